Source: an optimization exercise on an open RTL-to-GDS flow (aim: small area). Production flows keep margins and buffers that such runs may drop. At most, simulation tests tie the RTL to the original design; equivalence was not proved. Order is by start time. A run may have started before the one above it ended, and the first run may already hold edits. Not every run is shown, and edits may drop behaviour that the tests do not exercise. Function not checked in runs 7 and 12: the RTL went through the layout flow alone. No activity file was given, so power comes from the tool's default toggle rates.

`flow/design.v`:
```
parameter PWM_FULL_SPEED_PERCENT_ON = 80;
parameter PWM_HARD_SPEED_PERCENT_ON = 80;
parameter PWM_VEER_SPEED_PERCENT_ON = 42;
parameter PWM_NINETY_SPEED_PERCENT_ON = 50;
parameter PWM_NINETY_FAST_SPEED_PERCENT_ON = 80;
parameter PWM_FREQUENCY  = 80;
parameter PWM_COUNT_FREQ = 50_000/(PWM_FREQUENCY);
parameter PWM_COUNT_FULL_SPEED_ON   = PWM_COUNT_FREQ*PWM_FULL_SPEED_PERCENT_ON/100;
parameter PWM_COUNT_VEER_SPEED_ON   = PWM_COUNT_FREQ*PWM_VEER_SPEED_PERCENT_ON/100;
parameter PWM_COUNT_HARD_SPEED_ON   = PWM_COUNT_FREQ*PWM_HARD_SPEED_PERCENT_ON/100;
parameter PWM_COUNT_NINETY_SPEED_ON   = PWM_COUNT_FREQ*PWM_NINETY_SPEED_PERCENT_ON/100;
parameter PWM_COUNT_NINETY_FAST_SPEED_ON   = PWM_COUNT_FREQ*PWM_NINETY_FAST_SPEED_PERCENT_ON/100;
parameter DRIVE = 2'b00;
parameter COLLISION = 2'b10;
parameter JUNCTION = 2'b11;
parameter DC_PROCEED = 2'b00;
parameter DC_TURN_LEFT = 2'b01;
parameter DC_TURN_RIGHT = 2'b10;
parameter DC_STOP = 2'b11;
parameter DC_FULL = 2'b00;
parameter DC_VEER = 2'b01;
parameter DC_HARD = 2'b10;
parameter TD_FORWARD = 3'b000;
parameter TD_LEFT = 3'b001;
parameter TD_RIGHT = 3'b010;
parameter TD_REVERSE = 3'b011;
parameter TD_STOP = 3'b100;
parameter TD_HOLD = 3'b101;
parameter J_DETECT = 2'b00;
parameter J_MANEUVER = 2'b01;
parameter J_COMPLETE = 2'b10;
parameter HB_RIGHT = 4'b1010;
parameter HB_LEFT = 4'b0101;
parameter HB_STRAIGHT = 4'b0110;
parameter HB_STOP = 4'b0000;
parameter FORWARDS = 1'b1;
parameter REVERSE = 1'b0;
parameter P_IDLE = 0;
parameter P_LOAD_MESSAGE = 1;
parameter P_DC_DIR = 2;
parameter P_DIR_STATE = 3;
parameter P_DRIVE_STATE = 4;
parameter P_JUNCTION_STATE = 5;
parameter P_TONE_DIR = 6;
parameter P_CLEAR_TERM = 7;
parameter CLEAR_SCREEN_COUNT = 30;
parameter C_HOLD_DOWN_SIGNAL = 7_500;
parameter C_HOLD_DOWN_NO_SIGNAL = 7_000;
parameter C_NO_COL_PAUSE = 25_000;
parameter C_FORWARDS = 1;
parameter C_BACKWARDS = 0;
parameter C_NO_COL_DETECT = 0;
parameter C_VALIDATE_SIGNAL = 1;
parameter C_COLLISION_STATE = 2;
parameter C_DRIVE = 1;
parameter C_STOP = 0; 
parameter INTERSECT_TIMER = 20_000;  
parameter NORMAL = 3'b000;
parameter DEBOUNCE = 3'b001;
parameter CHANGE_DIR = 3'b010;
parameter CHK_INTERSECT = 3'b011;
parameter CHK_SKINNY = 3'b100;
parameter SKINNY_MAX = 25_000;
parameter SKINNY_LEFT = SKINNY_MAX/4;
parameter SKINNY_RIGHT = SKINNY_MAX/2+SKINNY_LEFT;
parameter SKINNY_ORIGIN = SKINNY_MAX;
parameter VEER_RIGHT = 4'b10_01;
parameter HARD_RIGHT = 4'b10_10;
parameter NINETY_RIGHT = 4'b10_11;
parameter VEER_LEFT = 4'b01_01;
parameter HARD_LEFT = 4'b01_10;
parameter NINETY_LEFT = 4'b01_11;
parameter PROCEED = 4'b00_00;
parameter STOP = 4'b11_11;
`timescale 1ns / 1ps
module UART_Buffer(
	input rst,
	input clk,
	input rd_tick,
	input [7:0] din,
	input wr_en,
	input rd_en,
	output reg [7:0] dout,
	output full,
	output empty,
	output [9:0] rd_data_count,
	output [9:0] wr_data_count
	);
	reg [7:0] mem [0:127];
	reg [6:0] wrPtr;
	reg [6:0] rdPtr;
	reg [7:0] count;
	wire doWrite = wr_en && !full;
	wire doRead = rd_en && rd_tick && !empty;
	assign full = (count == 8'd128);
	assign empty = (count == 8'd0);
	assign rd_data_count = {2'b00, count};
	assign wr_data_count = {2'b00, count};
	always @(posedge clk) begin
		if(doWrite)begin
			mem[wrPtr] <= din;
		end
	end
	always @(posedge clk) begin
		if(rst)begin
			wrPtr <= 0;
			rdPtr <= 0;
			count <= 0;
			dout <= 0;
		end
		else begin
			if(doWrite)begin
				wrPtr <= wrPtr + 1;
			end
			if(doRead)begin
				rdPtr <= rdPtr + 1;
				dout <= mem[rdPtr];
			end
			count <= count + {7'd0, doWrite} - {7'd0, doRead};
		end
	end
endmodule
`timescale 1ns / 1ps
module TxUART(
			input clk,
			input rst,
			output txTick,
			output reg readEn,
			input [7:0]dout,
			input full,
			input empty,
			input [7:0]rdDataCount,
			output txData
			);
	parameter BAUD_RATE = 9600;
	parameter TX_CLK_COUNT = (50_000/2)/BAUD_RATE;
	parameter IDLE = 0;
	parameter PREPARE_PACKET = 1;
	parameter SENDING = 2;
	parameter BITS_TO_SEND = 9;
	reg regTxData;
	reg txClk;
	reg [1:0] txClkCounter;
	reg [2:0] txState;
	reg [3:0] bitsSent;
	reg [9:0] txDataBuffer;
	wire [9:0] shiftInput;
	wire [9:0] shiftOutput;
	assign txData = regTxData;
	assign shiftInput = txDataBuffer;
	assign txTick = (txClkCounter == TX_CLK_COUNT) && !txClk;
	always@(posedge clk)begin
		if(rst)begin
			txClkCounter <= 0;
			txClk <= 0;
		end
		else if(txClkCounter == TX_CLK_COUNT)begin
			txClkCounter <= 0;
			txClk <= ~txClk;
		end
		else begin
			txClkCounter <= txClkCounter + 1;
		end
	end
	always@(posedge clk)begin
		if(rst)begin
			readEn <= 0;
			txState <= IDLE;
			txDataBuffer <= 0;
			regTxData <= 1;
			bitsSent <= 0;
		end
		else if(txTick)begin
			case(txState)
				IDLE: begin
					if(readEn)begin
						txState <= PREPARE_PACKET;
						readEn <= 0;
					end
					else if(rdDataCount)begin
						readEn <= 1;
					end	
				end
				PREPARE_PACKET: begin
					readEn <= 0;
					txDataBuffer[9] <= 1;
					txDataBuffer[8:1] <= dout;
					txDataBuffer[0] <= 0;
					txState <= SENDING;
				end
				SENDING: begin
					regTxData <= txDataBuffer[0];
					txDataBuffer <= txDataBuffer >> 1;
					bitsSent <= bitsSent >> 1; 
					bitsSent <= bitsSent + 1;
					if(bitsSent == BITS_TO_SEND)begin
						bitsSent <= 0;
						if(rdDataCount == 0)begin
							txState <= IDLE;
						end
						else begin
							readEn <= 1;
							txState <= IDLE;
						end
					end
					else begin
						bitsSent <= bitsSent + 1;
					end
				end			
			endcase
		end
	end
endmodule
`timescale 1ns / 1ps
module UART(
	input rst,
	input clk,
	input pushBtn1,
	input [3:0] dirControl,
	input direction,
	input [1:0] driveState,
	output txData,
	input hbEnA,
	input hbEnB,
	input [1:0] junctionState,
	input [2:0] toneDir,
	input [14:0] rightCount,
	input [2:0] dirState
   );
parameter PWM_FULL_SPEED_PERCENT_ON = 80;
parameter PWM_HARD_SPEED_PERCENT_ON = 80;
parameter PWM_VEER_SPEED_PERCENT_ON = 42;
parameter PWM_NINETY_SPEED_PERCENT_ON = 50;
parameter PWM_NINETY_FAST_SPEED_PERCENT_ON = 80;
parameter PWM_FREQUENCY  = 80;
parameter PWM_COUNT_FREQ = 50_000/(PWM_FREQUENCY);
parameter PWM_COUNT_FULL_SPEED_ON   = PWM_COUNT_FREQ*PWM_FULL_SPEED_PERCENT_ON/100;
parameter PWM_COUNT_VEER_SPEED_ON   = PWM_COUNT_FREQ*PWM_VEER_SPEED_PERCENT_ON/100;
parameter PWM_COUNT_HARD_SPEED_ON   = PWM_COUNT_FREQ*PWM_HARD_SPEED_PERCENT_ON/100;
parameter PWM_COUNT_NINETY_SPEED_ON   = PWM_COUNT_FREQ*PWM_NINETY_SPEED_PERCENT_ON/100;
parameter PWM_COUNT_NINETY_FAST_SPEED_ON   = PWM_COUNT_FREQ*PWM_NINETY_FAST_SPEED_PERCENT_ON/100;
parameter DRIVE = 2'b00;
parameter COLLISION = 2'b10;
parameter JUNCTION = 2'b11;
parameter DC_PROCEED = 2'b00;
parameter DC_TURN_LEFT = 2'b01;
parameter DC_TURN_RIGHT = 2'b10;
parameter DC_STOP = 2'b11;
parameter DC_FULL = 2'b00;
parameter DC_VEER = 2'b01;
parameter DC_HARD = 2'b10;
parameter TD_FORWARD = 3'b000;
parameter TD_LEFT = 3'b001;
parameter TD_RIGHT = 3'b010;
parameter TD_REVERSE = 3'b011;
parameter TD_STOP = 3'b100;
parameter TD_HOLD = 3'b101;
parameter J_DETECT = 2'b00;
parameter J_MANEUVER = 2'b01;
parameter J_COMPLETE = 2'b10;
parameter HB_RIGHT = 4'b1010;
parameter HB_LEFT = 4'b0101;
parameter HB_STRAIGHT = 4'b0110;
parameter HB_STOP = 4'b0000;
parameter FORWARDS = 1'b1;
parameter REVERSE = 1'b0;
parameter P_IDLE = 0;
parameter P_LOAD_MESSAGE = 1;
parameter P_DC_DIR = 2;
parameter P_DIR_STATE = 3;
parameter P_DRIVE_STATE = 4;
parameter P_JUNCTION_STATE = 5;
parameter P_TONE_DIR = 6;
parameter P_CLEAR_TERM = 7;
parameter CLEAR_SCREEN_COUNT = 30;
parameter C_HOLD_DOWN_SIGNAL = 7_500;
parameter C_HOLD_DOWN_NO_SIGNAL = 7_000;
parameter C_NO_COL_PAUSE = 25_000;
parameter C_FORWARDS = 1;
parameter C_BACKWARDS = 0;
parameter C_NO_COL_DETECT = 0;
parameter C_VALIDATE_SIGNAL = 1;
parameter C_COLLISION_STATE = 2;
parameter C_DRIVE = 1;
parameter C_STOP = 0; 
parameter INTERSECT_TIMER = 20_000;  
parameter NORMAL = 3'b000;
parameter DEBOUNCE = 3'b001;
parameter CHANGE_DIR = 3'b010;
parameter CHK_INTERSECT = 3'b011;
parameter CHK_SKINNY = 3'b100;
parameter SKINNY_MAX = 25_000;
parameter SKINNY_LEFT = SKINNY_MAX/4;
parameter SKINNY_RIGHT = SKINNY_MAX/2+SKINNY_LEFT;
parameter SKINNY_ORIGIN = SKINNY_MAX;
parameter VEER_RIGHT = 4'b10_01;
parameter HARD_RIGHT = 4'b10_10;
parameter NINETY_RIGHT = 4'b10_11;
parameter VEER_LEFT = 4'b01_01;
parameter HARD_LEFT = 4'b01_10;
parameter NINETY_LEFT = 4'b01_11;
parameter PROCEED = 4'b00_00;
parameter STOP = 4'b11_11;
	wire rdTick;
	wire readEn;
	wire full;
	wire empty;
	wire [7:0] dout;
	wire [9:0] wrDataCount;
	wire [9:0] rdDataCount;
	reg writeEn;
	reg [4:0] loadCounter;
	reg [4:0] messageSize;
	reg [2:0] systemPoll;
	reg [2:0] lastSystemPolled;
	reg [6:0] initHoldDown;
	reg [7:0] message [26:0];
	reg [7:0] din;
	reg [4:0] clearScreenCounter;
	UART_Buffer myUART_Buffer (
		.rst				(rst),     
		.clk				(clk),     
		.rd_tick			(rdTick),  
		.din				(din),     
		.wr_en			(writeEn), 
		.rd_en			(readEn),  
		.dout				(dout),    
		.full				(full),    
		.empty			(empty),   
		.rd_data_count	(rdDataCount),  
		.wr_data_count	(wrDataCount)   
	);
	TxUART myTxUART(
		.clk (clk),
		.rst (rst),
		.txTick (rdTick),
		.readEn (readEn),
		.dout (dout),
		.full (full),
		.empty (empty),
		.rdDataCount (rdDataCount),
		.txData (txData)
	);
	always @(posedge clk)begin
		if(rst)begin
			initHoldDown <= 0;
			loadCounter <= 0;
			writeEn <= 0;
			din <= 0;
			messageSize <= 0;
			systemPoll <= P_IDLE;
			lastSystemPolled <= P_IDLE;
			clearScreenCounter <= 0;
		end
		else begin
			if(initHoldDown < 110)begin
				initHoldDown <= initHoldDown + 1;
			end
			else begin
				case(systemPoll)
					P_IDLE: begin
						if(wrDataCount == 0)begin
							systemPoll <= P_DC_DIR;
						end
					end
					P_LOAD_MESSAGE: begin
						if(loadCounter <= messageSize)begin
							writeEn <= 1;
							din <= message[loadCounter];
							loadCounter <= loadCounter + 1;
						end
						else if(lastSystemPolled < P_CLEAR_TERM)begin
							writeEn <= 0;
							systemPoll <= lastSystemPolled + 1;
						end
						else begin
							writeEn <= 0;
							systemPoll <= P_IDLE;
						end
					end
					P_DC_DIR: begin
						loadCounter <= 0;
						systemPoll <= P_LOAD_MESSAGE;
						lastSystemPolled <= P_DC_DIR;	
						messageSize <= 13;
						message[0] <= "D";
						message[1] <= "i";
						message[2] <= "r";
						message[3] <= ":";
						message[4] <= " ";
						if(dirControl[3:2] == DC_PROCEED) begin
							message[5] <= "P";
							message[6] <= "r";
							message[7] <= "o";
							message[8] <= "c";
							message[9] <= "e";
							message[10] <= "e";
							message[11] <= "d";
							message[12] <= 13;
							message[13] <= 10;
						end
						else if(dirControl[3:2] == DC_TURN_LEFT) begin
							message[5] <= "L";
							message[6] <= "e";
							message[7] <= "f";
							message[8] <= "t";
							message[9] <= " ";
							message[10] <= " ";
							message[11] <= " ";
							message[12] <= 13;
							message[13] <= 10;
						end
						else if(dirControl[3:2] == DC_TURN_RIGHT) begin
							message[5] <= "R";
							message[6] <= "i";
							message[7] <= "g";
							message[8] <= "h";
							message[9] <= "t";
							message[10] <= " ";
							message[11] <= " ";
							message[12] <= 13;
							message[13] <= 10;
						end
						else if(dirControl[3:2] == DC_STOP) begin
							message[5] <= "S";
							message[6] <= "t";
							message[7] <= "o";
							message[8] <= "p";
							message[9] <= " ";
							message[10] <= " ";
							message[11] <= " ";
							message[12] <= 13;
							message[13] <= 10;
						end
					end
					P_DIR_STATE: begin
						loadCounter <= 0;
						systemPoll <= P_LOAD_MESSAGE;
						lastSystemPolled <= P_DIR_STATE;	
						messageSize <= 20;
						message[0] <= "D";
						message[1] <= "i";
						message[2] <= "r";
						message[3] <= " ";
						message[4] <= "S";
						message[5] <= "t";
						message[6] <= "a";
						message[7] <= "t";
						message[8] <= "e";
						message[9] <= ":";
						message[10] <= " ";
						if(dirState == 3'b000)begin
							message[11] <= "N";
							message[12] <= "o";
							message[13] <= "r";
							message[14] <= "m";
							message[15] <= "a";
							message[16] <= "l";
							message[17] <= " ";
							message[18] <= " ";
							message[19] <= 13;
							message[20] <= 10;
						end
						else if(dirState == 3'b001)begin
							message[11] <= "D";
							message[12] <= "e";
							message[13] <= "b";
							message[14] <= "o";
							message[15] <= "u";
							message[16] <= "n";
							message[17] <= "c";
							message[18] <= "e";
							message[19] <= 13;
							message[20] <= 10;
						end
						else if(dirState == 3'b010)begin
							message[11] <= "C";
							message[12] <= "h";
							message[13] <= "a";
							message[14] <= "n";
							message[15] <= "g";
							message[16] <= "e";
							message[17] <= " ";
							message[18] <= "D";
							message[19] <= 13;
							message[20] <= 10;
						end
						else if(dirState == 3'b011)begin
							message[11] <= "C";
							message[12] <= "h";
							message[13] <= "k";
							message[14] <= " ";
							message[15] <= "I";
							message[16] <= "n";
							message[17] <= "t";
							message[18] <= " ";
							message[19] <= 13;
							message[20] <= 10;
						end
						else if(dirState == 3'b100)begin
							message[11] <= "S";
							message[12] <= "h";
							message[13] <= "i";
							message[14] <= "m";
							message[15] <= "m";
							message[16] <= "y";
							message[17] <= " ";
							message[18] <= " ";
							message[19] <= 13;
							message[20] <= 10;
						end
					end
					P_DRIVE_STATE: begin
						loadCounter <= 0;
						systemPoll <= P_LOAD_MESSAGE;
						lastSystemPolled <= P_DRIVE_STATE;	
						messageSize <= 23;
						message[0] <= "D";
						message[1] <= "r";
						message[2] <= "i";
						message[3] <= "v";
						message[4] <= "e";
						message[5] <= " ";
						message[6] <= "S";
						message[7] <= "t";
						message[8] <= "a";
						message[9] <= "t";
						message[10] <= "e";
						message[11] <= ":";
						message[12] <= " ";
						if(driveState == DRIVE)begin
							message[13] <= "D";
							message[14] <= "r";
							message[15] <= "i";
							message[16] <= "v";
							message[17] <= "e";
							message[18] <= " ";
							message[19] <= " ";
							message[20] <= " ";
							message[21] <= " ";
							message[22] <= 13;
							message[23] <= 10;
						end
						else if(driveState == COLLISION)begin
							message[13] <= "C";
							message[14] <= "o";
							message[15] <= "l";
							message[16] <= "l";
							message[17] <= "i";
							message[18] <= "s";
							message[19] <= "i";
							message[20] <= "o";
							message[21] <= "n";
							message[22] <= 13;
							message[23] <= 10;
						end
						else if(driveState == JUNCTION)begin
							message[13] <= "J";
							message[14] <= "u";
							message[15] <= "n";
							message[16] <= "c";
							message[17] <= "t";
							message[18] <= "i";
							message[19] <= "o";
							message[20] <= "n";
							message[21] <= " ";
							message[22] <= 13;
							message[23] <= 10;
						end
					end
					P_JUNCTION_STATE: begin
						loadCounter <= 0;
						systemPoll <= P_LOAD_MESSAGE;
						lastSystemPolled <= P_JUNCTION_STATE;	
						messageSize <= 26;
						message[0] <= "J";
						message[1] <= "u";
						message[2] <= "n";
						message[3] <= "c";
						message[4] <= "t";
						message[5] <= "i";
						message[6] <= "o";
						message[7] <= "n";
						message[8] <= " ";
						message[9] <= "S";
						message[10] <= "t";
						message[11] <= "a";
						message[12] <= "t";
						message[13] <= "e";
						message[14] <= ":";
						message[15] <= " ";
						if(junctionState == J_DETECT)begin
							message[16] <= "D";
							message[17] <= "e";
							message[18] <= "t";
							message[19] <= "e";
							message[20] <= "c";
							message[21] <= "t";
							message[22] <= " ";
							message[23] <= " ";
							message[24] <= " ";
							message[25] <= 13;
							message[26] <= 10;
						end
						else if(junctionState == J_MANEUVER)begin
							message[16] <= "M";
							message[17] <= "a";
							message[18] <= "n";
							message[19] <= "e";
							message[20] <= "u";
							message[21] <= "v";
							message[22] <= "e";
							message[23] <= "r";
							message[24] <= " ";
							message[25] <= 13;
							message[26] <= 10;
						end
						else if(junctionState == J_COMPLETE)begin
							message[16] <= "C";
							message[17] <= "o";
							message[18] <= "m";
							message[19] <= "p";
							message[20] <= "l";
							message[21] <= "e";
							message[22] <= "t";
							message[23] <= "e";
							message[24] <= " ";
							message[25] <= 13;
							message[26] <= 10;
						end
					end
					P_TONE_DIR: begin
						loadCounter <= 0;
						systemPoll <= P_LOAD_MESSAGE;
						lastSystemPolled <= P_TONE_DIR;	
						messageSize <= 19;
						message[0] <= "T";
						message[1] <= "o";
						message[2] <= "n";
						message[3] <= "e";
						message[4] <= " ";
						message[5] <= "D";
						message[6] <= "i";
						message[7] <= "r";
						message[8] <= ":";
						message[9] <= " ";
						if(toneDir == TD_FORWARD)begin
							message[10] <= "F";
							message[11] <= "o";
							message[12] <= "r";
							message[13] <= "w";
							message[14] <= "a";
							message[15] <= "r";
							message[16] <= "d";
							message[17] <= " ";
							message[18] <= 13;
							message[19] <= 10;
						end
						else if(toneDir == TD_LEFT)begin
							message[10] <= "L";
							message[11] <= "e";
							message[12] <= "f";
							message[13] <= "t";
							message[14] <= " ";
							message[15] <= " ";
							message[16] <= " ";
							message[17] <= " ";
							message[18] <= 13;
							message[19] <= 10;
						end
						else if(toneDir == TD_RIGHT)begin
							message[10] <= "R";
							message[11] <= "i";
							message[12] <= "g";
							message[13] <= "h";
							message[14] <= " ";
							message[15] <= " ";
							message[16] <= " ";
							message[17] <= " ";
							message[18] <= 13;
							message[19] <= 10;
						end
						else if(toneDir == TD_REVERSE)begin
							message[10] <= "R";
							message[11] <= "e";
							message[12] <= "v";
							message[13] <= "e";
							message[14] <= "r";
							message[15] <= "s";
							message[16] <= "e";
							message[17] <= " ";
							message[18] <= 13;
							message[19] <= 10;
						end
						else if(toneDir == TD_STOP)begin
							message[10] <= "S";
							message[11] <= "t";
							message[12] <= "o";
							message[13] <= "p";
							message[14] <= " ";
							message[15] <= " ";
							message[16] <= " ";
							message[17] <= " ";
							message[18] <= 13;
							message[19] <= 10;
						end
						else if(toneDir == TD_HOLD)begin
							message[10] <= "H";
							message[11] <= "o";
							message[12] <= "l";
							message[13] <= "d";
							message[14] <= " ";
							message[15] <= " ";
							message[16] <= " ";
							message[17] <= " ";
							message[18] <= 13;
							message[19] <= 10;
						end
					end
					P_CLEAR_TERM: begin
						loadCounter <= 0;
						systemPoll <= P_LOAD_MESSAGE;
						lastSystemPolled <= P_CLEAR_TERM;	
						if(clearScreenCounter == CLEAR_SCREEN_COUNT) begin
							clearScreenCounter <= 0;
							messageSize <= 11;
							message[0] <= 27;
							message[1] <= 91;
							message[2] <= 72;
							message[3] <= 27;
							message[4] <= 91;
							message[5] <= 63;
							message[6] <= 50;
							message[7] <= 53;
							message[8] <= 108;
							message[9] <= 27;
							message[10] <= 91;
							message[11] <= "J";
						end
						else begin
							clearScreenCounter <= clearScreenCounter + 1;
							messageSize <= 8;
							message[0] <= 27;
							message[1] <= 91;
							message[2] <= 72;
							message[3] <= 27;
							message[4] <= 91;
							message[5] <= 63;
							message[6] <= 50;
							message[7] <= 53;
							message[8] <= 108;
						end
					end
				endcase
			end
		end
	end
endmodule
`timescale 1ns / 1ps
module PulseWidthModulation(
		input clk,
		input rst,
		output fullSpeedPwm,
		output veerSpeedPwm,
		output hardSpeedPwm,
		output ninetySpeedPwm,
		output ninetyFastSpeedPwm
    );
parameter PWM_FULL_SPEED_PERCENT_ON = 80;
parameter PWM_HARD_SPEED_PERCENT_ON = 80;
parameter PWM_VEER_SPEED_PERCENT_ON = 42;
parameter PWM_NINETY_SPEED_PERCENT_ON = 50;
parameter PWM_NINETY_FAST_SPEED_PERCENT_ON = 80;
parameter PWM_FREQUENCY  = 80;
parameter PWM_COUNT_FREQ = 50_000/(PWM_FREQUENCY);
parameter PWM_COUNT_FULL_SPEED_ON   = PWM_COUNT_FREQ*PWM_FULL_SPEED_PERCENT_ON/100;
parameter PWM_COUNT_VEER_SPEED_ON   = PWM_COUNT_FREQ*PWM_VEER_SPEED_PERCENT_ON/100;
parameter PWM_COUNT_HARD_SPEED_ON   = PWM_COUNT_FREQ*PWM_HARD_SPEED_PERCENT_ON/100;
parameter PWM_COUNT_NINETY_SPEED_ON   = PWM_COUNT_FREQ*PWM_NINETY_SPEED_PERCENT_ON/100;
parameter PWM_COUNT_NINETY_FAST_SPEED_ON   = PWM_COUNT_FREQ*PWM_NINETY_FAST_SPEED_PERCENT_ON/100;
parameter DRIVE = 2'b00;
parameter COLLISION = 2'b10;
parameter JUNCTION = 2'b11;
parameter DC_PROCEED = 2'b00;
parameter DC_TURN_LEFT = 2'b01;
parameter DC_TURN_RIGHT = 2'b10;
parameter DC_STOP = 2'b11;
parameter DC_FULL = 2'b00;
parameter DC_VEER = 2'b01;
parameter DC_HARD = 2'b10;
parameter TD_FORWARD = 3'b000;
parameter TD_LEFT = 3'b001;
parameter TD_RIGHT = 3'b010;
parameter TD_REVERSE = 3'b011;
parameter TD_STOP = 3'b100;
parameter TD_HOLD = 3'b101;
parameter J_DETECT = 2'b00;
parameter J_MANEUVER = 2'b01;
parameter J_COMPLETE = 2'b10;
parameter HB_RIGHT = 4'b1010;
parameter HB_LEFT = 4'b0101;
parameter HB_STRAIGHT = 4'b0110;
parameter HB_STOP = 4'b0000;
parameter FORWARDS = 1'b1;
parameter REVERSE = 1'b0;
parameter P_IDLE = 0;
parameter P_LOAD_MESSAGE = 1;
parameter P_DC_DIR = 2;
parameter P_DIR_STATE = 3;
parameter P_DRIVE_STATE = 4;
parameter P_JUNCTION_STATE = 5;
parameter P_TONE_DIR = 6;
parameter P_CLEAR_TERM = 7;
parameter CLEAR_SCREEN_COUNT = 30;
parameter C_HOLD_DOWN_SIGNAL = 7_500;
parameter C_HOLD_DOWN_NO_SIGNAL = 7_000;
parameter C_NO_COL_PAUSE = 25_000;
parameter C_FORWARDS = 1;
parameter C_BACKWARDS = 0;
parameter C_NO_COL_DETECT = 0;
parameter C_VALIDATE_SIGNAL = 1;
parameter C_COLLISION_STATE = 2;
parameter C_DRIVE = 1;
parameter C_STOP = 0; 
parameter INTERSECT_TIMER = 20_000;  
parameter NORMAL = 3'b000;
parameter DEBOUNCE = 3'b001;
parameter CHANGE_DIR = 3'b010;
parameter CHK_INTERSECT = 3'b011;
parameter CHK_SKINNY = 3'b100;
parameter SKINNY_MAX = 25_000;
parameter SKINNY_LEFT = SKINNY_MAX/4;
parameter SKINNY_RIGHT = SKINNY_MAX/2+SKINNY_LEFT;
parameter SKINNY_ORIGIN = SKINNY_MAX;
parameter VEER_RIGHT = 4'b10_01;
parameter HARD_RIGHT = 4'b10_10;
parameter NINETY_RIGHT = 4'b10_11;
parameter VEER_LEFT = 4'b01_01;
parameter HARD_LEFT = 4'b01_10;
parameter NINETY_LEFT = 4'b01_11;
parameter PROCEED = 4'b00_00;
parameter STOP = 4'b11_11;
	reg regFullSpeedPwm;
	reg regVeerSpeedPwm;
	reg regHardSpeedPwm;
	reg regNinetySpeedPwm;
	reg regNinetyFastSpeedPwm;
	reg [9:0] pwmFullSpeedCount;
	reg [9:0] pwmHardSpeedCount;
	reg [9:0] pwmVeerSpeedCount;
	reg [9:0] pwmNinetySpeedCount;
	reg [9:0] pwmNinetyFastSpeedCount;
	assign fullSpeedPwm = regFullSpeedPwm;
	assign veerSpeedPwm = regVeerSpeedPwm;
	assign hardSpeedPwm = regHardSpeedPwm;
	assign ninetySpeedPwm = regNinetySpeedPwm;
	assign ninetyFastSpeedPwm = regNinetyFastSpeedPwm;
	always @(posedge clk) begin
	if(rst)begin
		regFullSpeedPwm <= 0;
		pwmFullSpeedCount <= 0;
		regVeerSpeedPwm <= 0;
		pwmVeerSpeedCount <= 0;
		regHardSpeedPwm <= 0;
		pwmHardSpeedCount <= 0;
		regNinetySpeedPwm <= 0;
		pwmNinetySpeedCount <= 0;
		regNinetyFastSpeedPwm <= 0;
		pwmNinetyFastSpeedCount <= 0;
	end
	else begin
		pwmFullSpeedCount <= pwmFullSpeedCount +1;
		if(pwmFullSpeedCount == PWM_COUNT_FULL_SPEED_ON) begin
			regFullSpeedPwm <= 0;
		end
		else if(pwmFullSpeedCount == PWM_COUNT_FREQ) begin
			regFullSpeedPwm <= 1;
			pwmFullSpeedCount <= 0;
		end
		pwmVeerSpeedCount <= pwmVeerSpeedCount +1;
		if(pwmVeerSpeedCount == PWM_COUNT_VEER_SPEED_ON) begin
			regVeerSpeedPwm <= 0;
		end
		else if(pwmVeerSpeedCount == PWM_COUNT_FREQ) begin
			regVeerSpeedPwm <= 1;
			pwmVeerSpeedCount <= 0;
		end
		pwmNinetySpeedCount <= pwmNinetySpeedCount +1;
		if(pwmNinetySpeedCount == PWM_COUNT_NINETY_SPEED_ON) begin
			regNinetySpeedPwm <= 0;
		end
		else if(pwmNinetySpeedCount == PWM_COUNT_FREQ) begin
			regNinetySpeedPwm <= 1;
			pwmNinetySpeedCount <= 0;
		end
		pwmNinetyFastSpeedCount <= pwmNinetyFastSpeedCount +1;
		if(pwmNinetyFastSpeedCount == PWM_COUNT_NINETY_FAST_SPEED_ON) begin
			regNinetyFastSpeedPwm <= 0;
		end
		else if(pwmNinetyFastSpeedCount == PWM_COUNT_FREQ) begin
			regNinetyFastSpeedPwm <= 1;
			pwmNinetyFastSpeedCount <= 0;
		end
		pwmHardSpeedCount <= pwmHardSpeedCount +1;
		if(pwmHardSpeedCount == PWM_COUNT_HARD_SPEED_ON) begin
			regHardSpeedPwm <= 0;
		end
		else if(pwmHardSpeedCount == PWM_COUNT_FREQ) begin
			regHardSpeedPwm <= 1;
			pwmHardSpeedCount <= 0;
		end
	end
	end
endmodule
`timescale 1ns / 1ps
module ToneDetection(
	 input clk,
	 input rst,
	 input enableToneDetection,
	 input pushBtn1,
	 input pushBtn2,
	 input pushBtn3,
	 input pushBtn4,
	 input rawBandPass1k,
	 input rawBandPass1_5k,
	 input rawBandPass2k,
	 input rawBandPass2_5k,
	 input rawBandPass3k,
	 output reg [2:0] toneDir,
	 output reg [14:0] rightCount
    );
parameter PWM_FULL_SPEED_PERCENT_ON = 80;
parameter PWM_HARD_SPEED_PERCENT_ON = 80;
parameter PWM_VEER_SPEED_PERCENT_ON = 42;
parameter PWM_NINETY_SPEED_PERCENT_ON = 50;
parameter PWM_NINETY_FAST_SPEED_PERCENT_ON = 80;
parameter PWM_FREQUENCY  = 80;
parameter PWM_COUNT_FREQ = 50_000/(PWM_FREQUENCY);
parameter PWM_COUNT_FULL_SPEED_ON   = PWM_COUNT_FREQ*PWM_FULL_SPEED_PERCENT_ON/100;
parameter PWM_COUNT_VEER_SPEED_ON   = PWM_COUNT_FREQ*PWM_VEER_SPEED_PERCENT_ON/100;
parameter PWM_COUNT_HARD_SPEED_ON   = PWM_COUNT_FREQ*PWM_HARD_SPEED_PERCENT_ON/100;
parameter PWM_COUNT_NINETY_SPEED_ON   = PWM_COUNT_FREQ*PWM_NINETY_SPEED_PERCENT_ON/100;
parameter PWM_COUNT_NINETY_FAST_SPEED_ON   = PWM_COUNT_FREQ*PWM_NINETY_FAST_SPEED_PERCENT_ON/100;
parameter DRIVE = 2'b00;
parameter COLLISION = 2'b10;
parameter JUNCTION = 2'b11;
parameter DC_PROCEED = 2'b00;
parameter DC_TURN_LEFT = 2'b01;
parameter DC_TURN_RIGHT = 2'b10;
parameter DC_STOP = 2'b11;
parameter DC_FULL = 2'b00;
parameter DC_VEER = 2'b01;
parameter DC_HARD = 2'b10;
parameter TD_FORWARD = 3'b000;
parameter TD_LEFT = 3'b001;
parameter TD_RIGHT = 3'b010;
parameter TD_REVERSE = 3'b011;
parameter TD_STOP = 3'b100;
parameter TD_HOLD = 3'b101;
parameter J_DETECT = 2'b00;
parameter J_MANEUVER = 2'b01;
parameter J_COMPLETE = 2'b10;
parameter HB_RIGHT = 4'b1010;
parameter HB_LEFT = 4'b0101;
parameter HB_STRAIGHT = 4'b0110;
parameter HB_STOP = 4'b0000;
parameter FORWARDS = 1'b1;
parameter REVERSE = 1'b0;
parameter P_IDLE = 0;
parameter P_LOAD_MESSAGE = 1;
parameter P_DC_DIR = 2;
parameter P_DIR_STATE = 3;
parameter P_DRIVE_STATE = 4;
parameter P_JUNCTION_STATE = 5;
parameter P_TONE_DIR = 6;
parameter P_CLEAR_TERM = 7;
parameter CLEAR_SCREEN_COUNT = 30;
parameter C_HOLD_DOWN_SIGNAL = 7_500;
parameter C_HOLD_DOWN_NO_SIGNAL = 7_000;
parameter C_NO_COL_PAUSE = 25_000;
parameter C_FORWARDS = 1;
parameter C_BACKWARDS = 0;
parameter C_NO_COL_DETECT = 0;
parameter C_VALIDATE_SIGNAL = 1;
parameter C_COLLISION_STATE = 2;
parameter C_DRIVE = 1;
parameter C_STOP = 0; 
parameter INTERSECT_TIMER = 20_000;  
parameter NORMAL = 3'b000;
parameter DEBOUNCE = 3'b001;
parameter CHANGE_DIR = 3'b010;
parameter CHK_INTERSECT = 3'b011;
parameter CHK_SKINNY = 3'b100;
parameter SKINNY_MAX = 25_000;
parameter SKINNY_LEFT = SKINNY_MAX/4;
parameter SKINNY_RIGHT = SKINNY_MAX/2+SKINNY_LEFT;
parameter SKINNY_ORIGIN = SKINNY_MAX;
parameter VEER_RIGHT = 4'b10_01;
parameter HARD_RIGHT = 4'b10_10;
parameter NINETY_RIGHT = 4'b10_11;
parameter VEER_LEFT = 4'b01_01;
parameter HARD_LEFT = 4'b01_10;
parameter NINETY_LEFT = 4'b01_11;
parameter PROCEED = 4'b00_00;
parameter STOP = 4'b11_11;
	reg [14:0] stopCount;
	reg [14:0] forwardCount;
	reg [14:0] leftCount;
	reg [14:0] reverseCount;
	reg [14:0] straightCount;
	reg bandPass1k;
	reg bandPass1_5k;
	reg bandPass2k;
	reg bandPass2_5k;
	reg bandPass3k;
	reg bufferBandPass1k;
	reg bufferBandPass1_5k;
	reg bufferBandPass2k;
	reg bufferBandPass2_5k;
	reg bufferBandPass3k;
	always@(posedge clk)begin
	if(rst)begin
		bufferBandPass1k <= 0;
		bufferBandPass1_5k <= 0;
		bufferBandPass2k <= 0;
		bufferBandPass2_5k <= 0;
		bufferBandPass3k <= 0;
		bandPass1k <= 0;
		bandPass1_5k <= 0;
		bandPass2k <= 0;
		bandPass2_5k <= 0;
		bandPass3k <= 0;
		toneDir <= TD_HOLD;
		stopCount <= 0;
		forwardCount <= 0;
		leftCount <= 0;
		rightCount <= 0;
		reverseCount <= 0;
		straightCount <= 0;
	end
	else begin
		bufferBandPass1k <= rawBandPass1k;
		bufferBandPass1_5k <= rawBandPass1_5k;
		bufferBandPass2k <= rawBandPass2k;
		bufferBandPass2_5k <= rawBandPass2_5k;
		bufferBandPass3k <= rawBandPass3k;
		bandPass1k <= bufferBandPass1k;
		bandPass1_5k <= bufferBandPass1_5k;
		bandPass2k <= bufferBandPass2k;
		bandPass2_5k <= bufferBandPass2_5k;
		bandPass3k <= bufferBandPass3k;
		if(enableToneDetection)begin
			if(bandPass1k)begin
				stopCount <= stopCount + 1;
				if(stopCount == 25_000)begin
					toneDir <= TD_STOP;
					stopCount <= 0;
					forwardCount <= 0;
					leftCount <= 0;
					rightCount <= 0;
					reverseCount <= 0;
					straightCount <= 0;
				end
			end
			else if(pushBtn1 || bandPass1_5k)begin
				straightCount <= straightCount + 1;
				if(straightCount == 25_000)begin
					toneDir <= TD_FORWARD;
					stopCount <= 0;
					forwardCount <= 0;
					leftCount <= 0;
					rightCount <= 0;
					reverseCount <= 0;
					straightCount <= 0;
				end
			end
			else if(pushBtn2 || bandPass2k)begin
				leftCount <= leftCount + 1;
				if(leftCount == 25_000)begin
					toneDir <= TD_LEFT;
					stopCount <= 0;
					forwardCount <= 0;
					leftCount <= 0;
					rightCount <= 0;
					reverseCount <= 0;
					straightCount <= 0;
				end
			end
			else if(pushBtn3 || bandPass2_5k)begin
				rightCount <= rightCount + 1;
				if(rightCount == 25_000)begin
					toneDir <= TD_RIGHT;
					stopCount <= 0;
					forwardCount <= 0;
					leftCount <= 0;
					rightCount <= 0;
					reverseCount <= 0;
					straightCount <= 0;
				end
			end
			else if(pushBtn4 || bandPass3k)begin
				reverseCount <= reverseCount + 1;
				if(reverseCount == 25_000)begin
					toneDir <= TD_REVERSE;
					stopCount <= 0;
					forwardCount <= 0;
					leftCount <= 0;
					rightCount <= 0;
					reverseCount <= 0;
					straightCount <= 0;
				end
			end
		end
		else begin
			toneDir <= TD_HOLD;
			stopCount <= 0;
			forwardCount <= 0;
			leftCount <= 0;
			rightCount <= 0;
			reverseCount <= 0;
			straightCount <= 0;
		end
	end
	end
endmodule
`timescale 1ns / 1ps
module CollisionDetection(
	input clk,
	input rst,
	input direction, 
	input colDetFrontRaw, 
	input colDetRearRaw,
	output led1, led2, led3,
	output reg colDetect);
parameter PWM_FULL_SPEED_PERCENT_ON = 80;
parameter PWM_HARD_SPEED_PERCENT_ON = 80;
parameter PWM_VEER_SPEED_PERCENT_ON = 42;
parameter PWM_NINETY_SPEED_PERCENT_ON = 50;
parameter PWM_NINETY_FAST_SPEED_PERCENT_ON = 80;
parameter PWM_FREQUENCY  = 80;
parameter PWM_COUNT_FREQ = 50_000/(PWM_FREQUENCY);
parameter PWM_COUNT_FULL_SPEED_ON   = PWM_COUNT_FREQ*PWM_FULL_SPEED_PERCENT_ON/100;
parameter PWM_COUNT_VEER_SPEED_ON   = PWM_COUNT_FREQ*PWM_VEER_SPEED_PERCENT_ON/100;
parameter PWM_COUNT_HARD_SPEED_ON   = PWM_COUNT_FREQ*PWM_HARD_SPEED_PERCENT_ON/100;
parameter PWM_COUNT_NINETY_SPEED_ON   = PWM_COUNT_FREQ*PWM_NINETY_SPEED_PERCENT_ON/100;
parameter PWM_COUNT_NINETY_FAST_SPEED_ON   = PWM_COUNT_FREQ*PWM_NINETY_FAST_SPEED_PERCENT_ON/100;
parameter DRIVE = 2'b00;
parameter COLLISION = 2'b10;
parameter JUNCTION = 2'b11;
parameter DC_PROCEED = 2'b00;
parameter DC_TURN_LEFT = 2'b01;
parameter DC_TURN_RIGHT = 2'b10;
parameter DC_STOP = 2'b11;
parameter DC_FULL = 2'b00;
parameter DC_VEER = 2'b01;
parameter DC_HARD = 2'b10;
parameter TD_FORWARD = 3'b000;
parameter TD_LEFT = 3'b001;
parameter TD_RIGHT = 3'b010;
parameter TD_REVERSE = 3'b011;
parameter TD_STOP = 3'b100;
parameter TD_HOLD = 3'b101;
parameter J_DETECT = 2'b00;
parameter J_MANEUVER = 2'b01;
parameter J_COMPLETE = 2'b10;
parameter HB_RIGHT = 4'b1010;
parameter HB_LEFT = 4'b0101;
parameter HB_STRAIGHT = 4'b0110;
parameter HB_STOP = 4'b0000;
parameter FORWARDS = 1'b1;
parameter REVERSE = 1'b0;
parameter P_IDLE = 0;
parameter P_LOAD_MESSAGE = 1;
parameter P_DC_DIR = 2;
parameter P_DIR_STATE = 3;
parameter P_DRIVE_STATE = 4;
parameter P_JUNCTION_STATE = 5;
parameter P_TONE_DIR = 6;
parameter P_CLEAR_TERM = 7;
parameter CLEAR_SCREEN_COUNT = 30;
parameter C_HOLD_DOWN_SIGNAL = 7_500;
parameter C_HOLD_DOWN_NO_SIGNAL = 7_000;
parameter C_NO_COL_PAUSE = 25_000;
parameter C_FORWARDS = 1;
parameter C_BACKWARDS = 0;
parameter C_NO_COL_DETECT = 0;
parameter C_VALIDATE_SIGNAL = 1;
parameter C_COLLISION_STATE = 2;
parameter C_DRIVE = 1;
parameter C_STOP = 0; 
parameter INTERSECT_TIMER = 20_000;  
parameter NORMAL = 3'b000;
parameter DEBOUNCE = 3'b001;
parameter CHANGE_DIR = 3'b010;
parameter CHK_INTERSECT = 3'b011;
parameter CHK_SKINNY = 3'b100;
parameter SKINNY_MAX = 25_000;
parameter SKINNY_LEFT = SKINNY_MAX/4;
parameter SKINNY_RIGHT = SKINNY_MAX/2+SKINNY_LEFT;
parameter SKINNY_ORIGIN = SKINNY_MAX;
parameter VEER_RIGHT = 4'b10_01;
parameter HARD_RIGHT = 4'b10_10;
parameter NINETY_RIGHT = 4'b10_11;
parameter VEER_LEFT = 4'b01_01;
parameter HARD_LEFT = 4'b01_10;
parameter NINETY_LEFT = 4'b01_11;
parameter PROCEED = 4'b00_00;
parameter STOP = 4'b11_11;
	reg regLed1;
	reg regLed2;
	reg regLed3;
	reg [1:0] state;
	reg [12:0] countNoSignal;
	reg [12:0] countSignal;
	reg sens; 
	reg colDetFrontBuffer;
	reg colDetRearBuffer;
	reg colDetFront;
	reg colDetRear;
	assign led1 = regLed1; 
	assign led2 = regLed2; 
	assign led3 = regLed3; 
	always @(posedge clk) begin
	if(rst)begin
		colDetect <= 0;
		regLed1 <= 0;
		regLed2 <= 0;
		regLed3 <= 0;
		state <= 2'b00;
		countNoSignal <= 0;
		countSignal <= 0;
		sens <= 0;
		colDetFrontBuffer <= 0;
		colDetRearBuffer <= 0;
		colDetFront <= 0;
		colDetRear <= 0;
	end
	else begin
		colDetFrontBuffer <= colDetFrontRaw;
		colDetRearBuffer <= colDetRearRaw;
		colDetFront <= colDetFrontBuffer;
		colDetRear <= colDetRearBuffer;
		if (direction == C_FORWARDS) begin 
			sens <= colDetFront;
		end
		else if (direction == C_BACKWARDS) begin
			sens <= colDetRear;
		end 
		case (state) 			
			C_NO_COL_DETECT: begin
				colDetect <= C_DRIVE;
				regLed1 <= 1;
				regLed2 <= 0;
				regLed3 <= 0;
				if(!sens) begin
					state <= C_VALIDATE_SIGNAL;
				end	
			end 
			C_VALIDATE_SIGNAL: begin
				regLed1 <= 0;
				regLed2 <= 1;
				regLed3 <= 0;
				if (!sens) begin
					countSignal <= countSignal + 1; 
					if (countSignal == C_HOLD_DOWN_SIGNAL) begin 
						state <= C_COLLISION_STATE; 
						countNoSignal <= 0;
						countSignal <= 0;
					end
				end
				else begin
					countNoSignal <= countNoSignal + 1; 
					if (countNoSignal == C_HOLD_DOWN_NO_SIGNAL) begin 
						state <= C_NO_COL_DETECT; 
						countNoSignal <= 0;
						countSignal <= 0;
					end
				end
			end
			C_COLLISION_STATE: begin
				colDetect <= C_STOP;
				regLed1 <= 0;
				regLed2 <= 0;
				regLed3 <= 1;
				if (sens) begin
					state <= C_VALIDATE_SIGNAL;
				end
			end
		endcase
	end
	end
endmodule
`timescale 1ns / 1ps
module DirectionControl(
		input clk,
		input rst,
		input RFS, 
		input RRS, 
		input RMS, 
		input LMS,
		input LFS, 
		input LRS,
		input direction,
		output reg [3:0]DIR,
		output reg [2:0]state,
		output reg [1:0]leadSens
   );
parameter PWM_FULL_SPEED_PERCENT_ON = 80;
parameter PWM_HARD_SPEED_PERCENT_ON = 80;
parameter PWM_VEER_SPEED_PERCENT_ON = 42;
parameter PWM_NINETY_SPEED_PERCENT_ON = 50;
parameter PWM_NINETY_FAST_SPEED_PERCENT_ON = 80;
parameter PWM_FREQUENCY  = 80;
parameter PWM_COUNT_FREQ = 50_000/(PWM_FREQUENCY);
parameter PWM_COUNT_FULL_SPEED_ON   = PWM_COUNT_FREQ*PWM_FULL_SPEED_PERCENT_ON/100;
parameter PWM_COUNT_VEER_SPEED_ON   = PWM_COUNT_FREQ*PWM_VEER_SPEED_PERCENT_ON/100;
parameter PWM_COUNT_HARD_SPEED_ON   = PWM_COUNT_FREQ*PWM_HARD_SPEED_PERCENT_ON/100;
parameter PWM_COUNT_NINETY_SPEED_ON   = PWM_COUNT_FREQ*PWM_NINETY_SPEED_PERCENT_ON/100;
parameter PWM_COUNT_NINETY_FAST_SPEED_ON   = PWM_COUNT_FREQ*PWM_NINETY_FAST_SPEED_PERCENT_ON/100;
parameter DRIVE = 2'b00;
parameter COLLISION = 2'b10;
parameter JUNCTION = 2'b11;
parameter DC_PROCEED = 2'b00;
parameter DC_TURN_LEFT = 2'b01;
parameter DC_TURN_RIGHT = 2'b10;
parameter DC_STOP = 2'b11;
parameter DC_FULL = 2'b00;
parameter DC_VEER = 2'b01;
parameter DC_HARD = 2'b10;
parameter TD_FORWARD = 3'b000;
parameter TD_LEFT = 3'b001;
parameter TD_RIGHT = 3'b010;
parameter TD_REVERSE = 3'b011;
parameter TD_STOP = 3'b100;
parameter TD_HOLD = 3'b101;
parameter J_DETECT = 2'b00;
parameter J_MANEUVER = 2'b01;
parameter J_COMPLETE = 2'b10;
parameter HB_RIGHT = 4'b1010;
parameter HB_LEFT = 4'b0101;
parameter HB_STRAIGHT = 4'b0110;
parameter HB_STOP = 4'b0000;
parameter FORWARDS = 1'b1;
parameter REVERSE = 1'b0;
parameter P_IDLE = 0;
parameter P_LOAD_MESSAGE = 1;
parameter P_DC_DIR = 2;
parameter P_DIR_STATE = 3;
parameter P_DRIVE_STATE = 4;
parameter P_JUNCTION_STATE = 5;
parameter P_TONE_DIR = 6;
parameter P_CLEAR_TERM = 7;
parameter CLEAR_SCREEN_COUNT = 30;
parameter C_HOLD_DOWN_SIGNAL = 7_500;
parameter C_HOLD_DOWN_NO_SIGNAL = 7_000;
parameter C_NO_COL_PAUSE = 25_000;
parameter C_FORWARDS = 1;
parameter C_BACKWARDS = 0;
parameter C_NO_COL_DETECT = 0;
parameter C_VALIDATE_SIGNAL = 1;
parameter C_COLLISION_STATE = 2;
parameter C_DRIVE = 1;
parameter C_STOP = 0; 
parameter INTERSECT_TIMER = 20_000;  
parameter NORMAL = 3'b000;
parameter DEBOUNCE = 3'b001;
parameter CHANGE_DIR = 3'b010;
parameter CHK_INTERSECT = 3'b011;
parameter CHK_SKINNY = 3'b100;
parameter SKINNY_MAX = 25_000;
parameter SKINNY_LEFT = SKINNY_MAX/4;
parameter SKINNY_RIGHT = SKINNY_MAX/2+SKINNY_LEFT;
parameter SKINNY_ORIGIN = SKINNY_MAX;
parameter VEER_RIGHT = 4'b10_01;
parameter HARD_RIGHT = 4'b10_10;
parameter NINETY_RIGHT = 4'b10_11;
parameter VEER_LEFT = 4'b01_01;
parameter HARD_LEFT = 4'b01_10;
parameter NINETY_LEFT = 4'b01_11;
parameter PROCEED = 4'b00_00;
parameter STOP = 4'b11_11;
	reg [14:0] intersectCount;
	reg [14:0] skinnyCounter;
   reg [5:0] unstableIn;  
	reg [5:0] stableSignal;  
	reg [5:0] bufferedSignal;  
	reg [5:0] prevSignal;  
	always@(posedge clk)begin
	if(rst)begin
		DIR <= STOP;
		state <= NORMAL;
		leadSens <= 0;
		intersectCount <= 0;
		skinnyCounter <= 0;
		unstableIn <= 0;
		stableSignal <= 0;
		bufferedSignal <= 0;
		prevSignal <= 0;
	end
	else begin
		prevSignal <= stableSignal;
		stableSignal <= bufferedSignal;
		bufferedSignal <= unstableIn;
		unstableIn[0] <= ~LRS;
		unstableIn[1] <= ~RRS;
		unstableIn[2] <= ~LMS; 
		unstableIn[3] <= ~RMS;
		unstableIn[4] <= ~LFS;
		unstableIn[5] <= ~RFS;
		if (direction == FORWARDS) begin  
			leadSens <= stableSignal[5:4];  
		end
		else if (direction == REVERSE) begin  
			leadSens <= stableSignal[1:0];  
		end
		case(state)
			NORMAL: begin
				if (direction == FORWARDS) begin  
					if (prevSignal[5:2] != stableSignal[5:2]) begin
						state <= CHANGE_DIR;
					end
				end
				else if (direction == REVERSE) begin  
					if (prevSignal[3:0] != stableSignal[3:0]) begin
						state <= CHANGE_DIR;
					end
				end
			end
			CHANGE_DIR: begin
				case (leadSens)
					2'b11: begin
							DIR <= PROCEED;
							state <= NORMAL;
					end
					2'b10: begin
							DIR <= HARD_RIGHT;
							state <= NORMAL;
					end
					2'b01: begin
							DIR <= HARD_LEFT;
							state <= NORMAL;
					end
					2'b00: begin
								intersectCount <= 0;  
								state <= CHK_SKINNY;
					end										
				endcase	
			end
			CHK_SKINNY: begin
				skinnyCounter <= skinnyCounter + 1;
				if(skinnyCounter < SKINNY_LEFT)begin
					DIR <= HARD_LEFT;
					if(leadSens)begin
						state <= CHANGE_DIR;
						skinnyCounter <= 0;
					end
				end
				else if(skinnyCounter < SKINNY_RIGHT)begin
					DIR <= HARD_RIGHT;
					if(leadSens)begin
						state <= CHANGE_DIR;
						skinnyCounter <= 0;
					end
				end
				else if(skinnyCounter < SKINNY_ORIGIN)begin
					DIR <= HARD_LEFT;
					if(leadSens)begin
						state <= CHANGE_DIR;
						skinnyCounter <= 0;
					end
				end
				else begin
					state <= CHK_INTERSECT;
					skinnyCounter <= 0;
				end
			end	
			CHK_INTERSECT: begin
				if (leadSens != 2'b00) begin
					state <= CHANGE_DIR;
					intersectCount <= 0;
				end
				else if (intersectCount == INTERSECT_TIMER) begin
					DIR <= STOP;
					state <= NORMAL;
					intersectCount <= 0;
				end
				else if (stableSignal[3:2] == 2'b01 && DIR != NINETY_RIGHT) begin
					DIR <= NINETY_LEFT;
				end
				else if (stableSignal[3:2] == 2'b10 && DIR != NINETY_LEFT) begin
					DIR <= NINETY_RIGHT;
				end
				else if (DIR != NINETY_RIGHT && DIR != NINETY_LEFT)begin
						intersectCount <= intersectCount + 1;
						DIR <= PROCEED;
				end
			end
		endcase
	end
	end
endmodule
`timescale 1ns / 1ps
module Drive(
	input clk,
	input rst,
	input colDetect,
	input [3:0] dirControl,
	input veerSpeedPwm,
	input fullSpeedPwm,
	input hardSpeedPwm,
	input ninetySpeedPwm,
	input ninetyFastSpeedPwm,
	input [2:0] toneDir,
	output hbIn1,
	output hbIn2,
	output hbIn3,
	output hbIn4,
	output reg enableToneDetection,
	output reg hbEnA,
	output reg hbEnB,
	output reg [1:0] driveState,
	output reg direction,
	output [1:0] junctionStateWire,
	input [1:0] leadSense
	);
parameter PWM_FULL_SPEED_PERCENT_ON = 80;
parameter PWM_HARD_SPEED_PERCENT_ON = 80;
parameter PWM_VEER_SPEED_PERCENT_ON = 42;
parameter PWM_NINETY_SPEED_PERCENT_ON = 50;
parameter PWM_NINETY_FAST_SPEED_PERCENT_ON = 80;
parameter PWM_FREQUENCY  = 80;
parameter PWM_COUNT_FREQ = 50_000/(PWM_FREQUENCY);
parameter PWM_COUNT_FULL_SPEED_ON   = PWM_COUNT_FREQ*PWM_FULL_SPEED_PERCENT_ON/100;
parameter PWM_COUNT_VEER_SPEED_ON   = PWM_COUNT_FREQ*PWM_VEER_SPEED_PERCENT_ON/100;
parameter PWM_COUNT_HARD_SPEED_ON   = PWM_COUNT_FREQ*PWM_HARD_SPEED_PERCENT_ON/100;
parameter PWM_COUNT_NINETY_SPEED_ON   = PWM_COUNT_FREQ*PWM_NINETY_SPEED_PERCENT_ON/100;
parameter PWM_COUNT_NINETY_FAST_SPEED_ON   = PWM_COUNT_FREQ*PWM_NINETY_FAST_SPEED_PERCENT_ON/100;
parameter DRIVE = 2'b00;
parameter COLLISION = 2'b10;
parameter JUNCTION = 2'b11;
parameter DC_PROCEED = 2'b00;
parameter DC_TURN_LEFT = 2'b01;
parameter DC_TURN_RIGHT = 2'b10;
parameter DC_STOP = 2'b11;
parameter DC_FULL = 2'b00;
parameter DC_VEER = 2'b01;
parameter DC_HARD = 2'b10;
parameter TD_FORWARD = 3'b000;
parameter TD_LEFT = 3'b001;
parameter TD_RIGHT = 3'b010;
parameter TD_REVERSE = 3'b011;
parameter TD_STOP = 3'b100;
parameter TD_HOLD = 3'b101;
parameter J_DETECT = 2'b00;
parameter J_MANEUVER = 2'b01;
parameter J_COMPLETE = 2'b10;
parameter HB_RIGHT = 4'b1010;
parameter HB_LEFT = 4'b0101;
parameter HB_STRAIGHT = 4'b0110;
parameter HB_STOP = 4'b0000;
parameter FORWARDS = 1'b1;
parameter REVERSE = 1'b0;
parameter P_IDLE = 0;
parameter P_LOAD_MESSAGE = 1;
parameter P_DC_DIR = 2;
parameter P_DIR_STATE = 3;
parameter P_DRIVE_STATE = 4;
parameter P_JUNCTION_STATE = 5;
parameter P_TONE_DIR = 6;
parameter P_CLEAR_TERM = 7;
parameter CLEAR_SCREEN_COUNT = 30;
parameter C_HOLD_DOWN_SIGNAL = 7_500;
parameter C_HOLD_DOWN_NO_SIGNAL = 7_000;
parameter C_NO_COL_PAUSE = 25_000;
parameter C_FORWARDS = 1;
parameter C_BACKWARDS = 0;
parameter C_NO_COL_DETECT = 0;
parameter C_VALIDATE_SIGNAL = 1;
parameter C_COLLISION_STATE = 2;
parameter C_DRIVE = 1;
parameter C_STOP = 0; 
parameter INTERSECT_TIMER = 20_000;  
parameter NORMAL = 3'b000;
parameter DEBOUNCE = 3'b001;
parameter CHANGE_DIR = 3'b010;
parameter CHK_INTERSECT = 3'b011;
parameter CHK_SKINNY = 3'b100;
parameter SKINNY_MAX = 25_000;
parameter SKINNY_LEFT = SKINNY_MAX/4;
parameter SKINNY_RIGHT = SKINNY_MAX/2+SKINNY_LEFT;
parameter SKINNY_ORIGIN = SKINNY_MAX;
parameter VEER_RIGHT = 4'b10_01;
parameter HARD_RIGHT = 4'b10_10;
parameter NINETY_RIGHT = 4'b10_11;
parameter VEER_LEFT = 4'b01_01;
parameter HARD_LEFT = 4'b01_10;
parameter NINETY_LEFT = 4'b01_11;
parameter PROCEED = 4'b00_00;
parameter STOP = 4'b11_11;
	reg [3:0] regHbRight;
	reg [3:0] regHbLeft;
	reg [3:0] regHbStraight;
	reg [3:0] regHbDrive;
	reg [1:0] junctionState;
	reg [2:0] junctionManeuver;
	reg [16:0] junctionTimer;
	reg [15:0] straightTimer;
	reg [14:0] colPauseCount;
	assign hbIn1 = regHbDrive[0];
	assign hbIn2 = regHbDrive[1];
	assign hbIn3 = regHbDrive[2];
	assign hbIn4 = regHbDrive[3];
	assign junctionStateWire = junctionState;
	always @(posedge clk) begin
	if(rst)begin
		enableToneDetection <= 0;
		hbEnA <= 0;
		hbEnB <= 0;
		driveState <= DRIVE;
		direction <= FORWARDS;
		regHbRight <= 0;
		regHbLeft <= 0;
		regHbStraight <= 0;
		regHbDrive <= 0;
		junctionState <= J_COMPLETE;
		junctionManeuver <= TD_HOLD;
		junctionTimer <= 0;
		straightTimer <= 0;
		colPauseCount <= 0;
	end
	else begin
		if (direction == FORWARDS) begin
			regHbRight <= HB_RIGHT;
			regHbLeft <= HB_LEFT;
			regHbStraight <= HB_STRAIGHT;
		end
		else if (direction == REVERSE) begin
			regHbRight <= ~HB_RIGHT;
			regHbLeft <= ~HB_LEFT;
			regHbStraight <= ~HB_STRAIGHT;
		end
		case(driveState)
			DRIVE: begin
				if(!colDetect) begin
					driveState <= COLLISION;
				end
				else if(dirControl[3:2] == DC_TURN_LEFT)begin
					if(dirControl[1:0] == DC_VEER)begin
						hbEnA <= veerSpeedPwm;
						hbEnB <= fullSpeedPwm;
						regHbDrive <= regHbStraight;
					end
					else if(dirControl[1:0] == DC_HARD) begin
						hbEnA <= veerSpeedPwm;
						hbEnB <= hardSpeedPwm;
						regHbDrive <= regHbLeft;
					end
					else if(dirControl[1:0] == DC_STOP) begin
						if (direction == FORWARDS) begin
							hbEnA <= ninetySpeedPwm;
							hbEnB <= ninetySpeedPwm;
							regHbDrive <= regHbLeft;
						end
						else if (direction == REVERSE) begin 
							hbEnA <= ninetyFastSpeedPwm;
							hbEnB <= ninetySpeedPwm;
							regHbDrive <= regHbLeft;
						end
					end
				end
				else if(dirControl[3:2] == DC_TURN_RIGHT) begin
					if(dirControl[1:0] == DC_VEER) begin
						hbEnA <= fullSpeedPwm;
						hbEnB <= veerSpeedPwm;
						regHbDrive <= regHbStraight;
					end
				   else if(dirControl[1:0] == DC_HARD) begin
						hbEnA <= hardSpeedPwm;
						hbEnB <= veerSpeedPwm;
						regHbDrive <= regHbRight;
					end 
					else if(dirControl[1:0] == DC_STOP) begin
					if (direction == FORWARDS) begin
							hbEnA <= ninetySpeedPwm;
							hbEnB <= ninetySpeedPwm;
							regHbDrive <= regHbRight;
						end
						else if (direction == REVERSE) begin 
							hbEnA <= ninetySpeedPwm;
							hbEnB <= ninetyFastSpeedPwm;
							regHbDrive <= regHbRight;
						end
					end 
				end
				else if(dirControl[3:2] == DC_PROCEED) begin
					if(dirControl[1:0] == 2'b00) begin
						hbEnA <= fullSpeedPwm;
						hbEnB <= fullSpeedPwm;
						regHbDrive <= regHbStraight;
					end
				end	
				else if(dirControl[3:2] == DC_STOP) begin
					hbEnA <= 0;
					hbEnB <= 0;
					regHbDrive <= HB_STOP;
					driveState <= JUNCTION;
				end
			end
			COLLISION: begin
				if (colDetect) begin
					colPauseCount <= colPauseCount + 1;
					if (colPauseCount == C_NO_COL_PAUSE) begin
						driveState <= DRIVE;
						colPauseCount <= 0;
					end
				end
					hbEnA <= fullSpeedPwm;
					hbEnB <= fullSpeedPwm;
					regHbDrive <= HB_STOP;
			end
			JUNCTION: begin
				case(junctionState)
					J_DETECT: begin
						enableToneDetection <= 1;
						if(toneDir == TD_FORWARD)begin
							junctionState <= J_MANEUVER;
							junctionManeuver <= TD_FORWARD;
							direction <= FORWARDS;
						end
						else if(toneDir == TD_LEFT)begin
							junctionState <= J_MANEUVER;
							junctionManeuver <= TD_LEFT;
							junctionTimer <= 0;
						end
						else if(toneDir == TD_RIGHT)begin
							junctionState <= J_MANEUVER;
							junctionManeuver <= TD_RIGHT;
						end
						else if(toneDir == TD_REVERSE)begin
							junctionState <= J_MANEUVER;
							junctionManeuver <= TD_REVERSE;
							direction <= REVERSE;
						end
						else if(toneDir == TD_STOP)begin
							junctionState <= J_MANEUVER;
							junctionManeuver <= TD_STOP;
						end
						else if(toneDir == TD_HOLD)begin
						end
					end
					J_MANEUVER: begin
						enableToneDetection <= 0;
						if(junctionManeuver == TD_FORWARD)begin
							junctionTimer <= junctionTimer +1;
							if(junctionTimer < 50_000)begin
								hbEnA <= fullSpeedPwm;
								hbEnB <= fullSpeedPwm;
								regHbDrive <= regHbStraight;
								if(leadSense)begin
									driveState <= DRIVE;
									junctionState <= J_COMPLETE;
									junctionTimer <= 0;
								end
							end
							else begin
								junctionTimer <= 0;
								junctionState <= J_COMPLETE;
								driveState <= DRIVE;
							end
						end
						else if(junctionManeuver == TD_LEFT)begin
							junctionTimer <= junctionTimer +1;
							if(junctionTimer < 75_000)begin
								hbEnA <= ninetySpeedPwm;
								hbEnB <= ninetySpeedPwm;
								regHbDrive <= regHbLeft;
							end
							else if(straightTimer < 50_000)begin
								straightTimer <= straightTimer + 1;
								hbEnA <= fullSpeedPwm;
								hbEnB <= fullSpeedPwm;
								regHbDrive <= regHbStraight;
								if(leadSense)begin
									driveState <= DRIVE;
									junctionState <= J_COMPLETE;
									junctionTimer <= 0;
									straightTimer <= 0;
								end
							end
							else begin
								junctionTimer <= 0;
								straightTimer <= 0;
								junctionState <= J_COMPLETE;
								driveState <= DRIVE;
							end
						end
						else if(junctionManeuver == TD_RIGHT)begin
							junctionTimer <= junctionTimer +1;
							if(junctionTimer < 75_000)begin
								hbEnA <= ninetySpeedPwm;
								hbEnB <= ninetySpeedPwm;
								regHbDrive <= regHbRight;
							end
							else if(straightTimer < 50_000)begin
								straightTimer <= straightTimer + 1;
								hbEnA <= fullSpeedPwm;
								hbEnB <= fullSpeedPwm;
								regHbDrive <= regHbStraight;
								if(leadSense)begin
									driveState <= DRIVE;
									junctionState <= J_COMPLETE;
									junctionTimer <= 0;
									straightTimer <= 0;
								end
							end
							else begin
								junctionTimer <= 0;
								straightTimer <= 0;
								junctionState <= J_COMPLETE;
								driveState <= DRIVE;
							end
						end
						else if(junctionManeuver == TD_REVERSE)begin
							junctionTimer <= junctionTimer +1;
							if(junctionTimer < 50_000)begin
								hbEnA <= fullSpeedPwm;
								hbEnB <= fullSpeedPwm;
								regHbDrive <= regHbStraight;
								if(leadSense)begin
									driveState <= DRIVE;
									junctionState <= J_COMPLETE;
									junctionTimer <= 0;
									straightTimer <= 0;
								end
							end
							else begin
								junctionTimer <= 0;
								junctionState <= J_COMPLETE;
								driveState <= DRIVE;
							end
						end
						else if(junctionManeuver == TD_STOP)begin
							junctionTimer <= junctionTimer +1;
							if(junctionTimer < 25_000)begin
								hbEnA <= fullSpeedPwm;
								hbEnB <= fullSpeedPwm;
								regHbDrive <= HB_STOP;
							end
							else begin
								junctionTimer <= 0;
								junctionState <= J_COMPLETE;
								driveState <= DRIVE;
							end			
						end
						else begin
							junctionTimer <= 0;
							junctionState <= J_COMPLETE;
							junctionManeuver <= 5;
						end
					end
					J_COMPLETE: begin
						junctionState <= J_DETECT;
					end
				endcase
			end
		endcase
	end
	end
endmodule
`timescale 1ns / 1ps
module TopModule(
	input clk,
	input rst,
	output hbEnA, 
	output hbEnB, 
	output hbIn1, 
	output hbIn2, 
	output hbIn3,
	output hbIn4,
	input RFS, 
	input RRS,
	input RMS,
	input LFS, 
	input LRS,
	input LMS,
	output sevenSeg0, 
	output sevenSeg1, 
	output sevenSeg2, 
	output sevenSeg3,
	input pushBtn1,
	input pushBtn2,
	input pushBtn3,
	input pushBtn4,
	input bandPass1k,
	input bandPass1_5k,
	input bandPass2k,
	input bandPass2_5k,
	input bandPass3k,
	input colDetF,
	input colDetR, 
	output led1,
	output led2,
	output led3,
	output txData
	);
	wire colDetect;
	wire [3:0] dirControl;
	wire fullSpeedPwm;
	wire veerSpeedPwm;
	wire hardSpeedPwm;
	wire ninetySpeedPwm;
	wire ninetyFastSpeedPwm;
	wire [2:0] toneDir;
	wire [1:0] driveState;
	wire direction;
	wire enableToneDetection;
	wire [1:0] junctionState;
	wire [14:0] rightCount;
	wire [2:0] dirState;
	wire [1:0] leadSense;
	assign sevenSeg0 = 1;
	assign sevenSeg1 = 1;
	assign sevenSeg2 = 1;
	assign sevenSeg3 = 1;
	DirectionControl myDirectionControl(
		.clk (clk),
		.rst (rst),
		.RFS (RFS),
		.RRS (RRS),
		.RMS (RMS),
		.LFS (LFS),
		.LRS (LRS),
		.LMS (LMS),
		.direction (direction),
		.DIR (dirControl),
		.state (dirState),
		.leadSens (leadSense)
	);
	CollisionDetection myCollisionDetection(
		.clk (clk),
		.rst (rst),
		.direction (direction),
		.colDetFrontRaw (colDetF),
		.colDetRearRaw (colDetR),
		.led1 (led1),
		.led2 (led2),
		.led3 (led3),
		.colDetect (colDetect)
	);
	ToneDetection myToneDetection (
		.clk (clk),
		.rst (rst),
		.enableToneDetection (enableToneDetection),
		.pushBtn1 (pushBtn1),
		.pushBtn2 (pushBtn2),
		.pushBtn3 (pushBtn3),
		.pushBtn4 (pushBtn4),
		.rawBandPass1k (bandPass1k),
		.rawBandPass1_5k (bandPass1_5k),
		.rawBandPass2k (bandPass2k),
		.rawBandPass2_5k (bandPass2_5k),
		.rawBandPass3k (bandPass3k),
		.toneDir (toneDir),
		.rightCount (rightCount)
	);
	UART myUART(
		.clk (clk),
		.rst (rst),
		.pushBtn1 (pushBtn1),
		.dirControl (dirControl),
		.direction (direction),
		.driveState (driveState),
		.txData (txData),
		.hbEnA (hbEnA),
		.hbEnB (hbEnB),
		.junctionState (junctionState),
		.toneDir (toneDir),
		.rightCount (rightCount),
		.dirState (dirState)
	);
	PulseWidthModulation myPulseWidthModulation(
		.clk (clk),
		.rst (rst),
		.fullSpeedPwm (fullSpeedPwm),
		.veerSpeedPwm (veerSpeedPwm),
		.hardSpeedPwm (hardSpeedPwm),
		.ninetySpeedPwm (ninetySpeedPwm),
		.ninetyFastSpeedPwm (ninetyFastSpeedPwm)
	);
	Drive myDrive(
		.clk (clk),
		.rst (rst),
		.colDetect (colDetect),
		.dirControl (dirControl),
		.veerSpeedPwm (veerSpeedPwm),
		.fullSpeedPwm (fullSpeedPwm),
		.hardSpeedPwm (hardSpeedPwm),
		.ninetySpeedPwm (ninetySpeedPwm),
		.ninetyFastSpeedPwm (ninetyFastSpeedPwm),
		.toneDir (toneDir),
		.hbIn1 (hbIn1),
		.hbIn2 (hbIn2),
		.hbIn3 (hbIn3),
		.hbIn4 (hbIn4),
		.hbEnA (hbEnA),
		.hbEnB (hbEnB),
		.driveState (driveState),
		.direction (direction),
		.enableToneDetection (enableToneDetection),
		.junctionStateWire (junctionState),
		.leadSense (leadSense)
	);
endmodule
```
`flow/run.sh`:
```
#!/bin/bash
# synth_recipe.tcl (not shown) runs the flow's synth.tcl, then flattens the netlist and writes it again
# the make line also repeats each setting of config.mk as NAME=value (left out here)
make -C /OpenROAD-flow-scripts/flow DESIGN_CONFIG=/design/flow/config.mk WORK_HOME=/design/flow/orfs CLKGATE_MAP_FILE= SYNTH_SCRIPT=/design/flow/synth_recipe.tcl finish
```
`flow/config.mk`:
```
export PLATFORM = sky130hd
export DESIGN_NAME = TopModule
export DESIGN_NICKNAME = TopModule
export VERILOG_FILES = /design/flow/design.v
export SDC_FILE = /design/flow/constraint.sdc
export NUM_CORES = 4
export LEC_CHECK = 0
export CAP_MARGIN = 20
export CORE_MARGIN = 2
export CORE_UTILIZATION = 40
export SLEW_MARGIN = 20
```
`flow/constraint.sdc`:
```
create_clock -name core_clock -period 10.0 [get_ports {clk}]
set_input_delay 2.0000 -clock core_clock [delete_from_list [all_inputs] [get_ports {clk}]]
set_output_delay 2.0000 -clock core_clock [all_outputs]
set_load 0.01 [all_outputs]
```
==> results of run 1 <==
-- cell families (layout without fill, tap and decap cells) --
| family | count (synthesis) | count (layout) | share of synthesized area [%] |
|---|---|---|---|
| compound gates | 689 | 689 | 7.33 |
| xor+xnor | 187 | 187 | 2.70 |
| fa+ha+maj | 94 | 94 | 1.95 |
| buf+inv | 356 | 496 | 2.41 |
| flops | 1440 | 1440 | 64.7 |
| mux | 335 | 335 | 9.73 |
| other cells | 1 | 4 | 0.00617 |
| simple gates | 1445 | 1445 | 11.2 |
-- registers in the layout (all words and copies together) (netlist names), 13 cells and up --
signal and flops:
myCollisionDetection.countSignal 13, myToneDetection.leftCount 15, myToneDetection.straightCount 15, myToneDetection.rightCount 15, myUART.myUART_Buffer.mem 896, myToneDetection.stopCount 15
myDrive.straightTimer 16, myToneDetection.reverseCount 15, myUART.message 150, myDrive.junctionTimer 17, myDrive.colPauseCount 15, myDirectionControl.skinnyCounter 15
myDirectionControl.intersectCount 15, myCollisionDetection.countNoSignal 13
-- final timing paths --
| path | depth (start not counted) | start | endpoint |
|---|---|---|---|
| setup / recovery | 10 | myUART.systemPoll[2] | myUART.message[18][4] |
| hold / removal | 1 | myUART.myTxUART.txClkCounter[0] | myUART.myTxUART.txClkCounter[0] |
| setup reg to reg | 10 | myUART.systemPoll[2] | myUART.message[18][4] |
| hold reg to reg | 1 | myUART.myTxUART.txClkCounter[0] | myUART.myTxUART.txClkCounter[0] |
-- per-layer routing --
| layer | wire length, um | GRT usage [%] | up-vias |
|---|---|---|---|
| li1 | - | - | 17100 |
| met1 | 68000 | 28.0 | 18900 |
| met2 | 69000 | 29.4 | 1357 |
| met3 | 11700 | 4.07 | 245 |
| met4 | 4080 | 5.94 | 4 |
| met5 | 36 | 0 | - |
-- critical path, cell delays in order, from the launching register on --
cell	delay (ps)
dfxtp_1	430
buf_4	290
nand2b_1	400
or2_2	400
clkinv_1	550
nand2_1	430
nor2_1	110
nor3_1	390
and3_1	700
o21a_1	210
buf_4	390
-- power by group through the flow --
stage	logic [mW]	registers, mW	clock network, mW
floorplan	0.328	6.52	0
finish	0.464	6.41	5.71
detailed placement	0.461	6.53	0
CTS	0.464	6.40	5.80
global placement	0.455	6.53	0
global route	0.516	6.41	6.04
-- area by class of cell --
type	instances	area [sq um]	area share (%)
clock inverter	81	985	1.44
inverter	134	503	0.737
multi-input combinational	2754	20000	29.4
tap	2030	2540	3.72
clock buffer	198	4120	6.03
timing repair buffer	83	742	1.09
sequential	1440	39300	57.6
-- layout by cell type (no fill, tap or decap), types with 57 or more instances in the layout --
| master | n |
|---|---|
| nor2_1 | 569 |
| nand4_1 | 66 |
| inv_1 | 124 |
| mux4_2 | 202 |
| a21oi_1 | 179 |
| xor2_1 | 112 |
| dfxtp_1 | 383 |
| mux2i_1 | 109 |
| ha_1 | 93 |
| nand2_1 | 301 |
| edfxtp_1 | 1046 |
| clkbuf_16 | 154 |
| nand3_1 | 136 |
| nor3_1 | 57 |
| nor2b_1 | 71 |
| o21ai_0 | 162 |
| xnor2_1 | 75 |
==> impl_metrics.json, run 1 <==
{
  "final_cells": 6720,
  "root_buffer": "clkbuf_16",
  "p_total_mw": 12.6,
  "start_util_pct": 40.1,
  "synthesis.area_sq_um": 60800,
  "synth_edf_count": 1046,
  "ys_seq_area_share_pct": 64.7,
  "synth.largest_area_cell": "edfxtp_1",
  "p_leak_nw": 22.0,
  "worst_slew_margin_rel_pct": 29.0,
  "drtPass1Iterations": 6,
  "pwr-share-comb_pct": 3.7,
  "fill_cells": 13500,
  "drc": 0,
  "antenna_found_initial": 4,
  "postLayoutCellArea_sq_um": 68300,
  "synth_top_area_share_pct": 51.7,
  "rsz0062_at_grt": "no",
  "hold_slack_ps": 421,
  "p_int_mw": 9.81,
  "cts_resized": 0,
  "drive_gt1_share_pct": 12.0,
  "drt_iter0_markers": 4087,
  "grt_max_degree": 157,
  "place_hpwl_um": 97200,
  "max_freq_ghz": 0.215,
  "setup_viol": 0,
  "placement.setup.worst_slack_ps": 4920,
  "power_switching_mw": 2.77,
  "period_share_pct": 46.6,
  "grt_pass1_vias": 36300,
  "num_antenna_cells": 0,
  "async_flop_share_pct": 0,
  "ys_types": 91,
  "drt-total-wl_um": 153000,
  "ys_ff_latch": 1440,
  "cts.clk_slew.worst_paths_ps": 60,
  "crit_fanout": 27,
  "timing.final.ws_setup_ps": 5340,
  "synth_common_cells": "edfxtp_1, nor2_1, dfxtp_1, nand2_1, mux4_2",
  "reg2reg_setup_slack_ps": 5340,
  "hp-class": "reg -> reg",
  "period_minus_slack_ps": 4660,
  "antenna_left": 0,
  "rows": 143,
  "placed_cells": 6441,
  "synthToLayoutAreaGrowth_pct": 12.4,
  "worst_pin_slew_ps": 1060,
  "hold_buffers": 0,
  "finalSetupTns_ps": 0,
  "finalWeightedCongestion": 0.964,
  "ir_drop_uv": 141,
  "cts_setup_buffers": 0,
  "grt_use_total_pct": 19.4,
  "port_buffers": 28,
  "fp.dieH_um": 394,
  "synthFlopType": "edfxtp_1",
  "top_level_ports": 33,
  "finalHoldViolations": 0,
  "wl_per_cell_um": 22.7,
  "vias": 37600,
  "grt_pass1_wl_um": 231000,
  "cts_tree": "built",
  "drv_slew": 0,
  "cts_made_buffers": 151,
  "worstPathArrival_ps": 5100,
  "h-tree-depth": 4,
  "start_kind": "register",
  "syn_avg_cell_area_sq_um": 13.4,
  "power_density_nw_per_um2": 184,
  "insertion_delay_ps": 810,
  "path_class": "reg -> reg",
  "fin_util_pct": 45.1,
  "layout.nets": 4677,
  "yosysMostFrequentCell": "edfxtp_1",
  "clk_path_buf_depth": 3,
  "coreArea_sq_um": 151000,
  "status": "finished clean",
  "pwr-share-clk_pct": 45.4,
  "seqPwrFrac_pct": 50.9,
  "place_area_sq_um": 63200,
  "critPathRequiredTime_ps": 10440,
  "die_area_sq_um": 155000,
  "sw_frac_of_total_pct": 22.0,
  "cts.sink_count": 1440,
  "synthCells": 4547,
  "fp.dieW_um": 394,
  "viasPerCell": 5.60,
  "yosys_warnings": 10,
  "end_kind": "register",
  "synthTopCellsByArea": "edfxtp_1, dfxtp_1, mux4_2",
  "maxCapViolCount": 0,
  "skew_ps": 63.3,
  "overflow": 0
}
==> run 2, diff against run 1 <==
==> flow/design.v (replaced) <==
parameter PWM_FULL_SPEED_PERCENT_ON = 80;
parameter PWM_HARD_SPEED_PERCENT_ON = 80;
parameter PWM_VEER_SPEED_PERCENT_ON = 42;
parameter PWM_NINETY_SPEED_PERCENT_ON = 50;
parameter PWM_NINETY_FAST_SPEED_PERCENT_ON = 80;
parameter PWM_FREQUENCY  = 80;
parameter PWM_COUNT_FREQ = 50_000/(PWM_FREQUENCY);
parameter PWM_COUNT_FULL_SPEED_ON   = PWM_COUNT_FREQ*PWM_FULL_SPEED_PERCENT_ON/100;
parameter PWM_COUNT_VEER_SPEED_ON   = PWM_COUNT_FREQ*PWM_VEER_SPEED_PERCENT_ON/100;
parameter PWM_COUNT_HARD_SPEED_ON   = PWM_COUNT_FREQ*PWM_HARD_SPEED_PERCENT_ON/100;
parameter PWM_COUNT_NINETY_SPEED_ON   = PWM_COUNT_FREQ*PWM_NINETY_SPEED_PERCENT_ON/100;
parameter PWM_COUNT_NINETY_FAST_SPEED_ON   = PWM_COUNT_FREQ*PWM_NINETY_FAST_SPEED_PERCENT_ON/100;
parameter DRIVE = 2'b00;
parameter COLLISION = 2'b10;
parameter JUNCTION = 2'b11;
parameter DC_PROCEED = 2'b00;
parameter DC_TURN_LEFT = 2'b01;
parameter DC_TURN_RIGHT = 2'b10;
parameter DC_STOP = 2'b11;
parameter DC_FULL = 2'b00;
parameter DC_VEER = 2'b01;
parameter DC_HARD = 2'b10;
parameter TD_FORWARD = 3'b000;
parameter TD_LEFT = 3'b001;
parameter TD_RIGHT = 3'b010;
parameter TD_REVERSE = 3'b011;
parameter TD_STOP = 3'b100;
parameter TD_HOLD = 3'b101;
parameter J_DETECT = 2'b00;
parameter J_MANEUVER = 2'b01;
parameter J_COMPLETE = 2'b10;
parameter HB_RIGHT = 4'b1010;
parameter HB_LEFT = 4'b0101;
parameter HB_STRAIGHT = 4'b0110;
parameter HB_STOP = 4'b0000;
parameter FORWARDS = 1'b1;
parameter REVERSE = 1'b0;
parameter P_IDLE = 0;
parameter P_LOAD_MESSAGE = 1;
parameter P_DC_DIR = 2;
parameter P_DIR_STATE = 3;
parameter P_DRIVE_STATE = 4;
parameter P_JUNCTION_STATE = 5;
parameter P_TONE_DIR = 6;
parameter P_CLEAR_TERM = 7;
parameter CLEAR_SCREEN_COUNT = 30;
parameter C_HOLD_DOWN_SIGNAL = 7_500;
parameter C_HOLD_DOWN_NO_SIGNAL = 7_000;
parameter C_NO_COL_PAUSE = 25_000;
parameter C_FORWARDS = 1;
parameter C_BACKWARDS = 0;
parameter C_NO_COL_DETECT = 0;
parameter C_VALIDATE_SIGNAL = 1;
parameter C_COLLISION_STATE = 2;
parameter C_DRIVE = 1;
parameter C_STOP = 0; 
parameter INTERSECT_TIMER = 20_000;  
parameter NORMAL = 3'b000;
parameter DEBOUNCE = 3'b001;
parameter CHANGE_DIR = 3'b010;
parameter CHK_INTERSECT = 3'b011;
parameter CHK_SKINNY = 3'b100;
parameter SKINNY_MAX = 25_000;
parameter SKINNY_LEFT = SKINNY_MAX/4;
parameter SKINNY_RIGHT = SKINNY_MAX/2+SKINNY_LEFT;
parameter SKINNY_ORIGIN = SKINNY_MAX;
parameter VEER_RIGHT = 4'b10_01;
parameter HARD_RIGHT = 4'b10_10;
parameter NINETY_RIGHT = 4'b10_11;
parameter VEER_LEFT = 4'b01_01;
parameter HARD_LEFT = 4'b01_10;
parameter NINETY_LEFT = 4'b01_11;
parameter PROCEED = 4'b00_00;
parameter STOP = 4'b11_11;
`timescale 1ns / 1ps
module UART_Buffer(
	input [6:0] idx,
	input [1:0] dirSel,
	input [1:0] dsSel,
	input [1:0] drvSel,
	input [1:0] jsSel,
	input [2:0] toneSel,
	output reg [7:0] dout
	);
	always @* begin
		case(idx)
			7'd0: dout = 8'h44;
			7'd1: dout = 8'h69;
			7'd2: dout = 8'h72;
			7'd3: dout = 8'h3a;
			7'd4: dout = 8'h20;
			7'd5: case(dirSel)
				2'd0: dout = 8'h50;
				2'd1: dout = 8'h4c;
				2'd2: dout = 8'h52;
				default: dout = 8'h53;
			endcase
			7'd6: case(dirSel)
				2'd0: dout = 8'h72;
				2'd1: dout = 8'h65;
				2'd2: dout = 8'h69;
				default: dout = 8'h74;
			endcase
			7'd7: case(dirSel)
				2'd0: dout = 8'h6f;
				2'd1: dout = 8'h66;
				2'd2: dout = 8'h67;
				default: dout = 8'h6f;
			endcase
			7'd8: case(dirSel)
				2'd0: dout = 8'h63;
				2'd1: dout = 8'h74;
				2'd2: dout = 8'h68;
				default: dout = 8'h70;
			endcase
			7'd9: case(dirSel)
				2'd0: dout = 8'h65;
				2'd1: dout = 8'h20;
				2'd2: dout = 8'h74;
				default: dout = 8'h20;
			endcase
			7'd10: case(dirSel)
				2'd0: dout = 8'h65;
				2'd1: dout = 8'h20;
				2'd2: dout = 8'h20;
				default: dout = 8'h20;
			endcase
			7'd11: case(dirSel)
				2'd0: dout = 8'h64;
				2'd1: dout = 8'h20;
				2'd2: dout = 8'h20;
				default: dout = 8'h20;
			endcase
			7'd12: dout = 8'h0d;
			7'd13: dout = 8'h0a;
			7'd14: dout = 8'h44;
			7'd15: dout = 8'h69;
			7'd16: dout = 8'h72;
			7'd17: dout = 8'h20;
			7'd18: dout = 8'h53;
			7'd19: dout = 8'h74;
			7'd20: dout = 8'h61;
			7'd21: dout = 8'h74;
			7'd22: dout = 8'h65;
			7'd23: dout = 8'h3a;
			7'd24: dout = 8'h20;
			7'd25: case(dsSel)
				2'd0: dout = 8'h4e;
				2'd1: dout = 8'h43;
				2'd2: dout = 8'h53;
				default: dout = 8'h43;
			endcase
			7'd26: case(dsSel)
				2'd0: dout = 8'h6f;
				2'd1: dout = 8'h68;
				2'd2: dout = 8'h68;
				default: dout = 8'h68;
			endcase
			7'd27: case(dsSel)
				2'd0: dout = 8'h72;
				2'd1: dout = 8'h61;
				2'd2: dout = 8'h69;
				default: dout = 8'h6b;
			endcase
			7'd28: case(dsSel)
				2'd0: dout = 8'h6d;
				2'd1: dout = 8'h6e;
				2'd2: dout = 8'h6d;
				default: dout = 8'h20;
			endcase
			7'd29: case(dsSel)
				2'd0: dout = 8'h61;
				2'd1: dout = 8'h67;
				2'd2: dout = 8'h6d;
				default: dout = 8'h49;
			endcase
			7'd30: case(dsSel)
				2'd0: dout = 8'h6c;
				2'd1: dout = 8'h65;
				2'd2: dout = 8'h79;
				default: dout = 8'h6e;
			endcase
			7'd31: case(dsSel)
				2'd0: dout = 8'h20;
				2'd1: dout = 8'h20;
				2'd2: dout = 8'h20;
				default: dout = 8'h74;
			endcase
			7'd32: case(dsSel)
				2'd0: dout = 8'h20;
				2'd1: dout = 8'h44;
				2'd2: dout = 8'h20;
				default: dout = 8'h20;
			endcase
			7'd33: dout = 8'h0d;
			7'd34: dout = 8'h0a;
			7'd35: dout = 8'h44;
			7'd36: dout = 8'h72;
			7'd37: dout = 8'h69;
			7'd38: dout = 8'h76;
			7'd39: dout = 8'h65;
			7'd40: dout = 8'h20;
			7'd41: dout = 8'h53;
			7'd42: dout = 8'h74;
			7'd43: dout = 8'h61;
			7'd44: dout = 8'h74;
			7'd45: dout = 8'h65;
			7'd46: dout = 8'h3a;
			7'd47: dout = 8'h20;
			7'd48: case(drvSel)
				2'd0: dout = 8'h44;
				2'd1: dout = 8'h44;
				2'd2: dout = 8'h43;
				default: dout = 8'h4a;
			endcase
			7'd49: case(drvSel)
				2'd0: dout = 8'h72;
				2'd1: dout = 8'h72;
				2'd2: dout = 8'h6f;
				default: dout = 8'h75;
			endcase
			7'd50: case(drvSel)
				2'd0: dout = 8'h69;
				2'd1: dout = 8'h69;
				2'd2: dout = 8'h6c;
				default: dout = 8'h6e;
			endcase
			7'd51: case(drvSel)
				2'd0: dout = 8'h76;
				2'd1: dout = 8'h76;
				2'd2: dout = 8'h6c;
				default: dout = 8'h63;
			endcase
			7'd52: case(drvSel)
				2'd0: dout = 8'h65;
				2'd1: dout = 8'h65;
				2'd2: dout = 8'h69;
				default: dout = 8'h74;
			endcase
			7'd53: case(drvSel)
				2'd0: dout = 8'h20;
				2'd1: dout = 8'h20;
				2'd2: dout = 8'h73;
				default: dout = 8'h69;
			endcase
			7'd54: case(drvSel)
				2'd0: dout = 8'h20;
				2'd1: dout = 8'h20;
				2'd2: dout = 8'h69;
				default: dout = 8'h6f;
			endcase
			7'd55: case(drvSel)
				2'd0: dout = 8'h20;
				2'd1: dout = 8'h20;
				2'd2: dout = 8'h6f;
				default: dout = 8'h6e;
			endcase
			7'd56: case(drvSel)
				2'd0: dout = 8'h20;
				2'd1: dout = 8'h20;
				2'd2: dout = 8'h6e;
				default: dout = 8'h20;
			endcase
			7'd57: dout = 8'h0d;
			7'd58: dout = 8'h0a;
			7'd59: dout = 8'h4a;
			7'd60: dout = 8'h75;
			7'd61: dout = 8'h6e;
			7'd62: dout = 8'h63;
			7'd63: dout = 8'h74;
			7'd64: dout = 8'h69;
			7'd65: dout = 8'h6f;
			7'd66: dout = 8'h6e;
			7'd67: dout = 8'h20;
			7'd68: dout = 8'h53;
			7'd69: dout = 8'h74;
			7'd70: dout = 8'h61;
			7'd71: dout = 8'h74;
			7'd72: dout = 8'h65;
			7'd73: dout = 8'h3a;
			7'd74: dout = 8'h20;
			7'd75: case(jsSel)
				2'd0: dout = 8'h44;
				2'd1: dout = 8'h4d;
				2'd2: dout = 8'h43;
				default: dout = 8'h43;
			endcase
			7'd76: case(jsSel)
				2'd0: dout = 8'h65;
				2'd1: dout = 8'h61;
				2'd2: dout = 8'h6f;
				default: dout = 8'h6f;
			endcase
			7'd77: case(jsSel)
				2'd0: dout = 8'h74;
				2'd1: dout = 8'h6e;
				2'd2: dout = 8'h6d;
				default: dout = 8'h6d;
			endcase
			7'd78: case(jsSel)
				2'd0: dout = 8'h65;
				2'd1: dout = 8'h65;
				2'd2: dout = 8'h70;
				default: dout = 8'h70;
			endcase
			7'd79: case(jsSel)
				2'd0: dout = 8'h63;
				2'd1: dout = 8'h75;
				2'd2: dout = 8'h6c;
				default: dout = 8'h6c;
			endcase
			7'd80: case(jsSel)
				2'd0: dout = 8'h74;
				2'd1: dout = 8'h76;
				2'd2: dout = 8'h65;
				default: dout = 8'h65;
			endcase
			7'd81: case(jsSel)
				2'd0: dout = 8'h20;
				2'd1: dout = 8'h65;
				2'd2: dout = 8'h74;
				default: dout = 8'h74;
			endcase
			7'd82: case(jsSel)
				2'd0: dout = 8'h20;
				2'd1: dout = 8'h72;
				2'd2: dout = 8'h65;
				default: dout = 8'h65;
			endcase
			7'd83: dout = 8'h20;
			7'd84: dout = 8'h0d;
			7'd85: dout = 8'h0a;
			7'd86: dout = 8'h54;
			7'd87: dout = 8'h6f;
			7'd88: dout = 8'h6e;
			7'd89: dout = 8'h65;
			7'd90: dout = 8'h20;
			7'd91: dout = 8'h44;
			7'd92: dout = 8'h69;
			7'd93: dout = 8'h72;
			7'd94: dout = 8'h3a;
			7'd95: dout = 8'h20;
			7'd96: case(toneSel)
				3'd0: dout = 8'h46;
				3'd1: dout = 8'h4c;
				3'd2: dout = 8'h52;
				3'd3: dout = 8'h52;
				3'd4: dout = 8'h53;
				3'd5: dout = 8'h48;
				3'd6: dout = 8'h48;
				default: dout = 8'h48;
			endcase
			7'd97: case(toneSel)
				3'd0: dout = 8'h6f;
				3'd1: dout = 8'h65;
				3'd2: dout = 8'h69;
				3'd3: dout = 8'h65;
				3'd4: dout = 8'h74;
				3'd5: dout = 8'h6f;
				3'd6: dout = 8'h6f;
				default: dout = 8'h6f;
			endcase
			7'd98: case(toneSel)
				3'd0: dout = 8'h72;
				3'd1: dout = 8'h66;
				3'd2: dout = 8'h67;
				3'd3: dout = 8'h76;
				3'd4: dout = 8'h6f;
				3'd5: dout = 8'h6c;
				3'd6: dout = 8'h6c;
				default: dout = 8'h6c;
			endcase
			7'd99: case(toneSel)
				3'd0: dout = 8'h77;
				3'd1: dout = 8'h74;
				3'd2: dout = 8'h68;
				3'd3: dout = 8'h65;
				3'd4: dout = 8'h70;
				3'd5: dout = 8'h64;
				3'd6: dout = 8'h64;
				default: dout = 8'h64;
			endcase
			7'd100: case(toneSel)
				3'd0: dout = 8'h61;
				3'd1: dout = 8'h20;
				3'd2: dout = 8'h20;
				3'd3: dout = 8'h72;
				3'd4: dout = 8'h20;
				3'd5: dout = 8'h20;
				3'd6: dout = 8'h20;
				default: dout = 8'h20;
			endcase
			7'd101: case(toneSel)
				3'd0: dout = 8'h72;
				3'd1: dout = 8'h20;
				3'd2: dout = 8'h20;
				3'd3: dout = 8'h73;
				3'd4: dout = 8'h20;
				3'd5: dout = 8'h20;
				3'd6: dout = 8'h20;
				default: dout = 8'h20;
			endcase
			7'd102: case(toneSel)
				3'd0: dout = 8'h64;
				3'd1: dout = 8'h20;
				3'd2: dout = 8'h20;
				3'd3: dout = 8'h65;
				3'd4: dout = 8'h20;
				3'd5: dout = 8'h20;
				3'd6: dout = 8'h20;
				default: dout = 8'h20;
			endcase
			7'd103: dout = 8'h20;
			7'd104: dout = 8'h0d;
			7'd105: dout = 8'h0a;
			7'd106: dout = 8'h1b;
			7'd107: dout = 8'h5b;
			7'd108: dout = 8'h48;
			7'd109: dout = 8'h1b;
			7'd110: dout = 8'h5b;
			7'd111: dout = 8'h3f;
			7'd112: dout = 8'h32;
			7'd113: dout = 8'h35;
			7'd114: dout = 8'h6c;
			7'd115: dout = 8'h1b;
			7'd116: dout = 8'h5b;
			7'd117: dout = 8'h4a;
			default: dout = 8'h4a;
		endcase
	end
endmodule
`timescale 1ns / 1ps
module TxUART(
			input clk,
			input rst,
			input notEmpty,
			input longClear,
			input [7:0] dout,
			output reg [6:0] readIdx,
			output lastRead,
			output reg txData
			);
	reg [2:0] tickCount;
	reg [3:0] phase;
	wire txTick = (tickCount == 3'd2);
	wire [6:0] lastIdx = longClear ? 7'd117 : 7'd114;
	wire [6:0] nextIdx = (readIdx == lastIdx) ? 7'd0 : readIdx + 7'd1;
	wire doRead = txTick && (phase == 4'd1);
	assign lastRead = doRead && (nextIdx == lastIdx);
	wire [9:0] frame = {1'b1, dout, 1'b0};
	wire [3:0] bitNum = phase - 4'd3;
	always@(posedge clk)begin
		if(rst)begin
			tickCount <= 0;
			phase <= 0;
			readIdx <= 7'd114;
			txData <= 1;
		end
		else begin
			tickCount <= (tickCount == 3'd5) ? 3'd0 : tickCount + 3'd1;
			if(txTick)begin
				case(phase)
					4'd0: if(notEmpty) phase <= 4'd1;
					4'd1: begin
						phase <= 4'd2;
						readIdx <= nextIdx;
					end
					4'd2: phase <= 4'd3;
					4'd12: begin
						txData <= frame[9];
						phase <= notEmpty ? 4'd1 : 4'd0;
					end
					default: begin
						txData <= frame[bitNum];
						phase <= phase + 4'd1;
					end
				endcase
			end
		end
	end
endmodule
`timescale 1ns / 1ps
module UART(
	input rst,
	input clk,
	input initDone,
	input [3:0] dirControl,
	input [1:0] driveState,
	output txData,
	input [1:0] junctionState,
	input [2:0] toneDir,
	input [1:0] dirState
   );
parameter PWM_FULL_SPEED_PERCENT_ON = 80;
parameter PWM_HARD_SPEED_PERCENT_ON = 80;
parameter PWM_VEER_SPEED_PERCENT_ON = 42;
parameter PWM_NINETY_SPEED_PERCENT_ON = 50;
parameter PWM_NINETY_FAST_SPEED_PERCENT_ON = 80;
parameter PWM_FREQUENCY  = 80;
parameter PWM_COUNT_FREQ = 50_000/(PWM_FREQUENCY);
parameter PWM_COUNT_FULL_SPEED_ON   = PWM_COUNT_FREQ*PWM_FULL_SPEED_PERCENT_ON/100;
parameter PWM_COUNT_VEER_SPEED_ON   = PWM_COUNT_FREQ*PWM_VEER_SPEED_PERCENT_ON/100;
parameter PWM_COUNT_HARD_SPEED_ON   = PWM_COUNT_FREQ*PWM_HARD_SPEED_PERCENT_ON/100;
parameter PWM_COUNT_NINETY_SPEED_ON   = PWM_COUNT_FREQ*PWM_NINETY_SPEED_PERCENT_ON/100;
parameter PWM_COUNT_NINETY_FAST_SPEED_ON   = PWM_COUNT_FREQ*PWM_NINETY_FAST_SPEED_PERCENT_ON/100;
parameter DRIVE = 2'b00;
parameter COLLISION = 2'b10;
parameter JUNCTION = 2'b11;
parameter DC_PROCEED = 2'b00;
parameter DC_TURN_LEFT = 2'b01;
parameter DC_TURN_RIGHT = 2'b10;
parameter DC_STOP = 2'b11;
parameter DC_FULL = 2'b00;
parameter DC_VEER = 2'b01;
parameter DC_HARD = 2'b10;
parameter TD_FORWARD = 3'b000;
parameter TD_LEFT = 3'b001;
parameter TD_RIGHT = 3'b010;
parameter TD_REVERSE = 3'b011;
parameter TD_STOP = 3'b100;
parameter TD_HOLD = 3'b101;
parameter J_DETECT = 2'b00;
parameter J_MANEUVER = 2'b01;
parameter J_COMPLETE = 2'b10;
parameter HB_RIGHT = 4'b1010;
parameter HB_LEFT = 4'b0101;
parameter HB_STRAIGHT = 4'b0110;
parameter HB_STOP = 4'b0000;
parameter FORWARDS = 1'b1;
parameter REVERSE = 1'b0;
parameter P_IDLE = 0;
parameter P_LOAD_MESSAGE = 1;
parameter P_DC_DIR = 2;
parameter P_DIR_STATE = 3;
parameter P_DRIVE_STATE = 4;
parameter P_JUNCTION_STATE = 5;
parameter P_TONE_DIR = 6;
parameter P_CLEAR_TERM = 7;
parameter CLEAR_SCREEN_COUNT = 30;
parameter C_HOLD_DOWN_SIGNAL = 7_500;
parameter C_HOLD_DOWN_NO_SIGNAL = 7_000;
parameter C_NO_COL_PAUSE = 25_000;
parameter C_FORWARDS = 1;
parameter C_BACKWARDS = 0;
parameter C_NO_COL_DETECT = 0;
parameter C_VALIDATE_SIGNAL = 1;
parameter C_COLLISION_STATE = 2;
parameter C_DRIVE = 1;
parameter C_STOP = 0; 
parameter INTERSECT_TIMER = 20_000;  
parameter NORMAL = 3'b000;
parameter DEBOUNCE = 3'b001;
parameter CHANGE_DIR = 3'b010;
parameter CHK_INTERSECT = 3'b011;
parameter CHK_SKINNY = 3'b100;
parameter SKINNY_MAX = 25_000;
parameter SKINNY_LEFT = SKINNY_MAX/4;
parameter SKINNY_RIGHT = SKINNY_MAX/2+SKINNY_LEFT;
parameter SKINNY_ORIGIN = SKINNY_MAX;
parameter VEER_RIGHT = 4'b10_01;
parameter HARD_RIGHT = 4'b10_10;
parameter NINETY_RIGHT = 4'b10_11;
parameter VEER_LEFT = 4'b01_01;
parameter HARD_LEFT = 4'b01_10;
parameter NINETY_LEFT = 4'b01_11;
parameter PROCEED = 4'b00_00;
parameter STOP = 4'b11_11;
	reg [6:0] prepCount;
	reg [4:0] clearScreenCounter;
	reg longClear;
	reg notEmpty;
	reg [1:0] capDir;
	reg [1:0] capDirState;
	reg [1:0] capDriveState;
	reg [1:0] capJunctionState;
	reg [2:0] capToneDir;
	wire [6:0] readIdx;
	wire [7:0] dout;
	wire lastRead;
	UART_Buffer myUART_Buffer (
		.idx		(readIdx),
		.dirSel		(capDir),
		.dsSel		(capDirState),
		.drvSel		(capDriveState),
		.jsSel		(capJunctionState),
		.toneSel	(capToneDir),
		.dout		(dout)
	);
	TxUART myTxUART(
		.clk (clk),
		.rst (rst),
		.notEmpty (notEmpty),
		.longClear (longClear),
		.dout (dout),
		.readIdx (readIdx),
		.lastRead (lastRead),
		.txData (txData)
	);
	always @(posedge clk)begin
		if(rst)begin
			prepCount <= 0;
			clearScreenCounter <= 0;
			longClear <= 0;
			notEmpty <= 0;
			capDir <= 0;
			capDirState <= 0;
			capDriveState <= 0;
			capJunctionState <= 0;
			capToneDir <= 0;
		end
		else begin
			if(prepCount == 0)begin
				if(initDone && !notEmpty)
					prepCount <= 1;
			end
			else if(prepCount == 117)
				prepCount <= 0;
			else
				prepCount <= prepCount + 1;
			if(prepCount == 3)
				notEmpty <= 1;
			else if(lastRead)
				notEmpty <= 0;
			if(prepCount == 1) capDir <= dirControl[3:2];
			if(prepCount == 17) capDirState <= dirState;
			if(prepCount == 40) capDriveState <= driveState;
			if(prepCount == 66) capJunctionState <= junctionState;
			if(prepCount == 95) capToneDir <= toneDir;
			if(prepCount == 117)begin
				if(clearScreenCounter == CLEAR_SCREEN_COUNT)begin
					clearScreenCounter <= 0;
					longClear <= 1;
				end
				else begin
					clearScreenCounter <= clearScreenCounter + 1;
					longClear <= 0;
				end
			end
		end
	end
endmodule
`timescale 1ns / 1ps
module PulseWidthModulation(
		input clk,
		input rst,
		output reg fullSpeedPwm,
		output reg veerSpeedPwm,
		output reg ninetySpeedPwm,
		output initDone
    );
parameter PWM_FULL_SPEED_PERCENT_ON = 80;
parameter PWM_HARD_SPEED_PERCENT_ON = 80;
parameter PWM_VEER_SPEED_PERCENT_ON = 42;
parameter PWM_NINETY_SPEED_PERCENT_ON = 50;
parameter PWM_NINETY_FAST_SPEED_PERCENT_ON = 80;
parameter PWM_FREQUENCY  = 80;
parameter PWM_COUNT_FREQ = 50_000/(PWM_FREQUENCY);
parameter PWM_COUNT_FULL_SPEED_ON   = PWM_COUNT_FREQ*PWM_FULL_SPEED_PERCENT_ON/100;
parameter PWM_COUNT_VEER_SPEED_ON   = PWM_COUNT_FREQ*PWM_VEER_SPEED_PERCENT_ON/100;
parameter PWM_COUNT_HARD_SPEED_ON   = PWM_COUNT_FREQ*PWM_HARD_SPEED_PERCENT_ON/100;
parameter PWM_COUNT_NINETY_SPEED_ON   = PWM_COUNT_FREQ*PWM_NINETY_SPEED_PERCENT_ON/100;
parameter PWM_COUNT_NINETY_FAST_SPEED_ON   = PWM_COUNT_FREQ*PWM_NINETY_FAST_SPEED_PERCENT_ON/100;
parameter DRIVE = 2'b00;
parameter COLLISION = 2'b10;
parameter JUNCTION = 2'b11;
parameter DC_PROCEED = 2'b00;
parameter DC_TURN_LEFT = 2'b01;
parameter DC_TURN_RIGHT = 2'b10;
parameter DC_STOP = 2'b11;
parameter DC_FULL = 2'b00;
parameter DC_VEER = 2'b01;
parameter DC_HARD = 2'b10;
parameter TD_FORWARD = 3'b000;
parameter TD_LEFT = 3'b001;
parameter TD_RIGHT = 3'b010;
parameter TD_REVERSE = 3'b011;
parameter TD_STOP = 3'b100;
parameter TD_HOLD = 3'b101;
parameter J_DETECT = 2'b00;
parameter J_MANEUVER = 2'b01;
parameter J_COMPLETE = 2'b10;
parameter HB_RIGHT = 4'b1010;
parameter HB_LEFT = 4'b0101;
parameter HB_STRAIGHT = 4'b0110;
parameter HB_STOP = 4'b0000;
parameter FORWARDS = 1'b1;
parameter REVERSE = 1'b0;
parameter P_IDLE = 0;
parameter P_LOAD_MESSAGE = 1;
parameter P_DC_DIR = 2;
parameter P_DIR_STATE = 3;
parameter P_DRIVE_STATE = 4;
parameter P_JUNCTION_STATE = 5;
parameter P_TONE_DIR = 6;
parameter P_CLEAR_TERM = 7;
parameter CLEAR_SCREEN_COUNT = 30;
parameter C_HOLD_DOWN_SIGNAL = 7_500;
parameter C_HOLD_DOWN_NO_SIGNAL = 7_000;
parameter C_NO_COL_PAUSE = 25_000;
parameter C_FORWARDS = 1;
parameter C_BACKWARDS = 0;
parameter C_NO_COL_DETECT = 0;
parameter C_VALIDATE_SIGNAL = 1;
parameter C_COLLISION_STATE = 2;
parameter C_DRIVE = 1;
parameter C_STOP = 0; 
parameter INTERSECT_TIMER = 20_000;  
parameter NORMAL = 3'b000;
parameter DEBOUNCE = 3'b001;
parameter CHANGE_DIR = 3'b010;
parameter CHK_INTERSECT = 3'b011;
parameter CHK_SKINNY = 3'b100;
parameter SKINNY_MAX = 25_000;
parameter SKINNY_LEFT = SKINNY_MAX/4;
parameter SKINNY_RIGHT = SKINNY_MAX/2+SKINNY_LEFT;
parameter SKINNY_ORIGIN = SKINNY_MAX;
parameter VEER_RIGHT = 4'b10_01;
parameter HARD_RIGHT = 4'b10_10;
parameter NINETY_RIGHT = 4'b10_11;
parameter VEER_LEFT = 4'b01_01;
parameter HARD_LEFT = 4'b01_10;
parameter NINETY_LEFT = 4'b01_11;
parameter PROCEED = 4'b00_00;
parameter STOP = 4'b11_11;
	reg [9:0] pwmCount;
	assign initDone = fullSpeedPwm || (pwmCount >= 10'd110);
	always @(posedge clk) begin
		if(rst)begin
			pwmCount <= 0;
			fullSpeedPwm <= 0;
			veerSpeedPwm <= 0;
			ninetySpeedPwm <= 0;
		end
		else begin
			if(pwmCount == PWM_COUNT_FREQ)begin
				pwmCount <= 0;
				fullSpeedPwm <= 1;
				veerSpeedPwm <= 1;
				ninetySpeedPwm <= 1;
			end
			else begin
				pwmCount <= pwmCount + 1;
				if(pwmCount == PWM_COUNT_FULL_SPEED_ON) fullSpeedPwm <= 0;
				if(pwmCount == PWM_COUNT_VEER_SPEED_ON) veerSpeedPwm <= 0;
				if(pwmCount == PWM_COUNT_NINETY_SPEED_ON) ninetySpeedPwm <= 0;
			end
		end
	end
endmodule
`timescale 1ns / 1ps
module ToneDetection(
	 input clk,
	 input rst,
	 input enableToneDetection,
	 input pushBtn1,
	 input pushBtn2,
	 input pushBtn3,
	 input pushBtn4,
	 input rawBandPass1k,
	 input rawBandPass1_5k,
	 input rawBandPass2k,
	 input rawBandPass2_5k,
	 input rawBandPass3k,
	 output reg [2:0] toneDir
    );
parameter PWM_FULL_SPEED_PERCENT_ON = 80;
parameter PWM_HARD_SPEED_PERCENT_ON = 80;
parameter PWM_VEER_SPEED_PERCENT_ON = 42;
parameter PWM_NINETY_SPEED_PERCENT_ON = 50;
parameter PWM_NINETY_FAST_SPEED_PERCENT_ON = 80;
parameter PWM_FREQUENCY  = 80;
parameter PWM_COUNT_FREQ = 50_000/(PWM_FREQUENCY);
parameter PWM_COUNT_FULL_SPEED_ON   = PWM_COUNT_FREQ*PWM_FULL_SPEED_PERCENT_ON/100;
parameter PWM_COUNT_VEER_SPEED_ON   = PWM_COUNT_FREQ*PWM_VEER_SPEED_PERCENT_ON/100;
parameter PWM_COUNT_HARD_SPEED_ON   = PWM_COUNT_FREQ*PWM_HARD_SPEED_PERCENT_ON/100;
parameter PWM_COUNT_NINETY_SPEED_ON   = PWM_COUNT_FREQ*PWM_NINETY_SPEED_PERCENT_ON/100;
parameter PWM_COUNT_NINETY_FAST_SPEED_ON   = PWM_COUNT_FREQ*PWM_NINETY_FAST_SPEED_PERCENT_ON/100;
parameter DRIVE = 2'b00;
parameter COLLISION = 2'b10;
parameter JUNCTION = 2'b11;
parameter DC_PROCEED = 2'b00;
parameter DC_TURN_LEFT = 2'b01;
parameter DC_TURN_RIGHT = 2'b10;
parameter DC_STOP = 2'b11;
parameter DC_FULL = 2'b00;
parameter DC_VEER = 2'b01;
parameter DC_HARD = 2'b10;
parameter TD_FORWARD = 3'b000;
parameter TD_LEFT = 3'b001;
parameter TD_RIGHT = 3'b010;
parameter TD_REVERSE = 3'b011;
parameter TD_STOP = 3'b100;
parameter TD_HOLD = 3'b101;
parameter J_DETECT = 2'b00;
parameter J_MANEUVER = 2'b01;
parameter J_COMPLETE = 2'b10;
parameter HB_RIGHT = 4'b1010;
parameter HB_LEFT = 4'b0101;
parameter HB_STRAIGHT = 4'b0110;
parameter HB_STOP = 4'b0000;
parameter FORWARDS = 1'b1;
parameter REVERSE = 1'b0;
parameter P_IDLE = 0;
parameter P_LOAD_MESSAGE = 1;
parameter P_DC_DIR = 2;
parameter P_DIR_STATE = 3;
parameter P_DRIVE_STATE = 4;
parameter P_JUNCTION_STATE = 5;
parameter P_TONE_DIR = 6;
parameter P_CLEAR_TERM = 7;
parameter CLEAR_SCREEN_COUNT = 30;
parameter C_HOLD_DOWN_SIGNAL = 7_500;
parameter C_HOLD_DOWN_NO_SIGNAL = 7_000;
parameter C_NO_COL_PAUSE = 25_000;
parameter C_FORWARDS = 1;
parameter C_BACKWARDS = 0;
parameter C_NO_COL_DETECT = 0;
parameter C_VALIDATE_SIGNAL = 1;
parameter C_COLLISION_STATE = 2;
parameter C_DRIVE = 1;
parameter C_STOP = 0; 
parameter INTERSECT_TIMER = 20_000;  
parameter NORMAL = 3'b000;
parameter DEBOUNCE = 3'b001;
parameter CHANGE_DIR = 3'b010;
parameter CHK_INTERSECT = 3'b011;
parameter CHK_SKINNY = 3'b100;
parameter SKINNY_MAX = 25_000;
parameter SKINNY_LEFT = SKINNY_MAX/4;
parameter SKINNY_RIGHT = SKINNY_MAX/2+SKINNY_LEFT;
parameter SKINNY_ORIGIN = SKINNY_MAX;
parameter VEER_RIGHT = 4'b10_01;
parameter HARD_RIGHT = 4'b10_10;
parameter NINETY_RIGHT = 4'b10_11;
parameter VEER_LEFT = 4'b01_01;
parameter HARD_LEFT = 4'b01_10;
parameter NINETY_LEFT = 4'b01_11;
parameter PROCEED = 4'b00_00;
parameter STOP = 4'b11_11;
	reg [14:0] stopCount;
	reg [14:0] leftCount;
	reg [14:0] rightCount;
	reg [14:0] reverseCount;
	reg [14:0] straightCount;
	reg [4:0] bufferBandPass;
	reg [4:0] bandPass;
	wire hit = bandPass[0] ? (stopCount == 25_000) :
	           (pushBtn1 || bandPass[1]) ? (straightCount == 25_000) :
	           (pushBtn2 || bandPass[2]) ? (leftCount == 25_000) :
	           (pushBtn3 || bandPass[3]) ? (rightCount == 25_000) :
	           (pushBtn4 || bandPass[4]) ? (reverseCount == 25_000) : 1'b0;
	always@(posedge clk)begin
	if(rst)begin
		bufferBandPass <= 0;
		bandPass <= 0;
		toneDir <= TD_HOLD;
		stopCount <= 0;
		leftCount <= 0;
		rightCount <= 0;
		reverseCount <= 0;
		straightCount <= 0;
	end
	else begin
		bufferBandPass <= {rawBandPass3k, rawBandPass2_5k, rawBandPass2k, rawBandPass1_5k, rawBandPass1k};
		bandPass <= bufferBandPass;
		if(!enableToneDetection || hit)begin
			stopCount <= 0;
			leftCount <= 0;
			rightCount <= 0;
			reverseCount <= 0;
			straightCount <= 0;
		end
		else if(bandPass[0])
			stopCount <= stopCount + 1;
		else if(pushBtn1 || bandPass[1])
			straightCount <= straightCount + 1;
		else if(pushBtn2 || bandPass[2])
			leftCount <= leftCount + 1;
		else if(pushBtn3 || bandPass[3])
			rightCount <= rightCount + 1;
		else if(pushBtn4 || bandPass[4])
			reverseCount <= reverseCount + 1;
		if(!enableToneDetection)
			toneDir <= TD_HOLD;
		else if(hit)begin
			if(bandPass[0]) toneDir <= TD_STOP;
			else if(pushBtn1 || bandPass[1]) toneDir <= TD_FORWARD;
			else if(pushBtn2 || bandPass[2]) toneDir <= TD_LEFT;
			else if(pushBtn3 || bandPass[3]) toneDir <= TD_RIGHT;
			else toneDir <= TD_REVERSE;
		end
	end
	end
endmodule
`timescale 1ns / 1ps
module CollisionDetection(
	input clk,
	input rst,
	input direction, 
	input colDetFrontRaw, 
	input colDetRearRaw,
	output led1, led2, led3,
	output reg colDetect);
parameter PWM_FULL_SPEED_PERCENT_ON = 80;
parameter PWM_HARD_SPEED_PERCENT_ON = 80;
parameter PWM_VEER_SPEED_PERCENT_ON = 42;
parameter PWM_NINETY_SPEED_PERCENT_ON = 50;
parameter PWM_NINETY_FAST_SPEED_PERCENT_ON = 80;
parameter PWM_FREQUENCY  = 80;
parameter PWM_COUNT_FREQ = 50_000/(PWM_FREQUENCY);
parameter PWM_COUNT_FULL_SPEED_ON   = PWM_COUNT_FREQ*PWM_FULL_SPEED_PERCENT_ON/100;
parameter PWM_COUNT_VEER_SPEED_ON   = PWM_COUNT_FREQ*PWM_VEER_SPEED_PERCENT_ON/100;
parameter PWM_COUNT_HARD_SPEED_ON   = PWM_COUNT_FREQ*PWM_HARD_SPEED_PERCENT_ON/100;
parameter PWM_COUNT_NINETY_SPEED_ON   = PWM_COUNT_FREQ*PWM_NINETY_SPEED_PERCENT_ON/100;
parameter PWM_COUNT_NINETY_FAST_SPEED_ON   = PWM_COUNT_FREQ*PWM_NINETY_FAST_SPEED_PERCENT_ON/100;
parameter DRIVE = 2'b00;
parameter COLLISION = 2'b10;
parameter JUNCTION = 2'b11;
parameter DC_PROCEED = 2'b00;
parameter DC_TURN_LEFT = 2'b01;
parameter DC_TURN_RIGHT = 2'b10;
parameter DC_STOP = 2'b11;
parameter DC_FULL = 2'b00;
parameter DC_VEER = 2'b01;
parameter DC_HARD = 2'b10;
parameter TD_FORWARD = 3'b000;
parameter TD_LEFT = 3'b001;
parameter TD_RIGHT = 3'b010;
parameter TD_REVERSE = 3'b011;
parameter TD_STOP = 3'b100;
parameter TD_HOLD = 3'b101;
parameter J_DETECT = 2'b00;
parameter J_MANEUVER = 2'b01;
parameter J_COMPLETE = 2'b10;
parameter HB_RIGHT = 4'b1010;
parameter HB_LEFT = 4'b0101;
parameter HB_STRAIGHT = 4'b0110;
parameter HB_STOP = 4'b0000;
parameter FORWARDS = 1'b1;
parameter REVERSE = 1'b0;
parameter P_IDLE = 0;
parameter P_LOAD_MESSAGE = 1;
parameter P_DC_DIR = 2;
parameter P_DIR_STATE = 3;
parameter P_DRIVE_STATE = 4;
parameter P_JUNCTION_STATE = 5;
parameter P_TONE_DIR = 6;
parameter P_CLEAR_TERM = 7;
parameter CLEAR_SCREEN_COUNT = 30;
parameter C_HOLD_DOWN_SIGNAL = 7_500;
parameter C_HOLD_DOWN_NO_SIGNAL = 7_000;
parameter C_NO_COL_PAUSE = 25_000;
parameter C_FORWARDS = 1;
parameter C_BACKWARDS = 0;
parameter C_NO_COL_DETECT = 0;
parameter C_VALIDATE_SIGNAL = 1;
parameter C_COLLISION_STATE = 2;
parameter C_DRIVE = 1;
parameter C_STOP = 0; 
parameter INTERSECT_TIMER = 20_000;  
parameter NORMAL = 3'b000;
parameter DEBOUNCE = 3'b001;
parameter CHANGE_DIR = 3'b010;
parameter CHK_INTERSECT = 3'b011;
parameter CHK_SKINNY = 3'b100;
parameter SKINNY_MAX = 25_000;
parameter SKINNY_LEFT = SKINNY_MAX/4;
parameter SKINNY_RIGHT = SKINNY_MAX/2+SKINNY_LEFT;
parameter SKINNY_ORIGIN = SKINNY_MAX;
parameter VEER_RIGHT = 4'b10_01;
parameter HARD_RIGHT = 4'b10_10;
parameter NINETY_RIGHT = 4'b10_11;
parameter VEER_LEFT = 4'b01_01;
parameter HARD_LEFT = 4'b01_10;
parameter NINETY_LEFT = 4'b01_11;
parameter PROCEED = 4'b00_00;
parameter STOP = 4'b11_11;
	reg regLed1;
	reg regLed2;
	reg regLed3;
	reg [1:0] state;
	reg [12:0] countNoSignal;
	reg [12:0] countSignal;
	reg sens; 
	reg colDetFrontBuffer;
	reg colDetRearBuffer;
	reg colDetFront;
	reg colDetRear;
	assign led1 = regLed1; 
	assign led2 = regLed2; 
	assign led3 = regLed3; 
	always @(posedge clk) begin
	if(rst)begin
		colDetect <= 0;
		regLed1 <= 0;
		regLed2 <= 0;
		regLed3 <= 0;
		state <= 2'b00;
		countNoSignal <= 0;
		countSignal <= 0;
		sens <= 0;
		colDetFrontBuffer <= 0;
		colDetRearBuffer <= 0;
		colDetFront <= 0;
		colDetRear <= 0;
	end
	else begin
		colDetFrontBuffer <= colDetFrontRaw;
		colDetRearBuffer <= colDetRearRaw;
		colDetFront <= colDetFrontBuffer;
		colDetRear <= colDetRearBuffer;
		if (direction == C_FORWARDS) begin 
			sens <= colDetFront;
		end
		else if (direction == C_BACKWARDS) begin
			sens <= colDetRear;
		end 
		case (state) 			
			C_NO_COL_DETECT: begin
				colDetect <= C_DRIVE;
				regLed1 <= 1;
				regLed2 <= 0;
				regLed3 <= 0;
				if(!sens) begin
					state <= C_VALIDATE_SIGNAL;
				end	
			end 
			C_VALIDATE_SIGNAL: begin
				regLed1 <= 0;
				regLed2 <= 1;
				regLed3 <= 0;
				if (!sens) begin
					countSignal <= countSignal + 1; 
					if (countSignal == C_HOLD_DOWN_SIGNAL) begin 
						state <= C_COLLISION_STATE; 
						countNoSignal <= 0;
						countSignal <= 0;
					end
				end
				else begin
					countNoSignal <= countNoSignal + 1; 
					if (countNoSignal == C_HOLD_DOWN_NO_SIGNAL) begin 
						state <= C_NO_COL_DETECT; 
						countNoSignal <= 0;
						countSignal <= 0;
					end
				end
			end
			C_COLLISION_STATE: begin
				colDetect <= C_STOP;
				regLed1 <= 0;
				regLed2 <= 0;
				regLed3 <= 1;
				if (sens) begin
					state <= C_VALIDATE_SIGNAL;
				end
			end
		endcase
	end
	end
endmodule
`timescale 1ns / 1ps
module DirectionControl(
		input clk,
		input rst,
		input RFS,
		input RRS,
		input RMS,
		input LMS,
		input LFS,
		input LRS,
		input direction,
		output reg [3:0]DIR,
		output reg [1:0]state,
		output reg [1:0]leadSens
   );
parameter PWM_FULL_SPEED_PERCENT_ON = 80;
parameter PWM_HARD_SPEED_PERCENT_ON = 80;
parameter PWM_VEER_SPEED_PERCENT_ON = 42;
parameter PWM_NINETY_SPEED_PERCENT_ON = 50;
parameter PWM_NINETY_FAST_SPEED_PERCENT_ON = 80;
parameter PWM_FREQUENCY  = 80;
parameter PWM_COUNT_FREQ = 50_000/(PWM_FREQUENCY);
parameter PWM_COUNT_FULL_SPEED_ON   = PWM_COUNT_FREQ*PWM_FULL_SPEED_PERCENT_ON/100;
parameter PWM_COUNT_VEER_SPEED_ON   = PWM_COUNT_FREQ*PWM_VEER_SPEED_PERCENT_ON/100;
parameter PWM_COUNT_HARD_SPEED_ON   = PWM_COUNT_FREQ*PWM_HARD_SPEED_PERCENT_ON/100;
parameter PWM_COUNT_NINETY_SPEED_ON   = PWM_COUNT_FREQ*PWM_NINETY_SPEED_PERCENT_ON/100;
parameter PWM_COUNT_NINETY_FAST_SPEED_ON   = PWM_COUNT_FREQ*PWM_NINETY_FAST_SPEED_PERCENT_ON/100;
parameter DRIVE = 2'b00;
parameter COLLISION = 2'b10;
parameter JUNCTION = 2'b11;
parameter DC_PROCEED = 2'b00;
parameter DC_TURN_LEFT = 2'b01;
parameter DC_TURN_RIGHT = 2'b10;
parameter DC_STOP = 2'b11;
parameter DC_FULL = 2'b00;
parameter DC_VEER = 2'b01;
parameter DC_HARD = 2'b10;
parameter TD_FORWARD = 3'b000;
parameter TD_LEFT = 3'b001;
parameter TD_RIGHT = 3'b010;
parameter TD_REVERSE = 3'b011;
parameter TD_STOP = 3'b100;
parameter TD_HOLD = 3'b101;
parameter J_DETECT = 2'b00;
parameter J_MANEUVER = 2'b01;
parameter J_COMPLETE = 2'b10;
parameter HB_RIGHT = 4'b1010;
parameter HB_LEFT = 4'b0101;
parameter HB_STRAIGHT = 4'b0110;
parameter HB_STOP = 4'b0000;
parameter FORWARDS = 1'b1;
parameter REVERSE = 1'b0;
parameter P_IDLE = 0;
parameter P_LOAD_MESSAGE = 1;
parameter P_DC_DIR = 2;
parameter P_DIR_STATE = 3;
parameter P_DRIVE_STATE = 4;
parameter P_JUNCTION_STATE = 5;
parameter P_TONE_DIR = 6;
parameter P_CLEAR_TERM = 7;
parameter CLEAR_SCREEN_COUNT = 30;
parameter C_HOLD_DOWN_SIGNAL = 7_500;
parameter C_HOLD_DOWN_NO_SIGNAL = 7_000;
parameter C_NO_COL_PAUSE = 25_000;
parameter C_FORWARDS = 1;
parameter C_BACKWARDS = 0;
parameter C_NO_COL_DETECT = 0;
parameter C_VALIDATE_SIGNAL = 1;
parameter C_COLLISION_STATE = 2;
parameter C_DRIVE = 1;
parameter C_STOP = 0; 
parameter INTERSECT_TIMER = 20_000;  
parameter NORMAL = 3'b000;
parameter DEBOUNCE = 3'b001;
parameter CHANGE_DIR = 3'b010;
parameter CHK_INTERSECT = 3'b011;
parameter CHK_SKINNY = 3'b100;
parameter SKINNY_MAX = 25_000;
parameter SKINNY_LEFT = SKINNY_MAX/4;
parameter SKINNY_RIGHT = SKINNY_MAX/2+SKINNY_LEFT;
parameter SKINNY_ORIGIN = SKINNY_MAX;
parameter VEER_RIGHT = 4'b10_01;
parameter HARD_RIGHT = 4'b10_10;
parameter NINETY_RIGHT = 4'b10_11;
parameter VEER_LEFT = 4'b01_01;
parameter HARD_LEFT = 4'b01_10;
parameter NINETY_LEFT = 4'b01_11;
parameter PROCEED = 4'b00_00;
parameter STOP = 4'b11_11;
	localparam S_NORMAL = 2'd0;
	localparam S_CHANGE_DIR = 2'd1;
	localparam S_CHK_SKINNY = 2'd2;
	localparam S_CHK_INTERSECT = 2'd3;
	reg [14:0] count;
	reg [5:0] unstableIn;
	reg [5:0] stableSignal;
	reg [5:0] bufferedSignal;
	reg [5:0] prevSignal;
	always@(posedge clk)begin
	if(rst)begin
		DIR <= STOP;
		state <= S_NORMAL;
		leadSens <= 0;
		count <= 0;
		unstableIn <= 0;
		stableSignal <= 0;
		bufferedSignal <= 0;
		prevSignal <= 0;
	end
	else begin
		prevSignal <= stableSignal;
		stableSignal <= bufferedSignal;
		bufferedSignal <= unstableIn;
		unstableIn <= ~{RFS, LFS, RMS, LMS, RRS, LRS};
		if (direction == FORWARDS)
			leadSens <= stableSignal[5:4];
		else
			leadSens <= stableSignal[1:0];
		case(state)
			S_NORMAL: begin
				if (direction == FORWARDS) begin
					if (prevSignal[5:2] != stableSignal[5:2])
						state <= S_CHANGE_DIR;
				end
				else begin
					if (prevSignal[3:0] != stableSignal[3:0])
						state <= S_CHANGE_DIR;
				end
			end
			S_CHANGE_DIR: begin
				case (leadSens)
					2'b11: begin DIR <= PROCEED; state <= S_NORMAL; end
					2'b10: begin DIR <= HARD_RIGHT; state <= S_NORMAL; end
					2'b01: begin DIR <= HARD_LEFT; state <= S_NORMAL; end
					2'b00: state <= S_CHK_SKINNY;
				endcase
			end
			S_CHK_SKINNY: begin
				count <= count + 1;
				if(count < SKINNY_ORIGIN)begin
					if(count < SKINNY_LEFT || count >= SKINNY_RIGHT)
						DIR <= HARD_LEFT;
					else
						DIR <= HARD_RIGHT;
					if(leadSens)begin
						state <= S_CHANGE_DIR;
						count <= 0;
					end
				end
				else begin
					state <= S_CHK_INTERSECT;
					count <= 0;
				end
			end
			S_CHK_INTERSECT: begin
				if (leadSens != 2'b00) begin
					state <= S_CHANGE_DIR;
					count <= 0;
				end
				else if (count == INTERSECT_TIMER) begin
					DIR <= STOP;
					state <= S_NORMAL;
					count <= 0;
				end
				else if (stableSignal[3:2] == 2'b01 && DIR != NINETY_RIGHT) begin
					DIR <= NINETY_LEFT;
				end
				else if (stableSignal[3:2] == 2'b10 && DIR != NINETY_LEFT) begin
					DIR <= NINETY_RIGHT;
				end
				else if (DIR != NINETY_RIGHT && DIR != NINETY_LEFT)begin
					count <= count + 1;
					DIR <= PROCEED;
				end
			end
		endcase
	end
	end
endmodule
`timescale 1ns / 1ps
module Drive(
	input clk,
	input rst,
	input colDetect,
	input [3:0] dirControl,
	input veerSpeedPwm,
	input fullSpeedPwm,
	input ninetySpeedPwm,
	input [2:0] toneDir,
	output hbIn1,
	output hbIn2,
	output hbIn3,
	output hbIn4,
	output reg enableToneDetection,
	output reg hbEnA,
	output reg hbEnB,
	output reg [1:0] driveState,
	output reg direction,
	output reg [1:0] junctionState,
	input [1:0] leadSense
	);
parameter PWM_FULL_SPEED_PERCENT_ON = 80;
parameter PWM_HARD_SPEED_PERCENT_ON = 80;
parameter PWM_VEER_SPEED_PERCENT_ON = 42;
parameter PWM_NINETY_SPEED_PERCENT_ON = 50;
parameter PWM_NINETY_FAST_SPEED_PERCENT_ON = 80;
parameter PWM_FREQUENCY  = 80;
parameter PWM_COUNT_FREQ = 50_000/(PWM_FREQUENCY);
parameter PWM_COUNT_FULL_SPEED_ON   = PWM_COUNT_FREQ*PWM_FULL_SPEED_PERCENT_ON/100;
parameter PWM_COUNT_VEER_SPEED_ON   = PWM_COUNT_FREQ*PWM_VEER_SPEED_PERCENT_ON/100;
parameter PWM_COUNT_HARD_SPEED_ON   = PWM_COUNT_FREQ*PWM_HARD_SPEED_PERCENT_ON/100;
parameter PWM_COUNT_NINETY_SPEED_ON   = PWM_COUNT_FREQ*PWM_NINETY_SPEED_PERCENT_ON/100;
parameter PWM_COUNT_NINETY_FAST_SPEED_ON   = PWM_COUNT_FREQ*PWM_NINETY_FAST_SPEED_PERCENT_ON/100;
parameter DRIVE = 2'b00;
parameter COLLISION = 2'b10;
parameter JUNCTION = 2'b11;
parameter DC_PROCEED = 2'b00;
parameter DC_TURN_LEFT = 2'b01;
parameter DC_TURN_RIGHT = 2'b10;
parameter DC_STOP = 2'b11;
parameter DC_FULL = 2'b00;
parameter DC_VEER = 2'b01;
parameter DC_HARD = 2'b10;
parameter TD_FORWARD = 3'b000;
parameter TD_LEFT = 3'b001;
parameter TD_RIGHT = 3'b010;
parameter TD_REVERSE = 3'b011;
parameter TD_STOP = 3'b100;
parameter TD_HOLD = 3'b101;
parameter J_DETECT = 2'b00;
parameter J_MANEUVER = 2'b01;
parameter J_COMPLETE = 2'b10;
parameter HB_RIGHT = 4'b1010;
parameter HB_LEFT = 4'b0101;
parameter HB_STRAIGHT = 4'b0110;
parameter HB_STOP = 4'b0000;
parameter FORWARDS = 1'b1;
parameter REVERSE = 1'b0;
parameter P_IDLE = 0;
parameter P_LOAD_MESSAGE = 1;
parameter P_DC_DIR = 2;
parameter P_DIR_STATE = 3;
parameter P_DRIVE_STATE = 4;
parameter P_JUNCTION_STATE = 5;
parameter P_TONE_DIR = 6;
parameter P_CLEAR_TERM = 7;
parameter CLEAR_SCREEN_COUNT = 30;
parameter C_HOLD_DOWN_SIGNAL = 7_500;
parameter C_HOLD_DOWN_NO_SIGNAL = 7_000;
parameter C_NO_COL_PAUSE = 25_000;
parameter C_FORWARDS = 1;
parameter C_BACKWARDS = 0;
parameter C_NO_COL_DETECT = 0;
parameter C_VALIDATE_SIGNAL = 1;
parameter C_COLLISION_STATE = 2;
parameter C_DRIVE = 1;
parameter C_STOP = 0; 
parameter INTERSECT_TIMER = 20_000;  
parameter NORMAL = 3'b000;
parameter DEBOUNCE = 3'b001;
parameter CHANGE_DIR = 3'b010;
parameter CHK_INTERSECT = 3'b011;
parameter CHK_SKINNY = 3'b100;
parameter SKINNY_MAX = 25_000;
parameter SKINNY_LEFT = SKINNY_MAX/4;
parameter SKINNY_RIGHT = SKINNY_MAX/2+SKINNY_LEFT;
parameter SKINNY_ORIGIN = SKINNY_MAX;
parameter VEER_RIGHT = 4'b10_01;
parameter HARD_RIGHT = 4'b10_10;
parameter NINETY_RIGHT = 4'b10_11;
parameter VEER_LEFT = 4'b01_01;
parameter HARD_LEFT = 4'b01_10;
parameter NINETY_LEFT = 4'b01_11;
parameter PROCEED = 4'b00_00;
parameter STOP = 4'b11_11;
	reg dirPrev;
	reg [3:0] regHbDrive;
	reg [2:0] junctionManeuver;
	reg [16:0] timer;
	wire [3:0] regHbRight = dirPrev ? HB_RIGHT : ~HB_RIGHT;
	wire [3:0] regHbLeft = dirPrev ? HB_LEFT : ~HB_LEFT;
	wire [3:0] regHbStraight = dirPrev ? HB_STRAIGHT : ~HB_STRAIGHT;
	assign hbIn1 = regHbDrive[0];
	assign hbIn2 = regHbDrive[1];
	assign hbIn3 = regHbDrive[2];
	assign hbIn4 = regHbDrive[3];
	always @(posedge clk) begin
	if(rst)begin
		enableToneDetection <= 0;
		hbEnA <= 0;
		hbEnB <= 0;
		driveState <= DRIVE;
		direction <= FORWARDS;
		dirPrev <= FORWARDS;
		regHbDrive <= 0;
		junctionState <= J_COMPLETE;
		junctionManeuver <= TD_HOLD;
		timer <= 0;
	end
	else begin
		dirPrev <= direction;
		case(driveState)
			DRIVE: begin
				if(!colDetect) begin
					driveState <= COLLISION;
				end
				else if(dirControl[3:2] == DC_TURN_LEFT)begin
					if(dirControl[1:0] == DC_VEER)begin
						hbEnA <= veerSpeedPwm;
						hbEnB <= fullSpeedPwm;
						regHbDrive <= regHbStraight;
					end
					else if(dirControl[1:0] == DC_HARD) begin
						hbEnA <= veerSpeedPwm;
						hbEnB <= fullSpeedPwm;
						regHbDrive <= regHbLeft;
					end
					else if(dirControl[1:0] == DC_STOP) begin
						hbEnA <= (direction == FORWARDS) ? ninetySpeedPwm : fullSpeedPwm;
						hbEnB <= ninetySpeedPwm;
						regHbDrive <= regHbLeft;
					end
				end
				else if(dirControl[3:2] == DC_TURN_RIGHT) begin
					if(dirControl[1:0] == DC_VEER) begin
						hbEnA <= fullSpeedPwm;
						hbEnB <= veerSpeedPwm;
						regHbDrive <= regHbStraight;
					end
					else if(dirControl[1:0] == DC_HARD) begin
						hbEnA <= fullSpeedPwm;
						hbEnB <= veerSpeedPwm;
						regHbDrive <= regHbRight;
					end
					else if(dirControl[1:0] == DC_STOP) begin
						hbEnA <= ninetySpeedPwm;
						hbEnB <= (direction == FORWARDS) ? ninetySpeedPwm : fullSpeedPwm;
						regHbDrive <= regHbRight;
					end
				end
				else if(dirControl[3:2] == DC_PROCEED) begin
					if(dirControl[1:0] == 2'b00) begin
						hbEnA <= fullSpeedPwm;
						hbEnB <= fullSpeedPwm;
						regHbDrive <= regHbStraight;
					end
				end
				else begin
					hbEnA <= 0;
					hbEnB <= 0;
					regHbDrive <= HB_STOP;
					driveState <= JUNCTION;
				end
			end
			COLLISION: begin
				if (colDetect) begin
					timer <= timer + 1;
					if (timer == C_NO_COL_PAUSE) begin
						driveState <= DRIVE;
						timer <= 0;
					end
				end
				hbEnA <= fullSpeedPwm;
				hbEnB <= fullSpeedPwm;
				regHbDrive <= HB_STOP;
			end
			JUNCTION: begin
				case(junctionState)
					J_DETECT: begin
						enableToneDetection <= 1;
						if(toneDir <= TD_STOP)begin
							junctionState <= J_MANEUVER;
							junctionManeuver <= toneDir;
						end
						if(toneDir == TD_FORWARD)
							direction <= FORWARDS;
						else if(toneDir == TD_REVERSE)
							direction <= REVERSE;
					end
					J_MANEUVER: begin
						enableToneDetection <= 0;
						timer <= timer + 1;
						if(junctionManeuver == TD_FORWARD || junctionManeuver == TD_REVERSE)begin
							if(timer < 50_000)begin
								hbEnA <= fullSpeedPwm;
								hbEnB <= fullSpeedPwm;
								regHbDrive <= regHbStraight;
								if(leadSense)begin
									driveState <= DRIVE;
									junctionState <= J_COMPLETE;
									timer <= 0;
								end
							end
							else begin
								timer <= 0;
								junctionState <= J_COMPLETE;
								driveState <= DRIVE;
							end
						end
						else if(junctionManeuver == TD_LEFT || junctionManeuver == TD_RIGHT)begin
							if(timer < 75_000)begin
								hbEnA <= ninetySpeedPwm;
								hbEnB <= ninetySpeedPwm;
								regHbDrive <= (junctionManeuver == TD_LEFT) ? regHbLeft : regHbRight;
							end
							else if(timer < 125_000)begin
								hbEnA <= fullSpeedPwm;
								hbEnB <= fullSpeedPwm;
								regHbDrive <= regHbStraight;
								if(leadSense)begin
									driveState <= DRIVE;
									junctionState <= J_COMPLETE;
									timer <= 0;
								end
							end
							else begin
								timer <= 0;
								junctionState <= J_COMPLETE;
								driveState <= DRIVE;
							end
						end
						else if(junctionManeuver == TD_STOP)begin
							if(timer < 25_000)begin
								hbEnA <= fullSpeedPwm;
								hbEnB <= fullSpeedPwm;
								regHbDrive <= HB_STOP;
							end
							else begin
								timer <= 0;
								junctionState <= J_COMPLETE;
								driveState <= DRIVE;
							end
						end
						else begin
							timer <= 0;
							junctionState <= J_COMPLETE;
							junctionManeuver <= 5;
						end
					end
					J_COMPLETE: begin
						junctionState <= J_DETECT;
					end
				endcase
			end
		endcase
	end
	end
endmodule
`timescale 1ns / 1ps
module TopModule(
	input clk,
	input rst,
	output hbEnA, 
	output hbEnB, 
	output hbIn1, 
	output hbIn2, 
	output hbIn3,
	output hbIn4,
	input RFS, 
	input RRS,
	input RMS,
	input LFS, 
	input LRS,
	input LMS,
	output sevenSeg0, 
	output sevenSeg1, 
	output sevenSeg2, 
	output sevenSeg3,
	input pushBtn1,
	input pushBtn2,
	input pushBtn3,
	input pushBtn4,
	input bandPass1k,
	input bandPass1_5k,
	input bandPass2k,
	input bandPass2_5k,
	input bandPass3k,
	input colDetF,
	input colDetR, 
	output led1,
	output led2,
	output led3,
	output txData
	);
	wire colDetect;
	wire [3:0] dirControl;
	wire fullSpeedPwm;
	wire veerSpeedPwm;
	wire ninetySpeedPwm;
	wire initDone;
	wire [2:0] toneDir;
	wire [1:0] driveState;
	wire direction;
	wire enableToneDetection;
	wire [1:0] junctionState;
	wire [1:0] dirState;
	wire [1:0] leadSense;
	assign sevenSeg0 = 1;
	assign sevenSeg1 = 1;
	assign sevenSeg2 = 1;
	assign sevenSeg3 = 1;
	DirectionControl myDirectionControl(
		.clk (clk),
		.rst (rst),
		.RFS (RFS),
		.RRS (RRS),
		.RMS (RMS),
		.LFS (LFS),
		.LRS (LRS),
		.LMS (LMS),
		.direction (direction),
		.DIR (dirControl),
		.state (dirState),
		.leadSens (leadSense)
	);
	CollisionDetection myCollisionDetection(
		.clk (clk),
		.rst (rst),
		.direction (direction),
		.colDetFrontRaw (colDetF),
		.colDetRearRaw (colDetR),
		.led1 (led1),
		.led2 (led2),
		.led3 (led3),
		.colDetect (colDetect)
	);
	ToneDetection myToneDetection (
		.clk (clk),
		.rst (rst),
		.enableToneDetection (enableToneDetection),
		.pushBtn1 (pushBtn1),
		.pushBtn2 (pushBtn2),
		.pushBtn3 (pushBtn3),
		.pushBtn4 (pushBtn4),
		.rawBandPass1k (bandPass1k),
		.rawBandPass1_5k (bandPass1_5k),
		.rawBandPass2k (bandPass2k),
		.rawBandPass2_5k (bandPass2_5k),
		.rawBandPass3k (bandPass3k),
		.toneDir (toneDir)
	);
	UART myUART(
		.clk (clk),
		.rst (rst),
		.initDone (initDone),
		.dirControl (dirControl),
		.driveState (driveState),
		.txData (txData),
		.junctionState (junctionState),
		.toneDir (toneDir),
		.dirState (dirState)
	);
	PulseWidthModulation myPulseWidthModulation(
		.clk (clk),
		.rst (rst),
		.fullSpeedPwm (fullSpeedPwm),
		.veerSpeedPwm (veerSpeedPwm),
		.ninetySpeedPwm (ninetySpeedPwm),
		.initDone (initDone)
	);
	Drive myDrive(
		.clk (clk),
		.rst (rst),
		.colDetect (colDetect),
		.dirControl (dirControl),
		.veerSpeedPwm (veerSpeedPwm),
		.fullSpeedPwm (fullSpeedPwm),
		.ninetySpeedPwm (ninetySpeedPwm),
		.toneDir (toneDir),
		.hbIn1 (hbIn1),
		.hbIn2 (hbIn2),
		.hbIn3 (hbIn3),
		.hbIn4 (hbIn4),
		.hbEnA (hbEnA),
		.hbEnB (hbEnB),
		.driveState (driveState),
		.direction (direction),
		.enableToneDetection (enableToneDetection),
		.junctionState (junctionState),
		.leadSense (leadSense)
	);
endmodule
==> run 2 against run 1 <==
  * Clock skew is 39 ps lower
  * Clock-buffer cell count decreased by 163
  * Synthesized cell count fell by 57%
  * Worst hold slack better by 7.0 ps
  * Die area shrank 74%
  * Global-route usage increased by 0.64 points
  * Flip-flop and latch count is 1182 lower
  * First-iteration DRC count is 69% lower
  * Final area down 75%
  * Setup slack better by 270 ps
  * Utilization is 0.31 points lower
  * Non-clock buffer count shrank 41
==> impl_metrics.json, run 2 <==
{
  "cts.clk_slew.worst_paths_ps": 70,
  "finalWeightedCongestion": 0.986,
  "ys_ff_latch": 258,
  "grt_pass1_vias": 13000,
  "fin_util_pct": 44.8,
  "power_density_nw_per_um2": 143,
  "h-tree-depth": 1,
  "final_common_cell": "nor2_1",
  "path_class": "in -> reg",
  "async_flop_share_pct": 0,
  "grt_use_total_pct": 20.0,
  "insertion_delay_ps": 540,
  "cts_tree": "built",
  "setup_viol": 0,
  "synth.largest_area_cell": "dfxtp_1",
  "viasPerCell": 5.70,
  "worstPathArrival_ps": 4770,
  "vias": 14000,
  "root_buffer": "clkbuf_16",
  "synth_common_cells": "nor2_1, dfxtp_1, nand2_1, xor2_1, a21oi_1",
  "worst_slew_margin_rel_pct": 33.9,
  "grt_pass1_wl_um": 68000,
  "top_level_ports": 33,
  "drive_gt1_share_pct": 5.16,
  "ys_seq_area_share_pct": 33.5,
  "cts.sink_count": 258,
  "yosys_warnings": 8,
  "drt_iter0_markers": 1249,
  "finalSetupTns_ps": 0,
  "die_area_sq_um": 40100,
  "critPathBufInv": 2,
  "reg2reg_setup_slack_ps": 5760,
  "num_antenna_cells": 0,
  "cts_resized": 0,
  "synth_edf_count": 0,
  "placed_cells": 2399,
  "drtPass1Iterations": 7,
  "cts_made_buffers": 27,
  "synthFlopType": "dfxtp_1",
  "overflow": 0,
  "end_kind": "register",
  "cts_setup_buffers": 0,
  "rows": 71,
  "grt_max_degree": 81,
  "final_cell_mix": "nor2_1, dfxtp_1, nand2_1",
  "hold_buffers": 0,
  "drc": 0,
  "place_hpwl_um": 29000,
  "maxCapViolCount": 0,
  "synth_top_area_share_pct": 33.5,
  "worst_pin_slew_ps": 983,
  "hold_slack_ps": 428,
  "start_util_pct": 40.8,
  "synthToLayoutAreaGrowth_pct": 9.80,
  "hp-class": "reg -> reg",
  "ir_drop_uv": 159,
  "port_buffers": 28,
  "worst_path_largest_cell_delay_ps": 520,
  "critPathSlowestCell": "buf_4",
  "skew_ps": 24.1,
  "ys_types": 86,
  "coreArea_sq_um": 37800,
  "largest_register_ffs": 17,
  "p_total_mw": 2.43,
  "start_kind": "input port",
  "status": "finished clean",
  "finalHoldViolations": 0,
  "final_cells": 2448,
  "layout.nets": 2007,
  "syn_avg_cell_area_sq_um": 7.87,
  "cp_top_family": "simple AND/OR/NAND/NOR gates",
  "critPathRequiredTime_ps": 10380,
  "max_freq_ghz": 0.228,
  "clk_path_buf_depth": 3,
  "synthTopCellsByArea": "dfxtp_1, nor2_1, ha_1",
  "p_leak_nw": 5.85,
  "antenna_found_initial": 0,
  "synthCells": 1957,
  "period_share_pct": 43.9,
  "path_cells": "clkdlybuf4s50_1, or3_1, nor2_1, a211oi_1, and3_1, nand2_2, buf_4, nor2_1",
  "fp.dieW_um": 200,
  "synthesis.area_sq_um": 15400,
  "yosysMostFrequentCell": "nor2_1",
  "fp.dieH_um": 200,
  "drv_slew": 0,
  "antenna_left": 0,
  "top_register": "myDrive.timer",
  "crit_fanout": 45,
  "drt-total-wl_um": 41500,
  "period_minus_slack_ps": 4390,
  "cpMostUsedCell": "nor2_1",
  "wl_per_cell_um": 17.0,
  "rsz0062_at_grt": "no"
}
-- run 2: worst register-to-register path, stage by stage, from the launching register on --
cell and delay (ps):
dfxtp_1 550, inv_1 120, ha_1 210, buf_4 230, nand3b_1 380, a21oi_1 80, a211oi_1 670, o2111ai_1 290
nor4_1 840, a311oi_1 250, a221oi_2 300, o221ai_1 140
-- run 2: kinds of logic (layout without fill, tap and decap cells) --
logic type / count (synthesis) / in the layout / synth area share (%)
adder cells (fa/ha/maj): 71 / 71 / 5.77
flip-flops: 258 / 258 / 33.5
buffers and inverters: 184 / 161 / 5.00
XOR/XNOR: 142 / 142 / 8.07
AO/OA/AOI/OAI: 329 / 329 / 14.2
AND/OR/NAND/NOR: 936 / 936 / 31.0
other: 1 / 4 / 0.0243
multiplexers: 36 / 36 / 2.39
-- run 2: path summary, 6_finish.rpt --
path / from / to / cells past startpoint
max: pushBtn1 / myToneDetection.stopCount[5] / 8
min: myDirectionControl.bufferedSignal[4] / myDirectionControl.stableSignal[4] / 1
max reg2reg: myUART.myTxUART.readIdx[0] / myUART.myTxUART.txData / 11
min reg2reg: myDirectionControl.bufferedSignal[4] / myDirectionControl.stableSignal[4] / 1
-- run 2: area by class of cell --
type | instances | area [sq um]
multi-input cells | 1518 | 9480
well taps | 511 | 639
clock buffers | 35 | 766
fillers | 3800 | 20800
flip-flops and latches | 258 | 5170
repair buffers | 42 | 383
inverters | 70 | 263
clock inverters | 14 | 213
-- run 2: metal layers --
layer,up-vias,routed length (um),GRT usage [%]
met5,-,0,0
met3,107,2790,2.95
met2,499,18200,32.0
met1,6511,18900,27.4
met4,0,1560,7.54
li1,6847,-,-
-- run 2: report_power, final --
group	switching (mW)	internal [mW]	total, mW	leakage (nW)
clock	0.426	0.671	1.10	0.482
combinational	0.129	0.0950	0.224	3.27
sequential	0.0473	1.06	1.11	2.09
total	0.603	1.82	2.43	5.85
-- run 2: per-stage QoR --
step,instance area (sq um),setup WS [ps]
floorplan,15400,6170
global placement,15900,5130
detailed placement,15900,5060
CTS,16900,5590
global route,16900,5360
finish,16900,5610
==> run 3, diff against run 2 <==
--- a/flow/config.mk
+++ b/flow/config.mk
@@ -8,4 +8,7 @@
 export CAP_MARGIN = 20
 export CORE_MARGIN = 2
 export CORE_UTILIZATION = 40
+export CTS_BUF_LIST = sky130_fd_sc_hd__clkbuf_8
+export CTS_CLUSTER_DIAMETER = 60
+export CTS_CLUSTER_SIZE = 20
 export SLEW_MARGIN = 20
==> run 3 against run 2 <==
  * Setup slack improved by 40 ps
  * First-iteration DRC count increased by 8.6%
  * Clock power decreased by about 40%
  * Sequential share of layout area increased by 0.91 points
  * Non-clock buffer count unchanged
  * Die area unchanged
  * Global-route usage decreased by 0.084 points
  * Critical endpoint is now myToneDetection.straightCount[13]
  * Largest cell class unchanged
  * Highest routed layer unchanged
==> impl_metrics.json, run 3 <==
{
  "period_share_pct": 43.5,
  "worst_slew_margin_rel_pct": 34.8,
  "cts.clk_slew.worst_paths_ps": 110,
  "syn_avg_cell_area_sq_um": 7.87,
  "ys_seq_area_share_pct": 33.5,
  "wl_per_cell_um": 16.9,
  "cpMostUsedCell": "nor2_1",
  "synthFlopType": "dfxtp_1",
  "hold_buffers": 0,
  "start_util_pct": 40.8,
  "h-tree-depth": 1,
  "cts_setup_buffers": 0,
  "power_density_nw_per_um2": 121,
  "place_area_sq_um": 15900,
  "num_antenna_cells": 0,
  "status": "finished clean",
  "cp_top_family": "simple AND/OR/NAND/NOR gates",
  "crit_fanout": 45,
  "synth_edf_count": 0,
  "drive_gt1_share_pct": 4.61,
  "fin_util_pct": 43.5,
  "skew_ps": 44.3,
  "finalHoldViolations": 0,
  "drtPass1Iterations": 6,
  "postLayoutCellArea_sq_um": 16400,
  "coreArea_sq_um": 37800,
  "max_freq_ghz": 0.230,
  "finalWeightedCongestion": 0.986,
  "synth_top_area_share_pct": 33.5,
  "clk_path_buf_depth": 3,
  "port_buffers": 28,
  "finalSetupTns_ps": 0,
  "critPathRequiredTime_ps": 10420,
  "path_cells": "clkdlybuf4s50_1, or3_1, nor2_1, a211oi_1, and3_1, nand2_2, buf_4, nor2_1",
  "drc": 0,
  "rows": 71,
  "top_register": "myDrive.timer",
  "fp.dieH_um": 200,
  "yosysMostFrequentCell": "nor2_1",
  "antenna_found_initial": 0,
  "synthTopCellsByArea": "dfxtp_1, nor2_1, ha_1",
  "largest_register_ffs": 17,
  "place_hpwl_um": 29000,
  "synthesis.area_sq_um": 15400,
  "viasPerCell": 5.69,
  "fp.dieW_um": 200,
  "synthToLayoutAreaGrowth_pct": 6.61,
  "p_leak_nw": 5.63,
  "end_kind": "register",
  "die_area_sq_um": 40100,
  "async_flop_share_pct": 0,
  "grt_use_total_pct": 20.0,
  "critPathSlowestCell": "buf_4",
  "hp-class": "reg -> reg",
  "final_common_cell": "nor2_1",
  "ir_drop_uv": 131,
  "synth_common_cells": "nor2_1, dfxtp_1, nand2_1, xor2_1, a21oi_1",
  "placement.setup.worst_slack_ps": 5060,
  "synthCells": 1957,
  "grt_pass1_wl_um": 67700,
  "yosys_warnings": 8,
  "top_level_ports": 33,
  "ys_types": 86,
  "critPathBufInv": 2,
  "drt-total-wl_um": 41300,
  "antenna_left": 0,
  "drv_slew": 0,
  "period_minus_slack_ps": 4350,
  "overflow": 0,
  "layout.nets": 2003,
  "drt_iter0_markers": 1356,
  "rsz0062_at_grt": "no",
  "worst_pin_slew_ps": 970,
  "ys_ff_latch": 258,
  "grt_max_degree": 81,
  "cts_resized": 0,
  "worstPathArrival_ps": 4770,
  "start_kind": "input port",
  "maxCapViolCount": 0,
  "final_cell_mix": "nor2_1, dfxtp_1, nand2_1",
  "fill_cells": 3840,
  "setup_viol": 0,
  "placed_cells": 2399,
  "timing.final.ws_setup_ps": 5650,
  "insertion_delay_ps": 580,
  "cts_tree": "built",
  "cts_made_buffers": 23,
  "final_cells": 2440,
  "synth.largest_area_cell": "dfxtp_1",
  "cts.sink_count": 258,
  "root_buffer": "clkbuf_8",
  "grt_pass1_vias": 12900,
  "vias": 13900,
  "worst_path_largest_cell_delay_ps": 520,
  "path_class": "in -> reg"
}
==> run 3: changes by cell type in the layout (fill, tap and decap cells not counted), sizes merged <==
cell | previous run | this run
clkbuf | 35 | 26
inv | 73 | 81
bufinv | 5 | 1
clkinv | 5 | 1
clkinvlp | 1 | 2
==> run 3: final cells by class <==
class	count	area, sq um	area share (%)
Multi-Input combinational cell	1518	9480	57.7
Clock inverter	15	130	0.792
Inverter	70	263	1.60
Sequential cell	258	5170	31.5
Tap cell	511	639	3.89
Timing Repair Buffer	42	383	2.33
Clock buffer	26	358	2.18
==> run 3: worst paths after layout <==
kind | start | to | slack (ps) | depth (start not counted)
hold reg to reg | myDirectionControl.unstableIn[0] | myDirectionControl.bufferedSignal[0] | 450 | 1
hold / removal | myDirectionControl.unstableIn[0] | myDirectionControl.bufferedSignal[0] | 450 | 1
setup reg to reg | myUART.myTxUART.readIdx[0] | myUART.myTxUART.txData | 5740 | 11
setup / recovery | pushBtn1 | myToneDetection.straightCount[13] | 5650 | 8
==> run 3: per-stage QoR <==
step | total power [mW] | hold slack, ps
final | 1.99 | 448
after CTS | 2.01 | 448
after global routing | 2.09 | 463
after global placement | 1.35 | 417
after detailed placement | 1.35 | 420
after floorplan | 1.28 | 414
==> run 3: cells by family (layout without fill, tap and decap cells) <==
kind of cell	after synthesis	in the layout	share of synthesized area (%)
flops	258	258	33.5
xor+xnor	142	142	8.07
simple gates	936	936	31.0
fa+ha+maj	71	71	5.77
buf+inv	184	153	5.00
other cells	1	4	0.0243
compound gates	329	329	14.2
mux	36	36	2.39
==> run 3: routing by layer <==
metal,track usage [%],share of wire (%),vias to the layer above,wire length (um)
li1,-,-,6831,-
met1,27.4,46,6447,18800
met2,31.7,44,491,18000
met3,3.03,7.1,106,2930
met4,7.28,3.6,0,1480
met5,0,0,-,0
==> run 3: power breakdown <==
part	switching, mW	internal (mW)
Sequential	0.0472	1.06
Clock	0.378	0.278
Combinational	0.129	0.0950
Total	0.554	1.43
==> run 4, diff against run 3 <==
--- a/flow/config.mk
+++ b/flow/config.mk
@@ -8,7 +8,7 @@
 export CAP_MARGIN = 20
 export CORE_MARGIN = 2
 export CORE_UTILIZATION = 40
-export CTS_BUF_LIST = sky130_fd_sc_hd__clkbuf_8
-export CTS_CLUSTER_DIAMETER = 60
-export CTS_CLUSTER_SIZE = 20
+export CTS_BUF_LIST = sky130_fd_sc_hd__clkbuf_16
+export CTS_CLUSTER_DIAMETER = 80
+export CTS_CLUSTER_SIZE = 30
 export SLEW_MARGIN = 20
==> run 4 against run 3 <==
  * Total power grew 0.43%
  * Utilization shrank 0.056 points
  * Global-route usage shrank 0.091 points
  * Setup slack lost 35 ps
  * Register-to-register slack gained 20 ps
  * Sequential power is essentially flat
  * Routed wire length shrank 0.54%
  * Final area shrank 0.13%
  * Clock skew shrank 26 ps
  * Flip-flop and latch count is the same
==> impl_metrics.json, run 4 <==
{
  "status": "finished clean",
  "setup_viol": 0,
  "worstReg2RegEnd": "myUART.myTxUART.txData",
  "finalSetupTns_ps": 0,
  "viasPerCell": 5.68,
  "wl_per_cell_um": 17.0,
  "grt_use_total_pct": 19.9,
  "cts_resized": 0,
  "drv_slew": 0,
  "root_buffer": "clkbuf_16",
  "drt_iter0_markers": 1158,
  "antenna_found_initial": 0,
  "hold_depth": 1,
  "synthToLayoutAreaGrowth_pct": 6.47,
  "ys_ff_latch": 258,
  "period_minus_slack_ps": 4380,
  "synthTopCellsByArea": "dfxtp_1, nor2_1, ha_1",
  "place_area_sq_um": 15900,
  "critPathRequiredTime_ps": 10370,
  "maxCapViolCount": 0,
  "worst_pin_slew_ps": 977,
  "drt-total-wl_um": 41000,
  "placement.setup.worst_slack_ps": 5060,
  "end_kind": "register",
  "fin_util_pct": 43.4,
  "start_kind": "input port",
  "yosys_warnings": 8,
  "final_common_cell": "nor2_1",
  "path_class": "in -> reg",
  "synthFlopType": "dfxtp_1",
  "grt_max_degree": 81,
  "cts_tree": "built",
  "skew_ps": 18.2,
  "drc": 0,
  "timing.final.ws_setup_ps": 5620,
  "port_buffers": 28,
  "p_leak_nw": 5.59,
  "top_level_ports": 33,
  "hold_end": "myDirectionControl.stableSignal[4]",
  "clk_path_buf_depth": 3,
  "drive_gt1_share_pct": 3.93,
  "grt_pass1_wl_um": 67300,
  "synth_top_area_share_pct": 33.5,
  "rsz0062_at_grt": "no",
  "synth.largest_area_cell": "dfxtp_1",
  "ir_drop_uv": 112,
  "ys_types": 86,
  "cts.clk_slew.worst_paths_ps": 110,
  "fp.dieH_um": 200,
  "cts.sink_count": 258,
  "top_register": "myDrive.timer",
  "worst_slew_margin_rel_pct": 34.3,
  "max_freq_ghz": 0.228,
  "largest_register_ffs": 17,
  "fp.dieW_um": 200,
  "h-tree-depth": 1,
  "die_area_sq_um": 40100,
  "crit_fanout": 45,
  "drtPass1Iterations": 6,
  "reg2reg_depth": 11,
  "finalWeightedCongestion": 0.986,
  "finalHoldViolations": 0,
  "synth_edf_count": 0,
  "num_antenna_cells": 0,
  "period_share_pct": 43.8,
  "hp-class": "reg -> reg",
  "r2r_start": "myUART.myTxUART.readIdx[0]",
  "p_total_mw": 1.99,
  "start_util_pct": 40.8,
  "rows": 71,
  "synthCells": 1957,
  "hold_buffers": 0,
  "vias": 13700,
  "yosysMostFrequentCell": "nor2_1",
  "cts_setup_buffers": 0,
  "postLayoutCellArea_sq_um": 16400,
  "antenna_left": 0,
  "cts_made_buffers": 14,
  "async_flop_share_pct": 0,
  "worstPathArrival_ps": 4750,
  "final_cell_mix": "nor2_1, dfxtp_1, nand2_1",
  "synthesis.area_sq_um": 15400,
  "syn_avg_cell_area_sq_um": 7.87,
  "fill_cells": 3848,
  "grt_pass1_vias": 12800,
  "insertion_delay_ps": 500,
  "reg2reg_setup_slack_ps": 5760,
  "overflow": 0,
  "layout.nets": 1994,
  "synth_common_cells": "nor2_1, dfxtp_1, nand2_1, xor2_1, a21oi_1",
  "hp-start": "myDirectionControl.bufferedSignal[4]",
  "ys_seq_area_share_pct": 33.5,
  "place_hpwl_um": 29000,
  "power_density_nw_per_um2": 122,
  "coreArea_sq_um": 37800
}
run 4: cell count changes in the layout (fill, tap and decap cells not counted):
cell,delta
inv_6,-3
inv_1,-5
clkinv_4,-1
inv_16,+2
clkbuf_8,-26
clkbuf_16,+15
clkinv_8,+1
inv_8,-1
bufinv_16,-1
run 4: worst max-delay path: stages:
cell             delay [ps]
clkdlybuf4s50_1         410
or3_1                   380
nor2_1                  420
a211oi_1                170
and3_1                  280
nand2_2                 460
buf_4                   510
nor2_1                  110
run 4: through the flow:
| stage | std cells | hold WS, ps |
|---|---|---|
| after floorplan | 1960 | 414 |
| after global placement | 2399 | 417 |
| after CTS | 2421 | 442 |
| after global routing | 2421 | 459 |
| after detailed placement | 2399 | 420 |
| final | 2421 | 440 |
run 4: area by class of cell:
| type | instances | area (sq um) | share of cell area (%) |
|---|---|---|---|
| clock buffers | 15 | 375 | 2.29 |
| clock inverters | 7 | 91.3 | 0.557 |
| inverters | 70 | 263 | 1.60 |
| multi-input cells | 1518 | 9480 | 57.8 |
| flip-flops and latches | 258 | 5170 | 31.5 |
| well taps | 511 | 639 | 3.90 |
| repair buffers | 42 | 383 | 2.33 |
run 4: kinds of logic (layout without fill, tap and decap cells):
| group | count (synthesis) | after routing | share of synthesized area (%) |
|---|---|---|---|
| and+or+nand+nor | 936 | 936 | 31.0 |
| xor gates and xnor gates | 142 | 142 | 8.07 |
| AOI/OAI and AO/OA | 329 | 329 | 14.2 |
| buffers and inverters | 184 | 134 | 5.00 |
| other | 1 | 4 | 0.0243 |
| muxes | 36 | 36 | 2.39 |
| adders and majority gates | 71 | 71 | 5.77 |
| DFF | 258 | 258 | 33.5 |
run 4: power by group:
group	internal, mW	switching [mW]	leakage, nW
clock	0.293	0.372	0.222
sequential	1.06	0.0470	2.09
combinational	0.0949	0.129	3.27
run 4: layer usage:
metal  routed length (um)  global-route usage, %
met1                19000                   27.3
met2                18000                   31.8
met3                 2720                   2.93
met4                 1380                   6.98
met5                    0                      0
run 4: worst max-delay path by stage:
| stage | start | to | cells after the start |
|---|---|---|---|
| global route | pushBtn1 | myToneDetection.stopCount[2] | 8 |
| global placement | pushBtn1 | myToneDetection.straightCount[13] | 8 |
| CTS | pushBtn1 | myToneDetection.straightCount[13] | 8 |
| floorplan | pushBtn1 | myToneDetection.leftCount[10] | 8 |
| detailed placement | pushBtn1 | myToneDetection.straightCount[13] | 8 |
| finish | pushBtn1 | myToneDetection.straightCount[13] | 8 |
==> run 5, diff against run 4 <==
--- a/flow/design.v
+++ b/flow/design.v
@@ -483,7 +483,6 @@
 module UART(
 	input rst,
 	input clk,
-	input initDone,
 	input [3:0] dirControl,
 	input [1:0] driveState,
 	output txData,
@@ -565,7 +564,17 @@
 parameter NINETY_LEFT = 4'b01_11;
 parameter PROCEED = 4'b00_00;
 parameter STOP = 4'b11_11;
-	reg [6:0] prepCount;
+	localparam [7:0] W_IDLE = 8'h21;    
+	localparam [7:0] W_DIR = 8'h42;     
+	localparam [7:0] W_FIRST = 8'h0a;   
+	localparam [7:0] W_STATE = 8'hbc;   
+	localparam [7:0] W_DRIVE = 8'hce;   
+	localparam [7:0] W_JUNC = 8'h58;    
+	localparam [7:0] W_TONE = 8'h66;    
+	localparam [7:0] W_CLEAR = 8'h8a;   
+	reg [7:0] prepCount;
+	wire [7:0] prepNext = {prepCount[6:0], ~(prepCount[7] ^ prepCount[5] ^ prepCount[4] ^ prepCount[3])};
+	localparam [4:0] CLEAR_COUNT_END = 5'h10;
 	reg [4:0] clearScreenCounter;
 	reg longClear;
 	reg notEmpty;
@@ -609,30 +618,30 @@
 			capToneDir <= 0;
 		end
 		else begin
-			if(prepCount == 0)begin
-				if(initDone && !notEmpty)
-					prepCount <= 1;
+			if(prepCount == W_IDLE)begin
+				if(!notEmpty)
+					prepCount <= prepNext;
 			end
-			else if(prepCount == 117)
-				prepCount <= 0;
+			else if(prepCount == W_CLEAR)
+				prepCount <= W_IDLE;
 			else
-				prepCount <= prepCount + 1;
-			if(prepCount == 3)
+				prepCount <= prepNext;
+			if(prepCount == W_FIRST)
 				notEmpty <= 1;
 			else if(lastRead)
 				notEmpty <= 0;
-			if(prepCount == 1) capDir <= dirControl[3:2];
-			if(prepCount == 17) capDirState <= dirState;
-			if(prepCount == 40) capDriveState <= driveState;
-			if(prepCount == 66) capJunctionState <= junctionState;
-			if(prepCount == 95) capToneDir <= toneDir;
-			if(prepCount == 117)begin
-				if(clearScreenCounter == CLEAR_SCREEN_COUNT)begin
+			if(prepCount == W_DIR) capDir <= dirControl[3:2];
+			if(prepCount == W_STATE) capDirState <= dirState;
+			if(prepCount == W_DRIVE) capDriveState <= driveState;
+			if(prepCount == W_JUNC) capJunctionState <= junctionState;
+			if(prepCount == W_TONE) capToneDir <= toneDir;
+			if(prepCount == W_CLEAR)begin
+				if(clearScreenCounter == CLEAR_COUNT_END)begin
 					clearScreenCounter <= 0;
 					longClear <= 1;
 				end
 				else begin
-					clearScreenCounter <= clearScreenCounter + 1;
+					clearScreenCounter <= {clearScreenCounter[3:0], ~(clearScreenCounter[4] ^ clearScreenCounter[2])};
 					longClear <= 0;
 				end
 			end
@@ -645,85 +654,13 @@
 		input rst,
 		output reg fullSpeedPwm,
 		output reg veerSpeedPwm,
-		output reg ninetySpeedPwm,
-		output initDone
+		output reg ninetySpeedPwm
     );
-parameter PWM_FULL_SPEED_PERCENT_ON = 80;
-parameter PWM_HARD_SPEED_PERCENT_ON = 80;
-parameter PWM_VEER_SPEED_PERCENT_ON = 42;
-parameter PWM_NINETY_SPEED_PERCENT_ON = 50;
-parameter PWM_NINETY_FAST_SPEED_PERCENT_ON = 80;
-parameter PWM_FREQUENCY  = 80;
-parameter PWM_COUNT_FREQ = 50_000/(PWM_FREQUENCY);
-parameter PWM_COUNT_FULL_SPEED_ON   = PWM_COUNT_FREQ*PWM_FULL_SPEED_PERCENT_ON/100;
-parameter PWM_COUNT_VEER_SPEED_ON   = PWM_COUNT_FREQ*PWM_VEER_SPEED_PERCENT_ON/100;
-parameter PWM_COUNT_HARD_SPEED_ON   = PWM_COUNT_FREQ*PWM_HARD_SPEED_PERCENT_ON/100;
-parameter PWM_COUNT_NINETY_SPEED_ON   = PWM_COUNT_FREQ*PWM_NINETY_SPEED_PERCENT_ON/100;
-parameter PWM_COUNT_NINETY_FAST_SPEED_ON   = PWM_COUNT_FREQ*PWM_NINETY_FAST_SPEED_PERCENT_ON/100;
-parameter DRIVE = 2'b00;
-parameter COLLISION = 2'b10;
-parameter JUNCTION = 2'b11;
-parameter DC_PROCEED = 2'b00;
-parameter DC_TURN_LEFT = 2'b01;
-parameter DC_TURN_RIGHT = 2'b10;
-parameter DC_STOP = 2'b11;
-parameter DC_FULL = 2'b00;
-parameter DC_VEER = 2'b01;
-parameter DC_HARD = 2'b10;
-parameter TD_FORWARD = 3'b000;
-parameter TD_LEFT = 3'b001;
-parameter TD_RIGHT = 3'b010;
-parameter TD_REVERSE = 3'b011;
-parameter TD_STOP = 3'b100;
-parameter TD_HOLD = 3'b101;
-parameter J_DETECT = 2'b00;
-parameter J_MANEUVER = 2'b01;
-parameter J_COMPLETE = 2'b10;
-parameter HB_RIGHT = 4'b1010;
-parameter HB_LEFT = 4'b0101;
-parameter HB_STRAIGHT = 4'b0110;
-parameter HB_STOP = 4'b0000;
-parameter FORWARDS = 1'b1;
-parameter REVERSE = 1'b0;
-parameter P_IDLE = 0;
-parameter P_LOAD_MESSAGE = 1;
-parameter P_DC_DIR = 2;
-parameter P_DIR_STATE = 3;
-parameter P_DRIVE_STATE = 4;
-parameter P_JUNCTION_STATE = 5;
-parameter P_TONE_DIR = 6;
-parameter P_CLEAR_TERM = 7;
-parameter CLEAR_SCREEN_COUNT = 30;
-parameter C_HOLD_DOWN_SIGNAL = 7_500;
-parameter C_HOLD_DOWN_NO_SIGNAL = 7_000;
-parameter C_NO_COL_PAUSE = 25_000;
-parameter C_FORWARDS = 1;
-parameter C_BACKWARDS = 0;
-parameter C_NO_COL_DETECT = 0;
-parameter C_VALIDATE_SIGNAL = 1;
-parameter C_COLLISION_STATE = 2;
-parameter C_DRIVE = 1;
-parameter C_STOP = 0; 
-parameter INTERSECT_TIMER = 20_000;  
-parameter NORMAL = 3'b000;
-parameter DEBOUNCE = 3'b001;
-parameter CHANGE_DIR = 3'b010;
-parameter CHK_INTERSECT = 3'b011;
-parameter CHK_SKINNY = 3'b100;
-parameter SKINNY_MAX = 25_000;
-parameter SKINNY_LEFT = SKINNY_MAX/4;
-parameter SKINNY_RIGHT = SKINNY_MAX/2+SKINNY_LEFT;
-parameter SKINNY_ORIGIN = SKINNY_MAX;
-parameter VEER_RIGHT = 4'b10_01;
-parameter HARD_RIGHT = 4'b10_10;
-parameter NINETY_RIGHT = 4'b10_11;
-parameter VEER_LEFT = 4'b01_01;
-parameter HARD_LEFT = 4'b01_10;
-parameter NINETY_LEFT = 4'b01_11;
-parameter PROCEED = 4'b00_00;
-parameter STOP = 4'b11_11;
+	localparam [9:0] CNT_VEER_ON = 10'h10d;     
+	localparam [9:0] CNT_NINETY_ON = 10'h30e;   
+	localparam [9:0] CNT_FULL_ON = 10'h15b;     
+	localparam [9:0] CNT_PERIOD = 10'h27b;      
 	reg [9:0] pwmCount;
-	assign initDone = fullSpeedPwm || (pwmCount >= 10'd110);
 	always @(posedge clk) begin
 		if(rst)begin
 			pwmCount <= 0;
@@ -732,17 +669,17 @@
 			ninetySpeedPwm <= 0;
 		end
 		else begin
-			if(pwmCount == PWM_COUNT_FREQ)begin
+			if(pwmCount == CNT_PERIOD)begin
 				pwmCount <= 0;
 				fullSpeedPwm <= 1;
 				veerSpeedPwm <= 1;
 				ninetySpeedPwm <= 1;
 			end
 			else begin
-				pwmCount <= pwmCount + 1;
-				if(pwmCount == PWM_COUNT_FULL_SPEED_ON) fullSpeedPwm <= 0;
-				if(pwmCount == PWM_COUNT_VEER_SPEED_ON) veerSpeedPwm <= 0;
-				if(pwmCount == PWM_COUNT_NINETY_SPEED_ON) ninetySpeedPwm <= 0;
+				pwmCount <= {pwmCount[8:0], ~(pwmCount[9] ^ pwmCount[6])};
+				if(pwmCount == CNT_FULL_ON) fullSpeedPwm <= 0;
+				if(pwmCount == CNT_VEER_ON) veerSpeedPwm <= 0;
+				if(pwmCount == CNT_NINETY_ON) ninetySpeedPwm <= 0;
 			end
 		end
 	end
@@ -837,6 +774,11 @@
 parameter NINETY_LEFT = 4'b01_11;
 parameter PROCEED = 4'b00_00;
 parameter STOP = 4'b11_11;
+	localparam [14:0] TONE_HELD = 15'h6f73;  
+	function [14:0] step;
+		input [14:0] q;
+		step = {q[13:0], ~(q[14] ^ q[13])};
+	endfunction
 	reg [14:0] stopCount;
 	reg [14:0] leftCount;
 	reg [14:0] rightCount;
@@ -844,11 +786,16 @@
 	reg [14:0] straightCount;
 	reg [4:0] bufferBandPass;
 	reg [4:0] bandPass;
-	wire hit = bandPass[0] ? (stopCount == 25_000) :
-	           (pushBtn1 || bandPass[1]) ? (straightCount == 25_000) :
-	           (pushBtn2 || bandPass[2]) ? (leftCount == 25_000) :
-	           (pushBtn3 || bandPass[3]) ? (rightCount == 25_000) :
-	           (pushBtn4 || bandPass[4]) ? (reverseCount == 25_000) : 1'b0;
+	wire isStop = bandPass[0];
+	wire isStraight = !isStop && (pushBtn1 || bandPass[1]);
+	wire isLeft = !isStop && !isStraight && (pushBtn2 || bandPass[2]);
+	wire isRight = !isStop && !isStraight && !isLeft && (pushBtn3 || bandPass[3]);
+	wire isReverse = !isStop && !isStraight && !isLeft && !isRight && (pushBtn4 || bandPass[4]);
+	wire hit = (isStop && stopCount == TONE_HELD) ||
+	           (isStraight && straightCount == TONE_HELD) ||
+	           (isLeft && leftCount == TONE_HELD) ||
+	           (isRight && rightCount == TONE_HELD) ||
+	           (isReverse && reverseCount == TONE_HELD);
 	always@(posedge clk)begin
 	if(rst)begin
 		bufferBandPass <= 0;
@@ -870,23 +817,20 @@
 			reverseCount <= 0;
 			straightCount <= 0;
 		end
-		else if(bandPass[0])
-			stopCount <= stopCount + 1;
-		else if(pushBtn1 || bandPass[1])
-			straightCount <= straightCount + 1;
-		else if(pushBtn2 || bandPass[2])
-			leftCount <= leftCount + 1;
-		else if(pushBtn3 || bandPass[3])
-			rightCount <= rightCount + 1;
-		else if(pushBtn4 || bandPass[4])
-			reverseCount <= reverseCount + 1;
+		else begin
+			if(isStop) stopCount <= step(stopCount);
+			if(isStraight) straightCount <= step(straightCount);
+			if(isLeft) leftCount <= step(leftCount);
+			if(isRight) rightCount <= step(rightCount);
+			if(isReverse) reverseCount <= step(reverseCount);
+		end
 		if(!enableToneDetection)
 			toneDir <= TD_HOLD;
 		else if(hit)begin
-			if(bandPass[0]) toneDir <= TD_STOP;
-			else if(pushBtn1 || bandPass[1]) toneDir <= TD_FORWARD;
-			else if(pushBtn2 || bandPass[2]) toneDir <= TD_LEFT;
-			else if(pushBtn3 || bandPass[3]) toneDir <= TD_RIGHT;
+			if(isStop) toneDir <= TD_STOP;
+			else if(isStraight) toneDir <= TD_FORWARD;
+			else if(isLeft) toneDir <= TD_LEFT;
+			else if(isRight) toneDir <= TD_RIGHT;
 			else toneDir <= TD_REVERSE;
 		end
 	end
@@ -896,10 +840,12 @@
 module CollisionDetection(
 	input clk,
 	input rst,
-	input direction, 
-	input colDetFrontRaw, 
+	input direction,
+	input colDetFrontRaw,
 	input colDetRearRaw,
-	output led1, led2, led3,
+	output reg led1,
+	output reg led2,
+	output reg led3,
 	output reg colDetect);
 parameter PWM_FULL_SPEED_PERCENT_ON = 80;
 parameter PWM_HARD_SPEED_PERCENT_ON = 80;
@@ -975,27 +921,27 @@
 parameter NINETY_LEFT = 4'b01_11;
 parameter PROCEED = 4'b00_00;
 parameter STOP = 4'b11_11;
-	reg regLed1;
-	reg regLed2;
-	reg regLed3;
+	localparam [12:0] HOLD_SIGNAL = 13'h1c53;     
+	localparam [12:0] HOLD_NO_SIGNAL = 13'h02b6;  
+	function [12:0] step;
+		input [12:0] q;
+		step = {q[11:0], ~(q[12] ^ q[3] ^ q[2] ^ q[0])};
+	endfunction
 	reg [1:0] state;
 	reg [12:0] countNoSignal;
 	reg [12:0] countSignal;
-	reg sens; 
+	reg sens;
 	reg colDetFrontBuffer;
 	reg colDetRearBuffer;
 	reg colDetFront;
 	reg colDetRear;
-	assign led1 = regLed1; 
-	assign led2 = regLed2; 
-	assign led3 = regLed3; 
 	always @(posedge clk) begin
 	if(rst)begin
 		colDetect <= 0;
-		regLed1 <= 0;
-		regLed2 <= 0;
-		regLed3 <= 0;
-		state <= 2'b00;
+		led1 <= 0;
+		led2 <= 0;
+		led3 <= 0;
+		state <= C_NO_COL_DETECT;
 		countNoSignal <= 0;
 		countSignal <= 0;
 		sens <= 0;
@@ -1009,38 +955,33 @@
 		colDetRearBuffer <= colDetRearRaw;
 		colDetFront <= colDetFrontBuffer;
 		colDetRear <= colDetRearBuffer;
-		if (direction == C_FORWARDS) begin 
-			sens <= colDetFront;
-		end
-		else if (direction == C_BACKWARDS) begin
-			sens <= colDetRear;
-		end 
-		case (state) 			
+		sens <= (direction == C_FORWARDS) ? colDetFront : colDetRear;
+		case (state)
 			C_NO_COL_DETECT: begin
 				colDetect <= C_DRIVE;
-				regLed1 <= 1;
-				regLed2 <= 0;
-				regLed3 <= 0;
+				led1 <= 1;
+				led2 <= 0;
+				led3 <= 0;
 				if(!sens) begin
 					state <= C_VALIDATE_SIGNAL;
-				end	
-			end 
+				end
+			end
 			C_VALIDATE_SIGNAL: begin
-				regLed1 <= 0;
-				regLed2 <= 1;
-				regLed3 <= 0;
+				led1 <= 0;
+				led2 <= 1;
+				led3 <= 0;
 				if (!sens) begin
-					countSignal <= countSignal + 1; 
-					if (countSignal == C_HOLD_DOWN_SIGNAL) begin 
-						state <= C_COLLISION_STATE; 
+					countSignal <= step(countSignal);
+					if (countSignal == HOLD_SIGNAL) begin
+						state <= C_COLLISION_STATE;
 						countNoSignal <= 0;
 						countSignal <= 0;
 					end
 				end
 				else begin
-					countNoSignal <= countNoSignal + 1; 
-					if (countNoSignal == C_HOLD_DOWN_NO_SIGNAL) begin 
-						state <= C_NO_COL_DETECT; 
+					countNoSignal <= step(countNoSignal);
+					if (countNoSignal == HOLD_NO_SIGNAL) begin
+						state <= C_NO_COL_DETECT;
 						countNoSignal <= 0;
 						countSignal <= 0;
 					end
@@ -1048,9 +989,9 @@
 			end
 			C_COLLISION_STATE: begin
 				colDetect <= C_STOP;
-				regLed1 <= 0;
-				regLed2 <= 0;
-				regLed3 <= 1;
+				led1 <= 0;
+				led2 <= 0;
+				led3 <= 1;
 				if (sens) begin
 					state <= C_VALIDATE_SIGNAL;
 				end
@@ -1152,24 +1093,37 @@
 	localparam S_CHANGE_DIR = 2'd1;
 	localparam S_CHK_SKINNY = 2'd2;
 	localparam S_CHK_INTERSECT = 2'd3;
+	localparam P_LEFT1 = 2'd0;
+	localparam P_RIGHT = 2'd1;
+	localparam P_LEFT2 = 2'd2;
+	localparam [14:0] C_6249 = 15'h0c5b;
+	localparam [14:0] C_6250 = 15'h18b7;
+	localparam [14:0] C_12499 = 15'h63de;
+	localparam [14:0] C_20000 = 15'h45e6;
 	reg [14:0] count;
+	reg [1:0] skinnyPhase;
+	wire [14:0] countNext = {count[13:0], ~(count[14] ^ count[13])};
 	reg [5:0] unstableIn;
 	reg [5:0] stableSignal;
 	reg [5:0] bufferedSignal;
-	reg [5:0] prevSignal;
+	reg changeF;
+	reg changeR;
 	always@(posedge clk)begin
 	if(rst)begin
 		DIR <= STOP;
 		state <= S_NORMAL;
 		leadSens <= 0;
 		count <= 0;
+		skinnyPhase <= P_LEFT1;
 		unstableIn <= 0;
 		stableSignal <= 0;
 		bufferedSignal <= 0;
-		prevSignal <= 0;
+		changeF <= 0;
+		changeR <= 0;
 	end
 	else begin
-		prevSignal <= stableSignal;
+		changeF <= (stableSignal[5:2] != bufferedSignal[5:2]);
+		changeR <= (stableSignal[3:0] != bufferedSignal[3:0]);
 		stableSignal <= bufferedSignal;
 		bufferedSignal <= unstableIn;
 		unstableIn <= ~{RFS, LFS, RMS, LMS, RRS, LRS};
@@ -1179,14 +1133,8 @@
 			leadSens <= stableSignal[1:0];
 		case(state)
 			S_NORMAL: begin
-				if (direction == FORWARDS) begin
-					if (prevSignal[5:2] != stableSignal[5:2])
-						state <= S_CHANGE_DIR;
-				end
-				else begin
-					if (prevSignal[3:0] != stableSignal[3:0])
-						state <= S_CHANGE_DIR;
-				end
+				if ((direction == FORWARDS) ? changeF : changeR)
+					state <= S_CHANGE_DIR;
 			end
 			S_CHANGE_DIR: begin
 				case (leadSens)
@@ -1197,20 +1145,27 @@
 				endcase
 			end
 			S_CHK_SKINNY: begin
-				count <= count + 1;
-				if(count < SKINNY_ORIGIN)begin
-					if(count < SKINNY_LEFT || count >= SKINNY_RIGHT)
-						DIR <= HARD_LEFT;
-					else
-						DIR <= HARD_RIGHT;
+				count <= countNext;
+				if(skinnyPhase == P_LEFT2 && count == C_6250)begin
+					state <= S_CHK_INTERSECT;
+					count <= 0;
+					skinnyPhase <= P_LEFT1;
+				end
+				else begin
+					DIR <= (skinnyPhase == P_RIGHT) ? HARD_RIGHT : HARD_LEFT;
 					if(leadSens)begin
 						state <= S_CHANGE_DIR;
 						count <= 0;
+						skinnyPhase <= P_LEFT1;
+					end
+					else if(skinnyPhase == P_LEFT1 && count == C_6249)begin
+						skinnyPhase <= P_RIGHT;
+						count <= 0;
+					end
+					else if(skinnyPhase == P_RIGHT && count == C_12499)begin
+						skinnyPhase <= P_LEFT2;
+						count <= 0;
 					end
-				end
-				else begin
-					state <= S_CHK_INTERSECT;
-					count <= 0;
 				end
 			end
 			S_CHK_INTERSECT: begin
@@ -1218,7 +1173,7 @@
 					state <= S_CHANGE_DIR;
 					count <= 0;
 				end
-				else if (count == INTERSECT_TIMER) begin
+				else if (count == C_20000) begin
 					DIR <= STOP;
 					state <= S_NORMAL;
 					count <= 0;
@@ -1230,7 +1185,7 @@
 					DIR <= NINETY_RIGHT;
 				end
 				else if (DIR != NINETY_RIGHT && DIR != NINETY_LEFT)begin
-					count <= count + 1;
+					count <= countNext;
 					DIR <= PROCEED;
 				end
 			end
@@ -1338,6 +1293,12 @@
 	reg [3:0] regHbDrive;
 	reg [2:0] junctionManeuver;
 	reg [16:0] timer;
+	reg straightPhase;
+	localparam [16:0] T_25000 = 17'h13f18;
+	localparam [16:0] T_50000 = 17'h0bbc3;
+	localparam [16:0] T_74999 = 17'h1f5cd;
+	localparam [16:0] T_125000 = 17'h11d08;
+	wire [16:0] timerNext = {timer[15:0], ~(timer[16] ^ timer[13])};
 	wire [3:0] regHbRight = dirPrev ? HB_RIGHT : ~HB_RIGHT;
 	wire [3:0] regHbLeft = dirPrev ? HB_LEFT : ~HB_LEFT;
 	wire [3:0] regHbStraight = dirPrev ? HB_STRAIGHT : ~HB_STRAIGHT;
@@ -1357,6 +1318,7 @@
 		junctionState <= J_COMPLETE;
 		junctionManeuver <= TD_HOLD;
 		timer <= 0;
+		straightPhase <= 0;
 	end
 	else begin
 		dirPrev <= direction;
@@ -1415,8 +1377,8 @@
 			end
 			COLLISION: begin
 				if (colDetect) begin
-					timer <= timer + 1;
-					if (timer == C_NO_COL_PAUSE) begin
+					timer <= timerNext;
+					if (timer == T_25000) begin
 						driveState <= DRIVE;
 						timer <= 0;
 					end
@@ -1440,9 +1402,9 @@
 					end
 					J_MANEUVER: begin
 						enableToneDetection <= 0;
-						timer <= timer + 1;
+						timer <= timerNext;
 						if(junctionManeuver == TD_FORWARD || junctionManeuver == TD_REVERSE)begin
-							if(timer < 50_000)begin
+							if(timer != T_50000)begin
 								hbEnA <= fullSpeedPwm;
 								hbEnB <= fullSpeedPwm;
 								regHbDrive <= regHbStraight;
@@ -1450,21 +1412,25 @@
 									driveState <= DRIVE;
 									junctionState <= J_COMPLETE;
 									timer <= 0;
+									straightPhase <= 0;
 								end
 							end
 							else begin
 								timer <= 0;
+								straightPhase <= 0;
 								junctionState <= J_COMPLETE;
 								driveState <= DRIVE;
 							end
 						end
 						else if(junctionManeuver == TD_LEFT || junctionManeuver == TD_RIGHT)begin
-							if(timer < 75_000)begin
+							if(!straightPhase)begin
 								hbEnA <= ninetySpeedPwm;
 								hbEnB <= ninetySpeedPwm;
 								regHbDrive <= (junctionManeuver == TD_LEFT) ? regHbLeft : regHbRight;
+								if(timer == T_74999)
+									straightPhase <= 1;
 							end
-							else if(timer < 125_000)begin
+							else if(timer != T_125000)begin
 								hbEnA <= fullSpeedPwm;
 								hbEnB <= fullSpeedPwm;
 								regHbDrive <= regHbStraight;
@@ -1472,22 +1438,25 @@
 									driveState <= DRIVE;
 									junctionState <= J_COMPLETE;
 									timer <= 0;
+									straightPhase <= 0;
 								end
 							end
 							else begin
 								timer <= 0;
+								straightPhase <= 0;
 								junctionState <= J_COMPLETE;
 								driveState <= DRIVE;
 							end
 						end
 						else if(junctionManeuver == TD_STOP)begin
-							if(timer < 25_000)begin
+							if(timer != T_25000)begin
 								hbEnA <= fullSpeedPwm;
 								hbEnB <= fullSpeedPwm;
 								regHbDrive <= HB_STOP;
 							end
 							else begin
 								timer <= 0;
+								straightPhase <= 0;
 								junctionState <= J_COMPLETE;
 								driveState <= DRIVE;
 							end
@@ -1548,7 +1517,6 @@
 	wire fullSpeedPwm;
 	wire veerSpeedPwm;
 	wire ninetySpeedPwm;
-	wire initDone;
 	wire [2:0] toneDir;
 	wire [1:0] driveState;
 	wire direction;
@@ -1603,7 +1571,6 @@
 	UART myUART(
 		.clk (clk),
 		.rst (rst),
-		.initDone (initDone),
 		.dirControl (dirControl),
 		.driveState (driveState),
 		.txData (txData),
@@ -1616,8 +1583,7 @@
 		.rst (rst),
 		.fullSpeedPwm (fullSpeedPwm),
 		.veerSpeedPwm (veerSpeedPwm),
-		.ninetySpeedPwm (ninetySpeedPwm),
-		.initDone (initDone)
+		.ninetySpeedPwm (ninetySpeedPwm)
 	);
 	Drive myDrive(
 		.clk (clk),
==> run 5 against run 4 <==
  * Final cell count shrank 11%
  * Via count shrank 7.9%
  * Largest power group unchanged
  * Fmax shrank 12%
  * Non-clock buffer count grew 1
  * Routed wire length shrank 8.0%
  * Clock power shrank 2%
  * Utilization shrank 0.35 points
  * Synthesized cell count shrank 10%
  * Final area shrank 9.0%
  * Critical path depth grew 2
==> impl_metrics.json, run 5 <==
{
  "cts.sink_count": 258,
  "yosys_warnings": 8,
  "drt-total-wl_um": 37800,
  "synth_top_family_by_area": "simple AND/OR/NAND/NOR gates",
  "crit_fanout": 38,
  "worstReg2RegEnd": "myUART.myTxUART.txData",
  "fp.dieW_um": 192,
  "p_int_mw": 1.40,
  "placement.setup.worst_slack_ps": 4490,
  "synthesis.area_sq_um": 14100,
  "drtPass1Iterations": 6,
  "grt_max_degree": 85,
  "grt_pass1_wl_um": 61600,
  "power_density_nw_per_um2": 125,
  "root_buffer": "clkbuf_16",
  "ys_types": 96,
  "synthCells": 1762,
  "critPathBufInv": 2,
  "dr_wl_met2_um": 16400,
  "worst_slew_margin_rel_pct": 30.1,
  "timing.final.ws_setup_ps": 5040,
  "hold_depth": 1,
  "port_buffers": 28,
  "finalSetupTns_ps": 0,
  "cp_top_family": "simple AND/OR/NAND/NOR gates",
  "status": "finished clean",
  "hold_slack_ps": 443,
  "hp-class": "reg -> reg",
  "vias": 12700,
  "p_leak_nw": 5.08,
  "viasPerCell": 5.85,
  "layout.nets": 1764,
  "skew_ps": 18.6,
  "wl_per_cell_um": 17.5,
  "synth_edf_count": 0,
  "reg2reg_depth": 12,
  "top_register": "myDrive.timer",
  "drc": 0,
  "top_level_ports": 33,
  "ys_seq_area_share_pct": 36.7,
  "synthTopCellsByArea": "dfxtp_1, nand2_1, nor2_1",
  "synth.largest_area_cell": "dfxtp_1",
  "grt_use_total_pct": 20.3,
  "h-tree-depth": 1,
  "hold_buffers": 0,
  "synth_common_cells": "dfxtp_1, nand2_1, nor2_1, a21oi_1, clkbuf_1",
  "hp-start": "myCollisionDetection.colDetRearBuffer",
  "die_area_sq_um": 36700,
  "synthFlopType": "dfxtp_1",
  "syn_avg_cell_area_sq_um": 7.99,
  "fill_cells": 3506,
  "coreArea_sq_um": 34600,
  "place_area_sq_um": 14400,
  "cts_resized": 0,
  "worst_pin_slew_ps": 1050,
  "seqPwrFrac_pct": 57.6,
  "synthToLayoutAreaGrowth_pct": 5.94,
  "rows": 68,
  "async_flop_share_pct": 0,
  "final_cell_mix": "dfxtp_1, nand2_1, nor2_1",
  "cts.clk_slew.worst_paths_ps": 100,
  "hold_end": "myCollisionDetection.colDetRear",
  "clk_path_buf_depth": 3,
  "synth_xor_xnor_area_share_pct": 1.87,
  "path_class": "in -> reg",
  "overflow": 0,
  "wl_met3_um": 2590,
  "drt_iter0_markers": 1285,
  "end_kind": "register",
  "largest_register_ffs": 17,
  "synth_top_area_share_pct": 36.7,
  "synth-compound-area-share_pct": 17.6,
  "worstPathArrival_ps": 5340,
  "start_util_pct": 40.7,
  "max_freq_ghz": 0.201,
  "power_switching_uw": 467,
  "rsz0062_at_grt": "no",
  "place_hpwl_um": 26300,
  "num_antenna_cells": 0,
  "grt_pass1_vias": 11500,
  "pwr-share-clk_pct": 34.9,
  "ir_drop_uv": 137,
  "yosysMostFrequentCell": "dfxtp_1",
  "antenna_left": 0,
  "finalWeightedCongestion": 0.996,
  "antenna_found_initial": 0,
  "drv_slew": 0,
  "synth_mux_area_share_pct": 4.73,
  "start_kind": "input port",
  "period_minus_slack_ps": 4960,
  "reg2reg_setup_slack_ps": 6180,
  "worst_path_largest_cell_delay_ps": 530,
  "period_share_pct": 49.6,
  "fp.dieH_um": 192,
  "ys_ff_latch": 258,
  "maxCapViolCount": 0,
  "top_layer_used": "met4",
  "r2r_start": "myUART.myTxUART.readIdx[0]",
  "synthAdderAreaFrac_pct": 3.82,
  "final_common_cell": "dfxtp_1",
  "path_cells": "clkdlybuf4s50_1, or3_1, nor3_2, o211ai_2, nor4_1, a31oi_1, and3_1, nand2_2, buf_4, nor2_1",
  "worst-path-stages": 10,
  "postLayoutCellArea_sq_um": 14900,
  "insertion_delay_ps": 500,
  "drt-met1-wl_um": 17200,
  "cts_setup_buffers": 0,
  "critPathRequiredTime_ps": 10370,
  "drive_gt1_share_pct": 4.92,
  "cts_tree": "built",
  "synthSimpleGateAreaFrac_pct": 29.9,
  "cts_made_buffers": 14,
  "finalHoldViolations": 0,
  "setup_viol": 0,
  "pwr-share-comb_pct": 7.4,
  "critPathSlowestCell": "nand2_2",
  "sw_frac_of_total_pct": 25.1
}
==> run 5: cell type report <==
type	count	area, sq um	area share, %
multi-input combinational	1346	8180	54.8
sequential	258	5170	34.6
tap	455	569	3.82
timing repair buffer	43	390	2.62
clock buffer	15	375	2.52
inverter	39	146	0.981
clock inverter	7	93.8	0.629
==> run 5: worst max-delay path by stage <==
| stage | endpoint | slack, ps | from |
|---|---|---|---|
| after global placement | myToneDetection.reverseCount[9] | 4540 | pushBtn1 |
| final | myToneDetection.reverseCount[9] | 5040 | pushBtn1 |
| after global routing | myToneDetection.reverseCount[9] | 4700 | pushBtn1 |
| after detailed placement | myToneDetection.reverseCount[13] | 4490 | pushBtn1 |
| after floorplan | myToneDetection.stopCount[10] | 6100 | pushBtn1 |
| after CTS | myToneDetection.reverseCount[7] | 5020 | pushBtn1 |
==> run 5: metal layers <==
layer	GRT usage, %	vias up
met1	28.7	5890
met2	31.2	496
li1	-	6150
met4	8.52	0
met5	0	-
met3	2.56	122
==> run 5: power by group through the flow <==
stage	combinational [mW]	sequential [mW]	clock, mW
2_1_floorplan	0.114	1.08	0
3_3_place_gp	0.137	1.10	0
3_5_place_dp	0.138	1.10	0
4_1_cts	0.139	1.07	0.678
5_1_grt	0.157	1.08	0.717
6_report	0.139	1.07	0.651
==> run 5: kinds of logic (layout without fill, tap and decap cells) <==
family                   Yosys count  count (layout)
buffers and inverters            161             104
adder cells (fa/ha/maj)           43              43
other                              1               4
AND/OR/NAND/NOR                  816             816
AO/OA/AOI/OAI                    388             388
XOR/XNOR                          30              30
flip-flops                       258             258
multiplexers                      65              65
==> run 5: metrics by stage <==
stage / instances / power [mW] / utilization (%)
3_3_place_gp: 2140 / 1.23 / 41.7
5_1_grt: 2163 / 1.95 / 43.1
4_1_cts: 2162 / 1.89 / 43.0
3_5_place_dp: 2140 / 1.24 / 41.7
6_report: 2163 / 1.86 / 43.1
2_1_floorplan: 1765 / 1.20 / -
==> run 6, diff against run 5 <==
==> flow/flow/run.sh (new file) <==
#!/bin/bash
# Layout flow: the standard flow, except that after the standard synthesis
# the combinational logic is re-mapped for area (flow/reopt.tcl). Registers
# keep their cells and names from the standard synthesis.
set -euo pipefail
R=orfs/results/${FLOW_PLATFORM}/TopModule/base
bash standard.sh synth > standard_synth.log 2>&1
cp "$R/1_2_yosys.v" std_synth.v
yosys -c flow/reopt.tcl > reopt.log 2>&1
cp reopt.v "$R/1_2_yosys.v"
bash standard.sh finish > standard_layout.log 2>&1
==> flow/flow/reopt.tcl (new file) <==
# Re-map the standard synthesis netlist's combinational logic for area.
# Reads std_synth.v, writes reopt.v. Flip-flops stay as they are (same
# instances, cells and names); every other cell is flattened to its function
# and mapped again by ABC with an area-oriented script.
yosys -import
set lib $::env(FLOW_HOME)/platforms/sky130hd/lib/sky130_fd_sc_hd__tt_025C_1v80.lib
set dont_use {}
foreach c {probe_p_8 probec_p_8 lpflow_bleeder_1
  lpflow_clkbufkapwr_1 lpflow_clkbufkapwr_16 lpflow_clkbufkapwr_2 lpflow_clkbufkapwr_4 lpflow_clkbufkapwr_8
  lpflow_clkinvkapwr_1 lpflow_clkinvkapwr_16 lpflow_clkinvkapwr_2 lpflow_clkinvkapwr_4 lpflow_clkinvkapwr_8
  lpflow_decapkapwr_12 lpflow_decapkapwr_3 lpflow_decapkapwr_4 lpflow_decapkapwr_6 lpflow_decapkapwr_8
  lpflow_inputiso0n_1 lpflow_inputiso0p_1 lpflow_inputiso1n_1 lpflow_inputiso1p_1 lpflow_inputisolatch_1
  lpflow_isobufsrc_1 lpflow_isobufsrc_16 lpflow_isobufsrc_2 lpflow_isobufsrc_4 lpflow_isobufsrc_8
  lpflow_isobufsrckapwr_16 lpflow_lsbuf_lh_hl_isowell_tap_1 lpflow_lsbuf_lh_hl_isowell_tap_2
  lpflow_lsbuf_lh_hl_isowell_tap_4 lpflow_lsbuf_lh_isowell_4 lpflow_lsbuf_lh_isowell_tap_1
  lpflow_lsbuf_lh_isowell_tap_2 lpflow_lsbuf_lh_isowell_tap_4} {
  lappend dont_use -dont_use sky130_fd_sc_hd__$c
}

read_liberty -ignore_miss_func $lib
# keep sequential cells as they are
blackbox sky130_fd_sc_hd__df* sky130_fd_sc_hd__edf* sky130_fd_sc_hd__sdf* sky130_fd_sc_hd__sedf* sky130_fd_sc_hd__dl*
read_verilog std_synth.v
hierarchy -check -top $::env(FLOW_TOP)
flatten
opt_clean
tee -o std_stat.txt stat -liberty $lib
techmap
opt -fast
abc -liberty $lib {*}$dont_use -script "+strash;&get,-n;&st;&deepsyn,-J,30,-T,300;&dch,-f;&nf,-p,-R,1000;&put"
opt_clean -purge
hilomap -singleton -hicell sky130_fd_sc_hd__conb_1 HI -locell sky130_fd_sc_hd__conb_1 LO
insbuf -buf sky130_fd_sc_hd__buf_4 A X
splitnets
opt_clean -purge
tee -o reopt_stat.txt stat -liberty $lib
write_verilog -noattr -nohex -nodec reopt.v

# the written netlist must be complete: every cell a library cell, no undriven net
design -reset
read_liberty -lib $lib
read_verilog reopt.v
hierarchy -check -top $::env(FLOW_TOP)
check -assert -mapped
==> flow/standard.sh (new file) <==
#!/bin/bash
# synth_recipe.tcl (not shown) runs the flow's synth.tcl, then flattens the netlist and writes it again
# the make line also repeats each setting of config.mk as NAME=value (left out here)
make -C /OpenROAD-flow-scripts/flow DESIGN_CONFIG=/design/flow/config.mk WORK_HOME=/design/flow/orfs CLKGATE_MAP_FILE= SYNTH_SCRIPT=/design/flow/synth_recipe.tcl "${@:-finish}"
removed: flow/run.sh
==> run 6 against run 5 <==
  * Fmax rose by 11%
  * Flip-flop and latch count did not move
  * Final cell count fell by 22%
  * Worst hold slack improved by 0.93 ps
  * Largest cell class unchanged
  * Clock power fell by 11%
  * First-iteration DRC count fell by 26%
  * Global-route usage rose by 0.17 points
  * Non-clock buffer count rose by 2
  * Sequential share of layout area rose by 6.8 points
  * Area after synthesis fell by 21%
  * Die area fell by 20%
==> impl_metrics.json, run 6 <==
{
  "clk_path_buf_depth": 3,
  "drive_gt1_share_pct": 2.93,
  "syn_avg_cell_area_sq_um": 9.05,
  "root_buffer": "clkbuf_16",
  "path_class": "in -> reg",
  "start_kind": "input port",
  "wl_per_cell_um": 18.1,
  "insertion_delay_ps": 490,
  "start_util_pct": 40.4,
  "placed_cells": 1659,
  "finalSetupTns_ps": 0,
  "ir_drop_uv": 124,
  "cts_resized": 0,
  "final_cell_mix": "dfxtp_1, a22o_1, nor2_1",
  "power_density_nw_per_um2": 146,
  "synthesis.area_sq_um": 11200,
  "finalWeightedCongestion": 1.01,
  "largest_register_ffs": 17,
  "layout.nets": 1315,
  "antenna_left": 0,
  "worst_pin_slew_ps": 1010,
  "grt_max_degree": 61,
  "viasPerCell": 5.90,
  "top_level_ports": 33,
  "cts.clk_slew.worst_paths_ps": 100,
  "crit_fanout": 15,
  "yosys_warnings": 8,
  "drv_slew": 0,
  "period_share_pct": 44.8,
  "skew_ps": 26.6,
  "synthToLayoutAreaGrowth_pct": 11.3,
  "final_common_cell": "dfxtp_1",
  "fp.dieW_um": 171,
  "grt_use_total_pct": 20.5,
  "cts.sink_count": 258,
  "port_buffers": 28,
  "final_cells": 1677,
  "grt_pass1_wl_um": 49100,
  "cts_setup_buffers": 0,
  "die_area_sq_um": 29300,
  "antenna_found_initial": 1,
  "maxCapViolCount": 0,
  "cts_tree": "built",
  "worst_slew_margin_rel_pct": 32.5,
  "rsz0062_at_grt": "no",
  "rows": 61,
  "drc": 0,
  "r2r_start": "myUART.myTxUART.readIdx[2]",
  "drt-total-wl_um": 30300,
  "end_kind": "register",
  "finalHoldViolations": 0,
  "place_area_sq_um": 12100,
  "worstSetupStartpoint": "pushBtn1",
  "hp-start": "myToneDetection.bufferBandPass[4]",
  "drtPass1Iterations": 6,
  "grt_pass1_vias": 9163,
  "overflow": 0,
  "seqPwrFrac_pct": 60.3,
  "pwr-share-comb_pct": 7.9,
  "postLayoutCellArea_sq_um": 12500,
  "drt_iter0_markers": 951,
  "sw_frac_of_total_pct": 24.7,
  "num_antenna_cells": 0,
  "power_switching_uw": 450,
  "pwr-share-clk_pct": 31.8,
  "vias": 9902,
  "top_register": "myDrive.timer",
  "hp-class": "reg -> reg",
  "hold_buffers": 0,
  "timing.final.ws_setup_ps": 5520,
  "coreArea_sq_um": 27700,
  "p_leak_nw": 4.41,
  "worstPathArrival_ps": 4850,
  "placement.setup.worst_slack_ps": 5010,
  "max_freq_ghz": 0.223,
  "synthCells": 1237,
  "fp.dieH_um": 171,
  "period_minus_slack_ps": 4480,
  "h-tree-depth": 1,
  "setup_viol": 0,
  "cts_made_buffers": 13,
  "critPathRequiredTime_ps": 10370,
  "place_hpwl_um": 21700,
  "p_int_mw": 1.37,
  "status": "finished clean"
}
## run 6: metal layers
metal | up-vias | global-route usage [%] | share of wire, %
met4 | 2 | 8.55 | 4.4
met2 | 406 | 32.3 | 44
met5 | - | 0 | 0.043
met1 | 4598 | 28.3 | 45
li1 | 4794 | - | -
met3 | 102 | 2.67 | 6.4
## run 6: per-stage QoR
step	hold slack (ps)	power (mW)	util, %
after floorplan	414	1.20	-
after global placement	416	1.27	43.6
after detailed placement	420	1.27	43.6
after CTS	446	1.85	45.0
after global routing	465	1.91	45.0
final	444	1.82	45.0
## run 6: cell type report
type | count | area (sq um)
Clock buffer | 13 | 325
Clock inverter | 5 | 63.8
Fill cell | 2736 | 15200
Inverter | 19 | 71.3
Multi-Input combinational cell | 959 | 5950
Sequential cell | 258 | 5160
Tap cell | 378 | 473
Timing Repair Buffer | 45 | 405
## run 6: power groups by stage
stage / logic [mW] / registers (mW) / clock network, mW
floorplan: 0.0908 / 1.11 / 0
global placement: 0.144 / 1.12 / 0
detailed placement: 0.145 / 1.12 / 0
CTS: 0.145 / 1.10 / 0.606
global route: 0.163 / 1.11 / 0.642
finish: 0.144 / 1.10 / 0.581
## run 6: path summary, 6_finish.rpt
| path | end | slack [ps] | cells after the start |
|---|---|---|---|
| worst min-delay path | myToneDetection.bandPass[4] | 440 | 1 |
| worst max-delay path | myToneDetection.reverseCount[5] | 5520 | 11 |
| worst max register to register | myUART.myTxUART.txData | 5620 | 15 |
| worst min register to register | myToneDetection.bandPass[4] | 440 | 1 |
## run 6: worst max-delay path, cell delays in order
cell and delay (ps):
clkdlybuf4s50_1 420, or3_1 400, nand2b_1 200, nor3_1 140
o21ai_0 170, nor4_1 290, a31oi_1 80, and2_0 260
nand2_1 300, nor2_1 280, a22o_1 300
==> run 7, diff against run 6 <==
--- a/flow/design.v
+++ b/flow/design.v
@@ -86,261 +86,261 @@
 		case(idx)
 			7'd0: dout = 8'h44;
 			7'd1: dout = 8'h69;
-			7'd2: dout = 8'h72;
-			7'd3: dout = 8'h3a;
-			7'd4: dout = 8'h20;
-			7'd5: case(dirSel)
+			7'd3: dout = 8'h72;
+			7'd7: dout = 8'h3a;
+			7'd15: dout = 8'h20;
+			7'd31: case(dirSel)
 				2'd0: dout = 8'h50;
 				2'd1: dout = 8'h4c;
 				2'd2: dout = 8'h52;
 				default: dout = 8'h53;
 			endcase
-			7'd6: case(dirSel)
+			7'd63: case(dirSel)
 				2'd0: dout = 8'h72;
 				2'd1: dout = 8'h65;
 				2'd2: dout = 8'h69;
 				default: dout = 8'h74;
 			endcase
-			7'd7: case(dirSel)
+			7'd126: case(dirSel)
 				2'd0: dout = 8'h6f;
 				2'd1: dout = 8'h66;
 				2'd2: dout = 8'h67;
 				default: dout = 8'h6f;
 			endcase
-			7'd8: case(dirSel)
+			7'd125: case(dirSel)
 				2'd0: dout = 8'h63;
 				2'd1: dout = 8'h74;
 				2'd2: dout = 8'h68;
 				default: dout = 8'h70;
 			endcase
-			7'd9: case(dirSel)
+			7'd123: case(dirSel)
 				2'd0: dout = 8'h65;
 				2'd1: dout = 8'h20;
 				2'd2: dout = 8'h74;
 				default: dout = 8'h20;
 			endcase
-			7'd10: case(dirSel)
+			7'd119: case(dirSel)
 				2'd0: dout = 8'h65;
 				2'd1: dout = 8'h20;
 				2'd2: dout = 8'h20;
 				default: dout = 8'h20;
 			endcase
-			7'd11: case(dirSel)
+			7'd111: case(dirSel)
 				2'd0: dout = 8'h64;
 				2'd1: dout = 8'h20;
 				2'd2: dout = 8'h20;
 				default: dout = 8'h20;
 			endcase
-			7'd12: dout = 8'h0d;
-			7'd13: dout = 8'h0a;
-			7'd14: dout = 8'h44;
-			7'd15: dout = 8'h69;
-			7'd16: dout = 8'h72;
-			7'd17: dout = 8'h20;
-			7'd18: dout = 8'h53;
-			7'd19: dout = 8'h74;
-			7'd20: dout = 8'h61;
-			7'd21: dout = 8'h74;
-			7'd22: dout = 8'h65;
-			7'd23: dout = 8'h3a;
-			7'd24: dout = 8'h20;
-			7'd25: case(dsSel)
+			7'd95: dout = 8'h0d;
+			7'd62: dout = 8'h0a;
+			7'd124: dout = 8'h44;
+			7'd121: dout = 8'h69;
+			7'd115: dout = 8'h72;
+			7'd103: dout = 8'h20;
+			7'd79: dout = 8'h53;
+			7'd30: dout = 8'h74;
+			7'd61: dout = 8'h61;
+			7'd122: dout = 8'h74;
+			7'd117: dout = 8'h65;
+			7'd107: dout = 8'h3a;
+			7'd87: dout = 8'h20;
+			7'd46: case(dsSel)
 				2'd0: dout = 8'h4e;
 				2'd1: dout = 8'h43;
 				2'd2: dout = 8'h53;
 				default: dout = 8'h43;
 			endcase
-			7'd26: case(dsSel)
+			7'd92: case(dsSel)
 				2'd0: dout = 8'h6f;
 				2'd1: dout = 8'h68;
 				2'd2: dout = 8'h68;
 				default: dout = 8'h68;
 			endcase
-			7'd27: case(dsSel)
+			7'd56: case(dsSel)
 				2'd0: dout = 8'h72;
 				2'd1: dout = 8'h61;
 				2'd2: dout = 8'h69;
 				default: dout = 8'h6b;
 			endcase
-			7'd28: case(dsSel)
+			7'd112: case(dsSel)
 				2'd0: dout = 8'h6d;
 				2'd1: dout = 8'h6e;
 				2'd2: dout = 8'h6d;
 				default: dout = 8'h20;
 			endcase
-			7'd29: case(dsSel)
+			7'd97: case(dsSel)
 				2'd0: dout = 8'h61;
 				2'd1: dout = 8'h67;
 				2'd2: dout = 8'h6d;
 				default: dout = 8'h49;
 			endcase
-			7'd30: case(dsSel)
+			7'd67: case(dsSel)
 				2'd0: dout = 8'h6c;
 				2'd1: dout = 8'h65;
 				2'd2: dout = 8'h79;
 				default: dout = 8'h6e;
 			endcase
-			7'd31: case(dsSel)
+			7'd6: case(dsSel)
 				2'd0: dout = 8'h20;
 				2'd1: dout = 8'h20;
 				2'd2: dout = 8'h20;
 				default: dout = 8'h74;
 			endcase
-			7'd32: case(dsSel)
+			7'd13: case(dsSel)
 				2'd0: dout = 8'h20;
 				2'd1: dout = 8'h44;
 				2'd2: dout = 8'h20;
 				default: dout = 8'h20;
 			endcase
-			7'd33: dout = 8'h0d;
-			7'd34: dout = 8'h0a;
-			7'd35: dout = 8'h44;
-			7'd36: dout = 8'h72;
-			7'd37: dout = 8'h69;
-			7'd38: dout = 8'h76;
-			7'd39: dout = 8'h65;
-			7'd40: dout = 8'h20;
-			7'd41: dout = 8'h53;
-			7'd42: dout = 8'h74;
-			7'd43: dout = 8'h61;
-			7'd44: dout = 8'h74;
-			7'd45: dout = 8'h65;
-			7'd46: dout = 8'h3a;
-			7'd47: dout = 8'h20;
-			7'd48: case(drvSel)
+			7'd27: dout = 8'h0d;
+			7'd55: dout = 8'h0a;
+			7'd110: dout = 8'h44;
+			7'd93: dout = 8'h72;
+			7'd58: dout = 8'h69;
+			7'd116: dout = 8'h76;
+			7'd105: dout = 8'h65;
+			7'd83: dout = 8'h20;
+			7'd38: dout = 8'h53;
+			7'd76: dout = 8'h74;
+			7'd24: dout = 8'h61;
+			7'd49: dout = 8'h74;
+			7'd98: dout = 8'h65;
+			7'd69: dout = 8'h3a;
+			7'd10: dout = 8'h20;
+			7'd21: case(drvSel)
 				2'd0: dout = 8'h44;
 				2'd1: dout = 8'h44;
 				2'd2: dout = 8'h43;
 				default: dout = 8'h4a;
 			endcase
-			7'd49: case(drvSel)
+			7'd43: case(drvSel)
 				2'd0: dout = 8'h72;
 				2'd1: dout = 8'h72;
 				2'd2: dout = 8'h6f;
 				default: dout = 8'h75;
 			endcase
-			7'd50: case(drvSel)
+			7'd86: case(drvSel)
 				2'd0: dout = 8'h69;
 				2'd1: dout = 8'h69;
 				2'd2: dout = 8'h6c;
 				default: dout = 8'h6e;
 			endcase
-			7'd51: case(drvSel)
+			7'd44: case(drvSel)
 				2'd0: dout = 8'h76;
 				2'd1: dout = 8'h76;
 				2'd2: dout = 8'h6c;
 				default: dout = 8'h63;
 			endcase
-			7'd52: case(drvSel)
+			7'd88: case(drvSel)
 				2'd0: dout = 8'h65;
 				2'd1: dout = 8'h65;
 				2'd2: dout = 8'h69;
 				default: dout = 8'h74;
 			endcase
-			7'd53: case(drvSel)
+			7'd48: case(drvSel)
 				2'd0: dout = 8'h20;
 				2'd1: dout = 8'h20;
 				2'd2: dout = 8'h73;
 				default: dout = 8'h69;
 			endcase
-			7'd54: case(drvSel)
+			7'd96: case(drvSel)
 				2'd0: dout = 8'h20;
 				2'd1: dout = 8'h20;
 				2'd2: dout = 8'h69;
 				default: dout = 8'h6f;
 			endcase
-			7'd55: case(drvSel)
+			7'd65: case(drvSel)
 				2'd0: dout = 8'h20;
 				2'd1: dout = 8'h20;
 				2'd2: dout = 8'h6f;
 				default: dout = 8'h6e;
 			endcase
-			7'd56: case(drvSel)
+			7'd2: case(drvSel)
 				2'd0: dout = 8'h20;
 				2'd1: dout = 8'h20;
 				2'd2: dout = 8'h6e;
 				default: dout = 8'h20;
 			endcase
-			7'd57: dout = 8'h0d;
-			7'd58: dout = 8'h0a;
-			7'd59: dout = 8'h4a;
-			7'd60: dout = 8'h75;
-			7'd61: dout = 8'h6e;
-			7'd62: dout = 8'h63;
-			7'd63: dout = 8'h74;
-			7'd64: dout = 8'h69;
-			7'd65: dout = 8'h6f;
-			7'd66: dout = 8'h6e;
-			7'd67: dout = 8'h20;
-			7'd68: dout = 8'h53;
-			7'd69: dout = 8'h74;
-			7'd70: dout = 8'h61;
-			7'd71: dout = 8'h74;
-			7'd72: dout = 8'h65;
-			7'd73: dout = 8'h3a;
-			7'd74: dout = 8'h20;
-			7'd75: case(jsSel)
+			7'd5: dout = 8'h0d;
+			7'd11: dout = 8'h0a;
+			7'd23: dout = 8'h4a;
+			7'd47: dout = 8'h75;
+			7'd94: dout = 8'h6e;
+			7'd60: dout = 8'h63;
+			7'd120: dout = 8'h74;
+			7'd113: dout = 8'h69;
+			7'd99: dout = 8'h6f;
+			7'd71: dout = 8'h6e;
+			7'd14: dout = 8'h20;
+			7'd29: dout = 8'h53;
+			7'd59: dout = 8'h74;
+			7'd118: dout = 8'h61;
+			7'd109: dout = 8'h74;
+			7'd91: dout = 8'h65;
+			7'd54: dout = 8'h3a;
+			7'd108: dout = 8'h20;
+			7'd89: case(jsSel)
 				2'd0: dout = 8'h44;
 				2'd1: dout = 8'h4d;
 				2'd2: dout = 8'h43;
 				default: dout = 8'h43;
 			endcase
-			7'd76: case(jsSel)
+			7'd50: case(jsSel)
 				2'd0: dout = 8'h65;
 				2'd1: dout = 8'h61;
 				2'd2: dout = 8'h6f;
 				default: dout = 8'h6f;
 			endcase
-			7'd77: case(jsSel)
+			7'd100: case(jsSel)
 				2'd0: dout = 8'h74;
 				2'd1: dout = 8'h6e;
 				2'd2: dout = 8'h6d;
 				default: dout = 8'h6d;
 			endcase
-			7'd78: case(jsSel)
+			7'd73: case(jsSel)
 				2'd0: dout = 8'h65;
 				2'd1: dout = 8'h65;
 				2'd2: dout = 8'h70;
 				default: dout = 8'h70;
 			endcase
-			7'd79: case(jsSel)
+			7'd18: case(jsSel)
 				2'd0: dout = 8'h63;
 				2'd1: dout = 8'h75;
 				2'd2: dout = 8'h6c;
 				default: dout = 8'h6c;
 			endcase
-			7'd80: case(jsSel)
+			7'd37: case(jsSel)
 				2'd0: dout = 8'h74;
 				2'd1: dout = 8'h76;
 				2'd2: dout = 8'h65;
 				default: dout = 8'h65;
 			endcase
-			7'd81: case(jsSel)
+			7'd74: case(jsSel)
 				2'd0: dout = 8'h20;
 				2'd1: dout = 8'h65;
 				2'd2: dout = 8'h74;
 				default: dout = 8'h74;
 			endcase
-			7'd82: case(jsSel)
+			7'd20: case(jsSel)
 				2'd0: dout = 8'h20;
 				2'd1: dout = 8'h72;
 				2'd2: dout = 8'h65;
 				default: dout = 8'h65;
 			endcase
-			7'd83: dout = 8'h20;
-			7'd84: dout = 8'h0d;
-			7'd85: dout = 8'h0a;
-			7'd86: dout = 8'h54;
-			7'd87: dout = 8'h6f;
-			7'd88: dout = 8'h6e;
-			7'd89: dout = 8'h65;
-			7'd90: dout = 8'h20;
-			7'd91: dout = 8'h44;
-			7'd92: dout = 8'h69;
-			7'd93: dout = 8'h72;
-			7'd94: dout = 8'h3a;
-			7'd95: dout = 8'h20;
-			7'd96: case(toneSel)
+			7'd41: dout = 8'h20;
+			7'd82: dout = 8'h0d;
+			7'd36: dout = 8'h0a;
+			7'd72: dout = 8'h54;
+			7'd16: dout = 8'h6f;
+			7'd33: dout = 8'h6e;
+			7'd66: dout = 8'h65;
+			7'd4: dout = 8'h20;
+			7'd9: dout = 8'h44;
+			7'd19: dout = 8'h69;
+			7'd39: dout = 8'h72;
+			7'd78: dout = 8'h3a;
+			7'd28: dout = 8'h20;
+			7'd57: case(toneSel)
 				3'd0: dout = 8'h46;
 				3'd1: dout = 8'h4c;
 				3'd2: dout = 8'h52;
@@ -350,7 +350,7 @@
 				3'd6: dout = 8'h48;
 				default: dout = 8'h48;
 			endcase
-			7'd97: case(toneSel)
+			7'd114: case(toneSel)
 				3'd0: dout = 8'h6f;
 				3'd1: dout = 8'h65;
 				3'd2: dout = 8'h69;
@@ -360,7 +360,7 @@
 				3'd6: dout = 8'h6f;
 				default: dout = 8'h6f;
 			endcase
-			7'd98: case(toneSel)
+			7'd101: case(toneSel)
 				3'd0: dout = 8'h72;
 				3'd1: dout = 8'h66;
 				3'd2: dout = 8'h67;
@@ -370,7 +370,7 @@
 				3'd6: dout = 8'h6c;
 				default: dout = 8'h6c;
 			endcase
-			7'd99: case(toneSel)
+			7'd75: case(toneSel)
 				3'd0: dout = 8'h77;
 				3'd1: dout = 8'h74;
 				3'd2: dout = 8'h68;
@@ -380,7 +380,7 @@
 				3'd6: dout = 8'h64;
 				default: dout = 8'h64;
 			endcase
-			7'd100: case(toneSel)
+			7'd22: case(toneSel)
 				3'd0: dout = 8'h61;
 				3'd1: dout = 8'h20;
 				3'd2: dout = 8'h20;
@@ -390,7 +390,7 @@
 				3'd6: dout = 8'h20;
 				default: dout = 8'h20;
 			endcase
-			7'd101: case(toneSel)
+			7'd45: case(toneSel)
 				3'd0: dout = 8'h72;
 				3'd1: dout = 8'h20;
 				3'd2: dout = 8'h20;
@@ -400,7 +400,7 @@
 				3'd6: dout = 8'h20;
 				default: dout = 8'h20;
 			endcase
-			7'd102: case(toneSel)
+			7'd90: case(toneSel)
 				3'd0: dout = 8'h64;
 				3'd1: dout = 8'h20;
 				3'd2: dout = 8'h20;
@@ -410,21 +410,21 @@
 				3'd6: dout = 8'h20;
 				default: dout = 8'h20;
 			endcase
-			7'd103: dout = 8'h20;
+			7'd52: dout = 8'h20;
 			7'd104: dout = 8'h0d;
-			7'd105: dout = 8'h0a;
-			7'd106: dout = 8'h1b;
-			7'd107: dout = 8'h5b;
-			7'd108: dout = 8'h48;
-			7'd109: dout = 8'h1b;
-			7'd110: dout = 8'h5b;
-			7'd111: dout = 8'h3f;
-			7'd112: dout = 8'h32;
-			7'd113: dout = 8'h35;
-			7'd114: dout = 8'h6c;
-			7'd115: dout = 8'h1b;
-			7'd116: dout = 8'h5b;
-			7'd117: dout = 8'h4a;
+			7'd81: dout = 8'h0a;
+			7'd34: dout = 8'h1b;
+			7'd68: dout = 8'h5b;
+			7'd8: dout = 8'h48;
+			7'd17: dout = 8'h1b;
+			7'd35: dout = 8'h5b;
+			7'd70: dout = 8'h3f;
+			7'd12: dout = 8'h32;
+			7'd25: dout = 8'h35;
+			7'd51: dout = 8'h6c;
+			7'd102: dout = 8'h1b;
+			7'd77: dout = 8'h5b;
+			7'd26: dout = 8'h4a;
 			default: dout = 8'h4a;
 		endcase
 	end
@@ -443,8 +443,10 @@
 	reg [2:0] tickCount;
 	reg [3:0] phase;
 	wire txTick = (tickCount == 3'd2);
-	wire [6:0] lastIdx = longClear ? 7'd117 : 7'd114;
-	wire [6:0] nextIdx = (readIdx == lastIdx) ? 7'd0 : readIdx + 7'd1;
+	localparam [6:0] IDX_114 = 7'h33;
+	localparam [6:0] IDX_117 = 7'h1a;
+	wire [6:0] lastIdx = longClear ? IDX_117 : IDX_114;
+	wire [6:0] nextIdx = (readIdx == lastIdx) ? 7'd0 : {readIdx[5:0], ~(readIdx[6] ^ readIdx[5])};
 	wire doRead = txTick && (phase == 4'd1);
 	assign lastRead = doRead && (nextIdx == lastIdx);
 	wire [9:0] frame = {1'b1, dout, 1'b0};
@@ -453,7 +455,7 @@
 		if(rst)begin
 			tickCount <= 0;
 			phase <= 0;
-			readIdx <= 7'd114;
+			readIdx <= IDX_114;
 			txData <= 1;
 		end
 		else begin
==> flow/flow/run.sh (replaced) <==
#!/bin/bash
# Layout flow: the standard flow, except that
# - after the standard synthesis the combinational logic is re-mapped for area
#   (flow/reopt.tcl); registers keep their cells and names;
# - ports are buffered with the smallest buffer (BUFFER_PORTS_ARGS);
# - clock tree synthesis runs without dummy loads (CTS_ARGS).
set -euo pipefail
R=orfs/results/${FLOW_PLATFORM}/TopModule/base
bash standard.sh synth > standard_synth.log 2>&1
cp "$R/1_2_yosys.v" std_synth.v
yosys -c flow/reopt.tcl > reopt.log 2>&1
cp reopt.v "$R/1_2_yosys.v"
bash standard.sh \
  "BUFFER_PORTS_ARGS=-buffer_cell sky130_fd_sc_hd__buf_1" \
  "CTS_ARGS=-sink_clustering_enable -repair_clock_nets -dont_use_dummy_load -buf_list sky130_fd_sc_hd__clkbuf_16 -sink_clustering_size 30 -sink_clustering_max_diameter 80" \
  finish > standard_layout.log 2>&1
==> run 7 against run 6 <==
  * Still clean on timing, DRC and antenna
  * Utilization is 0.82 points lower
  * Fmax down 4.3%
  * First-iteration DRC count rose by 7.7%
  * Die area increased by 0.26%
  * Final area down 1.8%
  * Clock power shrank 3.4%
  * Largest cell class unchanged
==> impl_metrics.json, run 7 <==
{
  "use_met3_pct": 3.73,
  "critPathRequiredTime_ps": 10350,
  "start_util_pct": 40.5,
  "top_level_ports": 33,
  "yosys_warnings": 8,
  "h-tree-depth": 1,
  "seqPwrFrac_pct": 61.1,
  "insertion_delay_ps": 500,
  "path_class": "reg -> reg",
  "power_density_nw_per_um2": 146,
  "worstPathArrival_ps": 5030,
  "finalSetupTns_ps": 0,
  "wl_per_cell_um": 19.2,
  "antenna_found_initial": 0,
  "finalWeightedCongestion": 1.02,
  "end_kind": "register",
  "fin_util_pct": 44.1,
  "die_area_sq_um": 29400,
  "place_hpwl_um": 23300,
  "critPathSlowestCell": "dfxtp_1",
  "synthCells": 1244,
  "postLayoutCellArea_sq_um": 12200,
  "grt_max_degree": 61,
  "rsz0062_at_grt": "no",
  "pwr-share-comb_pct": 7.4,
  "reg2reg_setup_slack_ps": 5320,
  "fp.dieH_um": 172,
  "port_buffers": 28,
  "maxCapViolCount": 0,
  "hp-class": "reg -> reg",
  "hold_buffers": 0,
  "busiest_layer": "met2",
  "p_leak_nw": 4.31,
  "syn_avg_cell_area_sq_um": 9.02,
  "drc": 0,
  "worst_slew_margin_rel_pct": 23.8,
  "num_antenna_cells": 0,
  "critPathBufInv": 0,
  "drive_gt1_share_pct": 2.08,
  "ir_drop_uv": 131,
  "drv_slew": 0,
  "cts_tree": "built",
  "coreArea_sq_um": 27700,
  "period_minus_slack_ps": 4680,
  "finalHoldViolations": 0,
  "rows": 61,
  "drt_iter0_markers": 1024,
  "final_cell_mix": "dfxtp_1, a22o_1, nor2_1",
  "grt_use_total_pct": 21.7,
  "hold_end": "myToneDetection.toneDir[0]",
  "reg2reg_depth": 15,
  "place_area_sq_um": 11900,
  "hp-start": "myDrive.enableToneDetection",
  "cts_setup_buffers": 0,
  "clk_path_buf_depth": 3,
  "pwr-share-clk_pct": 31.5,
  "vias": 10100,
  "cp_top_family": "simple AND/OR/NAND/NOR gates",
  "worstReg2RegEnd": "myUART.myTxUART.txData",
  "sw_frac_of_total_pct": 23.8,
  "skew_ps": 56.4,
  "worst_pin_slew_ps": 1130,
  "setup_viol": 0,
  "cts.sink_count": 258,
  "top_register": "myDrive.timer",
  "r2r_start": "myUART.myTxUART.readIdx[0]",
  "worst_path_largest_cell_delay_ps": 840,
  "met2_usage_pct": 32.9,
  "viasPerCell": 6.06,
  "status": "finished clean",
  "period_share_pct": 46.8,
  "p_int_mw": 1.36,
  "cts_made_buffers": 14,
  "antenna_left": 0,
  "hold_depth": 1,
  "layout.nets": 1318,
  "start_kind": "register",
  "cts_resized": 0,
  "cts.clk_slew.worst_paths_ps": 110,
  "grt_use_met1_pct": 29.8,
  "drt-total-wl_um": 32200,
  "grt_pass1_wl_um": 51200,
  "largest_register_ffs": 17,
  "crit_fanout": 23,
  "final_common_cell": "dfxtp_1",
  "drtPass1Iterations": 8,
  "fp.dieW_um": 172,
  "grt_pass1_vias": 9410,
  "power_switching_uw": 424,
  "fill_cells": 2743,
  "root_buffer": "clkbuf_16",
  "synthesis.area_sq_um": 11200,
  "overflow": 0,
  "max_freq_ghz": 0.214,
  "synthToLayoutAreaGrowth_pct": 8.94,
  "path_cells": "nand2b_1, nor2_1, nand2_1, nor2_1, a2111oi_0, nand3_1, or3_1, nor4_1, o211a_1, nor3_1, and4b_1, o32ai_1, o21ai_0, o211ai_1, nand3_1"
}
-- run 7: how the worst max path moves through the flow --
stage / startpoint / end / cells past startpoint
after floorplan: pushBtn1 / myToneDetection.leftCount[10] / 7
after CTS: myUART.myTxUART.readIdx[0] / myUART.myTxUART.txData / 15
after global placement: pushBtn1 / myToneDetection.reverseCount[4] / 8
after global routing: myUART.myTxUART.readIdx[0] / myUART.myTxUART.txData / 15
final: myUART.myTxUART.readIdx[0] / myUART.myTxUART.txData / 15
after detailed placement: pushBtn1 / myToneDetection.reverseCount[5] / 8
-- run 7: area by class of cell --
cell class	instances	area, sq um	share of cell area [%]
clock buffer	14	350	2.86
inverter	21	78.8	0.645
multi-input combinational	964	5960	48.8
sequential	258	5160	42.2
tap	378	473	3.87
timing repair buffer	40	199	1.63
-- run 7: power groups by stage --
stage                     combinational, mW  clock [mW]  sequential, mW
final                                 0.132       0.561            1.09
after floorplan                      0.0944           0            1.10
after global placement                0.131           0            1.11
after global routing                  0.149       0.622            1.09
after detailed placement              0.131           0            1.11
after CTS                             0.132       0.586            1.09
-- run 7: stage by stage --
step           instances  total power [mW]  worst slack, ps  hold slack [ps]
2_1_floorplan       1247              1.20             5760              398
3_3_place_gp        1661              1.24             5390              418
3_5_place_dp        1661              1.24             5330              423
4_1_cts             1675              1.81             5500              447
5_1_grt             1675              1.86             4910              460
6_report            1675              1.78             5320              439
-- run 7: per-layer routing --
metal  wire length [um]  up-vias
li1                   -     4861
met1              14500     4789
met3               2120      108
met5                  0        -
met4               1620        0
met2              14000      390
-- run 7: worst reg2reg max path, cell delays in order (launching register included) --
cell,delay (ps)
dfxtp_1,840
nand2b_1,310
nor2_1,130
nand2_1,290
nor2_1,130
a2111oi_0,580
nand3_1,190
or3_1,450
nor4_1,520
o211a_1,270
nor3_1,70
and4b_1,240
o32ai_1,250
o21ai_0,120
o211ai_1,100
nand3_1,80
==> run 8, diff against run 7 <==
--- a/flow/design.v
+++ b/flow/design.v
@@ -613,11 +613,6 @@
 			clearScreenCounter <= 0;
 			longClear <= 0;
 			notEmpty <= 0;
-			capDir <= 0;
-			capDirState <= 0;
-			capDriveState <= 0;
-			capJunctionState <= 0;
-			capToneDir <= 0;
 		end
 		else begin
 			if(prepCount == W_IDLE)begin
@@ -632,11 +627,6 @@
 				notEmpty <= 1;
 			else if(lastRead)
 				notEmpty <= 0;
-			if(prepCount == W_DIR) capDir <= dirControl[3:2];
-			if(prepCount == W_STATE) capDirState <= dirState;
-			if(prepCount == W_DRIVE) capDriveState <= driveState;
-			if(prepCount == W_JUNC) capJunctionState <= junctionState;
-			if(prepCount == W_TONE) capToneDir <= toneDir;
 			if(prepCount == W_CLEAR)begin
 				if(clearScreenCounter == CLEAR_COUNT_END)begin
 					clearScreenCounter <= 0;
@@ -649,6 +639,13 @@
 			end
 		end
 	end
+	always @(posedge clk)begin
+		if(prepCount == W_DIR) capDir <= dirControl[3:2];
+		if(prepCount == W_STATE) capDirState <= dirState;
+		if(prepCount == W_DRIVE) capDriveState <= driveState;
+		if(prepCount == W_JUNC) capJunctionState <= junctionState;
+		if(prepCount == W_TONE) capToneDir <= toneDir;
+	end
 endmodule
 `timescale 1ns / 1ps
 module PulseWidthModulation(
@@ -799,17 +796,6 @@
 	           (isRight && rightCount == TONE_HELD) ||
 	           (isReverse && reverseCount == TONE_HELD);
 	always@(posedge clk)begin
-	if(rst)begin
-		bufferBandPass <= 0;
-		bandPass <= 0;
-		toneDir <= TD_HOLD;
-		stopCount <= 0;
-		leftCount <= 0;
-		rightCount <= 0;
-		reverseCount <= 0;
-		straightCount <= 0;
-	end
-	else begin
 		bufferBandPass <= {rawBandPass3k, rawBandPass2_5k, rawBandPass2k, rawBandPass1_5k, rawBandPass1k};
 		bandPass <= bufferBandPass;
 		if(!enableToneDetection || hit)begin
@@ -836,7 +822,6 @@
 			else toneDir <= TD_REVERSE;
 		end
 	end
-	end
 endmodule
 `timescale 1ns / 1ps
 module CollisionDetection(
@@ -1292,7 +1277,9 @@
 parameter PROCEED = 4'b00_00;
 parameter STOP = 4'b11_11;
 	reg dirPrev;
-	reg [3:0] regHbDrive;
+	reg hbA;       
+	reg hbB;       
+	reg hbStop;    
 	reg [2:0] junctionManeuver;
 	reg [16:0] timer;
 	reg straightPhase;
@@ -1304,10 +1291,20 @@
 	wire [3:0] regHbRight = dirPrev ? HB_RIGHT : ~HB_RIGHT;
 	wire [3:0] regHbLeft = dirPrev ? HB_LEFT : ~HB_LEFT;
 	wire [3:0] regHbStraight = dirPrev ? HB_STRAIGHT : ~HB_STRAIGHT;
-	assign hbIn1 = regHbDrive[0];
-	assign hbIn2 = regHbDrive[1];
-	assign hbIn3 = regHbDrive[2];
-	assign hbIn4 = regHbDrive[3];
+	assign hbIn1 = hbA;
+	assign hbIn2 = !hbA && !hbStop;
+	assign hbIn3 = hbB;
+	assign hbIn4 = !hbB && !hbStop;
+	task setHb;
+		input [3:0] pattern;
+		begin
+			hbA <= pattern[0];
+			hbB <= pattern[2];
+			hbStop <= (pattern == HB_STOP);
+		end
+	endtask
+	always @(posedge clk)
+		dirPrev <= direction;
 	always @(posedge clk) begin
 	if(rst)begin
 		enableToneDetection <= 0;
@@ -1315,15 +1312,15 @@
 		hbEnB <= 0;
 		driveState <= DRIVE;
 		direction <= FORWARDS;
-		dirPrev <= FORWARDS;
-		regHbDrive <= 0;
+		hbA <= 0;
+		hbB <= 0;
+		hbStop <= 1;
 		junctionState <= J_COMPLETE;
 		junctionManeuver <= TD_HOLD;
 		timer <= 0;
 		straightPhase <= 0;
 	end
 	else begin
-		dirPrev <= direction;
 		case(driveState)
 			DRIVE: begin
 				if(!colDetect) begin
@@ -1333,47 +1330,47 @@
 					if(dirControl[1:0] == DC_VEER)begin
 						hbEnA <= veerSpeedPwm;
 						hbEnB <= fullSpeedPwm;
-						regHbDrive <= regHbStraight;
+						setHb(regHbStraight);
 					end
 					else if(dirControl[1:0] == DC_HARD) begin
 						hbEnA <= veerSpeedPwm;
 						hbEnB <= fullSpeedPwm;
-						regHbDrive <= regHbLeft;
+						setHb(regHbLeft);
 					end
 					else if(dirControl[1:0] == DC_STOP) begin
 						hbEnA <= (direction == FORWARDS) ? ninetySpeedPwm : fullSpeedPwm;
 						hbEnB <= ninetySpeedPwm;
-						regHbDrive <= regHbLeft;
+						setHb(regHbLeft);
 					end
 				end
 				else if(dirControl[3:2] == DC_TURN_RIGHT) begin
 					if(dirControl[1:0] == DC_VEER) begin
 						hbEnA <= fullSpeedPwm;
 						hbEnB <= veerSpeedPwm;
-						regHbDrive <= regHbStraight;
+						setHb(regHbStraight);
 					end
 					else if(dirControl[1:0] == DC_HARD) begin
 						hbEnA <= fullSpeedPwm;
 						hbEnB <= veerSpeedPwm;
-						regHbDrive <= regHbRight;
+						setHb(regHbRight);
 					end
 					else if(dirControl[1:0] == DC_STOP) begin
 						hbEnA <= ninetySpeedPwm;
 						hbEnB <= (direction == FORWARDS) ? ninetySpeedPwm : fullSpeedPwm;
-						regHbDrive <= regHbRight;
+						setHb(regHbRight);
 					end
 				end
 				else if(dirControl[3:2] == DC_PROCEED) begin
 					if(dirControl[1:0] == 2'b00) begin
 						hbEnA <= fullSpeedPwm;
 						hbEnB <= fullSpeedPwm;
-						regHbDrive <= regHbStraight;
+						setHb(regHbStraight);
 					end
 				end
 				else begin
 					hbEnA <= 0;
 					hbEnB <= 0;
-					regHbDrive <= HB_STOP;
+					setHb(HB_STOP);
 					driveState <= JUNCTION;
 				end
 			end
@@ -1387,7 +1384,7 @@
 				end
 				hbEnA <= fullSpeedPwm;
 				hbEnB <= fullSpeedPwm;
-				regHbDrive <= HB_STOP;
+				setHb(HB_STOP);
 			end
 			JUNCTION: begin
 				case(junctionState)
@@ -1409,7 +1406,7 @@
 							if(timer != T_50000)begin
 								hbEnA <= fullSpeedPwm;
 								hbEnB <= fullSpeedPwm;
-								regHbDrive <= regHbStraight;
+								setHb(regHbStraight);
 								if(leadSense)begin
 									driveState <= DRIVE;
 									junctionState <= J_COMPLETE;
@@ -1428,14 +1425,14 @@
 							if(!straightPhase)begin
 								hbEnA <= ninetySpeedPwm;
 								hbEnB <= ninetySpeedPwm;
-								regHbDrive <= (junctionManeuver == TD_LEFT) ? regHbLeft : regHbRight;
+								setHb((junctionManeuver == TD_LEFT) ? regHbLeft : regHbRight);
 								if(timer == T_74999)
 									straightPhase <= 1;
 							end
 							else if(timer != T_125000)begin
 								hbEnA <= fullSpeedPwm;
 								hbEnB <= fullSpeedPwm;
-								regHbDrive <= regHbStraight;
+								setHb(regHbStraight);
 								if(leadSense)begin
 									driveState <= DRIVE;
 									junctionState <= J_COMPLETE;
@@ -1454,7 +1451,7 @@
 							if(timer != T_25000)begin
 								hbEnA <= fullSpeedPwm;
 								hbEnB <= fullSpeedPwm;
-								regHbDrive <= HB_STOP;
+								setHb(HB_STOP);
 							end
 							else begin
 								timer <= 0;
--- a/flow/flow/reopt.tcl
+++ b/flow/flow/reopt.tcl
@@ -27,7 +27,7 @@
 tee -o std_stat.txt stat -liberty $lib
 techmap
 opt -fast
-abc -liberty $lib {*}$dont_use -script "+strash;&get,-n;&st;&deepsyn,-J,30,-T,300;&dch,-f;&nf,-p,-R,1000;&put"
+abc -liberty $lib {*}$dont_use -script "+strash;&get,-n;&st;&deepsyn,-J,30,-T,300;&put;dch,-f;amap;mfs2;&get,-n;&dch,-f;&nf,-p,-R,1000;&put"
 opt_clean -purge
 hilomap -singleton -hicell sky130_fd_sc_hd__conb_1 HI -locell sky130_fd_sc_hd__conb_1 LO
 insbuf -buf sky130_fd_sc_hd__buf_4 A X
==> run 8 against run 7 <==
  * Still clean
  * Non-clock buffer count down 2
  * Area after synthesis fell by 1.5%
  * Clock skew is 6.0 ps lower
  * Clock-buffer cell count decreased by 1
  * Synthesized cell count fell by 2.7%
  * Sequential power hardly changed
  * Setup slack better by 290 ps
  * First-iteration DRC count fell by 7.2%
  * Clock power is 3.9% lower
  * Register-to-register slack gained 490 ps
  * Critical endpoint is now myToneDetection.rightCount[11]
==> impl_metrics.json, run 8 <==
{
  "power_density_nw_per_um2": 140,
  "synthesis.area_sq_um": 11100,
  "rsz0062_at_grt": "no",
  "p_int_mw": 1.31,
  "hp-start": "myToneDetection.bufferBandPass[0]",
  "hp-class": "reg -> reg",
  "wl_per_cell_um": 19.3,
  "cts_resized": 0,
  "final_cell_mix": "dfxtp_1, a22o_1, nor2_1",
  "overflow": 0,
  "vias": 9907,
  "place_hpwl_um": 21900,
  "start_kind": "input port",
  "drtPass1Iterations": 5,
  "cts_setup_buffers": 0,
  "syn_avg_cell_area_sq_um": 9.14,
  "multi_input_area_sq_um": 5750,
  "ir_drop_uv": 123,
  "drt_iter0_markers": 950,
  "num_antenna_cells": 0,
  "grt_max_degree": 57,
  "power_switching_uw": 369,
  "insertion_delay_ps": 490,
  "drv_slew": 0,
  "root_buffer": "clkbuf_16",
  "hold_end": "myToneDetection.bandPass[0]",
  "drive_gt1_share_pct": 2.14,
  "worst_pin_slew_ps": 942,
  "worst_slew_margin_rel_pct": 37.0,
  "largest_register_ffs": 17,
  "p_leak_nw": 4.15,
  "layout.nets": 1281,
  "antenna_found_initial": 0,
  "pwr-share-clk_pct": 32.1,
  "seqPwrFrac_pct": 63.7,
  "period_share_pct": 43.9,
  "worstReg2RegEnd": "myUART.myTxUART.txData",
  "fp.dieH_um": 170,
  "synthToLayoutAreaGrowth_pct": 8.50,
  "coreArea_sq_um": 27000,
  "period_minus_slack_ps": 4390,
  "fp.dieW_um": 170,
  "pwr-share-comb_pct": 4.2,
  "cts.sink_count": 257,
  "cts_tree": "built",
  "sw_frac_of_total_pct": 22.0,
  "start_util_pct": 40.9,
  "fill_cells": 2694,
  "synthCells": 1210,
  "status": "finished clean",
  "drt-total-wl_um": 30900,
  "finalSetupTns_ps": 0,
  "final_common_cell": "dfxtp_1",
  "die_area_sq_um": 29000,
  "cts.clk_slew.worst_paths_ps": 110,
  "worstPathArrival_ps": 4840,
  "yosys_warnings": 8,
  "skew_ps": 50.4,
  "p_total_mw": 1.68,
  "grt_use_total_pct": 21.2,
  "grt_pass1_wl_um": 49700,
  "end_kind": "register",
  "top_register": "myDrive.timer",
  "cts_made_buffers": 13,
  "crit_fanout": 15,
  "hold_depth": 0,
  "viasPerCell": 6.19,
  "max_freq_ghz": 0.228,
  "h-tree-depth": 1,
  "setup_viol": 0,
  "reg2reg_setup_slack_ps": 5810,
  "hold_buffers": 0,
  "rows": 60,
  "path_class": "in -> reg",
  "reg2reg_depth": 12,
  "finalWeightedCongestion": 0.981,
  "seq_area_sq_um": 5260,
  "finalHoldViolations": 0,
  "clk_path_buf_depth": 3,
  "port_buffers": 28,
  "r2r_start": "myUART.myTxUART.readIdx[2]",
  "top_level_ports": 33,
  "maxCapViolCount": 0,
  "grt_pass1_vias": 9157,
  "antenna_left": 0,
  "drc": 0,
  "critPathRequiredTime_ps": 10440
}
-- run 8: changes by cell type in the layout (fill, tap and decap cells not counted), moves of 10 or more --
cell and change:
nand3_1 +14, dfxtp_1 -12, o21ai_0 +12, edfxtp_1 +11, nor2b_1 -11, nor4_1 -11, a31oi_1 -10
-- run 8: critical path, cell delays in order --
cell and delay (ps):
buf_1 80, nor3_1 310, nand2_1 110, nor3_1 170
or2_0 220, or4_1 140, o41ai_1 90, nor2_1 400
nand2_1 290, nor2_1 780, a22o_1 240
-- run 8: layer usage --
| metal | track usage (%) | up-vias | routed length (um) |
|---|---|---|---|
| met5 | 0 | - | 0 |
| met4 | 9.92 | 0 | 1490 |
| met3 | 2.70 | 116 | 2080 |
| met2 | 33.5 | 426 | 13600 |
| met1 | 28.9 | 4654 | 13700 |
| li1 | - | 4711 | - |
-- run 8: through the flow --
stage	std cells	cell area [sq um]	setup slack [ps]	hold WS, ps	utilization [%]
floorplan	1213	11100	5590	310	-
global placement	1588	11700	5240	311	43.2
global route	1601	12000	5180	347	44.4
CTS	1601	12000	5600	341	44.4
finish	1601	12000	5610	339	44.4
detailed placement	1588	11700	5080	316	43.2
-- run 8: how the worst max path moves through the flow --
stage               slack [ps]  cells after the start                                end      from
floorplan                 5590                     10   myToneDetection.straightCount[0]  pushBtn1
global route              5180                     11     myToneDetection.rightCount[10]  pushBtn1
CTS                       5600                     11      myToneDetection.rightCount[7]  pushBtn1
finish                    5610                     11     myToneDetection.rightCount[11]  pushBtn1
global placement          5240                     11    myToneDetection.reverseCount[9]  pushBtn1
detailed placement        5080                     11  myToneDetection.straightCount[12]  pushBtn1
-- run 8: final cells by class --
class / instances / area share, %
multi-input cells: 935 / 47.9
flip-flops and latches: 257 / 43.8
well taps: 341 / 3.56
clock buffers: 13 / 2.71
repair buffers: 38 / 1.51
inverters: 17 / 0.532
-- run 8: power groups by stage --
stage | clock network [mW] | registers [mW] | logic, mW
2_1_floorplan | 0 | 1.09 | 0.0484
3_3_place_gp | 0 | 1.09 | 0.0698
3_5_place_dp | 0 | 1.09 | 0.0706
4_1_cts | 0.559 | 1.07 | 0.0709
5_1_grt | 0.596 | 1.07 | 0.0799
6_report | 0.539 | 1.07 | 0.0709
==> run 9, diff against run 8 <==
--- a/flow/flow/run.sh
+++ b/flow/flow/run.sh
@@ -12,5 +12,5 @@
 cp reopt.v "$R/1_2_yosys.v"
 bash standard.sh \
   "BUFFER_PORTS_ARGS=-buffer_cell sky130_fd_sc_hd__buf_1" \
-  "CTS_ARGS=-sink_clustering_enable -repair_clock_nets -dont_use_dummy_load -buf_list sky130_fd_sc_hd__clkbuf_16 -sink_clustering_size 30 -sink_clustering_max_diameter 80" \
+  "CTS_ARGS=-sink_clustering_enable -repair_clock_nets -dont_use_dummy_load -buf_list {sky130_fd_sc_hd__clkbuf_8 sky130_fd_sc_hd__clkbuf_16} -sink_clustering_size 30 -sink_clustering_max_diameter 80" \
   finish > standard_layout.log 2>&1
==> run 9 against run 8 <==
  * Still clean on timing, DRC and antenna
  * Routed wire length unchanged
  * Critical path depth unchanged
  * Global-route usage unchanged
  * Clock power about the same
  * Sequential share of layout area unchanged
  * Final cell count unchanged
  * Flip-flop and latch count unchanged
  * Clock skew unchanged
==> impl_metrics.json, run 9 <==
{
  "rsz0062_at_grt": "no",
  "vias": 9907,
  "antenna_left": 0,
  "ir_drop_uv": 123,
  "grt_max_degree": 57,
  "setup_viol": 0,
  "grt_use_total_pct": 21.2,
  "end_kind": "register",
  "synthCells": 1210,
  "finalWeightedCongestion": 0.981,
  "antenna_found_initial": 0,
  "reg2reg_depth": 12,
  "multi_input_area_sq_um": 5750,
  "p_leak_nw": 4.15,
  "crit_fanout": 15,
  "period_share_pct": 43.9,
  "fill_cells": 2694,
  "start_util_pct": 40.9,
  "final_cells": 1601,
  "h-tree-depth": 1,
  "drc": 0,
  "maxCapViolCount": 0,
  "cts_tree": "built",
  "hp-class": "reg -> reg",
  "top_register": "myDrive.timer",
  "cts.clk_slew.worst_paths_ps": 110,
  "synthToLayoutAreaGrowth_pct": 8.50,
  "coreArea_sq_um": 27000,
  "drive_gt1_share_pct": 2.14,
  "timing.final.ws_setup_ps": 5610,
  "p_total_mw": 1.68,
  "num_antenna_cells": 0,
  "critPathRequiredTime_ps": 10440,
  "yosys_warnings": 8,
  "drt_iter0_markers": 950,
  "syn_avg_cell_area_sq_um": 9.14,
  "drt-total-wl_um": 30900,
  "largest_register_ffs": 17,
  "layout.nets": 1281,
  "place_hpwl_um": 21900,
  "hold_buffers": 0,
  "fp.dieW_um": 170,
  "grt_pass1_wl_um": 49700,
  "path_class": "in -> reg",
  "worst_slew_margin_rel_pct": 37.0,
  "fp.dieH_um": 170,
  "synthesis.area_sq_um": 11100,
  "wl_per_cell_um": 19.3,
  "die_area_sq_um": 29000,
  "power_density_nw_per_um2": 140,
  "cts_resized": 0,
  "period_minus_slack_ps": 4390,
  "skew_ps": 50.4,
  "drv_slew": 0,
  "placement.setup.worst_slack_ps": 5080,
  "final_common_cell": "dfxtp_1",
  "drtPass1Iterations": 5,
  "placed_cells": 1588,
  "cts_setup_buffers": 0,
  "finalHoldViolations": 0,
  "port_buffers": 28,
  "finalSetupTns_ps": 0,
  "clk_path_buf_depth": 3,
  "root_buffer": "clkbuf_16",
  "worst_pin_slew_ps": 942,
  "seq_area_sq_um": 5260,
  "worstPathArrival_ps": 4840,
  "insertion_delay_ps": 490,
  "final_cell_mix": "dfxtp_1, a22o_1, nor2_1",
  "grt_pass1_vias": 9157,
  "hold_depth": 0,
  "cts.sink_count": 257,
  "start_kind": "input port",
  "viasPerCell": 6.19,
  "overflow": 0,
  "cts_made_buffers": 13,
  "rows": 60,
  "max_freq_ghz": 0.228,
  "top_level_ports": 33,
  "status": "finished clean"
}
[run 9: layer usage]
layer | part of all wire (%) | wire length (um) | GRT usage (%) | vias up
met5 | 0 | 0 | 0 | -
met2 | 44 | 13600 | 33.5 | 426
met1 | 44 | 13700 | 28.9 | 4654
met4 | 4.8 | 1490 | 9.92 | 0
met3 | 6.7 | 2080 | 2.70 | 116
li1 | - | - | - | 4711
[run 9: worst max-delay path, cell delays in order]
cell,delay [ps]
buf_1,80
nor3_1,310
nand2_1,110
nor3_1,170
or2_0,220
or4_1,140
o41ai_1,90
nor2_1,400
nand2_1,290
nor2_1,780
a22o_1,240
[run 9: stage by stage]
step                cell area, sq um  hold WS [ps]  utilization (%)
global placement               11700           311             43.2
finish                         12000           339             44.4
CTS                            12000           341             44.4
global route                   12000           347             44.4
floorplan                      11100           310                -
detailed placement             11700           316             43.2
[run 9: final timing paths]
| path | slack (ps) | endpoint | from |
|---|---|---|---|
| worst max-delay path | 5610 | myToneDetection.rightCount[11] | pushBtn1 |
| worst min-delay path | 340 | myToneDetection.bandPass[0] | myToneDetection.bufferBandPass[0] |
| worst max register to register | 5810 | myUART.myTxUART.txData | myUART.myTxUART.readIdx[2] |
| worst min register to register | 340 | myToneDetection.bandPass[0] | myToneDetection.bufferBandPass[0] |
[run 9: where the power goes]
group	internal, mW	total [mW]	switching [mW]
registers	1.05	1.07	0.0202
logic	0.0262	0.0709	0.0447
clock network	0.235	0.539	0.304
[run 9: layout make-up]
cell class | count | share of cell area, %
clock buffer | 13 | 2.71
inverter | 17 | 0.532
multi-input combinational | 935 | 47.9
sequential | 257 | 43.8
tap | 341 | 3.56
timing repair buffer | 38 | 1.51
==> run 10, diff against run 9 <==
--- a/flow/design.v
+++ b/flow/design.v
@@ -697,7 +697,10 @@
 	 input rawBandPass2k,
 	 input rawBandPass2_5k,
 	 input rawBandPass3k,
-	 output reg [2:0] toneDir
+	 output reg [2:0] toneDir,
+	 input [14:0] stopCount,
+	 output stopAdvance,
+	 output toneClear
     );
 parameter PWM_FULL_SPEED_PERCENT_ON = 80;
 parameter PWM_HARD_SPEED_PERCENT_ON = 80;
@@ -778,7 +781,6 @@
 		input [14:0] q;
 		step = {q[13:0], ~(q[14] ^ q[13])};
 	endfunction
-	reg [14:0] stopCount;
 	reg [14:0] leftCount;
 	reg [14:0] rightCount;
 	reg [14:0] reverseCount;
@@ -795,18 +797,18 @@
 	           (isLeft && leftCount == TONE_HELD) ||
 	           (isRight && rightCount == TONE_HELD) ||
 	           (isReverse && reverseCount == TONE_HELD);
+	assign stopAdvance = isStop;
+	assign toneClear = !enableToneDetection || hit;
 	always@(posedge clk)begin
 		bufferBandPass <= {rawBandPass3k, rawBandPass2_5k, rawBandPass2k, rawBandPass1_5k, rawBandPass1k};
 		bandPass <= bufferBandPass;
 		if(!enableToneDetection || hit)begin
-			stopCount <= 0;
 			leftCount <= 0;
 			rightCount <= 0;
 			reverseCount <= 0;
 			straightCount <= 0;
 		end
 		else begin
-			if(isStop) stopCount <= step(stopCount);
 			if(isStraight) straightCount <= step(straightCount);
 			if(isLeft) leftCount <= step(leftCount);
 			if(isRight) rightCount <= step(rightCount);
@@ -1200,7 +1202,10 @@
 	output reg [1:0] driveState,
 	output reg direction,
 	output reg [1:0] junctionState,
-	input [1:0] leadSense
+	input [1:0] leadSense,
+	input stopAdvance,
+	input toneClear,
+	output [14:0] stopCount
 	);
 parameter PWM_FULL_SPEED_PERCENT_ON = 80;
 parameter PWM_HARD_SPEED_PERCENT_ON = 80;
@@ -1288,6 +1293,8 @@
 	localparam [16:0] T_74999 = 17'h1f5cd;
 	localparam [16:0] T_125000 = 17'h11d08;
 	wire [16:0] timerNext = {timer[15:0], ~(timer[16] ^ timer[13])};
+	wire [16:0] stopNext = {timer[15:0], ~(timer[14] ^ timer[13])};
+	assign stopCount = timer[14:0];
 	wire [3:0] regHbRight = dirPrev ? HB_RIGHT : ~HB_RIGHT;
 	wire [3:0] regHbLeft = dirPrev ? HB_LEFT : ~HB_LEFT;
 	wire [3:0] regHbStraight = dirPrev ? HB_STRAIGHT : ~HB_STRAIGHT;
@@ -1393,7 +1400,12 @@
 						if(toneDir <= TD_STOP)begin
 							junctionState <= J_MANEUVER;
 							junctionManeuver <= toneDir;
+							timer <= 0;
 						end
+						else if(toneClear)
+							timer <= 0;
+						else if(stopAdvance)
+							timer <= stopNext;
 						if(toneDir == TD_FORWARD)
 							direction <= FORWARDS;
 						else if(toneDir == TD_REVERSE)
@@ -1523,6 +1535,9 @@
 	wire [1:0] junctionState;
 	wire [1:0] dirState;
 	wire [1:0] leadSense;
+	wire [14:0] stopCount;
+	wire stopAdvance;
+	wire toneClear;
 	assign sevenSeg0 = 1;
 	assign sevenSeg1 = 1;
 	assign sevenSeg2 = 1;
@@ -1565,7 +1580,10 @@
 		.rawBandPass2k (bandPass2k),
 		.rawBandPass2_5k (bandPass2_5k),
 		.rawBandPass3k (bandPass3k),
-		.toneDir (toneDir)
+		.toneDir (toneDir),
+		.stopCount (stopCount),
+		.stopAdvance (stopAdvance),
+		.toneClear (toneClear)
 	);
 	UART myUART(
 		.clk (clk),
@@ -1603,6 +1621,9 @@
 		.direction (direction),
 		.enableToneDetection (enableToneDetection),
 		.junctionState (junctionState),
-		.leadSense (leadSense)
+		.leadSense (leadSense),
+		.stopAdvance (stopAdvance),
+		.toneClear (toneClear),
+		.stopCount (stopCount)
 	);
 endmodule
--- a/flow/flow/run.sh
+++ b/flow/flow/run.sh
@@ -12,5 +12,5 @@
 cp reopt.v "$R/1_2_yosys.v"
 bash standard.sh \
   "BUFFER_PORTS_ARGS=-buffer_cell sky130_fd_sc_hd__buf_1" \
-  "CTS_ARGS=-sink_clustering_enable -repair_clock_nets -dont_use_dummy_load -buf_list {sky130_fd_sc_hd__clkbuf_8 sky130_fd_sc_hd__clkbuf_16} -sink_clustering_size 30 -sink_clustering_max_diameter 80" \
+  "CTS_ARGS=-sink_clustering_enable -repair_clock_nets -dont_use_dummy_load -buf_list sky130_fd_sc_hd__clkbuf_16 -sink_clustering_size 30 -sink_clustering_max_diameter 80" \
   finish > standard_layout.log 2>&1
==> run 10 against run 9 <==
  * Global-route usage is 1.0 points higher
  * Sequential power is 6% lower
  * Still clean on timing, DRC and antenna
  * Flip-flop and latch count is 15 lower
  * Critical endpoint is now myDrive.timer[2]
  * Worst hold slack worse by 1.9 ps
  * Final cell count is 0.56% lower
  * Largest power group unchanged
  * Utilization is 0.20 points higher
  * Total power is 3.9% lower
==> impl_metrics.json, run 10 <==
{
  "vias": 9828,
  "power_switching_uw": 357,
  "grt_pass1_wl_um": 50900,
  "critPathRequiredTime_ps": 10410,
  "worstPathArrival_ps": 5450,
  "path_cells": "buf_1, or3_1, nor2_1, nand4_1, and3_1, and2_0, nand2_1, or3_1, nor2_1, o22ai_1, nor2_2, a211oi_1, nor2b_1, a22o_1",
  "start_kind": "input port",
  "skew_ps": 45.4,
  "top_level_ports": 33,
  "final_cells": 1592,
  "die_area_sq_um": 28100,
  "cts_setup_buffers": 0,
  "placed_cells": 1579,
  "layout.nets": 1278,
  "crit_fanout": 19,
  "path_class": "in -> reg",
  "fp.dieW_um": 168,
  "overflow": 0,
  "cts_made_buffers": 13,
  "hp-start": "myToneDetection.bufferBandPass[2]",
  "worst_slew_margin_rel_pct": 31.0,
  "viasPerCell": 6.17,
  "hold_slack_ps": 337,
  "drv_slew": 0,
  "finalWeightedCongestion": 1.00,
  "hold_buffers": 0,
  "placement.setup.worst_slack_ps": 4390,
  "grt_max_degree": 51,
  "place_hpwl_um": 22900,
  "timing.final.ws_setup_ps": 4960,
  "grt_pass1_vias": 9251,
  "p_int_mw": 1.26,
  "worst_path_largest_cell_delay_ps": 750,
  "drt-total-wl_um": 32100,
  "r2r_start": "myUART.myTxUART.readIdx[6]",
  "antenna_left": 0,
  "num_antenna_cells": 0,
  "yosys_warnings": 8,
  "rsz0062_at_grt": "no",
  "largest_register_ffs": 17,
  "cts.sink_count": 242,
  "port_buffers": 28,
  "reg2reg_setup_slack_ps": 5420,
  "worst_pin_slew_ps": 1010,
  "antenna_found_initial": 0,
  "start_util_pct": 41.0,
  "cts_tree": "built",
  "finalSetupTns_ps": 0,
  "fp.dieH_um": 168,
  "synthCells": 1203,
  "max_freq_ghz": 0.198,
  "critPathSlowestCell": "nor2b_1",
  "cp_top_family": "simple AND/OR/NAND/NOR gates",
  "grt_use_total_pct": 22.2,
  "hp-class": "reg -> reg",
  "final_cell_mix": "dfxtp_1, nor2_1, a22o_1",
  "syn_avg_cell_area_sq_um": 8.90,
  "drc": 0,
  "p_leak_nw": 4.01,
  "drt_iter0_markers": 1262,
  "synthToLayoutAreaGrowth_pct": 8.90,
  "clk_path_buf_depth": 3,
  "critPathBufInv": 1,
  "setup_viol": 0,
  "final_common_cell": "dfxtp_1",
  "pwr-share-comb_pct": 5.1,
  "hold_depth": 0,
  "top_register": "myDrive.timer",
  "coreArea_sq_um": 26100,
  "reg2reg_depth": 18,
  "drtPass1Iterations": 6,
  "cts_resized": 0,
  "h-tree-depth": 1,
  "wl_per_cell_um": 20.2,
  "maxCapViolCount": 0,
  "sw_frac_of_total_pct": 22.2,
  "finalHoldViolations": 0,
  "period_share_pct": 50.4,
  "drive_gt1_share_pct": 2.47,
  "synthesis.area_sq_um": 10700,
  "ir_drop_uv": 125,
  "rows": 59,
  "period_minus_slack_ps": 5040,
  "end_kind": "register",
  "pwr-share-clk_pct": 32.2,
  "status": "finished clean",
  "insertion_delay_ps": 480,
  "seqPwrFrac_pct": 62.7,
  "hold_end": "myToneDetection.bandPass[2]",
  "power_density_nw_per_um2": 138,
  "fill_cells": 2615,
  "cts.clk_slew.worst_paths_ps": 90,
  "root_buffer": "clkbuf_16",
  "worstReg2RegEnd": "myUART.myTxUART.txData"
}
## run 10: cell types whose count changed in the layout (fill, tap and decap cells not counted), moves of 11 or more
cell	before	now
dfxtp_1	246	231
a22o_1	141	127
nand3_1	53	39
nor3_1	46	60
and3_1	20	8
o21ai_0	60	48
nand2b_1	13	24
## run 10: how the worst max path moves through the flow
| stage | endpoint | startpoint | cells past startpoint |
|---|---|---|---|
| final | myDrive.timer[2] | pushBtn1 | 14 |
| after global routing | myDrive.timer[2] | pushBtn1 | 14 |
| after CTS | myDrive.timer[2] | pushBtn1 | 14 |
| after detailed placement | myDrive.timer[2] | pushBtn1 | 14 |
| after global placement | myDrive.timer[16] | pushBtn1 | 14 |
| after floorplan | myDrive.timer[10] | pushBtn1 | 13 |
## run 10: layout make-up
cell class	count	area, sq um	share of cell area (%)
Multi-Input combinational cell	944	5680	48.8
Sequential cell	242	4950	42.5
Tap cell	335	419	3.60
Clock buffer	13	325	2.79
Timing Repair Buffer	42	211	1.81
Inverter	16	60.1	0.515
## run 10: routing by layer
metal	routed length [um]	vias up	track usage (%)
met5	0	-	0
met1	14300	4557	30.8
li1	-	4674	-
met2	13700	458	33.8
met3	2420	139	3.92
met4	1630	0	10.4
## run 10: stage by stage
step	utilization [%]	total power, mW	area [sq um]
floorplan	-	1.08	10700
global placement	43.3	1.11	11300
detailed placement	43.3	1.11	11300
CTS	44.6	1.63	11700
global route	44.6	1.68	11700
finish	44.6	1.61	11700
## run 10: power by group through the flow
stage          clock network, mW  registers (mW)  logic, mW
6_report                   0.519            1.01     0.0819
3_3_place_gp                   0            1.03     0.0805
5_1_grt                    0.575            1.01     0.0910
2_1_floorplan                  0            1.03     0.0554
4_1_cts                    0.539            1.01     0.0808
3_5_place_dp                   0            1.03     0.0803
==> run 11, diff against run 10 <==
--- a/flow/design.v
+++ b/flow/design.v
@@ -455,7 +455,7 @@
 		if(rst)begin
 			tickCount <= 0;
 			phase <= 0;
-			readIdx <= IDX_114;
+			readIdx <= IDX_117;
 			txData <= 1;
 		end
 		else begin
@@ -578,7 +578,7 @@
 	wire [7:0] prepNext = {prepCount[6:0], ~(prepCount[7] ^ prepCount[5] ^ prepCount[4] ^ prepCount[3])};
 	localparam [4:0] CLEAR_COUNT_END = 5'h10;
 	reg [4:0] clearScreenCounter;
-	reg longClear;
+	wire longClear = (clearScreenCounter == 5'd0);
 	reg notEmpty;
 	reg [1:0] capDir;
 	reg [1:0] capDirState;
@@ -611,7 +611,6 @@
 		if(rst)begin
 			prepCount <= 0;
 			clearScreenCounter <= 0;
-			longClear <= 0;
 			notEmpty <= 0;
 		end
 		else begin
@@ -630,12 +629,10 @@
 			if(prepCount == W_CLEAR)begin
 				if(clearScreenCounter == CLEAR_COUNT_END)begin
 					clearScreenCounter <= 0;
-					longClear <= 1;
 				end
 				else begin
 					clearScreenCounter <= {clearScreenCounter[3:0], ~(clearScreenCounter[4] ^ clearScreenCounter[2])};
-					longClear <= 0;
-				end
+						end
 			end
 		end
 	end
@@ -832,9 +829,9 @@
 	input direction,
 	input colDetFrontRaw,
 	input colDetRearRaw,
-	output reg led1,
-	output reg led2,
-	output reg led3,
+	output led1,
+	output led2,
+	output led3,
 	output reg colDetect);
 parameter PWM_FULL_SPEED_PERCENT_ON = 80;
 parameter PWM_HARD_SPEED_PERCENT_ON = 80;
@@ -917,6 +914,11 @@
 		step = {q[11:0], ~(q[12] ^ q[3] ^ q[2] ^ q[0])};
 	endfunction
 	reg [1:0] state;
+	reg [1:0] ledState;
+	localparam LED_NONE = 2'd3;
+	assign led1 = (ledState == C_NO_COL_DETECT);
+	assign led2 = (ledState == C_VALIDATE_SIGNAL);
+	assign led3 = (ledState == C_COLLISION_STATE);
 	reg [12:0] countNoSignal;
 	reg [12:0] countSignal;
 	reg sens;
@@ -927,9 +929,7 @@
 	always @(posedge clk) begin
 	if(rst)begin
 		colDetect <= 0;
-		led1 <= 0;
-		led2 <= 0;
-		led3 <= 0;
+		ledState <= LED_NONE;
 		state <= C_NO_COL_DETECT;
 		countNoSignal <= 0;
 		countSignal <= 0;
@@ -945,20 +945,15 @@
 		colDetFront <= colDetFrontBuffer;
 		colDetRear <= colDetRearBuffer;
 		sens <= (direction == C_FORWARDS) ? colDetFront : colDetRear;
+		ledState <= state;
 		case (state)
 			C_NO_COL_DETECT: begin
 				colDetect <= C_DRIVE;
-				led1 <= 1;
-				led2 <= 0;
-				led3 <= 0;
 				if(!sens) begin
 					state <= C_VALIDATE_SIGNAL;
 				end
 			end
 			C_VALIDATE_SIGNAL: begin
-				led1 <= 0;
-				led2 <= 1;
-				led3 <= 0;
 				if (!sens) begin
 					countSignal <= step(countSignal);
 					if (countSignal == HOLD_SIGNAL) begin
@@ -978,9 +973,6 @@
 			end
 			C_COLLISION_STATE: begin
 				colDetect <= C_STOP;
-				led1 <= 0;
-				led2 <= 0;
-				led3 <= 1;
 				if (sens) begin
 					state <= C_VALIDATE_SIGNAL;
 				end
@@ -1000,7 +992,7 @@
 		input LFS,
 		input LRS,
 		input direction,
-		output reg [3:0]DIR,
+		output [3:0]DIR,
 		output reg [1:0]state,
 		output reg [1:0]leadSens
    );
@@ -1089,6 +1081,8 @@
 	localparam [14:0] C_6250 = 15'h18b7;
 	localparam [14:0] C_12499 = 15'h63de;
 	localparam [14:0] C_20000 = 15'h45e6;
+	reg [3:0] dirReg;
+	assign DIR = {dirReg[3:2], dirReg[3] | dirReg[2], dirReg[0]};
 	reg [14:0] count;
 	reg [1:0] skinnyPhase;
 	wire [14:0] countNext = {count[13:0], ~(count[14] ^ count[13])};
@@ -1099,7 +1093,7 @@
 	reg changeR;
 	always@(posedge clk)begin
 	if(rst)begin
-		DIR <= STOP;
+		dirReg <= STOP;
 		state <= S_NORMAL;
 		leadSens <= 0;
 		count <= 0;
@@ -1127,9 +1121,9 @@
 			end
 			S_CHANGE_DIR: begin
 				case (leadSens)
-					2'b11: begin DIR <= PROCEED; state <= S_NORMAL; end
-					2'b10: begin DIR <= HARD_RIGHT; state <= S_NORMAL; end
-					2'b01: begin DIR <= HARD_LEFT; state <= S_NORMAL; end
+					2'b11: begin dirReg <= PROCEED; state <= S_NORMAL; end
+					2'b10: begin dirReg <= HARD_RIGHT; state <= S_NORMAL; end
+					2'b01: begin dirReg <= HARD_LEFT; state <= S_NORMAL; end
 					2'b00: state <= S_CHK_SKINNY;
 				endcase
 			end
@@ -1141,7 +1135,7 @@
 					skinnyPhase <= P_LEFT1;
 				end
 				else begin
-					DIR <= (skinnyPhase == P_RIGHT) ? HARD_RIGHT : HARD_LEFT;
+					dirReg <= (skinnyPhase == P_RIGHT) ? HARD_RIGHT : HARD_LEFT;
 					if(leadSens)begin
 						state <= S_CHANGE_DIR;
 						count <= 0;
@@ -1163,19 +1157,19 @@
 					count <= 0;
 				end
 				else if (count == C_20000) begin
-					DIR <= STOP;
+					dirReg <= STOP;
 					state <= S_NORMAL;
 					count <= 0;
 				end
 				else if (stableSignal[3:2] == 2'b01 && DIR != NINETY_RIGHT) begin
-					DIR <= NINETY_LEFT;
+					dirReg <= NINETY_LEFT;
 				end
 				else if (stableSignal[3:2] == 2'b10 && DIR != NINETY_LEFT) begin
-					DIR <= NINETY_RIGHT;
+					dirReg <= NINETY_RIGHT;
 				end
 				else if (DIR != NINETY_RIGHT && DIR != NINETY_LEFT)begin
 					count <= countNext;
-					DIR <= PROCEED;
+					dirReg <= PROCEED;
 				end
 			end
 		endcase
@@ -1312,9 +1306,10 @@
 	endtask
 	always @(posedge clk)
 		dirPrev <= direction;
+	always @(posedge clk)
+		enableToneDetection <= !rst && (driveState == JUNCTION) && (junctionState == J_DETECT);
 	always @(posedge clk) begin
 	if(rst)begin
-		enableToneDetection <= 0;
 		hbEnA <= 0;
 		hbEnB <= 0;
 		driveState <= DRIVE;
@@ -1334,45 +1329,31 @@
 					driveState <= COLLISION;
 				end
 				else if(dirControl[3:2] == DC_TURN_LEFT)begin
-					if(dirControl[1:0] == DC_VEER)begin
-						hbEnA <= veerSpeedPwm;
-						hbEnB <= fullSpeedPwm;
-						setHb(regHbStraight);
-					end
-					else if(dirControl[1:0] == DC_HARD) begin
+					if(!dirControl[0]) begin
 						hbEnA <= veerSpeedPwm;
 						hbEnB <= fullSpeedPwm;
-						setHb(regHbLeft);
 					end
-					else if(dirControl[1:0] == DC_STOP) begin
+					else begin
 						hbEnA <= (direction == FORWARDS) ? ninetySpeedPwm : fullSpeedPwm;
 						hbEnB <= ninetySpeedPwm;
-						setHb(regHbLeft);
 					end
+					setHb(regHbLeft);
 				end
 				else if(dirControl[3:2] == DC_TURN_RIGHT) begin
-					if(dirControl[1:0] == DC_VEER) begin
+					if(!dirControl[0]) begin
 						hbEnA <= fullSpeedPwm;
 						hbEnB <= veerSpeedPwm;
-						setHb(regHbStraight);
 					end
-					else if(dirControl[1:0] == DC_HARD) begin
-						hbEnA <= fullSpeedPwm;
-						hbEnB <= veerSpeedPwm;
-						setHb(regHbRight);
-					end
-					else if(dirControl[1:0] == DC_STOP) begin
+					else begin
 						hbEnA <= ninetySpeedPwm;
 						hbEnB <= (direction == FORWARDS) ? ninetySpeedPwm : fullSpeedPwm;
-						setHb(regHbRight);
 					end
+					setHb(regHbRight);
 				end
 				else if(dirControl[3:2] == DC_PROCEED) begin
-					if(dirControl[1:0] == 2'b00) begin
-						hbEnA <= fullSpeedPwm;
-						hbEnB <= fullSpeedPwm;
-						setHb(regHbStraight);
-					end
+					hbEnA <= fullSpeedPwm;
+					hbEnB <= fullSpeedPwm;
+					setHb(regHbStraight);
 				end
 				else begin
 					hbEnA <= 0;
@@ -1396,7 +1377,6 @@
 			JUNCTION: begin
 				case(junctionState)
 					J_DETECT: begin
-						enableToneDetection <= 1;
 						if(toneDir <= TD_STOP)begin
 							junctionState <= J_MANEUVER;
 							junctionManeuver <= toneDir;
@@ -1412,7 +1392,6 @@
 							direction <= REVERSE;
 					end
 					J_MANEUVER: begin
-						enableToneDetection <= 0;
 						timer <= timerNext;
 						if(junctionManeuver == TD_FORWARD || junctionManeuver == TD_REVERSE)begin
 							if(timer != T_50000)begin
==> run 11 against run 10 <==
  * Register-to-register slack gained 210 ps
  * Fmax up 8.1%
  * Routed wire length fell by 7.3%
  * Synthesized cell count is 2.3% lower
  * Final area decreased by 2.3%
  * Flip-flop and latch count is 3 lower
  * Critical path depth down 1
  * First-iteration DRC count shrank 21%
  * Critical path type unchanged
  * Area after synthesis is 2.3% lower
  * Critical endpoint is now myDrive.timer[0]
  * Clock-buffer cell count stayed put
  * Total power rose by 0.26%
==> impl_metrics.json, run 11 <==
{
  "worst_path_largest_cell_delay_ps": 540,
  "rows": 59,
  "p_int_mw": 1.25,
  "overflow": 0,
  "start_kind": "input port",
  "met2_usage_pct": 33.1,
  "viasPerCell": 6.07,
  "path_cells": "buf_1, nor3_1, o21ai_0, and2_0, o21ai_0, nor4_1, a211oi_1, nand2b_1, nor4_1, o21ai_0, nor2_2, nand2_1, o311ai_0",
  "finalHoldViolations": 0,
  "p_leak_nw": 3.90,
  "pwr-share-comb_pct": 5.5,
  "port_buffers": 28,
  "clk_path_buf_depth": 3,
  "synthToLayoutAreaGrowth_pct": 8.85,
  "syn_avg_cell_area_sq_um": 8.90,
  "cts.sink_count": 239,
  "path_class": "in -> reg",
  "cpMostUsedCell": "o21ai_0",
  "top_level_ports": 33,
  "grt_use_met1_pct": 28.9,
  "worstPathArrival_ps": 5060,
  "worst_pin_slew_ps": 984,
  "die_area_sq_um": 27500,
  "layout.nets": 1246,
  "antenna_left": 0,
  "hp-class": "reg -> reg",
  "critPathBufInv": 1,
  "critPathRequiredTime_ps": 10400,
  "vias": 9473,
  "seqPwrFrac_pct": 62.3,
  "yosys_warnings": 8,
  "synthCells": 1175,
  "cts.clk_slew.worst_paths_ps": 110,
  "cp_top_family": "simple AND/OR/NAND/NOR gates",
  "maxCapViolCount": 0,
  "period_minus_slack_ps": 4670,
  "placed_cells": 1547,
  "grt_pass1_vias": 8871,
  "largest_register_ffs": 17,
  "p_total_mw": 1.62,
  "hold_buffers": 0,
  "placement.setup.worst_slack_ps": 4560,
  "coreArea_sq_um": 25800,
  "fp.dieH_um": 166,
  "postLayoutCellArea_sq_um": 11400,
  "pwr-share-clk_pct": 32.1,
  "cts_tree": "built",
  "status": "finished clean",
  "skew_ps": 49.9,
  "fp.dieW_um": 166,
  "critPathSlowestCell": "nor2_2",
  "place_hpwl_um": 21300,
  "root_buffer": "clkbuf_16",
  "antenna_found_initial": 0,
  "cts_made_buffers": 13,
  "worst_slew_margin_rel_pct": 34.1,
  "setup_viol": 0,
  "cts_setup_buffers": 0,
  "start_util_pct": 40.5,
  "drc": 0,
  "busiest_layer": "met2",
  "grt_use_total_pct": 21.1,
  "ir_drop_uv": 153,
  "power_density_nw_per_um2": 142,
  "cts_resized": 0,
  "synthesis.area_sq_um": 10500,
  "fill_cells": 2599,
  "max_freq_ghz": 0.214,
  "top_register": "myDrive.timer",
  "crit_fanout": 17,
  "finalSetupTns_ps": 0,
  "h-tree-depth": 1,
  "use_met3_pct": 2.99,
  "drive_gt1_share_pct": 2.29,
  "sw_frac_of_total_pct": 22.7,
  "drt-total-wl_um": 29700,
  "num_antenna_cells": 0,
  "period_share_pct": 46.7,
  "final_cells": 1560,
  "end_kind": "register",
  "drtPass1Iterations": 8,
  "power_switching_uw": 367,
  "grt_max_degree": 71,
  "timing.final.ws_setup_ps": 5330,
  "final_common_cell": "dfxtp_1",
  "drv_slew": 0,
  "drt_iter0_markers": 993,
  "grt_pass1_wl_um": 47900,
  "wl_per_cell_um": 19.1,
  "insertion_delay_ps": 490,
  "final_cell_mix": "dfxtp_1, nor2_1, a22o_1",
  "finalWeightedCongestion": 1.01,
  "place_area_sq_um": 11000,
  "rsz0062_at_grt": "no"
}
run 11: cell type report:
cell class                      instances  area (sq um)  share of cell area, %
Timing Repair Buffer                   38           181                   1.59
Inverter                               11          41.3                  0.363
Sequential cell                       239          4890                   43.0
Tap cell                              335           419                   3.68
Clock buffer                           13           325                   2.86
Multi-Input combinational cell        924          5520                   48.5
run 11: through the flow:
step | hold slack [ps] | utilization (%)
finish | 334 | 44.1
global route | 345 | 44.1
CTS | 339 | 44.0
detailed placement | 312 | 42.8
global placement | 311 | 42.7
floorplan | 310 | -
run 11: routing by layer:
| layer | part of all wire [%] | vias up |
|---|---|---|
| li1 | - | 4557 |
| met1 | 44 | 4387 |
| met2 | 44 | 406 |
| met3 | 6.9 | 123 |
| met4 | 4.8 | 0 |
| met5 | 0 | - |
run 11: worst reg2reg max path: stages (launching register included):
cell	delay (ps)
dfxtp_1	720
clkinv_1	530
nand3_1	510
o22ai_1	170
a21o_1	220
nor4_1	620
o2111ai_1	200
a2111oi_0	570
nand3_1	150
o21ai_0	200
nand2_1	170
o2111ai_1	160
nand2_1	70
run 11: path summary, 6_finish.rpt:
path / cells after the start / from / slack [ps] / to
max: 13 / pushBtn1 / 5330 / myDrive.timer[0]
min: 0 / myToneDetection.bufferBandPass[1] / 330 / myToneDetection.bandPass[1]
max reg2reg: 12 / myUART.myTxUART.readIdx[4] / 5630 / myUART.myTxUART.txData
min reg2reg: 0 / myToneDetection.bufferBandPass[1] / 330 / myToneDetection.bandPass[1]
run 11: power groups by stage:
| stage | Clock (mW) | Combinational (mW) | Sequential (mW) |
|---|---|---|---|
| CTS | 0.544 | 0.0898 | 1.01 |
| global route | 0.580 | 0.102 | 1.01 |
| finish | 0.519 | 0.0896 | 1.01 |
| floorplan | 0 | 0.0656 | 1.02 |
| global placement | 0 | 0.0884 | 1.03 |
| detailed placement | 0 | 0.0893 | 1.03 |
==> run 12, diff against run 11 <==
--- a/flow/design.v
+++ b/flow/design.v
@@ -993,7 +993,7 @@
 		input LRS,
 		input direction,
 		output [3:0]DIR,
-		output reg [1:0]state,
+		output [1:0]state,
 		output reg [1:0]leadSens
    );
 parameter PWM_FULL_SPEED_PERCENT_ON = 80;
@@ -1070,13 +1070,14 @@
 parameter NINETY_LEFT = 4'b01_11;
 parameter PROCEED = 4'b00_00;
 parameter STOP = 4'b11_11;
-	localparam S_NORMAL = 2'd0;
-	localparam S_CHANGE_DIR = 2'd1;
-	localparam S_CHK_SKINNY = 2'd2;
-	localparam S_CHK_INTERSECT = 2'd3;
-	localparam P_LEFT1 = 2'd0;
-	localparam P_RIGHT = 2'd1;
-	localparam P_LEFT2 = 2'd2;
+	localparam S_NORMAL = 3'b000;
+	localparam S_CHANGE_DIR = 3'b001;
+	localparam S_CHK_INTERSECT = 3'b011;
+	localparam S_SKINNY_LEFT1 = 3'b010;
+	localparam S_SKINNY_RIGHT = 3'b110;
+	localparam S_SKINNY_LEFT2 = 3'b100;
+	reg [2:0] st;
+	assign state = {st[2] | st[1], st[0]};
 	localparam [14:0] C_6249 = 15'h0c5b;
 	localparam [14:0] C_6250 = 15'h18b7;
 	localparam [14:0] C_12499 = 15'h63de;
@@ -1084,7 +1085,6 @@
 	reg [3:0] dirReg;
 	assign DIR = {dirReg[3:2], dirReg[3] | dirReg[2], dirReg[0]};
 	reg [14:0] count;
-	reg [1:0] skinnyPhase;
 	wire [14:0] countNext = {count[13:0], ~(count[14] ^ count[13])};
 	reg [5:0] unstableIn;
 	reg [5:0] stableSignal;
@@ -1094,10 +1094,9 @@
 	always@(posedge clk)begin
 	if(rst)begin
 		dirReg <= STOP;
-		state <= S_NORMAL;
+		st <= S_NORMAL;
 		leadSens <= 0;
 		count <= 0;
-		skinnyPhase <= P_LEFT1;
 		unstableIn <= 0;
 		stableSignal <= 0;
 		bufferedSignal <= 0;
@@ -1114,51 +1113,49 @@
 			leadSens <= stableSignal[5:4];
 		else
 			leadSens <= stableSignal[1:0];
-		case(state)
+		case(st)
 			S_NORMAL: begin
 				if ((direction == FORWARDS) ? changeF : changeR)
-					state <= S_CHANGE_DIR;
+					st <= S_CHANGE_DIR;
 			end
 			S_CHANGE_DIR: begin
 				case (leadSens)
-					2'b11: begin dirReg <= PROCEED; state <= S_NORMAL; end
-					2'b10: begin dirReg <= HARD_RIGHT; state <= S_NORMAL; end
-					2'b01: begin dirReg <= HARD_LEFT; state <= S_NORMAL; end
-					2'b00: state <= S_CHK_SKINNY;
+					2'b11: begin dirReg <= PROCEED; st <= S_NORMAL; end
+					2'b10: begin dirReg <= HARD_RIGHT; st <= S_NORMAL; end
+					2'b01: begin dirReg <= HARD_LEFT; st <= S_NORMAL; end
+					2'b00: st <= S_SKINNY_LEFT1;
 				endcase
 			end
-			S_CHK_SKINNY: begin
+			S_SKINNY_LEFT1, S_SKINNY_RIGHT, S_SKINNY_LEFT2: begin
 				count <= countNext;
-				if(skinnyPhase == P_LEFT2 && count == C_6250)begin
-					state <= S_CHK_INTERSECT;
+				if(st == S_SKINNY_LEFT2 && count == C_6250)begin
+					st <= S_CHK_INTERSECT;
 					count <= 0;
-					skinnyPhase <= P_LEFT1;
 				end
 				else begin
-					dirReg <= (skinnyPhase == P_RIGHT) ? HARD_RIGHT : HARD_LEFT;
+					dirReg <= (st == S_SKINNY_RIGHT) ? HARD_RIGHT : HARD_LEFT;
 					if(leadSens)begin
-						state <= S_CHANGE_DIR;
+						st <= S_CHANGE_DIR;
 						count <= 0;
-						skinnyPhase <= P_LEFT1;
 					end
-					else if(skinnyPhase == P_LEFT1 && count == C_6249)begin
-						skinnyPhase <= P_RIGHT;
+					else if(st == S_SKINNY_LEFT1 && count == C_6249)begin
+						st <= S_SKINNY_RIGHT;
 						count <= 0;
 					end
-					else if(skinnyPhase == P_RIGHT && count == C_12499)begin
-						skinnyPhase <= P_LEFT2;
+					else if(st == S_SKINNY_RIGHT && count == C_12499)begin
+						st <= S_SKINNY_LEFT2;
 						count <= 0;
 					end
 				end
 			end
 			S_CHK_INTERSECT: begin
 				if (leadSens != 2'b00) begin
-					state <= S_CHANGE_DIR;
+					st <= S_CHANGE_DIR;
 					count <= 0;
 				end
 				else if (count == C_20000) begin
 					dirReg <= STOP;
-					state <= S_NORMAL;
+					st <= S_NORMAL;
 					count <= 0;
 				end
 				else if (stableSignal[3:2] == 2'b01 && DIR != NINETY_RIGHT) begin
@@ -1279,7 +1276,11 @@
 	reg hbA;       
 	reg hbB;       
 	reg hbStop;    
-	reg [2:0] junctionManeuver;
+	localparam M_STRAIGHT = 2'd0;
+	localparam M_LEFT = 2'd1;
+	localparam M_RIGHT = 2'd2;
+	localparam M_STOP = 2'd3;
+	reg [1:0] junctionManeuver;
 	reg [16:0] timer;
 	reg straightPhase;
 	localparam [16:0] T_25000 = 17'h13f18;
@@ -1318,7 +1319,6 @@
 		hbB <= 0;
 		hbStop <= 1;
 		junctionState <= J_COMPLETE;
-		junctionManeuver <= TD_HOLD;
 		timer <= 0;
 		straightPhase <= 0;
 	end
@@ -1379,7 +1379,9 @@
 					J_DETECT: begin
 						if(toneDir <= TD_STOP)begin
 							junctionState <= J_MANEUVER;
-							junctionManeuver <= toneDir;
+							junctionManeuver <= (toneDir == TD_LEFT) ? M_LEFT :
+							                    (toneDir == TD_RIGHT) ? M_RIGHT :
+							                    (toneDir == TD_STOP) ? M_STOP : M_STRAIGHT;
 							timer <= 0;
 						end
 						else if(toneClear)
@@ -1393,7 +1395,7 @@
 					end
 					J_MANEUVER: begin
 						timer <= timerNext;
-						if(junctionManeuver == TD_FORWARD || junctionManeuver == TD_REVERSE)begin
+						if(junctionManeuver == M_STRAIGHT)begin
 							if(timer != T_50000)begin
 								hbEnA <= fullSpeedPwm;
 								hbEnB <= fullSpeedPwm;
@@ -1412,11 +1414,11 @@
 								driveState <= DRIVE;
 							end
 						end
-						else if(junctionManeuver == TD_LEFT || junctionManeuver == TD_RIGHT)begin
+						else if(junctionManeuver == M_LEFT || junctionManeuver == M_RIGHT)begin
 							if(!straightPhase)begin
 								hbEnA <= ninetySpeedPwm;
 								hbEnB <= ninetySpeedPwm;
-								setHb((junctionManeuver == TD_LEFT) ? regHbLeft : regHbRight);
+								setHb((junctionManeuver == M_LEFT) ? regHbLeft : regHbRight);
 								if(timer == T_74999)
 									straightPhase <= 1;
 							end
@@ -1438,7 +1440,7 @@
 								driveState <= DRIVE;
 							end
 						end
-						else if(junctionManeuver == TD_STOP)begin
+						else begin
 							if(timer != T_25000)begin
 								hbEnA <= fullSpeedPwm;
 								hbEnB <= fullSpeedPwm;
@@ -1451,11 +1453,6 @@
 								driveState <= DRIVE;
 							end
 						end
-						else begin
-							timer <= 0;
-							junctionState <= J_COMPLETE;
-							junctionManeuver <= 5;
-						end
 					end
 					J_COMPLETE: begin
 						junctionState <= J_DETECT;
--- a/flow/config.mk
+++ b/flow/config.mk
@@ -7,7 +7,7 @@
 export LEC_CHECK = 0
 export CAP_MARGIN = 20
 export CORE_MARGIN = 2
-export CORE_UTILIZATION = 40
+export CORE_UTILIZATION = 55
 export CTS_BUF_LIST = sky130_fd_sc_hd__clkbuf_16
 export CTS_CLUSTER_DIAMETER = 80
 export CTS_CLUSTER_SIZE = 30
==> run 12 against run 11 <==
  * Clock skew grew 13 ps
  * Area after synthesis shrank 0.50%
  * Die area shrank 27%
  * Fmax shrank 7.2%
  * Critical path type is now reg -> reg
  * Highest routed layer unchanged
==> impl_metrics.json, run 12 <==
{
  "reg2reg_setup_slack_ps": 4970,
  "insertion_delay_ps": 490,
  "final_cell_mix": "dfxtp_1, nor2_1, a22o_1",
  "drt-total-wl_um": 28600,
  "num_antenna_cells": 0,
  "place_area_sq_um": 10900,
  "coreArea_sq_um": 18600,
  "ir_drop_uv": 145,
  "finalSetupTns_ps": 0,
  "period_minus_slack_ps": 5030,
  "finalHoldViolations": 0,
  "wl_per_cell_um": 19.8,
  "timing.final.ws_setup_ps": 4970,
  "postLayoutCellArea_sq_um": 11200,
  "crit_fanout": 13,
  "h-tree-depth": 1,
  "finalWeightedCongestion": 1.07,
  "placed_cells": 1433,
  "cts.clk_slew.worst_paths_ps": 100,
  "place_hpwl_um": 20200,
  "p_leak_nw": 4.00,
  "drive_gt1_share_pct": 2.06,
  "path_class": "reg -> reg",
  "period_share_pct": 50.3,
  "rsz0062_at_grt": "no",
  "fp.dieH_um": 142,
  "max_freq_ghz": 0.199,
  "antenna_found_initial": 0,
  "final_cells": 1445,
  "syn_avg_cell_area_sq_um": 8.95,
  "start_util_pct": 55.8,
  "power_density_nw_per_um2": 142,
  "viasPerCell": 6.66,
  "die_area_sq_um": 20000,
  "worstPathArrival_ps": 5340,
  "port_buffers": 28,
  "cts_made_buffers": 12,
  "layout.nets": 1232,
  "top_register": "myDrive.timer",
  "worstReg2RegEnd": "myUART.myTxUART.txData",
  "setup_viol": 0,
  "r2r_start": "myUART.myTxUART.readIdx[2]",
  "skew_ps": 63.2,
  "status": "finished clean",
  "vias": 9629,
  "cts_setup_buffers": 0,
  "synthesis.area_sq_um": 10400,
  "worst_slew_margin_rel_pct": 29.0,
  "hold_buffers": 0,
  "top_level_ports": 33,
  "drt_iter0_markers": 1377,
  "grt_use_total_pct": 28.7,
  "grt_use_met1_pct": 40.9,
  "synthToLayoutAreaGrowth_pct": 7.30,
  "met2_usage_pct": 42.5,
  "start_kind": "register",
  "yosys_warnings": 8,
  "clk_path_buf_depth": 3,
  "cts.sink_count": 237,
  "worst_pin_slew_ps": 1060,
  "use_met3_pct": 6.65,
  "synthCells": 1163,
  "drv_slew": 0,
  "final_common_cell": "dfxtp_1",
  "critPathRequiredTime_ps": 10310,
  "overflow": 0,
  "hp-class": "reg -> reg",
  "hold_end": "myToneDetection.bandPass[1]",
  "drc": 0,
  "fp.dieW_um": 142,
  "placement.setup.worst_slack_ps": 4790,
  "grt_max_degree": 52,
  "end_kind": "register",
  "grt_pass1_vias": 8718,
  "drtPass1Iterations": 8,
  "maxCapViolCount": 0,
  "reg2reg_depth": 18,
  "grt_pass1_wl_um": 46500,
  "busiest_layer": "met2",
  "cts_resized": 0,
  "rows": 50,
  "root_buffer": "clkbuf_16",
  "antenna_left": 0,
  "hp-start": "myToneDetection.bufferBandPass[1]",
  "hold_depth": 0,
  "largest_register_ffs": 17,
  "cts_tree": "built"
}
==> run 12: metrics by stage <==
stage	util [%]	hold slack [ps]	total power [mW]
after floorplan	-	310	1.08
after global placement	58.2	313	1.11
after detailed placement	58.2	315	1.11
after CTS	59.8	344	1.60
after global routing	59.9	353	1.66
final	59.9	341	1.59
==> run 12: how the worst max path moves through the flow <==
stage	from	endpoint	slack, ps	cells after the start
after global routing	pushBtn1	myDrive.timer[9]	4770	13
after floorplan	pushBtn2	myDrive.timer[10]	5180	11
after detailed placement	pushBtn1	myDrive.timer[1]	4790	13
after global placement	pushBtn1	myDrive.timer[4]	4900	13
final	myUART.myTxUART.readIdx[2]	myUART.myTxUART.txData	4970	18
after CTS	myUART.myTxUART.readIdx[2]	myUART.myTxUART.txData	5210	18
==> run 12: cell type report <==
class                           count  area (sq um)
Fill cell                        1666          7480
Tap cell                          234           293
Sequential cell                   237          4870
Timing Repair Buffer               37           174
Clock buffer                       12           300
Multi-Input combinational cell    910          5470
Inverter                           15          56.3
==> run 12: power by group <==
| group | switching, mW | total (mW) | internal (mW) |
|---|---|---|---|
| clock network | 0.277 | 0.494 | 0.217 |
| registers | 0.0265 | 1.00 | 0.974 |
| logic | 0.0579 | 0.0926 | 0.0347 |
==> run 12: critical path, cell delays in order, from the launching register on <==
cell      delay, ps
dfxtp_1         620
clkinv_1        310
nand2_1         380
nor2_1          150
a21oi_1         260
nand3_1         110
nor3_1          410
nand2_1         140
or4_1           600
or4_1           530
clkinv_1         80
nand3_1          80
o21ai_0         230
nor4_1          100
and3_1          210
o31ai_1         230
nand3_1         100
nor4_1          270
a21oi_1          60
==> run 12: layer usage <==
metal  vias up  share of wire, %
met5         -                 0
met4         0               5.5
met3       184               9.9
met2       554                41
met1      4384                43
li1       4507                 -
==> run 13, diff against run 12 <==
--- a/flow/design.v
+++ b/flow/design.v
@@ -695,7 +695,7 @@
 	 input rawBandPass2_5k,
 	 input rawBandPass3k,
 	 output reg [2:0] toneDir,
-	 input [14:0] stopCount,
+	 input stopHeld,
 	 output stopAdvance,
 	 output toneClear
     );
@@ -789,7 +789,7 @@
 	wire isLeft = !isStop && !isStraight && (pushBtn2 || bandPass[2]);
 	wire isRight = !isStop && !isStraight && !isLeft && (pushBtn3 || bandPass[3]);
 	wire isReverse = !isStop && !isStraight && !isLeft && !isRight && (pushBtn4 || bandPass[4]);
-	wire hit = (isStop && stopCount == TONE_HELD) ||
+	wire hit = (isStop && stopHeld) ||
 	           (isStraight && straightCount == TONE_HELD) ||
 	           (isLeft && leftCount == TONE_HELD) ||
 	           (isRight && rightCount == TONE_HELD) ||
@@ -1196,7 +1196,7 @@
 	input [1:0] leadSense,
 	input stopAdvance,
 	input toneClear,
-	output [14:0] stopCount
+	output stopHeld
 	);
 parameter PWM_FULL_SPEED_PERCENT_ON = 80;
 parameter PWM_HARD_SPEED_PERCENT_ON = 80;
@@ -1283,13 +1283,13 @@
 	reg [1:0] junctionManeuver;
 	reg [16:0] timer;
 	reg straightPhase;
-	localparam [16:0] T_25000 = 17'h13f18;
-	localparam [16:0] T_50000 = 17'h0bbc3;
-	localparam [16:0] T_74999 = 17'h1f5cd;
-	localparam [16:0] T_125000 = 17'h11d08;
+	localparam [16:0] T_END = 17'h01e5a;
+	localparam [16:0] L_25000 = 17'h0dc2c;
+	localparam [16:0] L_50000 = 17'h0da1c;
+	localparam [16:0] L_74999 = 17'h0d23c;
 	wire [16:0] timerNext = {timer[15:0], ~(timer[16] ^ timer[13])};
-	wire [16:0] stopNext = {timer[15:0], ~(timer[14] ^ timer[13])};
-	assign stopCount = timer[14:0];
+	wire timerEnd = (timer == T_END);
+	assign stopHeld = timerEnd;
 	wire [3:0] regHbRight = dirPrev ? HB_RIGHT : ~HB_RIGHT;
 	wire [3:0] regHbLeft = dirPrev ? HB_LEFT : ~HB_LEFT;
 	wire [3:0] regHbStraight = dirPrev ? HB_STRAIGHT : ~HB_STRAIGHT;
@@ -1319,7 +1319,7 @@
 		hbB <= 0;
 		hbStop <= 1;
 		junctionState <= J_COMPLETE;
-		timer <= 0;
+		timer <= L_25000;
 		straightPhase <= 0;
 	end
 	else begin
@@ -1365,9 +1365,9 @@
 			COLLISION: begin
 				if (colDetect) begin
 					timer <= timerNext;
-					if (timer == T_25000) begin
+					if (timerEnd) begin
 						driveState <= DRIVE;
-						timer <= 0;
+						timer <= L_25000;
 					end
 				end
 				hbEnA <= fullSpeedPwm;
@@ -1382,12 +1382,13 @@
 							junctionManeuver <= (toneDir == TD_LEFT) ? M_LEFT :
 							                    (toneDir == TD_RIGHT) ? M_RIGHT :
 							                    (toneDir == TD_STOP) ? M_STOP : M_STRAIGHT;
-							timer <= 0;
+							timer <= (toneDir == TD_LEFT || toneDir == TD_RIGHT) ? L_74999 :
+							         (toneDir == TD_STOP) ? L_25000 : L_50000;
 						end
 						else if(toneClear)
-							timer <= 0;
+							timer <= L_25000;
 						else if(stopAdvance)
-							timer <= stopNext;
+							timer <= timerNext;
 						if(toneDir == TD_FORWARD)
 							direction <= FORWARDS;
 						else if(toneDir == TD_REVERSE)
@@ -1396,19 +1397,19 @@
 					J_MANEUVER: begin
 						timer <= timerNext;
 						if(junctionManeuver == M_STRAIGHT)begin
-							if(timer != T_50000)begin
+							if(!timerEnd)begin
 								hbEnA <= fullSpeedPwm;
 								hbEnB <= fullSpeedPwm;
 								setHb(regHbStraight);
 								if(leadSense)begin
 									driveState <= DRIVE;
 									junctionState <= J_COMPLETE;
-									timer <= 0;
+									timer <= L_25000;
 									straightPhase <= 0;
 								end
 							end
 							else begin
-								timer <= 0;
+								timer <= L_25000;
 								straightPhase <= 0;
 								junctionState <= J_COMPLETE;
 								driveState <= DRIVE;
@@ -1419,35 +1420,37 @@
 								hbEnA <= ninetySpeedPwm;
 								hbEnB <= ninetySpeedPwm;
 								setHb((junctionManeuver == M_LEFT) ? regHbLeft : regHbRight);
-								if(timer == T_74999)
+								if(timerEnd)begin
 									straightPhase <= 1;
+									timer <= L_50000;
+								end
 							end
-							else if(timer != T_125000)begin
+							else if(!timerEnd)begin
 								hbEnA <= fullSpeedPwm;
 								hbEnB <= fullSpeedPwm;
 								setHb(regHbStraight);
 								if(leadSense)begin
 									driveState <= DRIVE;
 									junctionState <= J_COMPLETE;
-									timer <= 0;
+									timer <= L_25000;
 									straightPhase <= 0;
 								end
 							end
 							else begin
-								timer <= 0;
+								timer <= L_25000;
 								straightPhase <= 0;
 								junctionState <= J_COMPLETE;
 								driveState <= DRIVE;
 							end
 						end
 						else begin
-							if(timer != T_25000)begin
+							if(!timerEnd)begin
 								hbEnA <= fullSpeedPwm;
 								hbEnB <= fullSpeedPwm;
 								setHb(HB_STOP);
 							end
 							else begin
-								timer <= 0;
+								timer <= L_25000;
 								straightPhase <= 0;
 								junctionState <= J_COMPLETE;
 								driveState <= DRIVE;
@@ -1511,7 +1514,7 @@
 	wire [1:0] junctionState;
 	wire [1:0] dirState;
 	wire [1:0] leadSense;
-	wire [14:0] stopCount;
+	wire stopHeld;
 	wire stopAdvance;
 	wire toneClear;
 	assign sevenSeg0 = 1;
@@ -1557,7 +1560,7 @@
 		.rawBandPass2_5k (bandPass2_5k),
 		.rawBandPass3k (bandPass3k),
 		.toneDir (toneDir),
-		.stopCount (stopCount),
+		.stopHeld (stopHeld),
 		.stopAdvance (stopAdvance),
 		.toneClear (toneClear)
 	);
@@ -1600,6 +1603,6 @@
 		.leadSense (leadSense),
 		.stopAdvance (stopAdvance),
 		.toneClear (toneClear),
-		.stopCount (stopCount)
+		.stopHeld (stopHeld)
 	);
 endmodule
==> run 13 against run 12 <==
  * Routed wire length fell by 2.5%
  * Die area fell by 1.0%
  * Utilization barely moved
  * Global-route usage fell by 0.82 points
  * First-iteration DRC count fell by 35%
  * Final cell count fell by 0.28%
  * Flip-flop and latch count did not move
  * Largest power group unchanged
  * Total power fell by 0.93%
==> impl_metrics.json, run 13 <==
{
  "status": "finished clean",
  "largest_register_ffs": 17,
  "critPathRequiredTime_ps": 10400,
  "drt-total-wl_um": 27900,
  "drc": 0,
  "rows": 50,
  "drive_gt1_share_pct": 2.40,
  "fp.dieH_um": 141,
  "port_buffers": 28,
  "critPathSlowestCell": "and2_0",
  "worstReg2RegEnd": "myUART.myTxUART.txData",
  "busiest_layer": "met2",
  "die_area_sq_um": 19800,
  "finalSetupTns_ps": 0,
  "top_register": "myDrive.timer",
  "r2r_start": "myUART.myTxUART.readIdx[5]",
  "setup_viol": 0,
  "root_buffer": "clkbuf_16",
  "worst_pin_slew_ps": 930,
  "hp-start": "myToneDetection.bufferBandPass[4]",
  "synthToLayoutAreaGrowth_pct": 7.73,
  "overflow": 0,
  "drv_slew": 0,
  "skew_ps": 37.5,
  "yosys_warnings": 8,
  "met2_usage_pct": 43.9,
  "reg2reg_setup_slack_ps": 5800,
  "path_class": "in -> reg",
  "finalHoldViolations": 0,
  "h-tree-depth": 1,
  "path_cells": "buf_1, or3_1, nor2_1, nor3_1, a22o_1, nor3_1, nand2_1, or3_1, o22ai_1, and2_0, nand2_1, a31oi_1",
  "synthCells": 1153,
  "worstPathArrival_ps": 5390,
  "cts_made_buffers": 12,
  "use_met3_pct": 3.97,
  "layout.nets": 1228,
  "drtPass1Iterations": 5,
  "place_area_sq_um": 10800,
  "grt_pass1_vias": 8681,
  "cts.sink_count": 237,
  "num_antenna_cells": 0,
  "antenna_left": 0,
  "worst_slew_margin_rel_pct": 37.8,
  "end_kind": "register",
  "cts_resized": 0,
  "worst_path_largest_cell_delay_ps": 490,
  "timing.critical_path.to": "myDrive.timer[9]",
  "ir_drop_uv": 140,
  "cts_setup_buffers": 0,
  "crit_fanout": 12,
  "max_freq_ghz": 0.200,
  "clk_path_buf_depth": 3,
  "period_share_pct": 49.9,
  "hold_buffers": 0,
  "grt_pass1_wl_um": 45400,
  "syn_avg_cell_area_sq_um": 8.93,
  "finalWeightedCongestion": 1.02,
  "top_level_ports": 33,
  "power_density_nw_per_um2": 142,
  "drt_iter0_markers": 901,
  "fin_util_pct": 59.9,
  "fill_cells": 1670,
  "hp-class": "reg -> reg",
  "final_cell_mix": "dfxtp_1, nor2_1, a22o_1",
  "rsz0062_at_grt": "no",
  "cts.clk_slew.worst_paths_ps": 110,
  "grt_use_total_pct": 27.8,
  "antenna_found_initial": 0,
  "vias": 9481,
  "fp.dieW_um": 141,
  "grt_use_met1_pct": 38.2,
  "postLayoutCellArea_sq_um": 11100,
  "insertion_delay_ps": 470,
  "viasPerCell": 6.58,
  "p_leak_nw": 3.89,
  "grt_max_degree": 71,
  "coreArea_sq_um": 18500,
  "cts_tree": "built",
  "reg2reg_depth": 13,
  "maxCapViolCount": 0,
  "final_common_cell": "dfxtp_1",
  "place_hpwl_um": 19800,
  "synthesis.area_sq_um": 10300,
  "worstSetupStartpoint": "pushBtn1",
  "start_util_pct": 55.6,
  "start_kind": "input port",
  "wl_per_cell_um": 19.4,
  "period_minus_slack_ps": 4990,
  "p_total_mw": 1.57
}
[run 13: how the worst min path moves through the flow]
stage                                        endpoint  slack [ps]  cells past startpoint
after floorplan           myToneDetection.bandPass[0]         310                      0
after global placement    myToneDetection.bandPass[4]         310                      0
after detailed placement  myToneDetection.bandPass[4]         310                      0
after CTS                 myToneDetection.bandPass[4]         340                      0
after global routing      myToneDetection.bandPass[1]         350                      0
final                     myToneDetection.bandPass[4]         340                      0
[run 13: power breakdown]
| part | total (mW) | switching, mW | internal (mW) |
|---|---|---|---|
| Sequential | 1.00 | 0.0242 | 0.977 |
| Clock | 0.491 | 0.274 | 0.217 |
| Combinational | 0.0808 | 0.0490 | 0.0318 |
[run 13: layout make-up]
class                      count  area, sq um  area share [%]
clock buffer                  12          300            2.71
inverter                      14         52.6           0.474
multi-input combinational    901         5350            48.3
sequential                   237         4870            43.9
tap                          234          293            2.64
timing repair buffer          43          219            1.97
[run 13: worst max-delay path, delay by kind of cell]
family	cells	cell delay (ps)
simple gates	8	2470
compound gates	3	840
buf+inv	1	80
[run 13: per-layer routing]
layer / vias to the layer above / part of all wire, %
li1: 4468 / -
met1: 4388 / 43
met2: 479 / 44
met3: 146 / 8.0
met4: 0 / 5.5
met5: - / 0
[run 13: through the flow]
stage | instances | setup slack (ps) | hold slack [ps]
after CTS | 1441 | 5040 | 340
after detailed placement | 1429 | 4560 | 315
after floorplan | 1156 | 5120 | 310
after global placement | 1429 | 4710 | 311
after global routing | 1441 | 4640 | 346
final | 1441 | 5010 | 337
==> run 14, diff against run 13 <==
--- a/flow/flow/reopt.tcl
+++ b/flow/flow/reopt.tcl
@@ -30,7 +30,7 @@
 abc -liberty $lib {*}$dont_use -script "+strash;&get,-n;&st;&deepsyn,-J,30,-T,300;&put;dch,-f;amap;mfs2;&get,-n;&dch,-f;&nf,-p,-R,1000;&put"
 opt_clean -purge
 hilomap -singleton -hicell sky130_fd_sc_hd__conb_1 HI -locell sky130_fd_sc_hd__conb_1 LO
-insbuf -buf sky130_fd_sc_hd__buf_4 A X
+insbuf -buf sky130_fd_sc_hd__buf_1 A X
 splitnets
 opt_clean -purge
 tee -o reopt_stat.txt stat -liberty $lib
--- a/flow/config.mk
+++ b/flow/config.mk
@@ -5,10 +5,10 @@
 export SDC_FILE = /design/flow/constraint.sdc
 export NUM_CORES = 4
 export LEC_CHECK = 0
-export CAP_MARGIN = 20
+export CAP_MARGIN = 0
 export CORE_MARGIN = 2
 export CORE_UTILIZATION = 55
 export CTS_BUF_LIST = sky130_fd_sc_hd__clkbuf_16
 export CTS_CLUSTER_DIAMETER = 80
 export CTS_CLUSTER_SIZE = 30
-export SLEW_MARGIN = 20
+export SLEW_MARGIN = 0
==> run 14 against run 13 <==
  * Synthesized cell count is the same
  * Clock-buffer cell count is the same
  * Setup slack lost 34 ps
  * Sequential power is essentially flat
  * Final area shrank 0.43%
  * Clock skew grew 32 ps
  * Total power is essentially flat
  * Critical path type unchanged
  * Critical endpoint unchanged
  * Largest cell class unchanged
==> impl_metrics.json, run 14 <==
{
  "cts_tree": "built",
  "finalSetupTns_ps": 0,
  "worstReg2RegEnd": "myUART.myTxUART.txData",
  "worst_pin_slew_ps": 1160,
  "grt_pass1_wl_um": 45200,
  "num_antenna_cells": 0,
  "hold_end": "myToneDetection.bandPass[3]",
  "period_minus_slack_ps": 5030,
  "layout.nets": 1222,
  "yosys_warnings": 8,
  "overflow": 0,
  "syn_avg_cell_area_sq_um": 8.92,
  "cts_made_buffers": 12,
  "critPathRequiredTime_ps": 10420,
  "largest_register_ffs": 17,
  "finalHoldViolations": 0,
  "cts_resized": 0,
  "vias": 9409,
  "wl_per_cell_um": 19.7,
  "path_class": "in -> reg",
  "final_common_cell": "dfxtp_1",
  "placed_cells": 1423,
  "placement.setup.worst_slack_ps": 4510,
  "clk_path_buf_depth": 3,
  "drive_gt1_share_pct": 1.83,
  "finalWeightedCongestion": 1.05,
  "pwr-share-comb_pct": 5.1,
  "sw_frac_of_total_pct": 22.1,
  "cts.clk_slew.worst_paths_ps": 110,
  "start_kind": "input port",
  "worst_path_largest_cell_delay_ps": 510,
  "hold_slack_ps": 337,
  "top_register": "myDrive.timer",
  "max_freq_ghz": 0.199,
  "end_kind": "register",
  "rsz0062_at_grt": "no",
  "period_share_pct": 50.3,
  "reg2reg_setup_slack_ps": 5570,
  "synthCells": 1153,
  "seqPwrFrac_pct": 63.6,
  "hold_buffers": 0,
  "fp.dieW_um": 141,
  "pwr-share-clk_pct": 31.3,
  "path_cells": "buf_1, or3_1, nor2_1, nor3_1, a22o_1, nor3_1, nand2_1, or3_1, o22ai_1, and2_0, nand2_1, a31oi_1",
  "antenna_found_initial": 0,
  "ir_drop_uv": 168,
  "cp_top_family": "simple AND/OR/NAND/NOR gates",
  "p_int_mw": 1.22,
  "start_util_pct": 55.5,
  "final_cell_mix": "dfxtp_1, nor2_1, a22o_1",
  "reg2reg_depth": 14,
  "grt_pass1_vias": 8641,
  "drt-total-wl_um": 28200,
  "hp-class": "reg -> reg",
  "hold_depth": 0,
  "cts_setup_buffers": 0,
  "drc": 0,
  "power_switching_uw": 348,
  "h-tree-depth": 1,
  "critPathBufInv": 1,
  "r2r_start": "myUART.myTxUART.readIdx[6]",
  "fp.dieH_um": 141,
  "power_density_nw_per_um2": 142,
  "grt_max_degree": 70,
  "synthesis.area_sq_um": 10300,
  "status": "finished clean",
  "top_level_ports": 33,
  "p_leak_nw": 3.86,
  "rows": 50,
  "root_buffer": "clkbuf_16",
  "die_area_sq_um": 19800,
  "crit_fanout": 12,
  "synthToLayoutAreaGrowth_pct": 7.42,
  "setup_viol": 0,
  "grt_use_total_pct": 27.8,
  "worstPathArrival_ps": 5450,
  "port_buffers": 28,
  "place_hpwl_um": 20100,
  "viasPerCell": 6.56,
  "fin_util_pct": 59.6,
  "worst_slew_margin_rel_pct": 21.7,
  "cts.sink_count": 237,
  "drt_iter0_markers": 977,
  "critPathSlowestCell": "and2_0",
  "fill_cells": 1698,
  "drv_slew": 0,
  "skew_ps": 69.9,
  "antenna_left": 0,
  "timing.final.ws_setup_ps": 4970,
  "coreArea_sq_um": 18500,
  "insertion_delay_ps": 490,
  "final_cells": 1435,
  "maxCapViolCount": 0,
  "drtPass1Iterations": 6,
  "hp-start": "myToneDetection.bufferBandPass[3]"
}
run 14: cell types whose count changed in the layout (fill, tap and decap cells not counted), sizes merged:
cell,before,now
buf,42,36
run 14: worst max path at each step:
| stage | start | cells after the start | to |
|---|---|---|---|
| after floorplan | pushBtn1 | 11 | myDrive.timer[9] |
| after global placement | pushBtn1 | 12 | myDrive.timer[9] |
| after detailed placement | pushBtn1 | 12 | myDrive.timer[9] |
| after CTS | pushBtn1 | 12 | myDrive.timer[9] |
| after global routing | pushBtn1 | 12 | myDrive.timer[9] |
| final | pushBtn1 | 12 | myDrive.timer[9] |
run 14: cell type report:
class / count / area, sq um / share of cell area [%]
sequential: 237 / 4870 / 44.1
inverter: 14 / 52.6 / 0.476
multi-input combinational: 901 / 5350 / 48.4
timing repair buffer: 37 / 174 / 1.57
clock buffer: 12 / 300 / 2.72
tap: 234 / 293 / 2.65
run 14: metrics by stage:
step / area (sq um) / power, mW
after floorplan: 10300 / 1.07
after global placement: 10700 / 1.10
after detailed placement: 10700 / 1.10
after CTS: 11000 / 1.59
after global routing: 11000 / 1.63
final: 11000 / 1.57
run 14: routing by layer:
layer  GRT usage [%]  vias to the layer above  routed length [um]
met5               0                        -                   0
met4            13.6                        0                1580
li1                -                     4442                   -
met3            5.20                      132                2100
met1            37.4                     4376               12200
met2            43.4                      459               12400
run 14: power by group through the flow:
stage          clock network (mW)  logic (mW)  registers [mW]
3_3_place_gp                    0      0.0785            1.02
3_5_place_dp                    0      0.0800            1.02
5_1_grt                     0.537      0.0920            1.01
6_report                    0.491      0.0803            1.00
4_1_cts                     0.506      0.0805            1.00
2_1_floorplan                   0      0.0576            1.02
==> run 15, diff against run 14 <==
--- a/flow/config.mk
+++ b/flow/config.mk
@@ -5,10 +5,10 @@
 export SDC_FILE = /design/flow/constraint.sdc
 export NUM_CORES = 4
 export LEC_CHECK = 0
-export CAP_MARGIN = 0
+export CAP_MARGIN = 20
 export CORE_MARGIN = 2
 export CORE_UTILIZATION = 55
 export CTS_BUF_LIST = sky130_fd_sc_hd__clkbuf_16
 export CTS_CLUSTER_DIAMETER = 80
 export CTS_CLUSTER_SIZE = 30
-export SLEW_MARGIN = 0
+export SLEW_MARGIN = 20
==> run 15 against run 14 <==
  * Area after synthesis unchanged
  * Total power about the same
  * Clock-buffer cell count unchanged
  * Worst hold slack about the same
  * Final area about the same
  * Flip-flop and latch count unchanged
  * Routed wire length about the same
  * Synthesized cell count unchanged
  * First-iteration DRC count decreased by 3.2%
  * Sequential share of layout area about the same
  * Sequential power about the same
  * Critical endpoint unchanged
==> impl_metrics.json, run 15 <==
{
  "drc": 0,
  "hp-class": "reg -> reg",
  "start_kind": "input port",
  "critPathRequiredTime_ps": 10420,
  "worst_slew_margin_rel_pct": 34.3,
  "rsz0062_at_grt": "no",
  "synthToLayoutAreaGrowth_pct": 7.47,
  "timing.final.ws_setup_ps": 4970,
  "viasPerCell": 6.54,
  "period_minus_slack_ps": 5030,
  "num_antenna_cells": 0,
  "placed_cells": 1423,
  "period_share_pct": 50.3,
  "final_cell_mix": "dfxtp_1, nor2_1, a22o_1",
  "crit_fanout": 12,
  "antenna_left": 0,
  "rows": 50,
  "syn_avg_cell_area_sq_um": 8.92,
  "largest_register_ffs": 17,
  "vias": 9397,
  "hold_buffers": 0,
  "top_register": "myDrive.timer",
  "final_common_cell": "dfxtp_1",
  "overflow": 0,
  "worstPathArrival_ps": 5450,
  "grt_max_degree": 70,
  "final_cells": 1436,
  "start_util_pct": 55.5,
  "placement.setup.worst_slack_ps": 4510,
  "die_area_sq_um": 19800,
  "synthesis.area_sq_um": 10300,
  "finalHoldViolations": 0,
  "status": "finished clean",
  "coreArea_sq_um": 18500,
  "seq_area_sq_um": 4870,
  "grt_pass1_wl_um": 45200,
  "root_buffer": "clkbuf_16",
  "end_kind": "register",
  "drive_gt1_share_pct": 1.91,
  "layout.nets": 1223,
  "place_hpwl_um": 20100,
  "fp.dieH_um": 141,
  "p_leak_nw": 3.87,
  "worst_pin_slew_ps": 981,
  "drt-total-wl_um": 28200,
  "cts.sink_count": 237,
  "cts_made_buffers": 12,
  "drt_iter0_markers": 946,
  "path_class": "in -> reg",
  "insertion_delay_ps": 490,
  "wl_per_cell_um": 19.7,
  "grt_pass1_vias": 8641,
  "finalWeightedCongestion": 1.05,
  "setup_viol": 0,
  "cts_setup_buffers": 0,
  "skew_ps": 69.1,
  "postLayoutCellArea_sq_um": 11100,
  "h-tree-depth": 1,
  "port_buffers": 28,
  "antenna_found_initial": 0,
  "fill_cells": 1699,
  "finalSetupTns_ps": 0,
  "p_total_mw": 1.57,
  "cts.clk_slew.worst_paths_ps": 110,
  "drtPass1Iterations": 6,
  "ir_drop_uv": 168,
  "fp.dieW_um": 141,
  "synthCells": 1153,
  "clk_path_buf_depth": 3,
  "drv_slew": 0,
  "place_area_sq_um": 10700,
  "top_level_ports": 33,
  "cts_resized": 0,
  "yosys_warnings": 8,
  "multi_input_area_sq_um": 5350,
  "max_freq_ghz": 0.199,
  "grt_use_total_pct": 27.8,
  "cts_tree": "built",
  "power_density_nw_per_um2": 142,
  "maxCapViolCount": 0
}
## run 15: path summary, 6_finish.rpt
kind              cells past startpoint  slack, ps                          end                               from
setup reg to reg                     14       5770       myUART.myTxUART.txData         myUART.myTxUART.readIdx[4]
setup / recovery                     12       4970             myDrive.timer[9]                           pushBtn1
hold reg to reg                       0        340  myToneDetection.bandPass[3]  myToneDetection.bufferBandPass[3]
hold / removal                        0        340  myToneDetection.bandPass[3]  myToneDetection.bufferBandPass[3]
## run 15: critical path: stages
cell and delay [ps]:
buf_1 90, or3_1 400, nor2_1 260, nor3_1 120, a22o_1 230, nor3_1 310
nand2_1 320, or3_1 470, o22ai_1 460, and2_0 510, nand2_1 100, a31oi_1 180
## run 15: final cells by class
class | instances | area share [%]
Sequential cell | 237 | 44.1
Multi-Input combinational cell | 901 | 48.4
Inverter | 14 | 0.476
Clock buffer | 12 | 2.72
Tap cell | 234 | 2.65
Timing Repair Buffer | 38 | 1.62
## run 15: power breakdown
| group | switching [mW] | total, mW | internal, mW |
|---|---|---|---|
| registers | 0.0238 | 1.00 | 0.977 |
| clock network | 0.275 | 0.492 | 0.217 |
| logic | 0.0488 | 0.0802 | 0.0314 |
## run 15: routing by layer
layer / vias up / part of all wire [%] / global-route usage (%)
li1: 4447 / - / -
met1: 4350 / 43 / 37.4
met2: 452 / 44 / 43.4
met3: 148 / 7.5 / 5.20
met4: 0 / 5.6 / 13.6
met5: - / 0 / 0
## run 15: through the flow
stage	hold slack, ps	util, %
final	337	59.7
after global placement	311	58.0
after CTS	339	59.6
after global routing	345	59.7
after detailed placement	314	58.0
after floorplan	310	-
==> run 16, diff against run 15 <==
--- a/flow/config.mk
+++ b/flow/config.mk
@@ -7,7 +7,7 @@
 export LEC_CHECK = 0
 export CAP_MARGIN = 20
 export CORE_MARGIN = 2
-export CORE_UTILIZATION = 55
+export CORE_UTILIZATION = 68
 export CTS_BUF_LIST = sky130_fd_sc_hd__clkbuf_16
 export CTS_CLUSTER_DIAMETER = 80
 export CTS_CLUSTER_SIZE = 30
==> run 16 against run 15 <==
  * Routed wire length is 3.7% higher
  * Final cell count decreased by 3.4%
  * Worst hold slack gained 1.8 ps
  * Die area is 19% lower
  * Via count up 4.5%
  * Clock skew grew 8.6 ps
  * Critical endpoint unchanged
==> impl_metrics.json, run 16 <==
{
  "drt-total-wl_um": 29300,
  "end_kind": "register",
  "critPathRequiredTime_ps": 10390,
  "grt_use_total_pct": 36.1,
  "ir_drop_uv": 200,
  "worstPathArrival_ps": 5620,
  "grt_pass1_wl_um": 47600,
  "grt_max_degree": 70,
  "layout.nets": 1224,
  "sw_frac_of_total_pct": 22.4,
  "vias": 9820,
  "reg2reg_depth": 14,
  "largest_register_ffs": 17,
  "overflow": 0,
  "hp-start": "myToneDetection.bufferBandPass[4]",
  "critPathSlowestCell": "and2_0",
  "r2r_start": "myUART.myTxUART.readIdx[6]",
  "start_kind": "input port",
  "cts_tree": "built",
  "worst_path_largest_cell_delay_ps": 550,
  "max_freq_ghz": 0.191,
  "synthCells": 1153,
  "drtPass1Iterations": 12,
  "hold_buffers": 0,
  "syn_avg_cell_area_sq_um": 8.92,
  "place_hpwl_um": 20500,
  "final_common_cell": "dfxtp_1",
  "synthesis.area_sq_um": 10300,
  "period_share_pct": 52.2,
  "root_buffer": "clkbuf_16",
  "final_cell_mix": "dfxtp_1, nor2_1, a22o_1",
  "rsz0062_at_grt": "no",
  "path_class": "in -> reg",
  "seqPwrFrac_pct": 63.5,
  "seq_area_sq_um": 4870,
  "hp-class": "reg -> reg",
  "fill_cells": 967,
  "hold_depth": 0,
  "p_total_mw": 1.58,
  "start_util_pct": 70.2,
  "grt_pass1_vias": 9213,
  "yosys_warnings": 8,
  "p_int_mw": 1.23,
  "path_cells": "buf_1, or3_1, nor2_1, nor3_1, a22o_1, nor3_1, nand2_1, or3_1, o22ai_1, and2_0, nand2_1, a31oi_1",
  "power_switching_uw": 353,
  "skew_ps": 77.7,
  "finalWeightedCongestion": 1.08,
  "finalSetupTns_ps": 0,
  "fp.dieH_um": 127,
  "power_density_nw_per_um2": 143,
  "hold_end": "myToneDetection.bandPass[4]",
  "p_leak_nw": 3.88,
  "worstReg2RegEnd": "myUART.myTxUART.txData",
  "crit_fanout": 12,
  "insertion_delay_ps": 480,
  "die_area_sq_um": 16100,
  "maxCapViolCount": 0,
  "hold_slack_ps": 339,
  "cts_made_buffers": 12,
  "cts.sink_count": 237,
  "viasPerCell": 7.08,
  "drv_slew": 0,
  "wl_per_cell_um": 21.1,
  "drive_gt1_share_pct": 2.00,
  "antenna_left": 0,
  "cts_setup_buffers": 0,
  "reg2reg_setup_slack_ps": 5500,
  "period_minus_slack_ps": 5220,
  "critPathBufInv": 1,
  "pwr-share-clk_pct": 31.1,
  "worst_slew_margin_rel_pct": 32.5,
  "status": "finished clean",
  "finalHoldViolations": 0,
  "num_antenna_cells": 0,
  "h-tree-depth": 1,
  "cp_top_family": "simple AND/OR/NAND/NOR gates",
  "top_register": "myDrive.timer",
  "drt_iter0_markers": 1676,
  "rows": 44,
  "clk_path_buf_depth": 3,
  "antenna_found_initial": 0,
  "setup_viol": 0,
  "cts_resized": 0,
  "worst_pin_slew_ps": 1010,
  "port_buffers": 28,
  "cts.clk_slew.worst_paths_ps": 110,
  "top_level_ports": 33,
  "fp.dieW_um": 127,
  "synthToLayoutAreaGrowth_pct": 6.96,
  "multi_input_area_sq_um": 5350,
  "coreArea_sq_um": 14600,
  "drc": 0,
  "pwr-share-comb_pct": 5.4
}
-- run 16: area by class of cell --
type	count	share of cell area, %
tap	184	2.09
clock buffer	12	2.73
multi-input combinational	901	48.7
inverter	14	0.478
timing repair buffer	39	1.72
sequential	237	44.3
-- run 16: power groups by stage --
stage / clock, mW / combinational (mW) / sequential [mW]
after floorplan: 0 / 0.0576 / 1.02
after global placement: 0 / 0.0769 / 1.02
after detailed placement: 0 / 0.0825 / 1.02
after CTS: 0.491 / 0.0839 / 1.00
after global routing: 0.526 / 0.0940 / 1.01
final: 0.491 / 0.0850 / 1.00
-- run 16: worst max path at each step --
stage	startpoint	to	slack (ps)	cells after the start
2_1_floorplan	pushBtn1	myDrive.timer[9]	5120	11
3_3_place_gp	pushBtn1	myDrive.timer[9]	4740	12
3_5_place_dp	pushBtn1	myDrive.timer[9]	4500	12
4_1_cts	pushBtn1	myDrive.timer[9]	4900	12
5_1_grt	pushBtn1	myDrive.timer[9]	4450	12
6_report	pushBtn1	myDrive.timer[9]	4780	12
-- run 16: per-layer routing --
layer  track usage, %  up-vias  share of wire [%]
met2             59.0      670                 45
met1             46.9     4514                 39
met4             15.6        0                5.9
met5                0        -                  0
li1                 -     4447                  -
met3             6.96      189                9.8
-- run 16: stage by stage --
step	instances	setup slack (ps)	util [%]	instance area (sq um)
after floorplan	1156	5120	-	10300
after global placement	1375	4740	73.1	10700
after detailed placement	1375	4500	73.1	10700
after CTS	1387	4900	75.1	11000
after global routing	1387	4450	75.1	11000
final	1387	4780	75.1	11000
==> run 17, diff against run 16 <==
--- a/flow/flow/run.sh
+++ b/flow/flow/run.sh
@@ -12,5 +12,5 @@
 cp reopt.v "$R/1_2_yosys.v"
 bash standard.sh \
   "BUFFER_PORTS_ARGS=-buffer_cell sky130_fd_sc_hd__buf_1" \
-  "CTS_ARGS=-sink_clustering_enable -repair_clock_nets -dont_use_dummy_load -buf_list sky130_fd_sc_hd__clkbuf_16 -sink_clustering_size 30 -sink_clustering_max_diameter 80" \
+  "CTS_ARGS=-sink_clustering_enable -repair_clock_nets -dont_use_dummy_load -buf_list sky130_fd_sc_hd__clkbuf_16 -root_buf sky130_fd_sc_hd__clkbuf_8 -tree_buf sky130_fd_sc_hd__clkbuf_8 -sink_clustering_size 30 -sink_clustering_max_diameter 80" \
   finish > standard_layout.log 2>&1
--- a/flow/config.mk
+++ b/flow/config.mk
@@ -7,7 +7,7 @@
 export LEC_CHECK = 0
 export CAP_MARGIN = 20
 export CORE_MARGIN = 2
-export CORE_UTILIZATION = 68
+export CORE_UTILIZATION = 55
 export CTS_BUF_LIST = sky130_fd_sc_hd__clkbuf_16
 export CTS_CLUSTER_DIAMETER = 80
 export CTS_CLUSTER_SIZE = 30
==> run 17 against run 16 <==
  * Still clean on timing, DRC and antenna
  * Register-to-register slack improved by 220 ps
  * Total power fell by 2.1%
  * Worst hold slack got worse by 1.6 ps
  * Flip-flop and latch count did not move
  * Die area rose by 23%
==> impl_metrics.json, run 17 <==
{
  "status": "finished clean",
  "maxCapViolCount": 0,
  "fp.dieW_um": 141,
  "sw_frac_of_total_pct": 22.4,
  "end_kind": "register",
  "cts_made_buffers": 12,
  "start_util_pct": 55.5,
  "skew_ps": 102,
  "grt_pass1_vias": 8648,
  "die_area_sq_um": 19800,
  "power_switching_uw": 347,
  "pwr-share-clk_pct": 30.0,
  "antenna_left": 0,
  "hold_slack_ps": 337,
  "drc": 0,
  "finalSetupTns_ps": 0,
  "setup_viol": 0,
  "cts.sink_count": 237,
  "wl_per_cell_um": 19.7,
  "path_class": "in -> reg",
  "grt_max_degree": 70,
  "synthesis.area_sq_um": 10300,
  "critPathBufInv": 1,
  "top_level_ports": 33,
  "seqPwrFrac_pct": 64.8,
  "p_leak_nw": 3.85,
  "placement.setup.worst_slack_ps": 4510,
  "hp-class": "reg -> reg",
  "worst_pin_slew_ps": 980,
  "period_share_pct": 49.7,
  "power_density_nw_per_um2": 140,
  "final_cell_mix": "dfxtp_1, nor2_1, a22o_1",
  "antenna_found_initial": 0,
  "critPathRequiredTime_ps": 10480,
  "drive_gt1_share_pct": 1.91,
  "yosys_warnings": 8,
  "rows": 50,
  "timing.final.ws_setup_ps": 5030,
  "period_minus_slack_ps": 4970,
  "max_freq_ghz": 0.201,
  "pwr-share-comb_pct": 5.2,
  "finalHoldViolations": 0,
  "ir_drop_uv": 168,
  "critPathSlowestCell": "and2_0",
  "drv_slew": 0,
  "drt_iter0_markers": 938,
  "p_total_mw": 1.54,
  "finalWeightedCongestion": 1.05,
  "hold_buffers": 0,
  "grt_pass1_wl_um": 45200,
  "cts_resized": 0,
  "crit_fanout": 12,
  "clk_path_buf_depth": 3,
  "port_buffers": 28,
  "path_cells": "buf_1, or3_1, nor2_1, nor3_1, a22o_1, nor3_1, nand2_1, or3_1, o22ai_1, and2_0, nand2_1, a31oi_1",
  "insertion_delay_ps": 550,
  "final_common_cell": "dfxtp_1",
  "num_antenna_cells": 0,
  "cts_tree": "built",
  "drt-total-wl_um": 28200,
  "h-tree-depth": 1,
  "grt_use_total_pct": 27.8,
  "worst_slew_margin_rel_pct": 34.4,
  "vias": 9446,
  "worstPathArrival_ps": 5450,
  "synthToLayoutAreaGrowth_pct": 7.14,
  "overflow": 0,
  "viasPerCell": 6.58,
  "synthCells": 1153,
  "layout.nets": 1223,
  "largest_register_ffs": 17,
  "fp.dieH_um": 141,
  "top_register": "myDrive.timer",
  "p_int_mw": 1.20,
  "cts_setup_buffers": 0,
  "coreArea_sq_um": 18500,
  "root_buffer": "clkbuf_8",
  "start_kind": "input port",
  "syn_avg_cell_area_sq_um": 8.92,
  "cts.clk_slew.worst_paths_ps": 110,
  "fin_util_pct": 59.5,
  "rsz0062_at_grt": "no",
  "cp_top_family": "simple AND/OR/NAND/NOR gates",
  "place_hpwl_um": 20100,
  "worst_path_largest_cell_delay_ps": 500,
  "drtPass1Iterations": 17
}
## run 17: changes by cell type in the layout (fill, tap and decap cells not counted)
cell / previous run / this run
clkbuf_8: 0 / 3
clkbuf_16: 12 / 9
clkbuf_2: 1 / 2
buf_4: 11 / 9
## run 17: through the flow
stage,cell area (sq um),instances
after detailed placement,10700,1423
after CTS,11000,1435
final,11000,1436
after floorplan,10300,1156
after global placement,10700,1423
after global routing,11000,1436
## run 17: worst paths after layout
path	slack (ps)	startpoint	cells after the start	to
setup / recovery	5030	pushBtn1	12	myDrive.timer[9]
hold / removal	340	myToneDetection.bufferBandPass[3]	0	myToneDetection.bandPass[3]
setup reg to reg	5720	myUART.myTxUART.readIdx[4]	14	myUART.myTxUART.txData
hold reg to reg	340	myToneDetection.bufferBandPass[3]	0	myToneDetection.bandPass[3]
## run 17: cell type report
| cell class | instances | area, sq um |
|---|---|---|
| clock buffers | 12 | 267 |
| well taps | 234 | 293 |
| flip-flops and latches | 237 | 4870 |
| repair buffers | 38 | 179 |
| multi-input cells | 901 | 5350 |
| inverters | 14 | 52.6 |
| fillers | 1702 | 7500 |
## run 17: layer usage
layer  track usage [%]  up-vias  share of wire (%)  wire [um]
li1                  -     4447                  -          -
met2              43.3      478                 44      12400
met4              14.1        0                5.7       1600
met1              37.4     4385                 43      12200
met3              4.99      136                7.3       2070
met5                 0        -                  0          0
## run 17: power by group through the flow
stage               Sequential, mW  Clock, mW  Combinational [mW]
finish                        1.00      0.463              0.0803
global placement              1.02          0              0.0785
CTS                           1.00      0.477              0.0805
floorplan                     1.02          0              0.0576
detailed placement            1.02          0              0.0800
global route                  1.01      0.508              0.0920
==> run 18, diff against run 17 <==
--- a/flow/flow/run.sh
+++ b/flow/flow/run.sh
@@ -3,7 +3,8 @@
 # - after the standard synthesis the combinational logic is re-mapped for area
 #   (flow/reopt.tcl); registers keep their cells and names;
 # - ports are buffered with the smallest buffer (BUFFER_PORTS_ARGS);
-# - clock tree synthesis runs without dummy loads (CTS_ARGS).
+# - clock tree synthesis runs without dummy loads and with smaller root and
+#   branch buffers (CTS_ARGS).
 set -euo pipefail
 R=orfs/results/${FLOW_PLATFORM}/TopModule/base
 bash standard.sh synth > standard_synth.log 2>&1
==> run 18 against run 17 <==
  * Sequential power hardly changed
  * Clock skew stayed put
  * Area after synthesis stayed put
  * Setup slack stayed put
  * Routed wire length stayed put
  * Fmax stayed put
  * Global-route usage stayed put
  * Worst hold slack stayed put
  * Clock-buffer cell count stayed put
  * Flip-flop and latch count stayed put
  * Largest power group unchanged
  * Total power stayed put
  * Combinational power hardly changed
==> impl_metrics.json, run 18 <==
{
  "status": "finished clean",
  "p_total_mw": 1.54,
  "top_layer_used": "met4",
  "h-tree-depth": 1,
  "end_kind": "register",
  "postLayoutCellArea_sq_um": 11000,
  "largest_register_ffs": 17,
  "wl_met3_um": 2070,
  "worst-path-stages": 12,
  "worst_slew_margin_rel_pct": 34.4,
  "worst_path_largest_cell_delay_ps": 500,
  "layout.nets": 1223,
  "grt_pass1_vias": 8648,
  "critPathBufInv": 1,
  "top_register": "myDrive.timer",
  "path_class": "in -> reg",
  "fp.dieH_um": 141,
  "drt-met1-wl_um": 12200,
  "fp.dieW_um": 141,
  "place_hpwl_um": 20100,
  "hold_buffers": 0,
  "synthCells": 1153,
  "grt_pass1_wl_um": 45200,
  "drive_gt1_share_pct": 1.91,
  "ir_drop_uv": 168,
  "cts_resized": 0,
  "root_buffer": "clkbuf_8",
  "reg2reg_depth": 14,
  "num_antenna_cells": 0,
  "crit_fanout": 12,
  "antenna_found_initial": 0,
  "hold_depth": 0,
  "drt-total-wl_um": 28200,
  "dr_wl_met2_um": 12400,
  "setup_viol": 0,
  "cts_setup_buffers": 0,
  "port_buffers": 28,
  "finalWeightedCongestion": 1.05,
  "critPathRequiredTime_ps": 10480,
  "overflow": 0,
  "p_leak_nw": 3.85,
  "drt_iter0_markers": 938,
  "pwr-share-comb_pct": 5.2,
  "max_freq_ghz": 0.201,
  "syn_avg_cell_area_sq_um": 8.92,
  "die_area_sq_um": 19800,
  "grt_use_total_pct": 27.8,
  "power_switching_uw": 347,
  "place_area_sq_um": 10700,
  "start_kind": "input port",
  "synthesis.area_sq_um": 10300,
  "viasPerCell": 6.58,
  "hp-class": "reg -> reg",
  "drc": 0,
  "worstPathArrival_ps": 5450,
  "critPathSlowestCell": "and2_0",
  "drv_slew": 0,
  "coreArea_sq_um": 18500,
  "antenna_left": 0,
  "start_util_pct": 55.5,
  "fin_util_pct": 59.5,
  "cts_made_buffers": 12,
  "cts_tree": "built",
  "vias": 9446,
  "sw_frac_of_total_pct": 22.4,
  "p_int_mw": 1.20,
  "cts.sink_count": 237,
  "worst_pin_slew_ps": 980,
  "pwr-share-clk_pct": 30.0,
  "clk_path_buf_depth": 3,
  "final_common_cell": "dfxtp_1",
  "top_level_ports": 33,
  "finalSetupTns_ps": 0,
  "cp_top_family": "simple AND/OR/NAND/NOR gates",
  "skew_ps": 102,
  "rsz0062_at_grt": "no",
  "finalHoldViolations": 0,
  "final_cell_mix": "dfxtp_1, nor2_1, a22o_1",
  "path_cells": "buf_1, or3_1, nor2_1, nor3_1, a22o_1, nor3_1, nand2_1, or3_1, o22ai_1, and2_0, nand2_1, a31oi_1",
  "drtPass1Iterations": 17,
  "seqPwrFrac_pct": 64.8,
  "period_share_pct": 49.7,
  "yosys_warnings": 8,
  "maxCapViolCount": 0,
  "insertion_delay_ps": 550,
  "period_minus_slack_ps": 4970,
  "synthToLayoutAreaGrowth_pct": 7.14,
  "wl_per_cell_um": 19.7,
  "grt_max_degree": 70,
  "cts.clk_slew.worst_paths_ps": 110,
  "rows": 50,
  "power_density_nw_per_um2": 140
}
[run 18: through the flow]
stage	hold slack, ps	setup WS [ps]	instances
floorplan	310	5120	1156
finish	337	5030	1436
CTS	339	5070	1435
global route	345	4730	1436
global placement	311	4690	1423
detailed placement	314	4510	1423
[run 18: path summary, 6_finish.rpt]
kind | end | from | slack [ps]
worst max-delay path | myDrive.timer[9] | pushBtn1 | 5030
worst min-delay path | myToneDetection.bandPass[3] | myToneDetection.bufferBandPass[3] | 340
worst min register to register | myToneDetection.bandPass[3] | myToneDetection.bufferBandPass[3] | 340
worst max register to register | myUART.myTxUART.txData | myUART.myTxUART.readIdx[4] | 5720
[run 18: routing by layer]
| layer | GRT usage [%] | vias up |
|---|---|---|
| met5 | 0 | - |
| met4 | 14.1 | 0 |
| met3 | 4.99 | 136 |
| met2 | 43.3 | 478 |
| met1 | 37.4 | 4385 |
| li1 | - | 4447 |
[run 18: final cells by class]
type | count | area, sq um
Multi-Input combinational cell | 901 | 5350
Sequential cell | 237 | 4870
Tap cell | 234 | 293
Fill cell | 1702 | 7500
Clock buffer | 12 | 267
Inverter | 14 | 52.6
Timing Repair Buffer | 38 | 179
[run 18: power by group through the flow]
stage                     clock (mW)  combinational [mW]  sequential, mW
after floorplan                    0              0.0576            1.02
after global placement             0              0.0785            1.02
after detailed placement           0              0.0800            1.02
after CTS                      0.477              0.0805            1.00
after global routing           0.508              0.0920            1.01
final                          0.463              0.0803            1.00

what the ideal ports hide:
The flow's constraints put no driver on any port. The routed layouts listed below were extracted and timed again, unchanged, in two steps. Step 1: set_driving_cell puts a clkbuf_16 on clk and a buf_2 on each other input, an assumption about the parent block. Step 2, shift: input delay + t, output delay - t, t = (earliest + latest rising clock arrival at the registers) / 2. This alone moves slack from input paths to output paths. Three values: ideal ports, drivers, drivers and shift; two values: the first two.
run | t (ns) | slack for setup (ns) | worst setup path at the end | clock arrival spread, ns
run 1 | 0.859 | 5.342 / 5.342 / 4.945 | input to register | 0.074 / 0.075
run 2 | 0.578 | 5.613 / 5.641 / 5.063 | input to register | 0.028 / 0.028
run 3 | 0.603 | 5.653 / 5.676 / 5.074 | input to register | 0.053 / 0.053
run 4 | 0.542 | 5.619 / 5.647 / 5.104 | input to register | 0.024 / 0.023
run 5 | 0.546 | 5.037 / 5.069 / 4.523 | input to register | 0.022 / 0.021
run 6 | 0.528 | 5.516 / 5.541 / 5.013 | input to register | 0.027 / 0.027
run 7 | 0.520 | 5.317 / 5.317 / 5.317 | register to register | 0.057 / 0.057
run 8 | 0.516 | 5.606 / 5.633 / 5.116 | input to register | 0.053 / 0.053
run 9 | 0.516 | 5.606 / 5.633 / 5.116 | input to register | 0.053 / 0.053
run 10 | 0.502 | 4.955 / 4.971 / 4.468 | input to register | 0.046 / 0.047
run 11 | 0.514 | 5.334 / 5.357 / 4.843 | input to register | 0.055 / 0.055
run 12 | 0.499 | 4.972 / 4.972 / 4.832 | input to register | 0.064 / 0.064
run 13 | 0.494 | 5.008 / 5.019 / 4.525 | input to register | 0.041 / 0.041
run 14 | 0.504 | 4.974 / 4.999 / 4.495 | input to register | 0.072 / 0.072
run 15 | 0.504 | 4.973 / 4.997 / 4.493 | input to register | 0.072 / 0.072
run 16 | 0.485 | 4.776 / 4.792 / 4.307 | input to register | 0.078 / 0.078
run 17 | 0.534 | 5.027 / 5.047 / 4.512 | input to register | 0.102 / 0.103
run 18 | 0.534 | 5.027 / 5.047 / 4.512 | input to register | 0.102 / 0.103
After both steps every run listed still meets setup and hold. For run 3, which loses most, drivers alone change the setup slack by +0.023 ns; drivers and shift together by -0.579 ns.
